Background: an optimization exercise with open tools, aiming at small area, a short achievable clock period and few clock cycles per item. Do not read the settings as production practice. Where RTL was checked, it was by simulation tests only, not by an equivalence proof against the original. The runs stand in the order in which they began. Some may have run side by side, so a run need not build on the results above it, and the first need not be the original design. The series may have gaps, and a smaller design here may also do less where the tests do not look. Function not checked in runs 4 to 16, 22, 23, 25 to 29, 32 to 34, 40, 43 and 48: the RTL went through the layout flow alone.

==> design/flow/config.mk <==
export PLATFORM = sky130hd
export DESIGN_NAME = tiny_encryption_algorithm
export DESIGN_NICKNAME = tiny_encryption_algorithm
export VERILOG_FILES = /design/flow/design.v
export SDC_FILE = /design/flow/constraint.sdc
export NUM_CORES = 4
export LEC_CHECK = 0
export CAP_MARGIN = 20
export CORE_MARGIN = 2
export CORE_UTILIZATION = 40
export SLEW_MARGIN = 20
==> design/flow/constraint.sdc <==
create_clock -name core_clock -period 9.5 [get_ports {clk}]
set_input_delay 1.9000 -clock core_clock [delete_from_list [all_inputs] [get_ports {clk}]]
set_output_delay 1.9000 -clock core_clock [all_outputs]
set_load 0.01 [all_outputs]
==> design/flow/design.v <==
module tiny_encryption_algorithm(
     input              clk,         
   input              rst_n,       
   input              key_valid,   
   input              ptxt_valid,  
   input      [63:0]  ptxt,        
   input      [127:0] key,         
   output reg [63:0]  ctxt,        
   output reg         ctxt_ready  
);
localparam DELTA = 32'h9e3779b9;  
reg ctxt_ready_temp;
reg [31:0] key0, key1, key2, key3;
reg [31:0] sum;
wire [63:0] round_output;
reg [63:0] in;
reg [63:0] out;
integer round;
reg [1:0] star;
localparam s0 = 2'b00;
localparam s1 = 2'b01;
localparam s2 = 2'b10;
always_ff @(posedge clk or negedge rst_n)begin
    if (!rst_n)begin
		 key0 <= 32'b0;
       key1 <= 32'b0;
		 key2 <= 32'b0;
		 key3 <= 32'b0;
		 sum <= 32'b0;
		 in <= 64'b0;
		 round <= 0;
		 ctxt_ready_temp <= 1'b0;
		 out <= 64'b0;
       star <= s0;
    end
    else begin
        case(star)
            s0: begin
                star <= (key_valid && ptxt_valid) ? s1 : s0;
            end
            s1: begin
                    round <= 0;
                    key0 <= key[127:96];
                    key1 <= key[95:64];
                    key2 <= key[63:32];
                    key3 <= key[31:0];
                    sum <= DELTA;
					ctxt_ready_temp <= 1'b0;
					out <= 64'b0;
                    in <= ptxt;
                    star <= s2;
            end
            s2: begin
                in<=round_output;
                sum <= sum+DELTA;
					if (round == 32)begin
						ctxt_ready_temp <= 1'b1;
						out <= in;
						star <= s0;
						end
                    else round <= round + 1;
            end
        default: star <= s0;
        endcase
     end
end
always @(ctxt_ready_temp or out) begin
	ctxt = out;
	ctxt_ready = ctxt_ready_temp;
end
tea_round tiny_encryption_algorithm_round_i(
.in(in),
.key0(key0),
.key1(key1),
.key2(key2),
.key3(key3),
.sum(sum),
.out(round_output)
);
endmodule
module tea_round(
    input [63:0] in,
input [31:0] key0,
input [31:0] key1,
input [31:0] key2,
input [31:0] key3,
input [31:0] sum,
output [63:0] out
);
wire [31:0] uround_temp, lround_temp;
round uround(
.v0(in[63:32]),
.v1(in[31:0]),
.key0(key0),
.key1(key1),
.sum(sum),
.out(uround_temp)
);
round lround(
    .v0(in[31:0]),
    .v1(uround_temp),
    .key0(key2),
    .key1(key3),
    .sum(sum),
    .out(lround_temp)
);
assign out = {uround_temp, lround_temp};
endmodule
module round(
    input [31:0] v0,
    input [31:0] v1,
    input [31:0] key0,
    input [31:0] key1,
    input [31:0] sum,
    output [31:0] out
);
wire [31:0] v1_shifted_sx;
wire [31:0] v1_shifted_dx;
shift_sx shift_l(
    .in(v1),
    .out(v1_shifted_sx)
);
shift_dx shift_d (
    .in(v1),
    .out(v1_shifted_dx)
);
wire [31:0] add_tmp_0;
wire [31:0] add_tmp_1;
wire [31:0] add_tmp_2;
add_op add_0(
    .op1(v1_shifted_sx),
    .op2(key0),
    .res(add_tmp_0)
);
add_op add_1(
    .op1(v1),
    .op2(sum),
    .res(add_tmp_1)
);
add_op add_2(
    .op1(v1_shifted_dx),
    .op2(key1),
    .res(add_tmp_2)
);
wire [31:0] xor_tmp;
xor_op xor_(
    .op1(add_tmp_0),
    .op2(add_tmp_1),
    .op3(add_tmp_2),
    .res(xor_tmp)
);
wire[31:0] out_tmp;
add_op add_3(
    .op1(v0),
    .op2(xor_tmp),
    .res(out_tmp)
);
assign out = out_tmp;
endmodule
module shift_sx(
    input [31:0] in,
    output [31:0] out
);
assign out = in << 4;
endmodule
module shift_dx(
    input [31:0] in,
    output [31:0] out
);
assign out = in >>5;
endmodule
module add_op(
    input [31:0] op1,
    input [31:0] op2,
    output [31:0] res
);
assign res = op1 + op2;
endmodule
module xor_op (
    input [31:0] op1,
    input [31:0] op2,
    input [31:0] op3,
    output [31:0] res
);
assign res = op1^op2^op3;
endmodule
==> design/flow/run.sh <==
#!/bin/bash
# synth_recipe.tcl (not shown) runs the flow's synth.tcl, then flattens the netlist and writes it again
# the make line also repeats each setting of config.mk as NAME=value (left out here)
make -C /OpenROAD-flow-scripts/flow DESIGN_CONFIG=/design/flow/config.mk WORK_HOME=/design/flow/orfs CLKGATE_MAP_FILE= SYNTH_SCRIPT=/design/flow/synth_recipe.tcl finish
==> results of run 1 <==
## registers in the layout, summed over array words and instances (netlist names)
name	count
key1	32
in	64
sum	32
round	32
out	64
key0	32
key3	32
key2	32
ctxt_ready_temp	1
star	2
## timing repair
action | in CTS | in global routing
endpoints found under the setup margin | 2 | 8
gates resized for setup | 3 | 41
setup buffers | 0 | 13
pin swaps | 0 | 26
## critical path: cells and delay by family, from the launching register on
family                   cells  cell delay (ns)
AO/OA/AOI/OAI               26             4.98
XOR/XNOR                     6             1.23
adder cells (fa/ha/maj)      5             1.48
flip-flops                   1             0.44
AND/OR/NAND/NOR              6             0.82
## metrics by stage
stage	utilization [%]	setup TNS, ns	hold WS [ns]	std cells	area (sq um)
after CTS	48.4	0	0.481	4016	31100
after floorplan	-	0	0.460	2842	25900
after global routing	48.8	-0.0666	0.491	4029	31300
after detailed placement	46.5	-0.519	0.468	3950	29900
after global placement	46.5	-0.171	0.470	3950	29900
final	48.8	0	0.475	4029	31300
## area by class of cell
type	count	area (sq um)
clock inverter	13	114
timing repair buffer	350	3300
fill	6047	32900
multi-input combinational	2367	17400
clock buffer	53	1080
tap	855	1070
inverter	68	255
sequential	323	8080
## kinds of logic (layout without fill, tap and decap cells)
| family | count (synthesis) | count (layout) |
|---|---|---|
| and+or+nand+nor | 718 | 718 |
| adders and majority gates | 260 | 260 |
| muxes | 191 | 191 |
| AOI/OAI and AO/OA | 817 | 817 |
| buffers and inverters | 152 | 484 |
| xor gates and xnor gates | 381 | 381 |
| DFF | 323 | 323 |
## final timing paths
kind / from / endpoint / slack [ns] / cells past startpoint
setup reg to reg: in[0]$_DFFE_PN0P_ / in[31]$_DFFE_PN0P_ / 0.42 / 43
hold reg to reg: ctxt_ready_temp$_DFFE_PN0P_ / ctxt_ready_temp$_DFFE_PN0P_ / 0.48 / 1
hold / removal: ctxt_ready_temp$_DFFE_PN0P_ / ctxt_ready_temp$_DFFE_PN0P_ / 0.48 / 1
setup / recovery: in[0]$_DFFE_PN0P_ / in[31]$_DFFE_PN0P_ / 0.42 / 43
min in group asynchronous: rst_n / round[31]$_DFFE_PN0P_ / 1.39 / 1
max in group asynchronous: rst_n / key2[25]$_DFFE_PN0P_ / 6.62 / 2
## cell usage in the layout (no fill, tap or decap), types with 8 or more instances in the layout
cell type / instances
a211oi_1: 26
a21boi_0: 10
a21o_1: 128
a21oi_1: 260
a21oi_2: 8
a31oi_1: 19
and2_1: 8
and3_1: 24
and4_1: 8
buf_4: 89
clkbuf_1: 8
clkbuf_16: 38
clkdlybuf4s50_1: 259
dfrtp_1: 322
fa_1: 8
ha_1: 246
inv_1: 68
mux2_2: 127
mux2i_1: 64
nand2_1: 265
nand2b_1: 30
nand3_1: 58
nand4_1: 29
nor2_1: 187
nor2b_1: 28
nor3_1: 22
nor4_1: 13
o211ai_1: 20
o21a_1: 33
o21ai_0: 186
o21ai_1: 10
o21bai_1: 24
or3_1: 8
xnor2_1: 294
xor2_1: 76
## routing by layer
metal  track usage (%)  up-vias  routed length, microns
met3              2.69      118                    4830
met2              38.5      642                   36900
li1                  -    10900                       -
met4              6.73        0                    2190
met5                 0        -                       0
met1              36.1    11100                   40200
==> impl_metrics.tcl, run 1 <==
set metrics [dict create \
    status "no timing/DRC/antenna violations" \
    routed_wl_mm 84.1 \
    synthCells 2842 \
    syn-num-nets 3298 \
    cts_hold_buf 0 \
    period_share_pct 95.6 \
    gp_congestion 0.956 \
    cts_buffer_depth 3 \
    die_x_microns 258 \
    crit_required_ns 9.98 \
    synth_top_area_share_pct 31.3 \
    crit_type "flip-flop to flip-flop" \
    row_count 93 \
    arrival_ns 9.56 \
    drive_above_1_share_pct 10.9 \
    fin_ws_ns 0.419 \
    io_buffers 260 \
    antenna_found_initial 1 \
    avgSynthCellArea_sq_um 9.10 \
    relSlewSlack_pct 31.4 \
    antenna_left 0 \
    grt_start_max_net_pins 149 \
    ys_seq_area_share_pct 31.3 \
    slowest_stage "dfrtp_2" \
    ys_types 81 \
    synth-warning-count 1 \
    fmax_mhz 110 \
    io_pins 261 \
    insertion_delay_ns 0.57 \
    cp_max_fo 5 \
    grt_pass1_wl_mm 128 \
    synthAdderAreaFrac_pct 12.8 \
    first_pass_iters 5 \
    ys_ff_latch 323 \
    synth-simple-area-share_pct 12.8 \
    synth.area.mux_share_pct 8.01 \
    fin_nets 3604 \
    worst_slew_pin_slew_ns 1.03 \
    critical_path.max_stage_delay_ns 0.44 \
    slew_violations 0 \
    period_needed_ns 9.08 \
    synth_edf_count 0 \
    cts_tree "yes" \
    remaining_drc_errors 0 \
    synth_top_family_by_area "compound AO/OA/AOI/OAI gates" \
    clockRootBuffer "clkbuf_16" \
    clkTransAtPathRegs_ns 0.07 \
    syn2layout_area_growth_pct 21.2 \
    grt_overflow 0 \
    synth_xor_area_share_pct 13.1 \
    crit_top_cell "a21o_1" \
    first_iter_violations 1542 \
    initial_utilization_pct 40.3 \
    min_path_type "flip-flop to flip-flop" \
    die-area_sq_um 66700 \
    netlist_area_sq_um 25900 \
    diodes 0 \
    ys.flop_type "dfrtp_1" \
    post-dp-hpwl_mm 66.1 \
    synthTopCellsByCount "323 x dfrtp_1, 299 x xnor2_1, 267 x a21oi_1" \
    synthArstFlopShare_pct 100 \
    setup-violations-final 0 \
    synth_most_common_cell "dfrtp_1" \
    viasPerCell 5.63 \
    crit_path_end_kind "flip-flop" \
    htree_levels 2 \
    cts.sinks 323 \
    hold_violations 0 \
    die_y_microns 258 \
    grt_pass1_vias 22200 \
    synth_compound_area_share_pct 19.8 \
    cts-buffers-inserted 38 \
    yosysTopAreaCell "dfrtp_1" \
    place_ws_ns -0.351 \
    route.vias.total 22700 \
    coreArea_sq_um 64200 \
    clock_skew_ns 0.0204 \
    wl_per_cell_microns 20.9 \
    grt_usage_pct 24.6 \
    start_kind "flip-flop" \
    drv_cap 0 \
    yosys-top-cells-area "dfrtp_1 31%, ha_1 12%, xnor2_1 10%" \
]
Testbench counts, summed over its fixed seeds: cycles 17,920, items 512.
Power of run 1 is not shown: default switching activity piles up to over one toggle a cycle in this logic, so the estimate is an artifact.
==> run 2, diff against run 1 <==
==> design/flow/design.v (replaced) <==
module tiny_encryption_algorithm(
    input              clk,         
    input              rst_n,       
    input              key_valid,   
    input              ptxt_valid,  
    input      [63:0]  ptxt,        
    input      [127:0] key,         
    output     [63:0]  ctxt,        
    output reg         ctxt_ready   
);
localparam [31:0] DELTA   = 32'h9e3779b9;
localparam [31:0] SUM_END = 32'hc6ef3720;  
reg         busy;
reg         phase;   
reg [31:0]  sum;
reg [31:0]  a, b;
reg [127:0] k;
wire start = key_valid & ptxt_valid & ~busy;
wire last  = phase & (sum == SUM_END);
wire [31:0] f = ((b << 4) + k[127:96]) ^ (b + sum) ^ ((b >> 5) + k[95:64]);
wire [31:0] b_next = a + f;
always @(posedge clk or negedge rst_n) begin
    if (!rst_n) begin
        busy       <= 1'b0;
        ctxt_ready <= 1'b0;
    end else if (busy) begin
        if (last) begin
            busy       <= 1'b0;
            ctxt_ready <= 1'b1;
        end
    end else if (start) begin
        busy       <= 1'b1;
        ctxt_ready <= 1'b0;
    end
end
always @(posedge clk) begin
    if (busy) begin
        phase <= ~phase;
        if (phase) sum <= sum + DELTA;
        k <= {k[63:0], k[127:64]};
        a <= b;
        b <= b_next;
    end else begin
        phase <= 1'b0;
        sum   <= DELTA;
        k     <= key;
        if (start) begin
            a <= ptxt[63:32];
            b <= ptxt[31:0];
        end
    end
end
assign ctxt = {a, b};
endmodule
--- a/design/flow/config.mk
+++ b/design/flow/config.mk
@@ -6,4 +6,5 @@
 export NUM_CORES = 4
 export LEC_CHECK = 0
+export ABC_AREA = 1
 export CAP_MARGIN = 20
 export CORE_MARGIN = 2
==> run 2 against run 1 <==
Worst setup slack better by 4.3 ns. Global-route usage is 2.2 points higher. First-iteration DRC count is 32% lower. Non-clock buffer count is 84 lower. Via count is 27% lower. Clock-buffer cell count is 14 lower. Clock skew is 0.0080 ns lower. Final cell count is 20% lower. Design area is 35% lower. Sequential share of layout area is 0.46 points lower. Wire length is 30% lower. Synthesized area is 36% lower. Critical path type unchanged. Critical endpoint is now b[23]$_DFFE_PP_.
==> impl_metrics.tcl, run 2 <==
set metrics [dict create \
    route.vias.total 16500 \
    crit_top_cell "nand2_1" \
    drive_above_1_share_pct 5.45 \
    hold_violations 0 \
    io_buffers 260 \
    synth_edf_count 64 \
    row_count 74 \
    cp_max_fo 5 \
    avgSynthCellArea_sq_um 6.82 \
    mostFrequentLayoutCell "nand2_1" \
    largest_register_ffs 128 \
    worst_slew_pin_slew_ns 1.07 \
    start_kind "flip-flop" \
    viasPerCell 5.14 \
    io_pins 261 \
    tns_ns 0 \
    initial_utilization_pct 40.4 \
    period_share_pct 50.7 \
    ys_types 54 \
    diodes 0 \
    layout_common_cells "943 x nand2_1, 260 x clkdlybuf4s50_1, 205 x inv_1" \
    grt_usage_pct 26.8 \
    fillers 4112 \
    syn2layout_area_growth_pct 24.3 \
    grt_pass1_wl_mm 90.5 \
    die_y_microns 207 \
    die_x_microns 207 \
    post-dp-hpwl_mm 48.0 \
    rsz0062_at_grt "false" \
    cts_buffer_depth 3 \
    slowest_stage "edfxtp_1" \
    gp_congestion 0.987 \
    first_pass_iters 5 \
    wl_per_cell_microns 18.4 \
    postCtsSetupBuffers 0 \
    antenna_found_initial 0 \
    synthTopCellsByCount "944 x nand2_1, 206 x inv_1, 161 x dfxtp_1" \
    cts_tree "yes" \
    htree_levels 1 \
    crit_required_ns 9.81 \
    ys.flop_type "dfxtp_1" \
    grt_overflow 0 \
    regMostFlops "k" \
    synth_most_common_cell "nand2_1" \
    fin_nets 2987 \
    min_path_type "flip-flop to flip-flop" \
    slew_violations 0 \
    synth_top_area_share_pct 21.5 \
    insertion_delay_ns 0.57 \
    cp_cell_sequence "ha_1 > fa_1 > nand3_1 > nand2_1 > a21oi_1 > inv_1 > nand2_1 > nand2_1 > xnor2_1 > xor2_1 > ha_1 > a21oi_1 > o21a_1 > a21boi_0 > nand2_1 > nand2_1 > nand2_1 > a21oi_1 > nand2_1 > nand3_1 > nand2_1" \
    remaining_drc_errors 0 \
    setup-violations-final 0 \
    clkTransAtPathRegs_ns 0.06 \
    relSlewSlack_pct 28.9 \
    yosys-top-cells-area "nand2_1 21%, dfxtp_1 20%, edfxtp_1 12%" \
    ys_seq_area_share_pct 31.5 \
    netlist_area_sq_um 16500 \
    die-area_sq_um 42900 \
    ys_ff_latch 227 \
    coreArea_sq_um 40800 \
    fmax_mhz 207 \
    drv_cap 0 \
    clock_skew_ns 0.0124 \
    grt_pass1_vias 16000 \
    period_needed_ns 4.82 \
    grt_start_max_net_pins 114 \
    crit_type "flip-flop to flip-flop" \
    synthCells 2421 \
    cts_hold_buf 0 \
    cts.sinks 227 \
    routed_wl_mm 59.0 \
    synthArstFlopShare_pct 0.881 \
    yosysTopAreaCell "nand2_1" \
    antenna_left 0 \
    cts-buffers-inserted 26 \
    cts_resized 0 \
    arrival_ns 5.13 \
    crit_path_end_kind "flip-flop" \
    clockRootBuffer "clkbuf_16" \
    syn-num-nets 2744 \
    synth-warning-count 1 \
    first_iter_violations 1054 \
    critical_path.max_stage_delay_ns 0.55 \
    status "no timing/DRC/antenna violations" \
]
run 2: cell types whose count changed in the layout (fill, tap and decap cells not counted), sizes merged, moves of 85 or more:
cell	change
a21o	-108
a21oi	-118
buf	-85
dfrtp	-321
dfxtp	+161
ha	-129
inv	+149
mux2	-127
nand2	+698
o21ai	-92
xnor2	-239
run 2: worst paths after layout:
path | from | endpoint | slack, ns | depth (start not counted)
hold / removal | k[40]$_DFF_P_ | k[104]$_DFF_P_ | 0.42 | 2
max in group asynchronous | rst_n | busy$_DFF_PN0_ | 7.87 | 1
setup / recovery | b[5]$_DFFE_PP_ | b[23]$_DFFE_PP_ | 4.68 | 21
setup reg to reg | b[5]$_DFFE_PP_ | b[23]$_DFFE_PP_ | 4.68 | 21
min in group asynchronous | rst_n | busy$_DFF_PN0_ | 1.50 | 1
hold reg to reg | k[40]$_DFF_P_ | k[104]$_DFF_P_ | 0.42 | 2
run 2: cells by family (layout without fill, tap and decap cells):
logic type               after synthesis  in the layout  share of synthesized area [%]
buffers and inverters                270            530                           6.15
AND/OR/NAND/NOR                     1333           1333                           33.6
AO/OA/AOI/OAI                        336            336                           12.1
XOR/XNOR                             128            128                           6.88
adder cells (fa/ha/maj)              127            127                           9.81
flip-flops                           227            227                           31.5
run 2: cell type report:
| type | instances | area (sq um) | area share, % |
|---|---|---|---|
| tap | 532 | 666 | 3.24 |
| sequential | 227 | 5200 | 25.3 |
| clock buffer | 39 | 816 | 3.97 |
| inverter | 219 | 827 | 4.03 |
| timing repair buffer | 266 | 2670 | 13.0 |
| clock inverter | 6 | 48.8 | 0.238 |
| multi-input combinational | 1924 | 10300 | 50.2 |
run 2: metal layers:
metal  routed length [microns]  global-route usage (%)  up-vias
li1                          -                       -     8356
met1                     28400                    38.9     7594
met2                     25900                    42.1      488
met3                      3220                    2.94       77
met4                      1450                    7.22        0
met5                         0                       0        -
run 2: worst max-delay path, delay by kind of cell (launching register included):
family	cells	cell delay, ns
simple gates	10	1.03
compound gates	5	1.11
buf+inv	1	0.14
xor+xnor	2	0.69
fa+ha+maj	3	1.05
flops	1	0.55
run 2: through the flow:
step	worst slack (ns)	hold slack (ns)	utilization [%]	std cells	cell area [sq um]
after floorplan	5.74	0.403	-	2421	16500
after global placement	4.77	0.407	48.1	3167	19600
after detailed placement	4.75	0.410	48.1	3167	19600
after CTS	4.71	0.424	50.2	3212	20500
after global routing	4.38	0.431	50.3	3213	20500
final	4.68	0.421	50.3	3213	20500
Testbench counts for the RTL of run 2, summed over its fixed seeds: cycles 33,280, items 512.
Power of run 2 is left out for the same reason.
==> run 3, diff against run 2 <==
--- a/design/flow/config.mk
+++ b/design/flow/config.mk
@@ -10,3 +10,4 @@
 export CORE_MARGIN = 2
 export CORE_UTILIZATION = 40
+export SETUP_SLACK_MARGIN = 5
 export SLEW_MARGIN = 20
==> run 3 against run 2 <==
Still clean. Final cell count grew 0.56%. Maximum frequency up 11%. Via count increased by 0.55%.
==> impl_metrics.tcl, run 3 <==
set metrics [dict create \
    status "no timing/DRC/antenna violations" \
    syn2layout_area_growth_pct 27.1 \
    grt_pass1_vias 16000 \
    fin_nets 3005 \
    clkTransAtPathRegs_ns 0.07 \
    grt_pass1_wl_mm 90.7 \
    ys.flop_type "dfxtp_1" \
    min_path_type "flip-flop to flip-flop" \
    routed_wl_mm 59.4 \
    grt_usage_pct 26.9 \
    diodes 0 \
    io_pins 261 \
    crit_required_ns 9.81 \
    slew_violations 0 \
    ys_ff_latch 227 \
    rrSetupSlack_ns 5.14 \
    tns_ns 0 \
    route.vias.total 16600 \
    setup-violations-final 0 \
    syn-num-nets 2744 \
    crit_path_end_kind "flip-flop" \
    ys_types 54 \
    yosysTopAreaCell "nand2_1" \
    layout_common_cells "939 x nand2_1, 260 x clkdlybuf4s50_1, 205 x inv_1" \
    antenna_left 0 \
    crit_type "flip-flop to flip-flop" \
    die-area_sq_um 42900 \
    worst_slew_pin_slew_ns 1.06 \
    synth_top_family_by_area "simple AND/OR/NAND/NOR gates" \
    fmax_mhz 229 \
    synth_edf_count 64 \
    synth.area.mux_share_pct 0 \
    final_cell_area_sq_um 21000 \
    antenna_found_initial 0 \
    yosys-top-cells-area "nand2_1 21%, dfxtp_1 20%, edfxtp_1 12%" \
    synth-simple-area-share_pct 33.6 \
    synthArstFlopShare_pct 0.881 \
    cts-buffers-inserted 26 \
    avgSynthCellArea_sq_um 6.82 \
    synth_top_area_share_pct 21.5 \
    regMostFlops "k" \
    die_y_microns 207 \
    hold_violations 0 \
    gp_congestion 0.987 \
    arrival_ns 4.67 \
    drive_above_1_share_pct 8.04 \
    cts.sinks 227 \
    synthAdderAreaFrac_pct 9.81 \
    grt_start_max_net_pins 114 \
    ys_seq_area_share_pct 31.5 \
    synthTopCellsByCount "944 x nand2_1, 206 x inv_1, 161 x dfxtp_1" \
    remaining_drc_errors 0 \
    start_kind "flip-flop" \
    wl_per_cell_microns 18.4 \
    drv_cap 0 \
    die_x_microns 207 \
    htree_levels 1 \
    synthCells 2421 \
    viasPerCell 5.14 \
    first_pass_iters 6 \
    synth_compound_area_share_pct 12.1 \
    period_share_pct 45.9 \
    post-dp-hpwl_mm 48.0 \
    place_area_sq_um 19600 \
    cp_max_fo 5 \
    initial_utilization_pct 40.4 \
    final_core_util_pct 51.4 \
    first_iter_violations 1091 \
    period_needed_ns 4.36 \
    synth_xor_area_share_pct 6.88 \
    rsz0062_at_grt "true" \
    cts_buffer_depth 3 \
    cts_tree "yes" \
    row_count 74 \
    clock_skew_ns 0.0143 \
    coreArea_sq_um 40800 \
    insertion_delay_ns 0.56 \
    io_buffers 260 \
    relSlewSlack_pct 29.1 \
    fillers 4104 \
    netlist_area_sq_um 16500 \
    synth_most_common_cell "nand2_1" \
    largest_register_ffs 128 \
    grt_overflow 0 \
    synth-warning-count 1 \
    clockRootBuffer "clkbuf_16" \
    mostFrequentLayoutCell "nand2_1" \
]
run 3: final timing paths:
path	from	endpoint	depth (start not counted)
max reg2reg	b[14]$_DFFE_PP_	b[31]$_DFFE_PP_	20
min in group asynchronous	rst_n	busy$_DFF_PN0_	1
max in group asynchronous	rst_n	busy$_DFF_PN0_	1
min reg2reg	k[19]$_DFF_P_	k[83]$_DFF_P_	2
min	k[19]$_DFF_P_	k[83]$_DFF_P_	2
max	b[14]$_DFFE_PP_	b[31]$_DFFE_PP_	20
run 3: area by class of cell:
cell class | count | area [sq um] | share of cell area [%]
clock inverters | 6 | 48.8 | 0.233
inverters | 219 | 827 | 3.94
clock buffers | 39 | 816 | 3.89
flip-flops and latches | 227 | 5200 | 24.8
repair buffers | 284 | 2800 | 13.4
well taps | 532 | 666 | 3.17
multi-input cells | 1924 | 10600 | 50.6
run 3: layer usage:
layer	vias to the layer above	share of wire (%)	track usage [%]
li1	8377	-	-
met1	7656	48	39.1
met2	497	44	42.1
met3	76	5.6	2.90
met4	0	2.5	7.41
met5	-	0	0
run 3: cells by family after synthesis:
| kind of cell | after synthesis |
|---|---|
| XOR/XNOR | 128 |
| AND/OR/NAND/NOR | 1333 |
| AO/OA/AOI/OAI | 336 |
| flip-flops | 227 |
| buffers and inverters | 270 |
| adder cells (fa/ha/maj) | 127 |
run 3: timing repair:
action,in CTS,in global routing
hold buffers,0,0
endpoints found under the setup margin,9,15
pin swaps,1,19
setup buffers,3,15
resized for setup,10,57
run 3: worst max-delay path, stage by stage (launching register included):
cell	delay, ns
edfxtp_1	0.59
ha_4	0.39
nand2_1	0.09
nor2_2	0.18
inv_2	0.09
o21ai_0	0.30
nand2_1	0.16
nand3_2	0.15
xor2_2	0.20
xor2_2	0.26
xor2_1	0.13
ha_1	0.38
nand2_1	0.14
nor3_1	0.22
inv_1	0.11
nor2_1	0.13
nand4_1	0.14
nand3_1	0.18
nand3_1	0.11
nand3_1	0.09
nand2_1	0.06
run 3: metrics by stage:
stage | worst slack (ns) | hold slack (ns) | cells
global placement | 4.77 | 0.407 | 3167
detailed placement | 4.75 | 0.410 | 3167
floorplan | 5.74 | 0.403 | 2421
global route | 4.90 | 0.431 | 3231
CTS | 4.98 | 0.424 | 3215
finish | 5.14 | 0.421 | 3231
Power of run 3 is left out for the same reason.
==> run 4, diff against run 3 <==
--- a/design/flow/design.v
+++ b/design/flow/design.v
@@ -18,6 +18,7 @@
 wire start = key_valid & ptxt_valid & ~busy;
 wire last  = phase & (sum == SUM_END);
-wire [31:0] f = ((b << 4) + k[127:96]) ^ (b + sum) ^ ((b >> 5) + k[95:64]);
-wire [31:0] b_next = a + f;
+wire [31:0] f  = ((b << 4) + k[127:96]) ^ (b + sum) ^ ((b >> 5) + k[95:64]);
+wire [31:0] op = busy ? a : ptxt[31:0];
+wire [31:0] b_next = op + (f & {32{busy}});
 always @(posedge clk or negedge rst_n) begin
     if (!rst_n) begin
@@ -35,4 +36,5 @@
 end
 always @(posedge clk) begin
+    if (busy | start) b <= b_next;
     if (busy) begin
         phase <= ~phase;
@@ -40,13 +42,9 @@
         k <= {k[63:0], k[127:64]};
         a <= b;
-        b <= b_next;
     end else begin
         phase <= 1'b0;
         sum   <= DELTA;
         k     <= key;
-        if (start) begin
-            a <= ptxt[63:32];
-            b <= ptxt[31:0];
-        end
+        if (start) a <= ptxt[63:32];
     end
 end
--- a/design/flow/config.mk
+++ b/design/flow/config.mk
@@ -10,4 +10,3 @@
 export CORE_MARGIN = 2
 export CORE_UTILIZATION = 40
-export SETUP_SLACK_MARGIN = 5
 export SLEW_MARGIN = 20
==> run 4 against run 3 <==
Still clean. Flip-flop and latch count unchanged. Via count down 2.5%. Non-clock buffer count is 18 lower. Wire length decreased by 3.0%. Hold slack better by 0.00099 ns. First-iteration DRC count increased by 25%. Design area down 4.4%. Utilization is 0.88 points lower. Clock-buffer cell count is 1 higher. Synthesized area fell by 2.7%. Global-route usage is 0.58 points higher. Maximum frequency is 5.6% lower. Highest routed layer unchanged.
==> impl_metrics.tcl, run 4 <==
set metrics [dict create \
    period_share_pct 48.6 \
    htree_levels 1 \
    critical_path.max_stage_delay_ns 0.50 \
    tns_ns 0 \
    viasPerCell 5.17 \
    start_kind "flip-flop" \
    mostFrequentLayoutCell "nand2_1" \
    cts.sinks 227 \
    first_iter_violations 1367 \
    die_x_microns 204 \
    io_buffers 260 \
    synth_most_common_cell "nand2_1" \
    drive_above_1_share_pct 5.44 \
    crit_path_end_kind "flip-flop" \
    grt_start_max_net_pins 91 \
    worstReg2RegEnd "b[31]$_DFFE_PP_" \
    first_pass_iters 7 \
    cts-buffers-inserted 27 \
    layout_common_cells "935 x nand2_1, 260 x clkdlybuf4s50_1, 168 x nor2_1, 168 x a21oi_1, 164 x inv_1" \
    slew_violations 0 \
    yosysTopAreaCell "nand2_1" \
    period_needed_ns 4.62 \
    crit_type "flip-flop to flip-flop" \
    grt_overflow 0 \
    ys.flop_type "dfxtp_1" \
    syn-num-nets 2667 \
    regMostFlops "k" \
    cts_hold_buf 0 \
    worst_slew_pin_slew_ns 0.965 \
    post-dp-hpwl_mm 46.7 \
    synth_edf_count 64 \
    hold_violations 0 \
    cts_buffer_depth 3 \
    reg2reg_depth 25 \
    largest_register_ffs 128 \
    synth_top_area_share_pct 21.8 \
    clockRootBuffer "clkbuf_16" \
    crit_path_start "b[1]$_DFFE_PP_" \
    worstReg2RegStart "b[1]$_DFFE_PP_" \
    clkTransAtPathRegs_ns 0.06 \
    ys_seq_area_share_pct 32.3 \
    clock_skew_ns 0.0183 \
    crit_required_ns 9.82 \
    synthArstFlopShare_pct 0.881 \
    wl_per_cell_microns 18.4 \
    fmax_mhz 217 \
    rsz0062_at_grt "false" \
    min_path_type "flip-flop to flip-flop" \
    setup-violations-final 0 \
    die_y_microns 204 \
    drv_cap 0 \
    slowest_stage "edfxtp_1" \
    antenna_left 0 \
    cp_max_fo 5 \
    hold_depth 2 \
    ys_ff_latch 227 \
    grt_pass1_vias 15600 \
    cts_tree "yes" \
    route.vias.total 16200 \
    status "no timing/DRC/antenna violations" \
    crit_top_cell "nand2_1" \
    arrival_ns 4.94 \
    antenna_found_initial 0 \
    ys_types 52 \
    routed_wl_mm 57.7 \
    initial_utilization_pct 40.4 \
    insertion_delay_ns 0.57 \
    remaining_drc_errors 0 \
    relSlewSlack_pct 35.7 \
    row_count 73 \
    syn2layout_area_growth_pct 24.9 \
    grt_pass1_wl_mm 87.4 \
    yosys-top-cells-area "nand2_1 22%, dfxtp_1 20%, edfxtp_1 12%" \
    synthTopCellsByCount "935 x nand2_1, 168 x a21oi_1, 168 x nor2_1" \
    netlist_area_sq_um 16100 \
    cts_resized 0 \
    endpoint "b[31]$_DFFE_PP_" \
    diodes 0 \
    die-area_sq_um 41800 \
    avgSynthCellArea_sq_um 6.84 \
    postCtsSetupBuffers 0 \
    coreArea_sq_um 39700 \
    synthCells 2349 \
    rrSetupSlack_ns 4.88 \
    grt_usage_pct 27.5 \
    fin_nets 2906 \
    io_pins 261 \
    synth-warning-count 1 \
    gp_congestion 0.956 \
]
run 4: cells by family after synthesis:
| logic type | share of synthesized area, % |
|---|---|
| adders and majority gates | 9.69 |
| and+or+nand+nor | 32.6 |
| DFF | 32.3 |
| buffers and inverters | 5.47 |
| xor gates and xnor gates | 6.96 |
| AOI/OAI and AO/OA | 13.0 |
run 4: area by class of cell:
cell class,instances,area (sq um)
Clock buffer,40,838
Sequential cell,227,5200
Multi-Input combinational cell,1889,9990
Clock inverter,9,63.8
Timing Repair Buffer,266,2650
Fill cell,4007,19700
Inverter,177,669
Tap cell,525,657
run 4: through the flow:
stage               cells  cell area (sq um)  hold WS, ns  utilization (%)  setup slack [ns]
floorplan            2349              16100        0.403                -              5.64
global placement     3084              19200        0.406             48.2              4.82
detailed placement   3084              19200        0.410             48.2              4.80
CTS                  3133              20100        0.424             50.5              4.95
global route         3133              20100        0.434             50.5              4.42
finish               3133              20100        0.422             50.5              4.88
run 4: worst min-delay path by stage:
stage,to,start,slack (ns)
finish,k[84]$_DFF_P_,k[20]$_DFF_P_,0.42
global route,k[112]$_DFF_P_,k[48]$_DFF_P_,0.43
CTS,k[89]$_DFF_P_,k[25]$_DFF_P_,0.42
detailed placement,k[112]$_DFF_P_,k[48]$_DFF_P_,0.41
global placement,k[116]$_DFF_P_,k[52]$_DFF_P_,0.41
floorplan,k[100]$_DFF_P_,k[36]$_DFF_P_,0.40
run 4: routing by layer:
| layer | part of all wire, % | global-route usage [%] |
|---|---|---|
| met5 | 0 | 0 |
| met4 | 2.4 | 6.99 |
| met3 | 6.9 | 4.53 |
| met2 | 42 | 41.8 |
| met1 | 48 | 40.0 |
run 4: critical path: cells and delay by family, from the launching register on:
family / cells / cell delay, ns
adder cells (fa/ha/maj): 2 / 0.77
AO/OA/AOI/OAI: 7 / 1.29
buffers and inverters: 3 / 0.27
AND/OR/NAND/NOR: 12 / 1.32
XOR/XNOR: 1 / 0.22
flip-flops: 1 / 0.50
Power of run 4 is left out for the same reason.
==> run 5, diff against run 4 <==
--- a/design/flow/design.v
+++ b/design/flow/design.v
@@ -18,7 +18,10 @@
 wire start = key_valid & ptxt_valid & ~busy;
 wire last  = phase & (sum == SUM_END);
-wire [31:0] f  = ((b << 4) + k[127:96]) ^ (b + sum) ^ ((b >> 5) + k[95:64]);
+function automatic [31:0] add32(input [31:0] x, input [31:0] y);
+    add32 = x + y;
+endfunction
+wire [31:0] f  = add32(b << 4, k[127:96]) ^ add32(b, sum) ^ add32(b >> 5, k[95:64]);
 wire [31:0] op = busy ? a : ptxt[31:0];
-wire [31:0] b_next = op + (f & {32{busy}});
+wire [31:0] b_next = add32(op, f & {32{busy}});
 always @(posedge clk or negedge rst_n) begin
     if (!rst_n) begin
==> design/flow/flow/run.sh (new file) <==
#!/bin/bash
set -euo pipefail
bash standard.sh "BUFFER_PORTS_ARGS=-buffer_cell sky130_fd_sc_hd__buf_1" finish > standard_flow.log 2>&1
==> design/flow/standard.sh (new file) <==
#!/bin/bash
# synth_recipe.tcl (not shown) runs the flow's synth.tcl, then flattens the netlist and writes it again
# the make line also repeats each setting of config.mk as NAME=value (left out here)
make -C /OpenROAD-flow-scripts/flow DESIGN_CONFIG=/design/flow/config.mk WORK_HOME=/design/flow/orfs CLKGATE_MAP_FILE= SYNTH_SCRIPT=/design/flow/synth_recipe.tcl "${@:-finish}"
--- a/design/flow/config.mk
+++ b/design/flow/config.mk
@@ -10,3 +10,4 @@
 export CORE_MARGIN = 2
 export CORE_UTILIZATION = 40
+export SETUP_SLACK_MARGIN = 5
 export SLEW_MARGIN = 20
removed: design/flow/run.sh
==> run 5 against run 4 <==
Flip-flop and latch count stayed put. Sequential share of layout area is 1.5 points higher. Clock skew is 0.0058 ns higher. Non-clock buffer count is 32 higher. Hold slack hardly changed. Synthesized area is 0.39% higher. Largest cell class unchanged. Highest routed layer unchanged.
==> impl_metrics.tcl, run 5 <==
set metrics [dict create \
    io_pins 261 \
    drv_cap 0 \
    first_pass_iters 6 \
    arrival_ns 4.67 \
    die-area_sq_um 42000 \
    hold_start "k[31]$_DFF_P_" \
    diodes 0 \
    fin_nets 2993 \
    ys_seq_area_share_pct 32.2 \
    crit_top_cell "a21oi_1" \
    status "no timing/DRC/antenna violations" \
    slew_violations 0 \
    grt_start_max_net_pins 95 \
    cp_max_fo 4 \
    antenna_left 0 \
    min_to "k[95]$_DFF_P_" \
    die_y_microns 205 \
    cts.sinks 227 \
    mostFrequentLayoutCell "nand2_1" \
    grt_pass1_wl_mm 87.6 \
    use_met1_pct 39.7 \
    grt_util_met2_pct 42.2 \
    crit_path_start "b[6]$_DFFE_PP_" \
    viasPerCell 5.18 \
    synthTopCellsByCount "963 x nand2_1, 189 x inv_1, 180 x nor2_1" \
    htree_levels 1 \
    clock_skew_ns 0.0241 \
    rrSetupSlack_ns 5.14 \
    regMostFlops "k" \
    clkTransAtPathRegs_ns 0.07 \
    hold_violations 0 \
    rsz0062_at_grt "true" \
    whs_ns 0.422 \
    coreArea_sq_um 39700 \
    grt_pass1_vias 15700 \
    layout_common_cells "962 x nand2_1, 260 x buf_1, 188 x inv_1" \
    setup-violations-final 0 \
    worstReg2RegStart "b[6]$_DFFE_PP_" \
    synth-warning-count 1 \
    gp_congestion 1.00 \
    placedCellCount 3139 \
    synthArstFlopShare_pct 0.881 \
    insertion_delay_ns 0.57 \
    drive_above_1_share_pct 6.27 \
    cts-buffers-inserted 27 \
    synth_edf_count 64 \
    largest_register_ffs 128 \
    io_buffers 260 \
    worst_slew_pin_slew_ns 1.01 \
    critical_path.max_stage_delay_ns 0.54 \
    hold_depth 2 \
    syn-num-nets 2720 \
    crit_required_ns 9.81 \
    ys_ff_latch 227 \
    final_core_util_pct 47.7 \
    tns_ns 0 \
    slowest_stage "edfxtp_1" \
    syn2layout_area_growth_pct 17.5 \
    route.vias.total 16700 \
    wl_per_cell_microns 18.0 \
    period_needed_ns 4.36 \
    cts_hold_buf 0 \
    clockRootBuffer "clkbuf_16" \
    antenna_found_initial 0 \
    start_kind "flip-flop" \
    grt_usage_pct 27.2 \
    reg2reg_depth 17 \
    row_count 73 \
    relSlewSlack_pct 32.4 \
    post-dp-hpwl_mm 46.1 \
    cts_buffer_depth 3 \
    period_share_pct 45.9 \
    remaining_drc_errors 0 \
    routed_wl_mm 57.8 \
    cp_cell_sequence "inv_1 > fa_1 > o21ai_2 > nand2_1 > nand3_1 > nand3_1 > nand2_1 > xor2_1 > xor2_1 > nor2_1 > ha_1 > a21oi_1 > o21ai_2 > a21oi_1 > o21bai_1 > a21oi_1 > xnor2_1" \
    synth_top_area_share_pct 22.4 \
    grt_overflow 0 \
    min_path_type "flip-flop to flip-flop" \
    yosys-top-cells-area "nand2_1 22%, dfxtp_1 20%, edfxtp_1 12%" \
    fillers 4230 \
    yosysTopAreaCell "nand2_1" \
    worstReg2RegEnd "b[21]$_DFFE_PP_" \
    cts_tree "yes" \
    crit_type "flip-flop to flip-flop" \
    ys.flop_type "dfxtp_1" \
    netlist_area_sq_um 16100 \
    first_iter_violations 1362 \
    die_x_microns 205 \
    busiest_layer "met2" \
    crit_path_end_kind "flip-flop" \
    use_met3_pct 3.29 \
    synthCells 2402 \
    avgSynthCellArea_sq_um 6.72 \
    stdcell_count 3221 \
    synth_most_common_cell "nand2_1" \
    initial_utilization_pct 40.6 \
    fmax_mhz 230 \
    ys_types 48 \
]
-- run 5: changes by cell type after synthesis, sizes merged, moves of 5 or more --
cell | previous run | this run
a21oi | 182 | 187
buf | 8 | 3
inv | 177 | 189
nand2 | 958 | 970
nand3b | 5 | 10
nor2 | 170 | 191
nor3 | 18 | 23
o21ai | 106 | 119
xor2 | 80 | 72
-- run 5: repair_timing --
| item | in CTS | in global routing |
|---|---|---|
| pin swaps | 0 | 7 |
| buffers inserted | 3 | 29 |
| endpoints found under the setup margin | 6 | 12 |
| gates resized for setup | 1 | 37 |
-- run 5: metal layers --
| layer | vias to the layer above | routed length (microns) | share of wire [%] |
|---|---|---|---|
| met5 | - | 0 | 0 |
| met4 | 0 | 1410 | 2.4 |
| met3 | 84 | 3700 | 6.4 |
| met2 | 558 | 25000 | 43 |
| met1 | 7695 | 27700 | 48 |
| li1 | 8360 | - | - |
-- run 5: how the worst max path moves through the flow --
stage | to | cells past startpoint | slack, ns
3_5_place_dp | b[21]$_DFFE_PP_ | 12 | 4.70
2_1_floorplan | b[24]$_DFFE_PP_ | 14 | 5.58
5_1_grt | b[31]$_DFFE_PP_ | 23 | 4.84
3_3_place_gp | b[21]$_DFFE_PP_ | 18 | 4.78
6_report | b[21]$_DFFE_PP_ | 17 | 5.14
4_1_cts | b[30]$_DFFE_PP_ | 17 | 5.01
-- run 5: worst max-delay path: cells and delay by family, from the launching register on --
| family | cells | cell delay [ns] |
|---|---|---|
| AO/OA/AOI/OAI | 6 | 1.34 |
| XOR/XNOR | 3 | 0.69 |
| adder cells (fa/ha/maj) | 2 | 0.84 |
| buffers and inverters | 1 | 0.13 |
| flip-flops | 1 | 0.54 |
| AND/OR/NAND/NOR | 5 | 0.58 |
-- run 5: metrics by stage --
stage / cell area, sq um / worst slack (ns)
after floorplan: 16100 / 5.58
after global placement: 17600 / 4.78
after detailed placement: 17600 / 4.70
after CTS: 18600 / 5.01
after global routing: 19000 / 4.84
final: 19000 / 5.14
-- run 5: cell families after synthesis --
group,share of synthesized area (%)
AND/OR/NAND/NOR,32.9
AO/OA/AOI/OAI,13.0
buffers and inverters,5.69
flip-flops,32.2
adder cells (fa/ha/maj),9.65
XOR/XNOR,6.57
-- run 5: layout make-up --
| class | instances | area [sq um] | share of cell area, % |
|---|---|---|---|
| well taps | 525 | 657 | 3.46 |
| repair buffers | 298 | 1280 | 6.78 |
| inverters | 190 | 718 | 3.79 |
| clock buffers | 36 | 823 | 4.34 |
| flip-flops and latches | 227 | 5200 | 27.4 |
| clock inverters | 14 | 119 | 0.627 |
| multi-input cells | 1931 | 10200 | 53.6 |
Power of run 5 is left out for the same reason.
==> run 6, diff against run 5 <==
--- a/design/flow/design.v
+++ b/design/flow/design.v
@@ -19,5 +19,17 @@
 wire last  = phase & (sum == SUM_END);
 function automatic [31:0] add32(input [31:0] x, input [31:0] y);
-    add32 = x + y;
+    reg [31:0] p, gg, pp;
+    integer l, i, j;
+    begin
+        p = x ^ y; gg = x & y; pp = p;
+        for (l = 0; l < 5; l = l + 1)
+            for (i = 31; i >= 0; i = i - 1)
+                if ((i >> l) & 1) begin
+                    j = ((i >> l) << l) - 1;
+                    gg[i] = gg[i] | (pp[i] & gg[j]);
+                    pp[i] = pp[i] & pp[j];
+                end
+        add32 = p ^ {gg[30:0], 1'b0};
+    end
 endfunction
 wire [31:0] f  = add32(b << 4, k[127:96]) ^ add32(b, sum) ^ add32(b >> 5, k[95:64]);
==> design/flow/run.sh (new file) <==
#!/bin/bash
# synth_recipe.tcl (not shown) runs the flow's synth.tcl, then flattens the netlist and writes it again
# the make line also repeats each setting of config.mk as NAME=value (left out here)
make -C /OpenROAD-flow-scripts/flow DESIGN_CONFIG=/design/flow/config.mk WORK_HOME=/design/flow/orfs CLKGATE_MAP_FILE= SYNTH_SCRIPT=/design/flow/synth_recipe.tcl finish
removed: design/flow/flow/run.sh
removed: design/flow/standard.sh
==> run 6 against run 5 <==
Flip-flop and latch count did not move. Largest cell class unchanged. Design area rose by 0.52%. Die area fell by 9.5%. Critical endpoint is now b[31]$_DFFE_PP_.
==> impl_metrics.tcl, run 6 <==
set metrics [dict create \
    status "no timing/DRC/antenna violations" \
    ys.flop_type "dfxtp_1" \
    insertion_delay_ns 0.56 \
    worstReg2RegStart "b[5]$_DFFE_PP_" \
    path_delay_family "compound AO/OA/AOI/OAI gates" \
    io_buffers 260 \
    mostFrequentLayoutCell "nand2_1" \
    relSlewSlack_pct 55.2 \
    clockRootBuffer "clkbuf_16" \
    fillers 3472 \
    row_count 69 \
    first_pass_iters 5 \
    htree_levels 1 \
    die_x_microns 195 \
    setup-violations-final 0 \
    die_y_microns 195 \
    gp_congestion 0.854 \
    whs_ns 0.420 \
    synth.area.mux_share_pct 0.0687 \
    grt_util_met2_pct 34.6 \
    path_buf_inv 2 \
    ys_types 52 \
    io_pins 261 \
    top_layer "met4" \
    syn2layout_area_growth_pct 30.8 \
    remaining_drc_errors 0 \
    critical_path.max_stage_delay_ns 0.41 \
    final_core_util_pct 53.3 \
    hold_violations 0 \
    dr_wl_met3_mm 2.03 \
    grt_pass1_wl_mm 64.8 \
    synthAdderAreaFrac_pct 12.4 \
    wl_met1_mm 19.5 \
    rsz0062_at_grt "true" \
    synth_compound_area_share_pct 8.27 \
    drive_above_1_share_pct 7.28 \
    worstReg2RegEnd "b[31]$_DFFE_PP_" \
    synthCells 2028 \
    crit_required_ns 9.80 \
    drv_cap 0 \
    antenna_found_initial 0 \
    fin_nets 2629 \
    cts_tree "yes" \
    use_met3_pct 2.97 \
    tns_ns 0 \
    crit_top_cell "nand2_1" \
    wl_per_cell_microns 14.7 \
    regMostFlops "k" \
    clock_skew_ns 0.0193 \
    slowest_stage "edfxtp_1" \
    diodes 0 \
    first_iter_violations 798 \
    reg2reg_depth 25 \
    grt_usage_pct 21.1 \
    largest_register_ffs 128 \
    die-area_sq_um 38000 \
    cts_buffer_depth 3 \
    use_met1_pct 29.6 \
    synth_edf_count 64 \
    clkTransAtPathRegs_ns 0.06 \
    hold_start "k[17]$_DFF_P_" \
    yosys-top-cells-area "dfxtp_1 22%, nand2_1 21%, edfxtp_1 13%" \
    syn-num-nets 2357 \
    avgSynthCellArea_sq_um 7.18 \
    rrSetupSlack_ns 5.10 \
    yosysTopAreaCell "dfxtp_1" \
    grt_overflow 0 \
    synth-simple-area-share_pct 31.0 \
    busiest_layer "met2" \
    initial_utilization_pct 40.8 \
    min_path_type "flip-flop to flip-flop" \
    routed_wl_mm 41.0 \
    grt_start_max_net_pins 139 \
    slew_violations 0 \
    coreArea_sq_um 35700 \
    crit_path_end_kind "flip-flop" \
    layout_common_cells "825 x nand2_1, 260 x clkdlybuf4s50_1, 193 x inv_1" \
    route.vias.total 13500 \
    synth_top_family_by_area "simple AND/OR/NAND/NOR gates" \
    ys_ff_latch 227 \
    crit_type "flip-flop to flip-flop" \
    netlist_area_sq_um 14600 \
    fmax_mhz 227 \
    arrival_ns 4.71 \
    ys_seq_area_share_pct 35.7 \
    routed-wl-met2_mm 18.8 \
    viasPerCell 4.84 \
    hold_depth 2 \
    synth-warning-count 1 \
    regArea_sq_um 5200 \
    synthArstFlopShare_pct 0.881 \
    period_share_pct 46.3 \
    multi_input_area_sq_um 8680 \
    post-dp-hpwl_mm 30.5 \
    synth_xor_area_share_pct 6.06 \
    start_kind "flip-flop" \
    period_needed_ns 4.40 \
    min_to "k[81]$_DFF_P_" \
    antenna_left 0 \
    cp_max_fo 8 \
    synth_most_common_cell "nand2_1" \
    synth_top_area_share_pct 22.1 \
    grt_pass1_vias 12600 \
    cts.sinks 227 \
    worst_slew_pin_slew_ns 0.671 \
    cts-buffers-inserted 28 \
    synthTopCellsByCount "831 x nand2_1, 193 x inv_1, 161 x dfxtp_1" \
]
-- run 6: cell count changes after synthesis, sizes merged, moves of 8 or more --
cell    delta
nor2      -91
fa        +15
clkbuf     -8
xor2      -16
buf       +10
nand3     +13
nor3       -9
nand2    -111
a21oi     -79
nand4     -11
o21ai     -53
-- run 6: area by class of cell --
class | count | share of cell area [%]
Clock buffer | 38 | 4.36
Clock inverter | 14 | 0.578
Inverter | 194 | 3.89
Multi-Input combinational cell | 1551 | 45.5
Sequential cell | 227 | 27.3
Tap cell | 461 | 3.03
Timing Repair Buffer | 298 | 15.3
-- run 6: worst reg2reg max path, cell delays in order (launching register included) --
cell and delay, ns:
edfxtp_1 0.41, buf_4 0.18, ha_1 0.35, nand2_1 0.08, nand2_1 0.07, nand2_1 0.08, nand2_1 0.07, nand2_1 0.11
nand3_4 0.17, fa_2 0.42, xnor2_2 0.21, xnor2_2 0.14, o21ai_1 0.08, a21oi_1 0.18, ha_1 0.29, a21o_1 0.21
a21oi_2 0.22, o21bai_4 0.11, a21boi_4 0.20, o21bai_4 0.15, nand3_1 0.10, nand2_1 0.06, a21oi_2 0.12, inv_1 0.05
nand2_1 0.06, nand2_1 0.04
-- run 6: timing repair --
| item | CTS | global route |
|---|---|---|
| endpoints found under the setup margin | 9 | 17 |
| hold buffers | 0 | 0 |
| gates resized for setup | 4 | 48 |
| pin swaps | 1 | 13 |
| setup buffers | 4 | 28 |
-- run 6: cells by family (layout without fill, tap and decap cells) --
| group | Yosys count | in the layout |
|---|---|---|
| mux | 1 | 1 |
| xor+xnor | 100 | 100 |
| compound gates | 213 | 213 |
| simple gates | 1104 | 1104 |
| fa+ha+maj | 133 | 133 |
| buf+inv | 250 | 544 |
| flops | 227 | 227 |
-- run 6: worst max path at each step --
| stage | end | slack, ns | cells past startpoint | start |
|---|---|---|---|---|
| floorplan | b[31]$_DFFE_PP_ | 5.35 | 25 | b[0]$_DFFE_PP_ |
| global placement | b[16]$_DFFE_PP_ | 4.67 | 15 | ptxt[0] |
| detailed placement | b[16]$_DFFE_PP_ | 4.64 | 15 | ptxt[0] |
| CTS | b[31]$_DFFE_PP_ | 4.93 | 25 | b[0]$_DFFE_PP_ |
| global route | b[31]$_DFFE_PP_ | 4.80 | 25 | b[5]$_DFFE_PP_ |
| finish | b[31]$_DFFE_PP_ | 5.10 | 25 | b[5]$_DFFE_PP_ |
-- run 6: through the flow --
stage	worst slack [ns]	instance area (sq um)	std cells
floorplan	5.35	14600	2028
global placement	4.67	17600	2698
detailed placement	4.64	17600	2698
CTS	4.93	18600	2754
global route	4.80	19100	2783
finish	5.10	19100	2783
Power of run 6 is left out for the same reason.
==> run 7, diff against run 6 <==
--- a/design/flow/design.v
+++ b/design/flow/design.v
@@ -20,14 +20,17 @@
 function automatic [31:0] add32(input [31:0] x, input [31:0] y);
     reg [31:0] p, gg, pp;
-    integer l, i, j;
+    integer l, i;
     begin
         p = x ^ y; gg = x & y; pp = p;
         for (l = 0; l < 5; l = l + 1)
-            for (i = 31; i >= 0; i = i - 1)
-                if ((i >> l) & 1) begin
-                    j = ((i >> l) << l) - 1;
-                    gg[i] = gg[i] | (pp[i] & gg[j]);
-                    pp[i] = pp[i] & pp[j];
-                end
+            for (i = (2 << l) - 1; i < 32; i = i + (2 << l)) begin
+                gg[i] = gg[i] | (pp[i] & gg[i - (1 << l)]);
+                pp[i] = pp[i] & pp[i - (1 << l)];
+            end
+        for (l = 3; l >= 0; l = l - 1)
+            for (i = 3 * (1 << l) - 1; i < 32; i = i + (2 << l)) begin
+                gg[i] = gg[i] | (pp[i] & gg[i - (1 << l)]);
+                pp[i] = pp[i] & pp[i - (1 << l)];
+            end
         add32 = p ^ {gg[30:0], 1'b0};
     end
==> run 7 against run 6 <==
Still clean. Worst setup slack lost 0.45 ns. Synthesized area shrank 0.37%. Via count shrank 4.7%. Maximum frequency shrank 9.3%. Clock-buffer cell count shrank 3. First-iteration DRC count grew 6.0%. Clock skew shrank 0.0049 ns.
==> impl_metrics.tcl, run 7 <==
set metrics [dict create \
    syn2layout_area_growth_pct 33.6 \
    crit_required_ns 9.81 \
    htree_levels 1 \
    synth_edf_count 64 \
    worst_slew_pin_slew_ns 0.852 \
    arrival_ns 5.17 \
    coreArea_sq_um 35700 \
    antenna_left 0 \
    ys.flop_type "dfxtp_1" \
    largest_register_ffs 128 \
    reg2reg_depth 31 \
    tns_ns 0 \
    worstReg2RegEnd "b[31]$_DFFE_PP_" \
    relSlewSlack_pct 43.2 \
    fmax_mhz 206 \
    post-dp-hpwl_mm 31.5 \
    clockRootBuffer "clkbuf_16" \
    cts_hold_buf 0 \
    grt_overflow 0 \
    cts.sinks 227 \
    ys_types 50 \
    io_pins 261 \
    cts-buffers-inserted 29 \
    synthCells 1835 \
    grt_start_max_net_pins 154 \
    cp_max_fo 3 \
    gp_congestion 0.877 \
    die-area_sq_um 37800 \
    row_count 69 \
    cts_buffer_depth 3 \
    mostFrequentLayoutCell "nand2_1" \
    regArea_sq_um 5200 \
    path_buf_inv 5 \
    first_pass_iters 5 \
    die_x_microns 195 \
    netlist_area_sq_um 14500 \
    drive_above_1_share_pct 12.4 \
    wl_per_cell_microns 16.2 \
    synth_top_area_share_pct 22.2 \
    period_share_pct 51.1 \
    grt_pass1_wl_mm 65.7 \
    synth-warning-count 1 \
    synth_most_common_cell "nand2_1" \
    initial_utilization_pct 40.7 \
    rrSetupSlack_ns 4.65 \
    crit_path_start "b[5]$_DFFE_PP_" \
    routed_wl_mm 42.3 \
    period_needed_ns 4.85 \
    io_buffers 260 \
    multi_input_area_sq_um 8860 \
    status "no timing/DRC/antenna violations" \
    ys_ff_latch 227 \
    clkTransAtPathRegs_ns 0.06 \
    yosysTopAreaCell "dfxtp_1" \
    crit_cells 31 \
    setup-violations-final 0 \
    worstReg2RegStart "b[5]$_DFFE_PP_" \
    layout_common_cells "653 x nand2_1, 260 x clkdlybuf4s50_1, 159 x dfxtp_1" \
    antenna_found_initial 2 \
    endpoint "b[31]$_DFFE_PP_" \
    grt_usage_pct 21.6 \
    crit_path_end_kind "flip-flop" \
    crit_type "flip-flop to flip-flop" \
    path_delay_family "adder cells" \
    clock_skew_ns 0.0144 \
    fin_nets 2492 \
    cts_tree "yes" \
    first_iter_violations 846 \
    slew_violations 0 \
    synthArstFlopShare_pct 0.881 \
    rsz0062_at_grt "true" \
    critical_path.max_stage_delay_ns 0.54 \
    grt_pass1_vias 12400 \
    yosys-top-cells-area "dfxtp_1 22%, nand2_1 17%, edfxtp_1 13%" \
    syn-num-nets 2204 \
    fillers 3369 \
    remaining_drc_errors 0 \
    synthTopCellsByCount "671 x nand2_1, 161 x dfxtp_1, 154 x inv_1" \
    ys_seq_area_share_pct 35.8 \
    min_path_type "flip-flop to flip-flop" \
    drv_cap 0 \
    die_y_microns 195 \
    insertion_delay_ns 0.56 \
    avgSynthCellArea_sq_um 7.91 \
    slowest_stage "fa_2" \
    regMostFlops "k" \
    route.vias.total 12800 \
    start_kind "flip-flop" \
    crit_top_cell "nand2_2" \
    viasPerCell 4.92 \
    hold_violations 0 \
]
run 7: cell types whose count changed in the layout (fill, tap and decap cells not counted), moves of 14 or more:
cell | before | now
fa_1 | 14 | 41
nand3_1 | 94 | 52
nand2_1 | 825 | 653
a21oi_1 | 96 | 67
nor2_1 | 99 | 79
nand4_1 | 6 | 23
buf_4 | 35 | 50
o21ai_0 | 61 | 80
inv_1 | 193 | 142
fa_2 | 5 | 19
inv_2 | 0 | 19
run 7: worst min-delay path by stage:
| stage | cells after the start | endpoint | from |
|---|---|---|---|
| 2_1_floorplan | 2 | k[100]$_DFF_P_ | k[36]$_DFF_P_ |
| 3_3_place_gp | 2 | k[114]$_DFF_P_ | k[50]$_DFF_P_ |
| 3_5_place_dp | 2 | k[79]$_DFF_P_ | k[15]$_DFF_P_ |
| 4_1_cts | 2 | k[79]$_DFF_P_ | k[15]$_DFF_P_ |
| 5_1_grt | 2 | k[113]$_DFF_P_ | k[49]$_DFF_P_ |
| 6_report | 2 | k[79]$_DFF_P_ | k[15]$_DFF_P_ |
run 7: repair_timing:
action	CTS	global route
buffers inserted	20	28
pin swaps	33	53
gates resized for setup	37	66
setup endpoints to repair	18	20
hold endpoints to repair	0	0
run 7: layer usage:
metal | share of wire [%] | track usage, % | vias to the layer above
met5 | 0 | 0 | -
met4 | 2.2 | 5.98 | 0
met3 | 4.5 | 2.81 | 55
met2 | 46 | 35.0 | 300
met1 | 47 | 30.3 | 5992
li1 | - | - | 6482
run 7: cell type report:
class | count | share of cell area (%)
antenna | 2 | 0.0258
clock buffer | 35 | 4.17
clock inverter | 19 | 1.55
inverter | 164 | 3.25
multi-input combinational | 1388 | 45.7
sequential | 227 | 26.8
tap | 461 | 2.97
timing repair buffer | 313 | 15.5
run 7: cell families after synthesis:
family / Yosys count / synth area share (%)
xor gates and xnor gates: 104 / 6.27
AOI/OAI and AO/OA: 212 / 8.28
adders and majority gates: 173 / 18.0
and+or+nand+nor: 897 / 25.4
muxes: 2 / 0.138
buffers and inverters: 220 / 6.08
DFF: 227 / 35.8
run 7: per-stage QoR:
stage	cells	hold slack, ns	cell area [sq um]	utilization, %	worst slack (ns)
final	2609	0.421	19400	54.4	4.65
after global routing	2608	0.442	19400	54.4	4.41
after CTS	2579	0.422	18900	53.0	4.72
after detailed placement	2505	0.409	17500	49.1	4.09
after global placement	2505	0.405	17500	49.1	4.13
after floorplan	1835	0.403	14500	-	5.00
Power of run 7 is left out for the same reason.
==> run 8, diff against run 7 <==
--- a/design/flow/design.v
+++ b/design/flow/design.v
@@ -20,17 +20,14 @@
 function automatic [31:0] add32(input [31:0] x, input [31:0] y);
     reg [31:0] p, gg, pp;
-    integer l, i;
+    integer l, i, j;
     begin
         p = x ^ y; gg = x & y; pp = p;
         for (l = 0; l < 5; l = l + 1)
-            for (i = (2 << l) - 1; i < 32; i = i + (2 << l)) begin
-                gg[i] = gg[i] | (pp[i] & gg[i - (1 << l)]);
-                pp[i] = pp[i] & pp[i - (1 << l)];
-            end
-        for (l = 3; l >= 0; l = l - 1)
-            for (i = 3 * (1 << l) - 1; i < 32; i = i + (2 << l)) begin
-                gg[i] = gg[i] | (pp[i] & gg[i - (1 << l)]);
-                pp[i] = pp[i] & pp[i - (1 << l)];
-            end
+            for (i = 31; i >= 0; i = i - 1)
+                if ((i >> l) & 1) begin
+                    j = ((i >> l) << l) - 1;
+                    gg[i] = gg[i] | (pp[i] & gg[j]);
+                    pp[i] = pp[i] & pp[j];
+                end
         add32 = p ^ {gg[30:0], 1'b0};
     end
==> design/flow/flow/run.sh (new file) <==
#!/bin/bash
set -euo pipefail
bash standard.sh "BUFFER_PORTS_ARGS=-buffer_cell sky130_fd_sc_hd__buf_1" finish > standard_flow.log 2>&1
==> design/flow/standard.sh (new file) <==
#!/bin/bash
# synth_recipe.tcl (not shown) runs the flow's synth.tcl, then flattens the netlist and writes it again
# the make line also repeats each setting of config.mk as NAME=value (left out here)
make -C /OpenROAD-flow-scripts/flow DESIGN_CONFIG=/design/flow/config.mk WORK_HOME=/design/flow/orfs CLKGATE_MAP_FILE= SYNTH_SCRIPT=/design/flow/synth_recipe.tcl "${@:-finish}"
--- a/design/flow/config.mk
+++ b/design/flow/config.mk
@@ -10,4 +10,5 @@
 export CORE_MARGIN = 2
 export CORE_UTILIZATION = 40
+export CTS_BUF_LIST = sky130_fd_sc_hd__clkbuf_4 sky130_fd_sc_hd__clkbuf_8
 export SETUP_SLACK_MARGIN = 5
 export SLEW_MARGIN = 20
removed: design/flow/run.sh
==> run 8 against run 7 <==
Still clean. Register-to-register slack better by 0.55 ns. Worst setup slack better by 0.55 ns. Clock-buffer cell count up 30. Largest cell class unchanged.
==> impl_metrics.tcl, run 8 <==
set metrics [dict create \
    worst_slew_pin_slew_ns 1.03 \
    routed_wl_mm 40.9 \
    grt_overflow 0 \
    crit_type "flip-flop to flip-flop" \
    crit_top_cell "nand2_1" \
    largest_register_ffs 128 \
    gp_congestion 0.877 \
    netlist_area_sq_um 14600 \
    synth-warning-count 1 \
    ys.flop_type "dfxtp_1" \
    fin_nets 2634 \
    relSlewSlack_pct 31.3 \
    grt_usage_pct 21.4 \
    cts-buffers-inserted 43 \
    grt_pass1_wl_mm 65.1 \
    coreArea_sq_um 35700 \
    layout_common_cells "829 x nand2_1, 260 x buf_1, 193 x inv_1" \
    die-area_sq_um 38000 \
    cts.sinks 227 \
    path_delay_family "compound AO/OA/AOI/OAI gates" \
    cp_cell_sequence "ha_1 > a21oi_1 > a21boi_1 > nand2_1 > nand2_1 > nand2_4 > fa_1 > xnor2_1 > o21ai_1 > a21oi_1 > ha_1 > a21o_1 > a21oi_2 > o21bai_4 > a21boi_4 > o21bai_4 > nand3_1 > nand2_1 > a21oi_2 > inv_1 > nand2_1 > nand2_1" \
    ys_types 52 \
    slowest_stage "edfxtp_1" \
    arrival_ns 4.64 \
    status "no timing/DRC/antenna violations" \
    clock_skew_ns 0.0295 \
    regMostFlops "k" \
    grt_start_max_net_pins 177 \
    remaining_drc_errors 0 \
    fin_ws_ns 5.20 \
    antenna_found_initial 0 \
    cts_buffer_depth 3 \
    drive_above_1_share_pct 7.65 \
    first_pass_iters 5 \
    diodes 0 \
    period_needed_ns 4.30 \
    postCtsSetupBuffers 2 \
    row_count 69 \
    htree_levels 2 \
    cts_hold_buf 0 \
    fmax_mhz 233 \
    synth_top_area_share_pct 22.1 \
    die_x_microns 195 \
    period_share_pct 45.3 \
    rsz0062_at_grt "true" \
    avgSynthCellArea_sq_um 7.18 \
    ys_seq_area_share_pct 35.7 \
    slew_violations 0 \
    viasPerCell 4.84 \
    insertion_delay_ns 0.60 \
    fillers 3670 \
    post-dp-hpwl_mm 30.4 \
    syn2layout_area_growth_pct 18.1 \
    synthArstFlopShare_pct 0.881 \
    drv_cap 0 \
    io_pins 261 \
    min_path_type "flip-flop to flip-flop" \
    wl_per_cell_microns 14.6 \
    place_ws_ns 4.83 \
    start_kind "flip-flop" \
    hold_violations 0 \
    mostFrequentLayoutCell "nand2_1" \
    clkTransAtPathRegs_ns 0.06 \
    yosysTopAreaCell "dfxtp_1" \
    path_buf_inv 1 \
    grt_pass1_vias 12900 \
    io_buffers 260 \
    critical_path.max_stage_delay_ns 0.55 \
    synth_edf_count 64 \
    die_y_microns 195 \
    tns_ns 0 \
    cts_tree "yes" \
    synth_most_common_cell "nand2_1" \
    ys_ff_latch 227 \
    setup-violations-final 0 \
    crit_required_ns 9.84 \
    synthTopCellsByCount "831 x nand2_1, 193 x inv_1, 161 x dfxtp_1" \
    first_iter_violations 743 \
    syn-num-nets 2357 \
    clockRootBuffer "clkbuf_8" \
    cts_resized 5 \
    cp_max_fo 8 \
    route.vias.total 13500 \
    initial_utilization_pct 40.8 \
    crit_path_end_kind "flip-flop" \
    antenna_left 0 \
    yosys-top-cells-area "dfxtp_1 22%, nand2_1 21%, edfxtp_1 13%" \
    synthCells 2028 \
]
==> run 8: cell types whose count changed after synthesis, sizes merged, moves of 8 or more <==
cell	before	now
a31oi	13	3
o21ai	92	66
nor2	92	100
nand3	66	100
nand4	23	7
fa	60	19
nand2	691	859
a21oi	75	108
inv	163	193
==> run 8: worst reg2reg max path: cells and delay by family, from the launching register on <==
kind	cells	cell delay, ns
adders and majority gates	3	1.06
and+or+nand+nor	7	0.61
xor gates and xnor gates	1	0.21
AOI/OAI and AO/OA	10	1.59
DFF	1	0.55
buffers and inverters	1	0.05
==> run 8: cells by family after synthesis <==
kind of cell / after synthesis / synth area share (%)
AO/OA/AOI/OAI: 213 / 8.27
XOR/XNOR: 100 / 6.06
adder cells (fa/ha/maj): 133 / 12.4
buffers and inverters: 250 / 6.58
flip-flops: 227 / 35.7
multiplexers: 1 / 0.0687
AND/OR/NAND/NOR: 1104 / 31.0
==> run 8: layer usage <==
| metal | global-route usage [%] | vias to the layer above | part of all wire [%] |
|---|---|---|---|
| li1 | - | 7023 | - |
| met1 | 29.7 | 6133 | 48 |
| met2 | 34.4 | 334 | 45 |
| met3 | 3.30 | 52 | 5.3 |
| met4 | 6.39 | 0 | 2.1 |
| met5 | 0 | - | 0 |
==> run 8: metrics by stage <==
| step | instance area [sq um] | utilization, % | std cells | hold slack (ns) |
|---|---|---|---|---|
| final | 17200 | 48.1 | 2800 | 0.418 |
| after global routing | 17200 | 48.1 | 2800 | 0.436 |
| after CTS | 16900 | 47.4 | 2779 | 0.422 |
| after detailed placement | 16000 | 44.7 | 2698 | 0.409 |
| after global placement | 16000 | 44.7 | 2698 | 0.406 |
| after floorplan | 14600 | - | 2028 | 0.403 |
==> run 8: path summary, 6_finish.rpt <==
path                                  from         endpoint  slack (ns)  cells past startpoint
setup / recovery           b[12]$_DFFE_PP_  b[31]$_DFFE_PP_        5.20                     22
hold / removal               k[15]$_DFF_P_    k[79]$_DFF_P_        0.42                      2
setup reg to reg           b[12]$_DFFE_PP_  b[31]$_DFFE_PP_        5.20                     22
hold reg to reg              k[15]$_DFF_P_    k[79]$_DFF_P_        0.42                      2
max in group asynchronous            rst_n   busy$_DFF_PN0_        8.26                      1
min in group asynchronous            rst_n   busy$_DFF_PN0_        1.09                      1
==> run 8: final cells by class <==
class,instances,area (sq um),share of cell area (%)
Clock buffer,65,795,4.62
Clock inverter,14,141,0.822
Inverter,194,733,4.26
Multi-Input combinational cell,1551,8560,49.8
Sequential cell,227,5200,30.2
Tap cell,461,577,3.35
Timing Repair Buffer,288,1200,6.97
Power of run 8 is left out for the same reason.
==> run 9, diff against run 8 <==
--- a/design/flow/config.mk
+++ b/design/flow/config.mk
@@ -9,6 +9,6 @@
 export CAP_MARGIN = 20
 export CORE_MARGIN = 2
-export CORE_UTILIZATION = 40
-export CTS_BUF_LIST = sky130_fd_sc_hd__clkbuf_4 sky130_fd_sc_hd__clkbuf_8
+export CORE_UTILIZATION = 60
+export PLACE_DENSITY = 0.75
 export SETUP_SLACK_MARGIN = 5
 export SLEW_MARGIN = 20
==> run 9 against run 8 <==
Still clean on timing, DRC and antenna. Wire length is 8.9% lower. Critical path depth is 3 higher. Worst setup slack worse by 0.097 ns. Hold slack better by 0.0020 ns. Global-route usage is 7.0 points higher. Sequential share of layout area is 0.67 points higher. Register-to-register slack worse by 0.097 ns. Die area is 33% lower. First-iteration DRC count is 40% higher. Non-clock buffer count is 5 lower. Critical endpoint unchanged. Highest routed layer unchanged.
==> impl_metrics.tcl, run 9 <==
set metrics [dict create \
    first_iter_violations 1039 \
    viasPerCell 5.15 \
    hold_start "k[15]$_DFF_P_" \
    start_kind "flip-flop" \
    gp_congestion 0.895 \
    remaining_drc_errors 0 \
    crit_path_end_kind "flip-flop" \
    cp_max_fo 8 \
    htree_levels 1 \
    antenna_found_initial 0 \
    io_buffers 260 \
    first_pass_iters 5 \
    mostFrequentLayoutCell "nand2_1" \
    fin_nets 2611 \
    largest_register_ffs 128 \
    ys.flop_type "dfxtp_1" \
    relSlewSlack_pct 30.9 \
    reg2reg_depth 25 \
    min_to "k[79]$_DFF_P_" \
    multi_input_area_sq_um 8510 \
    ys_types 52 \
    grt_usage_pct 28.4 \
    regMostFlops "k" \
    antenna_left 0 \
    cts-buffers-inserted 25 \
    grt_overflow 0 \
    row_count 57 \
    stdcell_count 2624 \
    ys_seq_area_share_pct 35.7 \
    setup-violations-final 0 \
    hold_depth 2 \
    routed_wl_mm 37.2 \
    period_share_pct 46.3 \
    worst_slew_pin_slew_ns 1.04 \
    avgSynthCellArea_sq_um 7.18 \
    arrival_ns 4.68 \
    grt_pass1_wl_mm 59.7 \
    wl_per_cell_microns 14.2 \
    grt_start_max_net_pins 175 \
    cts.sinks 227 \
    worstReg2RegStart "b[5]$_DFFE_PP_" \
    initial_utilization_pct 60.4 \
    rrSetupSlack_ns 5.10 \
    yosysTopAreaCell "dfxtp_1" \
    diodes 0 \
    clock_skew_ns 0.0147 \
    tns_ns 0 \
    synth_top_area_share_pct 22.1 \
    worstReg2RegEnd "b[31]$_DFFE_PP_" \
    crit_required_ns 9.78 \
    die-area_sq_um 25500 \
    cts_tree "yes" \
    die_x_microns 160 \
    synth_most_common_cell "nand2_1" \
    ys_ff_latch 227 \
    syn2layout_area_growth_pct 15.5 \
    synthTopCellsByCount "831 x nand2_1, 193 x inv_1, 161 x dfxtp_1" \
    grt_pass1_vias 12400 \
    fillers 2135 \
    synth_edf_count 64 \
    cts_buffer_depth 3 \
    coreArea_sq_um 24100 \
    slew_violations 0 \
    die_y_microns 160 \
    layout_common_cells "829 x nand2_1, 260 x buf_1, 193 x inv_1" \
    crit_type "flip-flop to flip-flop" \
    period_needed_ns 4.40 \
    fmax_mhz 228 \
    hold_violations 0 \
    drive_above_1_share_pct 5.57 \
    min_path_type "flip-flop to flip-flop" \
    place_ws_ns 4.90 \
    io_pins 261 \
    placedCellCount 2560 \
    status "no timing/DRC/antenna violations" \
    regArea_sq_um 5200 \
    cts_hold_buf 0 \
    route.vias.total 13500 \
    clockRootBuffer "clkbuf_16" \
    netlist_area_sq_um 14600 \
    syn-num-nets 2357 \
    synth-warning-count 1 \
    rsz0062_at_grt "true" \
    fin_ws_ns 5.10 \
    synthCells 2028 \
    synthArstFlopShare_pct 0.881 \
    clkTransAtPathRegs_ns 0.06 \
    insertion_delay_ns 0.53 \
    post-dp-hpwl_mm 27.3 \
    yosys-top-cells-area "dfxtp_1 22%, nand2_1 21%, edfxtp_1 13%" \
    drv_cap 0 \
]
[run 9: cell counts after synthesis]
No cell type changed its count.
[run 9: what timing repair did]
item,in CTS,in global routing
setup endpoints to repair,7,14
buffers inserted,0,19
endpoints found under the hold margin,0,0
pin swaps,3,11
gates resized for setup,5,15
[run 9: cell families (layout without fill, tap and decap cells)]
group	count (synthesis)	in the layout	share of synthesized area [%]
muxes	1	1	0.0687
and+or+nand+nor	1104	1104	31.0
xor gates and xnor gates	100	100	6.06
DFF	227	227	35.7
buffers and inverters	250	522	6.58
adders and majority gates	133	133	12.4
AOI/OAI and AO/OA	213	213	8.27
[run 9: worst max path at each step]
stage | from | to | slack (ns) | depth (start not counted)
finish | b[5]$_DFFE_PP_ | b[31]$_DFFE_PP_ | 5.10 | 25
global route | b[0]$_DFFE_PP_ | b[31]$_DFFE_PP_ | 4.87 | 25
CTS | b[5]$_DFFE_PP_ | b[17]$_DFFE_PP_ | 5.02 | 20
detailed placement | b[0]$_DFFE_PP_ | b[31]$_DFFE_PP_ | 4.90 | 25
global placement | b[0]$_DFFE_PP_ | b[31]$_DFFE_PP_ | 5.00 | 25
floorplan | b[0]$_DFFE_PP_ | b[31]$_DFFE_PP_ | 5.35 | 25
[run 9: stage by stage]
step,utilization [%],area (sq um),hold WS (ns)
after floorplan,-,14600,0.403
after global placement,65.5,15800,0.405
after detailed placement,65.5,15800,0.410
after CTS,68.9,16600,0.422
after global routing,69.8,16800,0.435
final,69.8,16800,0.420
[run 9: metal layers]
metal | track usage [%] | wire [microns] | vias to the layer above
li1 | - | - | 6965
met1 | 40.7 | 17400 | 6057
met2 | 44.6 | 16300 | 435
met3 | 4.70 | 2730 | 62
met4 | 7.49 | 799 | 0
met5 | 0 | 0 | -
[run 9: final cells by class]
cell class,instances,area share [%]
clock inverters,5,0.193
inverters,194,4.36
clock buffers,40,4.66
multi-input cells,1551,50.6
repair buffers,283,6.90
well taps,324,2.41
flip-flops and latches,227,30.9
[run 9: worst max-delay path, cell delays in order (launching register included)]
cell      delay (ns)
edfxtp_1        0.43
buf_4           0.16
ha_1            0.34
nand2_1         0.08
nand2_1         0.06
a21oi_1         0.16
nand2_2         0.12
nand2_2         0.09
nand2_4         0.07
fa_2            0.41
xnor2_2         0.14
xnor2_1         0.18
o21ai_0         0.09
a21oi_1         0.20
ha_1            0.28
a21o_1          0.19
a21oi_2         0.19
o21bai_2        0.13
a21boi_2        0.23
o21bai_4        0.15
nand3_1         0.09
nand2_1         0.06
a21oi_2         0.13
inv_1           0.05
nand2_1         0.06
nand2_1         0.04
Power of run 9 is left out for the same reason.
==> run 10, diff against run 9 <==
==> design/flow/flow/run.sh (replaced) <==
#!/bin/bash
set -euo pipefail
args=()
while IFS= read -r line; do
  [[ -z "$line" || "$line" == \#* ]] && continue
  args+=("$line")
done < flow/make_vars.txt
bash standard.sh "${args[@]}" finish > standard_flow.log 2>&1
==> design/flow/flow/make_vars.txt (new file) <==
BUFFER_PORTS_ARGS=-buffer_cell sky130_fd_sc_hd__buf_1
SETUP_SLACK_MARGIN=6
--- a/design/flow/config.mk
+++ b/design/flow/config.mk
@@ -9,6 +9,6 @@
 export CAP_MARGIN = 20
 export CORE_MARGIN = 2
-export CORE_UTILIZATION = 60
-export PLACE_DENSITY = 0.75
+export CORE_UTILIZATION = 40
+export CTS_BUF_LIST = sky130_fd_sc_hd__clkbuf_4 sky130_fd_sc_hd__clkbuf_8
 export SETUP_SLACK_MARGIN = 5
 export SLEW_MARGIN = 20
==> run 10 against run 9 <==
Register-to-register slack improved by 0.07 ns. Flip-flop and latch count unchanged. Via count grew 0.44%. Still clean on timing, DRC and antenna. Maximum frequency increased by 1.6%. Synthesized cell count is the same. Global-route usage down 6.8 points. Non-clock buffer count is 41 higher. Critical endpoint is now b[30]$_DFFE_PP_. Critical path type unchanged. Design area rose by 6.7%. Synthesized area is the same. Worst setup slack improved by 0.070 ns. Wire length rose by 13%.
==> impl_metrics.tcl, run 10 <==
set metrics [dict create \
    status "no timing/DRC/antenna violations" \
    die_y_microns 195 \
    crit_type "flip-flop to flip-flop" \
    min_path_type "flip-flop to flip-flop" \
    antenna_left 0 \
    remaining_drc_errors 0 \
    fmax_mhz 231 \
    cts_tree "yes" \
    ys_types 52 \
    insertion_delay_ns 0.61 \
    cp_max_fo 8 \
    cp_cell_sequence "ha_1 > a21o_1 > a21boi_1 > nand2_2 > nand2_1 > nand2_4 > fa_1 > xnor2_1 > o21ai_1 > a21oi_1 > ha_1 > a21o_1 > a21oi_2 > o21bai_4 > a21boi_4 > o21bai_4 > buf_4 > a21oi_1 > nand2_1 > xor2_1" \
    ys_ff_latch 227 \
    fillers 3587 \
    ys_seq_area_share_pct 35.7 \
    relSlewSlack_pct 27.5 \
    cts_buffer_depth 3 \
    synth_most_common_cell "nand2_1" \
    start_kind "flip-flop" \
    slew_violations 0 \
    grt_overflow 0 \
    grt_usage_pct 21.5 \
    htree_levels 2 \
    die-area_sq_um 38000 \
    coreArea_sq_um 35700 \
    io_pins 261 \
    gp_congestion 0.909 \
    tns_ns 0 \
    drive_above_1_share_pct 12.2 \
    antenna_found_initial 0 \
    yosysTopAreaCell "dfxtp_1" \
    fin_nets 2670 \
    grt_pass1_wl_mm 65.6 \
    initial_utilization_pct 40.8 \
    diodes 0 \
    period_share_pct 45.5 \
    ys.flop_type "dfxtp_1" \
    grt_start_max_net_pins 88 \
    netlist_area_sq_um 14600 \
    clockRootBuffer "clkbuf_8" \
    synth_top_area_share_pct 22.1 \
    clock_skew_ns 0.0410 \
    synth_edf_count 64 \
    multi_input_area_sq_um 8960 \
    critical_path.max_stage_delay_ns 0.49 \
    routed_wl_mm 42.0 \
    regArea_sq_um 5200 \
    regMostFlops "k" \
    io_buffers 260 \
    syn2layout_area_growth_pct 23.2 \
    period_needed_ns 4.33 \
    viasPerCell 4.79 \
    layout_common_cells "817 x nand2_1, 260 x buf_1, 184 x inv_1" \
    crit_required_ns 9.86 \
    drv_cap 0 \
    avgSynthCellArea_sq_um 7.18 \
    grt_pass1_vias 12900 \
    cts.sinks 227 \
    synthCells 2028 \
    row_count 69 \
    clkTransAtPathRegs_ns 0.07 \
    yosys-top-cells-area "dfxtp_1 22%, nand2_1 21%, edfxtp_1 13%" \
    arrival_ns 4.69 \
    synthTopCellsByCount "831 x nand2_1, 193 x inv_1, 161 x dfxtp_1" \
    rsz0062_at_grt "true" \
    slowest_stage "edfxtp_1" \
    cts-buffers-inserted 43 \
    post-dp-hpwl_mm 30.4 \
    synthArstFlopShare_pct 0.881 \
    first_iter_violations 646 \
    first_pass_iters 6 \
    hold_violations 0 \
    mostFrequentLayoutCell "nand2_1" \
    route.vias.total 13600 \
    crit_path_end_kind "flip-flop" \
    setup-violations-final 0 \
    worst_slew_pin_slew_ns 1.09 \
    die_x_microns 195 \
    largest_register_ffs 128 \
    synth-warning-count 1 \
    syn-num-nets 2357 \
    wl_per_cell_microns 14.8 \
]
==> run 10: area by class of cell <==
class                   count  share of cell area, %
multi-input cells        1551                   49.9
flip-flops and latches    227                   29.0
repair buffers            324                   8.43
clock buffers              62                   4.41
inverters                 194                   4.11
well taps                 461                   3.21
clock inverters            18                  0.962
==> run 10: through the flow <==
| stage | worst slack, ns | utilization, % | hold WS, ns | instance area [sq um] | instances |
|---|---|---|---|---|---|
| floorplan | 5.49 | - | 0.403 | 14600 | 2028 |
| global placement | 5.02 | 44.9 | 0.406 | 16000 | 2700 |
| detailed placement | 4.91 | 44.9 | 0.412 | 16000 | 2700 |
| CTS | 5.34 | 48.6 | 0.402 | 17400 | 2807 |
| global route | 4.97 | 50.2 | 0.420 | 18000 | 2837 |
| finish | 5.17 | 50.2 | 0.404 | 18000 | 2837 |
==> run 10: worst max-delay path, delay by kind of cell, from the launching register on <==
| family | cells | cell delay, ns |
|---|---|---|
| flops | 1 | 0.49 |
| compound gates | 10 | 1.60 |
| simple gates | 4 | 0.41 |
| buf+inv | 1 | 0.15 |
| fa+ha+maj | 3 | 1.08 |
| xor+xnor | 2 | 0.35 |
==> run 10: repair_timing <==
item                       in CTS  in global routing
setup endpoints to repair      24                 25
pin swaps                      26                 39
hold buffers                    0                  0
resized for setup              37                 73
gates cloned                    0                  1
setup buffers                  27                 29
==> run 10: cell families (layout without fill, tap and decap cells) <==
group / after synthesis / after routing / synth area share, %
XOR/XNOR: 100 / 100 / 6.06
AO/OA/AOI/OAI: 213 / 213 / 8.27
adder cells (fa/ha/maj): 133 / 133 / 12.4
multiplexers: 1 / 1 / 0.0687
flip-flops: 227 / 227 / 35.7
AND/OR/NAND/NOR: 1104 / 1104 / 31.0
buffers and inverters: 250 / 598 / 6.58
==> run 10: per-layer routing <==
metal  part of all wire [%]  track usage (%)  wire length (microns)
met1                     47             29.5                  19900
met2                     44             33.9                  18600
met5                      0                0                      0
met4                    2.3             7.49                    965
met3                    6.1             4.23                   2560
==> run 10: path summary, 6_finish.rpt <==
kind                                   end  slack (ns)  cells after the start       startpoint
hold / removal              k[105]$_DFF_P_        0.40                      2    k[41]$_DFF_P_
setup reg to reg           b[30]$_DFFE_PP_        5.17                     20  b[10]$_DFFE_PP_
max in group asynchronous   busy$_DFF_PN0_        8.28                      1            rst_n
setup / recovery           b[30]$_DFFE_PP_        5.17                     20  b[10]$_DFFE_PP_
hold reg to reg             k[105]$_DFF_P_        0.40                      2    k[41]$_DFF_P_
min in group asynchronous   busy$_DFF_PN0_        1.07                      1            rst_n
Power of run 10 is left out for the same reason.
==> run 11, diff against run 10 <==
--- a/design/flow/design.v
+++ b/design/flow/design.v
@@ -11,4 +11,5 @@
 localparam [31:0] DELTA   = 32'h9e3779b9;
 localparam [31:0] SUM_END = 32'hc6ef3720;  
+reg         load;    
 reg         busy;
 reg         phase;   
@@ -16,5 +17,5 @@
 reg [31:0]  a, b;
 reg [127:0] k;
-wire start = key_valid & ptxt_valid & ~busy;
+wire start = key_valid & ptxt_valid & ~busy & ~load;
 wire last  = phase & (sum == SUM_END);
 function automatic [31:0] add32(input [31:0] x, input [31:0] y);
@@ -34,22 +35,21 @@
 endfunction
 wire [31:0] f  = add32(b << 4, k[127:96]) ^ add32(b, sum) ^ add32(b >> 5, k[95:64]);
-wire [31:0] op = busy ? a : ptxt[31:0];
+wire [31:0] op = load ? ptxt[31:0] : (busy ? a : b);
 wire [31:0] b_next = add32(op, f & {32{busy}});
 always @(posedge clk or negedge rst_n) begin
     if (!rst_n) begin
+        load       <= 1'b0;
         busy       <= 1'b0;
         ctxt_ready <= 1'b0;
-    end else if (busy) begin
-        if (last) begin
-            busy       <= 1'b0;
-            ctxt_ready <= 1'b1;
-        end
-    end else if (start) begin
-        busy       <= 1'b1;
-        ctxt_ready <= 1'b0;
+    end else begin
+        load <= start;
+        if (load) busy <= 1'b1;
+        else if (busy & last) busy <= 1'b0;
+        if (start) ctxt_ready <= 1'b0;
+        else if (busy & last) ctxt_ready <= 1'b1;
     end
 end
 always @(posedge clk) begin
-    if (busy | start) b <= b_next;
+    b <= b_next;
     if (busy) begin
         phase <= ~phase;
@@ -61,5 +61,5 @@
         sum   <= DELTA;
         k     <= key;
-        if (start) a <= ptxt[63:32];
+        if (load) a <= ptxt[63:32];
     end
 end
==> design/flow/flow/make_vars.txt (replaced) <==
BUFFER_PORTS_ARGS=-buffer_cell sky130_fd_sc_hd__buf_1
==> run 11 against run 10 <==
Utilization down 2.6 points. Worst setup slack better by 0.059 ns. Die area down 0.74%. Critical path type unchanged. Critical endpoint is now b[17]$_DFF_P_. Still clean on timing, DRC and antenna. Largest cell class unchanged. Synthesized cell count up 1.7%. Wire length up 6.3%. Register-to-register slack better by 0.06 ns. Non-clock buffer count down 50. Synthesized area down 0.76%. Via count up 2.9%.
==> impl_metrics.tcl, run 11 <==
set metrics [dict create \
    ys_types 49 \
    mostFrequentLayoutCell "nand2_1" \
    synthTopCellsByCount "767 x nand2_1, 193 x dfxtp_1, 186 x inv_1" \
    drv_cap 0 \
    crit_type "flip-flop to flip-flop" \
    cts_tree "yes" \
    route.vias.total 14000 \
    avgSynthCellArea_sq_um 7.01 \
    yosysTopAreaCell "dfxtp_1" \
    clock_skew_ns 0.0370 \
    final_core_util_pct 47.6 \
    initial_utilization_pct 40.7 \
    largest_register_ffs 128 \
    grt_pass1_wl_mm 69.9 \
    io_pins 261 \
    first_iter_violations 1021 \
    crit_path_end_kind "flip-flop" \
    synthArstFlopShare_pct 1.32 \
    status "no timing/DRC/antenna violations" \
    post-dp-hpwl_mm 33.7 \
    coreArea_sq_um 35600 \
    htree_levels 2 \
    routed_wl_mm 44.6 \
    clkTransAtPathRegs_ns 0.06 \
    regArea_sq_um 4930 \
    die_x_microns 194 \
    ys.flop_type "dfxtp_1" \
    grt_pass1_vias 13200 \
    grt_usage_pct 23.2 \
    first_pass_iters 6 \
    cts-buffers-inserted 43 \
    stdcell_count 2812 \
    rsz0062_at_grt "true" \
    fin_nets 2649 \
    layout_common_cells "766 x nand2_1, 260 x buf_1, 186 x inv_1" \
    min_path_type "flip-flop to flip-flop" \
    viasPerCell 4.97 \
    antenna_left 0 \
    fillers 3683 \
    synth_most_common_cell "nand2_1" \
    clockRootBuffer "clkbuf_8" \
    synth_top_area_share_pct 26.7 \
    die_y_microns 194 \
    period_share_pct 44.9 \
    multi_input_area_sq_um 8700 \
    cts_buffer_depth 3 \
    grt_start_max_net_pins 98 \
    synth-warning-count 1 \
    tns_ns 0 \
    yosys-top-cells-area "dfxtp_1 27%, nand2_1 20%, ha_1 9.9%" \
    grt_overflow 0 \
    synth_edf_count 32 \
    insertion_delay_ns 0.60 \
    cp_max_fo 15 \
    drive_above_1_share_pct 7.02 \
    crit_required_ns 9.98 \
    remaining_drc_errors 0 \
    ys_seq_area_share_pct 33.9 \
    setup-violations-final 0 \
    wl_per_cell_microns 15.9 \
    ys_ff_latch 228 \
    regMostFlops "k" \
    netlist_area_sq_um 14500 \
    syn-num-nets 2392 \
    start_kind "flip-flop" \
    row_count 69 \
    synthCells 2063 \
    antenna_found_initial 0 \
    die-area_sq_um 37700 \
    hold_violations 0 \
    diodes 0 \
    cts.sinks 228 \
    placedCellCount 2730 \
    io_buffers 260 \
    syn2layout_area_growth_pct 17.1 \
    cts_hold_buf 0 \
    period_needed_ns 4.27 \
    gp_congestion 0.891 \
    fmax_mhz 234 \
    place_area_sq_um 15800 \
    arrival_ns 4.75 \
    slew_violations 0 \
    relSlewSlack_pct 35.0 \
    worst_slew_pin_slew_ns 0.976 \
    final_cell_area_sq_um 16900 \
]
==> run 11: metal layers <==
metal	vias to the layer above	wire, microns	track usage, %
li1	7139	-	-
met1	6324	21300	33.2
met2	439	18900	34.9
met3	67	3420	5.15
met4	0	982	6.87
met5	-	0	0
==> run 11: logic make-up (layout without fill, tap and decap cells) <==
group / count (synthesis) / in the layout / share of synthesized area [%]
XOR/XNOR: 103 / 103 / 6.24
AO/OA/AOI/OAI: 284 / 284 / 10.9
buffers and inverters: 252 / 540 / 6.62
flip-flops: 228 / 228 / 33.9
adder cells (fa/ha/maj): 133 / 133 / 12.5
AND/OR/NAND/NOR: 1063 / 1063 / 29.9
==> run 11: through the flow <==
step	hold WS, ns	setup WS [ns]
after floorplan	0.403	5.47
after global placement	0.406	5.06
after detailed placement	0.409	5.00
after CTS	0.385	5.02
after global routing	0.408	4.94
final	0.388	5.23
==> run 11: area by class of cell <==
class,instances,share of cell area [%]
inverters,190,4.26
multi-input cells,1583,51.4
clock buffers,64,4.76
clock inverters,12,0.687
flip-flops and latches,228,29.1
repair buffers,274,6.41
well taps,461,3.41
==> run 11: worst max-delay path: stages, from the launching register on <==
cell	delay, ns
dfxtp_4	0.39
ha_1	0.15
inv_1	0.04
fa_1	0.40
nand3b_1	0.18
nand2_1	0.13
inv_1	0.08
fa_1	0.39
xor2_1	0.29
xor2_1	0.17
nor2_1	0.06
ha_1	0.33
a21oi_1	0.19
nand2_2	0.10
nand3_1	0.07
nand2_1	0.09
a21oi_2	0.23
inv_2	0.07
nand2_2	0.08
nand2_4	0.14
fa_1	0.41
xor2_1	0.16
==> run 11: timing repair <==
action	4_1_cts	5_1_grt
setup buffers	0	6
gates cloned	0	0
pin swaps	0	9
gates resized for setup	3	38
setup endpoints to repair	2	15
==> run 11: path summary, 6_finish.rpt <==
check                           depth (start not counted)  slack (ns)           from          endpoint
worst max register to register                         21        5.23   b[5]$_DFF_P_     b[17]$_DFF_P_
max in group asynchronous                               1        8.23          rst_n  busy$_DFFE_PN0P_
worst max-delay path                                   21        5.23   b[5]$_DFF_P_     b[17]$_DFF_P_
worst min register to register                          2        0.39  k[49]$_DFF_P_    k[113]$_DFF_P_
worst min-delay path                                    2        0.39  k[49]$_DFF_P_    k[113]$_DFF_P_
min in group asynchronous                               1        1.10          rst_n  busy$_DFFE_PN0P_
Power of run 11 is left out for the same reason.
==> run 12, diff against run 11 <==
--- a/design/flow/design.v
+++ b/design/flow/design.v
@@ -11,5 +11,4 @@
 localparam [31:0] DELTA   = 32'h9e3779b9;
 localparam [31:0] SUM_END = 32'hc6ef3720;  
-reg         load;    
 reg         busy;
 reg         phase;   
@@ -17,5 +16,5 @@
 reg [31:0]  a, b;
 reg [127:0] k;
-wire start = key_valid & ptxt_valid & ~busy & ~load;
+wire start = key_valid & ptxt_valid & ~busy;
 wire last  = phase & (sum == SUM_END);
 function automatic [31:0] add32(input [31:0] x, input [31:0] y);
@@ -35,21 +34,22 @@
 endfunction
 wire [31:0] f  = add32(b << 4, k[127:96]) ^ add32(b, sum) ^ add32(b >> 5, k[95:64]);
-wire [31:0] op = load ? ptxt[31:0] : (busy ? a : b);
+wire [31:0] op = busy ? a : ptxt[31:0];
 wire [31:0] b_next = add32(op, f & {32{busy}});
 always @(posedge clk or negedge rst_n) begin
     if (!rst_n) begin
-        load       <= 1'b0;
         busy       <= 1'b0;
         ctxt_ready <= 1'b0;
-    end else begin
-        load <= start;
-        if (load) busy <= 1'b1;
-        else if (busy & last) busy <= 1'b0;
-        if (start) ctxt_ready <= 1'b0;
-        else if (busy & last) ctxt_ready <= 1'b1;
+    end else if (busy) begin
+        if (last) begin
+            busy       <= 1'b0;
+            ctxt_ready <= 1'b1;
+        end
+    end else if (start) begin
+        busy       <= 1'b1;
+        ctxt_ready <= 1'b0;
     end
 end
 always @(posedge clk) begin
-    b <= b_next;
+    if (busy | start) b <= b_next;
     if (busy) begin
         phase <= ~phase;
@@ -61,5 +61,5 @@
         sum   <= DELTA;
         k     <= key;
-        if (load) a <= ptxt[63:32];
+        if (start) a <= ptxt[63:32];
     end
 end
--- a/design/flow/config.mk
+++ b/design/flow/config.mk
@@ -6,5 +6,5 @@
 export NUM_CORES = 4
 export LEC_CHECK = 0
-export ABC_AREA = 1
+export ABC_AREA = 0
 export CAP_MARGIN = 20
 export CORE_MARGIN = 2
==> run 12 against run 11 <==
Still clean on timing, DRC and antenna. Synthesized cell count fell by 40%. Via count fell by 26%. Clock skew fell by 0.019 ns. Hold slack improved by 0.064 ns. Sequential share of layout area rose by 2.1 points. Clock-buffer cell count rose by 6. Critical endpoint is now b[27]$_DFFE_PP_. First-iteration DRC count fell by 58%. Critical path depth rose by 3. Critical path type unchanged. Non-clock buffer count rose by 31. Highest routed layer unchanged. Die area fell by 6.0%. Maximum frequency fell by 21%.
==> impl_metrics.tcl, run 12 <==
set metrics [dict create \
    avgSynthCellArea_sq_um 11.0 \
    cp_max_fo 4 \
    synth-warning-count 1 \
    slew_violations 0 \
    io_buffers 260 \
    synth_edf_count 64 \
    clkTransAtPathRegs_ns 0.06 \
    place_ws_ns 3.56 \
    tns_ns 0 \
    fin_ws_ns 4.09 \
    cts-buffers-inserted 42 \
    first_iter_violations 425 \
    row_count 67 \
    first_pass_iters 4 \
    largest_register_ffs 128 \
    status "no timing/DRC/antenna violations" \
    ys_types 59 \
    stdcell_count 2030 \
    placedCellCount 1910 \
    synthCells 1231 \
    diodes 0 \
    remaining_drc_errors 0 \
    synth_top_family_by_area "multiplexers" \
    cts_tree "yes" \
    regMostFlops "k" \
    netlist_area_sq_um 13600 \
    synth_top_area_share_pct 23.7 \
    gp_congestion 0.853 \
    yosys-top-cells-area "dfxtp_1 24%, mux2_2 16%, edfxtp_1 14%" \
    synth-simple-area-share_pct 9.14 \
    grt_pass1_wl_mm 55.3 \
    yosysTopAreaCell "dfxtp_1" \
    layout_common_cells "260 x buf_1, 190 x mux2_2, 161 x dfxtp_1" \
    wl_per_cell_microns 17.7 \
    setup-violations-final 0 \
    synth_compound_area_share_pct 9.32 \
    drv_cap 0 \
    drive_above_1_share_pct 23.8 \
    io_pins 261 \
    arrival_ns 5.72 \
    crit_path_end_kind "flip-flop" \
    relSlewSlack_pct 31.0 \
    die_x_microns 188 \
    antenna_found_initial 0 \
    viasPerCell 5.06 \
    worst_slew_pin_slew_ns 1.03 \
    ys_seq_area_share_pct 38.3 \
    htree_levels 2 \
    route.vias.total 10300 \
    post-dp-hpwl_mm 26.2 \
    die-area_sq_um 35400 \
    cts_buffer_depth 3 \
    fmax_mhz 185 \
    grt_overflow 0 \
    period_needed_ns 5.41 \
    synth.area.mux_share_pct 16.0 \
    ys_ff_latch 227 \
    crit_required_ns 9.81 \
    clock_skew_ns 0.0182 \
    coreArea_sq_um 33400 \
    min_path_type "flip-flop to flip-flop" \
    synthArstFlopShare_pct 0.881 \
    start_kind "flip-flop" \
    clockRootBuffer "clkbuf_8" \
    grt_usage_pct 19.9 \
    insertion_delay_ns 0.56 \
    syn-num-nets 1560 \
    period_share_pct 57.0 \
    cts.sinks 227 \
    hold_violations 0 \
    die_y_microns 188 \
    syn2layout_area_growth_pct 22.7 \
    synthAdderAreaFrac_pct 13.3 \
    crit_type "flip-flop to flip-flop" \
    synth_most_common_cell "mux2_2" \
    ys.flop_type "dfxtp_1" \
    rsz0062_at_grt "true" \
    synthTopCellsByCount "190 x mux2_2, 161 x dfxtp_1, 147 x xnor2_1" \
    grt_start_max_net_pins 141 \
    synth_xor_area_share_pct 12.0 \
    antenna_left 0 \
    mostFrequentLayoutCell "buf_1" \
    fin_nets 1877 \
    routed_wl_mm 35.8 \
    grt_pass1_vias 10300 \
    initial_utilization_pct 40.6 \
]
## run 12: cell count changes after synthesis, moves of 69 or more
cell / delta
nand2_1: -705
nor2_1: -97
mux2_2: +190
inv_1: -146
a21oi_1: -102
nand3_1: -69
xnor2_1: +102
## run 12: routing by layer
layer	vias up	share of wire [%]	GRT usage, %
met2	285	45	31.5
met5	-	0	0
li1	5057	-	-
met1	4869	47	27.4
met4	0	2.2	5.72
met3	65	5.9	3.99
## run 12: cell type report
type	count	area, sq um
clock inverters	8	120
clock buffers	70	882
multi-input cells	932	8410
inverters	40	150
repair buffers	305	1330
well taps	448	561
flip-flops and latches	227	5200
fillers	3105	16800
## run 12: logic make-up (layout without fill, tap and decap cells)
kind of cell,Yosys count,in the layout
buffers and inverters,72,423
adders and majority gates,133,133
muxes,193,193
and+or+nand+nor,238,238
AOI/OAI and AO/OA,187,187
DFF,227,227
xor gates and xnor gates,181,181
## run 12: worst max-delay path, stage by stage, from the launching register on
cell and delay (ns):
edfxtp_1 0.42, ha_2 0.20, fa_2 0.33, a21o_1 0.18
a2111o_1 0.50, nand3_2 0.13, o211ai_1 0.12, a21o_1 0.19
a21o_1 0.17, a21o_1 0.21, xnor2_2 0.15, xnor2_1 0.21
and2_4 0.18, ha_4 0.20, a21o_1 0.16, a21o_1 0.18
a21oi_2 0.16, o21ai_2 0.09, o31ai_4 0.31, a21boi_2 0.13
o41ai_4 0.39, buf_4 0.20, o21bai_4 0.08, buf_4 0.14
xor2_1 0.13
## run 12: metrics by stage
step	hold WS, ns	utilization (%)	instance area, sq um
floorplan	0.433	-	13700
global placement	0.436	45.2	15100
detailed placement	0.441	45.2	15100
CTS	0.455	49.3	16500
global route	0.463	49.8	16700
finish	0.452	49.8	16700
## run 12: worst paths after layout
kind / cells after the start / to / from / slack [ns]
max: 24 / b[27]$_DFFE_PP_ / b[0]$_DFFE_PP_ / 4.09
max in group asynchronous: 1 / busy$_DFF_PN0_ / rst_n / 8.24
max reg2reg: 24 / b[27]$_DFFE_PP_ / b[0]$_DFFE_PP_ / 4.09
min: 1 / k[119]$_DFF_P_ / k[55]$_DFF_P_ / 0.45
min in group asynchronous: 1 / ctxt_ready$_DFFE_PN0P_ / rst_n / 1.11
min reg2reg: 1 / k[119]$_DFF_P_ / k[55]$_DFF_P_ / 0.45
## run 12: what timing repair did
item                       CTS  global route
buffers inserted            35             7
hold buffers                 0             0
setup endpoints to repair   19            20
pin swaps                   17            18
resized for setup           27            18
Power of run 12 is left out for the same reason.
==> run 13, diff against run 12 <==
==> design/flow/design.v (replaced) <==
module tiny_encryption_algorithm(
    input              clk,         
    input              rst_n,       
    input              key_valid,   
    input              ptxt_valid,  
    input      [63:0]  ptxt,        
    input      [127:0] key,         
    output     [63:0]  ctxt,        
    output reg         ctxt_ready   
);
localparam [31:0] DELTA   = 32'h9e3779b9;
localparam [31:0] SUM_END = 32'hc6ef3720;  
reg         load;    
reg         busy;
reg         phase;   
reg [31:0]  sum;
reg [31:0]  a, b;
reg [127:0] k;
wire start = key_valid & ptxt_valid & ~busy & ~load;
wire last  = phase & (sum == SUM_END);
function automatic [31:0] add32(input [31:0] x, input [31:0] y);
    reg [31:0] p, gg, pp, g2, p2;
    integer l, i;
    begin
        p = x ^ y; gg = x & y; pp = p;
        for (l = 0; l < 5; l = l + 1) begin
            g2 = gg; p2 = pp;
            for (i = (1 << l); i < 32; i = i + 1) begin
                g2[i] = gg[i] | (pp[i] & gg[i - (1 << l)]);
                p2[i] = pp[i] & pp[i - (1 << l)];
            end
            gg = g2; pp = p2;
        end
        add32 = p ^ {gg[30:0], 1'b0};
    end
endfunction
wire [31:0] f  = add32(b << 4, k[127:96]) ^ add32(b, sum) ^ add32(b >> 5, k[95:64]);
wire [31:0] op = load ? ptxt[31:0] : (busy ? a : b);
wire [31:0] b_next = add32(op, f & {32{busy}});
always @(posedge clk or negedge rst_n) begin
    if (!rst_n) begin
        load       <= 1'b0;
        busy       <= 1'b0;
        ctxt_ready <= 1'b0;
    end else begin
        load <= start;
        if (load) busy <= 1'b1;
        else if (busy & last) busy <= 1'b0;
        if (start) ctxt_ready <= 1'b0;
        else if (busy & last) ctxt_ready <= 1'b1;
    end
end
always @(posedge clk) begin
    b <= b_next;
    if (busy) begin
        phase <= ~phase;
        if (phase) sum <= sum + DELTA;
        k <= {k[63:0], k[127:64]};
        a <= b;
    end else begin
        phase <= 1'b0;
        sum   <= DELTA;
        k     <= key;
        if (load) a <= ptxt[63:32];
    end
end
assign ctxt = {a, b};
endmodule
--- a/design/flow/config.mk
+++ b/design/flow/config.mk
@@ -6,5 +6,5 @@
 export NUM_CORES = 4
 export LEC_CHECK = 0
-export ABC_AREA = 0
+export ABC_AREA = 1
 export CAP_MARGIN = 20
 export CORE_MARGIN = 2
==> run 13 against run 12 <==
Still clean on timing, DRC and antenna. Worst setup slack gained 1.2 ns. Global-route usage increased by 7.7 points. Via count is 64% higher. Synthesized cell count up 98%. Largest cell class unchanged.
==> impl_metrics.tcl, run 13 <==
set metrics [dict create \
    grt_overflow 0 \
    htree_levels 2 \
    period_share_pct 44.8 \
    route.vias.total 16800 \
    largest_register_ffs 128 \
    drive_above_1_share_pct 6.08 \
    ys_seq_area_share_pct 30.4 \
    coreArea_sq_um 39700 \
    synth_top_area_share_pct 24.0 \
    first_iter_violations 1235 \
    hold_violations 0 \
    crit_required_ns 9.99 \
    avgSynthCellArea_sq_um 6.61 \
    initial_utilization_pct 40.6 \
    use_met1_pct 38.9 \
    antenna_found_initial 0 \
    viasPerCell 5.17 \
    netlist_area_sq_um 16100 \
    gp_congestion 0.963 \
    synthTopCellsByCount "891 x nand2_1, 222 x a21oi_1, 209 x nor2_1" \
    io_buffers 260 \
    ys.flop_type "dfxtp_1" \
    busiest_layer "met2" \
    relSlewSlack_pct 48.1 \
    grt_pass1_wl_mm 89.0 \
    fmax_mhz 235 \
    routed-wl-met2_mm 25.7 \
    use_met3_pct 3.66 \
    post-dp-hpwl_mm 46.2 \
    cts-buffers-inserted 44 \
    cts.sinks 228 \
    tns_ns 0 \
    mostFrequentLayoutCell "nand2_1" \
    grt_pass1_vias 16100 \
    remaining_drc_errors 0 \
    syn2layout_area_growth_pct 15.7 \
    slew_violations 0 \
    row_count 73 \
    first_pass_iters 5 \
    cts_hold_buf 0 \
    wl_met1_mm 27.2 \
    diodes 0 \
    synthCells 2439 \
    crit_path_end_kind "flip-flop" \
    synthArstFlopShare_pct 1.32 \
    drv_cap 0 \
    clock_skew_ns 0.0316 \
    routed_wl_mm 57.9 \
    cp_max_fo 5 \
    cts_tree "yes" \
    yosysTopAreaCell "dfxtp_1" \
    synth_edf_count 32 \
    start_kind "flip-flop" \
    insertion_delay_ns 0.61 \
    io_pins 261 \
    clockRootBuffer "clkbuf_8" \
    rrSetupSlack_ns 5.25 \
    die_y_microns 205 \
    cts_buffer_depth 3 \
    arrival_ns 4.74 \
    synth-warning-count 1 \
    fin_nets 3011 \
    worst_slew_pin_slew_ns 0.779 \
    crit_type "flip-flop to flip-flop" \
    grt_usage_pct 27.5 \
    yosys-top-cells-area "dfxtp_1 24%, nand2_1 21%, ha_1 9.2%" \
    min_path_type "flip-flop to flip-flop" \
    synth_most_common_cell "nand2_1" \
    ys_types 59 \
    layout_common_cells "891 x nand2_1, 260 x buf_1, 221 x a21oi_1" \
    grt_util_met2_pct 43.5 \
    status "no timing/DRC/antenna violations" \
    dr_wl_met3_mm 3.52 \
    regMostFlops "k" \
    grt_start_max_net_pins 93 \
    die_x_microns 205 \
    top_layer "met4" \
    wl_per_cell_microns 17.8 \
    clkTransAtPathRegs_ns 0.06 \
    setup-violations-final 0 \
    rsz0062_at_grt "true" \
    ys_ff_latch 228 \
    antenna_left 0 \
    syn-num-nets 2757 \
    period_needed_ns 4.25 \
    die-area_sq_um 41900 \
]
[run 13: changes by cell type after synthesis, moves of 88 or more]
cell     previous run  this run
a21oi_1            61       222
inv_1              40       183
mux2_2            190         0
nand2_1            62       891
nand3_1            16       104
nor2_1             36       209
xnor2_1           147        52
[run 13: final timing paths]
check                                   start                     end  depth (start not counted)
max in group asynchronous               rst_n        busy$_DFFE_PN0P_                          1
worst min-delay path            k[20]$_DFF_P_           k[84]$_DFF_P_                          2
worst max register to register   b[0]$_DFF_P_           b[21]$_DFF_P_                         20
min in group asynchronous               rst_n  ctxt_ready$_DFFE_PN0P_                          1
worst min register to register  k[20]$_DFF_P_           k[84]$_DFF_P_                          2
worst max-delay path             b[0]$_DFF_P_           b[21]$_DFF_P_                         20
[run 13: worst max-delay path, cell delays in order (launching register included)]
cell and delay, ns:
dfxtp_1 0.38, ha_1 0.26, fa_1 0.40, nand2_1 0.09, nand2_1 0.06, o21ai_2 0.11, o21ai_4 0.10, nand3_1 0.10
nand2_2 0.09, xnor2_1 0.36, o21ai_0 0.12, a21oi_1 0.16, ha_1 0.31, a21o_1 0.21, a31oi_1 0.19, nand3_1 0.27
a21oi_1 0.28, inv_1 0.09, a21oi_1 0.28, o21ai_1 0.12, xor2_1 0.16
[run 13: area by class of cell]
type	count	area (sq um)
fillers	4259	21100
multi-input cells	1955	10300
flip-flops and latches	228	4900
repair buffers	271	1060
clock buffers	69	868
inverters	193	729
well taps	525	657
clock inverters	13	169
[run 13: repair_timing]
item / CTS / global route
gates resized for setup: 0 / 6
setup buffers: 0 / 2
endpoints found under the setup margin: 0 / 5
[run 13: logic make-up (layout without fill, tap and decap cells)]
family,after synthesis,count (layout),share of synthesized area (%)
xor gates and xnor gates,123,123,6.68
AOI/OAI and AO/OA,416,416,14.9
and+or+nand+nor,1294,1294,32.4
buffers and inverters,256,546,6.03
adders and majority gates,122,122,9.65
DFF,228,228,30.4
[run 13: per-stage QoR]
| step | cells | cell area (sq um) | hold WS, ns | util, % | setup slack [ns] |
|---|---|---|---|---|---|
| after global routing | 3254 | 18700 | 0.435 | 47.0 | 4.98 |
| after global placement | 3170 | 17600 | 0.406 | 44.3 | 5.17 |
| after CTS | 3252 | 18600 | 0.417 | 46.9 | 5.26 |
| after detailed placement | 3170 | 17600 | 0.411 | 44.3 | 5.14 |
| final | 3254 | 18700 | 0.419 | 47.0 | 5.25 |
| after floorplan | 2439 | 16100 | 0.403 | - | 5.58 |
Power of run 13 is left out for the same reason.
==> run 14, diff against run 13 <==
==> design/flow/design.v (replaced) <==
module tiny_encryption_algorithm(
    input              clk,         
    input              rst_n,       
    input              key_valid,   
    input              ptxt_valid,  
    input      [63:0]  ptxt,        
    input      [127:0] key,         
    output     [63:0]  ctxt,        
    output reg         ctxt_ready   
);
localparam [31:0] DELTA   = 32'h9e3779b9;
localparam [31:0] SUM_END = 32'hc6ef3720;  
reg         load;    
reg         busy;
reg         idle;    
reg         hold;    
reg         phase;   
reg [31:0]  sum;
reg [31:0]  a, b;
reg [127:0] k;
wire start = key_valid & ptxt_valid & ~busy & ~load;
wire last  = phase & (sum == SUM_END);
function automatic [31:0] add32(input [31:0] x, input [31:0] y);
    reg [31:0] p, gg, pp;
    integer l, i, j;
    begin
        p = x ^ y; gg = x & y; pp = p;
        for (l = 0; l < 5; l = l + 1)
            for (i = 31; i >= 0; i = i - 1)
                if ((i >> l) & 1) begin
                    j = ((i >> l) << l) - 1;
                    gg[i] = gg[i] | (pp[i] & gg[j]);
                    pp[i] = pp[i] & pp[j];
                end
        add32 = p ^ {gg[30:0], 1'b0};
    end
endfunction
wire [31:0] f  = add32(b << 4, k[127:96]) ^ add32(b, sum) ^ add32(b >> 5, k[95:64]);
wire [31:0] op = ({32{load}} & ptxt[31:0]) | ({32{busy}} & a) | ({32{hold}} & b);
wire [31:0] b_next = add32(op, f & {32{busy}});
always @(posedge clk or negedge rst_n) begin
    if (!rst_n) begin
        load       <= 1'b0;
        busy       <= 1'b0;
        ctxt_ready <= 1'b0;
    end else begin
        load <= start;
        busy <= busy_next;
        if (start) ctxt_ready <= 1'b0;
        else if (busy & last) ctxt_ready <= 1'b1;
    end
end
wire busy_next = load | (busy & ~last);
always @(posedge clk) begin
    idle <= ~busy_next;
    hold <= ~busy_next & ~start;
    b <= b_next;
    k <= ({128{busy}} & {k[63:0], k[127:64]}) | ({128{idle}} & key);
    if (busy | load) a <= ({32{busy}} & b) | ({32{load}} & ptxt[63:32]);
    if (busy) begin
        phase <= ~phase;
        if (phase) sum <= sum + DELTA;
    end else begin
        phase <= 1'b0;
        sum   <= DELTA;
    end
end
assign ctxt = {a, b};
endmodule
--- a/design/flow/config.mk
+++ b/design/flow/config.mk
@@ -10,5 +10,7 @@
 export CORE_MARGIN = 2
 export CORE_UTILIZATION = 40
-export CTS_BUF_LIST = sky130_fd_sc_hd__clkbuf_4 sky130_fd_sc_hd__clkbuf_8
+export CTS_BUF_LIST = sky130_fd_sc_hd__clkbuf_8
+export CTS_CLUSTER_DIAMETER = 60
+export CTS_CLUSTER_SIZE = 12
 export SETUP_SLACK_MARGIN = 5
 export SLEW_MARGIN = 20
==> run 14 against run 13 <==
Global-route usage is 5.4 points lower. Non-clock buffer count is 2 higher. Utilization decreased by 0.51 points. Final cell count decreased by 22%. Critical path type unchanged. Largest cell class unchanged. Highest routed layer unchanged.
==> impl_metrics.tcl, run 14 <==
set metrics [dict create \
    status "no timing/DRC/antenna violations" \
    crit_path_end_kind "flip-flop" \
    netlist_area_sq_um 14200 \
    crit_top_cell "nand2_1" \
    min_path_type "flip-flop to flip-flop" \
    cts_tree "yes" \
    synth_edf_count 32 \
    largest_register_ffs 128 \
    ys_ff_latch 230 \
    crit_required_ns 10.01 \
    row_count 69 \
    worstReg2RegEnd "b[25]$_DFF_P_" \
    ys_types 55 \
    slew_violations 0 \
    insertion_delay_ns 0.63 \
    first_iter_violations 727 \
    cts.sinks 230 \
    synthTopCellsByCount "410 x nand2_1, 195 x dfxtp_1, 188 x inv_1" \
    worst_slew_pin_slew_ns 0.952 \
    fmax_mhz 233 \
    viasPerCell 5.15 \
    clock_skew_ns 0.0271 \
    first_pass_iters 5 \
    grt_usage_pct 22.1 \
    slowest_stage "fa_2" \
    drv_cap 0 \
    synth.area.mux_share_pct 0 \
    regMostFlops "k" \
    syn-num-nets 2122 \
    arrival_ns 4.80 \
    io_pins 261 \
    coreArea_sq_um 35300 \
    synth_compound_area_share_pct 17.3 \
    synth-simple-area-share_pct 21.9 \
    synth_top_family_by_area "simple AND/OR/NAND/NOR gates" \
    mostFrequentLayoutCell "nand2_1" \
    grt_overflow 0 \
    syn2layout_area_growth_pct 15.3 \
    synth_xor_area_share_pct 6.43 \
    synthAdderAreaFrac_pct 12.7 \
    initial_utilization_pct 40.3 \
    crit_type "flip-flop to flip-flop" \
    die_y_microns 193 \
    io_buffers 260 \
    cp_max_fo 8 \
    ys.flop_type "dfxtp_1" \
    fin_nets 2370 \
    die-area_sq_um 37100 \
    die_x_microns 193 \
    hold_violations 0 \
    drive_above_1_share_pct 7.17 \
    yosysTopAreaCell "dfxtp_1" \
    gp_congestion 0.873 \
    period_share_pct 45.1 \
    endpoint "b[25]$_DFF_P_" \
    avgSynthCellArea_sq_um 7.94 \
    setup-violations-final 0 \
    grt_start_max_net_pins 84 \
    ys_seq_area_share_pct 34.7 \
    relSlewSlack_pct 36.5 \
    synth_top_area_share_pct 27.4 \
    grt_pass1_wl_mm 64.4 \
    cts-buffers-inserted 31 \
    post-dp-hpwl_mm 31.4 \
    routed_wl_mm 41.6 \
    wl_per_cell_microns 16.5 \
    htree_levels 1 \
    rsz0062_at_grt "true" \
    cts_hold_buf 0 \
    rrSetupSlack_ns 5.21 \
    cts_buffer_depth 3 \
    critical_path.max_stage_delay_ns 0.38 \
    antenna_left 0 \
    synthCells 1793 \
    clkTransAtPathRegs_ns 0.09 \
    grt_pass1_vias 12200 \
    diodes 0 \
    antenna_found_initial 0 \
    layout_common_cells "408 x nand2_1, 260 x buf_1, 194 x inv_1" \
    period_needed_ns 4.29 \
    synth-warning-count 1 \
    yosys-top-cells-area "dfxtp_1 27%, nand2_1 11%, ha_1 10%" \
    crit_path_start "b[0]$_DFF_P_" \
    synth_most_common_cell "nand2_1" \
    route.vias.total 13000 \
    synthArstFlopShare_pct 1.30 \
    remaining_drc_errors 0 \
    tns_ns 0 \
    clockRootBuffer "clkbuf_8" \
    reg2reg_depth 25 \
    worstReg2RegStart "b[0]$_DFF_P_" \
    start_kind "flip-flop" \
]
run 14: changes by cell type after synthesis, sizes merged, moves of 6 or more:
cell / change
nand2: -470
a22o: +141
a21oi: -122
nor2: -104
o21ai: -45
xor2: -18
nand3: +16
fa: +15
nor3: -10
clkbuf: -9
a31oi: -7
a21o: -6
o21bai: -6
run 14: layer usage:
layer	track usage, %	part of all wire [%]	vias up
met4	5.28	2.2	0
met2	34.4	44	343
met5	0	0	-
met3	3.78	6.0	71
met1	31.7	48	6050
li1	-	-	6543
run 14: critical path: cells and delay by family, from the launching register on:
kind	cells	cell delay (ns)
adder cells (fa/ha/maj)	4	1.21
AND/OR/NAND/NOR	11	1.17
AO/OA/AOI/OAI	6	0.87
XOR/XNOR	3	0.48
flip-flops	1	0.37
buffers and inverters	1	0.10
run 14: how the worst min path moves through the flow:
stage	to	depth (start not counted)	startpoint
2_1_floorplan	k[100]$_DFF_P_	1	k[36]$_DFF_P_
3_3_place_gp	k[117]$_DFF_P_	1	k[53]$_DFF_P_
3_5_place_dp	k[80]$_DFF_P_	1	k[16]$_DFF_P_
4_1_cts	k[106]$_DFF_P_	1	k[42]$_DFF_P_
5_1_grt	k[114]$_DFF_P_	1	k[50]$_DFF_P_
6_report	k[106]$_DFF_P_	1	k[42]$_DFF_P_
run 14: logic make-up after synthesis:
family                   Yosys count
AND/OR/NAND/NOR                  719
AO/OA/AOI/OAI                    358
buffers and inverters            251
flip-flops                       230
adder cells (fa/ha/maj)          133
XOR/XNOR                         102
run 14: timing repair:
action,CTS,global route
resized for setup,1,36
buffers inserted,0,5
pin swaps,0,11
endpoints found under the setup margin,2,15
cloned,0,0
run 14: layout make-up:
| type | instances | area [sq um] |
|---|---|---|
| fill | 3552 | 18900 |
| inverter | 193 | 724 |
| multi-input combinational | 1312 | 8380 |
| timing repair buffer | 273 | 1070 |
| sequential | 230 | 4970 |
| clock buffer | 33 | 454 |
| tap | 461 | 577 |
| clock inverter | 22 | 231 |
run 14: stage by stage:
stage / setup slack [ns] / hold WS [ns] / cells / cell area (sq um) / utilization [%]
5_1_grt: 4.93 / 0.464 / 2524 / 16400 / 46.5
6_report: 5.21 / 0.443 / 2524 / 16400 / 46.5
3_5_place_dp: 4.99 / 0.440 / 2464 / 15600 / 44.1
4_1_cts: 5.02 / 0.451 / 2519 / 16300 / 46.1
2_1_floorplan: 5.39 / 0.433 / 1793 / 14200 / -
3_3_place_gp: 5.02 / 0.437 / 2464 / 15600 / 44.1
Power of run 14 is left out for the same reason.
==> run 15, diff against run 14 <==
--- a/design/flow/design.v
+++ b/design/flow/design.v
@@ -22,10 +22,20 @@
 wire last  = phase & (sum == SUM_END);
 function automatic [31:0] add32(input [31:0] x, input [31:0] y);
-    reg [31:0] p, gg, pp;
+    reg [31:0] p, g, c;
+    reg [31:0] g2, p2;    
+    reg [15:0] gg, pp;    
     integer l, i, j;
     begin
-        p = x ^ y; gg = x & y; pp = p;
-        for (l = 0; l < 5; l = l + 1)
-            for (i = 31; i >= 0; i = i - 1)
+        p = x ^ y; g = x & y;
+        g2[0] = g[0]; p2[0] = p[0];
+        for (i = 1; i < 32; i = i + 1) begin
+            g2[i] = g[i] | (p[i] & g[i-1]);
+            p2[i] = p[i] & p[i-1];
+        end
+        for (i = 0; i < 16; i = i + 1) begin
+            gg[i] = g2[2*i+1]; pp[i] = p2[2*i+1];
+        end
+        for (l = 0; l < 4; l = l + 1)
+            for (i = 15; i >= 0; i = i - 1)
                 if ((i >> l) & 1) begin
                     j = ((i >> l) << l) - 1;
@@ -33,5 +43,11 @@
                     pp[i] = pp[i] & pp[j];
                 end
-        add32 = p ^ {gg[30:0], 1'b0};
+        c[0] = 1'b0;
+        c[1] = g[0];
+        for (i = 1; i < 16; i = i + 1) begin
+            c[2*i] = gg[i-1];
+            c[2*i+1] = g2[2*i] | (p2[2*i] & gg[i-1]);
+        end
+        add32 = p ^ c;
     end
 endfunction
--- a/design/flow/config.mk
+++ b/design/flow/config.mk
@@ -10,7 +10,5 @@
 export CORE_MARGIN = 2
 export CORE_UTILIZATION = 40
-export CTS_BUF_LIST = sky130_fd_sc_hd__clkbuf_8
-export CTS_CLUSTER_DIAMETER = 60
-export CTS_CLUSTER_SIZE = 12
+export CTS_BUF_LIST = sky130_fd_sc_hd__clkbuf_4 sky130_fd_sc_hd__clkbuf_8
 export SETUP_SLACK_MARGIN = 5
 export SLEW_MARGIN = 20
==> run 15 against run 14 <==
Synthesized area fell by 1.5%. Hold slack gained 0.0084 ns. Register-to-register slack better by 0.03 ns.
==> impl_metrics.tcl, run 15 <==
set metrics [dict create \
    min_path_type "flip-flop to flip-flop" \
    ys_ff_latch 230 \
    period_needed_ns 4.26 \
    io_buffers 260 \
    grt_start_max_net_pins 159 \
    hold_violations 0 \
    synth-warning-count 1 \
    synth_top_area_share_pct 27.8 \
    arrival_ns 4.73 \
    cp_max_fo 6 \
    row_count 68 \
    io_pins 261 \
    antenna_found_initial 0 \
    clockRootBuffer "clkbuf_8" \
    fin_ws_ns 5.24 \
    insertion_delay_ns 0.57 \
    remaining_drc_errors 0 \
    first_iter_violations 878 \
    grt_usage_pct 22.2 \
    cts_buffer_depth 3 \
    dr_wl_met3_mm 2.26 \
    drive_above_1_share_pct 9.89 \
    antenna_left 0 \
    netlist_area_sq_um 14000 \
    rrSetupSlack_ns 5.24 \
    start_kind "flip-flop" \
    first_pass_iters 5 \
    ys_seq_area_share_pct 35.2 \
    cts_hold_buf 0 \
    relSlewSlack_pct 44.0 \
    crit_type "flip-flop to flip-flop" \
    htree_levels 2 \
    ys.flop_type "dfxtp_1" \
    clkTransAtPathRegs_ns 0.06 \
    diodes 0 \
    cts.sinks 230 \
    worst_slew_pin_slew_ns 0.840 \
    initial_utilization_pct 40.6 \
    cts_tree "yes" \
    critical_path.max_stage_delay_ns 0.42 \
    largest_register_ffs 128 \
    synth_most_common_cell "nand2_1" \
    endpoint "b[27]$_DFF_P_" \
    crit_required_ns 9.97 \
    worstReg2RegEnd "b[27]$_DFF_P_" \
    use_met1_pct 30.8 \
    die-area_sq_um 36600 \
    post-dp-hpwl_mm 30.4 \
    use_met3_pct 3.51 \
    regMostFlops "k" \
    path_buf_inv 2 \
    path_delay_family "simple AND/OR/NAND/NOR gates" \
    gp_congestion 0.870 \
    mostFrequentLayoutCell "nand2_1" \
    reg2reg_depth 27 \
    wl_per_cell_microns 16.7 \
    setup-violations-final 0 \
    grt_overflow 0 \
    crit_path_end_kind "flip-flop" \
    fin_nets 2316 \
    synthArstFlopShare_pct 1.30 \
    die_y_microns 191 \
    synthTopCellsByCount "382 x nand2_1, 195 x dfxtp_1, 150 x a22o_1" \
    drv_cap 0 \
    grt_pass1_wl_mm 63.7 \
    place_ws_ns 4.77 \
    syn-num-nets 2047 \
    worstReg2RegStart "b[0]$_DFF_P_" \
    grt_util_met2_pct 35.4 \
    routed-wl-met2_mm 18.8 \
    synthCells 1729 \
    busiest_layer "met2" \
    viasPerCell 5.16 \
    ys_types 53 \
    crit_top_cell "nand2_1" \
    wl_met1_mm 19.7 \
    slowest_stage "fa_1" \
    route.vias.total 12900 \
    cts-buffers-inserted 44 \
    avgSynthCellArea_sq_um 8.11 \
    yosysTopAreaCell "dfxtp_1" \
    routed_wl_mm 41.6 \
    crit_cells 27 \
    die_x_microns 191 \
    tns_ns 0 \
    fmax_mhz 235 \
    status "no timing/DRC/antenna violations" \
    period_share_pct 44.8 \
    syn2layout_area_growth_pct 18.1 \
    clock_skew_ns 0.0265 \
    layout_common_cells "375 x nand2_1, 260 x buf_1, 188 x dfxtp_1" \
    crit_path_start "b[0]$_DFF_P_" \
    grt_pass1_vias 12000 \
    yosys-top-cells-area "dfxtp_1 28%, ha_1 11%, nand2_1 10%" \
    synth_edf_count 32 \
    rsz0062_at_grt "true" \
    top_layer "met4" \
    coreArea_sq_um 34500 \
    slew_violations 0 \
]
[run 15: cell types whose count changed after synthesis, moves of 6 or more]
| cell | before | now |
|---|---|---|
| a21oi_1 | 106 | 130 |
| a22o_1 | 141 | 150 |
| fa_1 | 19 | 4 |
| inv_1 | 188 | 133 |
| nand2_1 | 410 | 382 |
| nand2_4 | 9 | 3 |
| nor2_1 | 110 | 74 |
| nor3_1 | 11 | 22 |
| o21ai_0 | 60 | 49 |
| o21ai_2 | 0 | 6 |
| xor2_1 | 52 | 80 |
[run 15: through the flow]
stage	hold slack (ns)	utilization, %	area (sq um)	cells
3_5_place_dp	0.441	44.6	15400	2393
2_1_floorplan	0.433	-	14000	1729
3_3_place_gp	0.435	44.6	15400	2393
6_report	0.452	48.0	16600	2488
4_1_cts	0.452	47.3	16300	2474
5_1_grt	0.459	48.0	16600	2488
[run 15: worst register-to-register path: stages (launching register included)]
cell      delay [ns]
dfxtp_4         0.36
ha_1            0.21
fa_1            0.42
nand2_1         0.12
nand3_4         0.08
nand3_2         0.09
nand2_4         0.09
nand2_4         0.08
nand2_4         0.10
a21oi_4         0.18
nand3b_1        0.13
nand2_1         0.08
or2_1           0.24
nand2_1         0.08
nand3_2         0.08
a21oi_1         0.14
nor2_1          0.07
ha_1            0.35
nand2_1         0.12
nor3_2          0.13
inv_2           0.08
nor4_4          0.27
buf_4           0.18
a21oi_4         0.08
o21ai_2         0.19
nand3_2         0.09
nand3_1         0.09
nand2_1         0.05
[run 15: kinds of logic after synthesis]
kind of cell	share of synthesized area [%]
and+or+nand+nor	20.7
AOI/OAI and AO/OA	19.4
DFF	35.2
buffers and inverters	5.31
xor gates and xnor gates	8.18
adders and majority gates	11.1
[run 15: cell type report]
cell class / instances / area (sq um)
fill: 3522 / 18000
multi-input combinational: 1304 / 8450
sequential: 230 / 4960
timing repair buffer: 281 / 1150
clock buffer: 63 / 786
tap: 455 / 569
inverter: 137 / 514
clock inverter: 18 / 143
[run 15: repair_timing]
action / CTS / global route
hold endpoints to repair: 0 / 0
pin swaps: 0 / 15
endpoints found under the setup margin: 6 / 15
setup buffers: 0 / 14
gates resized for setup: 2 / 35
[run 15: how the worst min path moves through the flow]
stage                       start             end  slack (ns)  depth (start not counted)
CTS                  k[3]$_DFF_P_   k[67]$_DFF_P_        0.45                          1
finish              k[34]$_DFF_P_   k[98]$_DFF_P_        0.45                          1
global route         k[3]$_DFF_P_   k[67]$_DFF_P_        0.46                          1
detailed placement  k[14]$_DFF_P_   k[78]$_DFF_P_        0.44                          1
floorplan           k[36]$_DFF_P_  k[100]$_DFF_P_        0.43                          1
global placement    k[40]$_DFF_P_  k[104]$_DFF_P_        0.44                          1
Power of run 15 is left out for the same reason.
==> run 16, diff against run 15 <==
--- a/design/flow/design.v
+++ b/design/flow/design.v
@@ -11,14 +11,13 @@
 localparam [31:0] DELTA   = 32'h9e3779b9;
 localparam [31:0] SUM_END = 32'hc6ef3720;  
-reg         load;    
 reg         busy;
 reg         idle;    
-reg         hold;    
 reg         phase;   
 reg [31:0]  sum;
 reg [31:0]  a, b;
 reg [127:0] k;
-wire start = key_valid & ptxt_valid & ~busy & ~load;
+wire start = key_valid & ptxt_valid & ~busy;
 wire last  = phase & (sum == SUM_END);
+wire busy_next = busy ? ~last : start;
 function automatic [31:0] add32(input [31:0] x, input [31:0] y);
     reg [31:0] p, g, c;
@@ -30,5 +29,6 @@
         g2[0] = g[0]; p2[0] = p[0];
         for (i = 1; i < 32; i = i + 1) begin
-            g2[i] = g[i] | (p[i] & g[i-1]);
+            if (i == 1) g2[i] = g[i] | (((x[i] | y[i]) & x[i-1]) & y[i-1]);
+            else g2[i] = g[i] | (p[i] & g[i-1]);
             p2[i] = p[i] & p[i-1];
         end
@@ -52,26 +52,56 @@
     end
 endfunction
-wire [31:0] f  = add32(b << 4, k[127:96]) ^ add32(b, sum) ^ add32(b >> 5, k[95:64]);
-wire [31:0] op = ({32{load}} & ptxt[31:0]) | ({32{busy}} & a) | ({32{hold}} & b);
+function automatic [31:0] add32s4(input [31:0] x, input [31:0] y);
+    reg [31:0] p, g, c;
+    reg [31:0] g2, p2;    
+    reg [15:0] gg, pp;    
+    integer l, i, j;
+    begin
+        p = x ^ y; g = x & y;
+        g2[0] = g[0]; p2[0] = p[0];
+        for (i = 1; i < 32; i = i + 1) begin
+            if (i == 5) g2[i] = g[i] | (((x[i] | y[i]) & x[i-1]) & y[i-1]);
+            else g2[i] = g[i] | (p[i] & g[i-1]);
+            p2[i] = p[i] & p[i-1];
+        end
+        for (i = 0; i < 16; i = i + 1) begin
+            gg[i] = g2[2*i+1]; pp[i] = p2[2*i+1];
+        end
+        for (l = 0; l < 4; l = l + 1)
+            for (i = 15; i >= 0; i = i - 1)
+                if ((i >> l) & 1) begin
+                    j = ((i >> l) << l) - 1;
+                    gg[i] = gg[i] | (pp[i] & gg[j]);
+                    pp[i] = pp[i] & pp[j];
+                end
+        c[0] = 1'b0;
+        c[1] = g[0];
+        for (i = 1; i < 16; i = i + 1) begin
+            c[2*i] = gg[i-1];
+            c[2*i+1] = g2[2*i] | (p2[2*i] & gg[i-1]);
+        end
+        add32s4 = p ^ c;
+    end
+endfunction
+wire [31:0] f  = add32s4(b << 4, k[127:96]) ^ add32(b, sum) ^ add32(b >> 5, k[95:64]);
+wire [31:0] op = ({32{busy}} & a) | ({32{idle}} & ptxt[31:0]);
 wire [31:0] b_next = add32(op, f & {32{busy}});
 always @(posedge clk or negedge rst_n) begin
     if (!rst_n) begin
-        load       <= 1'b0;
         busy       <= 1'b0;
         ctxt_ready <= 1'b0;
     end else begin
-        load <= start;
         busy <= busy_next;
-        if (start) ctxt_ready <= 1'b0;
-        else if (busy & last) ctxt_ready <= 1'b1;
+        if (busy & last) ctxt_ready <= 1'b1;
+        else if (start) ctxt_ready <= 1'b0;
     end
 end
-wire busy_next = load | (busy & ~last);
 always @(posedge clk) begin
     idle <= ~busy_next;
-    hold <= ~busy_next & ~start;
-    b <= b_next;
     k <= ({128{busy}} & {k[63:0], k[127:64]}) | ({128{idle}} & key);
-    if (busy | load) a <= ({32{busy}} & b) | ({32{load}} & ptxt[63:32]);
+    if (busy | start) begin
+        a <= ({32{busy}} & b) | ({32{idle}} & ptxt[63:32]);
+        b <= b_next;
+    end
     if (busy) begin
         phase <= ~phase;
--- a/design/flow/config.mk
+++ b/design/flow/config.mk
@@ -10,5 +10,7 @@
 export CORE_MARGIN = 2
 export CORE_UTILIZATION = 40
-export CTS_BUF_LIST = sky130_fd_sc_hd__clkbuf_4 sky130_fd_sc_hd__clkbuf_8
+export CTS_BUF_LIST = sky130_fd_sc_hd__clkbuf_8
+export CTS_CLUSTER_DIAMETER = 60
+export CTS_CLUSTER_SIZE = 12
 export SETUP_SLACK_MARGIN = 5
 export SLEW_MARGIN = 20
==> run 16 against run 15 <==
Still clean. Final cell count down 1.3%. Via count up 0.30%. Register-to-register slack worse by 0.10 ns. Clock skew up 0.011 ns. Worst setup slack got worse by 0.10 ns. Critical path depth is 1 lower. Synthesized area up 2.2%.
==> impl_metrics.tcl, run 16 <==
set metrics [dict create \
    cp_max_fo 5 \
    synth_top_area_share_pct 22.6 \
    remaining_drc_errors 0 \
    cts-buffers-inserted 28 \
    multi_input_area_sq_um 8680 \
    synth_edf_count 64 \
    crit_required_ns 9.86 \
    reg2reg_depth 26 \
    rrSetupSlack_ns 5.14 \
    drv_cap 0 \
    period_share_pct 45.9 \
    regMostFlops "k" \
    hold_violations 0 \
    whs_ns 0.458 \
    fillers 3510 \
    worstReg2RegEnd "b[31]$_DFFE_PP_" \
    gp_congestion 0.883 \
    start_kind "flip-flop" \
    antenna_found_initial 0 \
    viasPerCell 5.25 \
    arrival_ns 4.72 \
    regArea_sq_um 5220 \
    synthArstFlopShare_pct 0.877 \
    grt_usage_pct 21.0 \
    synthTopCellsByCount "285 x nand2_1, 179 x a22o_1, 162 x dfxtp_1" \
    grt_start_max_net_pins 80 \
    grt_overflow 0 \
    row_count 69 \
    synthCells 1686 \
    yosys-top-cells-area "dfxtp_1 23%, edfxtp_1 13%, a22o_1 11%" \
    layout_common_cells "279 x nand2_1, 260 x buf_1, 179 x a22o_1" \
    syn2layout_area_growth_pct 18.2 \
    clockRootBuffer "clkbuf_8" \
    min_path_type "flip-flop to flip-flop" \
    initial_utilization_pct 40.5 \
    ys_seq_area_share_pct 36.4 \
    wl_per_cell_microns 16.8 \
    ys_types 51 \
    yosysTopAreaCell "dfxtp_1" \
    die-area_sq_um 37300 \
    mostFrequentLayoutCell "nand2_1" \
    largest_register_ffs 128 \
    synth-simple-area-share_pct 18.9 \
    stdcell_count 2455 \
    synth_most_common_cell "nand2_1" \
    crit_type "flip-flop to flip-flop" \
    worstReg2RegStart "b[5]$_DFFE_PP_" \
    grt_pass1_vias 12300 \
    cts.sinks 228 \
    relSlewSlack_pct 30.4 \
    coreArea_sq_um 35400 \
    status "no timing/DRC/antenna violations" \
    post-dp-hpwl_mm 30.4 \
    io_pins 261 \
    tns_ns 0 \
    cts_hold_buf 0 \
    io_buffers 260 \
    synth_compound_area_share_pct 20.6 \
    syn-num-nets 2004 \
    antenna_left 0 \
    rsz0062_at_grt "true" \
    cts_tree "yes" \
    slew_violations 0 \
    diodes 0 \
    drive_above_1_share_pct 11.8 \
    synth_xor_area_share_pct 7.89 \
    ys.flop_type "dfxtp_1" \
    first_pass_iters 5 \
    endpoint "b[31]$_DFFE_PP_" \
    period_needed_ns 4.36 \
    avgSynthCellArea_sq_um 8.50 \
    fin_nets 2292 \
    routed_wl_mm 41.3 \
    synthAdderAreaFrac_pct 10.7 \
    insertion_delay_ns 0.60 \
    clkTransAtPathRegs_ns 0.08 \
    synth_top_family_by_area "compound AO/OA/AOI/OAI gates" \
    die_x_microns 193 \
    crit_path_start "b[5]$_DFFE_PP_" \
    placedCellCount 2361 \
    postCtsSetupBuffers 4 \
    die_y_microns 193 \
    htree_levels 1 \
    synth-warning-count 1 \
    route.vias.total 12900 \
    crit_path_end_kind "flip-flop" \
    setup-violations-final 0 \
    cts_buffer_depth 3 \
    fmax_mhz 229 \
    synth.area.mux_share_pct 0 \
    cts_resized 1 \
    ys_ff_latch 228 \
    grt_pass1_wl_mm 64.3 \
    hold_depth 1 \
    clock_skew_ns 0.0376 \
    netlist_area_sq_um 14300 \
    first_iter_violations 758 \
    worst_slew_pin_slew_ns 1.04 \
]
==> run 16: cell types whose count changed in the layout (fill, tap and decap cells not counted), moves of 13 or more <==
cell,previous run,this run
inv_1,132,155
edfxtp_1,32,64
clkbuf_8,50,29
buf_4,20,50
clkbuf_4,13,0
a22o_1,150,179
nand2_1,375,279
dfxtp_1,188,160
==> run 16: worst min path at each step <==
stage	start	endpoint	slack (ns)
3_3_place_gp	k[57]$_DFF_P_	k[121]$_DFF_P_	0.44
4_1_cts	k[28]$_DFF_P_	k[92]$_DFF_P_	0.46
2_1_floorplan	k[36]$_DFF_P_	k[100]$_DFF_P_	0.43
6_report	k[28]$_DFF_P_	k[92]$_DFF_P_	0.46
3_5_place_dp	k[35]$_DFF_P_	k[99]$_DFF_P_	0.44
5_1_grt	k[4]$_DFF_P_	k[68]$_DFF_P_	0.47
==> run 16: cell families (layout without fill, tap and decap cells) <==
| family | Yosys count | count (layout) |
|---|---|---|
| AND/OR/NAND/NOR | 581 | 582 |
| AO/OA/AOI/OAI | 419 | 419 |
| flip-flops | 228 | 228 |
| buffers and inverters | 207 | 514 |
| XOR/XNOR | 129 | 129 |
| adder cells (fa/ha/maj) | 122 | 122 |
==> run 16: layout make-up <==
type	instances	area share, %
inverter	153	3.39
tap	461	3.41
timing repair buffer	311	8.04
clock inverter	21	0.746
multi-input combinational	1252	51.2
sequential	228	30.8
clock buffer	29	2.36
==> run 16: layer usage <==
metal | global-route usage (%) | share of wire, %
met5 | 0 | 0
met4 | 4.81 | 2.2
met3 | 3.31 | 5.0
met2 | 33.7 | 45
met1 | 29.6 | 48
==> run 16: worst max-delay path, stage by stage, from the launching register on <==
cell,delay [ns]
edfxtp_1,0.45
ha_1,0.39
a21o_1,0.22
a21boi_4,0.19
nand2_4,0.10
nand3_1,0.08
nand2_1,0.09
nand3_1,0.08
nand2_1,0.07
xor2_1,0.16
xor2_1,0.30
xor2_1,0.18
nor2_1,0.05
ha_1,0.35
inv_1,0.08
nor4_4,0.28
inv_1,0.09
nor4_2,0.18
nand2_2,0.17
nand2_4,0.14
nand2_1,0.08
nand2_2,0.11
nand2_1,0.06
nand2_1,0.07
inv_1,0.04
nand3_1,0.07
nand2_1,0.05
==> run 16: per-stage QoR <==
stage | cell area (sq um) | utilization (%) | worst slack (ns)
CTS | 16300 | 46.0 | 5.00
floorplan | 14300 | - | 5.54
detailed placement | 15700 | 44.5 | 4.92
global route | 16900 | 47.9 | 4.87
finish | 16900 | 47.9 | 5.14
global placement | 15700 | 44.5 | 4.94
Power of run 16 is left out for the same reason.
==> run 17, diff against run 16 <==
--- a/design/flow/design.v
+++ b/design/flow/design.v
@@ -29,6 +29,5 @@
         g2[0] = g[0]; p2[0] = p[0];
         for (i = 1; i < 32; i = i + 1) begin
-            if (i == 1) g2[i] = g[i] | (((x[i] | y[i]) & x[i-1]) & y[i-1]);
-            else g2[i] = g[i] | (p[i] & g[i-1]);
+            g2[i] = g[i] | (p[i] & g[i-1]);
             p2[i] = p[i] & p[i-1];
         end
@@ -52,37 +51,5 @@
     end
 endfunction
-function automatic [31:0] add32s4(input [31:0] x, input [31:0] y);
-    reg [31:0] p, g, c;
-    reg [31:0] g2, p2;    
-    reg [15:0] gg, pp;    
-    integer l, i, j;
-    begin
-        p = x ^ y; g = x & y;
-        g2[0] = g[0]; p2[0] = p[0];
-        for (i = 1; i < 32; i = i + 1) begin
-            if (i == 5) g2[i] = g[i] | (((x[i] | y[i]) & x[i-1]) & y[i-1]);
-            else g2[i] = g[i] | (p[i] & g[i-1]);
-            p2[i] = p[i] & p[i-1];
-        end
-        for (i = 0; i < 16; i = i + 1) begin
-            gg[i] = g2[2*i+1]; pp[i] = p2[2*i+1];
-        end
-        for (l = 0; l < 4; l = l + 1)
-            for (i = 15; i >= 0; i = i - 1)
-                if ((i >> l) & 1) begin
-                    j = ((i >> l) << l) - 1;
-                    gg[i] = gg[i] | (pp[i] & gg[j]);
-                    pp[i] = pp[i] & pp[j];
-                end
-        c[0] = 1'b0;
-        c[1] = g[0];
-        for (i = 1; i < 16; i = i + 1) begin
-            c[2*i] = gg[i-1];
-            c[2*i+1] = g2[2*i] | (p2[2*i] & gg[i-1]);
-        end
-        add32s4 = p ^ c;
-    end
-endfunction
-wire [31:0] f  = add32s4(b << 4, k[127:96]) ^ add32(b, sum) ^ add32(b >> 5, k[95:64]);
+wire [31:0] f  = add32(b << 4, k[127:96]) ^ add32(b, sum) ^ add32(b >> 5, k[95:64]);
 wire [31:0] op = ({32{busy}} & a) | ({32{idle}} & ptxt[31:0]);
 wire [31:0] b_next = add32(op, f & {32{busy}});
==> run 17 against run 16 <==
Critical path depth grew 2. Clock skew is essentially flat. Utilization grew 0.057 points. Via count shrank 3.9%. Flip-flop and latch count is the same. Design area shrank 2.1%. Global-route usage shrank 0.26 points. Critical endpoint is now b[29]$_DFFE_PP_. Highest routed layer unchanged.
==> impl_metrics.tcl, run 17 <==
set metrics [dict create \
    start_kind "flip-flop" \
    first_iter_violations 567 \
    grt_pass1_wl_mm 60.3 \
    crit_path_end_kind "flip-flop" \
    synth_most_common_cell "nand2_1" \
    cp_max_fo 8 \
    die-area_sq_um 36800 \
    regArea_sq_um 5220 \
    wl_per_cell_microns 16.5 \
    gp_congestion 0.832 \
    cts_hold_buf 0 \
    wl_met1_mm 18.1 \
    cts_tree "yes" \
    die_x_microns 192 \
    mostFrequentLayoutCell "nand2_1" \
    netlist_area_sq_um 14100 \
    first_pass_iters 4 \
    die_y_microns 192 \
    top_layer "met4" \
    regMostFlops "k" \
    synthArstFlopShare_pct 0.877 \
    insertion_delay_ns 0.62 \
    yosysTopAreaCell "dfxtp_1" \
    synth_edf_count 64 \
    io_buffers 260 \
    antenna_found_initial 0 \
    cts_buffer_depth 3 \
    slew_violations 0 \
    io_pins 261 \
    min_path_type "flip-flop to flip-flop" \
    rrSetupSlack_ns 5.24 \
    drive_above_1_share_pct 10.2 \
    crit_required_ns 9.86 \
    grt_overflow 0 \
    coreArea_sq_um 34600 \
    routed-wl-met2_mm 19.0 \
    arrival_ns 4.61 \
    tns_ns 0 \
    grt_pass1_vias 11700 \
    clkTransAtPathRegs_ns 0.08 \
    cts.sinks 228 \
    ys.flop_type "dfxtp_1" \
    synthCells 1649 \
    clockRootBuffer "clkbuf_8" \
    relSlewSlack_pct 32.3 \
    initial_utilization_pct 40.7 \
    row_count 68 \
    layout_common_cells "283 x nand2_1, 260 x buf_1, 181 x a22o_1" \
    ys_types 53 \
    drv_cap 0 \
    post-dp-hpwl_mm 29.1 \
    period_needed_ns 4.26 \
    avgSynthCellArea_sq_um 8.55 \
    synth_top_area_share_pct 23.0 \
    fillers 3439 \
    fmax_mhz 235 \
    synthTopCellsByCount "291 x nand2_1, 181 x a22o_1, 162 x dfxtp_1" \
    grt_usage_pct 20.7 \
    cts-buffers-inserted 27 \
    viasPerCell 5.15 \
    place_ws_ns 4.68 \
    hold_violations 0 \
    crit_type "flip-flop to flip-flop" \
    ys_seq_area_share_pct 37.0 \
    htree_levels 1 \
    crit_top_cell "nand2_1" \
    remaining_drc_errors 0 \
    syn2layout_area_growth_pct 17.6 \
    period_share_pct 44.8 \
    syn-num-nets 1967 \
    setup-violations-final 0 \
    worst_slew_pin_slew_ns 1.01 \
    fin_ws_ns 5.24 \
    yosys-top-cells-area "dfxtp_1 23%, edfxtp_1 14%, a22o_1 11%" \
    clock_skew_ns 0.0378 \
    diodes 0 \
    dr_wl_met3_mm 1.92 \
    largest_register_ffs 128 \
    slowest_stage "edfxtp_1" \
    routed_wl_mm 39.6 \
    multi_input_area_sq_um 8340 \
    ys_ff_latch 228 \
    antenna_left 0 \
    rsz0062_at_grt "true" \
    grt_start_max_net_pins 159 \
    status "no timing/DRC/antenna violations" \
    synth-warning-count 1 \
    route.vias.total 12400 \
    critical_path.max_stage_delay_ns 0.45 \
    fin_nets 2245 \
]
[run 17: path summary, 6_finish.rpt]
| path | from | end | depth (start not counted) |
|---|---|---|---|
| setup / recovery | b[0]$_DFFE_PP_ | b[29]$_DFFE_PP_ | 28 |
| hold / removal | k[18]$_DFF_P_ | k[82]$_DFF_P_ | 1 |
| setup reg to reg | b[0]$_DFFE_PP_ | b[29]$_DFFE_PP_ | 28 |
| hold reg to reg | k[18]$_DFF_P_ | k[82]$_DFF_P_ | 1 |
| max in group asynchronous | rst_n | busy$_DFF_PN0_ | 1 |
| min in group asynchronous | rst_n | busy$_DFF_PN0_ | 1 |
[run 17: final cells by class]
type | instances | area share [%]
Tap cell | 455 | 3.43
Clock buffer | 29 | 2.41
Multi-Input combinational cell | 1216 | 50.3
Timing Repair Buffer | 303 | 7.98
Clock inverter | 21 | 1.03
Inverter | 151 | 3.42
Sequential cell | 228 | 31.5
[run 17: through the flow]
step / area [sq um] / util (%) / instances / hold WS [ns]
2_1_floorplan: 14100 / - / 1649 / 0.433
6_report: 16600 / 47.9 / 2403 / 0.447
5_1_grt: 16600 / 47.9 / 2403 / 0.457
4_1_cts: 16100 / 46.5 / 2370 / 0.448
3_5_place_dp: 15500 / 44.8 / 2316 / 0.440
3_3_place_gp: 15500 / 44.8 / 2316 / 0.437
[run 17: layer usage]
layer | GRT usage [%] | vias up
li1 | - | 6337
met1 | 27.5 | 5750
met2 | 35.7 | 263
met3 | 3.27 | 37
met4 | 3.96 | 0
met5 | 0 | -
[run 17: repair_timing]
| action | in CTS | in global routing |
|---|---|---|
| pin swaps | 1 | 28 |
| endpoints found under the setup margin | 7 | 16 |
| setup buffers | 4 | 33 |
| gates resized for setup | 6 | 57 |
[run 17: worst max-delay path: cells and delay by family, from the launching register on]
kind / cells / cell delay, ns
and+or+nand+nor: 14 / 1.12
adders and majority gates: 3 / 0.78
buffers and inverters: 4 / 0.31
xor gates and xnor gates: 3 / 0.55
DFF: 1 / 0.45
AOI/OAI and AO/OA: 4 / 0.79
[run 17: cell families (layout without fill, tap and decap cells)]
logic type | Yosys count | count (layout) | synth area share (%)
adder cells (fa/ha/maj) | 122 | 122 | 11.0
XOR/XNOR | 129 | 129 | 8.01
AND/OR/NAND/NOR | 541 | 541 | 17.3
AO/OA/AOI/OAI | 424 | 424 | 21.1
flip-flops | 228 | 228 | 37.0
buffers and inverters | 205 | 504 | 5.61
Testbench counts for the RTL of run 17, summed over its fixed seeds: cycles 33,280, items 512.
Power of run 17 is left out for the same reason.
==> run 18, diff against run 17 <==
--- a/design/flow/config.mk
+++ b/design/flow/config.mk
@@ -11,6 +11,6 @@
 export CORE_UTILIZATION = 40
 export CTS_BUF_LIST = sky130_fd_sc_hd__clkbuf_8
-export CTS_CLUSTER_DIAMETER = 60
-export CTS_CLUSTER_SIZE = 12
+export CTS_CLUSTER_DIAMETER = 70
+export CTS_CLUSTER_SIZE = 16
 export SETUP_SLACK_MARGIN = 5
 export SLEW_MARGIN = 20
==> run 18 against run 17 <==
Wire length down 0.11%. Sequential share of layout area up 0.064 points. Design area down 0.20%. Register-to-register slack worse by 0.05 ns. Synthesized cell count unchanged. Via count rose by 0.15%. Worst setup slack lost 0.054 ns. Hold slack worse by 0.0040 ns. Clock-buffer cell count shrank 6. Die area did not move. Critical path depth shrank 1. Non-clock buffer count up 3. Largest cell class unchanged.
==> impl_metrics.tcl, run 18 <==
set metrics [dict create \
    row_count 68 \
    grt_start_max_net_pins 159 \
    grt_usage_pct 20.6 \
    rrSetupSlack_ns 5.19 \
    coreArea_sq_um 34600 \
    synth_compound_area_share_pct 21.1 \
    place_area_sq_um 15500 \
    synth-simple-area-share_pct 17.3 \
    ys_seq_area_share_pct 37.0 \
    cts_hold_buf 0 \
    crit_top_cell "xor2_1" \
    clock_skew_ns 0.0264 \
    synth.area.mux_share_pct 0 \
    routed_wl_mm 39.5 \
    final_cell_area_sq_um 16600 \
    ys.flop_type "dfxtp_1" \
    gp_congestion 0.832 \
    period_share_pct 45.4 \
    whs_ns 0.443 \
    synth-warning-count 1 \
    diodes 0 \
    syn-num-nets 1967 \
    status "no timing/DRC/antenna violations" \
    netlist_area_sq_um 14100 \
    io_buffers 260 \
    tns_ns 0 \
    clkTransAtPathRegs_ns 0.10 \
    ys_ff_latch 228 \
    io_pins 261 \
    fillers 3427 \
    arrival_ns 4.65 \
    worstReg2RegStart "b[0]$_DFFE_PP_" \
    route.vias.total 12400 \
    ys_types 53 \
    layout_common_cells "281 x nand2_1, 260 x buf_1, 181 x a22o_1" \
    relSlewSlack_pct 32.2 \
    rsz0062_at_grt "true" \
    reg2reg_depth 27 \
    synthTopCellsByCount "291 x nand2_1, 181 x a22o_1, 162 x dfxtp_1" \
    critical_path.max_stage_delay_ns 0.46 \
    grt_pass1_wl_mm 60.2 \
    hold_start "k[18]$_DFF_P_" \
    avgSynthCellArea_sq_um 8.55 \
    path_buf_inv 5 \
    start_kind "flip-flop" \
    synthAdderAreaFrac_pct 11.0 \
    synth_xor_area_share_pct 8.01 \
    fin_nets 2244 \
    cts_buffer_depth 3 \
    die-area_sq_um 36800 \
    drive_above_1_share_pct 10.4 \
    first_pass_iters 7 \
    viasPerCell 5.18 \
    cts.sinks 228 \
    largest_register_ffs 128 \
    yosysTopAreaCell "dfxtp_1" \
    antenna_left 0 \
    hold_violations 0 \
    hold_depth 1 \
    drv_cap 0 \
    die_x_microns 192 \
    insertion_delay_ns 0.57 \
    synth_most_common_cell "nand2_1" \
    initial_utilization_pct 40.7 \
    cts-buffers-inserted 23 \
    clockRootBuffer "clkbuf_8" \
    synth_top_area_share_pct 23.0 \
    mostFrequentLayoutCell "nand2_1" \
    yosys-top-cells-area "dfxtp_1 23%, edfxtp_1 14%, a22o_1 11%" \
    setup-violations-final 0 \
    min_path_type "flip-flop to flip-flop" \
    crit_path_end_kind "flip-flop" \
    crit_required_ns 9.84 \
    path_delay_family "simple AND/OR/NAND/NOR gates" \
    grt_overflow 0 \
    worstReg2RegEnd "b[23]$_DFFE_PP_" \
    synth_top_family_by_area "compound AO/OA/AOI/OAI gates" \
    slew_violations 0 \
    min_to "k[82]$_DFF_P_" \
    first_iter_violations 588 \
    syn2layout_area_growth_pct 17.4 \
    die_y_microns 192 \
    htree_levels 1 \
    crit_type "flip-flop to flip-flop" \
    synth_edf_count 64 \
    synthArstFlopShare_pct 0.877 \
    regMostFlops "k" \
    cts_tree "yes" \
    worst_slew_pin_slew_ns 1.02 \
    period_needed_ns 4.31 \
    fmax_mhz 232 \
    wl_per_cell_microns 16.5 \
    grt_pass1_vias 11600 \
    cp_max_fo 7 \
    post-dp-hpwl_mm 29.1 \
    synthCells 1649 \
    remaining_drc_errors 0 \
    slowest_stage "edfxtp_1" \
    antenna_found_initial 0 \
]
-- run 18: cell counts after synthesis --
No cell type changed its count.
-- run 18: cell type report --
cell class	instances	area, sq um	area share (%)
sequential	228	5220	31.5
clock buffer	23	317	1.91
inverter	151	567	3.42
tap	455	569	3.44
multi-input combinational	1216	8320	50.3
timing repair buffer	306	1350	8.13
clock inverter	18	211	1.28
-- run 18: per-layer routing --
| metal | GRT usage (%) | wire length (microns) | up-vias | share of wire [%] |
|---|---|---|---|---|
| met4 | 4.26 | 762 | 0 | 1.9 |
| met5 | 0 | 0 | - | 0 |
| li1 | - | - | 6340 | - |
| met2 | 35.5 | 19000 | 254 | 48 |
| met1 | 27.7 | 18200 | 5770 | 46 |
| met3 | 2.41 | 1620 | 41 | 4.1 |
-- run 18: worst register-to-register path: stages (launching register included) --
cell and delay, ns:
edfxtp_1 0.46, ha_2 0.20, inv_1 0.08, fa_2 0.22, inv_1 0.06, nand2_2 0.06
nand2_2 0.07, nand2_4 0.10, nand2_4 0.07, a31o_4 0.23, a21oi_2 0.15, xor2_1 0.18
xor2_1 0.21, xor2_1 0.18, nor2_1 0.07, ha_1 0.35, inv_2 0.07, nor3_1 0.06
nor3_2 0.22, inv_1 0.09, a21oi_2 0.20, nand2_4 0.12, buf_4 0.17, nand4_1 0.07
nand2_1 0.09, nand3_1 0.08, nand2_1 0.06, xor2_1 0.14
-- run 18: kinds of logic (layout without fill, tap and decap cells) --
family / after synthesis / count (layout)
XOR/XNOR: 129 / 129
AND/OR/NAND/NOR: 541 / 541
AO/OA/AOI/OAI: 424 / 424
buffers and inverters: 205 / 498
flip-flops: 228 / 228
adder cells (fa/ha/maj): 122 / 122
-- run 18: repair_timing --
item,CTS,global route
resized for setup,6,58
pin swaps,1,35
endpoints found under the setup margin,7,16
setup buffers,4,36
-- run 18: worst max-delay path by stage --
stage	depth (start not counted)	slack (ns)	start	to
6_report	27	5.19	b[0]$_DFFE_PP_	b[23]$_DFFE_PP_
5_1_grt	28	4.91	b[0]$_DFFE_PP_	b[29]$_DFFE_PP_
4_1_cts	28	5.04	b[0]$_DFFE_PP_	b[29]$_DFFE_PP_
3_5_place_dp	30	4.68	b[5]$_DFFE_PP_	b[31]$_DFFE_PP_
3_3_place_gp	18	4.90	ptxt[0]	b[31]$_DFFE_PP_
2_1_floorplan	18	5.33	ptxt[0]	b[27]$_DFFE_PP_
-- run 18: through the flow --
step	worst slack (ns)	std cells	utilization, %
after CTS	5.04	2361	46.4
final	5.19	2397	47.8
after floorplan	5.33	1649	-
after global routing	4.91	2397	47.8
after global placement	4.90	2316	44.8
after detailed placement	4.68	2316	44.8
Power of run 18 is left out for the same reason.
==> run 19, diff against run 18 <==
--- a/design/flow/config.mk
+++ b/design/flow/config.mk
@@ -11,6 +11,6 @@
 export CORE_UTILIZATION = 40
 export CTS_BUF_LIST = sky130_fd_sc_hd__clkbuf_8
-export CTS_CLUSTER_DIAMETER = 70
-export CTS_CLUSTER_SIZE = 16
-export SETUP_SLACK_MARGIN = 5
+export CTS_CLUSTER_DIAMETER = 60
+export CTS_CLUSTER_SIZE = 12
+export SETUP_SLACK_MARGIN = 4
 export SLEW_MARGIN = 20
==> run 19 against run 18 <==
Flip-flop and latch count unchanged. Synthesized cell count unchanged. Utilization decreased by 1.4 points. Critical endpoint is now b[31]$_DFFE_PP_. Synthesized area unchanged. Wire length decreased by 1.9%. First-iteration DRC count increased by 0.68%. Non-clock buffer count decreased by 40. Register-to-register slack got worse by 0.58 ns. Largest cell class unchanged. Die area unchanged.
==> impl_metrics.tcl, run 19 <==
set metrics [dict create \
    status "no timing/DRC/antenna violations" \
    grt_pass1_vias 11700 \
    die-area_sq_um 36800 \
    htree_levels 1 \
    drive_above_1_share_pct 5.86 \
    period_share_pct 51.5 \
    first_iter_violations 592 \
    initial_utilization_pct 40.7 \
    layout_common_cells "290 x nand2_1, 260 x buf_1, 181 x a22o_1" \
    fillers 3483 \
    cts_buffer_depth 3 \
    slowest_stage "edfxtp_1" \
    crit_top_cell "nand2_1" \
    cts.sinks 228 \
    rsz0062_at_grt "false" \
    insertion_delay_ns 0.61 \
    arrival_ns 5.24 \
    die_x_microns 192 \
    antenna_left 0 \
    routed_wl_mm 38.8 \
    ys.flop_type "dfxtp_1" \
    ys_types 53 \
    cts-buffers-inserted 27 \
    post-dp-hpwl_mm 29.1 \
    reg2reg_depth 30 \
    fin_nets 2208 \
    grt_overflow 0 \
    cp_max_fo 8 \
    hold_depth 1 \
    synth_edf_count 64 \
    antenna_found_initial 0 \
    crit_type "flip-flop to flip-flop" \
    relSlewSlack_pct 32.5 \
    wl_per_cell_microns 16.4 \
    crit_path_end_kind "flip-flop" \
    setup-violations-final 0 \
    grt_pass1_wl_mm 60.1 \
    clockRootBuffer "clkbuf_8" \
    postCtsSetupBuffers 0 \
    die_y_microns 192 \
    drv_cap 0 \
    synth_most_common_cell "nand2_1" \
    synthArstFlopShare_pct 0.877 \
    tns_ns 0 \
    synth-warning-count 1 \
    coreArea_sq_um 34600 \
    viasPerCell 5.16 \
    io_pins 261 \
    diodes 0 \
    first_pass_iters 5 \
    yosys-top-cells-area "dfxtp_1 23%, edfxtp_1 14%, a22o_1 11%" \
    min_path_type "flip-flop to flip-flop" \
    clock_skew_ns 0.0397 \
    synthCells 1649 \
    largest_register_ffs 128 \
    clkTransAtPathRegs_ns 0.08 \
    crit_required_ns 9.85 \
    syn-num-nets 1967 \
    remaining_drc_errors 0 \
    row_count 68 \
    hold_violations 0 \
    route.vias.total 12200 \
    critical_path.max_stage_delay_ns 0.44 \
    period_needed_ns 4.89 \
    regMostFlops "k" \
    fmax_mhz 204 \
    worst_slew_pin_slew_ns 1.01 \
    netlist_area_sq_um 14100 \
    gp_congestion 0.832 \
    ys_ff_latch 228 \
    slew_violations 0 \
    mostFrequentLayoutCell "nand2_1" \
    grt_start_max_net_pins 159 \
    io_buffers 260 \
    yosysTopAreaCell "dfxtp_1" \
    synth_top_area_share_pct 23.0 \
    cts_hold_buf 0 \
    cts_resized 0 \
    synthTopCellsByCount "291 x nand2_1, 181 x a22o_1, 162 x dfxtp_1" \
    syn2layout_area_growth_pct 13.9 \
    start_kind "flip-flop" \
    ys_seq_area_share_pct 37.0 \
    grt_usage_pct 20.7 \
    avgSynthCellArea_sq_um 8.55 \
    cts_tree "yes" \
]
==> run 19: cell counts after synthesis <==
No cell type changed its count.
==> run 19: area by class of cell <==
cell class	instances	area (sq um)	area share [%]
clock inverter	21	170	1.06
timing repair buffer	266	1030	6.43
inverter	151	567	3.53
tap	455	569	3.54
multi-input combinational	1216	8110	50.4
clock buffer	29	399	2.48
sequential	228	5220	32.5
==> run 19: cell families (layout without fill, tap and decap cells) <==
kind of cell | Yosys count | count (layout) | synth area share, %
simple gates | 541 | 541 | 17.3
compound gates | 424 | 424 | 21.1
flops | 228 | 228 | 37.0
buf+inv | 205 | 467 | 5.61
xor+xnor | 129 | 129 | 8.01
fa+ha+maj | 122 | 122 | 11.0
==> run 19: path summary, 6_finish.rpt <==
path / endpoint / startpoint / slack, ns
max: b[31]$_DFFE_PP_ / b[5]$_DFFE_PP_ / 4.61
min: k[82]$_DFF_P_ / k[18]$_DFF_P_ / 0.45
max reg2reg: b[31]$_DFFE_PP_ / b[5]$_DFFE_PP_ / 4.61
min reg2reg: k[82]$_DFF_P_ / k[18]$_DFF_P_ / 0.45
max in group asynchronous: busy$_DFF_PN0_ / rst_n / 8.28
min in group asynchronous: busy$_DFF_PN0_ / rst_n / 1.06
==> run 19: per-layer routing <==
| metal | up-vias | wire (microns) | track usage [%] |
|---|---|---|---|
| li1 | 6263 | - | - |
| met4 | 0 | 608 | 3.96 |
| met2 | 259 | 18500 | 35.5 |
| met3 | 40 | 1790 | 3.27 |
| met5 | - | 0 | 0 |
| met1 | 5658 | 17900 | 27.4 |
==> run 19: critical path, delay by kind of cell (launching register included) <==
kind	cells	cell delay, ns
simple gates	20	2.13
fa+ha+maj	3	0.92
compound gates	4	0.77
flops	1	0.44
xor+xnor	1	0.20
buf+inv	2	0.15
==> run 19: through the flow <==
stage               utilization (%)  hold WS (ns)  setup WS (ns)  std cells  area (sq um)
floorplan                         -         0.433           5.33       1649         14100
global placement               44.8         0.437           4.90       2316         15500
detailed placement             44.8         0.440           4.68       2316         15500
CTS                            46.4         0.448           4.65       2366         16100
global route                   46.4         0.457           4.15       2366         16100
finish                         46.4         0.449           4.61       2366         16100
Power of run 19 is left out for the same reason.
==> run 20, diff against run 19 <==
==> design/flow/flow/make_vars.txt (replaced) <==
BUFFER_PORTS_ARGS=-buffer_cell sky130_fd_sc_hd__buf_1
CTS_ARGS=-sink_clustering_enable -repair_clock_nets -sink_clustering_size 12 -sink_clustering_max_diameter 60 -buf_list sky130_fd_sc_hd__clkbuf_8 -dont_use_dummy_load
--- a/design/flow/config.mk
+++ b/design/flow/config.mk
@@ -13,4 +13,4 @@
 export CTS_CLUSTER_DIAMETER = 60
 export CTS_CLUSTER_SIZE = 12
-export SETUP_SLACK_MARGIN = 4
+export SETUP_SLACK_MARGIN = 5
 export SLEW_MARGIN = 20
==> run 20 against run 19 <==
First-iteration DRC count down 8.8%. Register-to-register slack better by 0.60 ns. Design area up 2.1%. Die area unchanged. Synthesized area unchanged. Hold slack worse by 0.025 ns. Final cell count up 0.68%. Critical path depth down 3. Utilization up 0.97 points. Sequential share of layout area down 0.65 points. Clock-buffer cell count down 2. Critical path type unchanged. Critical endpoint is now b[23]$_DFFE_PP_.
==> impl_metrics.tcl, run 20 <==
set metrics [dict create \
    start_kind "flip-flop" \
    antenna_left 0 \
    clkTransAtPathRegs_ns 0.08 \
    worstReg2RegStart "b[0]$_DFFE_PP_" \
    period_needed_ns 4.30 \
    rrSetupSlack_ns 5.20 \
    syn-num-nets 1967 \
    synthTopCellsByCount "291 x nand2_1, 181 x a22o_1, 162 x dfxtp_1" \
    regArea_sq_um 5230 \
    grt_pass1_vias 11600 \
    wl_per_cell_microns 16.5 \
    yosys-top-cells-area "dfxtp_1 23%, edfxtp_1 14%, a22o_1 11%" \
    crit_required_ns 9.83 \
    setup-violations-final 0 \
    path_delay_family "simple AND/OR/NAND/NOR gates" \
    initial_utilization_pct 40.7 \
    mostFrequentLayoutCell "nand2_1" \
    die_x_microns 192 \
    crit_type "flip-flop to flip-flop" \
    post-dp-hpwl_mm 29.1 \
    cts.sinks 228 \
    crit_path_end_kind "flip-flop" \
    ys_ff_latch 228 \
    routed_wl_mm 39.4 \
    drv_cap 0 \
    diodes 0 \
    arrival_ns 4.63 \
    io_buffers 260 \
    layout_common_cells "285 x nand2_1, 260 x buf_1, 181 x a22o_1" \
    gp_congestion 0.832 \
    grt_pass1_wl_mm 60.2 \
    netlist_area_sq_um 14100 \
    period_share_pct 45.2 \
    ys_types 53 \
    hold_depth 1 \
    hold_violations 0 \
    relSlewSlack_pct 31.8 \
    die_y_microns 192 \
    critical_path.max_stage_delay_ns 0.43 \
    worst_slew_pin_slew_ns 1.02 \
    route.vias.total 12400 \
    tns_ns 0 \
    reg2reg_depth 27 \
    final_core_util_pct 47.4 \
    largest_register_ffs 128 \
    clockRootBuffer "clkbuf_8" \
    hold_start "k[12]$_DFF_P_" \
    antenna_found_initial 0 \
    io_pins 261 \
    synthCells 1649 \
    first_pass_iters 4 \
    first_iter_violations 540 \
    synth-warning-count 1 \
    fillers 3448 \
    regMostFlops "k" \
    synth_edf_count 64 \
    remaining_drc_errors 0 \
    fin_nets 2247 \
    routed-wl-met2_mm 18.7 \
    cts-buffers-inserted 27 \
    ys_seq_area_share_pct 37.0 \
    cts_buffer_depth 3 \
    grt_overflow 0 \
    cts_tree "yes" \
    slowest_stage "edfxtp_1" \
    dr_wl_met3_mm 1.81 \
    coreArea_sq_um 34600 \
    synth_most_common_cell "nand2_1" \
    min_to "k[76]$_DFF_P_" \
    synth_top_area_share_pct 23.0 \
    grt_usage_pct 20.7 \
    syn2layout_area_growth_pct 16.3 \
    clock_skew_ns 0.0899 \
    wl_met1_mm 18.2 \
    multi_input_area_sq_um 8330 \
    status "no timing/DRC/antenna violations" \
    worstReg2RegEnd "b[23]$_DFFE_PP_" \
    synthArstFlopShare_pct 0.877 \
    path_buf_inv 5 \
    rsz0062_at_grt "true" \
    drive_above_1_share_pct 9.65 \
    cp_max_fo 7 \
    htree_levels 1 \
    fmax_mhz 233 \
    slew_violations 0 \
    ys.flop_type "dfxtp_1" \
    row_count 68 \
    insertion_delay_ns 0.61 \
    viasPerCell 5.19 \
    yosysTopAreaCell "dfxtp_1" \
    grt_start_max_net_pins 159 \
    die-area_sq_um 36800 \
    min_path_type "flip-flop to flip-flop" \
    top_layer "met4" \
    avgSynthCellArea_sq_um 8.55 \
    cts_hold_buf 0 \
]
run 20: cell counts after synthesis:
No cell type changed its count.
run 20: cells by family (layout without fill, tap and decap cells):
| group | after synthesis | in the layout | share of synthesized area, % |
|---|---|---|---|
| buf+inv | 205 | 483 | 5.61 |
| xor+xnor | 129 | 129 | 8.01 |
| fa+ha+maj | 122 | 122 | 11.0 |
| compound gates | 424 | 424 | 21.1 |
| simple gates | 541 | 541 | 17.3 |
| flops | 228 | 228 | 37.0 |
run 20: worst max path at each step:
stage / startpoint / end / slack (ns) / cells after the start
final: b[0]$_DFFE_PP_ / b[23]$_DFFE_PP_ / 5.20 / 27
after floorplan: ptxt[0] / b[27]$_DFFE_PP_ / 5.33 / 18
after CTS: k[64]$_DFF_P_ / b[31]$_DFFE_PP_ / 4.98 / 30
after detailed placement: b[5]$_DFFE_PP_ / b[31]$_DFFE_PP_ / 4.68 / 30
after global placement: ptxt[0] / b[31]$_DFFE_PP_ / 4.90 / 18
after global routing: b[1]$_DFFE_PP_ / b[29]$_DFFE_PP_ / 4.89 / 27
run 20: timing repair:
item                       CTS  global route
pin swaps                    1            32
setup endpoints to repair    9            15
resized for setup            6            54
buffers inserted             4            35
run 20: area by class of cell:
type	instances	area share [%]
inverters	151	3.46
multi-input cells	1216	50.8
clock buffers	27	2.27
flip-flops and latches	228	31.9
repair buffers	305	8.16
well taps	455	3.47
run 20: metal layers:
metal  track usage [%]  vias to the layer above
met2              35.5                      258
met3              3.16                       41
met4              3.99                        0
met1              27.5                     5744
li1                  -                     6315
met5                 0                        -
run 20: per-stage QoR:
stage / hold WS, ns / instance area (sq um) / setup slack [ns] / std cells
final: 0.424 / 16400 / 5.20 / 2382
after global routing: 0.440 / 16400 / 4.89 / 2382
after CTS: 0.426 / 15900 / 4.98 / 2347
after detailed placement: 0.440 / 15500 / 4.68 / 2316
after global placement: 0.437 / 15500 / 4.90 / 2316
after floorplan: 0.433 / 14100 / 5.33 / 1649
Power of run 20 is left out for the same reason.
==> run 21, diff against run 20 <==
==> design/flow/flow/make_vars.txt (replaced) <==
BUFFER_PORTS_ARGS=-buffer_cell sky130_fd_sc_hd__buf_1
--- a/design/flow/config.mk
+++ b/design/flow/config.mk
@@ -13,4 +13,5 @@
 export CTS_CLUSTER_DIAMETER = 60
 export CTS_CLUSTER_SIZE = 12
+export GPL_ROUTABILITY_DRIVEN = 0
 export SETUP_SLACK_MARGIN = 5
 export SLEW_MARGIN = 20
==> run 21 against run 20 <==
Still clean. Maximum frequency is 0.87% higher. First-iteration DRC count increased by 5.0%. Clock skew fell by 0.052 ns. Synthesized cell count unchanged. Hold slack better by 0.023 ns. Worst setup slack improved by 0.037 ns. Critical path type unchanged.
==> impl_metrics.tcl, run 21 <==
set metrics [dict create \
    path_buf_inv 4 \
    antenna_found_initial 0 \
    die-area_sq_um 36800 \
    netlist_area_sq_um 14100 \
    remaining_drc_errors 0 \
    io_buffers 260 \
    ys_types 53 \
    insertion_delay_ns 0.62 \
    ys_ff_latch 228 \
    rrSetupSlack_ns 5.24 \
    grt_start_max_net_pins 159 \
    clockRootBuffer "clkbuf_8" \
    slowest_stage "edfxtp_1" \
    start_kind "flip-flop" \
    layout_common_cells "283 x nand2_1, 260 x buf_1, 181 x a22o_1" \
    yosys-top-cells-area "dfxtp_1 23%, edfxtp_1 14%, a22o_1 11%" \
    crit_path_end_kind "flip-flop" \
    post-dp-hpwl_mm 29.1 \
    worstReg2RegStart "b[0]$_DFFE_PP_" \
    avgSynthCellArea_sq_um 8.55 \
    route.vias.total 12400 \
    crit_cells 28 \
    synth_edf_count 64 \
    initial_utilization_pct 40.7 \
    multi_input_area_sq_um 8340 \
    arrival_ns 4.61 \
    hold_violations 0 \
    synthTopCellsByCount "291 x nand2_1, 181 x a22o_1, 162 x dfxtp_1" \
    clkTransAtPathRegs_ns 0.08 \
    grt_pass1_wl_mm 60.3 \
    status "no timing/DRC/antenna violations" \
    clock_skew_ns 0.0378 \
    synth-warning-count 1 \
    row_count 68 \
    syn-num-nets 1967 \
    viasPerCell 5.15 \
    cts_hold_buf 0 \
    grt_overflow 0 \
    grt_pass1_vias 11700 \
    relSlewSlack_pct 32.3 \
    setup-violations-final 0 \
    cts-buffers-inserted 27 \
    crit_path_start "b[0]$_DFFE_PP_" \
    fmax_mhz 235 \
    diodes 0 \
    synthCells 1649 \
    drive_above_1_share_pct 10.2 \
    drv_cap 0 \
    coreArea_sq_um 34600 \
    yosysTopAreaCell "dfxtp_1" \
    grt_usage_pct 20.7 \
    cts_tree "yes" \
    slew_violations 0 \
    cts_buffer_depth 3 \
    synth_most_common_cell "nand2_1" \
    worstReg2RegEnd "b[29]$_DFFE_PP_" \
    crit_top_cell "nand2_1" \
    path_delay_family "simple AND/OR/NAND/NOR gates" \
    regMostFlops "k" \
    critical_path.max_stage_delay_ns 0.45 \
    die_y_microns 192 \
    first_pass_iters 4 \
    syn2layout_area_growth_pct 17.6 \
    cts.sinks 228 \
    cp_max_fo 8 \
    ys.flop_type "dfxtp_1" \
    first_iter_violations 567 \
    period_needed_ns 4.26 \
    die_x_microns 192 \
    crit_required_ns 9.86 \
    crit_type "flip-flop to flip-flop" \
    synth_top_area_share_pct 23.0 \
    fin_nets 2245 \
    reg2reg_depth 28 \
    min_path_type "flip-flop to flip-flop" \
    rsz0062_at_grt "true" \
    period_share_pct 44.8 \
    worst_slew_pin_slew_ns 1.01 \
    endpoint "b[29]$_DFFE_PP_" \
    io_pins 261 \
    ys_seq_area_share_pct 37.0 \
    tns_ns 0 \
    synthArstFlopShare_pct 0.877 \
    largest_register_ffs 128 \
    mostFrequentLayoutCell "nand2_1" \
    fillers 3439 \
    antenna_left 0 \
    routed_wl_mm 39.6 \
    regArea_sq_um 5220 \
    htree_levels 1 \
    wl_per_cell_microns 16.5 \
    hold_depth 1 \
]
==> run 21: changes by cell type in the layout (fill, tap and decap cells not counted), sizes merged <==
cell / before / now
bufinv: 0 / 2
buf: 305 / 303
clkinv: 1 / 2
clkbuf: 27 / 29
inv: 150 / 167
clkinvlp: 0 / 1
==> run 21: kinds of logic (layout without fill, tap and decap cells) <==
family,count (synthesis),count (layout),synth area share (%)
simple gates,541,541,17.3
compound gates,424,424,21.1
flops,228,228,37.0
buf+inv,205,504,5.61
xor+xnor,129,129,8.01
fa+ha+maj,122,122,11.0
==> run 21: worst reg2reg max path, delay by kind of cell (launching register included) <==
kind                       cells  cell delay, ns
AOI/OAI and AO/OA              4            0.80
xor gates and xnor gates       3            0.56
and+or+nand+nor               14            1.12
buffers and inverters          4            0.32
adders and majority gates      3            0.78
DFF                            1            0.45
==> run 21: cell type report <==
class,instances,area share (%)
flip-flops and latches,228,31.5
multi-input cells,1216,50.3
inverters,151,3.42
well taps,455,3.43
clock buffers,29,2.41
clock inverters,21,1.03
repair buffers,303,7.98
==> run 21: worst min path at each step <==
stage | startpoint | to | slack [ns]
floorplan | k[36]$_DFF_P_ | k[100]$_DFF_P_ | 0.43
global route | k[41]$_DFF_P_ | k[105]$_DFF_P_ | 0.46
detailed placement | k[45]$_DFF_P_ | k[109]$_DFF_P_ | 0.44
CTS | k[18]$_DFF_P_ | k[82]$_DFF_P_ | 0.45
finish | k[18]$_DFF_P_ | k[82]$_DFF_P_ | 0.45
global placement | k[21]$_DFF_P_ | k[85]$_DFF_P_ | 0.44
==> run 21: what timing repair did <==
| item | 4_1_cts | 5_1_grt |
|---|---|---|
| buffers inserted | 4 | 33 |
| pin swaps | 1 | 28 |
| gates cloned | 0 | 0 |
| endpoints found under the setup margin | 7 | 16 |
| resized for setup | 6 | 57 |
==> run 21: per-stage QoR <==
| stage | area, sq um | hold WS [ns] | worst slack, ns | cells | util [%] |
|---|---|---|---|---|---|
| floorplan | 14100 | 0.433 | 5.33 | 1649 | - |
| global placement | 15500 | 0.437 | 4.90 | 2316 | 44.8 |
| detailed placement | 15500 | 0.440 | 4.68 | 2316 | 44.8 |
| CTS | 16100 | 0.448 | 5.01 | 2370 | 46.5 |
| global route | 16600 | 0.457 | 4.95 | 2403 | 47.9 |
| finish | 16600 | 0.447 | 5.24 | 2403 | 47.9 |
==> run 21: per-layer routing <==
metal  global-route usage [%]  share of wire, %
met1                     27.5                46
met3                     3.27               4.8
met4                     3.96               1.5
met5                        0                 0
met2                     35.7                48
Power of run 21 is left out for the same reason.
==> run 22, diff against run 21 <==
--- a/design/flow/design.v
+++ b/design/flow/design.v
@@ -11,13 +11,14 @@
 localparam [31:0] DELTA   = 32'h9e3779b9;
 localparam [31:0] SUM_END = 32'hc6ef3720;  
-reg         busy;
+reg         busy;    
+reg         fin;     
 reg         idle;    
 reg         phase;   
 reg [31:0]  sum;
-reg [31:0]  a, b;
+reg [31:0]  r, p, q;
 reg [127:0] k;
 wire start = key_valid & ptxt_valid & ~busy;
 wire last  = phase & (sum == SUM_END);
-wire busy_next = busy ? ~last : start;
+wire busy_next = busy ? ~fin : start;
 function automatic [31:0] add32(input [31:0] x, input [31:0] y);
     reg [31:0] p, g, c;
@@ -51,14 +52,83 @@
     end
 endfunction
-wire [31:0] f  = add32(b << 4, k[127:96]) ^ add32(b, sum) ^ add32(b >> 5, k[95:64]);
-wire [31:0] op = ({32{busy}} & a) | ({32{idle}} & ptxt[31:0]);
-wire [31:0] b_next = add32(op, f & {32{busy}});
+function automatic [32:0] add32c(input [31:0] x, input [31:0] y);
+    reg [31:0] p, g, c;
+    reg [31:0] g2, p2;    
+    reg [15:0] gg, pp;    
+    integer l, i, j;
+    begin
+        p = x ^ y; g = x & y;
+        g2[0] = g[0]; p2[0] = p[0];
+        for (i = 1; i < 32; i = i + 1) begin
+            g2[i] = g[i] | (p[i] & g[i-1]);
+            p2[i] = p[i] & p[i-1];
+        end
+        for (i = 0; i < 16; i = i + 1) begin
+            gg[i] = g2[2*i+1]; pp[i] = p2[2*i+1];
+        end
+        for (l = 0; l < 4; l = l + 1)
+            for (i = 15; i >= 0; i = i - 1)
+                if ((i >> l) & 1) begin
+                    j = ((i >> l) << l) - 1;
+                    gg[i] = gg[i] | (pp[i] & gg[j]);
+                    pp[i] = pp[i] & pp[j];
+                end
+        c[0] = 1'b0;
+        c[1] = g[0];
+        for (i = 1; i < 16; i = i + 1) begin
+            c[2*i] = gg[i-1];
+            c[2*i+1] = g2[2*i] | (p2[2*i] & gg[i-1]);
+        end
+        add32c = {gg[15], p ^ c};
+    end
+endfunction
+function automatic [63:0] csa(input [31:0] x, input [31:0] y, input [31:0] z);
+    csa = {(x & y) | (x & z) | (y & z), x ^ y ^ z};
+endfunction
+function automatic gp5(input [4:0] x, input [4:0] y);
+    reg [4:0] g, t;
+    begin
+        g = x & y; t = x | y;
+        gp5 = g[4] | (t[4] & g[3]) | (t[4] & t[3] & g[2]) | (t[4] & t[3] & t[2] & g[1])
+            | (t[4] & t[3] & t[2] & t[1] & g[0]);
+    end
+endfunction
+function automatic [27:0] add27ci(input [26:0] x, input [26:0] y, input cin);
+    reg [26:0] p, g, gg, pp, c;
+    integer l, i, j;
+    begin
+        p = x ^ y; g = x & y; gg = g; pp = p;
+        for (l = 0; l < 5; l = l + 1)
+            for (i = 26; i >= 0; i = i - 1)
+                if ((i >> l) & 1) begin
+                    j = ((i >> l) << l) - 1;
+                    gg[i] = gg[i] | (pp[i] & gg[j]);
+                    pp[i] = pp[i] & pp[j];
+                end
+        c = {gg[25:0] | (pp[25:0] & {26{cin}}), cin};
+        add27ci = {gg[26] | (pp[26] & cin), p ^ c};
+    end
+endfunction
+wire [63:0] cs0 = csa(p << 4, q << 4, k[127:96]);
+wire [63:0] cs1 = csa(p, q, sum);
+wire [63:0] cs2 = csa(p >> 5, q >> 5, k[95:64]);
+wire        c5  = gp5(p[4:0], q[4:0]);
+wire [32:0] pq  = add32c(p, q);
+wire        ov  = pq[32];
+wire [31:0] t0  = add32(cs0[31:0], {cs0[62:32], 1'b0});
+wire [31:0] t1  = add32(cs1[31:0], {cs1[62:32], 1'b0});
+wire [27:0] t2l = add27ci(cs2[26:0], {cs2[57:32], 1'b0}, c5);
+wire [4:0]  t2b = cs2[31:27] + {cs2[62:59], cs2[58]};
+wire [4:0]  t2h = (t2l[27] == ov) ? t2b : (t2l[27] ? t2b + 5'd1 : t2b - 5'd1);
+wire [31:0] f   = t0 ^ t1 ^ {t2h, t2l[26:0]};
 always @(posedge clk or negedge rst_n) begin
     if (!rst_n) begin
         busy       <= 1'b0;
+        fin        <= 1'b0;
         ctxt_ready <= 1'b0;
     end else begin
         busy <= busy_next;
-        if (busy & last) ctxt_ready <= 1'b1;
+        fin  <= busy & ~fin & last;
+        if (fin) ctxt_ready <= 1'b1;
         else if (start) ctxt_ready <= 1'b0;
     end
@@ -68,7 +138,8 @@
     k <= ({128{busy}} & {k[63:0], k[127:64]}) | ({128{idle}} & key);
     if (busy | start) begin
-        a <= ({32{busy}} & b) | ({32{idle}} & ptxt[63:32]);
-        b <= b_next;
+        r <= ({32{busy}} & pq[31:0]) | ({32{idle}} & ptxt[63:32]);
+        p <= ({32{busy}} & r)        | ({32{idle}} & ptxt[31:0]);
     end
+    q <= f & {32{busy & ~fin}};
     if (busy) begin
         phase <= ~phase;
@@ -79,4 +150,4 @@
     end
 end
-assign ctxt = {a, b};
+assign ctxt = {p, r};
 endmodule
--- a/design/flow/config.mk
+++ b/design/flow/config.mk
@@ -13,5 +13,4 @@
 export CTS_CLUSTER_DIAMETER = 60
 export CTS_CLUSTER_SIZE = 12
-export GPL_ROUTABILITY_DRIVEN = 0
 export SETUP_SLACK_MARGIN = 5
 export SLEW_MARGIN = 20
==> run 22 against run 21 <==
Highest routed layer unchanged. First-iteration DRC count increased by 39%. Die area is 23% higher. Global-route usage is 1.2 points higher. Register-to-register slack improved by 0.34 ns.
==> impl_metrics.tcl, run 22 <==
set metrics [dict create \
    status "no timing/DRC/antenna violations" \
    cts.sinks 261 \
    fillers 4331 \
    clockRootBuffer "clkbuf_8" \
    synthCells 2015 \
    cts_tree "yes" \
    rsz0062_at_grt "false" \
    synth_top_family_by_area "adder cells" \
    yosys-top-cells-area "dfxtp_1 22%, edfxtp_1 11%, fa_1 10%" \
    cts_resized 0 \
    post-dp-hpwl_mm 38.5 \
    ys.flop_type "dfxtp_1" \
    synth.area.mux_share_pct 0 \
    route.vias.total 14600 \
    worst_slew_pin_slew_ns 1.05 \
    synth_compound_area_share_pct 16.3 \
    synth_most_common_cell "nand2_1" \
    synth-simple-area-share_pct 19.0 \
    hold_depth 1 \
    grt_pass1_vias 14100 \
    arrival_ns 4.47 \
    gp_congestion 0.893 \
    drv_cap 0 \
    crit_required_ns 10.05 \
    worstReg2RegStart "p[6]$_DFFE_PP_" \
    reg2reg_depth 23 \
    synth_xor_area_share_pct 5.58 \
    synth_edf_count 64 \
    synth-warning-count 1 \
    rrSetupSlack_ns 5.58 \
    place_ws_ns 5.67 \
    fin_nets 2677 \
    die_y_microns 212 \
    clkTransAtPathRegs_ns 0.08 \
    viasPerCell 5.06 \
    yosysTopAreaCell "dfxtp_1" \
    crit_path_end_kind "flip-flop" \
    cts_hold_buf 0 \
    hold_start "k[37]$_DFF_P_" \
    remaining_drc_errors 0 \
    period_needed_ns 3.92 \
    period_share_pct 41.3 \
    postCtsSetupBuffers 0 \
    die-area_sq_um 45100 \
    htree_levels 2 \
    coreArea_sq_um 43000 \
    synthArstFlopShare_pct 1.15 \
    mostFrequentLayoutCell "nand2_1" \
    synthTopCellsByCount "436 x nand2_1, 205 x inv_1, 194 x dfxtp_1" \
    regMostFlops "k" \
    cp_max_fo 7 \
    syn2layout_area_growth_pct 13.3 \
    slew_violations 0 \
    layout_common_cells "436 x nand2_1, 260 x buf_1, 211 x inv_1" \
    drive_above_1_share_pct 7.11 \
    ys_seq_area_share_pct 33.9 \
    initial_utilization_pct 40.4 \
    antenna_left 0 \
    fmax_mhz 255 \
    wl_per_cell_microns 17.1 \
    worstReg2RegEnd "q[31]$_DFF_P_" \
    row_count 76 \
    hold_violations 0 \
    avgSynthCellArea_sq_um 8.61 \
    cts_buffer_depth 3 \
    antenna_found_initial 0 \
    first_pass_iters 5 \
    min_path_type "flip-flop to flip-flop" \
    io_pins 261 \
    syn-num-nets 2426 \
    routed_wl_mm 49.3 \
    insertion_delay_ns 0.62 \
    die_x_microns 212 \
    synthAdderAreaFrac_pct 19.3 \
    tns_ns 0 \
    io_buffers 260 \
    first_iter_violations 790 \
    ys_ff_latch 261 \
    crit_type "flip-flop to flip-flop" \
    grt_start_max_net_pins 96 \
    netlist_area_sq_um 17400 \
    min_to "k[101]$_DFF_P_" \
    start_kind "flip-flop" \
    synth_top_area_share_pct 22.4 \
    largest_register_ffs 128 \
    diodes 0 \
    grt_usage_pct 22.0 \
    setup-violations-final 0 \
    fin_ws_ns 5.58 \
    grt_overflow 0 \
    clock_skew_ns 0.0388 \
    ys_types 52 \
    relSlewSlack_pct 30.3 \
    multi_input_area_sq_um 10500 \
    grt_pass1_wl_mm 76.2 \
    cts-buffers-inserted 35 \
    regArea_sq_um 5890 \
]
==> run 22: worst max path at each step <==
stage,start,end,cells after the start
floorplan,ptxt_valid,p[0]$_DFFE_PP_,2
global route,p[6]$_DFFE_PP_,q[31]$_DFF_P_,23
detailed placement,p[12]$_DFFE_PP_,q[31]$_DFF_P_,22
CTS,p[12]$_DFFE_PP_,q[31]$_DFF_P_,23
finish,p[6]$_DFFE_PP_,q[31]$_DFF_P_,23
global placement,p[12]$_DFFE_PP_,q[31]$_DFF_P_,23
==> run 22: area by class of cell <==
| class | count | area share, % |
|---|---|---|
| clock buffers | 37 | 2.59 |
| clock inverters | 27 | 1.13 |
| inverters | 217 | 4.17 |
| multi-input cells | 1484 | 53.2 |
| flip-flops and latches | 261 | 29.9 |
| well taps | 585 | 3.72 |
| repair buffers | 267 | 5.23 |
==> run 22: per-stage QoR <==
stage / hold WS, ns / util, % / cell area, sq um / instances
after floorplan: 0.433 / - / 17400 / 2015
after global placement: 0.437 / 44.1 / 18900 / 2814
after detailed placement: 0.442 / 44.1 / 18900 / 2814
after CTS: 0.437 / 45.8 / 19700 / 2878
after global routing: 0.472 / 45.8 / 19700 / 2878
final: 0.445 / 45.8 / 19700 / 2878
==> run 22: kinds of logic (layout without fill, tap and decap cells) <==
| logic type | after synthesis | in the layout |
|---|---|---|
| AO/OA/AOI/OAI | 413 | 413 |
| XOR/XNOR | 108 | 108 |
| adder cells (fa/ha/maj) | 215 | 215 |
| buffers and inverters | 270 | 548 |
| flip-flops | 261 | 261 |
| AND/OR/NAND/NOR | 748 | 748 |
==> run 22: routing by layer <==
| metal | vias to the layer above | track usage [%] | share of wire, % |
|---|---|---|---|
| met2 | 345 | 35.1 | 44 |
| met4 | 0 | 7.11 | 2.6 |
| met5 | - | 0 | 0 |
| met1 | 6825 | 30.1 | 48 |
| met3 | 73 | 4.02 | 5.6 |
| li1 | 7329 | - | - |
==> run 22: critical path: stages, from the launching register on <==
cell      delay, ns
edfxtp_1       0.47
inv_1          0.09
fa_1           0.54
inv_1          0.04
ha_1           0.32
nand4_1        0.17
nor2_2         0.29
nand2_2        0.11
clkinv_4       0.11
nand3_4        0.08
inv_2          0.09
nor2_4         0.06
ha_1           0.32
inv_1          0.11
o21bai_1       0.07
a31oi_1        0.33
inv_1          0.11
nand2_1        0.08
nand2_1        0.05
nand3_1        0.07
nand2_1        0.07
nand3_1        0.06
nand2_1        0.05
nor2_1         0.13
Power of run 22 is left out for the same reason.
==> run 23, diff against run 22 <==
==> design/flow/flow/make_vars.txt (replaced) <==
BUFFER_PORTS_ARGS=-buffer_cell sky130_fd_sc_hd__buf_1
SETUP_SLACK_MARGIN=6.3
==> run 23 against run 22 <==
Still clean. Wire length increased by 6.6%. First-iteration DRC count increased by 8.2%. Utilization increased by 5.4 points. Via count increased by 4.1%. Final cell count increased by 3.6%. Design area increased by 12%. Non-clock buffer count increased by 103. Synthesized area unchanged. Largest cell class unchanged.
==> impl_metrics.tcl, run 23 <==
set metrics [dict create \
    status "no timing/DRC/antenna violations" \
    hold_violations 0 \
    tns_ns 0 \
    crit_required_ns 10.01 \
    synth_top_area_share_pct 22.4 \
    ys_ff_latch 261 \
    netlist_area_sq_um 17400 \
    cp_max_fo 4 \
    cts_tree "yes" \
    critical_path.max_stage_delay_ns 0.64 \
    insertion_delay_ns 0.61 \
    gp_congestion 0.896 \
    clock_skew_ns 0.0299 \
    grt_start_max_net_pins 83 \
    grt_usage_pct 22.8 \
    diodes 0 \
    final_cell_area_sq_um 22000 \
    start_kind "flip-flop" \
    yosys-top-cells-area "dfxtp_1 22%, edfxtp_1 11%, fa_1 10%" \
    mostFrequentLayoutCell "nand2_1" \
    fmax_mhz 296 \
    wl_per_cell_microns 17.6 \
    viasPerCell 5.09 \
    drive_above_1_share_pct 20.2 \
    die-area_sq_um 45100 \
    cts_buffer_depth 3 \
    yosysTopAreaCell "dfxtp_1" \
    die_y_microns 212 \
    crit_type "flip-flop to flip-flop" \
    post-dp-hpwl_mm 38.1 \
    ys_seq_area_share_pct 33.9 \
    wl_met1_mm 24.3 \
    crit_path_end_kind "flip-flop" \
    arrival_ns 3.89 \
    route.vias.total 15200 \
    crit_top_cell "nand2_4" \
    place_area_sq_um 19200 \
    antenna_found_initial 0 \
    die_x_microns 212 \
    ys.flop_type "dfxtp_1" \
    first_pass_iters 5 \
    regArea_sq_um 5900 \
    setup-violations-final 0 \
    slowest_stage "fa_1" \
    synth-warning-count 1 \
    slew_violations 0 \
    dr_wl_met3_mm 3.10 \
    io_buffers 260 \
    avgSynthCellArea_sq_um 8.61 \
    synth_edf_count 64 \
    relSlewSlack_pct 21.4 \
    row_count 76 \
    syn-num-nets 2426 \
    io_pins 261 \
    final_core_util_pct 51.2 \
    largest_register_ffs 128 \
    first_iter_violations 855 \
    grt_pass1_vias 14700 \
    worst_slew_pin_slew_ns 1.18 \
    period_needed_ns 3.38 \
    place_ws_ns 5.36 \
    path_buf_inv 1 \
    antenna_left 0 \
    cp_cell_sequence "fa_1 > ha_4 > nand2_2 > nand2_2 > a21oi_2 > nand2_4 > nand2_4 > nand2_4 > nand2_4 > nand2_4 > nor2_4 > ha_4 > inv_4 > o21bai_4 > a31oi_4 > nand4_1 > nand2_1 > nand3_1 > nand2_1 > nand3_1 > nand2_1 > nor2_1" \
    syn2layout_area_growth_pct 26.8 \
    coreArea_sq_um 43000 \
    grt_pass1_wl_mm 79.5 \
    rsz0062_at_grt "true" \
    synthArstFlopShare_pct 1.15 \
    top_layer "met4" \
    path_delay_family "simple AND/OR/NAND/NOR gates" \
    initial_utilization_pct 40.4 \
    synthTopCellsByCount "436 x nand2_1, 205 x inv_1, 194 x dfxtp_1" \
    clkTransAtPathRegs_ns 0.09 \
    clockRootBuffer "clkbuf_8" \
    min_path_type "flip-flop to flip-flop" \
    period_share_pct 35.6 \
    layout_common_cells "377 x nand2_1, 242 x buf_1, 200 x inv_1" \
    ys_types 52 \
    multi_input_area_sq_um 11800 \
    fin_ws_ns 6.12 \
    drv_cap 0 \
    routed-wl-met2_mm 24.1 \
    cts-buffers-inserted 36 \
    regMostFlops "k" \
    cts.sinks 261 \
    synth_most_common_cell "nand2_1" \
    htree_levels 2 \
    synthCells 2015 \
    routed_wl_mm 52.6 \
    grt_overflow 0 \
    remaining_drc_errors 0 \
    fillers 4099 \
    fin_nets 2784 \
]
## run 23: cell counts after synthesis
Identical to the previous run, type by type.
## run 23: cell type report
type | count | area share [%]
inverter | 217 | 3.79
tap | 585 | 3.33
clock inverter | 25 | 0.990
timing repair buffer | 370 | 9.26
clock buffer | 38 | 2.38
sequential | 261 | 26.8
multi-input combinational | 1487 | 53.4
## run 23: per-stage QoR
step	std cells	hold slack (ns)
after CTS	2944	0.449
final	2983	0.445
after global routing	2983	0.459
after floorplan	2015	0.433
after detailed placement	2814	0.440
after global placement	2814	0.437
## run 23: worst paths after layout
check,start,endpoint,slack [ns],cells past startpoint
max reg2reg,p[10]$_DFFE_PP_,q[31]$_DFF_P_,6.12,22
max in group asynchronous,rst_n,busy$_DFF_PN0_,8.19,1
min in group asynchronous,rst_n,ctxt_ready$_DFFE_PN0P_,1.12,1
min reg2reg,k[36]$_DFF_P_,k[100]$_DFF_P_,0.44,1
max,p[10]$_DFFE_PP_,q[31]$_DFF_P_,6.12,22
min,k[36]$_DFF_P_,k[100]$_DFF_P_,0.44,1
## run 23: logic make-up after synthesis
group | share of synthesized area (%)
xor+xnor | 5.58
buf+inv | 5.90
simple gates | 19.0
flops | 33.9
fa+ha+maj | 19.3
compound gates | 16.3
## run 23: routing by layer
metal | track usage, % | vias up
li1 | - | 7542
met1 | 31.2 | 7169
met2 | 37.0 | 397
met3 | 3.93 | 64
met4 | 6.56 | 0
met5 | 0 | -
## run 23: what timing repair did
action / in CTS / in global routing
pin swaps: 31 / 105
cloned: 2 / 1
hold buffers: 0 / 0
endpoints found under the setup margin: 71 / 77
setup buffers: 65 / 38
gates resized for setup: 87 / 194
Power of run 23 is left out for the same reason.
==> run 24, diff against run 23 <==
==> design/flow/design.v: back to that of run 17 <==
==> design/flow/flow/make_vars.txt (replaced) <==
BUFFER_PORTS_ARGS=-buffer_cell sky130_fd_sc_hd__buf_1
CTS_ARGS=-sink_clustering_enable -repair_clock_nets -sink_clustering_size 12 -sink_clustering_max_diameter 60 -buf_list sky130_fd_sc_hd__clkbuf_8 -dont_use_dummy_load
SETUP_SLACK_MARGIN=5.5
==> run 24 against run 23 <==
Design area shrank 23%. Global-route usage shrank 1.7 points. Worst setup slack lost 0.80 ns. Via count shrank 17%. Maximum frequency shrank 19%. Clock-buffer cell count shrank 11. Hold slack gained 0.0011 ns. Synthesized area shrank 19%. Die area shrank 18%. Wire length shrank 23%.
==> impl_metrics.tcl, run 24 <==
set metrics [dict create \
    avgSynthCellArea_sq_um 8.55 \
    cts_buffer_depth 3 \
    status "no timing/DRC/antenna violations" \
    die_y_microns 192 \
    hold_violations 0 \
    yosys-top-cells-area "dfxtp_1 23%, edfxtp_1 14%, a22o_1 11%" \
    final_core_util_pct 49.2 \
    synth-warning-count 1 \
    clock_skew_ns 0.0635 \
    wl_per_cell_microns 16.8 \
    hold_depth 1 \
    hold_start "k[41]$_DFF_P_" \
    regMostFlops "k" \
    drive_above_1_share_pct 14.9 \
    first_iter_violations 629 \
    worstReg2RegEnd "b[31]$_DFFE_PP_" \
    grt_start_max_net_pins 148 \
    tns_ns 0 \
    syn-num-nets 1967 \
    yosysTopAreaCell "dfxtp_1" \
    stdcell_count 2414 \
    fmax_mhz 239 \
    min_to "k[105]$_DFF_P_" \
    route.vias.total 12600 \
    period_needed_ns 4.19 \
    start_kind "flip-flop" \
    post-dp-hpwl_mm 29.3 \
    syn2layout_area_growth_pct 20.8 \
    netlist_area_sq_um 14100 \
    mostFrequentLayoutCell "nand2_1" \
    rsz0062_at_grt "true" \
    slew_violations 0 \
    reg2reg_depth 26 \
    antenna_found_initial 0 \
    crit_path_end_kind "flip-flop" \
    die_x_microns 192 \
    arrival_ns 4.51 \
    viasPerCell 5.23 \
    gp_congestion 0.846 \
    first_pass_iters 5 \
    diodes 0 \
    grt_pass1_wl_mm 61.8 \
    ys_ff_latch 228 \
    grt_usage_pct 21.1 \
    ys.flop_type "dfxtp_1" \
    ys_seq_area_share_pct 37.0 \
    synth_edf_count 64 \
    cp_max_fo 6 \
    initial_utilization_pct 40.7 \
    clockRootBuffer "clkbuf_8" \
    cts-buffers-inserted 27 \
    htree_levels 1 \
    die-area_sq_um 36800 \
    period_share_pct 44.1 \
    io_buffers 260 \
    routed_wl_mm 40.5 \
    worst_slew_pin_slew_ns 0.753 \
    insertion_delay_ns 0.58 \
    relSlewSlack_pct 49.8 \
    row_count 68 \
    largest_register_ffs 128 \
    worstReg2RegStart "b[0]$_DFFE_PP_" \
    drv_cap 0 \
    cts_tree "yes" \
    grt_overflow 0 \
    crit_type "flip-flop to flip-flop" \
    clkTransAtPathRegs_ns 0.08 \
    cts_hold_buf 0 \
    coreArea_sq_um 34600 \
    io_pins 261 \
    crit_required_ns 9.83 \
    placedCellCount 2317 \
    antenna_left 0 \
    min_path_type "flip-flop to flip-flop" \
    grt_pass1_vias 12000 \
    layout_common_cells "265 x nand2_1, 260 x buf_1, 181 x a22o_1" \
    setup-violations-final 0 \
    synthTopCellsByCount "291 x nand2_1, 181 x a22o_1, 162 x dfxtp_1" \
    ys_types 53 \
    synthArstFlopShare_pct 0.877 \
    cts.sinks 228 \
    remaining_drc_errors 0 \
    synth_most_common_cell "nand2_1" \
    rrSetupSlack_ns 5.31 \
    synth_top_area_share_pct 23.0 \
    synthCells 1649 \
    fin_nets 2279 \
]
==> run 24: changes by cell type after synthesis, moves of 8 or more <==
cell	delta
nand2_1	-145
dfxtp_1	-32
nor3_1	+8
inv_1	-58
o21ai_0	-9
fa_1	-85
ha_1	-8
xnor2_1	-8
nor2_1	-27
nand3_1	-29
a22o_1	+22
nand2_2	-8
xor2_1	+32
==> run 24: worst max path at each step <==
stage               cells after the start      startpoint  slack, ns               to
detailed placement                     30  b[5]$_DFFE_PP_       4.85  b[31]$_DFFE_PP_
global placement                       30  b[5]$_DFFE_PP_       5.04  b[31]$_DFFE_PP_
global route                           31  b[5]$_DFFE_PP_       5.06  b[29]$_DFFE_PP_
CTS                                    28  b[0]$_DFFE_PP_       5.37  b[29]$_DFFE_PP_
floorplan                              19         ptxt[0]       5.49  b[29]$_DFFE_PP_
finish                                 26  b[0]$_DFFE_PP_       5.31  b[31]$_DFFE_PP_
==> run 24: through the flow <==
stage / hold slack, ns / worst slack, ns / instance area, sq um
floorplan: 0.433 / 5.49 / 14100
global placement: 0.436 / 5.04 / 15500
detailed placement: 0.440 / 4.85 / 15500
CTS: 0.447 / 5.37 / 16300
global route: 0.462 / 5.06 / 17000
finish: 0.446 / 5.31 / 17000
==> run 24: cell type report <==
type | count | area, sq um
Inverter | 151 | 567
Multi-Input combinational cell | 1216 | 8730
Timing Repair Buffer | 337 | 1580
Sequential cell | 228 | 5220
Fill cell | 3364 | 17600
Clock buffer | 27 | 372
Tap cell | 455 | 569
==> run 24: cell families after synthesis <==
group           share of synthesized area (%)
xor+xnor                                 8.01
buf+inv                                  5.61
flops                                    37.0
simple gates                             17.3
fa+ha+maj                                11.0
compound gates                           21.1
==> run 24: layer usage <==
metal	wire, microns	track usage [%]	vias up
li1	-	-	6380
met1	18600	28.2	5869
met2	19000	36.0	324
met3	2100	2.96	54
met4	762	5.09	0
met5	0	0	-
==> run 24: critical path, cell delays in order (launching register included) <==
cell,delay [ns]
edfxtp_1,0.44
ha_2,0.22
fa_2,0.42
nand2_2,0.08
nand2_2,0.06
nand3_2,0.08
nand2_4,0.08
nand2_4,0.10
nand2_8,0.08
nand3_2,0.08
nand2_2,0.07
nand3_2,0.06
nand2_2,0.06
xor2_2,0.15
or2_1,0.27
a21oi_2,0.14
nor2_1,0.06
ha_1,0.35
nand2_1,0.09
inv_1,0.05
nor3_2,0.23
o21ai_2,0.14
a21oi_2,0.18
nand2_2,0.10
a21boi_2,0.15
nand3b_1,0.13
nand2_1,0.06
==> run 24: what timing repair did <==
action,in CTS,in global routing
setup endpoints to repair,17,19
cloned,0,0
setup buffers,34,35
pin swaps,42,76
gates resized for setup,42,98
Testbench counts for the RTL of run 24, summed over its fixed seeds: cycles 33,280, items 512.
Power of run 24 is left out for the same reason.
==> run 25, diff against run 24 <==
--- a/design/flow/design.v
+++ b/design/flow/design.v
@@ -21,20 +21,10 @@
 wire busy_next = busy ? ~last : start;
 function automatic [31:0] add32(input [31:0] x, input [31:0] y);
-    reg [31:0] p, g, c;
-    reg [31:0] g2, p2;    
-    reg [15:0] gg, pp;    
+    reg [31:0] p, gg, pp;
     integer l, i, j;
     begin
-        p = x ^ y; g = x & y;
-        g2[0] = g[0]; p2[0] = p[0];
-        for (i = 1; i < 32; i = i + 1) begin
-            g2[i] = g[i] | (p[i] & g[i-1]);
-            p2[i] = p[i] & p[i-1];
-        end
-        for (i = 0; i < 16; i = i + 1) begin
-            gg[i] = g2[2*i+1]; pp[i] = p2[2*i+1];
-        end
-        for (l = 0; l < 4; l = l + 1)
-            for (i = 15; i >= 0; i = i - 1)
+        p = x ^ y; gg = x & y; pp = p;
+        for (l = 0; l < 5; l = l + 1)
+            for (i = 31; i >= 0; i = i - 1)
                 if ((i >> l) & 1) begin
                     j = ((i >> l) << l) - 1;
@@ -42,11 +32,5 @@
                     pp[i] = pp[i] & pp[j];
                 end
-        c[0] = 1'b0;
-        c[1] = g[0];
-        for (i = 1; i < 16; i = i + 1) begin
-            c[2*i] = gg[i-1];
-            c[2*i+1] = g2[2*i] | (p2[2*i] & gg[i-1]);
-        end
-        add32 = p ^ c;
+        add32 = p ^ {gg[30:0], 1'b0};
     end
 endfunction
==> design/flow/flow/make_vars.txt (replaced) <==
BUFFER_PORTS_ARGS=-buffer_cell sky130_fd_sc_hd__buf_1
CTS_ARGS=-sink_clustering_enable -repair_clock_nets -sink_clustering_size 12 -sink_clustering_max_diameter 60 -buf_list sky130_fd_sc_hd__clkbuf_8 -dont_use_dummy_load
==> run 25 against run 24 <==
Maximum frequency down 3.2%. Critical endpoint is now b[30]$_DFFE_PP_. Worst setup slack worse by 0.14 ns. Via count down 1.1%. Utilization down 2.1 points. Clock skew up 0.015 ns. Critical path type unchanged. Design area down 2.1%. Die area up 1.3%. Register-to-register slack worse by 0.14 ns. Still clean on timing, DRC and antenna.
==> impl_metrics.tcl, run 25 <==
set metrics [dict create \
    first_iter_violations 462 \
    io_buffers 260 \
    post-dp-hpwl_mm 29.5 \
    path_delay_family "compound AO/OA/AOI/OAI gates" \
    grt_overflow 0 \
    synthCells 1707 \
    drive_above_1_share_pct 8.42 \
    crit_required_ns 9.80 \
    period_share_pct 45.5 \
    viasPerCell 5.11 \
    avgSynthCellArea_sq_um 8.37 \
    grt_pass1_vias 11800 \
    cts_hold_buf 0 \
    hold_start "k[18]$_DFF_P_" \
    fmax_mhz 231 \
    synth_most_common_cell "nand2_1" \
    cp_max_fo 8 \
    io_pins 261 \
    cts_tree "yes" \
    syn-num-nets 2036 \
    initial_utilization_pct 40.4 \
    gp_congestion 0.843 \
    hold_depth 1 \
    mostFrequentLayoutCell "nand2_1" \
    status "no timing/DRC/antenna violations" \
    synthTopCellsByCount "312 x nand2_1, 201 x inv_1, 169 x a22o_1" \
    clockRootBuffer "clkbuf_8" \
    diodes 0 \
    antenna_left 0 \
    fin_nets 2315 \
    clkTransAtPathRegs_ns 0.09 \
    start_kind "flip-flop" \
    worst_slew_pin_slew_ns 1.06 \
    clock_skew_ns 0.0786 \
    arrival_ns 4.62 \
    ys_ff_latch 228 \
    fin_ws_ns 5.18 \
    setup-violations-final 0 \
    yosys-top-cells-area "dfxtp_1 23%, edfxtp_1 13%, a22o_1 10%" \
    crit_cells 22 \
    drv_cap 0 \
    netlist_area_sq_um 14300 \
    path_buf_inv 2 \
    hold_violations 0 \
    regMostFlops "k" \
    worstReg2RegEnd "b[30]$_DFFE_PP_" \
    synth-warning-count 1 \
    cts.sinks 228 \
    yosysTopAreaCell "dfxtp_1" \
    cts-buffers-inserted 27 \
    crit_type "flip-flop to flip-flop" \
    antenna_found_initial 0 \
    grt_pass1_wl_mm 60.9 \
    critical_path.max_stage_delay_ns 0.43 \
    rrSetupSlack_ns 5.18 \
    synthArstFlopShare_pct 0.877 \
    grt_start_max_net_pins 183 \
    reg2reg_depth 22 \
    insertion_delay_ns 0.61 \
    fillers 3518 \
    cp_cell_sequence "buf_4 > ha_1 > inv_1 > fa_2 > nand3b_1 > nand2_2 > nand3_2 > nand3_4 > fa_2 > xnor2_2 > xnor2_1 > o21ai_0 > a21oi_1 > ha_1 > a21o_1 > a21oi_2 > o21bai_4 > a21boi_4 > o21bai_4 > a21oi_2 > nand2_1 > xor2_1" \
    stdcell_count 2445 \
    synth_edf_count 64 \
    period_needed_ns 4.33 \
    cts_buffer_depth 3 \
    remaining_drc_errors 0 \
    rsz0062_at_grt "true" \
    whs_ns 0.436 \
    placedCellCount 2375 \
    worstReg2RegStart "b[0]$_DFFE_PP_" \
    largest_register_ffs 128 \
    syn2layout_area_growth_pct 16.7 \
    wl_per_cell_microns 16.3 \
    ys_seq_area_share_pct 36.5 \
    die_x_microns 193 \
    ys_types 58 \
    die_y_microns 193 \
    crit_path_end_kind "flip-flop" \
    relSlewSlack_pct 29.5 \
    ys.flop_type "dfxtp_1" \
    die-area_sq_um 37200 \
    coreArea_sq_um 35400 \
    grt_usage_pct 20.7 \
    place_ws_ns 4.75 \
    min_to "k[82]$_DFF_P_" \
    synth_top_area_share_pct 22.7 \
    tns_ns 0 \
    layout_common_cells "308 x nand2_1, 260 x buf_1, 201 x inv_1" \
    min_path_type "flip-flop to flip-flop" \
    slew_violations 0 \
    routed_wl_mm 40.0 \
    row_count 69 \
    htree_levels 1 \
    slowest_stage "edfxtp_1" \
    first_pass_iters 5 \
    route.vias.total 12500 \
]
[run 25: cell types whose count changed in the layout (fill, tap and decap cells not counted), moves of 27 or more]
cell	change
inv_1	+61
nand2_1	+43
buf_4	-30
nand3_1	+28
nor2_1	+27
[run 25: worst max path at each step]
stage	end	slack, ns	startpoint
after floorplan	b[17]$_DFFE_PP_	5.23	ptxt[0]
after global placement	b[16]$_DFFE_PP_	4.88	b[5]$_DFFE_PP_
after detailed placement	b[17]$_DFFE_PP_	4.75	b[5]$_DFFE_PP_
after CTS	b[30]$_DFFE_PP_	5.00	b[0]$_DFFE_PP_
after global routing	b[31]$_DFFE_PP_	4.91	b[0]$_DFFE_PP_
final	b[30]$_DFFE_PP_	5.18	b[0]$_DFFE_PP_
[run 25: per-layer routing]
layer / global-route usage (%) / vias to the layer above / routed length (microns)
li1: - / 6389 / -
met1: 27.3 / 5768 / 18200
met2: 36.0 / 281 / 18900
met3: 2.50 / 55 / 1950
met4: 5.07 / 0 / 954
met5: 0 / - / 0
[run 25: metrics by stage]
stage                     utilization, %  cell area, sq um
after floorplan                        -             14300
final                               47.1             16700
after CTS                           45.6             16100
after detailed placement            44.3             15700
after global routing                47.1             16700
after global placement              44.3             15700
[run 25: what timing repair did]
action	4_1_cts	5_1_grt
gates cloned	0	0
setup buffers	7	36
pin swaps	2	17
endpoints found under the setup margin	12	16
hold endpoints to repair	0	0
gates resized for setup	6	47
[run 25: layout make-up]
type                    instances  area [sq um]  share of cell area (%)
well taps                     461           577                    3.46
flip-flops and latches        228          5220                    31.3
multi-input cells            1219          8380                    50.2
inverters                     203           762                    4.57
clock buffers                  27           372                    2.23
repair buffers                307          1370                    8.19
[run 25: kinds of logic after synthesis]
group	Yosys count	share of synthesized area, %
DFF	228	36.5
adders and majority gates	133	12.6
buffers and inverters	260	6.93
AOI/OAI and AO/OA	395	19.4
and+or+nand+nor	585	18.0
xor gates and xnor gates	106	6.55
Power of run 25 is left out for the same reason.
==> run 26, diff against run 25 <==
--- a/design/flow/design.v
+++ b/design/flow/design.v
@@ -21,10 +21,20 @@
 wire busy_next = busy ? ~last : start;
 function automatic [31:0] add32(input [31:0] x, input [31:0] y);
-    reg [31:0] p, gg, pp;
+    reg [31:0] p, g, c;
+    reg [31:0] g2, p2;    
+    reg [15:0] gg, pp;    
     integer l, i, j;
     begin
-        p = x ^ y; gg = x & y; pp = p;
-        for (l = 0; l < 5; l = l + 1)
-            for (i = 31; i >= 0; i = i - 1)
+        p = x ^ y; g = x & y;
+        g2[0] = g[0]; p2[0] = p[0];
+        for (i = 1; i < 32; i = i + 1) begin
+            g2[i] = g[i] | (p[i] & g[i-1]);
+            p2[i] = p[i] & p[i-1];
+        end
+        for (i = 0; i < 16; i = i + 1) begin
+            gg[i] = g2[2*i+1]; pp[i] = p2[2*i+1];
+        end
+        for (l = 0; l < 4; l = l + 1)
+            for (i = 15; i >= 0; i = i - 1)
                 if ((i >> l) & 1) begin
                     j = ((i >> l) << l) - 1;
@@ -32,10 +42,49 @@
                     pp[i] = pp[i] & pp[j];
                 end
-        add32 = p ^ {gg[30:0], 1'b0};
+        c[0] = 1'b0;
+        c[1] = g[0];
+        for (i = 1; i < 16; i = i + 1) begin
+            c[2*i] = gg[i-1];
+            c[2*i+1] = g2[2*i] | (p2[2*i] & gg[i-1]);
+        end
+        add32 = p ^ c;
     end
 endfunction
-wire [31:0] f  = add32(b << 4, k[127:96]) ^ add32(b, sum) ^ add32(b >> 5, k[95:64]);
-wire [31:0] op = ({32{busy}} & a) | ({32{idle}} & ptxt[31:0]);
-wire [31:0] b_next = add32(op, f & {32{busy}});
+function automatic [31:0] addgp(input [31:0] g, input [31:0] p);
+    reg [31:0] c, g2, p2;
+    reg [15:0] gg, pp;
+    integer l, i, j;
+    begin
+        g2[0] = g[0]; p2[0] = p[0];
+        for (i = 1; i < 32; i = i + 1) begin
+            g2[i] = g[i] | (p[i] & g[i-1]);
+            p2[i] = p[i] & p[i-1];
+        end
+        for (i = 0; i < 16; i = i + 1) begin
+            gg[i] = g2[2*i+1]; pp[i] = p2[2*i+1];
+        end
+        for (l = 0; l < 4; l = l + 1)
+            for (i = 15; i >= 0; i = i - 1)
+                if ((i >> l) & 1) begin
+                    j = ((i >> l) << l) - 1;
+                    gg[i] = gg[i] | (pp[i] & gg[j]);
+                    pp[i] = pp[i] & pp[j];
+                end
+        c[0] = 1'b0;
+        c[1] = g[0];
+        for (i = 1; i < 16; i = i + 1) begin
+            c[2*i] = gg[i-1];
+            c[2*i+1] = g2[2*i] | (p2[2*i] & gg[i-1]);
+        end
+        addgp = p ^ c;
+    end
+endfunction
+wire [31:0] t0 = add32(b << 4, k[127:96]);
+wire [31:0] t1 = add32(b, sum);
+wire [31:0] t2 = add32(b >> 5, k[95:64]);
+wire [31:0] f  = t0 ^ t1 ^ t2;
+wire [31:0] fg = {32{busy}} & a & f;
+wire [31:0] fp = ({32{busy}} & (a ^ t0 ^ t1 ^ t2)) | ({32{idle}} & ptxt[31:0]);
+wire [31:0] b_next = addgp(fg, fp);
 always @(posedge clk or negedge rst_n) begin
     if (!rst_n) begin
==> run 26 against run 25 <==
Die area grew 9.2%. Non-clock buffer count shrank 40. Critical endpoint is now b[31]$_DFFE_PP_. Maximum frequency grew 6.4%. Clock skew shrank 0.011 ns. Synthesized area grew 9.4%. Still clean. Final cell count grew 18%. Wire length grew 12%. Clock-buffer cell count grew 4. Register-to-register slack gained 0.26 ns. Via count grew 17%.
==> impl_metrics.tcl, run 26 <==
set metrics [dict create \
    viasPerCell 5.08 \
    antenna_left 0 \
    io_buffers 260 \
    avgSynthCellArea_sq_um 7.38 \
    synthArstFlopShare_pct 0.877 \
    setup-violations-final 0 \
    synth_most_common_cell "nand2_1" \
    insertion_delay_ns 0.63 \
    yosysTopAreaCell "dfxtp_1" \
    clock_skew_ns 0.0673 \
    crit_required_ns 9.89 \
    syn-num-nets 2405 \
    cts.sinks 228 \
    cts_tree "yes" \
    cp_max_fo 7 \
    start_kind "flip-flop" \
    worst_slew_pin_slew_ns 0.963 \
    rsz0062_at_grt "false" \
    fmax_mhz 246 \
    clkTransAtPathRegs_ns 0.08 \
    cts_buffer_depth 3 \
    yosys-top-cells-area "dfxtp_1 21%, nand2_1 15%, edfxtp_1 12%" \
    synth-warning-count 1 \
    regMostFlops "k" \
    drv_cap 0 \
    diodes 0 \
    initial_utilization_pct 40.5 \
    synth_top_area_share_pct 20.8 \
    hold_violations 0 \
    fin_nets 2651 \
    synthTopCellsByCount "605 x nand2_1, 238 x inv_1, 192 x nand3_1" \
    ys_seq_area_share_pct 33.4 \
    ys_ff_latch 228 \
    remaining_drc_errors 0 \
    largest_register_ffs 128 \
    die-area_sq_um 40700 \
    period_needed_ns 4.07 \
    die_x_microns 202 \
    gp_congestion 0.860 \
    grt_pass1_vias 13900 \
    ys.flop_type "dfxtp_1" \
    synthCells 2118 \
    antenna_found_initial 0 \
    routed_wl_mm 44.7 \
    drive_above_1_share_pct 6.27 \
    period_share_pct 42.8 \
    route.vias.total 14600 \
    crit_type "flip-flop to flip-flop" \
    clockRootBuffer "clkbuf_8" \
    arrival_ns 4.46 \
    crit_path_end_kind "flip-flop" \
    wl_per_cell_microns 15.5 \
    status "no timing/DRC/antenna violations" \
    post-dp-hpwl_mm 33.9 \
    syn2layout_area_growth_pct 12.3 \
    grt_usage_pct 21.6 \
    layout_common_cells "603 x nand2_1, 260 x buf_1, 238 x inv_1" \
    first_iter_violations 831 \
    first_pass_iters 5 \
    die_y_microns 202 \
    min_path_type "flip-flop to flip-flop" \
    ys_types 53 \
    row_count 72 \
    io_pins 261 \
    grt_overflow 0 \
    netlist_area_sq_um 15600 \
    grt_pass1_wl_mm 70.9 \
    mostFrequentLayoutCell "nand2_1" \
    grt_start_max_net_pins 176 \
    slew_violations 0 \
    cts-buffers-inserted 31 \
    coreArea_sq_um 38600 \
    synth_edf_count 64 \
    relSlewSlack_pct 35.8 \
    tns_ns 0 \
    htree_levels 1 \
]
run 26: logic make-up after synthesis:
family / synth area share [%]
buf+inv: 7.47
compound gates: 15.0
flops: 33.4
xor+xnor: 7.02
fa+ha+maj: 7.43
simple gates: 29.7
run 26: repair_timing:
item                                    in CTS  in global routing
hold endpoints to repair                     0                  0
buffers inserted                             0                  2
resized for setup                            0                  1
endpoints found under the setup margin       0                  5
hold buffers                                 0                  0
run 26: layer usage:
layer  vias to the layer above  global-route usage (%)  wire length, microns
li1                       7543                       -                     -
met1                      6669                    29.6                 21300
met2                       351                    35.4                 19900
met3                        70                    3.11                  2350
met4                         0                    5.93                  1170
met5                         -                       0                     0
run 26: final timing paths:
check,slack (ns),start,cells past startpoint,to
max in group asynchronous,8.30,rst_n,1,busy$_DFF_PN0_
worst max-delay path,5.43,b[5]$_DFFE_PP_,25,b[31]$_DFFE_PP_
worst min-delay path,0.42,k[30]$_DFF_P_,1,k[94]$_DFF_P_
worst max register to register,5.43,b[5]$_DFFE_PP_,25,b[31]$_DFFE_PP_
worst min register to register,0.42,k[30]$_DFF_P_,1,k[94]$_DFF_P_
min in group asynchronous,1.04,rst_n,1,ctxt_ready$_DFFE_PN0P_
run 26: layout make-up:
cell class / instances / area (sq um)
Timing Repair Buffer: 267 / 1040
Tap cell: 518 / 648
Inverter: 253 / 950
Clock buffer: 31 / 427
Sequential cell: 228 / 5220
Multi-Input combinational cell: 1583 / 9260
Fill cell: 4032 / 21000
run 26: metrics by stage:
| step | util [%] | instance area, sq um | hold WS (ns) | std cells | setup slack, ns |
|---|---|---|---|---|---|
| after global routing | 45.5 | 17500 | 0.424 | 2880 | 5.04 |
| after floorplan | - | 15600 | 0.433 | 2118 | 5.69 |
| after detailed placement | 44.3 | 17100 | 0.440 | 2847 | 5.08 |
| after CTS | 45.4 | 17500 | 0.422 | 2878 | 5.35 |
| final | 45.5 | 17500 | 0.420 | 2880 | 5.43 |
| after global placement | 44.3 | 17100 | 0.438 | 2847 | 5.12 |
run 26: critical path, stage by stage (launching register included):
cell      delay, ns
edfxtp_1       0.46
ha_1           0.19
inv_1          0.05
fa_1           0.40
inv_1          0.09
nand3_1        0.07
nand2_1        0.15
nand2_1        0.09
nand3b_2       0.19
nand2_1        0.13
nand2_2        0.19
nand2_1        0.09
nand2_2        0.10
xor2_1         0.37
nand3b_1       0.17
nand3_1        0.09
nand2_2        0.13
inv_2          0.05
nor2_2         0.19
nand2_1        0.12
nor2_2         0.11
nand3_1        0.10
nand3_2        0.11
nand2_1        0.07
nand3_1        0.07
nand2_1        0.05
Power of run 26 is left out for the same reason.
==> run 27, diff against run 26 <==
--- a/design/flow/design.v
+++ b/design/flow/design.v
@@ -83,7 +83,8 @@
 wire [31:0] t1 = add32(b, sum);
 wire [31:0] t2 = add32(b >> 5, k[95:64]);
-wire [31:0] f  = t0 ^ t1 ^ t2;
+wire [31:0] u  = t1 ^ t2;
+wire [31:0] f  = t0 ^ u;
 wire [31:0] fg = {32{busy}} & a & f;
-wire [31:0] fp = ({32{busy}} & (a ^ t0 ^ t1 ^ t2)) | ({32{idle}} & ptxt[31:0]);
+wire [31:0] fp = ({32{busy}} & ((a ^ t0) ^ u)) | ({32{idle}} & ptxt[31:0]);
 wire [31:0] b_next = addgp(fg, fp);
 always @(posedge clk or negedge rst_n) begin
==> run 27 against run 26 <==
Worst setup slack lost 0.10 ns. Critical path depth grew 1. Non-clock buffer count shrank 2. Via count grew 0.79%. Critical path type unchanged. Critical endpoint unchanged.
==> impl_metrics.tcl, run 27 <==
set metrics [dict create \
    status "no timing/DRC/antenna violations" \
    wl_per_cell_microns 15.6 \
    diodes 0 \
    synth-simple-area-share_pct 31.3 \
    gp_congestion 0.855 \
    critical_path.max_stage_delay_ns 0.48 \
    synth_most_common_cell "nand2_1" \
    die_x_microns 202 \
    coreArea_sq_um 38700 \
    worst_slew_pin_slew_ns 1.07 \
    netlist_area_sq_um 15700 \
    syn-num-nets 2419 \
    min_path_type "flip-flop to flip-flop" \
    cts_resized 0 \
    tns_ns 0 \
    crit_path_end_kind "flip-flop" \
    period_share_pct 43.9 \
    start_kind "flip-flop" \
    multi_input_area_sq_um 9320 \
    synth-warning-count 1 \
    synth_top_family_by_area "simple AND/OR/NAND/NOR gates" \
    grt_overflow 0 \
    die-area_sq_um 41000 \
    antenna_found_initial 0 \
    grt_pass1_wl_mm 71.9 \
    remaining_drc_errors 0 \
    fmax_mhz 240 \
    synthAdderAreaFrac_pct 7.38 \
    grt_pass1_vias 14000 \
    slew_violations 0 \
    initial_utilization_pct 40.6 \
    post-dp-hpwl_mm 33.9 \
    mostFrequentLayoutCell "nand2_1" \
    syn2layout_area_growth_pct 12.0 \
    layout_common_cells "618 x nand2_1, 260 x buf_1, 251 x inv_1" \
    ys_seq_area_share_pct 33.1 \
    routed_wl_mm 45.1 \
    route.vias.total 14700 \
    largest_register_ffs 128 \
    crit_type "flip-flop to flip-flop" \
    crit_top_cell "nand2_1" \
    relSlewSlack_pct 29.0 \
    synthCells 2132 \
    synth_xor_area_share_pct 6.16 \
    arrival_ns 4.51 \
    cts_hold_buf 0 \
    first_iter_violations 737 \
    ys_types 51 \
    clockRootBuffer "clkbuf_8" \
    drv_cap 0 \
    synth_top_area_share_pct 20.6 \
    yosys-top-cells-area "dfxtp_1 21%, nand2_1 15%, edfxtp_1 12%" \
    regMostFlops "k" \
    fin_nets 2662 \
    slowest_stage "edfxtp_1" \
    synthTopCellsByCount "619 x nand2_1, 251 x inv_1, 162 x dfxtp_1" \
    first_pass_iters 5 \
    drive_above_1_share_pct 7.59 \
    period_needed_ns 4.17 \
    crit_required_ns 9.85 \
    io_pins 261 \
    row_count 72 \
    synth_compound_area_share_pct 14.4 \
    hold_violations 0 \
    antenna_left 0 \
    ys_ff_latch 228 \
    insertion_delay_ns 0.63 \
    cts-buffers-inserted 30 \
    regArea_sq_um 5220 \
    clkTransAtPathRegs_ns 0.08 \
    ys.flop_type "dfxtp_1" \
    rsz0062_at_grt "false" \
    synthArstFlopShare_pct 0.877 \
    cts_buffer_depth 3 \
    cp_max_fo 9 \
    yosysTopAreaCell "dfxtp_1" \
    synth.area.mux_share_pct 0 \
    grt_usage_pct 21.6 \
    cts_tree "yes" \
    setup-violations-final 0 \
    grt_start_max_net_pins 178 \
    cts.sinks 228 \
    htree_levels 1 \
    die_y_microns 202 \
    clock_skew_ns 0.0561 \
    avgSynthCellArea_sq_um 7.38 \
    fillers 4002 \
    io_buffers 260 \
    viasPerCell 5.10 \
    synth_edf_count 64 \
]
## run 27: changes by cell type in the layout (fill, tap and decap cells not counted), sizes merged, moves of 8 or more
cell	before	now
xor2	87	62
nand2	651	688
inv	253	265
nand3	203	175
a21oi	108	98
nand4	18	30
xnor2	33	41
nor2	99	109
## run 27: final timing paths
path	slack [ns]	endpoint	cells past startpoint	from
min in group asynchronous	1.07	busy$_DFF_PN0_	1	rst_n
max in group asynchronous	8.28	busy$_DFF_PN0_	1	rst_n
setup / recovery	5.33	b[31]$_DFFE_PP_	26	b[5]$_DFFE_PP_
hold reg to reg	0.41	k[77]$_DFF_P_	1	k[13]$_DFF_P_
setup reg to reg	5.33	b[31]$_DFFE_PP_	26	b[5]$_DFFE_PP_
hold / removal	0.41	k[77]$_DFF_P_	1	k[13]$_DFF_P_
## run 27: cell families after synthesis
group | after synthesis
AO/OA/AOI/OAI | 318
adder cells (fa/ha/maj) | 91
buffers and inverters | 320
AND/OR/NAND/NOR | 1071
XOR/XNOR | 104
flip-flops | 228
## run 27: timing repair
action	CTS	global route
endpoints found under the hold margin	0	0
setup endpoints to repair	0	6
buffers inserted	0	1
## run 27: per-stage QoR
stage,util (%),setup slack [ns],hold slack [ns],instance area [sq um],std cells
6_report,45.5,5.33,0.411,17600,2891
5_1_grt,45.5,4.97,0.415,17600,2891
4_1_cts,45.5,5.31,0.417,17600,2890
3_5_place_dp,44.4,5.23,0.441,17200,2860
3_3_place_gp,44.4,5.29,0.438,17200,2860
2_1_floorplan,-,5.69,0.433,15700,2132
## run 27: worst max-delay path, delay by kind of cell (launching register included)
family                   cells  cell delay [ns]
AND/OR/NAND/NOR             17             1.62
buffers and inverters        1             0.07
XOR/XNOR                     2             0.47
adder cells (fa/ha/maj)      3             0.85
AO/OA/AOI/OAI                3             0.37
flip-flops                   1             0.48
## run 27: cell type report
cell class	count	area share [%]
clock buffers	30	2.34
inverters	266	5.66
multi-input cells	1584	52.9
flip-flops and latches	228	29.6
well taps	518	3.68
repair buffers	265	5.82
## run 27: metal layers
layer	global-route usage, %	vias to the layer above	part of all wire, %
met5	0	-	0
li1	-	7554	-
met3	2.89	67	4.5
met4	5.94	0	2.8
met1	30.4	6784	49
met2	34.6	343	44
Power of run 27 is left out for the same reason.
==> run 28, diff against run 27 <==
--- a/design/flow/design.v
+++ b/design/flow/design.v
@@ -51,41 +51,7 @@
     end
 endfunction
-function automatic [31:0] addgp(input [31:0] g, input [31:0] p);
-    reg [31:0] c, g2, p2;
-    reg [15:0] gg, pp;
-    integer l, i, j;
-    begin
-        g2[0] = g[0]; p2[0] = p[0];
-        for (i = 1; i < 32; i = i + 1) begin
-            g2[i] = g[i] | (p[i] & g[i-1]);
-            p2[i] = p[i] & p[i-1];
-        end
-        for (i = 0; i < 16; i = i + 1) begin
-            gg[i] = g2[2*i+1]; pp[i] = p2[2*i+1];
-        end
-        for (l = 0; l < 4; l = l + 1)
-            for (i = 15; i >= 0; i = i - 1)
-                if ((i >> l) & 1) begin
-                    j = ((i >> l) << l) - 1;
-                    gg[i] = gg[i] | (pp[i] & gg[j]);
-                    pp[i] = pp[i] & pp[j];
-                end
-        c[0] = 1'b0;
-        c[1] = g[0];
-        for (i = 1; i < 16; i = i + 1) begin
-            c[2*i] = gg[i-1];
-            c[2*i+1] = g2[2*i] | (p2[2*i] & gg[i-1]);
-        end
-        addgp = p ^ c;
-    end
-endfunction
-wire [31:0] t0 = add32(b << 4, k[127:96]);
-wire [31:0] t1 = add32(b, sum);
-wire [31:0] t2 = add32(b >> 5, k[95:64]);
-wire [31:0] u  = t1 ^ t2;
-wire [31:0] f  = t0 ^ u;
-wire [31:0] fg = {32{busy}} & a & f;
-wire [31:0] fp = ({32{busy}} & ((a ^ t0) ^ u)) | ({32{idle}} & ptxt[31:0]);
-wire [31:0] b_next = addgp(fg, fp);
+wire [31:0] f  = add32(b << 4, k[127:96]) ^ add32(b, sum) ^ add32(b >> 5, k[95:64]);
+wire [31:0] op = ({32{busy}} & a) | ({32{idle}} & ptxt[31:0]);
+wire [31:0] b_next = add32(op, f & {32{busy}});
 always @(posedge clk or negedge rst_n) begin
     if (!rst_n) begin
@@ -107,5 +73,5 @@
     if (busy) begin
         phase <= ~phase;
-        if (phase) sum <= sum + DELTA;
+        if (phase) sum <= add32(sum, DELTA);
     end else begin
         phase <= 1'b0;
==> run 28 against run 27 <==
Register-to-register slack got worse by 0.16 ns. Non-clock buffer count grew 31. Clock-buffer cell count down 4. First-iteration DRC count decreased by 19%. Final cell count is 20% lower. Synthesized cell count down 26%. Global-route usage decreased by 1.3 points. Design area down 9.0%. Hold slack gained 0.028 ns. Still clean on timing, DRC and antenna. Highest routed layer unchanged. Die area decreased by 12%. Critical path type unchanged.
==> impl_metrics.tcl, run 28 <==
set metrics [dict create \
    cts_tree "yes" \
    row_count 68 \
    fin_nets 2177 \
    antenna_left 0 \
    mostFrequentLayoutCell "buf_1" \
    syn2layout_area_growth_pct 16.3 \
    gp_congestion 0.857 \
    synth_edf_count 64 \
    grt_util_met2_pct 34.7 \
    yosysTopAreaCell "dfxtp_1" \
    first_pass_iters 5 \
    cts.sinks 228 \
    slowest_stage "edfxtp_1" \
    start_kind "flip-flop" \
    synthTopCellsByCount "264 x nand2_1, 181 x a22o_1, 162 x dfxtp_1" \
    cts-buffers-inserted 26 \
    slew_violations 0 \
    period_needed_ns 4.32 \
    synth-warning-count 1 \
    initial_utilization_pct 40.2 \
    die_x_microns 190 \
    cts_buffer_depth 3 \
    crit_type "flip-flop to flip-flop" \
    layout_common_cells "260 x buf_1, 258 x nand2_1, 181 x a22o_1" \
    antenna_found_initial 0 \
    grt_overflow 0 \
    grt_pass1_wl_mm 58.7 \
    relSlewSlack_pct 28.9 \
    busiest_layer "met2" \
    synth_top_area_share_pct 23.5 \
    synthArstFlopShare_pct 0.877 \
    placedCellCount 2254 \
    fmax_mhz 231 \
    drv_cap 0 \
    grt_start_max_net_pins 152 \
    synthCells 1587 \
    ys_ff_latch 228 \
    yosys-top-cells-area "dfxtp_1 24%, edfxtp_1 14%, a22o_1 11%" \
    period_share_pct 45.5 \
    grt_usage_pct 20.3 \
    die_y_microns 190 \
    drive_above_1_share_pct 8.56 \
    crit_required_ns 9.82 \
    cp_max_fo 5 \
    use_met1_pct 27.3 \
    ys.flop_type "dfxtp_1" \
    routed_wl_mm 38.4 \
    htree_levels 1 \
    post-dp-hpwl_mm 27.8 \
    ys_types 50 \
    status "no timing/DRC/antenna violations" \
    wl_per_cell_microns 16.6 \
    die-area_sq_um 36000 \
    use_met3_pct 2.77 \
    avgSynthCellArea_sq_um 8.69 \
    io_pins 261 \
    ys_seq_area_share_pct 37.8 \
    worst_slew_pin_slew_ns 1.07 \
    remaining_drc_errors 0 \
    critical_path.max_stage_delay_ns 0.44 \
    largest_register_ffs 128 \
    io_buffers 260 \
    tns_ns 0 \
    netlist_area_sq_um 13800 \
    crit_path_end_kind "flip-flop" \
    min_path_type "flip-flop to flip-flop" \
    crit_top_cell "nand2_1" \
    coreArea_sq_um 34300 \
    syn-num-nets 1905 \
    diodes 0 \
    arrival_ns 4.64 \
    clock_skew_ns 0.0424 \
    insertion_delay_ns 0.58 \
    viasPerCell 5.21 \
    rsz0062_at_grt "true" \
    grt_pass1_vias 11300 \
    final_core_util_pct 46.8 \
    stdcell_count 2312 \
    setup-violations-final 0 \
    regMostFlops "k" \
    hold_violations 0 \
    route.vias.total 12100 \
    synth_most_common_cell "nand2_1" \
    first_iter_violations 599 \
    clockRootBuffer "clkbuf_8" \
    fillers 3480 \
    clkTransAtPathRegs_ns 0.09 \
]
run 28: cell type report:
type	count	area (sq um)	area share, %
Inverter	143	537	3.34
Tap cell	455	569	3.55
Sequential cell	228	5220	32.5
Clock buffer	26	358	2.23
Timing Repair Buffer	296	1270	7.92
Multi-Input combinational cell	1164	8090	50.4
run 28: worst paths after layout:
check	startpoint	end	slack, ns	depth (start not counted)
setup / recovery	b[5]$_DFFE_PP_	b[31]$_DFFE_PP_	5.18	28
hold / removal	k[48]$_DFF_P_	k[112]$_DFF_P_	0.44	1
setup reg to reg	b[5]$_DFFE_PP_	b[31]$_DFFE_PP_	5.18	28
hold reg to reg	k[48]$_DFF_P_	k[112]$_DFF_P_	0.44	1
max in group asynchronous	rst_n	busy$_DFF_PN0_	8.26	1
min in group asynchronous	rst_n	busy$_DFF_PN0_	1.10	1
run 28: logic make-up after synthesis:
kind of cell    Yosys count  share of synthesized area (%)
xor+xnor                131                           8.32
buf+inv                 195                           5.40
fa+ha+maj               122                           11.3
simple gates            498                           16.0
compound gates          413                           21.2
flops                   228                           37.8
run 28: timing repair:
action	in CTS	in global routing
setup endpoints to repair	10	15
hold buffers	0	0
pin swaps	4	28
setup buffers	7	25
resized for setup	12	43
run 28: metal layers:
layer / vias up / wire length [microns]
met2: 304 / 18200
met5: - / 0
met1: 5584 / 17500
met3: 54 / 1900
li1: 6108 / -
met4: 0 / 851
run 28: through the flow:
| stage | setup WS (ns) | hold WS, ns | area [sq um] |
|---|---|---|---|
| 2_1_floorplan | 5.28 | 0.420 | 13800 |
| 3_3_place_gp | 4.64 | 0.422 | 15200 |
| 3_5_place_dp | 4.58 | 0.423 | 15200 |
| 4_1_cts | 5.00 | 0.434 | 15700 |
| 5_1_grt | 4.92 | 0.453 | 16100 |
| 6_report | 5.18 | 0.439 | 16100 |
run 28: critical path: cells and delay by family, from the launching register on:
kind,cells,cell delay (ns)
XOR/XNOR,1,0.26
AO/OA/AOI/OAI,7,1.13
flip-flops,1,0.44
AND/OR/NAND/NOR,14,1.18
adder cells (fa/ha/maj),3,0.76
buffers and inverters,3,0.30
Power of run 28 is left out for the same reason.
==> run 29, diff against run 28 <==
--- a/design/flow/config.mk
+++ b/design/flow/config.mk
@@ -9,8 +9,9 @@
 export CAP_MARGIN = 20
 export CORE_MARGIN = 2
-export CORE_UTILIZATION = 40
+export CORE_UTILIZATION = 55
 export CTS_BUF_LIST = sky130_fd_sc_hd__clkbuf_8
 export CTS_CLUSTER_DIAMETER = 60
 export CTS_CLUSTER_SIZE = 12
+export PLACE_DENSITY = 0.7
 export SETUP_SLACK_MARGIN = 5
 export SLEW_MARGIN = 20
==> run 29 against run 28 <==
Still clean on timing, DRC and antenna. Sequential share of layout area increased by 0.34 points. Clock skew increased by 0.011 ns. Wire length decreased by 5.0%. Clock-buffer cell count decreased by 2. Synthesized area unchanged.
==> impl_metrics.tcl, run 29 <==
set metrics [dict create \
    status "no timing/DRC/antenna violations" \
    grt_overflow 0 \
    ys_types 50 \
    cp_max_fo 6 \
    cts_tree "yes" \
    critical_path.max_stage_delay_ns 0.42 \
    hold_violations 0 \
    first_iter_violations 683 \
    period_needed_ns 4.35 \
    route.vias.total 12100 \
    grt_start_max_net_pins 91 \
    clockRootBuffer "clkbuf_8" \
    synth_top_family_by_area "compound AO/OA/AOI/OAI gates" \
    regMostFlops "k" \
    netlist_area_sq_um 13800 \
    synthCells 1587 \
    path_delay_family "simple AND/OR/NAND/NOR gates" \
    synthAdderAreaFrac_pct 11.3 \
    crit_top_cell "nand2_1" \
    start_kind "flip-flop" \
    syn-num-nets 1905 \
    yosysTopAreaCell "dfxtp_1" \
    slew_violations 0 \
    synth_edf_count 64 \
    ys_ff_latch 228 \
    slowest_stage "edfxtp_1" \
    synth-warning-count 1 \
    fillers 2119 \
    remaining_drc_errors 0 \
    place_area_sq_um 15000 \
    mostFrequentLayoutCell "buf_1" \
    clock_skew_ns 0.0539 \
    crit_required_ns 9.81 \
    insertion_delay_ns 0.56 \
    die_y_microns 162 \
    cts.sinks 228 \
    io_pins 261 \
    place_ws_ns 4.75 \
    path_buf_inv 1 \
    crit_path_end_kind "flip-flop" \
    worst_slew_pin_slew_ns 1.02 \
    placedCellCount 2125 \
    diodes 0 \
    post-dp-hpwl_mm 26.9 \
    gp_congestion 0.922 \
    io_buffers 260 \
    layout_common_cells "260 x buf_1, 257 x nand2_1, 181 x a22o_1" \
    htree_levels 1 \
    ys.flop_type "dfxtp_1" \
    routed_wl_mm 36.5 \
    avgSynthCellArea_sq_um 8.69 \
    synth_compound_area_share_pct 21.2 \
    rsz0062_at_grt "true" \
    tns_ns 0 \
    cts_hold_buf 0 \
    drv_cap 0 \
    ys_seq_area_share_pct 37.8 \
    grt_usage_pct 26.5 \
    grt_pass1_wl_mm 56.0 \
    largest_register_ffs 128 \
    min_path_type "flip-flop to flip-flop" \
    relSlewSlack_pct 32.0 \
    period_share_pct 45.8 \
    drive_above_1_share_pct 8.80 \
    row_count 57 \
    synth_top_area_share_pct 23.5 \
    clkTransAtPathRegs_ns 0.08 \
    fin_nets 2184 \
    crit_type "flip-flop to flip-flop" \
    grt_pass1_vias 11400 \
    die-area_sq_um 26400 \
    antenna_left 0 \
    cts_buffer_depth 3 \
    synth-simple-area-share_pct 16.0 \
    coreArea_sq_um 24500 \
    synth_most_common_cell "nand2_1" \
    arrival_ns 4.66 \
    wl_per_cell_microns 16.7 \
    yosys-top-cells-area "dfxtp_1 24%, edfxtp_1 14%, a22o_1 11%" \
    stdcell_count 2188 \
    fin_ws_ns 5.15 \
    multi_input_area_sq_um 8080 \
    final_cell_area_sq_um 15900 \
    synth.area.mux_share_pct 0 \
    setup-violations-final 0 \
    first_pass_iters 5 \
    synthTopCellsByCount "264 x nand2_1, 181 x a22o_1, 162 x dfxtp_1" \
    syn2layout_area_growth_pct 15.2 \
    synth_xor_area_share_pct 8.32 \
    regArea_sq_um 5220 \
    antenna_found_initial 0 \
    cts-buffers-inserted 24 \
    die_x_microns 162 \
    viasPerCell 5.53 \
    synthArstFlopShare_pct 0.877 \
    rrSetupSlack_ns 5.15 \
    initial_utilization_pct 56.4 \
    fmax_mhz 230 \
]
run 29: cells by family after synthesis:
group           after synthesis
buf+inv                     195
flops                       228
simple gates                498
compound gates              413
xor+xnor                    131
fa+ha+maj                   122
run 29: timing repair:
item | CTS | global route
setup buffers | 1 | 38
pin swaps | 0 | 34
setup endpoints to repair | 8 | 14
resized for setup | 7 | 48
run 29: layout make-up:
class / count / area share (%)
well taps: 324 / 2.55
repair buffers: 305 / 8.27
inverters: 143 / 3.38
clock buffers: 24 / 2.08
flip-flops and latches: 228 / 32.9
multi-input cells: 1164 / 50.9
run 29: final timing paths:
path | from | endpoint | cells past startpoint
worst max-delay path | b[0]$_DFFE_PP_ | b[29]$_DFFE_PP_ | 26
worst min-delay path | k[15]$_DFF_P_ | k[79]$_DFF_P_ | 1
worst max register to register | b[0]$_DFFE_PP_ | b[29]$_DFFE_PP_ | 26
worst min register to register | k[15]$_DFF_P_ | k[79]$_DFF_P_ | 1
max in group asynchronous | rst_n | busy$_DFF_PN0_ | 1
min in group asynchronous | rst_n | busy$_DFF_PN0_ | 1
run 29: per-stage QoR:
stage               util, %  hold WS [ns]
floorplan                 -         0.420
global placement       61.4         0.422
detailed placement     61.4         0.425
CTS                    62.9         0.390
global route           64.9         0.417
finish                 64.9         0.390
run 29: per-layer routing:
layer / track usage, % / wire (microns) / part of all wire (%) / up-vias
met4: 8.93 / 1270 / 3.5 / 0
met1: 34.3 / 15700 / 43 / 5550
met2: 45.6 / 17300 / 47 / 353
li1: - / - / - / 6123
met3: 3.59 / 2250 / 6.2 / 75
met5: 0 / 0 / 0 / -
Power of run 29 is left out for the same reason.
==> run 30, diff against run 29 <==
--- a/design/flow/design.v
+++ b/design/flow/design.v
@@ -51,7 +51,40 @@
     end
 endfunction
-wire [31:0] f  = add32(b << 4, k[127:96]) ^ add32(b, sum) ^ add32(b >> 5, k[95:64]);
-wire [31:0] op = ({32{busy}} & a) | ({32{idle}} & ptxt[31:0]);
-wire [31:0] b_next = add32(op, f & {32{busy}});
+function automatic [31:0] addgp(input [31:0] g, input [31:0] p);
+    reg [31:0] c, g2, p2;
+    reg [15:0] gg, pp;
+    integer l, i, j;
+    begin
+        g2[0] = g[0]; p2[0] = p[0];
+        for (i = 1; i < 32; i = i + 1) begin
+            g2[i] = g[i] | (p[i] & g[i-1]);
+            p2[i] = p[i] & p[i-1];
+        end
+        for (i = 0; i < 16; i = i + 1) begin
+            gg[i] = g2[2*i+1]; pp[i] = p2[2*i+1];
+        end
+        for (l = 0; l < 4; l = l + 1)
+            for (i = 15; i >= 0; i = i - 1)
+                if ((i >> l) & 1) begin
+                    j = ((i >> l) << l) - 1;
+                    gg[i] = gg[i] | (pp[i] & gg[j]);
+                    pp[i] = pp[i] & pp[j];
+                end
+        c[0] = 1'b0;
+        c[1] = g[0];
+        for (i = 1; i < 16; i = i + 1) begin
+            c[2*i] = gg[i-1];
+            c[2*i+1] = g2[2*i] | (p2[2*i] & gg[i-1]);
+        end
+        addgp = p ^ c;
+    end
+endfunction
+wire [31:0] t0 = add32(b << 4, k[127:96]);
+wire [31:0] t1 = add32(b, sum);
+wire [31:0] t2 = add32(b >> 5, k[95:64]);
+wire [31:0] f  = t0 ^ t1 ^ t2;
+wire [31:0] fg = {32{busy}} & a & f;
+wire [31:0] fp = ({32{busy}} & (a ^ t0 ^ t1 ^ t2)) | ({32{idle}} & ptxt[31:0]);
+wire [31:0] b_next = addgp(fg, fp);
 always @(posedge clk or negedge rst_n) begin
     if (!rst_n) begin
==> design/flow/flow/make_vars.txt (replaced) <==
BUFFER_PORTS_ARGS=-buffer_cell sky130_fd_sc_hd__buf_1
CTS_ARGS=-sink_clustering_enable -repair_clock_nets -sink_clustering_size 12 -sink_clustering_max_diameter 60 -buf_list sky130_fd_sc_hd__clkbuf_8 -dont_use_dummy_load
SETUP_SLACK_MARGIN=5.8
--- a/design/flow/config.mk
+++ b/design/flow/config.mk
@@ -9,9 +9,8 @@
 export CAP_MARGIN = 20
 export CORE_MARGIN = 2
-export CORE_UTILIZATION = 55
+export CORE_UTILIZATION = 40
 export CTS_BUF_LIST = sky130_fd_sc_hd__clkbuf_8
 export CTS_CLUSTER_DIAMETER = 60
 export CTS_CLUSTER_SIZE = 12
-export PLACE_DENSITY = 0.7
 export SETUP_SLACK_MARGIN = 5
 export SLEW_MARGIN = 20
==> run 30 against run 29 <==
Still clean. First-iteration DRC count grew 27%. Critical path depth shrank 5. Worst setup slack gained 0.55 ns. Non-clock buffer count grew 27. Clock-buffer cell count grew 4. Utilization shrank 16 points. Via count grew 22%. Hold slack gained 0.043 ns. Critical endpoint is now b[23]$_DFFE_PP_.
==> impl_metrics.tcl, run 30 <==
set metrics [dict create \
    die_y_microns 199 \
    period_share_pct 40.0 \
    cp_cell_sequence "ha_1 > nand2_1 > nor2_2 > nand3_4 > nand3_4 > buf_6 > xnor2_4 > or2_1 > nand2_1 > nand2_2 > nand3_1 > nand3_1 > nand2_2 > inv_2 > a21oi_4 > buf_4 > nand4_1 > o21ai_4 > nand3_2 > nand3_1 > nand2_1" \
    synth_top_area_share_pct 21.3 \
    crit_path_end_kind "flip-flop" \
    row_count 71 \
    regMostFlops "k" \
    yosysTopAreaCell "dfxtp_1" \
    synthArstFlopShare_pct 0.877 \
    layout_common_cells "523 x nand2_1, 260 x buf_1, 235 x inv_1" \
    first_pass_iters 5 \
    wl_per_cell_microns 16.2 \
    crit_path_start "b[4]$_DFFE_PP_" \
    regArea_sq_um 5220 \
    avgSynthCellArea_sq_um 7.44 \
    start_kind "flip-flop" \
    netlist_area_sq_um 15200 \
    cts_tree "yes" \
    mostFrequentLayoutCell "nand2_1" \
    gp_congestion 0.893 \
    worstReg2RegStart "b[4]$_DFFE_PP_" \
    fillers 3747 \
    grt_usage_pct 22.4 \
    syn2layout_area_growth_pct 20.6 \
    synth_edf_count 64 \
    crit_cells 21 \
    rsz0062_at_grt "true" \
    rrSetupSlack_ns 5.70 \
    grt_pass1_vias 13600 \
    coreArea_sq_um 37600 \
    synthCells 2043 \
    worst_slew_pin_slew_ns 1.09 \
    crit_type "flip-flop to flip-flop" \
    cts.sinks 228 \
    critical_path.max_stage_delay_ns 0.53 \
    route.vias.total 14700 \
    slowest_stage "edfxtp_1" \
    status "no timing/DRC/antenna violations" \
    drive_above_1_share_pct 13.7 \
    setup-violations-final 0 \
    min_path_type "flip-flop to flip-flop" \
    path_buf_inv 3 \
    cts_buffer_depth 3 \
    viasPerCell 5.14 \
    die_x_microns 199 \
    yosys-top-cells-area "dfxtp_1 21%, nand2_1 15%, edfxtp_1 13%" \
    tns_ns 0 \
    first_iter_violations 868 \
    slew_violations 0 \
    period_needed_ns 3.80 \
    hold_start "k[44]$_DFF_P_" \
    cp_max_fo 7 \
    crit_required_ns 9.83 \
    htree_levels 1 \
    ys.flop_type "dfxtp_1" \
    grt_start_max_net_pins 85 \
    fmax_mhz 263 \
    ys_ff_latch 228 \
    initial_utilization_pct 40.4 \
    ys_seq_area_share_pct 34.3 \
    antenna_left 0 \
    clkTransAtPathRegs_ns 0.09 \
    reg2reg_depth 21 \
    synth-warning-count 1 \
    ys_types 52 \
    grt_pass1_wl_mm 69.9 \
    worstReg2RegEnd "b[23]$_DFFE_PP_" \
    fin_nets 2640 \
    remaining_drc_errors 0 \
    grt_overflow 0 \
    syn-num-nets 2330 \
    post-dp-hpwl_mm 34.3 \
    arrival_ns 4.13 \
    die-area_sq_um 39600 \
    synth_most_common_cell "nand2_1" \
    routed_wl_mm 46.4 \
    relSlewSlack_pct 27.2 \
    drv_cap 0 \
    insertion_delay_ns 0.60 \
    clockRootBuffer "clkbuf_8" \
    hold_violations 0 \
    endpoint "b[23]$_DFFE_PP_" \
    largest_register_ffs 128 \
    clock_skew_ns 0.0577 \
    io_buffers 260 \
    path_delay_family "simple AND/OR/NAND/NOR gates" \
    antenna_found_initial 0 \
    synthTopCellsByCount "589 x nand2_1, 241 x inv_1, 197 x nand3_1" \
    diodes 0 \
    multi_input_area_sq_um 9610 \
    cts-buffers-inserted 28 \
    io_pins 261 \
]
run 30: changes by cell type in the layout (fill, tap and decap cells not counted), moves of 15 or more:
cell,before,now
nand3_2,12,28
nand2_2,18,80
a21oi_1,126,94
nand2_1,257,523
buf_4,45,66
ha_1,115,76
nor2_1,62,77
nand3_1,84,172
inv_1,140,235
a22o_1,181,149
xnor2_1,55,39
run 30: cell families after synthesis:
family,synth area share [%]
fa+ha+maj,7.64
compound gates,15.3
flops,34.3
simple gates,27.7
xor+xnor,7.49
buf+inv,7.58
run 30: final cells by class:
cell class	count	area share, %
Timing Repair Buffer	332	8.40
Sequential cell	228	28.5
Tap cell	511	3.49
Multi-Input combinational cell	1516	52.4
Clock buffer	28	2.10
Inverter	247	5.07
run 30: worst min-delay path by stage:
stage | depth (start not counted) | endpoint | slack (ns)
after floorplan | 1 | k[100]$_DFF_P_ | 0.43
after global placement | 1 | k[119]$_DFF_P_ | 0.44
after detailed placement | 1 | k[79]$_DFF_P_ | 0.44
after CTS | 1 | k[108]$_DFF_P_ | 0.44
after global routing | 1 | k[108]$_DFF_P_ | 0.43
final | 1 | k[108]$_DFF_P_ | 0.43
run 30: worst register-to-register path: stages (launching register included):
cell      delay, ns
edfxtp_1       0.53
ha_1           0.41
nand2_1        0.10
nor2_2         0.29
nand3_4        0.13
nand3_4        0.18
buf_6          0.15
xnor2_4        0.07
or2_1          0.27
nand2_1        0.09
nand2_2        0.05
nand3_1        0.06
nand3_1        0.09
nand2_2        0.15
inv_2          0.06
a21oi_4        0.17
buf_4          0.14
nand4_1        0.16
o21ai_4        0.19
nand3_2        0.09
nand3_1        0.09
nand2_1        0.05
run 30: timing repair:
item	in CTS	in global routing
pin swaps	32	51
hold buffers	0	0
endpoints found under the setup margin	19	20
setup buffers	25	40
resized for setup	57	120
run 30: routing by layer:
layer  vias up  wire length [microns]  GRT usage, %
met5         -                      0             0
met4         0                   1010          5.83
li1       7392                      -             -
met1      6862                  21600          30.7
met3        60                   2600          3.44
met2       392                  21200          36.7
run 30: per-stage QoR:
| step | setup slack (ns) | std cells | utilization [%] | instance area, sq um | hold slack (ns) |
|---|---|---|---|---|---|
| final | 5.70 | 2862 | 48.8 | 18300 | 0.433 |
| after global placement | 5.31 | 2769 | 44.4 | 16700 | 0.437 |
| after floorplan | 5.79 | 2043 | - | 15200 | 0.433 |
| after detailed placement | 5.28 | 2769 | 44.4 | 16700 | 0.439 |
| after global routing | 5.50 | 2862 | 48.8 | 18300 | 0.434 |
| after CTS | 5.74 | 2822 | 46.6 | 17500 | 0.441 |
Testbench counts for the RTL of run 30, summed over its fixed seeds: cycles 33,280, items 512.
Power of run 30 is left out for the same reason.
==> run 31, diff against run 30 <==
==> design/flow/flow/make_vars.txt (replaced) <==
BUFFER_PORTS_ARGS=-buffer_cell sky130_fd_sc_hd__buf_1
CTS_ARGS=-sink_clustering_enable -repair_clock_nets -sink_clustering_size 12 -sink_clustering_max_diameter 60 -buf_list sky130_fd_sc_hd__clkbuf_8 -dont_use_dummy_load
SETUP_SLACK_MARGIN=5.5
==> run 31 against run 30 <==
Still clean on timing, DRC and antenna. Clock skew decreased by 0.011 ns. Global-route usage decreased by 0.37 points. Maximum frequency is 0.71% lower. Final cell count shrank 1.0%. First-iteration DRC count down 3.2%. Via count fell by 2.3%. Wire length down 2.9%. Utilization fell by 1.2 points. Clock-buffer cell count increased by 1. Flip-flop and latch count is the same. Critical path depth is 4 higher. Register-to-register slack got worse by 0.03 ns.
==> impl_metrics.tcl, run 31 <==
set metrics [dict create \
    status "no timing/DRC/antenna violations" \
    yosys-top-cells-area "dfxtp_1 21%, nand2_1 15%, edfxtp_1 13%" \
    tns_ns 0 \
    row_count 71 \
    clock_skew_ns 0.0462 \
    ys_seq_area_share_pct 34.3 \
    min_path_type "flip-flop to flip-flop" \
    avgSynthCellArea_sq_um 7.44 \
    relSlewSlack_pct 26.2 \
    io_pins 261 \
    fmax_mhz 261 \
    path_buf_inv 2 \
    io_buffers 260 \
    ys_types 52 \
    slew_violations 0 \
    regMostFlops "k" \
    route.vias.total 14400 \
    worst_slew_pin_slew_ns 1.11 \
    path_delay_family "simple AND/OR/NAND/NOR gates" \
    viasPerCell 5.07 \
    synthCells 2043 \
    die_x_microns 199 \
    wl_per_cell_microns 15.9 \
    whs_ns 0.420 \
    cts_tree "yes" \
    clkTransAtPathRegs_ns 0.08 \
    grt_start_max_net_pins 88 \
    start_kind "flip-flop" \
    syn2layout_area_growth_pct 17.5 \
    clockRootBuffer "clkbuf_8" \
    insertion_delay_ns 0.60 \
    synth_most_common_cell "nand2_1" \
    cts_buffer_depth 3 \
    slowest_stage "fa_2" \
    first_pass_iters 5 \
    largest_register_ffs 128 \
    grt_overflow 0 \
    netlist_area_sq_um 15200 \
    arrival_ns 4.17 \
    syn-num-nets 2330 \
    ys_ff_latch 228 \
    diodes 0 \
    period_share_pct 40.3 \
    drv_cap 0 \
    ys.flop_type "dfxtp_1" \
    synth-warning-count 1 \
    crit_top_cell "nand2_1" \
    hold_violations 0 \
    routed_wl_mm 45.0 \
    cts.sinks 228 \
    first_iter_violations 840 \
    mostFrequentLayoutCell "nand2_1" \
    antenna_found_initial 0 \
    synth_top_area_share_pct 21.3 \
    htree_levels 1 \
    critical_path.max_stage_delay_ns 0.58 \
    die_y_microns 199 \
    crit_type "flip-flop to flip-flop" \
    crit_path_end_kind "flip-flop" \
    period_needed_ns 3.83 \
    coreArea_sq_um 37600 \
    setup-violations-final 0 \
    cts_hold_buf 0 \
    layout_common_cells "539 x nand2_1, 260 x buf_1, 237 x inv_1" \
    post-dp-hpwl_mm 33.8 \
    gp_congestion 0.860 \
    rsz0062_at_grt "false" \
    remaining_drc_errors 0 \
    antenna_left 0 \
    synthTopCellsByCount "589 x nand2_1, 241 x inv_1, 197 x nand3_1" \
    synth_edf_count 64 \
    cp_max_fo 8 \
    fin_nets 2610 \
    initial_utilization_pct 40.4 \
    drive_above_1_share_pct 10.8 \
    grt_pass1_wl_mm 68.7 \
    crit_required_ns 9.85 \
    die-area_sq_um 39600 \
    yosysTopAreaCell "dfxtp_1" \
    grt_usage_pct 22.0 \
    cts-buffers-inserted 29 \
    grt_pass1_vias 13200 \
    synthArstFlopShare_pct 0.877 \
]
## run 31: cell count changes in the layout (fill, tap and decap cells not counted), sizes merged
| cell | previous run | this run |
|---|---|---|
| buf | 332 | 301 |
| clkbuf | 28 | 29 |
## run 31: worst paths after layout
check	slack, ns	start	cells after the start	to
min in group asynchronous	1.07	rst_n	1	busy$_DFF_PN0_
max in group asynchronous	8.28	rst_n	1	busy$_DFF_PN0_
hold reg to reg	0.42	k[20]$_DFF_P_	1	k[84]$_DFF_P_
setup / recovery	5.67	b[0]$_DFFE_PP_	25	b[21]$_DFFE_PP_
setup reg to reg	5.67	b[0]$_DFFE_PP_	25	b[21]$_DFFE_PP_
hold / removal	0.42	k[20]$_DFF_P_	1	k[84]$_DFF_P_
## run 31: layer usage
layer  wire length [microns]  GRT usage [%]  vias to the layer above
li1                        -              -                     7367
met1                   21900           30.9                     6661
met2                   20400           36.2                      291
met3                    2080           2.58                       50
met4                     753           5.09                        0
met5                       0              0                        -
## run 31: area by class of cell
class,count,area (sq um)
well taps,511,639
clock buffers,29,399
fillers,3803,19700
repair buffers,301,1310
inverters,247,930
flip-flops and latches,228,5220
multi-input cells,1516,9360
## run 31: kinds of logic (layout without fill, tap and decap cells)
| group | count (synthesis) | after routing | share of synthesized area [%] |
|---|---|---|---|
| simple gates | 970 | 970 | 27.7 |
| compound gates | 331 | 331 | 15.3 |
| buf+inv | 299 | 577 | 7.58 |
| flops | 228 | 228 | 34.3 |
| xor+xnor | 124 | 124 | 7.49 |
| fa+ha+maj | 91 | 91 | 7.64 |
## run 31: repair_timing
item,CTS,global route
setup buffers,4,32
gates resized for setup,7,126
pin swaps,1,46
setup endpoints to repair,19,18
## run 31: through the flow
stage / setup WS, ns / instances / utilization, % / area (sq um)
after global placement: 4.93 / 2767 / 44.3 / 16600
after CTS: 5.51 / 2800 / 45.5 / 17100
final: 5.67 / 2832 / 47.5 / 17900
after floorplan: 5.63 / 2043 / - / 15200
after global routing: 5.42 / 2832 / 47.5 / 17900
after detailed placement: 4.91 / 2767 / 44.3 / 16600
## run 31: worst register-to-register path, delay by kind of cell, from the launching register on
kind | cells | cell delay [ns]
compound gates | 3 | 0.45
flops | 1 | 0.39
simple gates | 15 | 1.38
fa+ha+maj | 3 | 0.96
buf+inv | 2 | 0.12
xor+xnor | 2 | 0.29
Power of run 31 is left out for the same reason.
==> run 32, diff against run 31 <==
--- a/design/flow/design.v
+++ b/design/flow/design.v
@@ -21,20 +21,10 @@
 wire busy_next = busy ? ~last : start;
 function automatic [31:0] add32(input [31:0] x, input [31:0] y);
-    reg [31:0] p, g, c;
-    reg [31:0] g2, p2;    
-    reg [15:0] gg, pp;    
+    reg [31:0] p, gg, pp;
     integer l, i, j;
     begin
-        p = x ^ y; g = x & y;
-        g2[0] = g[0]; p2[0] = p[0];
-        for (i = 1; i < 32; i = i + 1) begin
-            g2[i] = g[i] | (p[i] & g[i-1]);
-            p2[i] = p[i] & p[i-1];
-        end
-        for (i = 0; i < 16; i = i + 1) begin
-            gg[i] = g2[2*i+1]; pp[i] = p2[2*i+1];
-        end
-        for (l = 0; l < 4; l = l + 1)
-            for (i = 15; i >= 0; i = i - 1)
+        p = x ^ y; gg = x & y; pp = p;
+        for (l = 0; l < 5; l = l + 1)
+            for (i = 31; i >= 0; i = i - 1)
                 if ((i >> l) & 1) begin
                     j = ((i >> l) << l) - 1;
@@ -42,11 +32,5 @@
                     pp[i] = pp[i] & pp[j];
                 end
-        c[0] = 1'b0;
-        c[1] = g[0];
-        for (i = 1; i < 16; i = i + 1) begin
-            c[2*i] = gg[i-1];
-            c[2*i+1] = g2[2*i] | (p2[2*i] & gg[i-1]);
-        end
-        add32 = p ^ c;
+        add32 = p ^ {gg[30:0], 1'b0};
     end
 endfunction
==> run 32 against run 31 <==
First-iteration DRC count rose by 24%. Synthesized cell count rose by 3.2%. Hold slack improved by 0.011 ns. Register-to-register slack got worse by 0.31 ns. Global-route usage rose by 1.0 points. Critical path depth fell by 1. Via count rose by 4.6%. Non-clock buffer count rose by 21. Maximum frequency fell by 7.4%. Critical path type unchanged.
==> impl_metrics.tcl, run 32 <==
set metrics [dict create \
    antenna_left 0 \
    route.vias.total 15000 \
    worstReg2RegStart "b[5]$_DFFE_PP_" \
    largest_register_ffs 128 \
    synth_top_area_share_pct 20.8 \
    regMostFlops "k" \
    remaining_drc_errors 0 \
    crit_path_end_kind "flip-flop" \
    grt_pass1_vias 14100 \
    setup-violations-final 0 \
    insertion_delay_ns 0.63 \
    synth-warning-count 1 \
    ys_types 52 \
    fmax_mhz 242 \
    crit_required_ns 9.86 \
    netlist_area_sq_um 15600 \
    drv_cap 0 \
    synth_most_common_cell "nand2_1" \
    initial_utilization_pct 40.4 \
    synthArstFlopShare_pct 0.877 \
    use_met3_pct 3.55 \
    clock_skew_ns 0.0683 \
    mostFrequentLayoutCell "nand2_1" \
    cp_cell_sequence "ha_2 > inv_2 > fa_2 > inv_2 > nand2_2 > nand2_2 > nand4_1 > nand2_2 > inv_2 > fa_2 > xnor2_2 > xnor2_2 > buf_4 > nand2_2 > a32o_2 > nand2_1 > nor2_1 > nand2_1 > nand2_2 > buf_6 > buf_6 > a31o_4 > a21oi_2 > xnor2_1" \
    slowest_stage "fa_2" \
    fin_nets 2705 \
    cts-buffers-inserted 30 \
    hold_depth 1 \
    period_share_pct 43.5 \
    synthCells 2108 \
    reg2reg_depth 24 \
    worstReg2RegEnd "b[15]$_DFFE_PP_" \
    arrival_ns 4.49 \
    wl_per_cell_microns 16.6 \
    min_path_type "flip-flop to flip-flop" \
    grt_util_met2_pct 37.1 \
    viasPerCell 5.14 \
    routed_wl_mm 48.5 \
    min_to "k[108]$_DFF_P_" \
    start_kind "flip-flop" \
    ys_ff_latch 228 \
    tns_ns 0 \
    cp_max_fo 3 \
    critical_path.max_stage_delay_ns 0.64 \
    synthTopCellsByCount "583 x nand2_1, 278 x inv_1, 201 x nand3_1" \
    yosys-top-cells-area "dfxtp_1 21%, nand2_1 14%, edfxtp_1 12%" \
    cts_hold_buf 0 \
    path_buf_inv 6 \
    yosysTopAreaCell "dfxtp_1" \
    ys_seq_area_share_pct 33.5 \
    grt_overflow 0 \
    first_pass_iters 5 \
    die-area_sq_um 40500 \
    hold_start "k[44]$_DFF_P_" \
    slew_violations 0 \
    drive_above_1_share_pct 11.2 \
    worst_slew_pin_slew_ns 1.08 \
    period_needed_ns 4.13 \
    die_x_microns 201 \
    status "no timing/DRC/antenna violations" \
    cts_tree "yes" \
    post-dp-hpwl_mm 35.9 \
    cts_buffer_depth 3 \
    io_buffers 260 \
    path_delay_family "adder cells" \
    ys.flop_type "dfxtp_1" \
    stdcell_count 2922 \
    clkTransAtPathRegs_ns 0.08 \
    coreArea_sq_um 38600 \
    avgSynthCellArea_sq_um 7.38 \
    syn-num-nets 2407 \
    rsz0062_at_grt "true" \
    relSlewSlack_pct 27.7 \
    grt_pass1_wl_mm 74.2 \
    row_count 72 \
    rrSetupSlack_ns 5.37 \
    diodes 0 \
    clockRootBuffer "clkbuf_8" \
    htree_levels 1 \
    antenna_found_initial 0 \
    first_iter_violations 1044 \
    hold_violations 0 \
    cts.sinks 228 \
    grt_start_max_net_pins 80 \
    synth_edf_count 64 \
    io_pins 261 \
    grt_usage_pct 23.1 \
    layout_common_cells "559 x nand2_1, 269 x inv_1, 260 x buf_1" \
    die_y_microns 201 \
    placedCellCount 2835 \
    syn2layout_area_growth_pct 17.7 \
    busiest_layer "met2" \
    gp_congestion 0.915 \
    crit_top_cell "nand2_2" \
    use_met1_pct 32.6 \
    crit_type "flip-flop to flip-flop" \
]
run 32: changes by cell type after synthesis, sizes merged, moves of 10 or more:
| cell | delta |
|---|---|
| a22o | -11 |
| fa | +11 |
| inv | +32 |
| nand2 | +16 |
| nand4 | +10 |
| nor2 | +13 |
| xor2 | -23 |
run 32: cell type report:
type	count	area, sq um
multi-input combinational	1545	9510
fill	3879	20200
tap	518	648
timing repair buffer	322	1470
sequential	228	5230
clock buffer	30	413
inverter	279	1050
run 32: cell families (layout without fill, tap and decap cells):
group | after synthesis | after routing | share of synthesized area, %
AO/OA/AOI/OAI | 322 | 322 | 14.4
XOR/XNOR | 100 | 100 | 5.73
adder cells (fa/ha/maj) | 103 | 103 | 8.96
buffers and inverters | 335 | 631 | 8.33
flip-flops | 228 | 228 | 33.5
AND/OR/NAND/NOR | 1020 | 1020 | 29.1
run 32: metal layers:
| metal | part of all wire, % | up-vias |
|---|---|---|
| li1 | - | 7558 |
| met2 | 44 | 429 |
| met3 | 5.6 | 59 |
| met5 | 0 | - |
| met1 | 48 | 6986 |
| met4 | 2.1 | 0 |
run 32: stage by stage:
step	setup WS [ns]	hold WS [ns]	util (%)	area (sq um)
after floorplan	5.57	0.420	-	15600
after detailed placement	4.87	0.423	44.1	17000
after global placement	4.97	0.423	44.1	17000
after global routing	5.18	0.443	47.5	18300
after CTS	5.50	0.427	46.6	18000
final	5.37	0.430	47.5	18300
run 32: worst max path at each step:
| stage | depth (start not counted) | slack [ns] | start | to |
|---|---|---|---|---|
| global placement | 27 | 4.97 | b[0]$_DFFE_PP_ | b[31]$_DFFE_PP_ |
| CTS | 28 | 5.50 | b[0]$_DFFE_PP_ | b[29]$_DFFE_PP_ |
| finish | 24 | 5.37 | b[5]$_DFFE_PP_ | b[15]$_DFFE_PP_ |
| floorplan | 30 | 5.57 | b[0]$_DFFE_PP_ | b[29]$_DFFE_PP_ |
| global route | 24 | 5.18 | b[5]$_DFFE_PP_ | b[15]$_DFFE_PP_ |
| detailed placement | 27 | 4.87 | b[0]$_DFFE_PP_ | b[31]$_DFFE_PP_ |
run 32: timing repair:
action	in CTS	in global routing
setup buffers	40	17
resized for setup	63	51
endpoints found under the setup margin	19	19
pin swaps	45	42
Power of run 32 is left out for the same reason.
==> run 33, diff against run 32 <==
--- a/design/flow/design.v
+++ b/design/flow/design.v
@@ -21,10 +21,20 @@
 wire busy_next = busy ? ~last : start;
 function automatic [31:0] add32(input [31:0] x, input [31:0] y);
-    reg [31:0] p, gg, pp;
+    reg [31:0] p, g, c;
+    reg [31:0] g2, p2;    
+    reg [15:0] gg, pp;    
     integer l, i, j;
     begin
-        p = x ^ y; gg = x & y; pp = p;
-        for (l = 0; l < 5; l = l + 1)
-            for (i = 31; i >= 0; i = i - 1)
+        p = x ^ y; g = x & y;
+        g2[0] = g[0]; p2[0] = p[0];
+        for (i = 1; i < 32; i = i + 1) begin
+            g2[i] = g[i] | (p[i] & g[i-1]);
+            p2[i] = p[i] & p[i-1];
+        end
+        for (i = 0; i < 16; i = i + 1) begin
+            gg[i] = g2[2*i+1]; pp[i] = p2[2*i+1];
+        end
+        for (l = 0; l < 4; l = l + 1)
+            for (i = 15; i >= 0; i = i - 1)
                 if ((i >> l) & 1) begin
                     j = ((i >> l) << l) - 1;
@@ -32,5 +42,42 @@
                     pp[i] = pp[i] & pp[j];
                 end
-        add32 = p ^ {gg[30:0], 1'b0};
+        c[0] = 1'b0;
+        c[1] = g[0];
+        for (i = 1; i < 16; i = i + 1) begin
+            c[2*i] = gg[i-1];
+            c[2*i+1] = g2[2*i] | (p2[2*i] & gg[i-1]);
+        end
+        add32 = p ^ c;
+    end
+endfunction
+function automatic [31:0] cy32(input [31:0] x, input [31:0] y);
+    reg [31:0] p, g, c;
+    reg [31:0] g2, p2;    
+    reg [15:0] gg, pp;    
+    integer l, i, j;
+    begin
+        p = x ^ y; g = x & y;
+        g2[0] = g[0]; p2[0] = p[0];
+        for (i = 1; i < 32; i = i + 1) begin
+            g2[i] = g[i] | (p[i] & g[i-1]);
+            p2[i] = p[i] & p[i-1];
+        end
+        for (i = 0; i < 16; i = i + 1) begin
+            gg[i] = g2[2*i+1]; pp[i] = p2[2*i+1];
+        end
+        for (l = 0; l < 4; l = l + 1)
+            for (i = 15; i >= 0; i = i - 1)
+                if ((i >> l) & 1) begin
+                    j = ((i >> l) << l) - 1;
+                    gg[i] = gg[i] | (pp[i] & gg[j]);
+                    pp[i] = pp[i] & pp[j];
+                end
+        c[0] = 1'b0;
+        c[1] = g[0];
+        for (i = 1; i < 16; i = i + 1) begin
+            c[2*i] = gg[i-1];
+            c[2*i+1] = g2[2*i] | (p2[2*i] & gg[i-1]);
+        end
+        cy32 = c;
     end
 endfunction
@@ -64,10 +111,11 @@
     end
 endfunction
-wire [31:0] t0 = add32(b << 4, k[127:96]);
-wire [31:0] t1 = add32(b, sum);
-wire [31:0] t2 = add32(b >> 5, k[95:64]);
-wire [31:0] f  = t0 ^ t1 ^ t2;
+wire [31:0] c0 = cy32(b << 4, k[127:96]);
+wire [31:0] c1 = cy32(b, sum);
+wire [31:0] c2 = cy32(b >> 5, k[95:64]);
+wire [31:0] pe = (b << 4) ^ k[127:96] ^ b ^ sum ^ (b >> 5) ^ k[95:64];
+wire [31:0] f  = (c0 ^ c1) ^ (c2 ^ pe);
 wire [31:0] fg = {32{busy}} & a & f;
-wire [31:0] fp = ({32{busy}} & (a ^ t0 ^ t1 ^ t2)) | ({32{idle}} & ptxt[31:0]);
+wire [31:0] fp = ({32{busy}} & ((c0 ^ c1) ^ (c2 ^ (pe ^ a)))) | ({32{idle}} & ptxt[31:0]);
 wire [31:0] b_next = addgp(fg, fp);
 always @(posedge clk or negedge rst_n) begin
==> run 33 against run 32 <==
Still clean. Die area up 3.7%. Final cell count grew 2.0%. Utilization down 1.3 points. First-iteration DRC count is 8.4% lower. Non-clock buffer count shrank 20. Register-to-register slack gained 0.38 ns. Flip-flop and latch count did not move.
==> impl_metrics.tcl, run 33 <==
set metrics [dict create \
    remaining_drc_errors 0 \
    layout_common_cells "637 x nand2_1, 260 x buf_1, 229 x inv_1" \
    crit_type "flip-flop to flip-flop" \
    synthAdderAreaFrac_pct 6.67 \
    synth_top_family_by_area "simple AND/OR/NAND/NOR gates" \
    cts_tree "yes" \
    synth-warning-count 1 \
    setup-violations-final 0 \
    die-area_sq_um 42000 \
    min_path_type "flip-flop to flip-flop" \
    synth.area.mux_share_pct 0 \
    rrSetupSlack_ns 5.75 \
    ys_seq_area_share_pct 32.3 \
    cts_buffer_depth 3 \
    start_kind "flip-flop" \
    drv_cap 0 \
    grt_start_max_net_pins 76 \
    synth-simple-area-share_pct 28.9 \
    post-dp-hpwl_mm 36.6 \
    cts-buffers-inserted 30 \
    syn2layout_area_growth_pct 14.1 \
    diodes 0 \
    synth_most_common_cell "nand2_1" \
    die_x_microns 205 \
    synth_compound_area_share_pct 14.6 \
    first_iter_violations 956 \
    htree_levels 1 \
    synthTopCellsByCount "639 x nand2_1, 229 x inv_1, 173 x nand3_1" \
    crit_path_start "b[13]$_DFFE_PP_" \
    antenna_found_initial 0 \
    initial_utilization_pct 40.5 \
    first_pass_iters 5 \
    clock_skew_ns 0.0450 \
    relSlewSlack_pct 46.4 \
    grt_pass1_wl_mm 75.0 \
    routed_wl_mm 49.1 \
    gp_congestion 0.872 \
    worstReg2RegEnd "b[31]$_DFFE_PP_" \
    tns_ns 0 \
    status "no timing/DRC/antenna violations" \
    crit_path_end_kind "flip-flop" \
    period_share_pct 39.5 \
    grt_overflow 0 \
    rsz0062_at_grt "false" \
    antenna_left 0 \
    regMostFlops "k" \
    coreArea_sq_um 39800 \
    insertion_delay_ns 0.63 \
    io_pins 261 \
    ys_ff_latch 228 \
    crit_required_ns 9.85 \
    yosys-top-cells-area "dfxtp_1 20%, nand2_1 15%, edfxtp_1 12%" \
    cp_max_fo 10 \
    row_count 73 \
    grt_pass1_vias 14300 \
    route.vias.total 15400 \
    synth_xor_area_share_pct 10.8 \
    synthCells 2175 \
    hold_violations 0 \
    mostFrequentLayoutCell "nand2_1" \
    drive_above_1_share_pct 7.78 \
    worstReg2RegStart "b[13]$_DFFE_PP_" \
    ys.flop_type "dfxtp_1" \
    synth_top_area_share_pct 20.1 \
    reg2reg_depth 23 \
    viasPerCell 5.18 \
    fin_nets 2739 \
    grt_usage_pct 22.6 \
    largest_register_ffs 128 \
    ys_types 51 \
    fillers 4106 \
    period_needed_ns 3.75 \
    endpoint "b[31]$_DFFE_PP_" \
    clkTransAtPathRegs_ns 0.08 \
    cts.sinks 228 \
    netlist_area_sq_um 16100 \
    wl_per_cell_microns 16.5 \
    slew_violations 0 \
    die_y_microns 205 \
    fmax_mhz 267 \
    clockRootBuffer "clkbuf_8" \
    synth_edf_count 64 \
    cts_hold_buf 0 \
    io_buffers 260 \
    syn-num-nets 2457 \
    worst_slew_pin_slew_ns 0.804 \
    avgSynthCellArea_sq_um 7.42 \
    synthArstFlopShare_pct 0.877 \
    arrival_ns 4.10 \
    yosysTopAreaCell "dfxtp_1" \
]
## run 33: cell types whose count changed in the layout (fill, tap and decap cells not counted), moves of 9 or more
cell	before	now
xnor2_1	35	86
nand3_1	189	173
nand3b_1	12	21
nand2_2	62	47
fa_2	9	0
inv_1	269	229
nand3_2	21	10
xnor2_2	10	0
a21oi_1	91	116
nand4_1	21	11
nor2_1	96	82
xor2_1	53	96
buf_4	57	37
nand2_1	559	637
## run 33: kinds of logic (layout without fill, tap and decap cells)
logic type,Yosys count,in the layout
xor+xnor,190,190
buf+inv,287,567
simple gates,1039,1039
compound gates,345,345
fa+ha+maj,86,86
flops,228,228
## run 33: critical path, stage by stage (launching register included)
cell and delay [ns]:
edfxtp_1 0.62, ha_1 0.37, a21oi_1 0.28, o21ai_1 0.17, a21oi_2 0.27, nand2_8 0.14
nand3_1 0.14, nand2_1 0.11, nand2_1 0.08, nand2_1 0.04, nand2_1 0.06, nand3_1 0.08
nand2_1 0.15, nand2_1 0.07, nand2_1 0.08, nand3_1 0.08, nand2_1 0.17, nand2_1 0.08
nand2_2 0.14, nand2_1 0.09, nand3_2 0.09, nand2_1 0.07, nand3_1 0.06, nand2_1 0.05
## run 33: area by class of cell
class / count / area (sq um) / share of cell area, %
Multi-Input combinational cell: 1660 / 9880 / 53.6
Sequential cell: 228 / 5220 / 28.4
Timing Repair Buffer: 302 / 1360 / 7.37
Inverter: 235 / 886 / 4.81
Tap cell: 525 / 657 / 3.57
Clock buffer: 30 / 413 / 2.24
## run 33: metrics by stage
step	utilization (%)	instance area (sq um)	cells	worst slack, ns	hold WS [ns]
finish	46.2	18400	2980	5.75	0.415
detailed placement	44.3	17600	2915	5.16	0.441
floorplan	-	16100	2175	5.69	0.433
CTS	45.4	18100	2945	5.56	0.410
global placement	44.3	17600	2915	5.21	0.437
global route	46.2	18400	2980	5.50	0.428
## run 33: what timing repair did
action / in CTS / in global routing
resized for setup: 2 / 7
setup buffers: 0 / 35
endpoints found under the setup margin: 17 / 16
## run 33: metal layers
metal | GRT usage [%] | part of all wire [%]
met1 | 31.4 | 48
met2 | 37.2 | 45
met3 | 3.02 | 5.6
met4 | 4.96 | 1.7
met5 | 0 | 0
## run 33: worst min path at each step
stage / from / to / cells past startpoint
global placement: k[26]$_DFF_P_ / k[90]$_DFF_P_ / 1
finish: k[18]$_DFF_P_ / k[82]$_DFF_P_ / 1
CTS: k[18]$_DFF_P_ / k[82]$_DFF_P_ / 1
global route: k[20]$_DFF_P_ / k[84]$_DFF_P_ / 1
detailed placement: k[37]$_DFF_P_ / k[101]$_DFF_P_ / 1
floorplan: k[36]$_DFF_P_ / k[100]$_DFF_P_ / 1
Power of run 33 is left out for the same reason.
==> run 34, diff against run 33 <==
==> design/flow/flow/make_vars.txt (replaced) <==
BUFFER_PORTS_ARGS=-buffer_cell sky130_fd_sc_hd__buf_1
CTS_ARGS=-sink_clustering_enable -repair_clock_nets -sink_clustering_size 12 -sink_clustering_max_diameter 60 -buf_list sky130_fd_sc_hd__clkbuf_8 -dont_use_dummy_load
SETUP_SLACK_MARGIN=5.8
==> run 34 against run 33 <==
Still clean on timing, DRC and antenna. Non-clock buffer count up 57. Synthesized area unchanged. First-iteration DRC count shrank 13%. Via count grew 0.62%. Design area up 5.4%. Global-route usage is 0.52 points higher. Synthesized cell count unchanged. Final cell count rose by 2.1%.
==> impl_metrics.tcl, run 34 <==
set metrics [dict create \
    htree_levels 2 \
    slowest_stage "nand3_4" \
    cts.sinks 228 \
    io_buffers 260 \
    crit_path_end_kind "flip-flop" \
    synth-simple-area-share_pct 28.9 \
    cp_max_fo 5 \
    largest_register_ffs 128 \
    clock_skew_ns 0.0467 \
    worstReg2RegStart "b[12]$_DFFE_PP_" \
    fin_nets 2801 \
    syn2layout_area_growth_pct 20.3 \
    rrSetupSlack_ns 5.93 \
    yosys-top-cells-area "dfxtp_1 20%, nand2_1 15%, edfxtp_1 12%" \
    synthCells 2175 \
    min_to "k[126]$_DFF_P_" \
    rsz0062_at_grt "true" \
    viasPerCell 5.11 \
    coreArea_sq_um 39800 \
    row_count 73 \
    slew_violations 0 \
    hold_depth 1 \
    period_share_pct 37.7 \
    io_pins 261 \
    drv_cap 0 \
    synth.area.mux_share_pct 0 \
    ys_types 51 \
    synth_most_common_cell "nand2_1" \
    crit_required_ns 9.80 \
    synthAdderAreaFrac_pct 6.67 \
    reg2reg_depth 25 \
    crit_type "input port to flip-flop" \
    path_delay_family "simple AND/OR/NAND/NOR gates" \
    worstReg2RegEnd "b[31]$_DFFE_PP_" \
    crit_top_cell "nand2_1" \
    tns_ns 0 \
    clockRootBuffer "clkbuf_8" \
    grt_pass1_vias 14600 \
    avgSynthCellArea_sq_um 7.42 \
    critical_path.max_stage_delay_ns 0.22 \
    yosysTopAreaCell "dfxtp_1" \
    grt_start_max_net_pins 81 \
    cts-buffers-inserted 34 \
    grt_usage_pct 23.1 \
    die_x_microns 205 \
    clkTransAtPathRegs_ns 0.08 \
    status "no timing/DRC/antenna violations" \
    remaining_drc_errors 0 \
    first_iter_violations 830 \
    fmax_mhz 279 \
    syn-num-nets 2457 \
    die_y_microns 205 \
    synth_xor_area_share_pct 10.8 \
    cts_buffer_depth 3 \
    ys.flop_type "dfxtp_1" \
    hold_violations 0 \
    setup-violations-final 0 \
    die-area_sq_um 42000 \
    first_pass_iters 5 \
    route.vias.total 15500 \
    arrival_ns 3.88 \
    cts_hold_buf 0 \
    ys_seq_area_share_pct 32.3 \
    synthArstFlopShare_pct 0.877 \
    regMostFlops "k" \
    routed_wl_mm 50.5 \
    grt_pass1_wl_mm 76.0 \
    grt_overflow 0 \
    start_kind "input port" \
    path_buf_inv 2 \
    synth_edf_count 64 \
    synthTopCellsByCount "639 x nand2_1, 229 x inv_1, 173 x nand3_1" \
    relSlewSlack_pct 43.6 \
    period_needed_ns 3.58 \
    wl_per_cell_microns 16.6 \
    synth-warning-count 1 \
    antenna_found_initial 1 \
    min_path_type "flip-flop to flip-flop" \
    mostFrequentLayoutCell "nand2_1" \
    synth_compound_area_share_pct 14.6 \
    ys_ff_latch 228 \
    cp_cell_sequence "buf_1 > nand2_1 > o21ai_2 > ha_1 > inv_1 > o21ai_1 > nand2_1 > nand2_1 > nand2_1 > nand2_1 > nand2_1 > nand2_4 > nand3_4 > nand3_4 > nand2_2 > nand2_2 > nand3_1 > nand3_1 > nand2_1" \
    netlist_area_sq_um 16100 \
    drive_above_1_share_pct 13.9 \
    cts_tree "yes" \
    post-dp-hpwl_mm 36.4 \
    gp_congestion 0.870 \
    hold_start "k[62]$_DFF_P_" \
    antenna_left 0 \
    initial_utilization_pct 40.5 \
    synth_top_area_share_pct 20.1 \
    worst_slew_pin_slew_ns 0.847 \
    synth_top_family_by_area "simple AND/OR/NAND/NOR gates" \
    layout_common_cells "587 x nand2_1, 260 x buf_1, 229 x inv_1" \
    insertion_delay_ns 0.58 \
]
## run 34: cell counts after synthesis
No cell type changed its count.
## run 34: layout make-up
class / count / area, sq um
Timing Repair Buffer: 359 / 1810
Inverter: 235 / 886
Antenna cell: 1 / 2.50
Tap cell: 525 / 657
Multi-Input combinational cell: 1661 / 10400
Sequential cell: 228 / 5220
Clock buffer: 34 / 468
Fill cell: 4081 / 20400
## run 34: repair_timing
action / CTS / global route
buffers inserted: 26 / 65
endpoints found under the setup margin: 20 / 16
gates cloned: 0 / 1
gates resized for setup: 5 / 125
pin swaps: 0 / 49
## run 34: metal layers
metal	global-route usage [%]	routed length, microns	part of all wire, %	up-vias
met5	0	0	0	-
met4	7.84	1440	2.8	0
met3	3.21	2610	5.2	82
met2	37.7	23000	45	352
li1	-	-	-	7891
met1	31.2	23500	47	7215
## run 34: cell families (layout without fill, tap and decap cells)
kind of cell / after synthesis / count (layout)
AOI/OAI and AO/OA: 345 / 345
xor gates and xnor gates: 190 / 190
adders and majority gates: 86 / 86
buffers and inverters: 287 / 628
DFF: 228 / 228
other: 0 / 1
and+or+nand+nor: 1039 / 1040
## run 34: how the worst max path moves through the flow
stage | depth (start not counted) | start | to | slack, ns
floorplan | 18 | ptxt[1] | b[19]$_DFFE_PP_ | 5.83
global placement | 19 | ptxt[1] | b[31]$_DFFE_PP_ | 5.21
detailed placement | 19 | ptxt[1] | b[23]$_DFFE_PP_ | 5.17
CTS | 22 | b[24]$_DFFE_PP_ | b[31]$_DFFE_PP_ | 5.81
global route | 26 | b[7]$_DFFE_PP_ | b[31]$_DFFE_PP_ | 5.72
finish | 19 | ptxt[1] | b[23]$_DFFE_PP_ | 5.92
## run 34: per-stage QoR
step | setup WS [ns] | cells | instance area, sq um | hold WS [ns] | util, %
floorplan | 5.83 | 2175 | 16100 | 0.433 | -
global placement | 5.21 | 2915 | 17600 | 0.437 | 44.3
detailed placement | 5.17 | 2915 | 17600 | 0.440 | 44.3
CTS | 5.81 | 2975 | 18400 | 0.434 | 46.1
global route | 5.72 | 3042 | 19400 | 0.455 | 48.7
finish | 5.92 | 3043 | 19400 | 0.440 | 48.7
Power of run 34 is left out for the same reason.
==> run 35, diff against run 34 <==
--- a/design/flow/design.v
+++ b/design/flow/design.v
@@ -51,35 +51,4 @@
     end
 endfunction
-function automatic [31:0] cy32(input [31:0] x, input [31:0] y);
-    reg [31:0] p, g, c;
-    reg [31:0] g2, p2;    
-    reg [15:0] gg, pp;    
-    integer l, i, j;
-    begin
-        p = x ^ y; g = x & y;
-        g2[0] = g[0]; p2[0] = p[0];
-        for (i = 1; i < 32; i = i + 1) begin
-            g2[i] = g[i] | (p[i] & g[i-1]);
-            p2[i] = p[i] & p[i-1];
-        end
-        for (i = 0; i < 16; i = i + 1) begin
-            gg[i] = g2[2*i+1]; pp[i] = p2[2*i+1];
-        end
-        for (l = 0; l < 4; l = l + 1)
-            for (i = 15; i >= 0; i = i - 1)
-                if ((i >> l) & 1) begin
-                    j = ((i >> l) << l) - 1;
-                    gg[i] = gg[i] | (pp[i] & gg[j]);
-                    pp[i] = pp[i] & pp[j];
-                end
-        c[0] = 1'b0;
-        c[1] = g[0];
-        for (i = 1; i < 16; i = i + 1) begin
-            c[2*i] = gg[i-1];
-            c[2*i+1] = g2[2*i] | (p2[2*i] & gg[i-1]);
-        end
-        cy32 = c;
-    end
-endfunction
 function automatic [31:0] addgp(input [31:0] g, input [31:0] p);
     reg [31:0] c, g2, p2;
@@ -111,11 +80,10 @@
     end
 endfunction
-wire [31:0] c0 = cy32(b << 4, k[127:96]);
-wire [31:0] c1 = cy32(b, sum);
-wire [31:0] c2 = cy32(b >> 5, k[95:64]);
-wire [31:0] pe = (b << 4) ^ k[127:96] ^ b ^ sum ^ (b >> 5) ^ k[95:64];
-wire [31:0] f  = (c0 ^ c1) ^ (c2 ^ pe);
+wire [31:0] t0 = add32(b << 4, k[127:96]);
+wire [31:0] t1 = add32(b, sum);
+wire [31:0] t2 = add32(b >> 5, k[95:64]);
+wire [31:0] f  = t0 ^ t1 ^ t2;
 wire [31:0] fg = {32{busy}} & a & f;
-wire [31:0] fp = ({32{busy}} & ((c0 ^ c1) ^ (c2 ^ (pe ^ a)))) | ({32{idle}} & ptxt[31:0]);
+wire [31:0] fp = ({32{busy}} & (a ^ t0 ^ t1 ^ t2)) | ({32{idle}} & ptxt[31:0]);
 wire [31:0] b_next = addgp(fg, fp);
 always @(posedge clk or negedge rst_n) begin
==> design/flow/flow/make_vars.txt (replaced) <==
BUFFER_PORTS_ARGS=-buffer_cell sky130_fd_sc_hd__buf_1
CTS_ARGS=-sink_clustering_enable -repair_clock_nets -sink_clustering_size 12 -sink_clustering_max_diameter 60 -buf_list sky130_fd_sc_hd__clkbuf_8 -dont_use_dummy_load
SETUP_SLACK_MARGIN=5.5
--- a/design/flow/config.mk
+++ b/design/flow/config.mk
@@ -15,2 +15,3 @@
 export SETUP_SLACK_MARGIN = 5
 export SLEW_MARGIN = 20
+export TNS_END_PERCENT = 10
==> run 35 against run 34 <==
Sequential share of layout area grew 2.4 points. Still clean on timing, DRC and antenna. Critical path depth is 5 higher. Global-route usage decreased by 1.1 points. Critical path type is now flip-flop to flip-flop.
==> impl_metrics.tcl, run 35 <==
set metrics [dict create \
    die_x_microns 199 \
    cts_hold_buf 0 \
    worst_slew_pin_slew_ns 1.11 \
    crit_required_ns 9.84 \
    place_ws_ns 4.91 \
    worstReg2RegEnd "b[21]$_DFFE_PP_" \
    cp_max_fo 8 \
    slowest_stage "fa_2" \
    path_delay_family "simple AND/OR/NAND/NOR gates" \
    insertion_delay_ns 0.60 \
    clkTransAtPathRegs_ns 0.08 \
    layout_common_cells "539 x nand2_1, 260 x buf_1, 237 x inv_1" \
    yosysTopAreaCell "dfxtp_1" \
    synthCells 2043 \
    ys_seq_area_share_pct 34.3 \
    min_to "k[84]$_DFF_P_" \
    remaining_drc_errors 0 \
    antenna_found_initial 0 \
    grt_start_max_net_pins 88 \
    syn2layout_area_growth_pct 17.4 \
    rrSetupSlack_ns 5.64 \
    reg2reg_depth 24 \
    gp_congestion 0.860 \
    hold_start "k[20]$_DFF_P_" \
    cts_buffer_depth 3 \
    synth_most_common_cell "nand2_1" \
    crit_top_cell "nand2_1" \
    die_y_microns 199 \
    cts.sinks 228 \
    hold_violations 0 \
    diodes 0 \
    hold_depth 1 \
    fmax_mhz 259 \
    drv_cap 0 \
    fin_nets 2610 \
    status "no timing/DRC/antenna violations" \
    mostFrequentLayoutCell "nand2_1" \
    wl_per_cell_microns 15.9 \
    initial_utilization_pct 40.4 \
    die-area_sq_um 39600 \
    largest_register_ffs 128 \
    grt_pass1_wl_mm 68.6 \
    path_buf_inv 2 \
    ys.flop_type "dfxtp_1" \
    arrival_ns 4.20 \
    cts_tree "yes" \
    start_kind "flip-flop" \
    grt_overflow 0 \
    relSlewSlack_pct 25.9 \
    ys_types 52 \
    grt_usage_pct 22.0 \
    drive_above_1_share_pct 10.6 \
    period_needed_ns 3.86 \
    synth_top_area_share_pct 21.3 \
    io_pins 261 \
    synth-warning-count 1 \
    coreArea_sq_um 37600 \
    grt_pass1_vias 13200 \
    synth_edf_count 64 \
    placedCellCount 2767 \
    clock_skew_ns 0.0470 \
    ys_ff_latch 228 \
    crit_type "flip-flop to flip-flop" \
    rsz0062_at_grt "true" \
    worstReg2RegStart "b[0]$_DFFE_PP_" \
    routed_wl_mm 45.1 \
    cts-buffers-inserted 29 \
    cp_cell_sequence "ha_2 > inv_2 > fa_2 > xnor2_2 > xor2_1 > nor2_1 > o21ai_2 > ha_2 > a21o_1 > nand2_1 > nand2_1 > nand2_1 > nand2_2 > nand3_2 > nand2_2 > nand2_2 > nand2_4 > nand3_4 > nand3_4 > inv_4 > o21bai_2 > nand3_1 > nand3_1 > nand2_1" \
    crit_path_start "b[0]$_DFFE_PP_" \
    yosys-top-cells-area "dfxtp_1 21%, nand2_1 15%, edfxtp_1 13%" \
    min_path_type "flip-flop to flip-flop" \
    first_pass_iters 5 \
    tns_ns 0 \
    critical_path.max_stage_delay_ns 0.58 \
    stdcell_count 2832 \
    viasPerCell 5.08 \
    fin_ws_ns 5.64 \
    crit_path_end_kind "flip-flop" \
    setup-violations-final 0 \
    period_share_pct 40.6 \
    htree_levels 1 \
    regMostFlops "k" \
    synthTopCellsByCount "589 x nand2_1, 241 x inv_1, 197 x nand3_1" \
    synthArstFlopShare_pct 0.877 \
    netlist_area_sq_um 15200 \
    syn-num-nets 2330 \
    row_count 71 \
    avgSynthCellArea_sq_um 7.44 \
    antenna_left 0 \
    route.vias.total 14400 \
    post-dp-hpwl_mm 33.8 \
    first_iter_violations 890 \
    io_buffers 260 \
    clockRootBuffer "clkbuf_8" \
    whs_ns 0.420 \
    slew_violations 0 \
]
## run 35: cell count changes in the layout (fill, tap and decap cells not counted), moves of 8 or more
cell,delta
or2_2,-9
nand3b_1,-12
nand3_1,+18
inv_1,+8
a22o_1,+9
buf_4,-52
nand2_1,-48
a21oi_2,-11
nand2_2,-21
xor2_1,-23
xnor2_1,-46
## run 35: worst max path at each step
stage                 endpoint  depth (start not counted)
6_report       b[21]$_DFFE_PP_                         24
4_1_cts        b[31]$_DFFE_PP_                         28
5_1_grt        b[21]$_DFFE_PP_                         30
3_3_place_gp   b[31]$_DFFE_PP_                         21
3_5_place_dp   b[31]$_DFFE_PP_                         21
2_1_floorplan  b[31]$_DFFE_PP_                         20
## run 35: per-layer routing
layer	track usage, %	up-vias	routed length, microns
met5	0	-	0
met4	5.09	0	751
met3	2.58	49	2090
met2	36.1	289	20400
met1	30.9	6676	21800
li1	-	7367	-
## run 35: cells by family after synthesis
| logic type | Yosys count | share of synthesized area, % |
|---|---|---|
| DFF | 228 | 34.3 |
| adders and majority gates | 91 | 7.64 |
| buffers and inverters | 299 | 7.58 |
| and+or+nand+nor | 970 | 27.7 |
| AOI/OAI and AO/OA | 331 | 15.3 |
| xor gates and xnor gates | 124 | 7.49 |
## run 35: area by class of cell
cell class                 count  area, sq um
tap                          511          639
clock buffer                  29          399
timing repair buffer         301         1310
sequential                   228         5220
multi-input combinational   1516         9340
fill                        3806        19700
inverter                     247          930
## run 35: per-stage QoR
| step | util (%) | area (sq um) |
|---|---|---|
| 3_3_place_gp | 44.3 | 16600 |
| 3_5_place_dp | 44.3 | 16600 |
| 5_1_grt | 47.5 | 17800 |
| 6_report | 47.5 | 17800 |
| 2_1_floorplan | - | 15200 |
| 4_1_cts | 45.5 | 17100 |
## run 35: what timing repair did
| action | CTS | global route |
|---|---|---|
| pin swaps | 1 | 46 |
| cloned | 0 | 0 |
| buffers inserted | 3 | 33 |
| resized for setup | 7 | 123 |
| setup endpoints to repair | 19 | 18 |
Testbench counts for the RTL of run 35, summed over its fixed seeds: cycles 33,280, items 512.
Power of run 35 is left out for the same reason.
==> run 36, diff against run 35 <==
==> design/flow/flow/make_vars.txt (replaced) <==
BUFFER_PORTS_ARGS=-buffer_cell sky130_fd_sc_hd__buf_1
CTS_ARGS=-sink_clustering_enable -repair_clock_nets -sink_clustering_size 12 -sink_clustering_max_diameter 60 -buf_list sky130_fd_sc_hd__clkbuf_8 -dont_use_dummy_load
SETUP_SLACK_MARGIN=5.25
--- a/design/flow/config.mk
+++ b/design/flow/config.mk
@@ -15,3 +15,2 @@
 export SETUP_SLACK_MARGIN = 5
 export SLEW_MARGIN = 20
-export TNS_END_PERCENT = 10
==> run 36 against run 35 <==
Hold slack about the same. Die area unchanged. Design area shrank 3.2%. Utilization decreased by 1.5 points. Global-route usage fell by 0.15 points. Non-clock buffer count is 23 lower. Register-to-register slack worse by 0.09 ns. Clock skew about the same. Clock-buffer cell count unchanged. Synthesized cell count unchanged. First-iteration DRC count is 2.0% lower. Final cell count fell by 0.81%. Highest routed layer unchanged.
==> impl_metrics.tcl, run 36 <==
set metrics [dict create \
    clockRootBuffer "clkbuf_8" \
    drive_above_1_share_pct 6.40 \
    die-area_sq_um 39600 \
    gp_congestion 0.860 \
    slew_violations 0 \
    ys_types 52 \
    mostFrequentLayoutCell "nand2_1" \
    rsz0062_at_grt "false" \
    critical_path.max_stage_delay_ns 0.46 \
    synth_top_area_share_pct 21.3 \
    syn-num-nets 2330 \
    netlist_area_sq_um 15200 \
    fmax_mhz 253 \
    remaining_drc_errors 0 \
    setup-violations-final 0 \
    largest_register_ffs 128 \
    io_buffers 260 \
    post-dp-hpwl_mm 33.8 \
    relSlewSlack_pct 27.9 \
    cts.sinks 228 \
    min_path_type "flip-flop to flip-flop" \
    clkTransAtPathRegs_ns 0.08 \
    clock_skew_ns 0.0475 \
    synthCells 2043 \
    start_kind "flip-flop" \
    status "no timing/DRC/antenna violations" \
    grt_pass1_vias 13200 \
    io_pins 261 \
    avgSynthCellArea_sq_um 7.44 \
    period_share_pct 41.5 \
    synth-warning-count 1 \
    dr_wl_met3_mm 2.12 \
    wl_met1_mm 21.5 \
    grt_pass1_wl_mm 68.3 \
    coreArea_sq_um 37600 \
    first_pass_iters 5 \
    ys_seq_area_share_pct 34.3 \
    yosys-top-cells-area "dfxtp_1 21%, nand2_1 15%, edfxtp_1 13%" \
    htree_levels 1 \
    grt_start_max_net_pins 88 \
    grt_usage_pct 21.8 \
    viasPerCell 5.07 \
    period_needed_ns 3.95 \
    antenna_found_initial 0 \
    synthTopCellsByCount "589 x nand2_1, 241 x inv_1, 197 x nand3_1" \
    crit_path_end_kind "flip-flop" \
    yosysTopAreaCell "dfxtp_1" \
    cts_hold_buf 0 \
    crit_top_cell "nand2_1" \
    layout_common_cells "577 x nand2_1, 260 x buf_1, 241 x inv_1" \
    crit_required_ns 9.86 \
    ys.flop_type "dfxtp_1" \
    cp_max_fo 8 \
    crit_type "flip-flop to flip-flop" \
    synth_edf_count 64 \
    slowest_stage "edfxtp_1" \
    drv_cap 0 \
    top_layer "met4" \
    regMostFlops "k" \
    hold_violations 0 \
    tns_ns 0 \
    fin_nets 2587 \
    grt_overflow 0 \
    cts_buffer_depth 3 \
    synthArstFlopShare_pct 0.877 \
    arrival_ns 4.30 \
    die_x_microns 199 \
    insertion_delay_ns 0.60 \
    routed-wl-met2_mm 19.9 \
    wl_per_cell_microns 15.8 \
    diodes 0 \
    antenna_left 0 \
    cts-buffers-inserted 29 \
    cts_tree "yes" \
    initial_utilization_pct 40.4 \
    route.vias.total 14300 \
    first_iter_violations 872 \
    worst_slew_pin_slew_ns 1.08 \
    synth_most_common_cell "nand2_1" \
    die_y_microns 199 \
    ys_ff_latch 228 \
    syn2layout_area_growth_pct 13.6 \
    row_count 71 \
    routed_wl_mm 44.3 \
]
run 36: cell counts after synthesis:
No cell type changed its count.
run 36: final cells by class:
type	instances	area (sq um)
multi-input combinational	1516	8950
clock buffer	29	399
timing repair buffer	278	1130
fill	3837	20300
inverter	247	927
sequential	228	5220
tap	511	639
run 36: worst max-delay path: cells and delay by family (launching register included):
kind,cells,cell delay [ns]
adder cells (fa/ha/maj),3,0.88
flip-flops,1,0.46
buffers and inverters,1,0.06
XOR/XNOR,2,0.38
AO/OA/AOI/OAI,2,0.26
AND/OR/NAND/NOR,18,1.65
run 36: kinds of logic (layout without fill, tap and decap cells):
logic type	Yosys count	in the layout	share of synthesized area (%)
buffers and inverters	299	554	7.58
xor gates and xnor gates	124	124	7.49
DFF	228	228	34.3
AOI/OAI and AO/OA	331	331	15.3
adders and majority gates	91	91	7.64
and+or+nand+nor	970	970	27.7
run 36: through the flow:
step	hold slack, ns	instance area [sq um]	utilization [%]	cells	worst slack [ns]
2_1_floorplan	0.433	15200	-	2043	5.63
3_3_place_gp	0.436	16600	44.3	2767	4.93
3_5_place_dp	0.439	16600	44.3	2767	4.91
4_1_cts	0.420	17100	45.4	2796	5.31
5_1_grt	0.430	17300	45.9	2809	5.24
6_report	0.420	17300	45.9	2809	5.55
run 36: final timing paths:
path | start | to | slack, ns | depth (start not counted)
worst max-delay path | b[0]$_DFFE_PP_ | b[31]$_DFFE_PP_ | 5.55 | 26
worst min-delay path | k[20]$_DFF_P_ | k[84]$_DFF_P_ | 0.42 | 1
worst max register to register | b[0]$_DFFE_PP_ | b[31]$_DFFE_PP_ | 5.55 | 26
worst min register to register | k[20]$_DFF_P_ | k[84]$_DFF_P_ | 0.42 | 1
max in group asynchronous | rst_n | busy$_DFF_PN0_ | 8.27 | 1
min in group asynchronous | rst_n | busy$_DFF_PN0_ | 1.07 | 1
run 36: what timing repair did:
| action | CTS | global route |
|---|---|---|
| endpoints found under the setup margin | 8 | 18 |
| pin swaps | 0 | 8 |
| resized for setup | 3 | 28 |
| setup buffers | 0 | 13 |
| cloned | 0 | 0 |
run 36: metal layers:
metal	vias to the layer above	GRT usage, %
met5	-	0
met4	0	5.09
met3	55	2.58
met2	304	35.9
met1	6586	30.6
li1	7308	-
Power of run 36 is left out for the same reason.
==> run 37, diff against run 36 <==
--- a/design/flow/design.v
+++ b/design/flow/design.v
@@ -51,4 +51,35 @@
     end
 endfunction
+function automatic [31:0] cy32(input [31:0] x, input [31:0] y);
+    reg [31:0] p, g, c;
+    reg [31:0] g2, p2;    
+    reg [15:0] gg, pp;    
+    integer l, i, j;
+    begin
+        p = x ^ y; g = x & y;
+        g2[0] = g[0]; p2[0] = p[0];
+        for (i = 1; i < 32; i = i + 1) begin
+            g2[i] = g[i] | (p[i] & g[i-1]);
+            p2[i] = p[i] & p[i-1];
+        end
+        for (i = 0; i < 16; i = i + 1) begin
+            gg[i] = g2[2*i+1]; pp[i] = p2[2*i+1];
+        end
+        for (l = 0; l < 4; l = l + 1)
+            for (i = 15; i >= 0; i = i - 1)
+                if ((i >> l) & 1) begin
+                    j = ((i >> l) << l) - 1;
+                    gg[i] = gg[i] | (pp[i] & gg[j]);
+                    pp[i] = pp[i] & pp[j];
+                end
+        c[0] = 1'b0;
+        c[1] = g[0];
+        for (i = 1; i < 16; i = i + 1) begin
+            c[2*i] = gg[i-1];
+            c[2*i+1] = g2[2*i] | (p2[2*i] & gg[i-1]);
+        end
+        cy32 = c;
+    end
+endfunction
 function automatic [31:0] addgp(input [31:0] g, input [31:0] p);
     reg [31:0] c, g2, p2;
@@ -80,10 +111,11 @@
     end
 endfunction
-wire [31:0] t0 = add32(b << 4, k[127:96]);
-wire [31:0] t1 = add32(b, sum);
-wire [31:0] t2 = add32(b >> 5, k[95:64]);
-wire [31:0] f  = t0 ^ t1 ^ t2;
-wire [31:0] fg = {32{busy}} & a & f;
-wire [31:0] fp = ({32{busy}} & (a ^ t0 ^ t1 ^ t2)) | ({32{idle}} & ptxt[31:0]);
+wire [31:0] c0 = cy32(b << 4, k[127:96]);
+wire [31:0] c1 = cy32(b, sum);
+wire [31:0] c2 = cy32(b >> 5, k[95:64]);
+wire [31:0] pe = (b << 4) ^ k[127:96] ^ b ^ sum ^ (b >> 5) ^ k[95:64];
+wire [31:0] pf = (c0 ^ c1) ^ (c2 ^ (pe ^ a));     
+wire [31:0] fg = {32{busy}} & a & ~pf;
+wire [31:0] fp = ({32{busy}} & pf) | ({32{idle}} & ptxt[31:0]);
 wire [31:0] b_next = addgp(fg, fp);
 always @(posedge clk or negedge rst_n) begin
==> design/flow/flow/make_vars.txt (replaced) <==
BUFFER_PORTS_ARGS=-buffer_cell sky130_fd_sc_hd__buf_1
CTS_ARGS=-sink_clustering_enable -repair_clock_nets -sink_clustering_size 12 -sink_clustering_max_diameter 60 -buf_list sky130_fd_sc_hd__clkbuf_8 -dont_use_dummy_load
SETUP_SLACK_MARGIN=6.0
==> run 37 against run 36 <==
Hold slack worse by 0.0011 ns. Critical endpoint is now b[24]$_DFFE_PP_. Sequential share of layout area down 2.3 points. Critical path type is now input port to flip-flop. First-iteration DRC count down 15%. Largest cell class unchanged. Synthesized cell count down 3.7%. Clock skew up 0.0051 ns. Maximum frequency up 10%. Wire length up 3.7%.
==> impl_metrics.tcl, run 37 <==
set metrics [dict create \
    grt_usage_pct 22.1 \
    tns_ns 0 \
    cp_cell_sequence "buf_1 > a22o_1 > ha_2 > inv_2 > nand2_2 > nand2_2 > nand2_2 > nand2_2 > nand2_2 > nand2_2 > nand2_4 > nand2_4 > nand2_4 > nand3_4 > nand3_4 > nand2_2 > nand3_2 > buf_4 > xor2_1" \
    initial_utilization_pct 40.6 \
    arrival_ns 3.93 \
    diodes 0 \
    placedCellCount 2692 \
    ys_seq_area_share_pct 34.1 \
    clockRootBuffer "clkbuf_8" \
    io_pins 261 \
    path_buf_inv 3 \
    row_count 71 \
    crit_required_ns 9.85 \
    start_kind "input port" \
    gp_congestion 0.859 \
    routed_wl_mm 46.0 \
    cts_tree "yes" \
    cts_buffer_depth 3 \
    grt_overflow 0 \
    coreArea_sq_um 37700 \
    crit_path_end_kind "flip-flop" \
    synthTopCellsByCount "537 x nand2_1, 218 x inv_1, 162 x dfxtp_1" \
    netlist_area_sq_um 15300 \
    crit_cells 19 \
    regMostFlops "k" \
    ys_types 53 \
    status "no timing/DRC/antenna violations" \
    drive_above_1_share_pct 15.1 \
    io_buffers 260 \
    drv_cap 0 \
    crit_path_start "ptxt[1]" \
    syn-num-nets 2249 \
    slew_violations 0 \
    viasPerCell 5.02 \
    layout_common_cells "500 x nand2_1, 260 x buf_1, 217 x inv_1" \
    period_needed_ns 3.58 \
    critical_path.max_stage_delay_ns 0.25 \
    yosys-top-cells-area "dfxtp_1 21%, nand2_1 13%, edfxtp_1 13%" \
    first_pass_iters 5 \
    place_area_sq_um 16800 \
    hold_depth 1 \
    synth_edf_count 64 \
    synth_most_common_cell "nand2_1" \
    die_x_microns 200 \
    grt_pass1_vias 13300 \
    period_share_pct 37.7 \
    final_cell_area_sq_um 18700 \
    yosysTopAreaCell "dfxtp_1" \
    setup-violations-final 0 \
    synthCells 1967 \
    die_y_microns 200 \
    fin_nets 2601 \
    clkTransAtPathRegs_ns 0.08 \
    first_iter_violations 742 \
    hold_start "k[26]$_DFF_P_" \
    cts-buffers-inserted 29 \
    syn2layout_area_growth_pct 22.1 \
    mostFrequentLayoutCell "nand2_1" \
    cts_hold_buf 0 \
    remaining_drc_errors 0 \
    htree_levels 1 \
    cp_max_fo 8 \
    synth-warning-count 1 \
    stdcell_count 2828 \
    fmax_mhz 279 \
    ys.flop_type "dfxtp_1" \
    path_delay_family "simple AND/OR/NAND/NOR gates" \
    post-dp-hpwl_mm 33.1 \
    synth_top_area_share_pct 21.2 \
    clock_skew_ns 0.0526 \
    final_core_util_pct 49.6 \
    rrSetupSlack_ns 6.00 \
    grt_pass1_wl_mm 69.3 \
    largest_register_ffs 128 \
    grt_start_max_net_pins 89 \
    wl_per_cell_microns 16.3 \
    rsz0062_at_grt "true" \
    die-area_sq_um 39800 \
    min_path_type "flip-flop to flip-flop" \
    slowest_stage "a22o_1" \
    route.vias.total 14200 \
    avgSynthCellArea_sq_um 7.78 \
    worstReg2RegStart "b[9]$_DFFE_PP_" \
    reg2reg_depth 19 \
    cts.sinks 228 \
    crit_top_cell "nand2_2" \
    relSlewSlack_pct 32.4 \
    crit_type "input port to flip-flop" \
    antenna_left 0 \
    worst_slew_pin_slew_ns 1.01 \
    synthArstFlopShare_pct 0.877 \
    insertion_delay_ns 0.62 \
    hold_violations 0 \
    antenna_found_initial 0 \
    ys_ff_latch 228 \
]
==> run 37: cell count changes after synthesis, sizes merged, moves of 9 or more <==
cell	before	now
a21boi	2	11
nand3	206	126
xnor2	46	127
a21oi	109	119
or2	14	4
inv	247	227
o21ai	49	40
nor2	89	52
nand2	620	596
==> run 37: metal layers <==
metal	global-route usage [%]	up-vias	routed length (microns)
met4	5.08	0	966
met3	2.62	56	2120
met5	0	-	0
met2	37.1	325	21500
li1	-	7213	-
met1	30.2	6606	21400
==> run 37: kinds of logic after synthesis <==
kind of cell    after synthesis  synth area share (%)
compound gates              340                  15.6
flops                       228                  34.1
buf+inv                     279                  7.06
fa+ha+maj                    86                  7.03
simple gates                828                  24.3
xor+xnor                    206                  11.9
==> run 37: worst paths after layout <==
path / end
max in group asynchronous: busy$_DFF_PN0_
hold reg to reg: k[90]$_DFF_P_
hold / removal: k[90]$_DFF_P_
setup reg to reg: b[21]$_DFFE_PP_
min in group asynchronous: ctxt_ready$_DFFE_PN0P_
setup / recovery: b[24]$_DFFE_PP_
==> run 37: timing repair <==
item	in CTS	in global routing
pin swaps	6	46
setup endpoints to repair	15	17
gates resized for setup	8	127
cloned	0	0
setup buffers	52	55
==> run 37: worst register-to-register path, stage by stage, from the launching register on <==
cell,delay [ns]
edfxtp_1,0.55
buf_6,0.21
ha_4,0.16
a21o_1,0.21
a21boi_4,0.22
nand2_8,0.10
buf_4,0.15
xnor2_1,0.19
nand2_1,0.07
nand2_1,0.09
nand2_1,0.05
nand2_1,0.23
nand2_1,0.12
nor2_2,0.16
nand3_4,0.09
nand3_4,0.21
a21o_1,0.19
nand3_1,0.09
nand3_1,0.09
nand2_1,0.06
==> run 37: stage by stage <==
step	hold slack (ns)	setup WS, ns
finish	0.419	5.92
floorplan	0.433	5.76
global route	0.438	5.80
CTS	0.417	6.00
global placement	0.437	5.29
detailed placement	0.441	5.24
==> run 37: layout make-up <==
class	count	area (sq um)
fill	3809	19000
multi-input combinational	1460	9680
sequential	228	5220
timing repair buffer	373	1890
inverter	227	855
tap	511	639
clock buffer	29	399
Testbench counts for the RTL of run 37, summed over its fixed seeds: cycles 33,280, items 512.
Power of run 37 is left out for the same reason.
==> run 38, diff against run 37 <==
==> design/flow/flow/make_vars.txt (replaced) <==
BUFFER_PORTS_ARGS=-buffer_cell sky130_fd_sc_hd__buf_1
CTS_ARGS=-sink_clustering_enable -repair_clock_nets -sink_clustering_size 12 -sink_clustering_max_diameter 60 -buf_list sky130_fd_sc_hd__clkbuf_8 -dont_use_dummy_load
SETUP_SLACK_MARGIN=5.8
==> run 38 against run 37 <==
Still clean on timing, DRC and antenna. Hold slack worse by 0.0074 ns. Design area is 3.2% lower. Non-clock buffer count decreased by 15. Via count decreased by 0.56%. Worst setup slack got worse by 0.013 ns. Flip-flop and latch count unchanged. Die area unchanged. Critical path depth grew 1. Global-route usage down 0.32 points. Wire length fell by 1.8%. Critical path type unchanged. Largest cell class unchanged.
==> impl_metrics.tcl, run 38 <==
set metrics [dict create \
    status "no timing/DRC/antenna violations" \
    crit_path_end_kind "flip-flop" \
    synth_most_common_cell "nand2_1" \
    routed_wl_mm 45.1 \
    ys_seq_area_share_pct 34.1 \
    clock_skew_ns 0.0764 \
    relSlewSlack_pct 32.3 \
    final_core_util_pct 48.0 \
    wl_per_cell_microns 16.1 \
    multi_input_area_sq_um 9240 \
    yosysTopAreaCell "dfxtp_1" \
    clockRootBuffer "clkbuf_8" \
    io_buffers 260 \
    gp_congestion 0.860 \
    slew_violations 0 \
    regArea_sq_um 5220 \
    stdcell_count 2811 \
    cts_hold_buf 0 \
    post-dp-hpwl_mm 33.0 \
    fmax_mhz 278 \
    hold_depth 1 \
    synth_top_area_share_pct 21.2 \
    grt_pass1_wl_mm 68.4 \
    tns_ns 0 \
    rrSetupSlack_ns 5.93 \
    period_needed_ns 3.59 \
    diodes 0 \
    start_kind "input port" \
    period_share_pct 37.8 \
    viasPerCell 5.02 \
    ys_types 53 \
    endpoint "b[21]$_DFFE_PP_" \
    worstReg2RegStart "b[1]$_DFFE_PP_" \
    synth-warning-count 1 \
    reg2reg_depth 28 \
    die_x_microns 200 \
    remaining_drc_errors 0 \
    syn-num-nets 2249 \
    die_y_microns 200 \
    layout_common_cells "522 x nand2_1, 260 x buf_1, 218 x inv_1" \
    io_pins 261 \
    cts-buffers-inserted 27 \
    arrival_ns 3.93 \
    synth_edf_count 64 \
    worst_slew_pin_slew_ns 1.02 \
    cts_buffer_depth 3 \
    route.vias.total 14100 \
    grt_start_max_net_pins 148 \
    setup-violations-final 0 \
    crit_type "input port to flip-flop" \
    worstReg2RegEnd "b[21]$_DFFE_PP_" \
    placedCellCount 2691 \
    hold_violations 0 \
    die-area_sq_um 39800 \
    fillers 3847 \
    regMostFlops "k" \
    drv_cap 0 \
    htree_levels 1 \
    synthTopCellsByCount "537 x nand2_1, 218 x inv_1, 162 x dfxtp_1" \
    avgSynthCellArea_sq_um 7.78 \
    ys_ff_latch 228 \
    grt_overflow 0 \
    grt_usage_pct 21.7 \
    initial_utilization_pct 40.6 \
    syn2layout_area_growth_pct 18.2 \
    crit_required_ns 9.84 \
    rsz0062_at_grt "true" \
    yosys-top-cells-area "dfxtp_1 21%, nand2_1 13%, edfxtp_1 13%" \
    insertion_delay_ns 0.63 \
    antenna_found_initial 0 \
    drive_above_1_share_pct 11.5 \
    whs_ns 0.412 \
    coreArea_sq_um 37700 \
    fin_nets 2584 \
    synthArstFlopShare_pct 0.877 \
    grt_pass1_vias 13000 \
    antenna_left 0 \
    first_pass_iters 5 \
    first_iter_violations 720 \
    min_path_type "flip-flop to flip-flop" \
    largest_register_ffs 128 \
    cp_max_fo 8 \
    netlist_area_sq_um 15300 \
    cts.sinks 228 \
    cts_tree "yes" \
    clkTransAtPathRegs_ns 0.08 \
    synthCells 1967 \
    crit_path_start "ptxt[1]" \
    ys.flop_type "dfxtp_1" \
    mostFrequentLayoutCell "nand2_1" \
    row_count 71 \
]
[run 38: cell families after synthesis]
logic type | Yosys count | share of synthesized area [%]
flops | 228 | 34.1
buf+inv | 279 | 7.06
simple gates | 828 | 24.3
fa+ha+maj | 86 | 7.03
compound gates | 340 | 15.6
xor+xnor | 206 | 11.9
[run 38: cell type report]
class / instances / share of cell area, %
well taps: 511 / 3.53
multi-input cells: 1460 / 51.1
flip-flops and latches: 228 / 28.9
inverters: 227 / 4.71
repair buffers: 358 / 9.76
clock buffers: 27 / 2.05
[run 38: routing by layer]
| layer | track usage [%] | up-vias | part of all wire [%] |
|---|---|---|---|
| li1 | - | 7178 | - |
| met1 | 30.3 | 6575 | 48 |
| met2 | 36.0 | 326 | 46 |
| met3 | 2.67 | 42 | 4.7 |
| met4 | 4.66 | 0 | 1.8 |
| met5 | 0 | - | 0 |
[run 38: repair_timing]
action                                  in CTS  in global routing
pin swaps                                    0                 26
setup buffers                                2                 91
resized for setup                            3                 50
endpoints found under the setup margin      76                 16
[run 38: worst min path at each step]
stage	startpoint	end	slack, ns
after floorplan	k[36]$_DFF_P_	k[100]$_DFF_P_	0.43
after global placement	k[47]$_DFF_P_	k[111]$_DFF_P_	0.44
after detailed placement	k[50]$_DFF_P_	k[114]$_DFF_P_	0.44
after CTS	k[37]$_DFF_P_	k[101]$_DFF_P_	0.42
after global routing	k[37]$_DFF_P_	k[101]$_DFF_P_	0.43
final	k[37]$_DFF_P_	k[101]$_DFF_P_	0.41
[run 38: worst max-delay path, stage by stage]
cell and delay [ns]:
buf_1 0.08, a22o_1 0.24, ha_2 0.18, inv_1 0.06, nand2_2 0.07, nand2_2 0.07, nand2_2 0.06, nand2_2 0.07
nand2_2 0.07, nand2_2 0.08, nand2_4 0.07, nand2_4 0.07, nand2_4 0.08, nand3_4 0.10, nand3_4 0.21, a21o_1 0.28
nand3_2 0.08, nand2_1 0.05, nand2_1 0.05, nand2_1 0.04
[run 38: metrics by stage]
step / setup WS (ns) / area [sq um]
detailed placement: 5.23 / 16800
CTS: 5.83 / 17200
global route: 5.71 / 18100
global placement: 5.27 / 16800
floorplan: 5.76 / 15300
finish: 5.91 / 18100
Power of run 38 is left out for the same reason.
==> run 39, diff against run 38 <==
==> design/flow/flow/make_vars.txt (replaced) <==
BUFFER_PORTS_ARGS=-buffer_cell sky130_fd_sc_hd__buf_1
CTS_ARGS=-sink_clustering_enable -repair_clock_nets -sink_clustering_size 12 -sink_clustering_max_diameter 60 -buf_list sky130_fd_sc_hd__clkbuf_8 -dont_use_dummy_load
SETUP_SLACK_MARGIN=5.25
==> run 39 against run 38 <==
Worst setup slack lost 0.18 ns. Wire length decreased by 2.9%. Clock skew decreased by 0.037 ns. Synthesized cell count is the same. Register-to-register slack lost 0.20 ns. Flip-flop and latch count did not move. Clock-buffer cell count decreased by 1. First-iteration DRC count decreased by 5.7%. Sequential share of layout area increased by 1.6 points. Hold slack better by 0.013 ns. Non-clock buffer count shrank 92.
==> impl_metrics.tcl, run 39 <==
set metrics [dict create \
    synth_edf_count 64 \
    critical_path.max_stage_delay_ns 0.64 \
    endpoint "b[31]$_DFFE_PP_" \
    io_buffers 260 \
    grt_pass1_vias 13100 \
    path_buf_inv 2 \
    regMostFlops "k" \
    whs_ns 0.424 \
    insertion_delay_ns 0.60 \
    yosysTopAreaCell "dfxtp_1" \
    synthCells 1967 \
    min_path_type "flip-flop to flip-flop" \
    slew_violations 0 \
    synth-simple-area-share_pct 24.3 \
    synth_top_family_by_area "simple AND/OR/NAND/NOR gates" \
    place_area_sq_um 16800 \
    cts_resized 0 \
    coreArea_sq_um 37700 \
    synth_most_common_cell "nand2_1" \
    hold_violations 0 \
    arrival_ns 4.12 \
    initial_utilization_pct 40.6 \
    largest_register_ffs 128 \
    gp_congestion 0.869 \
    layout_common_cells "536 x nand2_1, 260 x buf_1, 218 x inv_1" \
    fmax_mhz 265 \
    htree_levels 1 \
    grt_pass1_wl_mm 68.8 \
    syn-num-nets 2249 \
    synthTopCellsByCount "537 x nand2_1, 218 x inv_1, 162 x dfxtp_1" \
    synth_top_area_share_pct 21.2 \
    reg2reg_depth 26 \
    syn2layout_area_growth_pct 12.0 \
    cts_tree "yes" \
    route.vias.total 13700 \
    ys.flop_type "dfxtp_1" \
    synth.area.mux_share_pct 0 \
    ys_ff_latch 228 \
    drive_above_1_share_pct 6.16 \
    post-dp-hpwl_mm 32.7 \
    path_delay_family "simple AND/OR/NAND/NOR gates" \
    start_kind "flip-flop" \
    crit_required_ns 9.85 \
    synth_xor_area_share_pct 11.9 \
    viasPerCell 5.04 \
    first_pass_iters 10 \
    final_cell_area_sq_um 17100 \
    worstReg2RegStart "b[10]$_DFFE_PP_" \
    crit_cells 26 \
    tns_ns 0 \
    netlist_area_sq_um 15300 \
    cts_buffer_depth 3 \
    rrSetupSlack_ns 5.73 \
    setup-violations-final 0 \
    worstReg2RegEnd "b[31]$_DFFE_PP_" \
    die_y_microns 200 \
    synthArstFlopShare_pct 0.877 \
    synth_compound_area_share_pct 15.6 \
    period_share_pct 39.7 \
    grt_overflow 0 \
    rsz0062_at_grt "false" \
    cts_hold_buf 0 \
    clock_skew_ns 0.0389 \
    remaining_drc_errors 0 \
    die-area_sq_um 39800 \
    crit_top_cell "nand2_1" \
    io_pins 261 \
    antenna_found_initial 0 \
    synthAdderAreaFrac_pct 7.03 \
    diodes 0 \
    mostFrequentLayoutCell "nand2_1" \
    relSlewSlack_pct 27.8 \
    period_needed_ns 3.77 \
    clkTransAtPathRegs_ns 0.08 \
    antenna_left 0 \
    routed_wl_mm 43.9 \
    crit_path_end_kind "flip-flop" \
    synth-warning-count 1 \
    crit_type "flip-flop to flip-flop" \
    cts.sinks 228 \
    die_x_microns 200 \
    status "no timing/DRC/antenna violations" \
    ys_types 53 \
    ys_seq_area_share_pct 34.1 \
    crit_path_start "b[10]$_DFFE_PP_" \
    row_count 71 \
    clockRootBuffer "clkbuf_8" \
    drv_cap 0 \
    grt_start_max_net_pins 222 \
    wl_per_cell_microns 16.1 \
    postCtsSetupBuffers 0 \
    slowest_stage "edfxtp_1" \
    first_iter_violations 679 \
    worst_slew_pin_slew_ns 1.08 \
    avgSynthCellArea_sq_um 7.78 \
    cp_max_fo 8 \
    yosys-top-cells-area "dfxtp_1 21%, nand2_1 13%, edfxtp_1 13%" \
    cts-buffers-inserted 26 \
    fin_nets 2491 \
    grt_usage_pct 21.9 \
]
run 39: cell counts after synthesis:
Identical to the previous run, type by type.
run 39: how the worst min path moves through the flow:
stage,startpoint,endpoint,cells past startpoint,slack (ns)
2_1_floorplan,k[36]$_DFF_P_,k[100]$_DFF_P_,1,0.43
3_3_place_gp,k[26]$_DFF_P_,k[90]$_DFF_P_,1,0.44
3_5_place_dp,k[39]$_DFF_P_,k[103]$_DFF_P_,1,0.44
4_1_cts,k[29]$_DFF_P_,k[93]$_DFF_P_,1,0.43
5_1_grt,k[55]$_DFF_P_,k[119]$_DFF_P_,1,0.44
6_report,k[29]$_DFF_P_,k[93]$_DFF_P_,1,0.42
run 39: worst register-to-register path: stages, from the launching register on:
cell and delay [ns]:
edfxtp_1 0.64, ha_1 0.46, nand2_1 0.09, nor2_1 0.15, inv_1 0.05, nor2_1 0.10
nand2_2 0.06, nand3_2 0.22, nand2_1 0.09, nand2_1 0.18, nand2_1 0.09, nand2_2 0.08
nand2_1 0.06, nand2_1 0.11, nand3_1 0.10, nand2_1 0.09, nand2_1 0.07, nand3_1 0.10
nand2_1 0.14, nand2_2 0.10, inv_1 0.04, a21oi_1 0.16, nand3_2 0.12, nand2_2 0.07
nand2_1 0.05, nand2_1 0.06, nand2_1 0.05
run 39: cell families (layout without fill, tap and decap cells):
kind of cell	after synthesis	count (layout)
XOR/XNOR	206	206
flip-flops	228	228
adder cells (fa/ha/maj)	86	86
AO/OA/AOI/OAI	340	340
AND/OR/NAND/NOR	828	828
buffers and inverters	279	519
run 39: through the flow:
stage	setup WS, ns	cells	util (%)
after CTS	5.73	2716	45.4
final	5.73	2718	45.5
after floorplan	5.67	1967	-
after global routing	5.28	2718	45.5
after global placement	5.18	2690	44.5
after detailed placement	5.15	2690	44.5
run 39: final cells by class:
cell class                      count  area [sq um]
Sequential cell                   228          5220
Tap cell                          511           639
Multi-Input combinational cell   1460          9010
Inverter                          227           852
Clock buffer                       26           358
Fill cell                        3918         20500
Timing Repair Buffer              266          1050
run 39: layer usage:
| metal | share of wire (%) | GRT usage, % |
|---|---|---|
| met1 | 48 | 30.3 |
| met4 | 1.8 | 5.08 |
| met3 | 4.7 | 2.97 |
| met5 | 0 | 0 |
| met2 | 46 | 36.2 |
Power of run 39 is left out for the same reason.
==> run 40, diff against run 39 <==
--- a/design/flow/design.v
+++ b/design/flow/design.v
@@ -21,63 +21,43 @@
 wire busy_next = busy ? ~last : start;
 function automatic [31:0] add32(input [31:0] x, input [31:0] y);
-    reg [31:0] p, g, c;
-    reg [31:0] g2, p2;    
-    reg [15:0] gg, pp;    
-    integer l, i, j;
+    reg [31:0] p, gg, pp, g2, p2;
+    integer l, i;
     begin
-        p = x ^ y; g = x & y;
-        g2[0] = g[0]; p2[0] = p[0];
-        for (i = 1; i < 32; i = i + 1) begin
-            g2[i] = g[i] | (p[i] & g[i-1]);
-            p2[i] = p[i] & p[i-1];
+        p = x ^ y; gg = x & y; pp = p;
+        for (l = 0; l < 5; l = l + 1) begin
+            g2 = gg; p2 = pp;
+            for (i = 1; i < 32; i = i + 2)
+                if (i - (1 << l) >= 0) begin
+                    g2[i] = gg[i] | (pp[i] & gg[i - (1 << l)]);
+                    p2[i] = pp[i] & pp[i - (1 << l)];
+                end
+            gg = g2; pp = p2;
         end
-        for (i = 0; i < 16; i = i + 1) begin
-            gg[i] = g2[2*i+1]; pp[i] = p2[2*i+1];
+        for (i = 2; i < 32; i = i + 2) begin
+            gg[i] = gg[i] | (pp[i] & gg[i - 1]);
+            pp[i] = pp[i] & pp[i - 1];
         end
-        for (l = 0; l < 4; l = l + 1)
-            for (i = 15; i >= 0; i = i - 1)
-                if ((i >> l) & 1) begin
-                    j = ((i >> l) << l) - 1;
-                    gg[i] = gg[i] | (pp[i] & gg[j]);
-                    pp[i] = pp[i] & pp[j];
-                end
-        c[0] = 1'b0;
-        c[1] = g[0];
-        for (i = 1; i < 16; i = i + 1) begin
-            c[2*i] = gg[i-1];
-            c[2*i+1] = g2[2*i] | (p2[2*i] & gg[i-1]);
-        end
-        add32 = p ^ c;
+        add32 = p ^ {gg[30:0], 1'b0};
     end
 endfunction
 function automatic [31:0] cy32(input [31:0] x, input [31:0] y);
-    reg [31:0] p, g, c;
-    reg [31:0] g2, p2;    
-    reg [15:0] gg, pp;    
-    integer l, i, j;
+    reg [31:0] p, gg, pp, g2, p2;
+    integer l, i;
     begin
-        p = x ^ y; g = x & y;
-        g2[0] = g[0]; p2[0] = p[0];
-        for (i = 1; i < 32; i = i + 1) begin
-            g2[i] = g[i] | (p[i] & g[i-1]);
-            p2[i] = p[i] & p[i-1];
+        p = x ^ y; gg = x & y; pp = p;
+        for (l = 0; l < 5; l = l + 1) begin
+            g2 = gg; p2 = pp;
+            for (i = 1; i < 32; i = i + 2)
+                if (i - (1 << l) >= 0) begin
+                    g2[i] = gg[i] | (pp[i] & gg[i - (1 << l)]);
+                    p2[i] = pp[i] & pp[i - (1 << l)];
+                end
+            gg = g2; pp = p2;
         end
-        for (i = 0; i < 16; i = i + 1) begin
-            gg[i] = g2[2*i+1]; pp[i] = p2[2*i+1];
+        for (i = 2; i < 32; i = i + 2) begin
+            gg[i] = gg[i] | (pp[i] & gg[i - 1]);
+            pp[i] = pp[i] & pp[i - 1];
         end
-        for (l = 0; l < 4; l = l + 1)
-            for (i = 15; i >= 0; i = i - 1)
-                if ((i >> l) & 1) begin
-                    j = ((i >> l) << l) - 1;
-                    gg[i] = gg[i] | (pp[i] & gg[j]);
-                    pp[i] = pp[i] & pp[j];
-                end
-        c[0] = 1'b0;
-        c[1] = g[0];
-        for (i = 1; i < 16; i = i + 1) begin
-            c[2*i] = gg[i-1];
-            c[2*i+1] = g2[2*i] | (p2[2*i] & gg[i-1]);
-        end
-        cy32 = c;
+        cy32 = {gg[30:0], 1'b0};
     end
 endfunction
==> design/flow/flow/make_vars.txt (replaced) <==
BUFFER_PORTS_ARGS=-buffer_cell sky130_fd_sc_hd__buf_1
CTS_ARGS=-sink_clustering_enable -repair_clock_nets -sink_clustering_size 12 -sink_clustering_max_diameter 60 -buf_list sky130_fd_sc_hd__clkbuf_8 -dont_use_dummy_load
SETUP_SLACK_MARGIN=5.5
==> run 40 against run 39 <==
Clock-buffer cell count increased by 3. Clock skew increased by 0.0063 ns. Final cell count increased by 10%. Utilization increased by 0.44 points. Hold slack improved by 0.0093 ns. Largest cell class unchanged. Non-clock buffer count increased by 29. Die area increased by 5.5%. Global-route usage increased by 1.3 points. Design area increased by 6.7%. Sequential share of layout area decreased by 1.9 points. Synthesized cell count increased by 12%.
==> impl_metrics.tcl, run 40 <==
set metrics [dict create \
    worstReg2RegEnd "b[27]$_DFFE_PP_" \
    hold_violations 0 \
    crit_top_cell "nand2_1" \
    diodes 0 \
    cts.sinks 228 \
    min_path_type "flip-flop to flip-flop" \
    io_pins 261 \
    post-dp-hpwl_mm 38.6 \
    die_y_microns 205 \
    slowest_stage "edfxtp_1" \
    antenna_left 0 \
    ys_ff_latch 228 \
    slew_violations 0 \
    start_kind "flip-flop" \
    min_to "k[90]$_DFF_P_" \
    setup-violations-final 0 \
    cts_hold_buf 0 \
    antenna_found_initial 0 \
    arrival_ns 4.08 \
    htree_levels 1 \
    crit_path_end_kind "flip-flop" \
    syn2layout_area_growth_pct 13.1 \
    yosysTopAreaCell "dfxtp_1" \
    initial_utilization_pct 40.6 \
    grt_pass1_wl_mm 76.1 \
    largest_register_ffs 128 \
    grt_usage_pct 23.2 \
    synth_edf_count 64 \
    ys_seq_area_share_pct 32.3 \
    synthArstFlopShare_pct 0.877 \
    insertion_delay_ns 0.62 \
    syn-num-nets 2495 \
    cts_buffer_depth 3 \
    grt_pass1_vias 14200 \
    coreArea_sq_um 39800 \
    synth_top_area_share_pct 20.1 \
    synthCells 2198 \
    crit_required_ns 9.88 \
    mostFrequentLayoutCell "nand2_1" \
    ys.flop_type "dfxtp_1" \
    row_count 73 \
    fmax_mhz 270 \
    cp_cell_sequence "ha_1 > a21oi_1 > o21ai_0 > a21oi_1 > nand3_1 > nand2_1 > nand2_1 > nand2_1 > nand2_1 > nand3_1 > nand3_1 > nand2_2 > nand2_2 > nor2_2 > nand2_1 > nor2_1 > nand2_1 > nand3_2 > nand2_1 > nand3_1 > nand2_1" \
    die-area_sq_um 42000 \
    clock_skew_ns 0.0453 \
    die_x_microns 205 \
    hold_depth 1 \
    layout_common_cells "659 x nand2_1, 270 x inv_1, 260 x buf_1" \
    worstReg2RegStart "b[24]$_DFFE_PP_" \
    reg2reg_depth 21 \
    yosys-top-cells-area "dfxtp_1 20%, nand2_1 15%, edfxtp_1 12%" \
    synth-warning-count 1 \
    first_iter_violations 909 \
    route.vias.total 15200 \
    ys_types 48 \
    period_needed_ns 3.70 \
    gp_congestion 0.910 \
    tns_ns 0 \
    hold_start "k[26]$_DFF_P_" \
    rrSetupSlack_ns 5.80 \
    grt_overflow 0 \
    grt_start_max_net_pins 104 \
    critical_path.max_stage_delay_ns 0.65 \
    crit_type "flip-flop to flip-flop" \
    clockRootBuffer "clkbuf_8" \
    synthTopCellsByCount "660 x nand2_1, 271 x inv_1, 162 x dfxtp_1" \
    drive_above_1_share_pct 7.46 \
    netlist_area_sq_um 16200 \
    viasPerCell 5.07 \
    io_buffers 260 \
    cts-buffers-inserted 29 \
    drv_cap 0 \
    period_share_pct 39.0 \
    cp_max_fo 7 \
    avgSynthCellArea_sq_um 7.35 \
    worst_slew_pin_slew_ns 1.04 \
    wl_per_cell_microns 16.8 \
    routed_wl_mm 50.2 \
    cts_tree "yes" \
    synth_most_common_cell "nand2_1" \
    relSlewSlack_pct 31.0 \
    fin_nets 2766 \
    clkTransAtPathRegs_ns 0.09 \
    remaining_drc_errors 0 \
    first_pass_iters 5 \
    status "no timing/DRC/antenna violations" \
    rsz0062_at_grt "false" \
    regMostFlops "k" \
]
## run 40: timing repair
| item | 4_1_cts | 5_1_grt |
|---|---|---|
| endpoints found under the setup margin | 0 | 6 |
| gates resized for setup | 0 | 1 |
| endpoints found under the hold margin | 0 | 0 |
| buffers inserted | 0 | 30 |
## run 40: metal layers
| layer | global-route usage, % | wire [microns] | up-vias |
|---|---|---|---|
| met4 | 6.40 | 1120 | 0 |
| li1 | - | - | 7700 |
| met2 | 38.2 | 22400 | 409 |
| met5 | 0 | 0 | - |
| met1 | 31.7 | 23700 | 6979 |
| met3 | 3.15 | 3050 | 77 |
## run 40: kinds of logic (layout without fill, tap and decap cells)
kind of cell,after synthesis,in the layout,share of synthesized area [%]
AND/OR/NAND/NOR,1012,1012,27.6
buffers and inverters,340,609,7.94
AO/OA/AOI/OAI,327,327,14.1
XOR/XNOR,190,190,10.3
adder cells (fa/ha/maj),101,101,7.82
flip-flops,228,228,32.3
## run 40: area by class of cell
cell class / count / area, sq um
Tap cell: 525 / 657
Clock buffer: 29 / 399
Multi-Input combinational cell: 1630 / 9680
Timing Repair Buffer: 295 / 1260
Inverter: 285 / 1070
Sequential cell: 228 / 5220
Fill cell: 4109 / 21500
## run 40: critical path: cells and delay by family, from the launching register on
family | cells | cell delay [ns]
flops | 1 | 0.65
compound gates | 3 | 0.68
fa+ha+maj | 1 | 0.43
simple gates | 17 | 1.72
## run 40: per-stage QoR
stage	hold slack (ns)	cells	setup WS, ns	util [%]	instance area (sq um)
4_1_cts	0.443	2962	5.69	45.3	18000
2_1_floorplan	0.420	2198	5.69	-	16200
5_1_grt	0.438	2992	5.50	45.9	18300
3_3_place_gp	0.424	2933	5.38	44.3	17600
6_report	0.434	2992	5.80	45.9	18300
3_5_place_dp	0.424	2933	5.36	44.3	17600
## run 40: worst max-delay path by stage
| stage | from | end | slack (ns) | cells past startpoint |
|---|---|---|---|---|
| finish | b[24]$_DFFE_PP_ | b[27]$_DFFE_PP_ | 5.80 | 21 |
| global route | b[20]$_DFFE_PP_ | b[29]$_DFFE_PP_ | 5.50 | 22 |
| CTS | b[6]$_DFFE_PP_ | b[31]$_DFFE_PP_ | 5.69 | 21 |
| detailed placement | ptxt[1] | b[29]$_DFFE_PP_ | 5.36 | 19 |
| global placement | ptxt[1] | b[29]$_DFFE_PP_ | 5.38 | 19 |
| floorplan | key_valid | a[0]$_DFFE_PP_ | 5.69 | 2 |
Power of run 40 is left out for the same reason.
==> run 41, diff against run 40 <==
==> design/flow/design.v: back to that of run 37 <==
==> run 41 against run 40 <==
Still clean. Hold slack worse by 0.0088 ns. First-iteration DRC count is 24% lower. Clock skew is 0.0058 ns lower. Synthesized area is 5.3% lower. Utilization is 0.23 points higher. Register-to-register slack better by 0.08 ns. Die area is 5.2% lower. Maximum frequency is 0.17% lower. Critical endpoint is now b[29]$_DFFE_PP_. Largest cell class unchanged.
==> impl_metrics.tcl, run 41 <==
set metrics [dict create \
    syn2layout_area_growth_pct 13.6 \
    ys_seq_area_share_pct 34.1 \
    diodes 0 \
    insertion_delay_ns 0.60 \
    tns_ns 0 \
    viasPerCell 5.02 \
    fmax_mhz 270 \
    die-area_sq_um 39800 \
    min_to "k[93]$_DFF_P_" \
    clkTransAtPathRegs_ns 0.08 \
    gp_congestion 0.869 \
    cts_tree "yes" \
    final_core_util_pct 46.2 \
    synthArstFlopShare_pct 0.877 \
    place_ws_ns 5.15 \
    critical_path.max_stage_delay_ns 0.26 \
    grt_pass1_vias 13100 \
    route.vias.total 13800 \
    largest_register_ffs 128 \
    rrSetupSlack_ns 5.88 \
    netlist_area_sq_um 15300 \
    arrival_ns 4.06 \
    path_buf_inv 2 \
    synth_top_area_share_pct 21.2 \
    hold_start "k[29]$_DFF_P_" \
    synth_most_common_cell "nand2_1" \
    mostFrequentLayoutCell "nand2_1" \
    setup-violations-final 0 \
    crit_top_cell "nand2_1" \
    slew_violations 0 \
    post-dp-hpwl_mm 32.7 \
    antenna_found_initial 0 \
    regMostFlops "k" \
    reg2reg_depth 25 \
    cts-buffers-inserted 26 \
    relSlewSlack_pct 30.6 \
    path_delay_family "simple AND/OR/NAND/NOR gates" \
    crit_required_ns 9.85 \
    io_pins 261 \
    regArea_sq_um 5220 \
    synth_edf_count 64 \
    multi_input_area_sq_um 9030 \
    yosys-top-cells-area "dfxtp_1 21%, nand2_1 13%, edfxtp_1 13%" \
    grt_overflow 0 \
    hold_depth 1 \
    start_kind "input port" \
    grt_pass1_wl_mm 68.8 \
    layout_common_cells "536 x nand2_1, 260 x buf_1, 218 x inv_1" \
    fin_nets 2521 \
    die_y_microns 200 \
    htree_levels 1 \
    rsz0062_at_grt "false" \
    hold_violations 0 \
    io_buffers 260 \
    ys.flop_type "dfxtp_1" \
    initial_utilization_pct 40.6 \
    cts.sinks 228 \
    crit_path_end_kind "flip-flop" \
    slowest_stage "a22o_1" \
    drv_cap 0 \
    cp_cell_sequence "buf_1 > a22o_1 > ha_1 > inv_1 > nand2_1 > nand2_1 > nand2_1 > nand2_1 > nand2_2 > nand2_1 > nand2_2 > nand2_1 > nand2_2 > nand3_2 > nand3_4 > a21oi_2 > nand2_2 > nand2_1 > nand2_1 > nand2_1 > nand2_1" \
    synthCells 1967 \
    first_iter_violations 694 \
    row_count 71 \
    cp_max_fo 9 \
    worst_slew_pin_slew_ns 1.04 \
    grt_usage_pct 21.9 \
    min_path_type "flip-flop to flip-flop" \
    antenna_left 0 \
    ys_types 53 \
    fin_ws_ns 5.79 \
    first_pass_iters 7 \
    syn-num-nets 2249 \
    final_cell_area_sq_um 17400 \
    worstReg2RegStart "b[13]$_DFFE_PP_" \
    coreArea_sq_um 37700 \
    die_x_microns 200 \
    place_area_sq_um 16800 \
    remaining_drc_errors 0 \
    worstReg2RegEnd "b[31]$_DFFE_PP_" \
    clockRootBuffer "clkbuf_8" \
    yosysTopAreaCell "dfxtp_1" \
    status "no timing/DRC/antenna violations" \
    routed_wl_mm 44.1 \
    ys_ff_latch 228 \
    period_needed_ns 3.71 \
    crit_type "input port to flip-flop" \
    wl_per_cell_microns 16.1 \
    grt_start_max_net_pins 222 \
    fillers 3907 \
    period_share_pct 39.0 \
    avgSynthCellArea_sq_um 7.78 \
    clock_skew_ns 0.0395 \
    synth-warning-count 1 \
    drive_above_1_share_pct 7.51 \
    cts_buffer_depth 3 \
    synthTopCellsByCount "537 x nand2_1, 218 x inv_1, 162 x dfxtp_1" \
]
[run 41: final cells by class]
cell class / count / share of cell area, %
Multi-Input combinational cell: 1460 / 51.9
Sequential cell: 228 / 30.0
Timing Repair Buffer: 296 / 7.38
Inverter: 227 / 4.90
Tap cell: 511 / 3.68
Clock buffer: 26 / 2.06
[run 41: worst max path at each step]
stage / depth (start not counted) / to / slack [ns] / start
floorplan: 20 / b[29]$_DFFE_PP_ / 5.67 / ptxt[1]
global placement: 21 / b[29]$_DFFE_PP_ / 5.18 / ptxt[1]
detailed placement: 21 / b[29]$_DFFE_PP_ / 5.15 / ptxt[1]
CTS: 25 / b[31]$_DFFE_PP_ / 5.73 / b[7]$_DFFE_PP_
global route: 23 / b[29]$_DFFE_PP_ / 5.50 / b[1]$_DFFE_PP_
finish: 21 / b[29]$_DFFE_PP_ / 5.79 / ptxt[1]
[run 41: per-layer routing]
| metal | wire (microns) | up-vias | global-route usage, % |
|---|---|---|---|
| li1 | - | 7066 | - |
| met1 | 21000 | 6400 | 30.3 |
| met2 | 20200 | 295 | 36.2 |
| met3 | 2020 | 45 | 2.97 |
| met4 | 808 | 0 | 5.08 |
| met5 | 0 | - | 0 |
[run 41: repair_timing]
item                       4_1_cts  5_1_grt
hold endpoints to repair         0        0
setup endpoints to repair        0        9
gates resized for setup          0        3
buffers inserted                 0       32
hold buffers                     0        0
[run 41: cells by family after synthesis]
kind of cell | count (synthesis) | synth area share, %
AND/OR/NAND/NOR | 828 | 24.3
flip-flops | 228 | 34.1
XOR/XNOR | 206 | 11.9
adder cells (fa/ha/maj) | 86 | 7.03
AO/OA/AOI/OAI | 340 | 15.6
buffers and inverters | 279 | 7.06
[run 41: stage by stage]
| step | cells | hold WS (ns) |
|---|---|---|
| global placement | 2690 | 0.437 |
| detailed placement | 2690 | 0.440 |
| global route | 2748 | 0.436 |
| floorplan | 1967 | 0.433 |
| finish | 2748 | 0.425 |
| CTS | 2716 | 0.430 |
Testbench counts for the RTL of run 41, summed over its fixed seeds: cycles 33,280, items 512.
Power of run 41 is left out for the same reason.
==> run 42, diff against run 41 <==
==> design/flow/flow/make_vars.txt (replaced) <==
BUFFER_PORTS_ARGS=-buffer_cell sky130_fd_sc_hd__buf_1
CTS_ARGS=-sink_clustering_enable -repair_clock_nets -sink_clustering_size 16 -sink_clustering_max_diameter 70 -buf_list sky130_fd_sc_hd__clkbuf_8 -dont_use_dummy_load
SETUP_SLACK_MARGIN=5.5
==> run 42 against run 41 <==
Utilization decreased by 0.23 points. Register-to-register slack got worse by 0.02 ns. Highest routed layer unchanged. Die area unchanged. Still clean. Clock skew increased by 0.0034 ns.
==> impl_metrics.tcl, run 42 <==
set metrics [dict create \
    synth_top_area_share_pct 21.2 \
    coreArea_sq_um 37700 \
    mostFrequentLayoutCell "nand2_1" \
    ys_types 53 \
    grt_start_max_net_pins 222 \
    row_count 71 \
    relSlewSlack_pct 29.9 \
    start_kind "input port" \
    final_core_util_pct 45.9 \
    insertion_delay_ns 0.59 \
    crit_type "input port to flip-flop" \
    clkTransAtPathRegs_ns 0.10 \
    ys.flop_type "dfxtp_1" \
    hold_violations 0 \
    status "no timing/DRC/antenna violations" \
    hold_depth 1 \
    crit_top_cell "nand2_1" \
    diodes 0 \
    yosysTopAreaCell "dfxtp_1" \
    largest_register_ffs 128 \
    reg2reg_depth 22 \
    path_buf_inv 2 \
    synth_edf_count 64 \
    fmax_mhz 268 \
    grt_pass1_wl_mm 68.6 \
    cts_tree "yes" \
    clockRootBuffer "clkbuf_8" \
    wl_per_cell_microns 16.1 \
    arrival_ns 4.04 \
    die_y_microns 200 \
    post-dp-hpwl_mm 32.7 \
    first_iter_violations 651 \
    drive_above_1_share_pct 7.26 \
    remaining_drc_errors 0 \
    tns_ns 0 \
    cp_cell_sequence "buf_1 > a22o_1 > ha_1 > inv_1 > nand2_1 > nand2_1 > nand2_1 > nand2_1 > nand2_2 > nand2_1 > nand2_2 > nand2_1 > nand2_2 > nand3_2 > nand3_4 > nand2_1 > nand3_2 > nand3_1 > nand2_1 > nand2_1 > nand2_1" \
    grt_overflow 0 \
    yosys-top-cells-area "dfxtp_1 21%, nand2_1 13%, edfxtp_1 13%" \
    grt_usage_pct 21.9 \
    route.vias.total 13800 \
    crit_path_end_kind "flip-flop" \
    crit_cells 21 \
    path_delay_family "simple AND/OR/NAND/NOR gates" \
    syn2layout_area_growth_pct 13.1 \
    avgSynthCellArea_sq_um 7.78 \
    worst_slew_pin_slew_ns 1.05 \
    initial_utilization_pct 40.6 \
    die-area_sq_um 39800 \
    slowest_stage "a22o_1" \
    cts_hold_buf 0 \
    io_buffers 260 \
    die_x_microns 200 \
    crit_required_ns 9.81 \
    setup-violations-final 0 \
    layout_common_cells "535 x nand2_1, 260 x buf_1, 218 x inv_1" \
    antenna_found_initial 0 \
    synth-warning-count 1 \
    fin_nets 2515 \
    regMostFlops "k" \
    slew_violations 0 \
    rsz0062_at_grt "false" \
    viasPerCell 5.03 \
    period_share_pct 39.3 \
    drv_cap 0 \
    cts_buffer_depth 3 \
    gp_congestion 0.869 \
    ys_ff_latch 228 \
    first_pass_iters 5 \
    cts-buffers-inserted 22 \
    htree_levels 1 \
    routed_wl_mm 44.0 \
    critical_path.max_stage_delay_ns 0.26 \
    synthCells 1967 \
    clock_skew_ns 0.0428 \
    cp_max_fo 9 \
    period_needed_ns 3.73 \
    synth_most_common_cell "nand2_1" \
    synthArstFlopShare_pct 0.877 \
    cts.sinks 228 \
    min_path_type "flip-flop to flip-flop" \
    netlist_area_sq_um 15300 \
    synthTopCellsByCount "537 x nand2_1, 218 x inv_1, 162 x dfxtp_1" \
    syn-num-nets 2249 \
    antenna_left 0 \
    io_pins 261 \
    ys_seq_area_share_pct 34.1 \
    grt_pass1_vias 13100 \
]
## run 42: cell counts after synthesis
No cell type changed its count.
## run 42: repair_timing
| action | CTS | global route |
|---|---|---|
| buffers inserted | 0 | 30 |
| resized for setup | 0 | 3 |
| endpoints found under the setup margin | 0 | 10 |
## run 42: routing by layer
layer / vias to the layer above / wire [microns] / global-route usage, %
li1: 7061 / - / -
met1: 6388 / 20800 / 30.3
met2: 313 / 20100 / 36.3
met3: 42 / 2380 / 2.55
met4: 0 / 717 / 5.29
met5: - / 0 / 0
## run 42: cell families (layout without fill, tap and decap cells)
group | count (synthesis) | count (layout) | synth area share (%)
fa+ha+maj | 86 | 86 | 7.03
flops | 228 | 228 | 34.1
compound gates | 340 | 340 | 15.6
xor+xnor | 206 | 206 | 11.9
buf+inv | 279 | 543 | 7.06
simple gates | 828 | 828 | 24.3
## run 42: cell type report
type,instances,area [sq um]
multi-input combinational,1460,9030
fill,3909,20400
sequential,228,5220
inverter,227,852
clock buffer,22,303
tap,511,639
timing repair buffer,294,1260
## run 42: worst paths after layout
kind,slack [ns],endpoint,start
setup / recovery,5.77,b[25]$_DFFE_PP_,ptxt[1]
hold / removal,0.41,k[119]$_DFF_P_,k[55]$_DFF_P_
setup reg to reg,5.86,b[25]$_DFFE_PP_,b[5]$_DFFE_PP_
hold reg to reg,0.41,k[119]$_DFF_P_,k[55]$_DFF_P_
max in group asynchronous,8.25,busy$_DFF_PN0_,rst_n
min in group asynchronous,1.09,ctxt_ready$_DFFE_PN0P_,rst_n
## run 42: per-stage QoR
stage               instances  cell area (sq um)  hold WS [ns]  setup WS (ns)
finish                   2742              17300         0.410           5.77
global route             2742              17300         0.422           5.50
CTS                      2712              17100         0.413           5.73
detailed placement       2690              16800         0.440           5.15
global placement         2690              16800         0.437           5.18
floorplan                1967              15300         0.433           5.67
## run 42: worst register-to-register path, cell delays in order, from the launching register on
cell      delay, ns
edfxtp_1       0.50
buf_4          0.18
ha_1           0.32
a21o_1         0.21
a21boi_2       0.17
nand2_4        0.11
nand2_2        0.09
nand2_4        0.10
nand2_1        0.09
nand2_1        0.10
xor2_1         0.17
xnor2_1        0.27
nand2_1        0.10
nand2_2        0.15
nand2_2        0.09
nor2_4         0.10
nand2_2        0.10
inv_2          0.10
nand2_1        0.08
nand3_2        0.09
nand3_1        0.09
nand3_1        0.08
nand2_1        0.05
Power of run 42 is left out for the same reason.
==> run 43, diff against run 42 <==
--- a/design/flow/design.v
+++ b/design/flow/design.v
@@ -21,20 +21,10 @@
 wire busy_next = busy ? ~last : start;
 function automatic [31:0] add32(input [31:0] x, input [31:0] y);
-    reg [31:0] p, g, c;
-    reg [31:0] g2, p2;    
-    reg [15:0] gg, pp;    
+    reg [31:0] p, gg, pp;
     integer l, i, j;
     begin
-        p = x ^ y; g = x & y;
-        g2[0] = g[0]; p2[0] = p[0];
-        for (i = 1; i < 32; i = i + 1) begin
-            g2[i] = g[i] | (p[i] & g[i-1]);
-            p2[i] = p[i] & p[i-1];
-        end
-        for (i = 0; i < 16; i = i + 1) begin
-            gg[i] = g2[2*i+1]; pp[i] = p2[2*i+1];
-        end
-        for (l = 0; l < 4; l = l + 1)
-            for (i = 15; i >= 0; i = i - 1)
+        p = x ^ y; gg = x & y; pp = p;
+        for (l = 0; l < 5; l = l + 1)
+            for (i = 31; i >= 0; i = i - 1)
                 if ((i >> l) & 1) begin
                     j = ((i >> l) << l) - 1;
@@ -42,30 +32,14 @@
                     pp[i] = pp[i] & pp[j];
                 end
-        c[0] = 1'b0;
-        c[1] = g[0];
-        for (i = 1; i < 16; i = i + 1) begin
-            c[2*i] = gg[i-1];
-            c[2*i+1] = g2[2*i] | (p2[2*i] & gg[i-1]);
-        end
-        add32 = p ^ c;
+        add32 = p ^ {gg[30:0], 1'b0};
     end
 endfunction
 function automatic [31:0] cy32(input [31:0] x, input [31:0] y);
-    reg [31:0] p, g, c;
-    reg [31:0] g2, p2;    
-    reg [15:0] gg, pp;    
+    reg [31:0] p, gg, pp;
     integer l, i, j;
     begin
-        p = x ^ y; g = x & y;
-        g2[0] = g[0]; p2[0] = p[0];
-        for (i = 1; i < 32; i = i + 1) begin
-            g2[i] = g[i] | (p[i] & g[i-1]);
-            p2[i] = p[i] & p[i-1];
-        end
-        for (i = 0; i < 16; i = i + 1) begin
-            gg[i] = g2[2*i+1]; pp[i] = p2[2*i+1];
-        end
-        for (l = 0; l < 4; l = l + 1)
-            for (i = 15; i >= 0; i = i - 1)
+        p = x ^ y; gg = x & y; pp = p;
+        for (l = 0; l < 5; l = l + 1)
+            for (i = 31; i >= 0; i = i - 1)
                 if ((i >> l) & 1) begin
                     j = ((i >> l) << l) - 1;
@@ -73,11 +47,5 @@
                     pp[i] = pp[i] & pp[j];
                 end
-        c[0] = 1'b0;
-        c[1] = g[0];
-        for (i = 1; i < 16; i = i + 1) begin
-            c[2*i] = gg[i-1];
-            c[2*i+1] = g2[2*i] | (p2[2*i] & gg[i-1]);
-        end
-        cy32 = c;
+        cy32 = {gg[30:0], 1'b0};
     end
 endfunction
==> design/flow/flow/make_vars.txt (replaced) <==
BUFFER_PORTS_ARGS=-buffer_cell sky130_fd_sc_hd__buf_1
CTS_ARGS=-sink_clustering_enable -repair_clock_nets -sink_clustering_size 12 -sink_clustering_max_diameter 60 -buf_list sky130_fd_sc_hd__clkbuf_8 -dont_use_dummy_load
SETUP_SLACK_MARGIN=5.5
==> run 43 against run 42 <==
Still clean. Flip-flop and latch count unchanged. Utilization grew 0.47 points. Clock skew rose by 0.0047 ns. Sequential share of layout area is 1.2 points lower. Global-route usage rose by 0.55 points. Design area grew 4.1%. Die area rose by 3.3%. Via count increased by 7.1%. First-iteration DRC count increased by 36%. Register-to-register slack lost 0.05 ns.
==> impl_metrics.tcl, run 43 <==
set metrics [dict create \
    status "no timing/DRC/antenna violations" \
    period_needed_ns 3.76 \
    yosysTopAreaCell "dfxtp_1" \
    regMostFlops "k" \
    clock_skew_ns 0.0476 \
    die_x_microns 203 \
    insertion_delay_ns 0.61 \
    stdcell_count 2906 \
    die-area_sq_um 41100 \
    clkTransAtPathRegs_ns 0.08 \
    min_path_type "flip-flop to flip-flop" \
    synthCells 2105 \
    reg2reg_depth 21 \
    fmax_mhz 266 \
    grt_start_max_net_pins 86 \
    worst_slew_pin_slew_ns 1.04 \
    synth-warning-count 1 \
    largest_register_ffs 128 \
    placedCellCount 2833 \
    grt_usage_pct 22.4 \
    antenna_left 0 \
    cts.sinks 228 \
    io_pins 261 \
    clockRootBuffer "clkbuf_8" \
    setup-violations-final 0 \
    wl_per_cell_microns 16.3 \
    final_core_util_pct 46.4 \
    grt_pass1_vias 13900 \
    antenna_found_initial 0 \
    crit_type "input port to flip-flop" \
    route.vias.total 14800 \
    gp_congestion 0.887 \
    relSlewSlack_pct 31.0 \
    cts_hold_buf 0 \
    crit_required_ns 9.85 \
    diodes 0 \
    grt_overflow 0 \
    fillers 3933 \
    grt_pass1_wl_mm 73.8 \
    yosys-top-cells-area "dfxtp_1 21%, nand2_1 14%, edfxtp_1 12%" \
    multi_input_area_sq_um 9410 \
    cts-buffers-inserted 29 \
    ys_ff_latch 228 \
    worstReg2RegEnd "b[31]$_DFFE_PP_" \
    row_count 72 \
    drive_above_1_share_pct 7.87 \
    rrSetupSlack_ns 5.81 \
    period_share_pct 39.6 \
    synth_edf_count 64 \
    routed_wl_mm 47.4 \
    post-dp-hpwl_mm 35.3 \
    avgSynthCellArea_sq_um 7.51 \
    drv_cap 0 \
    start_kind "input port" \
    ys_types 52 \
    worstReg2RegStart "b[21]$_DFFE_PP_" \
    crit_path_end_kind "flip-flop" \
    ys.flop_type "dfxtp_1" \
    viasPerCell 5.09 \
    synthArstFlopShare_pct 0.877 \
    remaining_drc_errors 0 \
    rsz0062_at_grt "true" \
    hold_violations 0 \
    final_cell_area_sq_um 18000 \
    netlist_area_sq_um 15800 \
    first_iter_violations 883 \
    initial_utilization_pct 40.7 \
    regArea_sq_um 5220 \
    mostFrequentLayoutCell "nand2_1" \
    synth_top_area_share_pct 20.5 \
    cts_tree "yes" \
    io_buffers 260 \
    cp_max_fo 9 \
    ys_seq_area_share_pct 33.0 \
    syn-num-nets 2391 \
    cts_buffer_depth 3 \
    endpoint "b[23]$_DFFE_PP_" \
    fin_nets 2676 \
    place_area_sq_um 17300 \
    syn2layout_area_growth_pct 13.9 \
    layout_common_cells "586 x nand2_1, 260 x buf_1, 244 x inv_1" \
    first_pass_iters 5 \
    tns_ns 0 \
    slew_violations 0 \
    coreArea_sq_um 38800 \
    die_y_microns 203 \
    synthTopCellsByCount "587 x nand2_1, 244 x inv_1, 162 x dfxtp_1" \
    htree_levels 1 \
    arrival_ns 4.12 \
    crit_path_start "ptxt[1]" \
    synth_most_common_cell "nand2_1" \
]
-- run 43: worst min-delay path by stage --
stage | endpoint | startpoint | cells past startpoint
after global routing | k[100]$_DFF_P_ | k[36]$_DFF_P_ | 1
after detailed placement | k[103]$_DFF_P_ | k[39]$_DFF_P_ | 1
after global placement | k[84]$_DFF_P_ | k[20]$_DFF_P_ | 1
final | k[100]$_DFF_P_ | k[36]$_DFF_P_ | 1
after floorplan | k[100]$_DFF_P_ | k[36]$_DFF_P_ | 1
after CTS | k[100]$_DFF_P_ | k[36]$_DFF_P_ | 1
-- run 43: cells by family after synthesis --
| group | Yosys count | share of synthesized area [%] |
|---|---|---|
| AOI/OAI and AO/OA | 354 | 15.5 |
| xor gates and xnor gates | 185 | 10.2 |
| adders and majority gates | 90 | 7.12 |
| buffers and inverters | 310 | 7.60 |
| DFF | 228 | 33.0 |
| and+or+nand+nor | 938 | 26.6 |
-- run 43: layout make-up --
| cell class | count | share of cell area (%) |
|---|---|---|
| sequential | 228 | 29.0 |
| inverter | 254 | 5.29 |
| tap | 518 | 3.60 |
| clock buffer | 29 | 2.22 |
| timing repair buffer | 310 | 7.67 |
| multi-input combinational | 1567 | 52.2 |
-- run 43: stage by stage --
step	hold WS [ns]	worst slack [ns]
3_5_place_dp	0.424	5.14
5_1_grt	0.407	5.48
4_1_cts	0.405	5.53
3_3_place_gp	0.422	5.20
2_1_floorplan	0.420	5.69
6_report	0.397	5.74
-- run 43: layer usage --
metal	wire [microns]	global-route usage, %	vias to the layer above
li1	-	-	7532
met1	22000	30.4	6863
met2	22100	37.9	329
met3	2360	3.07	59
met4	885	5.08	0
met5	0	0	-
-- run 43: what timing repair did --
action,in CTS,in global routing
endpoints found under the setup margin,0,17
buffers inserted,0,44
gates resized for setup,0,5
-- run 43: critical path: stages --
cell and delay, ns:
buf_1 0.09, a22o_1 0.25, ha_1 0.19, inv_1 0.05
nand2_1 0.07, nand2_1 0.07, nand2_1 0.06, nand2_1 0.06
nand2_1 0.13, nand2_1 0.12, nand3_2 0.15, nand2_1 0.13
nand3_2 0.31, nand2_1 0.18, nand2_1 0.09, nand3_1 0.10
nand2_1 0.06, nand2_1 0.06, nand2_1 0.04
Power of run 43 is left out for the same reason.
==> run 44, diff against run 43 <==
--- a/design/flow/design.v
+++ b/design/flow/design.v
@@ -21,10 +21,20 @@
 wire busy_next = busy ? ~last : start;
 function automatic [31:0] add32(input [31:0] x, input [31:0] y);
-    reg [31:0] p, gg, pp;
+    reg [31:0] p, g, c;
+    reg [31:0] g2, p2;    
+    reg [15:0] gg, pp;    
     integer l, i, j;
     begin
-        p = x ^ y; gg = x & y; pp = p;
-        for (l = 0; l < 5; l = l + 1)
-            for (i = 31; i >= 0; i = i - 1)
+        p = x ^ y; g = x & y;
+        g2[0] = g[0]; p2[0] = p[0];
+        for (i = 1; i < 32; i = i + 1) begin
+            g2[i] = g[i] | (p[i] & g[i-1]);
+            p2[i] = p[i] & p[i-1];
+        end
+        for (i = 0; i < 16; i = i + 1) begin
+            gg[i] = g2[2*i+1]; pp[i] = p2[2*i+1];
+        end
+        for (l = 0; l < 4; l = l + 1)
+            for (i = 15; i >= 0; i = i - 1)
                 if ((i >> l) & 1) begin
                     j = ((i >> l) << l) - 1;
@@ -32,14 +42,30 @@
                     pp[i] = pp[i] & pp[j];
                 end
-        add32 = p ^ {gg[30:0], 1'b0};
+        c[0] = 1'b0;
+        c[1] = g[0];
+        for (i = 1; i < 16; i = i + 1) begin
+            c[2*i] = gg[i-1];
+            c[2*i+1] = g2[2*i] | (p2[2*i] & gg[i-1]);
+        end
+        add32 = p ^ c;
     end
 endfunction
 function automatic [31:0] cy32(input [31:0] x, input [31:0] y);
-    reg [31:0] p, gg, pp;
+    reg [31:0] p, g, c;
+    reg [31:0] g2, p2;    
+    reg [15:0] gg, pp;    
     integer l, i, j;
     begin
-        p = x ^ y; gg = x & y; pp = p;
-        for (l = 0; l < 5; l = l + 1)
-            for (i = 31; i >= 0; i = i - 1)
+        p = x ^ y; g = x & y;
+        g2[0] = g[0]; p2[0] = p[0];
+        for (i = 1; i < 32; i = i + 1) begin
+            g2[i] = g[i] | (p[i] & g[i-1]);
+            p2[i] = p[i] & p[i-1];
+        end
+        for (i = 0; i < 16; i = i + 1) begin
+            gg[i] = g2[2*i+1]; pp[i] = p2[2*i+1];
+        end
+        for (l = 0; l < 4; l = l + 1)
+            for (i = 15; i >= 0; i = i - 1)
                 if ((i >> l) & 1) begin
                     j = ((i >> l) << l) - 1;
@@ -47,8 +73,14 @@
                     pp[i] = pp[i] & pp[j];
                 end
-        cy32 = {gg[30:0], 1'b0};
+        c[0] = 1'b0;
+        c[1] = g[0];
+        for (i = 1; i < 16; i = i + 1) begin
+            c[2*i] = gg[i-1];
+            c[2*i+1] = g2[2*i] | (p2[2*i] & gg[i-1]);
+        end
+        cy32 = c;
     end
 endfunction
-function automatic [31:0] addgp(input [31:0] g, input [31:0] p);
+function automatic [31:0] addgp(input [31:0] g, input [31:0] p, input [31:0] ps);
     reg [31:0] c, g2, p2;
     reg [15:0] gg, pp;
@@ -76,5 +108,5 @@
             c[2*i+1] = g2[2*i] | (p2[2*i] & gg[i-1]);
         end
-        addgp = p ^ c;
+        addgp = ps ^ c;
     end
 endfunction
@@ -85,6 +117,7 @@
 wire [31:0] pf = (c0 ^ c1) ^ (c2 ^ (pe ^ a));     
 wire [31:0] fg = {32{busy}} & a & ~pf;
-wire [31:0] fp = ({32{busy}} & pf) | ({32{idle}} & ptxt[31:0]);
-wire [31:0] b_next = addgp(fg, fp);
+wire [31:0] fp = pf;
+wire [31:0] fs = ({32{busy}} & pf) | ({32{idle}} & ptxt[31:0]);
+wire [31:0] b_next = addgp(fg, fp, fs);
 always @(posedge clk or negedge rst_n) begin
     if (!rst_n) begin
==> run 44 against run 43 <==
Still clean. Clock-buffer cell count unchanged. Global-route usage up 0.24 points. First-iteration DRC count down 9.2%. Highest routed layer unchanged.
==> impl_metrics.tcl, run 44 <==
set metrics [dict create \
    io_pins 261 \
    fillers 4023 \
    cp_max_fo 9 \
    clockRootBuffer "clkbuf_8" \
    first_pass_iters 5 \
    cts.sinks 228 \
    synth.area.mux_share_pct 0 \
    ys_seq_area_share_pct 33.0 \
    period_share_pct 38.9 \
    drv_cap 0 \
    die-area_sq_um 41100 \
    grt_overflow 0 \
    clkTransAtPathRegs_ns 0.08 \
    synthTopCellsByCount "671 x nand2_1, 227 x inv_1, 162 x dfxtp_1" \
    drive_above_1_share_pct 6.33 \
    wl_per_cell_microns 16.4 \
    first_iter_violations 802 \
    layout_common_cells "670 x nand2_1, 260 x buf_1, 226 x inv_1" \
    antenna_left 0 \
    die_y_microns 203 \
    avgSynthCellArea_sq_um 7.38 \
    synth_most_common_cell "nand2_1" \
    synthArstFlopShare_pct 0.877 \
    antenna_found_initial 0 \
    grt_start_max_net_pins 82 \
    synth_edf_count 64 \
    rsz0062_at_grt "true" \
    synth_top_area_share_pct 20.5 \
    largest_register_ffs 128 \
    syn-num-nets 2423 \
    synth_compound_area_share_pct 14.8 \
    route.vias.total 14800 \
    arrival_ns 4.04 \
    min_path_type "flip-flop to flip-flop" \
    cts-buffers-inserted 29 \
    place_ws_ns 5.82 \
    remaining_drc_errors 0 \
    cts_buffer_depth 3 \
    relSlewSlack_pct 31.0 \
    crit_path_end_kind "flip-flop" \
    crit_required_ns 9.84 \
    synth-simple-area-share_pct 28.7 \
    fin_ws_ns 5.81 \
    diodes 0 \
    routed_wl_mm 47.5 \
    grt_pass1_vias 14100 \
    cts_hold_buf 0 \
    slew_violations 0 \
    grt_usage_pct 22.7 \
    row_count 72 \
    synth-warning-count 1 \
    post-dp-hpwl_mm 36.4 \
    ys_ff_latch 228 \
    ys.flop_type "dfxtp_1" \
    gp_congestion 0.910 \
    synthAdderAreaFrac_pct 6.73 \
    grt_pass1_wl_mm 74.5 \
    synthCells 2142 \
    status "no timing/DRC/antenna violations" \
    io_buffers 260 \
    yosysTopAreaCell "dfxtp_1" \
    synth_xor_area_share_pct 9.89 \
    syn2layout_area_growth_pct 12.0 \
    mostFrequentLayoutCell "nand2_1" \
    start_kind "flip-flop" \
    initial_utilization_pct 40.7 \
    hold_violations 0 \
    coreArea_sq_um 38800 \
    crit_type "flip-flop to flip-flop" \
    viasPerCell 5.11 \
    htree_levels 1 \
    final_core_util_pct 45.6 \
    ys_types 56 \
    insertion_delay_ns 0.60 \
    rrSetupSlack_ns 5.81 \
    setup-violations-final 0 \
    fin_nets 2668 \
    cts_tree "yes" \
    die_x_microns 203 \
    netlist_area_sq_um 15800 \
    tns_ns 0 \
    synth_top_family_by_area "simple AND/OR/NAND/NOR gates" \
    clock_skew_ns 0.0540 \
    period_needed_ns 3.69 \
    regMostFlops "k" \
    worst_slew_pin_slew_ns 1.03 \
    fmax_mhz 271 \
    yosys-top-cells-area "dfxtp_1 21%, nand2_1 16%, edfxtp_1 12%" \
]
## run 44: cell count changes after synthesis, sizes merged, moves of 14 or more
cell / change
a21oi: -32
a22o: -14
inv: -16
nand2: +90
nand3: -25
o21ai: +31
## run 44: logic make-up after synthesis
logic type	Yosys count
AO/OA/AOI/OAI	341
buffers and inverters	290
XOR/XNOR	176
adder cells (fa/ha/maj)	85
AND/OR/NAND/NOR	1022
flip-flops	228
## run 44: final timing paths
check	startpoint	cells past startpoint	to
setup / recovery	b[10]$_DFFE_PP_	24	b[21]$_DFFE_PP_
max in group asynchronous	rst_n	1	busy$_DFF_PN0_
hold reg to reg	k[36]$_DFF_P_	1	k[100]$_DFF_P_
setup reg to reg	b[10]$_DFFE_PP_	24	b[21]$_DFFE_PP_
hold / removal	k[36]$_DFF_P_	1	k[100]$_DFF_P_
min in group asynchronous	rst_n	1	ctxt_ready$_DFFE_PN0P_
## run 44: per-stage QoR
step / cell area (sq um) / instances / hold slack, ns
3_5_place_dp: 17300 / 2873 / 0.441
3_3_place_gp: 17300 / 2873 / 0.437
5_1_grt: 17700 / 2903 / 0.425
4_1_cts: 17700 / 2902 / 0.418
2_1_floorplan: 15800 / 2142 / 0.433
6_report: 17700 / 2903 / 0.417
## run 44: final cells by class
class	count	area (sq um)	share of cell area [%]
inverter	237	890	5.03
tap	518	648	3.66
clock buffer	29	399	2.25
sequential	228	5220	29.5
multi-input combinational	1624	9510	53.7
timing repair buffer	267	1030	5.83
## run 44: critical path, cell delays in order, from the launching register on
cell and delay, ns:
edfxtp_1 0.75, ha_1 0.37, a21o_1 0.22, a21boi_2 0.20, nand2_4 0.12, nand2_1 0.10, nand2_1 0.08, nand2_1 0.09
nand2_1 0.05, nand2_1 0.06, nand2_1 0.09, inv_1 0.08, nand2_1 0.05, nand2_1 0.12, nand2_1 0.07, nand2_1 0.07
nand2_1 0.07, nand2_1 0.11, nand3_4 0.21, nand2_1 0.13, nand3_1 0.11, nand3_1 0.12, nand2_1 0.06, nand2_1 0.06
nand2_1 0.05
## run 44: routing by layer
| layer | vias to the layer above | track usage (%) | share of wire, % |
|---|---|---|---|
| met5 | - | 0 | 0 |
| met4 | 0 | 6.78 | 3.1 |
| met3 | 92 | 3.02 | 4.6 |
| met2 | 363 | 36.7 | 44 |
| met1 | 6854 | 31.5 | 48 |
| li1 | 7527 | - | - |
## run 44: what timing repair did
item,CTS,global route
resized for setup,0,2
buffers inserted,0,1
setup endpoints to repair,0,8
Testbench counts for the RTL of run 44, summed over its fixed seeds: cycles 33,280, items 512.
Power of run 44 is left out for the same reason.
==> run 45, diff against run 44 <==
==> design/flow/flow/make_vars.txt (replaced) <==
BUFFER_PORTS_ARGS=-buffer_cell sky130_fd_sc_hd__buf_1
CTS_ARGS=-sink_clustering_enable -repair_clock_nets -sink_clustering_size 12 -sink_clustering_max_diameter 60 -buf_list sky130_fd_sc_hd__clkbuf_8 -dont_use_dummy_load
SETUP_SLACK_MARGIN=6.0
==> run 45 against run 44 <==
Via count rose by 2.7%. Non-clock buffer count rose by 91. Utilization rose by 4.0 points. Clock skew rose by 0.028 ns. Worst setup slack improved by 0.23 ns. Synthesized area did not move. Register-to-register slack improved by 0.30 ns. Sequential share of layout area fell by 2.4 points. Die area did not move. Design area rose by 8.8%. Critical endpoint is now ctxt[5]. Highest routed layer unchanged.
==> impl_metrics.tcl, run 45 <==
set metrics [dict create \
    critical_path.max_stage_delay_ns 0.59 \
    grt_pass1_vias 14100 \
    arrival_ns 1.56 \
    tns_ns 0 \
    remaining_drc_errors 0 \
    cts_buffer_depth 3 \
    antenna_found_initial 0 \
    grt_pass1_wl_mm 75.0 \
    grt_overflow 0 \
    crit_path_end_kind "primary output" \
    dr_wl_met3_mm 2.43 \
    synthArstFlopShare_pct 0.877 \
    row_count 72 \
    start_kind "flip-flop" \
    insertion_delay_ns 0.64 \
    ys_seq_area_share_pct 33.0 \
    routed-wl-met2_mm 23.1 \
    syn2layout_area_growth_pct 21.8 \
    cts_hold_buf 0 \
    die_y_microns 203 \
    drv_cap 0 \
    syn-num-nets 2423 \
    stdcell_count 2993 \
    first_pass_iters 7 \
    placedCellCount 2873 \
    crit_required_ns 7.60 \
    synth_top_area_share_pct 20.5 \
    largest_register_ffs 128 \
    die_x_microns 203 \
    hold_depth 1 \
    reg2reg_depth 22 \
    path_delay_family "flip-flops" \
    antenna_left 0 \
    cts.sinks 228 \
    grt_start_max_net_pins 82 \
    slowest_stage "edfxtp_1" \
    status "no timing/DRC/antenna violations" \
    rsz0062_at_grt "true" \
    synthCells 2142 \
    fin_nets 2758 \
    post-dp-hpwl_mm 36.7 \
    yosys-top-cells-area "dfxtp_1 21%, nand2_1 16%, edfxtp_1 12%" \
    ys.flop_type "dfxtp_1" \
    path_buf_inv 2 \
    fin_ws_ns 6.04 \
    routed_wl_mm 50.0 \
    die-area_sq_um 41100 \
    crit_cells 2 \
    first_iter_violations 940 \
    layout_common_cells "624 x nand2_1, 259 x buf_1, 223 x inv_1" \
    synth_edf_count 64 \
    avgSynthCellArea_sq_um 7.38 \
    yosysTopAreaCell "dfxtp_1" \
    cts-buffers-inserted 28 \
    period_needed_ns 3.46 \
    slew_violations 0 \
    min_path_type "flip-flop to flip-flop" \
    worst_slew_pin_slew_ns 1.03 \
    period_share_pct 36.5 \
    synth-warning-count 1 \
    cp_max_fo 4 \
    grt_usage_pct 22.8 \
    gp_congestion 0.890 \
    diodes 0 \
    route.vias.total 15200 \
    mostFrequentLayoutCell "nand2_1" \
    place_ws_ns 5.86 \
    clkTransAtPathRegs_ns 0.08 \
    hold_violations 0 \
    crit_type "flip-flop to primary output" \
    io_buffers 260 \
    ys_ff_latch 228 \
    netlist_area_sq_um 15800 \
    fmax_mhz 289 \
    htree_levels 1 \
    drive_above_1_share_pct 14.5 \
    setup-violations-final 0 \
    io_pins 261 \
    top_layer "met4" \
    clock_skew_ns 0.0821 \
    cts_tree "yes" \
    regMostFlops "k" \
    viasPerCell 5.09 \
    initial_utilization_pct 40.7 \
    cp_cell_sequence "buf_4 > buf_1" \
    synthTopCellsByCount "671 x nand2_1, 227 x inv_1, 162 x dfxtp_1" \
    ys_types 56 \
    coreArea_sq_um 38800 \
    wl_per_cell_microns 16.7 \
    relSlewSlack_pct 31.4 \
    synth_most_common_cell "nand2_1" \
    clockRootBuffer "clkbuf_8" \
    wl_met1_mm 23.4 \
]
run 45: cell counts after synthesis:
No cell type changed its count.
run 45: worst paths after layout:
kind	to	from	slack [ns]
max in group asynchronous	busy$_DFF_PN0_	rst_n	8.25
setup / recovery	ctxt[5]	b[5]$_DFFE_PP_	6.04
setup reg to reg	b[31]$_DFFE_PP_	b[5]$_DFFE_PP_	6.11
min in group asynchronous	busy$_DFF_PN0_	rst_n	1.07
hold reg to reg	k[92]$_DFF_P_	k[28]$_DFF_P_	0.45
hold / removal	k[92]$_DFF_P_	k[28]$_DFF_P_	0.45
run 45: cells by family after synthesis:
kind of cell             after synthesis  synth area share, %
AO/OA/AOI/OAI                        341                 14.8
XOR/XNOR                             176                 9.89
adder cells (fa/ha/maj)               85                 6.73
buffers and inverters                290                 6.91
flip-flops                           228                 33.0
AND/OR/NAND/NOR                     1022                 28.7
run 45: final cells by class:
type	instances	area [sq um]
clock buffer	28	385
fill	3867	19600
inverter	237	890
multi-input combinational	1624	10300
sequential	228	5220
tap	518	648
timing repair buffer	358	1810
run 45: timing repair:
| item | 4_1_cts | 5_1_grt |
|---|---|---|
| endpoints found under the setup margin | 16 | 19 |
| setup buffers | 21 | 71 |
| pin swaps | 0 | 64 |
| gates resized for setup | 2 | 161 |
run 45: per-layer routing:
metal  GRT usage (%)  vias to the layer above
met5               0                        -
met3            2.81                       68
met1            31.9                     7029
met4            5.79                        0
met2            37.2                      410
li1                -                     7734
run 45: per-stage QoR:
step           hold WS [ns]  utilization (%)  cell area, sq um
6_report              0.448             49.6             19300
3_3_place_gp          0.437             44.5             17300
4_1_cts               0.448             46.0             17900
2_1_floorplan         0.433                -             15800
5_1_grt               0.464             49.6             19300
3_5_place_dp          0.439             44.5             17300
Power of run 45 is left out for the same reason.
==> run 46, diff against run 45 <==
==> design/flow/flow/make_vars.txt (replaced) <==
BUFFER_PORTS_ARGS=-buffer_cell sky130_fd_sc_hd__buf_1
CTS_ARGS=-sink_clustering_enable -repair_clock_nets -sink_clustering_size 12 -sink_clustering_max_diameter 60 -buf_list sky130_fd_sc_hd__clkbuf_8 -dont_use_dummy_load
SETUP_SLACK_MARGIN=6.2
==> run 46 against run 45 <==
Still clean on timing, DRC and antenna. Sequential share of layout area is 0.68 points lower. First-iteration DRC count rose by 0.64%. Worst setup slack improved by 0.054 ns. Via count rose by 1.4%. Die area stayed put. Non-clock buffer count rose by 34. Design area up 2.6%. Clock skew decreased by 0.0051 ns. Critical endpoint is now ctxt[3]. Largest cell class unchanged. Highest routed layer unchanged.
==> impl_metrics.tcl, run 46 <==
set metrics [dict create \
    crit_cells 3 \
    grt_overflow 0 \
    avgSynthCellArea_sq_um 7.38 \
    fin_ws_ns 6.09 \
    synth_top_area_share_pct 20.5 \
    path_delay_family "flip-flops" \
    worstReg2RegEnd "b[31]$_DFFE_PP_" \
    synth_edf_count 64 \
    path_buf_inv 3 \
    die_y_microns 203 \
    die_x_microns 203 \
    ys_ff_latch 228 \
    grt_pass1_vias 14800 \
    row_count 72 \
    syn-num-nets 2423 \
    drv_cap 0 \
    status "no timing/DRC/antenna violations" \
    grt_usage_pct 24.0 \
    reg2reg_depth 25 \
    antenna_left 0 \
    slowest_stage "edfxtp_1" \
    first_iter_violations 946 \
    synth_most_common_cell "nand2_1" \
    regMostFlops "k" \
    crit_type "flip-flop to primary output" \
    clockRootBuffer "clkbuf_8" \
    cts-buffers-inserted 28 \
    grt_start_max_net_pins 82 \
    fillers 3887 \
    place_ws_ns 5.86 \
    layout_common_cells "588 x nand2_1, 252 x buf_1, 222 x inv_1" \
    synthTopCellsByCount "671 x nand2_1, 227 x inv_1, 162 x dfxtp_1" \
    io_pins 261 \
    fmax_mhz 293 \
    hold_violations 0 \
    whs_ns 0.448 \
    slew_violations 0 \
    worstReg2RegStart "b[1]$_DFFE_PP_" \
    period_needed_ns 3.41 \
    coreArea_sq_um 38800 \
    diodes 0 \
    synthCells 2142 \
    crit_required_ns 7.60 \
    ys.flop_type "dfxtp_1" \
    antenna_found_initial 0 \
    initial_utilization_pct 40.7 \
    route.vias.total 15500 \
    tns_ns 0 \
    cp_max_fo 3 \
    crit_top_cell "buf_6" \
    io_buffers 260 \
    clkTransAtPathRegs_ns 0.07 \
    fin_nets 2793 \
    arrival_ns 1.51 \
    cp_cell_sequence "buf_6 > buf_4 > buf_6" \
    yosysTopAreaCell "dfxtp_1" \
    remaining_drc_errors 0 \
    htree_levels 1 \
    synth-warning-count 1 \
    ys_types 56 \
    min_path_type "flip-flop to flip-flop" \
    rrSetupSlack_ns 6.11 \
    first_pass_iters 5 \
    post-dp-hpwl_mm 36.7 \
    mostFrequentLayoutCell "nand2_1" \
    wl_per_cell_microns 17.0 \
    clock_skew_ns 0.0771 \
    insertion_delay_ns 0.64 \
    cts_buffer_depth 3 \
    crit_path_end_kind "primary output" \
    largest_register_ffs 128 \
    syn2layout_area_growth_pct 24.9 \
    yosys-top-cells-area "dfxtp_1 21%, nand2_1 16%, edfxtp_1 12%" \
    synthArstFlopShare_pct 0.877 \
    cts.sinks 228 \
    setup-violations-final 0 \
    endpoint "ctxt[3]" \
    ys_seq_area_share_pct 33.0 \
    rsz0062_at_grt "true" \
    cts_tree "yes" \
    period_share_pct 35.9 \
    netlist_area_sq_um 15800 \
    die-area_sq_um 41100 \
    relSlewSlack_pct 30.9 \
    worst_slew_pin_slew_ns 1.04 \
    critical_path.max_stage_delay_ns 0.47 \
    crit_path_start "b[3]$_DFFE_PP_" \
    start_kind "flip-flop" \
    routed_wl_mm 51.5 \
    drive_above_1_share_pct 17.3 \
    grt_pass1_wl_mm 78.6 \
    viasPerCell 5.11 \
    gp_congestion 0.890 \
]
-- run 46: kinds of logic after synthesis --
kind of cell	after synthesis	share of synthesized area (%)
adder cells (fa/ha/maj)	85	6.73
AO/OA/AOI/OAI	341	14.8
buffers and inverters	290	6.91
flip-flops	228	33.0
AND/OR/NAND/NOR	1022	28.7
XOR/XNOR	176	9.89
-- run 46: repair_timing --
action | in CTS | in global routing
resized for setup | 95 | 156
pin swaps | 31 | 71
endpoints found under the hold margin | 0 | 0
gates cloned | 1 | 0
hold buffers | 0 | 0
buffers inserted | 100 | 26
endpoints found under the setup margin | 49 | 27
-- run 46: worst register-to-register path, stage by stage, from the launching register on --
cell,delay [ns]
edfxtp_1,0.43
buf_4,0.18
ha_4,0.28
nand2_1,0.07
nand2_2,0.11
nand2_2,0.08
nand2_4,0.13
nand3_2,0.11
nand3_4,0.16
nand2_2,0.07
nand3_2,0.12
nand2_2,0.09
nand2_2,0.09
nand2_1,0.08
nand2_1,0.11
nand3_4,0.11
nand2_4,0.10
nand2_4,0.07
nor2_4,0.16
nand2_4,0.09
nor2_4,0.14
nand3_4,0.08
nand3_4,0.10
nand2_2,0.06
nand3_1,0.07
nand2_1,0.06
-- run 46: worst min path at each step --
stage / from / to / slack (ns) / cells after the start
floorplan: k[36]$_DFF_P_ / k[100]$_DFF_P_ / 0.43 / 1
global placement: k[34]$_DFF_P_ / k[98]$_DFF_P_ / 0.44 / 1
detailed placement: k[32]$_DFF_P_ / k[96]$_DFF_P_ / 0.44 / 1
CTS: k[28]$_DFF_P_ / k[92]$_DFF_P_ / 0.45 / 1
global route: k[28]$_DFF_P_ / k[92]$_DFF_P_ / 0.46 / 1
finish: k[28]$_DFF_P_ / k[92]$_DFF_P_ / 0.45 / 1
-- run 46: layout make-up --
cell class / instances / area, sq um / area share, %
clock buffers: 28 / 385 / 1.95
flip-flops and latches: 228 / 5220 / 26.4
repair buffers: 392 / 2180 / 11.0
well taps: 518 / 648 / 3.28
inverters: 237 / 897 / 4.54
multi-input cells: 1625 / 10400 / 52.8
-- run 46: metal layers --
| metal | vias up | GRT usage, % | part of all wire (%) |
|---|---|---|---|
| li1 | 7804 | - | - |
| met1 | 7164 | 32.9 | 46 |
| met2 | 410 | 39.8 | 46 |
| met3 | 82 | 3.00 | 4.9 |
| met4 | 0 | 6.49 | 2.8 |
| met5 | - | 0 | 0 |
-- run 46: through the flow --
step                instance area [sq um]  std cells  util [%]
floorplan                           15800       2142         -
global placement                    17300       2873      44.5
detailed placement                  17300       2873      44.5
CTS                                 18900       3002      48.7
global route                        19800       3028      50.9
finish                              19800       3028      50.9
Power of run 46 is left out for the same reason.
==> run 47, diff against run 46 <==
==> design/flow/flow/make_vars.txt (replaced) <==
BUFFER_PORTS_ARGS=-buffer_cell sky130_fd_sc_hd__buf_1
CTS_ARGS=-sink_clustering_enable -repair_clock_nets -sink_clustering_size 12 -sink_clustering_max_diameter 60 -buf_list sky130_fd_sc_hd__clkbuf_8 -dont_use_dummy_load
SETUP_SLACK_MARGIN=5.8
==> run 47 against run 46 <==
Register-to-register slack got worse by 0.04 ns. Wire length decreased by 6.2%. Global-route usage decreased by 1.3 points. Clock-buffer cell count unchanged. Design area decreased by 7.9%. Critical path type unchanged. Critical endpoint is now ctxt[24]. Highest routed layer unchanged.
==> impl_metrics.tcl, run 47 <==
set metrics [dict create \
    slew_violations 0 \
    synth_edf_count 64 \
    clkTransAtPathRegs_ns 0.08 \
    die_y_microns 203 \
    crit_type "flip-flop to primary output" \
    drv_cap 0 \
    start_kind "flip-flop" \
    regMostFlops "k" \
    htree_levels 1 \
    largest_register_ffs 128 \
    initial_utilization_pct 40.7 \
    grt_pass1_wl_mm 74.7 \
    path_buf_inv 1 \
    post-dp-hpwl_mm 36.7 \
    syn-num-nets 2423 \
    yosys-top-cells-area "dfxtp_1 21%, nand2_1 16%, edfxtp_1 12%" \
    avgSynthCellArea_sq_um 7.38 \
    io_buffers 260 \
    hold_violations 0 \
    remaining_drc_errors 0 \
    row_count 72 \
    synthArstFlopShare_pct 0.877 \
    synthCells 2142 \
    synth-warning-count 1 \
    viasPerCell 5.04 \
    crit_path_end_kind "primary output" \
    yosysTopAreaCell "dfxtp_1" \
    arrival_ns 1.55 \
    diodes 0 \
    drive_above_1_share_pct 8.91 \
    grt_usage_pct 22.7 \
    coreArea_sq_um 38800 \
    ys_seq_area_share_pct 33.0 \
    antenna_found_initial 0 \
    ys_ff_latch 228 \
    netlist_area_sq_um 15800 \
    layout_common_cells "666 x nand2_1, 260 x buf_1, 226 x inv_1" \
    cp_max_fo 7 \
    critical_path.max_stage_delay_ns 0.71 \
    setup-violations-final 0 \
    relSlewSlack_pct 32.1 \
    rsz0062_at_grt "false" \
    synth_top_area_share_pct 20.5 \
    ys_types 56 \
    fmax_mhz 290 \
    slowest_stage "edfxtp_1" \
    fin_ws_ns 6.05 \
    place_ws_ns 5.86 \
    first_iter_violations 902 \
    io_pins 261 \
    die-area_sq_um 41100 \
    clockRootBuffer "clkbuf_8" \
    mostFrequentLayoutCell "nand2_1" \
    ys.flop_type "dfxtp_1" \
    path_delay_family "flip-flops" \
    period_share_pct 36.3 \
    wl_per_cell_microns 16.3 \
    insertion_delay_ns 0.63 \
    gp_congestion 0.890 \
    cts.sinks 228 \
    die_x_microns 203 \
    min_path_type "flip-flop to flip-flop" \
    grt_start_max_net_pins 82 \
    grt_pass1_vias 14100 \
    cp_cell_sequence "buf_1" \
    worst_slew_pin_slew_ns 1.02 \
    rrSetupSlack_ns 6.07 \
    status "no timing/DRC/antenna violations" \
    cts_tree "yes" \
    grt_overflow 0 \
    syn2layout_area_growth_pct 15.1 \
    antenna_left 0 \
    synth_most_common_cell "nand2_1" \
    route.vias.total 14900 \
    fin_nets 2719 \
    tns_ns 0 \
    cts_buffer_depth 3 \
    routed_wl_mm 48.3 \
    cts-buffers-inserted 28 \
    first_pass_iters 5 \
    period_needed_ns 3.45 \
    synthTopCellsByCount "671 x nand2_1, 227 x inv_1, 162 x dfxtp_1" \
    fillers 3988 \
    clock_skew_ns 0.0849 \
    cts_hold_buf 0 \
    crit_required_ns 7.60 \
]
run 47: changes by cell type in the layout (fill, tap and decap cells not counted), sizes merged:
cell / change
nand3: -1
buf: -73
run 47: cells by family (layout without fill, tap and decap cells):
logic type,count (synthesis),in the layout,synth area share [%]
flip-flops,228,228,33.0
AO/OA/AOI/OAI,341,341,14.8
buffers and inverters,290,584,6.91
XOR/XNOR,176,176,9.89
AND/OR/NAND/NOR,1022,1022,28.7
adder cells (fa/ha/maj),85,85,6.73
run 47: stage by stage:
stage	util (%)	instances	cell area (sq um)	hold WS [ns]
2_1_floorplan	-	2142	15800	0.433
5_1_grt	46.9	2954	18200	0.464
3_5_place_dp	44.5	2873	17300	0.439
6_report	46.9	2954	18200	0.447
4_1_cts	45.5	2901	17700	0.448
3_3_place_gp	44.5	2873	17300	0.437
run 47: final timing paths:
kind	start	endpoint	depth (start not counted)
worst max register to register	b[15]$_DFFE_PP_	b[31]$_DFFE_PP_	20
min in group asynchronous	rst_n	busy$_DFF_PN0_	1
worst min register to register	k[28]$_DFF_P_	k[92]$_DFF_P_	1
worst min-delay path	k[28]$_DFF_P_	k[92]$_DFF_P_	1
max in group asynchronous	rst_n	busy$_DFF_PN0_	1
worst max-delay path	b[24]$_DFFE_PP_	ctxt[24]	1
run 47: layout make-up:
cell class	instances	area (sq um)	area share, %
Multi-Input combinational cell	1624	9610	52.8
Timing Repair Buffer	319	1440	7.91
Sequential cell	228	5220	28.7
Clock buffer	28	385	2.12
Tap cell	518	648	3.56
Inverter	237	890	4.89
run 47: layer usage:
| metal | track usage, % | vias up | part of all wire [%] |
|---|---|---|---|
| li1 | - | 7653 | - |
| met1 | 31.7 | 6804 | 48 |
| met2 | 37.0 | 363 | 45 |
| met3 | 2.91 | 63 | 4.2 |
| met4 | 5.97 | 0 | 2.2 |
| met5 | 0 | - | 0 |
run 47: repair_timing:
action | CTS | global route
setup buffers | 0 | 53
setup endpoints to repair | 0 | 18
resized for setup | 0 | 21
Power of run 47 is left out for the same reason.
==> run 48, diff against run 47 <==
--- a/design/flow/design.v
+++ b/design/flow/design.v
@@ -21,20 +21,10 @@
 wire busy_next = busy ? ~last : start;
 function automatic [31:0] add32(input [31:0] x, input [31:0] y);
-    reg [31:0] p, g, c;
-    reg [31:0] g2, p2;    
-    reg [15:0] gg, pp;    
+    reg [31:0] p, gg, pp;
     integer l, i, j;
     begin
-        p = x ^ y; g = x & y;
-        g2[0] = g[0]; p2[0] = p[0];
-        for (i = 1; i < 32; i = i + 1) begin
-            g2[i] = g[i] | (p[i] & g[i-1]);
-            p2[i] = p[i] & p[i-1];
-        end
-        for (i = 0; i < 16; i = i + 1) begin
-            gg[i] = g2[2*i+1]; pp[i] = p2[2*i+1];
-        end
-        for (l = 0; l < 4; l = l + 1)
-            for (i = 15; i >= 0; i = i - 1)
+        p = x ^ y; gg = x & y; pp = p;
+        for (l = 0; l < 5; l = l + 1)
+            for (i = 31; i >= 0; i = i - 1)
                 if ((i >> l) & 1) begin
                     j = ((i >> l) << l) - 1;
@@ -42,30 +32,14 @@
                     pp[i] = pp[i] & pp[j];
                 end
-        c[0] = 1'b0;
-        c[1] = g[0];
-        for (i = 1; i < 16; i = i + 1) begin
-            c[2*i] = gg[i-1];
-            c[2*i+1] = g2[2*i] | (p2[2*i] & gg[i-1]);
-        end
-        add32 = p ^ c;
+        add32 = p ^ {gg[30:0], 1'b0};
     end
 endfunction
 function automatic [31:0] cy32(input [31:0] x, input [31:0] y);
-    reg [31:0] p, g, c;
-    reg [31:0] g2, p2;    
-    reg [15:0] gg, pp;    
+    reg [31:0] p, gg, pp;
     integer l, i, j;
     begin
-        p = x ^ y; g = x & y;
-        g2[0] = g[0]; p2[0] = p[0];
-        for (i = 1; i < 32; i = i + 1) begin
-            g2[i] = g[i] | (p[i] & g[i-1]);
-            p2[i] = p[i] & p[i-1];
-        end
-        for (i = 0; i < 16; i = i + 1) begin
-            gg[i] = g2[2*i+1]; pp[i] = p2[2*i+1];
-        end
-        for (l = 0; l < 4; l = l + 1)
-            for (i = 15; i >= 0; i = i - 1)
+        p = x ^ y; gg = x & y; pp = p;
+        for (l = 0; l < 5; l = l + 1)
+            for (i = 31; i >= 0; i = i - 1)
                 if ((i >> l) & 1) begin
                     j = ((i >> l) << l) - 1;
@@ -73,11 +47,5 @@
                     pp[i] = pp[i] & pp[j];
                 end
-        c[0] = 1'b0;
-        c[1] = g[0];
-        for (i = 1; i < 16; i = i + 1) begin
-            c[2*i] = gg[i-1];
-            c[2*i+1] = g2[2*i] | (p2[2*i] & gg[i-1]);
-        end
-        cy32 = c;
+        cy32 = {gg[30:0], 1'b0};
     end
 endfunction
==> run 48 against run 47 <==
Global-route usage increased by 0.49 points. Critical path depth rose by 22. Register-to-register slack lost 0.04 ns. Still clean. First-iteration DRC count up 14%. Flip-flop and latch count stayed put. Sequential share of layout area down 1.6 points. Via count rose by 7.9%. Die area is 5.5% higher. Worst setup slack got worse by 0.017 ns. Non-clock buffer count up 17.
==> impl_metrics.tcl, run 48 <==
set metrics [dict create \
    setup-violations-final 0 \
    cp_max_fo 10 \
    grt_pass1_vias 14700 \
    avgSynthCellArea_sq_um 7.19 \
    netlist_area_sq_um 16700 \
    crit_required_ns 9.90 \
    grt_pass1_wl_mm 80.2 \
    row_count 74 \
    ys_types 56 \
    clock_skew_ns 0.0738 \
    synthArstFlopShare_pct 0.877 \
    final_cell_area_sq_um 19300 \
    htree_levels 1 \
    syn2layout_area_growth_pct 15.4 \
    min_path_type "flip-flop to flip-flop" \
    placedCellCount 3054 \
    antenna_found_initial 0 \
    ys_ff_latch 228 \
    stdcell_count 3157 \
    cts.sinks 228 \
    synth_most_common_cell "nand2_1" \
    fmax_mhz 289 \
    period_needed_ns 3.47 \
    clkTransAtPathRegs_ns 0.08 \
    mostFrequentLayoutCell "nand2_1" \
    post-dp-hpwl_mm 39.1 \
    synthTopCellsByCount "762 x nand2_1, 277 x inv_1, 162 x dfxtp_1" \
    io_pins 261 \
    synth_top_area_share_pct 19.4 \
    synth-warning-count 1 \
    coreArea_sq_um 41000 \
    fin_nets 2912 \
    status "no timing/DRC/antenna violations" \
    ys_seq_area_share_pct 31.2 \
    first_iter_violations 1024 \
    regMostFlops "k" \
    drive_above_1_share_pct 10.2 \
    yosys-top-cells-area "dfxtp_1 19%, nand2_1 17%, edfxtp_1 12%" \
    die-area_sq_um 43400 \
    route.vias.total 16100 \
    crit_path_end_kind "flip-flop" \
    crit_type "flip-flop to flip-flop" \
    io_buffers 260 \
    synth_edf_count 64 \
    hold_violations 0 \
    gp_congestion 0.900 \
    remaining_drc_errors 0 \
    yosysTopAreaCell "dfxtp_1" \
    tns_ns 0 \
    whs_ns 0.407 \
    hold_start "k[53]$_DFF_P_" \
    cts_buffer_depth 3 \
    clockRootBuffer "clkbuf_8" \
    initial_utilization_pct 40.7 \
    routed_wl_mm 52.9 \
    viasPerCell 5.09 \
    period_share_pct 36.5 \
    layout_common_cells "756 x nand2_1, 275 x inv_1, 260 x buf_1" \
    diodes 0 \
    wl_per_cell_microns 16.8 \
    ys.flop_type "dfxtp_1" \
    start_kind "flip-flop" \
    worst_slew_pin_slew_ns 0.812 \
    rrSetupSlack_ns 6.03 \
    grt_overflow 0 \
    place_area_sq_um 18100 \
    grt_usage_pct 23.2 \
    rsz0062_at_grt "true" \
    worstReg2RegStart "b[8]$_DFFE_PP_" \
    slew_violations 0 \
    relSlewSlack_pct 45.8 \
    arrival_ns 3.86 \
    first_pass_iters 6 \
    antenna_left 0 \
    cts-buffers-inserted 30 \
    crit_path_start "b[8]$_DFFE_PP_" \
    grt_start_max_net_pins 80 \
    die_x_microns 208 \
    drv_cap 0 \
    synthCells 2323 \
    cts_tree "yes" \
    largest_register_ffs 128 \
    insertion_delay_ns 0.65 \
    die_y_microns 208 \
    syn-num-nets 2608 \
]
[run 48: cell types whose count changed after synthesis, sizes merged, moves of 8 or more]
cell and change:
nand3 -11, nor2 +18, o21bai +9, buf +8, inv +60, nand2 +88
[run 48: area by class of cell]
type | instances | area (sq um)
clock buffers | 30 | 413
well taps | 532 | 666
fillers | 4163 | 21700
flip-flops and latches | 228 | 5220
multi-input cells | 1735 | 10300
repair buffers | 336 | 1560
inverters | 296 | 1110
[run 48: cell families after synthesis]
family	after synthesis	synth area share [%]
xor+xnor	173	9.25
flops	228	31.2
simple gates	1109	29.3
buf+inv	362	8.55
fa+ha+maj	89	6.67
compound gates	362	15.0
[run 48: path summary, 6_finish.rpt]
kind / cells past startpoint / to
min reg2reg: 1 / k[117]$_DFF_P_
min: 1 / k[117]$_DFF_P_
max reg2reg: 23 / b[31]$_DFFE_PP_
min in group asynchronous: 1 / busy$_DFF_PN0_
max in group asynchronous: 1 / busy$_DFF_PN0_
max: 23 / b[31]$_DFFE_PP_
[run 48: through the flow]
step | util [%] | worst slack, ns
finish | 47.0 | 6.03
detailed placement | 44.1 | 5.75
CTS | 45.2 | 5.79
floorplan | - | 6.28
global placement | 44.1 | 5.85
global route | 47.0 | 5.77
[run 48: what timing repair did]
action                     CTS  global route
pin swaps                    0             7
hold buffers                 0             0
setup buffers                3            68
setup endpoints to repair    7            18
gates resized for setup      1            43
cloned                       0             2
[run 48: worst max-delay path, cell delays in order (launching register included)]
cell,delay [ns]
edfxtp_1,0.39
buf_4,0.20
ha_1,0.32
a21oi_1,0.24
nand2_4,0.12
nand2_4,0.13
nand2_8,0.09
nand2_2,0.13
nand2_8,0.09
buf_4,0.19
nand3_2,0.06
nand2_1,0.08
xnor2_1,0.22
inv_1,0.08
nand2_1,0.08
nand2_2,0.07
nand3_1,0.10
nand2_1,0.08
a21oi_1,0.15
nand3_2,0.15
nand2_2,0.09
nand2_1,0.05
nand2_1,0.06
nand2_1,0.04
[run 48: layer usage]
metal / global-route usage (%) / vias to the layer above / share of wire (%)
met5: 0 / - / 0
met3: 3.32 / 54 / 5.9
met2: 37.6 / 453 / 45
met4: 5.81 / 0 / 2.0
met1: 32.4 / 7416 / 47
li1: - / 8136 / -
Power of run 48 is left out for the same reason.
==> run 49, diff against run 48 <==
--- a/design/flow/design.v
+++ b/design/flow/design.v
@@ -21,10 +21,20 @@
 wire busy_next = busy ? ~last : start;
 function automatic [31:0] add32(input [31:0] x, input [31:0] y);
-    reg [31:0] p, gg, pp;
+    reg [31:0] p, g, c;
+    reg [31:0] g2, p2;    
+    reg [15:0] gg, pp;    
     integer l, i, j;
     begin
-        p = x ^ y; gg = x & y; pp = p;
-        for (l = 0; l < 5; l = l + 1)
-            for (i = 31; i >= 0; i = i - 1)
+        p = x ^ y; g = x & y;
+        g2[0] = g[0]; p2[0] = p[0];
+        for (i = 1; i < 32; i = i + 1) begin
+            g2[i] = g[i] | (p[i] & g[i-1]);
+            p2[i] = p[i] & p[i-1];
+        end
+        for (i = 0; i < 16; i = i + 1) begin
+            gg[i] = g2[2*i+1]; pp[i] = p2[2*i+1];
+        end
+        for (l = 0; l < 4; l = l + 1)
+            for (i = 15; i >= 0; i = i - 1)
                 if ((i >> l) & 1) begin
                     j = ((i >> l) << l) - 1;
@@ -32,14 +42,30 @@
                     pp[i] = pp[i] & pp[j];
                 end
-        add32 = p ^ {gg[30:0], 1'b0};
+        c[0] = 1'b0;
+        c[1] = g[0];
+        for (i = 1; i < 16; i = i + 1) begin
+            c[2*i] = gg[i-1];
+            c[2*i+1] = g2[2*i] | (p2[2*i] & gg[i-1]);
+        end
+        add32 = p ^ c;
     end
 endfunction
 function automatic [31:0] cy32(input [31:0] x, input [31:0] y);
-    reg [31:0] p, gg, pp;
+    reg [31:0] p, g, c;
+    reg [31:0] g2, p2;    
+    reg [15:0] gg, pp;    
     integer l, i, j;
     begin
-        p = x ^ y; gg = x & y; pp = p;
-        for (l = 0; l < 5; l = l + 1)
-            for (i = 31; i >= 0; i = i - 1)
+        p = x ^ y; g = x & y;
+        g2[0] = g[0]; p2[0] = p[0];
+        for (i = 1; i < 32; i = i + 1) begin
+            g2[i] = g[i] | (p[i] & g[i-1]);
+            p2[i] = p[i] & p[i-1];
+        end
+        for (i = 0; i < 16; i = i + 1) begin
+            gg[i] = g2[2*i+1]; pp[i] = p2[2*i+1];
+        end
+        for (l = 0; l < 4; l = l + 1)
+            for (i = 15; i >= 0; i = i - 1)
                 if ((i >> l) & 1) begin
                     j = ((i >> l) << l) - 1;
@@ -47,5 +73,11 @@
                     pp[i] = pp[i] & pp[j];
                 end
-        cy32 = {gg[30:0], 1'b0};
+        c[0] = 1'b0;
+        c[1] = g[0];
+        for (i = 1; i < 16; i = i + 1) begin
+            c[2*i] = gg[i-1];
+            c[2*i+1] = g2[2*i] | (p2[2*i] & gg[i-1]);
+        end
+        cy32 = c;
     end
 endfunction
==> design/flow/flow/make_vars.txt (replaced) <==
BUFFER_PORTS_ARGS=-buffer_cell sky130_fd_sc_hd__buf_1
CTS_ARGS=-sink_clustering_enable -repair_clock_nets -sink_clustering_size 12 -sink_clustering_max_diameter 60 -buf_list sky130_fd_sc_hd__clkbuf_8 -dont_use_dummy_load
==> run 49 against run 48 <==
Final cell count is 8.1% lower. Wire length is 10% lower. Hold slack better by 0.010 ns. Critical endpoint is now b[21]$_DFFE_PP_. Clock skew is 0.018 ns lower. Clock-buffer cell count is 1 lower. Die area is 5.2% lower. Critical path depth is 5 lower. First-iteration DRC count is 28% lower. Register-to-register slack worse by 0.25 ns.
==> impl_metrics.tcl, run 49 <==
set metrics [dict create \
    min_to "k[100]$_DFF_P_" \
    row_count 72 \
    wl_per_cell_microns 16.4 \
    ys.flop_type "dfxtp_1" \
    synthTopCellsByCount "671 x nand2_1, 227 x inv_1, 162 x dfxtp_1" \
    clockRootBuffer "clkbuf_8" \
    io_buffers 260 \
    grt_overflow 0 \
    syn2layout_area_growth_pct 11.9 \
    first_pass_iters 5 \
    relSlewSlack_pct 30.5 \
    routed_wl_mm 47.5 \
    cts.sinks 228 \
    worst_slew_pin_slew_ns 1.04 \
    whs_ns 0.417 \
    clkTransAtPathRegs_ns 0.09 \
    mostFrequentLayoutCell "nand2_1" \
    viasPerCell 5.10 \
    fin_nets 2667 \
    largest_register_ffs 128 \
    die_y_microns 203 \
    period_share_pct 39.1 \
    period_needed_ns 3.72 \
    synth_most_common_cell "nand2_1" \
    gp_congestion 0.910 \
    initial_utilization_pct 40.7 \
    drv_cap 0 \
    remaining_drc_errors 0 \
    cts_resized 0 \
    cts_hold_buf 0 \
    syn-num-nets 2423 \
    final_core_util_pct 45.6 \
    worstReg2RegStart "busy$_DFF_PN0_" \
    worstReg2RegEnd "b[21]$_DFFE_PP_" \
    route.vias.total 14800 \
    grt_usage_pct 22.7 \
    crit_required_ns 9.84 \
    status "no timing/DRC/antenna violations" \
    cp_max_fo 81 \
    first_iter_violations 734 \
    yosys-top-cells-area "dfxtp_1 21%, nand2_1 16%, edfxtp_1 12%" \
    rsz0062_at_grt "false" \
    netlist_area_sq_um 15800 \
    clock_skew_ns 0.0554 \
    cts_tree "yes" \
    yosysTopAreaCell "dfxtp_1" \
    tns_ns 0 \
    crit_path_end_kind "flip-flop" \
    synth_edf_count 64 \
    cts_buffer_depth 3 \
    antenna_left 0 \
    min_path_type "flip-flop to flip-flop" \
    insertion_delay_ns 0.60 \
    htree_levels 1 \
    crit_type "flip-flop to flip-flop" \
    coreArea_sq_um 38800 \
    grt_pass1_wl_mm 74.5 \
    post-dp-hpwl_mm 36.4 \
    grt_pass1_vias 14100 \
    arrival_ns 4.06 \
    reg2reg_depth 18 \
    rrSetupSlack_ns 5.78 \
    slew_violations 0 \
    regMostFlops "k" \
    synthArstFlopShare_pct 0.877 \
    ys_seq_area_share_pct 33.0 \
    postCtsSetupBuffers 0 \
    synth_top_area_share_pct 20.5 \
    ys_types 56 \
    synthCells 2142 \
    cts-buffers-inserted 29 \
    hold_violations 0 \
    ys_ff_latch 228 \
    setup-violations-final 0 \
    fmax_mhz 269 \
    avgSynthCellArea_sq_um 7.38 \
    hold_depth 1 \
    synth-warning-count 1 \
    die-area_sq_um 41100 \
    layout_common_cells "670 x nand2_1, 260 x buf_1, 226 x inv_1" \
    die_x_microns 203 \
    start_kind "flip-flop" \
    diodes 0 \
    drive_above_1_share_pct 6.25 \
    antenna_found_initial 0 \
    io_pins 261 \
    grt_start_max_net_pins 82 \
    hold_start "k[36]$_DFF_P_" \
]
[run 49: changes by cell type after synthesis, sizes merged, moves of 8 or more]
cell	change
nand3	+11
buf	-8
o21bai	-9
nand2	-88
inv	-60
nor2	-18
[run 49: layout make-up]
class / instances / area (sq um)
Timing Repair Buffer: 266 / 1020
Fill cell: 4023 / 21100
Clock buffer: 29 / 399
Multi-Input combinational cell: 1624 / 9510
Tap cell: 518 / 648
Sequential cell: 228 / 5220
Inverter: 237 / 890
[run 49: critical path, stage by stage (launching register included)]
cell and delay [ns]:
dfrtp_4 0.71, buf_4 0.77, nand2_1 0.14, a21oi_2 0.18, nand2_1 0.07, nand2_1 0.12, nand2_1 0.08, nand2_1 0.11
nand2_1 0.08, nand2_2 0.11, nand2_1 0.08, nand2_2 0.14, nand3_2 0.11, nand3_4 0.21, nand2_1 0.09, nand3_1 0.12
nand3_1 0.11, nand3b_1 0.10, nand2_1 0.06
[run 49: how the worst max path moves through the flow]
stage                     slack [ns]               to            start
after floorplan                 5.69   a[0]$_DFFE_PP_        key_valid
after global placement          5.87  b[15]$_DFFE_PP_  b[10]$_DFFE_PP_
after detailed placement        5.82  b[29]$_DFFE_PP_   b[3]$_DFFE_PP_
after CTS                       5.79  b[21]$_DFFE_PP_   busy$_DFF_PN0_
after global routing            5.37  b[21]$_DFFE_PP_   busy$_DFF_PN0_
final                           5.78  b[21]$_DFFE_PP_   busy$_DFF_PN0_
[run 49: kinds of logic (layout without fill, tap and decap cells)]
logic type,Yosys count,in the layout,synth area share (%)
simple gates,1022,1022,28.7
compound gates,341,341,14.8
buf+inv,290,532,6.91
flops,228,228,33.0
xor+xnor,176,176,9.89
fa+ha+maj,85,85,6.73
[run 49: stage by stage]
step / std cells / worst slack [ns] / area [sq um]
after CTS: 2902 / 5.79 / 17700
after global placement: 2873 / 5.87 / 17300
after floorplan: 2142 / 5.69 / 15800
after global routing: 2902 / 5.37 / 17700
final: 2902 / 5.78 / 17700
after detailed placement: 2873 / 5.82 / 17300
[run 49: metal layers]
layer	GRT usage (%)	part of all wire (%)	vias to the layer above
met3	3.02	4.9	86
met2	36.7	44	364
met1	31.5	48	6827
met4	6.78	3.0	0
met5	0	0	-
li1	-	-	7530
Testbench counts for the RTL of run 49, summed over its fixed seeds: cycles 33,280, items 512.
Power of run 49 is left out for the same reason.
==> run 50, diff against run 49 <==
==> design/flow/run.sh (new file) <==
#!/bin/bash
# synth_recipe.tcl (not shown) runs the flow's synth.tcl, then flattens the netlist and writes it again
# the make line also repeats each setting of config.mk as NAME=value (left out here)
make -C /OpenROAD-flow-scripts/flow DESIGN_CONFIG=/design/flow/config.mk WORK_HOME=/design/flow/orfs CLKGATE_MAP_FILE= SYNTH_SCRIPT=/design/flow/synth_recipe.tcl finish
removed: design/flow/flow/run.sh
removed: design/flow/flow/make_vars.txt
removed: design/flow/standard.sh
==> run 50 against run 49 <==
Hold slack better by 0.035 ns. Wire length is 1.5% higher. Global-route usage is 0.34 points higher. Final cell count is 0.79% higher. Maximum frequency is 4.4% lower. Critical endpoint is now ctxt[24]. Worst setup slack worse by 0.17 ns. Synthesized area stayed put. Still clean on timing, DRC and antenna.
==> impl_metrics.tcl, run 50 <==
set metrics [dict create \
    regArea_sq_um 5220 \
    fin_nets 2666 \
    io_pins 261 \
    stdcell_count 2925 \
    clkTransAtPathRegs_ns 0.08 \
    initial_utilization_pct 40.7 \
    netlist_area_sq_um 15800 \
    setup-violations-final 0 \
    start_kind "flip-flop" \
    ys_types 56 \
    relSlewSlack_pct 35.0 \
    cts.sinks 228 \
    cts-buffers-inserted 28 \
    cp_cell_sequence "clkdlybuf4s50_1" \
    placedCellCount 2873 \
    cts_tree "yes" \
    ys_ff_latch 228 \
    path_buf_inv 1 \
    syn2layout_area_growth_pct 23.1 \
    status "no timing/DRC/antenna violations" \
    synth_top_area_share_pct 20.5 \
    clock_skew_ns 0.0248 \
    synth_most_common_cell "nand2_1" \
    fmax_mhz 257 \
    syn-num-nets 2423 \
    synthArstFlopShare_pct 0.877 \
    row_count 72 \
    avgSynthCellArea_sq_um 7.38 \
    layout_common_cells "670 x nand2_1, 260 x clkdlybuf4s50_1, 238 x inv_1" \
    slowest_stage "edfxtp_1" \
    min_path_type "flip-flop to flip-flop" \
    first_iter_violations 738 \
    crit_type "flip-flop to primary output" \
    ys_seq_area_share_pct 33.0 \
    mostFrequentLayoutCell "nand2_1" \
    tns_ns 0 \
    crit_path_start "b[24]$_DFFE_PP_" \
    grt_overflow 0 \
    remaining_drc_errors 0 \
    fillers 3901 \
    ys.flop_type "dfxtp_1" \
    regMostFlops "k" \
    drv_cap 0 \
    worstReg2RegStart "busy$_DFF_PN0_" \
    first_pass_iters 5 \
    post-dp-hpwl_mm 36.7 \
    antenna_found_initial 1 \
    antenna_left 0 \
    cp_max_fo 7 \
    htree_levels 1 \
    period_needed_ns 3.89 \
    crit_path_end_kind "primary output" \
    grt_pass1_vias 14300 \
    routed_wl_mm 48.2 \
    viasPerCell 5.05 \
    die-area_sq_um 41100 \
    synth-warning-count 1 \
    wl_per_cell_microns 16.5 \
    rsz0062_at_grt "false" \
    arrival_ns 1.99 \
    critical_path.max_stage_delay_ns 0.72 \
    grt_usage_pct 23.0 \
    postCtsSetupBuffers 0 \
    hold_violations 0 \
    coreArea_sq_um 38800 \
    synthCells 2142 \
    slew_violations 0 \
    io_buffers 260 \
    yosys-top-cells-area "dfxtp_1 21%, nand2_1 16%, edfxtp_1 12%" \
    worst_slew_pin_slew_ns 0.975 \
    whs_ns 0.451 \
    grt_pass1_wl_mm 75.7 \
    largest_register_ffs 128 \
    gp_congestion 0.875 \
    insertion_delay_ns 0.62 \
    final_core_util_pct 50.1 \
    drive_above_1_share_pct 6.65 \
    hold_start "k[22]$_DFF_P_" \
    die_x_microns 203 \
    clockRootBuffer "clkbuf_8" \
    rrSetupSlack_ns 5.70 \
    synthTopCellsByCount "671 x nand2_1, 227 x inv_1, 162 x dfxtp_1" \
    path_delay_family "flip-flops" \
    synth_edf_count 64 \
    crit_required_ns 7.60 \
    cts_resized 0 \
    diodes 0 \
    period_share_pct 40.9 \
    cts_hold_buf 0 \
    cts_buffer_depth 3 \
    die_y_microns 203 \
    route.vias.total 14800 \
    multi_input_area_sq_um 9510 \
    yosysTopAreaCell "dfxtp_1" \
    grt_start_max_net_pins 76 \
]
## run 50: cell count changes in the layout (fill, tap and decap cells not counted), sizes merged
cell           before  now
buf               266    6
clkbuf             29   30
clkdlybuf4s50       0  260
clkinv              1    5
inv               236  254
## run 50: area by class of cell
cell class / instances / share of cell area, %
tap: 518 / 3.33
clock inverter: 22 / 0.701
sequential: 228 / 26.8
timing repair buffer: 266 / 13.6
inverter: 237 / 4.57
clock buffer: 30 / 2.12
multi-input combinational: 1624 / 48.8
## run 50: routing by layer
layer	vias up	GRT usage [%]	part of all wire (%)
met2	357	38.2	45
li1	7561	-	-
met3	55	3.77	5.5
met4	2	4.85	1.9
met1	6787	31.5	47
met5	-	0	0.027
## run 50: worst paths after layout
check                                  end  cells past startpoint
max reg2reg                b[29]$_DFFE_PP_                     15
max in group asynchronous   busy$_DFF_PN0_                      1
min in group asynchronous   busy$_DFF_PN0_                      1
min reg2reg                  k[86]$_DFF_P_                      1
max                               ctxt[24]                      1
min                          k[86]$_DFF_P_                      1
## run 50: through the flow
step,setup slack [ns],cell area (sq um)
2_1_floorplan,5.69,15800
3_3_place_gp,5.75,18900
3_5_place_dp,5.72,18900
4_1_cts,5.55,19500
5_1_grt,5.36,19500
6_report,5.61,19500
## run 50: cells by family (layout without fill, tap and decap cells)
kind of cell | Yosys count | in the layout | share of synthesized area [%]
buffers and inverters | 290 | 555 | 6.91
flip-flops | 228 | 228 | 33.0
adder cells (fa/ha/maj) | 85 | 85 | 6.73
AO/OA/AOI/OAI | 341 | 341 | 14.8
XOR/XNOR | 176 | 176 | 9.89
AND/OR/NAND/NOR | 1022 | 1022 | 28.7
Power of run 50 is left out for the same reason.

## what the ideal ports hide
Ports are ideal in the flow. The routed layouts listed here were re-timed in OpenROAD.
Step 1 sets driving cells, clkbuf_16 on the clock port and buf_2 on the other inputs (assumed; they add their load-dependent delay and slew).
Step 2 adds t to the input delays and takes it off the output delays; t is the mean of the earliest and latest rising clock arrival at the registers after step 1. Input paths then give back, and output paths get back, about the clock's delay inside the block.
Three values: no drivers, after step 1, after step 2; two values: the first two.
| run | t (ns) | setup WS [ns] | worst setup path at the end | slew at the worst register clock pin (ns) | worst data-port slew with drivers (ns) |
|---|---|---|---|---|---|
| run 1 | 0.626 | 0.419 / 0.419 / 0.419 | register to register | 0.07 / 0.07 | 0.05 |
| run 2 | 0.609 | 4.680 / 4.680 / 4.680 | register to register | 0.07 / 0.07 | 0.06 |
| run 3 | 0.607 | 5.142 / 5.142 / 5.142 | register to register | 0.07 / 0.07 | 0.06 |
| run 4 | 0.621 | 4.883 / 4.883 / 4.776 | input to register | 0.07 / 0.07 | 0.06 |
| run 5 | 0.619 | 5.143 / 5.143 / 4.911 | input to register | 0.07 / 0.07 | 0.05 |
| run 6 | 0.594 | 5.100 / 5.100 / 4.642 | input to register | 0.06 / 0.06 | 0.05 |
| run 7 | 0.601 | 4.646 / 4.646 / 4.308 | input to register | 0.07 / 0.07 | 0.13 |
| run 8 | 0.628 | 5.201 / 5.201 / 4.993 | input to register | 0.06 / 0.06 | 0.05 |
| run 9 | 0.571 | 5.104 / 5.104 / 5.092 | input to register | 0.06 / 0.06 | 0.05 |
| run 10 | 0.635 | 5.175 / 5.175 / 5.141 | input to register | 0.07 / 0.07 | 0.05 |
| run 11 | 0.629 | 5.234 / 5.234 / 5.122 | input to register | 0.06 / 0.06 | 0.09 |
| run 12 | 0.602 | 4.088 / 4.088 / 4.088 | register to register | 0.07 / 0.07 | 0.06 |
| run 13 | 0.644 | 5.248 / 5.248 / 5.167 | input to register | 0.07 / 0.07 | 0.05 |
| run 14 | 0.663 | 5.211 / 5.211 / 5.057 | input to register | 0.09 / 0.09 | 0.09 |
| run 15 | 0.607 | 5.240 / 5.240 / 5.004 | input to register | 0.06 / 0.06 | 0.06 |
| run 16 | 0.637 | 5.138 / 5.138 / 5.138 | register to register | 0.09 / 0.09 | 0.05 |
| run 17 | 0.645 | 5.240 / 5.240 / 4.928 | input to register | 0.09 / 0.09 | 0.08 |
| run 18 | 0.607 | 5.186 / 5.186 / 4.966 | input to register | 0.11 / 0.11 | 0.08 |
| run 19 | 0.643 | 4.606 / 4.606 / 4.606 | register to register | 0.09 / 0.09 | 0.08 |
| run 20 | 0.620 | 5.203 / 5.203 / 4.897 | input to register | 0.09 / 0.09 | 0.07 |
| run 21 | 0.645 | 5.240 / 5.240 / 4.928 | input to register | 0.09 / 0.09 | 0.08 |
| run 22 | 0.653 | 5.578 / 5.578 / 5.578 | register to register | 0.08 / 0.08 | 0.06 |
| run 23 | 0.645 | 6.120 / 6.085 / 6.120 | register to register | 0.09 / 0.09 | 0.06 |
| run 24 | 0.600 | 5.315 / 5.315 / 5.134 | input to register | 0.08 / 0.08 | 0.08 |
| run 25 | 0.615 | 5.175 / 5.175 / 5.033 | input to register | 0.09 / 0.09 | 0.07 |
| run 26 | 0.648 | 5.435 / 5.435 / 5.190 | input to register | 0.08 / 0.08 | 0.06 |
| run 27 | 0.650 | 5.334 / 5.334 / 5.187 | input to register | 0.09 / 0.09 | 0.05 |
| run 28 | 0.601 | 5.176 / 5.176 / 4.922 | input to register | 0.09 / 0.09 | 0.07 |
| run 29 | 0.576 | 5.148 / 5.148 / 4.855 | input to register | 0.09 / 0.09 | 0.07 |
| run 30 | 0.629 | 5.701 / 5.701 / 5.377 | input to register | 0.09 / 0.09 | 0.07 |
| run 31 | 0.633 | 5.674 / 5.674 / 5.330 | input to register | 0.08 / 0.08 | 0.07 |
| run 32 | 0.654 | 5.368 / 5.368 / 5.170 | input to register | 0.08 / 0.08 | 0.07 |
| run 33 | 0.657 | 5.748 / 5.748 / 5.277 | input to register | 0.08 / 0.08 | 0.08 |
| run 34 | 0.613 | 5.921 / 5.933 / 5.328 | input to register | 0.08 / 0.08 | 0.08 |
| run 35 | 0.633 | 5.642 / 5.642 / 5.326 | input to register | 0.08 / 0.08 | 0.07 |
| run 36 | 0.629 | 5.554 / 5.554 / 5.238 | input to register | 0.08 / 0.08 | 0.07 |
| run 37 | 0.641 | 5.922 / 5.929 / 5.306 | input to register | 0.08 / 0.08 | 0.05 |
| run 38 | 0.633 | 5.908 / 5.918 / 5.285 | input to register | 0.09 / 0.09 | 0.06 |
| run 39 | 0.621 | 5.726 / 5.726 / 5.153 | input to register | 0.08 / 0.08 | 0.05 |
| run 40 | 0.645 | 5.799 / 5.799 / 5.357 | input to register | 0.09 / 0.09 | 0.06 |
| run 41 | 0.622 | 5.792 / 5.809 / 5.187 | input to register | 0.08 / 0.08 | 0.05 |
| run 42 | 0.613 | 5.771 / 5.787 / 5.174 | input to register | 0.10 / 0.10 | 0.05 |
| run 43 | 0.636 | 5.735 / 5.744 / 5.108 | input to register | 0.08 / 0.08 | 0.07 |
| run 44 | 0.626 | 5.807 / 5.807 / 5.807 | register to register | 0.08 / 0.08 | 0.06 |
| run 45 | 0.648 | 6.036 / 5.984 / 6.020 | input to register | 0.08 / 0.08 | 0.06 |
| run 46 | 0.651 | 6.089 / 6.037 / 6.038 | input to register | 0.08 / 0.08 | 0.06 |
| run 47 | 0.641 | 6.051 / 6.002 / 6.026 | input to register | 0.08 / 0.08 | 0.06 |
| run 48 | 0.660 | 6.034 / 6.007 / 6.034 | register to register | 0.09 / 0.09 | 0.06 |
| run 49 | 0.625 | 5.783 / 5.783 / 5.783 | register to register | 0.09 / 0.09 | 0.06 |
| run 50 | 0.661 | 5.610 / 5.561 / 5.697 | register to register | 0.09 / 0.09 | 0.07 |
After both steps every run listed still meets setup and hold. For run 43, which loses most, drivers alone change the setup slack by +0.009 ns; drivers and shift together by -0.627 ns.
